Source: an optimization exercise on an open RTL-to-GDS flow (aim: small area, a short achievable clock period and few clock cycles per item). Production flows keep margins and buffers that such runs may drop.
At most, simulation tests tie the RTL to the original design; equivalence was not proved.
Runs are listed by start time; runs that overlapped did not see each other's results, and the first one shown may already differ from the original design.
Not every run is shown, and edits may drop behaviour that the tests do not exercise.
The RTL of runs 2, 3, 6, 8, 10, 13 and 18 was laid out without a check of its function.

$ cat flow/design.v
module mult_ex #(
    parameter WIDTH = 32
) (
    input  logic            clk,
    input  logic            rst_n,
    input  logic[WIDTH-1:0] a,
    input  logic[WIDTH-1:0] b,
    output logic[WIDTH-1:0] lo,
    output logic[WIDTH-1:0] hi,
    input  logic           valid_in,
    output logic           ready_out,
    output logic           valid_out,
    input  logic           ready_in
);
logic[WIDTH-1:0] data_lo;
logic[WIDTH-1:0] data_hi;
typedef enum logic[1:0] {
    IDLE,
    WORKING1,
    WORKING2,
    FINISH
} state_e;
state_e state;
always_ff @(posedge clk, negedge rst_n) begin
    if (!rst_n) begin
        data_lo <= 'd0;
        data_hi <= 'd0;
        state <= IDLE;
    end 
    else begin
        unique case (state)
            IDLE: begin
                if (valid_in) begin
                    {data_hi, data_lo} <= a * b;
                    state <= WORKING1;
                end
            end
            WORKING1: begin
                state <= WORKING2;
            end
            WORKING2: begin
                state <= FINISH;
            end
            FINISH: begin
                if (ready_in)
                    state <= IDLE;
            end
            default:
                state <= IDLE;
        endcase
    end
end
always_comb begin
    ready_out = 1'b0;
    valid_out = 1'b0;
    lo = 0;
    hi = 0;
    unique case (state)
        IDLE: begin
            ready_out = 1'b1;
        end
        FINISH: begin
            valid_out = 1'b1;
            lo = data_lo;
            hi = data_hi;
        end
        default: begin
        end
    endcase
end
endmodule
$ cat flow/run.sh
#!/bin/bash
# synth_recipe.tcl (not shown) runs the flow's synth.tcl, then flattens the netlist and writes it again
# the make line also repeats each setting of config.mk as NAME=value (left out here)
make -C /OpenROAD-flow-scripts/flow DESIGN_CONFIG=/design/flow/config.mk WORK_HOME=/design/flow/orfs CLKGATE_MAP_FILE= SYNTH_SCRIPT=/design/flow/synth_recipe.tcl finish
$ cat flow/config.mk
export PLATFORM = sky130hd
export DESIGN_NAME = mult_ex
export DESIGN_NICKNAME = mult_ex
export VERILOG_FILES = /design/flow/design.v
export SDC_FILE = /design/flow/constraint.sdc
export NUM_CORES = 4
export LEC_CHECK = 0
export CAP_MARGIN = 20
export CORE_MARGIN = 2
export CORE_UTILIZATION = 40
export SLEW_MARGIN = 20
$ cat flow/constraint.sdc
create_clock -name core_clock -period 11.0 [get_ports {clk}]
set_input_delay 2.2000 -clock core_clock [delete_from_list [all_inputs] [get_ports {clk}]]
set_output_delay 2.2000 -clock core_clock [all_outputs]
set_load 0.01 [all_outputs]
==> results.yml, run 1 <==
run_status:
  run_status: "timing/DRC/antenna clean"
detailed_routing:
  final_antenna_net_count: 0
  first_pass_iters: 6
  routed-via-count: 25700
  routed_wirelength_um: 94900
  remaining_drc_errors: 0
  wire_per_inst_um: 18.3
  vias_per_cell: 4.96
  drt_iter0_markers: 1251
cells_and_area:
  drive_above_1_share: 0.0350
  finalCoreUtilization: 0.436
  nets: 5228
  flip_flop_and_latch_area_mm2: 0.00165
  syn2layout_area_growth_pct: 8.49
  num-fill-cells: 8883
  multiInputGateArea_mm2: 0.0302
timing:
  finalMaxSlewViolations: 0
  post-route-period-util: 0.932
  finalSetupViolations: 0
  timing.final.ws_setup_ns: 0.744
  worst_pin_slew_ns: 1.01
  slew_headroom: 0.322
  clock-skew-final_ns: 0.00639
  whs_ns: 0.469
  grt_setup_unrepaired: "no"
  number_of_hold_slack_violations_in_the_final_timing_report: 0
  finalWorstPathRequiredPeriod_ns: 10.26
  max_clock_freq_mhz: 97.5
  fin_setup_tns_ns: 0
synth:
  yosys_synthesis_warning_count: 1
  synth_nets: 5210
  syn_avg_cell_area_um2: 9.05
  prevailing_post_synth_register_cell: "sky130_fd_sc_hd__dfrtp_1"
  synth_enable_flop_cells: 0
  synth_sequential_area_ratio: 0.0458
  yosys_register_bits: 66
  post_synth_cell_types: 55
  synth_async_sr_flop_share: 1.00
  netlist_area_mm2: 0.0360
  syn_inst: 3980
clock_tree:
  clk_path_buf_depth: 2
  ctsHoldBuffers: 0
  tritoncts.num_buffers: 9
  tritoncts: "yes"
  depth_of_the_cts_h_tree: 3
  cts_repair_resize_count: 0
  clk_latency_ns: 0.34
  clock_sinks: 66
  cts_setup_buffers: 0
  ctsRootBufferMaster: "sky130_fd_sc_hd__clkbuf_16"
  path_clk_slew_ns: 0.06
hold_path:
  worst_hold_path.num_cells: 2
  hold_path_startpoint: "data_lo[3]"
  min-delay-path-class: "reg2reg"
die:
  floorplan.die.height_um: 304
  design.portCount: 134
  row_cnt: 110
  placeable_core_region_mm2: 0.0896
  chipWidth_um: 304
  design.die.area_mm2: 0.0925
  start_util: 0.402
placed_design:
  finalWeightedCongestion: 0.885
  detailed_place_hpwl_um: 82700
  portBuffers: 133
  placement.setup.worst_slack_ns: 0.389
setup_path:
  end_kind: "register"
  cp-startpoint: "a[16]"
  crit_path_start_kind: "input port"
  critPathRequiredTime_ns: 11.27
  timing.setup.critical_path_class: "in2reg"
  worst_r2r_path_depth: 6
  reg2reg_from: "state[0]"
  worstPathArrival_ns: 10.53
  critical_path_peak_fanout: 13
grt:
  globalRouteOverflowTotal: 0
  grt_first_pass_wirelength_um: 157000
  vias_in_the_first_global_route: 28600
  initial_antenna_violation_count: 2
  grt_max_degree: 79
  grtUsageTotal: 0.215
flow_run:
  max_cap_violations: 0
routing by layer:
layer | share of wire | track usage | wire, µm
met3 | 0.035 | 0.0204 | 3330
met2 | 0.52 | 0.389 | 49800
met5 | 0 | 0 | 0
met1 | 0.41 | 0.274 | 39200
met4 | 0.028 | 0.0553 | 2640
kinds of logic after synthesis:
| kind of cell | synth area share |
|---|---|
| and+or+nand+nor | 0.190 |
| adders and majority gates | 0.590 |
| buffers and inverters | 0.116 |
| AOI/OAI and AO/OA | 0.0441 |
| DFF | 0.0458 |
| xor gates and xnor gates | 0.0136 |
| muxes | 0.000278 |
cell type report:
| class | instances | area share |
|---|---|---|
| multi-input cells | 2805 | 0.773 |
| inverters | 870 | 0.0836 |
| repair buffers | 246 | 0.0556 |
| flip-flops and latches | 66 | 0.0423 |
| well taps | 1176 | 0.0377 |
| clock buffers | 9 | 0.00576 |
| clock inverters | 7 | 0.00202 |
| diodes | 3 | 0.000192 |
cells in the mapped netlist, drive strengths merged (2+ instances only):
master	n	area [µm²]
nand2b	4	25.0
o21ai	90	450
nand4	22	138
ha	266	3330
xor2	23	201
o311ai	2	17.5
a221oi	2	17.5
nor2	30	113
a211o	2	17.5
o21bai	12	90.1
xnor2	33	289
fa	896	17900
a21boi	3	22.5
clkbuf	231	867
o31ai	5	37.5
and4	4	35.0
nor3b	3	22.5
o221ai	4	35.0
or3	5	31.3
inv	870	3270
and2	667	4170
nand3	17	85.1
nor4	3	18.8
a41oi	2	17.5
a21oi	69	353
or2	3	18.8
nand2	545	2050
and3	6	37.5
nor3	11	55.1
a31oi	9	56.3
or4	2	15.0
o211ai	5	47.5
a211oi	4	30.0
o31a	4	36.3
o21a	8	60.1
a21o	34	255
buf	8	41.3
dfrtp	66	1650
cells in the final DEF (no fill, tap or decap), types with 34 or more instances in the layout:
master,netlist,final
sky130_fd_sc_hd__a21oi_1,67,67
sky130_fd_sc_hd__buf_4,1,113
sky130_fd_sc_hd__inv_1,870,870
sky130_fd_sc_hd__dfrtp_1,66,66
sky130_fd_sc_hd__nand2_1,545,544
sky130_fd_sc_hd__clkdlybuf4s50_1,0,132
sky130_fd_sc_hd__a21o_1,34,34
sky130_fd_sc_hd__o21ai_0,84,84
sky130_fd_sc_hd__and2_1,667,667
sky130_fd_sc_hd__ha_1,266,266
sky130_fd_sc_hd__fa_1,896,896
path summary, 6_finish.rpt:
check	to	slack [ns]
hold reg to reg	data_lo[3]	0.47
max in group asynchronous	data_lo[15]	8.31
setup reg to reg	data_lo[27]	8.65
setup / recovery	data_hi[30]	0.74
min in group asynchronous	data_hi[29]	2.06
hold / removal	data_lo[3]	0.47
worst max-delay path, stage by stage:
cell                              delay, ns
sky130_fd_sc_hd__clkdlybuf4s50_1       0.84
sky130_fd_sc_hd__buf_4                 0.39
sky130_fd_sc_hd__and2_1                0.16
sky130_fd_sc_hd__fa_1                  0.54
sky130_fd_sc_hd__inv_1                 0.05
sky130_fd_sc_hd__fa_1                  0.50
sky130_fd_sc_hd__fa_1                  0.45
sky130_fd_sc_hd__fa_1                  0.54
sky130_fd_sc_hd__inv_1                 0.05
sky130_fd_sc_hd__fa_1                  0.49
sky130_fd_sc_hd__inv_1                 0.05
sky130_fd_sc_hd__fa_1                  0.54
sky130_fd_sc_hd__inv_1                 0.05
sky130_fd_sc_hd__fa_1                  0.52
sky130_fd_sc_hd__fa_1                  0.43
sky130_fd_sc_hd__ha_1                  0.44
sky130_fd_sc_hd__nand2_1               0.15
sky130_fd_sc_hd__o211ai_1              0.20
sky130_fd_sc_hd__a221oi_1              0.15
sky130_fd_sc_hd__or3_1                 0.39
sky130_fd_sc_hd__a31oi_1               0.33
sky130_fd_sc_hd__nor2_1                0.16
sky130_fd_sc_hd__o21ai_1               0.34
sky130_fd_sc_hd__nand3_1               0.15
sky130_fd_sc_hd__a211o_1               0.32
sky130_fd_sc_hd__nand3_1               0.06
through the flow:
stage / instances / area, µm²
floorplan: 3980 / 36000
global placement: 5163 / 38800
detailed placement: 5163 / 38800
CTS: 5179 / 39100
global route: 5181 / 39100
finish: 5182 / 39100
registers in the layout, summed over array words and instances (netlist names):
register and cells:
data_hi 32, data_lo 32, state 2
Testbench counts, summed over its fixed seeds: cycles 8,192, items 2,048.
Power of run 1 is not shown: default switching activity piles up to over one toggle a cycle in this logic, so the estimate is an artifact.
## Run 2: large edit since run 1, in outline
flow/design.v: 71 -> 3573 lines; modules unchanged: 0
  mult_ex: edited, 71 -> 3573 lines, shown in part
==> module mult_ex, changes in run 2, first 97 of 3614 lines <==
@@ -12,60 +12,3562 @@
     output logic           valid_out,
     input  logic           ready_in
 );
-logic[WIDTH-1:0] data_lo;
-logic[WIDTH-1:0] data_hi;
-typedef enum logic[1:0] {
-    IDLE,
-    WORKING1,
-    WORKING2,
-    FINISH
-} state_e;
-state_e state;
-always_ff @(posedge clk, negedge rst_n) begin
-    if (!rst_n) begin
-        data_lo <= 'd0;
-        data_hi <= 'd0;
-        state <= IDLE;
-    end 
-    else begin
-        unique case (state)
-            IDLE: begin
-                if (valid_in) begin
-                    {data_hi, data_lo} <= a * b;
-                    state <= WORKING1;
-                end
-            end
-            WORKING1: begin
-                state <= WORKING2;
-            end
-            WORKING2: begin
-                state <= FINISH;
-            end
-            FINISH: begin
-                if (ready_in)
-                    state <= IDLE;
-            end
-            default:
-                state <= IDLE;
-        endcase
+logic v0, v1, sv, head_v;
+logic adv;
+logic [WIDTH-1:0] a_r, b_r;
+logic [63:0] res, skid, head;
+logic [16:0] b_one, b_two, b_neg;
+logic pp1;
+logic pp2;
+logic pp3;
+logic pp4;
+logic pp5;
+logic pp6;
+logic pp7;
+logic pp8;
+logic pp9;
+logic pp10;
+logic pp11;
+logic pp12;
+logic pp13;
+logic pp14;
+logic pp15;
+logic pp16;
+logic pp17;
+logic pp18;
+logic pp19;
+logic pp20;
+logic pp21;
+logic pp22;
+logic pp23;
+logic pp24;
+logic pp25;
+logic pp26;
+logic pp27;
+logic pp28;
+logic pp29;
+logic pp30;
+logic pp31;
+logic pp32;
+logic pp33;
+logic ns34;
+logic pp35;
+logic pp36;
+logic pp37;
+logic pp38;
+logic pp39;
+logic pp40;
+logic pp41;
+logic pp42;
+logic pp43;
+logic pp44;
+logic pp45;
+logic pp46;
+logic pp47;
+logic pp48;
+logic pp49;
+logic pp50;
+logic pp51;
+logic pp52;
==> run 2 against run 1 <==
Non-clock buffer count rose by 17. Synthesized area rose by 23%. Clock skew rose by 0.029 ns. Critical path type is now reg2reg.
==> results.yml, run 2 <==
run_status:
  run_status: "timing/DRC/antenna clean"
detailed_routing:
  first_pass_iters: 7
  vias_per_cell: 6.02
  drt_iter0_markers: 5461
  wire_per_inst_um: 22.8
  remaining_drc_errors: 0
  routed-via-count: 41000
  routed_wirelength_um: 155000
  final_antenna_net_count: 0
synth:
  synth_async_sr_flop_share: 0.0124
  synth_sequential_area_ratio: 0.205
  synth.top_cell.area_share: 0.206
  syn_inst: 5671
  synth_nets: 6315
  prevailing_post_synth_register_cell: "sky130_fd_sc_hd__edfxtp_1"
  cell_type_with_the_largest_total_area_after_synthesis: "sky130_fd_sc_hd__fa_1"
  yosys_register_bits: 323
  post_synth_cell_types: 73
  ys_top_cells_by_area: "sky130_fd_sc_hd__fa_1 (21%), sky130_fd_sc_hd__edfxtp_1 (17%), sky130_fd_sc_hd__nand2_1 (6.9%), sky130_fd_sc_hd__a21oi_1 (6.5%), sky130_fd_sc_hd__o21ai_0 (5.2%)"
  syn_avg_cell_area_um2: 7.78
  netlist_area_mm2: 0.0441
  synth_most_common_cell: "sky130_fd_sc_hd__nand2_1"
  synthTopCellsByCount: "sky130_fd_sc_hd__nand2_1 (812), sky130_fd_sc_hd__a21oi_1 (574), sky130_fd_sc_hd__clkbuf_1 (562)"
  yosys_synthesis_warning_count: 1
  synth_enable_flop_cells: 255
grt:
  groute.layer.met2.usage: 0.394
  initial_antenna_violation_count: 4
  grt.met1_usage: 0.396
  globalRouteOverflowTotal: 0
  grtUsageTotal: 0.271
  grt_use_met3: 0.0669
  grt_max_degree: 183
  vias_in_the_first_global_route: 37700
  globalRoute.busiestLayer: "met1"
  grt_first_pass_wirelength_um: 237000
setup_path:
  critical_path_peak_fanout: 60
  timing.setup.critical_path_class: "reg2reg"
  slowest_stage: "sky130_fd_sc_hd__fa_1"
  cpMostUsedCell: "sky130_fd_sc_hd__fa_1"
  worstPathArrival_ns: 6.28
  path_cells: "buf_4 > buf_4 > inv_1 > nor2_1 > buf_4 > nand2_1 > o21ai_0 > a21oi_1 > fa_1 > inv_1 > fa_1 > fa_1 > fa_1 > fa_1 > inv_1 > fa_1"
  critPathBufInv: 6
  end_kind: "register"
  critPathRequiredTime_ns: 11.35
  crit_path_start_kind: "register"
  critPathMaxStageDelay_ns: 0.57
  cell_type_group_with_the_largest_total_delay_on_the_critical_path: "adder cells"
timing:
  finalMaxSlewViolations: 0
  max_clock_freq_mhz: 169
  post-route-period-util: 0.539
  fin_setup_tns_ns: 0
  worst_pin_slew_ns: 1.07
  finalSetupViolations: 0
  number_of_hold_slack_violations_in_the_final_timing_report: 0
  clock-skew-final_ns: 0.0357
  grt_setup_unrepaired: "no"
  finalWorstPathRequiredPeriod_ns: 5.93
  whs_ns: 0.457
  slew_headroom: 0.288
clock_tree:
  cts_setup_buffers: 0
  tritoncts: "yes"
  cts_repair_resize_count: 0
  ctsHoldBuffers: 0
  path_clk_slew_ns: 0.06
  ctsRootBufferMaster: "sky130_fd_sc_hd__clkbuf_16"
  tritoncts.num_buffers: 46
  clock_sinks: 323
  clk_latency_ns: 0.64
  clk_path_buf_depth: 3
  depth_of_the_cts_h_tree: 2
cells_and_area:
  stdcell_count: 6805
  syn2layout_area_growth_pct: 7.24
  most_frequent_standard_cell_in_the_layout_excluding_fill_and_tap_cells: "sky130_fd_sc_hd__nand2_1"
  multiInputGateArea_mm2: 0.0309
  nets: 5937
  most-common-layout-cells: "sky130_fd_sc_hd__nand2_1 (811), sky130_fd_sc_hd__a21oi_1 (574), sky130_fd_sc_hd__o21ai_0 (461)"
  layout_top_registers: "head (64), skid (64)"
  num-fill-cells: 10900
  drive_above_1_share: 0.0467
  flip_flop_and_latch_area_mm2: 0.00904
die:
  start_util: 0.404
  row_cnt: 121
  floorplan.die.height_um: 336
  design.portCount: 134
  placeable_core_region_mm2: 0.109
  design.die.area_mm2: 0.113
  chipWidth_um: 336
flow_run:
  max_cap_violations: 0
placed_design:
  post-place-cells: 6720
  detailed_place_hpwl_um: 104000
  portBuffers: 133
  finalWeightedCongestion: 0.890
hold_path:
  min-delay-path-class: "reg2reg"
-- run 2: stage by stage --
stage          utilization  instance area, µm²  setup slack (ns)
2_1_floorplan            -               44100              2.87
3_3_place_gp         0.420               45800              5.20
3_5_place_dp         0.420               45800              5.16
4_1_cts              0.434               47300              5.12
5_1_grt              0.434               47300              4.77
6_report             0.434               47300              5.07
-- run 2: final timing paths --
path                               from      end  slack, ns  cells after the start
min in group asynchronous         rst_n       sv       1.79                      1
worst min-delay path            skid[9]  skid[9]       0.46                      2
worst max-delay path            b_r[23]  m_c34_1       5.07                     16
worst max register to register  b_r[23]  m_c34_1       5.07                     16
max in group asynchronous         rst_n       sv       9.03                      1
worst min register to register  skid[9]  skid[9]       0.46                      2
-- run 2: cell type report --
cell class / instances / share of cell area
multi-input combinational: 4198 / 0.652
timing repair buffer: 263 / 0.0497
antenna: 1 / 0.0000529
clock inverter: 30 / 0.00608
sequential: 323 / 0.191
tap: 1476 / 0.0390
clock buffer: 53 / 0.0255
inverter: 461 / 0.0367
-- run 2: cell families (layout without fill, tap and decap cells) --
kind of cell	after synthesis	in the layout	synth area share
and+or+nand+nor	1495	1495	0.140
buffers and inverters	1150	807	0.0978
other	0	1	0
adders and majority gates	709	709	0.271
AOI/OAI and AO/OA	1883	1883	0.263
DFF	323	323	0.205
xor gates and xnor gates	81	81	0.0161
muxes	30	30	0.00706
-- run 2: tightest hold or removal path: stages (launching register included) --
cell,delay (ns)
sky130_fd_sc_hd__dfxtp_1,0.30
sky130_fd_sc_hd__nand2_1,0.05
sky130_fd_sc_hd__o41ai_1,0.07
-- run 2: metal layers --
metal | wire, µm | part of all wire | vias up
met4 | 4720 | 0.030 | 6
met3 | 18500 | 0.12 | 264
met2 | 64900 | 0.42 | 2242
met1 | 66900 | 0.43 | 19700
met5 | 33 | 0.00021 | -
li1 | - | - | 18800
Power of run 2 is left out for the same reason.
--- run 3: outline of the changes from run 2 ---
flow/design.v: 3573 -> 3866 lines; modules unchanged: 0
  mult_ex: edited, 3573 -> 3866 lines, shown in part
==> module mult_ex, changes in run 3, first 120 of 3921 lines <==
@@ -14,9 +14,10 @@
 );
 logic v0, v1, sv, head_v;
 logic adv;
-logic [WIDTH-1:0] a_r, b_r;
+logic [WIDTH-1:0] a_r;
 logic [63:0] res, skid, head;
-logic [16:0] b_one, b_two, b_neg;
+logic [16:0] e_one, e_two, e_neg;
+logic [16:0] n_one, n_two, n_neg;
 logic pp1;
 logic pp2;
 logic pp3;
@@ -1645,21 +1646,152 @@
 logic c1626;
 logic s1627;
 logic c1628;
+logic s1629;
+logic c1630;
+logic s1631;
+logic c1632;
+logic s1633;
+logic c1634;
+logic s1635;
+logic c1636;
+logic s1637;
+logic c1638;
+logic s1639;
+logic c1640;
+logic s1641;
+logic c1642;
+logic s1643;
+logic c1644;
+logic s1645;
+logic c1646;
+logic s1647;
+logic c1648;
+logic s1649;
+logic c1650;
+logic s1651;
+logic c1652;
+logic s1653;
+logic c1654;
+logic s1655;
+logic c1656;
+logic s1657;
+logic c1658;
+logic s1659;
+logic c1660;
+logic s1661;
+logic c1662;
+logic s1663;
+logic c1664;
+logic s1665;
+logic c1666;
+logic s1667;
+logic c1668;
+logic s1669;
+logic c1670;
+logic s1671;
+logic c1672;
+logic s1673;
+logic c1674;
+logic s1675;
+logic c1676;
+logic s1677;
+logic c1678;
+logic s1679;
+logic c1680;
+logic s1681;
+logic c1682;
+logic s1683;
+logic c1684;
+logic s1685;
+logic c1686;
+logic s1687;
+logic c1688;
+logic s1689;
+logic c1690;
+logic s1691;
+logic c1692;
+logic s1693;
+logic c1694;
+logic s1695;
+logic c1696;
+logic s1697;
+logic c1698;
+logic s1699;
+logic c1700;
+logic s1701;
+logic c1702;
+logic s1703;
+logic c1704;
+logic s1705;
+logic c1706;
+logic s1707;
+logic c1708;
+logic s1709;
+logic c1710;
+logic s1711;
+logic c1712;
+logic s1713;
+logic c1714;
+logic s1715;
+logic c1716;
+logic s1717;
+logic c1718;
+logic s1719;
+logic c1720;
+logic s1721;
+logic c1722;
+logic s1723;
+logic c1724;
+logic s1725;
+logic c1726;
+logic s1727;
+logic c1728;
+logic s1729;
+logic c1730;
+logic s1731;
removed: flow/run.sh
==> flow/flow/run.sh (new file) <==
#!/bin/bash
set -euo pipefail
sed '1s/-noshare /-noshare -noabc /' synth_recipe.tcl > flow_synth.tcl
grep -q -- '-noabc' flow_synth.tcl
bash standard.sh SYNTH_SCRIPT="$PWD/flow_synth.tcl" SETUP_SLACK_MARGIN=7.5 finish > standard_flow.log 2>&1
==> flow/standard.sh (new file) <==
#!/bin/bash
# synth_recipe.tcl (not shown) runs the flow's synth.tcl, then flattens the netlist and writes it again
# the make line also repeats each setting of config.mk as NAME=value (left out here)
make -C /OpenROAD-flow-scripts/flow DESIGN_CONFIG=/design/flow/config.mk WORK_HOME=/design/flow/orfs CLKGATE_MAP_FILE= SYNTH_SCRIPT=/design/flow/synth_recipe.tcl "${@:-finish}"
--- a/flow/config.mk
+++ b/flow/config.mk
@@ -5,6 +5,7 @@
 export SDC_FILE = /design/flow/constraint.sdc
 export NUM_CORES = 4
 export LEC_CHECK = 0
+export ABC_CLOCK_PERIOD_IN_PS = 3000
 export CAP_MARGIN = 20
 export CORE_MARGIN = 2
 export CORE_UTILIZATION = 40
==> run 3 against run 2 <==
Still clean on timing, DRC and antenna. Critical path depth decreased by 8. Clock-buffer cell count is 1 lower. Clock skew fell by 0.0080 ns. Register-to-register slack improved by 1.9 ns. Hold slack got worse by 0.0039 ns. Synthesized cell count fell by 44%. Wire length fell by 15%. Critical path type unchanged.
==> results.yml, run 3 <==
run_status:
  run_status: "timing/DRC/antenna clean"
detailed_routing:
  final_antenna_net_count: 0
  wire_per_inst_um: 29.8
  first_pass_iters: 6
  vias_per_cell: 6.20
  routed_wirelength_um: 132000
  drt_iter0_markers: 2972
  remaining_drc_errors: 0
  routed-via-count: 27500
clock_tree:
  tritoncts: "yes"
  depth_of_the_cts_h_tree: 2
  clk_latency_ns: 0.61
  tritoncts.num_buffers: 42
  clk_path_buf_depth: 3
  path_clk_slew_ns: 0.06
  ctsRootBufferMaster: "sky130_fd_sc_hd__clkbuf_16"
  clock_sinks: 350
setup_path:
  timing.setup.critical_path_class: "reg2reg"
  end_kind: "register"
  critPathMaxStageDelay_ns: 0.60
  critical_path_peak_fanout: 32
  critPathRequiredTime_ns: 11.33
  r2r_slack_ns: 6.96
  r2r_end: "m_c40_0"
  worst_r2r_path_depth: 8
  path_cells: "buf_8 > a22oi_2 > xnor2_1 > fa_1 > fa_1 > fa_1 > fa_2 > fa_2"
  cp-startpoint: "e_one[6]"
  crit_path_start_kind: "register"
  slowest_stage: "sky130_fd_sc_hd__fa_2"
  cpMostUsedCell: "sky130_fd_sc_hd__fa_1"
  worst_setup_path_endpoint: "m_c40_0"
  reg2reg_from: "e_one[6]"
  worstPathArrival_ns: 4.36
timing:
  grt_setup_unrepaired: "yes"
  finalSetupViolations: 0
  clock-skew-final_ns: 0.0277
  max_clock_freq_mhz: 248
  fin_setup_tns_ns: 0
  slew_headroom: 0.327
  number_of_hold_slack_violations_in_the_final_timing_report: 0
  finalWorstPathRequiredPeriod_ns: 4.04
  finalMaxSlewViolations: 0
  worst_pin_slew_ns: 1.01
  post-route-period-util: 0.367
cells_and_area:
  syn2layout_area_growth_pct: 30.1
  most_frequent_standard_cell_in_the_layout_excluding_fill_and_tap_cells: "sky130_fd_sc_hd__xnor2_1"
  most-common-layout-cells: "sky130_fd_sc_hd__xnor2_1 (324), sky130_fd_sc_hd__fa_1 (323), sky130_fd_sc_hd__a22oi_2 (310)"
  nets: 3960
  drive_above_1_share: 0.334
  layout_top_registers: "head (64), skid (64), a_r (32)"
placed_design:
  finalWeightedCongestion: 0.929
  detailed_place_hpwl_um: 73900
  portBuffers: 133
die:
  chipWidth_um: 302
  start_util: 0.402
  design.die.area_mm2: 0.0912
  placeable_core_region_mm2: 0.0882
  row_cnt: 109
  design.portCount: 134
  floorplan.die.height_um: 302
synth:
  yosys_register_bits: 350
  post_synth_cell_types: 72
  synthTopCellsByCount: "sky130_fd_sc_hd__xnor2_1 (512), sky130_fd_sc_hd__a22oi_1 (496), sky130_fd_sc_hd__fa_1 (470)"
  syn_inst: 3152
  ys_top_cells_by_area: "sky130_fd_sc_hd__fa_1 (26%), sky130_fd_sc_hd__edfxtp_1 (24%), sky130_fd_sc_hd__xnor2_1 (13%), sky130_fd_sc_hd__a22oi_1 (10%), sky130_fd_sc_hd__ha_1 (6.3%)"
  synth_async_sr_flop_share: 0.0114
  prevailing_post_synth_register_cell: "sky130_fd_sc_hd__edfxtp_1"
  synth_sequential_area_ratio: 0.277
  cell_type_with_the_largest_total_area_after_synthesis: "sky130_fd_sc_hd__fa_1"
  synth_nets: 3869
  syn_avg_cell_area_um2: 11.3
  synth.top_cell.area_share: 0.265
  netlist_area_mm2: 0.0355
  synth_enable_flop_cells: 282
  yosys_synthesis_warning_count: 1
  synth_most_common_cell: "sky130_fd_sc_hd__xnor2_1"
grt:
  vias_in_the_first_global_route: 29200
  globalRouteOverflowTotal: 0
  grtUsageTotal: 0.283
  grt_first_pass_wirelength_um: 191000
  initial_antenna_violation_count: 8
  grt_max_degree: 107
hold_path:
  min-delay-path-class: "reg2reg"
  hold_path_startpoint: "skid[54]"
flow_run:
  max_cap_violations: 0
run 3: worst min path at each step:
stage | endpoint | slack, ns | depth (start not counted)
floorplan | skid[49] | 0.42 | 2
CTS | skid[59] | 0.46 | 2
global route | skid[54] | 0.49 | 2
detailed placement | skid[49] | 0.44 | 2
finish | skid[54] | 0.45 | 2
global placement | skid[18] | 0.45 | 2
run 3: what timing repair did:
| action | 4_1_cts | 5_1_grt |
|---|---|---|
| setup endpoints to repair | 224 | 152 |
| gates resized for setup | 476 | 280 |
| hold buffers | 0 | 0 |
| cloned | 18 | 11 |
| pin swaps | 175 | 221 |
| buffers inserted | 90 | 38 |
| endpoints found under the hold margin | 0 | 0 |
run 3: cells by family after synthesis:
logic type / synth area share
AND/OR/NAND/NOR: 0.0486
XOR/XNOR: 0.145
AO/OA/AOI/OAI: 0.154
buffers and inverters: 0.0451
adder cells (fa/ha/maj): 0.328
flip-flops: 0.277
multiplexers: 0.00215
run 3: area by class of cell:
class                           instances  area [µm²]
Antenna cell                            1        2.50
Inverter                               96         379
Clock buffer                           52        1160
Fill cell                            7376       42100
Tap cell                             1165        1460
Sequential cell                       350        9850
Timing Repair inverter                  2        17.5
Timing Repair Buffer                  372        4840
Clock inverter                         25         220
Multi-Input combinational cell       2379       28200
run 3: critical path, delay by kind of cell, from the launching register on:
family	cells	cell delay, ns
buffers and inverters	1	0.35
AO/OA/AOI/OAI	1	0.10
flip-flops	1	0.35
XOR/XNOR	1	0.28
adder cells (fa/ha/maj)	5	2.64
run 3: layer usage:
layer  global-route usage  vias up  share of wire  wire length [µm]
li1                     -    11200              -                 -
met1                0.370    14000           0.39             52100
met2                0.432     1760           0.44             57800
met3               0.0847      498           0.12             15300
met4                0.131        8          0.055              7230
met5                    0        -        0.00042                55
run 3: per-stage QoR:
| stage | instance area, µm² | instances | setup WS, ns | util | hold WS [ns] |
|---|---|---|---|---|---|
| after global placement | 40200 | 4207 | 6.22 | 0.455 | 0.447 |
| after floorplan | 40000 | 3152 | 6.86 | - | 0.417 |
| after global routing | 46200 | 4441 | 6.93 | 0.523 | 0.486 |
| after CTS | 44400 | 4392 | 7.00 | 0.503 | 0.461 |
| after detailed placement | 40200 | 4207 | 6.18 | 0.455 | 0.439 |
| final | 46200 | 4442 | 6.96 | 0.523 | 0.453 |
Power of run 3 is left out for the same reason.
==> run 4: changes to the inputs <==
--- a/flow/design.v
+++ b/flow/design.v
@@ -1810,86 +1810,119 @@
 logic m_c16_0;
 logic m_c16_1;
 logic m_c17_0;
+logic m_c17_1;
+logic m_c17_2;
 logic m_c18_0;
 logic m_c18_1;
 logic m_c19_0;
 logic m_c19_1;
+logic m_c19_2;
 logic m_c20_0;
 logic m_c20_1;
+logic m_c20_2;
 logic m_c21_0;
 logic m_c21_1;
+logic m_c21_2;
 logic m_c22_0;
 logic m_c22_1;
+logic m_c22_2;
 logic m_c23_0;
 logic m_c23_1;
+logic m_c23_2;
 logic m_c24_0;
 logic m_c24_1;
+logic m_c24_2;
 logic m_c25_0;
 logic m_c25_1;
+logic m_c25_2;
 logic m_c26_0;
 logic m_c26_1;
 logic m_c26_2;
+logic m_c26_3;
 logic m_c27_0;
 logic m_c27_1;
+logic m_c27_2;
 logic m_c28_0;
 logic m_c28_1;
 logic m_c28_2;
+logic m_c28_3;
 logic m_c29_0;
 logic m_c29_1;
 logic m_c29_2;
+logic m_c29_3;
 logic m_c30_0;
 logic m_c30_1;
 logic m_c30_2;
+logic m_c30_3;
 logic m_c31_0;
 logic m_c31_1;
 logic m_c31_2;
+logic m_c31_3;
 logic m_c32_0;
 logic m_c32_1;
 logic m_c32_2;
+logic m_c32_3;
 logic m_c33_0;
 logic m_c33_1;
 logic m_c33_2;
+logic m_c33_3;
 logic m_c34_0;
 logic m_c34_1;
 logic m_c34_2;
+logic m_c34_3;
 logic m_c35_0;
 logic m_c35_1;
 logic m_c35_2;
+logic m_c35_3;
 logic m_c36_0;
 logic m_c36_1;
 logic m_c36_2;
+logic m_c36_3;
 logic m_c37_0;
 logic m_c37_1;
 logic m_c37_2;
+logic m_c37_3;
 logic m_c38_0;
 logic m_c38_1;
 logic m_c38_2;
+logic m_c38_3;
 logic m_c39_0;
 logic m_c39_1;
 logic m_c39_2;
+logic m_c39_3;
 logic m_c40_0;
 logic m_c40_1;
 logic m_c40_2;
+logic m_c40_3;
 logic m_c41_0;
 logic m_c41_1;
 logic m_c41_2;
+logic m_c41_3;
 logic m_c42_0;
 logic m_c42_1;
 logic m_c42_2;
+logic m_c42_3;
 logic m_c43_0;
 logic m_c43_1;
+logic m_c43_2;
 logic m_c44_0;
 logic m_c44_1;
+logic m_c44_2;
 logic m_c45_0;
 logic m_c45_1;
+logic m_c45_2;
 logic m_c46_0;
 logic m_c46_1;
+logic m_c46_2;
 logic m_c47_0;
 logic m_c47_1;
+logic m_c47_2;
 logic m_c48_0;
 logic m_c48_1;
+logic m_c48_2;
 logic m_c49_0;
 logic m_c49_1;
+logic m_c49_2;
 logic m_c50_0;
 logic m_c50_1;
 logic m_c51_0;
@@ -3523,177 +3556,177 @@
 assign c1590 = s1451 & c1450;
 assign s1591 = s1453 ^ c1452;
 assign c1592 = s1453 & c1452;
-assign s1593 = s1467 ^ c1282 ^ c1466;
-assign c1594 = (s1467 & c1282) | (s1467 & c1466) | (c1282 & c1466);
-assign s1595 = s1469 ^ c1468;
-assign c1596 = s1469 & c1468;
-assign s1597 = s1471 ^ c1288 ^ c1470;
-assign c1598 = (s1471 & c1288) | (s1471 & c1470) | (c1288 & c1470);
-assign s1599 = s1473 ^ c1292 ^ c1472;
-assign c1600 = (s1473 & c1292) | (s1473 & c1472) | (c1292 & c1472);
-assign s1601 = s1475 ^ c1296 ^ c1474;
-assign c1602 = (s1475 & c1296) | (s1475 & c1474) | (c1296 & c1474);
-assign s1603 = s1477 ^ c1300 ^ c1476;
-assign c1604 = (s1477 & c1300) | (s1477 & c1476) | (c1300 & c1476);
-assign s1605 = s1479 ^ c1304 ^ c1478;
-assign c1606 = (s1479 & c1304) | (s1479 & c1478) | (c1304 & c1478);
-assign s1607 = s1481 ^ c1308 ^ c1480;
-assign c1608 = (s1481 & c1308) | (s1481 & c1480) | (c1308 & c1480);
-assign s1609 = s1483 ^ s1485 ^ c1482;
-assign c1610 = (s1483 & s1485) | (s1483 & c1482) | (s1485 & c1482);
-assign s1611 = s1487 ^ c1316 ^ c1484;
-assign c1612 = (s1487 & c1316) | (s1487 & c1484) | (c1316 & c1484);
-assign s1613 = s1489 ^ s1491 ^ c1488;
-assign c1614 = (s1489 & s1491) | (s1489 & c1488) | (s1491 & c1488);
-assign s1615 = s1493 ^ s1495 ^ c1490;
-assign c1616 = (s1493 & s1495) | (s1493 & c1490) | (s1495 & c1490);
-assign s1617 = s1497 ^ s1499 ^ c1494;
-assign c1618 = (s1497 & s1499) | (s1497 & c1494) | (s1499 & c1494);
-assign s1619 = s1501 ^ s1503 ^ c1498;
-assign c1620 = (s1501 & s1503) | (s1501 & c1498) | (s1503 & c1498);
-assign s1621 = s1505 ^ s1507 ^ c1502;
-assign c1622 = (s1505 & s1507) | (s1505 & c1502) | (s1507 & c1502);
-assign s1623 = s1509 ^ s1511 ^ c1506;
-assign c1624 = (s1509 & s1511) | (s1509 & c1506) | (s1511 & c1506);
-assign s1625 = s1513 ^ s1515 ^ c1510;
-assign c1626 = (s1513 & s1515) | (s1513 & c1510) | (s1515 & c1510);
-assign s1627 = s1517 ^ s1519 ^ c1514;
-assign c1628 = (s1517 & s1519) | (s1517 & c1514) | (s1519 & c1514);
-assign s1629 = s1521 ^ s1523 ^ c1518;
-assign c1630 = (s1521 & s1523) | (s1521 & c1518) | (s1523 & c1518);
-assign s1631 = s1525 ^ s1527 ^ c1522;
-assign c1632 = (s1525 & s1527) | (s1525 & c1522) | (s1527 & c1522);
-assign s1633 = s1529 ^ s1531 ^ c1526;
-assign c1634 = (s1529 & s1531) | (s1529 & c1526) | (s1531 & c1526);
-assign s1635 = s1533 ^ s1535 ^ c1530;
-assign c1636 = (s1533 & s1535) | (s1533 & c1530) | (s1535 & c1530);
-assign s1637 = s1537 ^ s1539 ^ c1534;
-assign c1638 = (s1537 & s1539) | (s1537 & c1534) | (s1539 & c1534);
-assign s1639 = s1541 ^ s1543 ^ c1538;
-assign c1640 = (s1541 & s1543) | (s1541 & c1538) | (s1543 & c1538);
-assign s1641 = s1545 ^ s1547 ^ c1542;
-assign c1642 = (s1545 & s1547) | (s1545 & c1542) | (s1547 & c1542);
-assign s1643 = s1549 ^ c1396 ^ c1546;
-assign c1644 = (s1549 & c1396) | (s1549 & c1546) | (c1396 & c1546);
-assign s1645 = s1551 ^ c1400 ^ c1550;
-assign c1646 = (s1551 & c1400) | (s1551 & c1550) | (c1400 & c1550);
-assign s1647 = s1553 ^ c1404 ^ c1552;
-assign c1648 = (s1553 & c1404) | (s1553 & c1552) | (c1404 & c1552);
-assign s1649 = s1555 ^ c1408 ^ c1554;
-assign c1650 = (s1555 & c1408) | (s1555 & c1554) | (c1408 & c1554);
-assign s1651 = s1557 ^ c1412 ^ c1556;
-assign c1652 = (s1557 & c1412) | (s1557 & c1556) | (c1412 & c1556);
-assign s1653 = s1559 ^ c1416 ^ c1558;
-assign c1654 = (s1559 & c1416) | (s1559 & c1558) | (c1416 & c1558);
-assign s1655 = s1561 ^ c1420 ^ c1560;
-assign c1656 = (s1561 & c1420) | (s1561 & c1560) | (c1420 & c1560);
-assign s1657 = s1563 ^ c1424 ^ c1562;
-assign c1658 = (s1563 & c1424) | (s1563 & c1562) | (c1424 & c1562);
-assign s1659 = s1565 ^ c1564;
-assign c1660 = s1565 & c1564;
-assign s1661 = s1567 ^ c1566;
-assign c1662 = s1567 & c1566;
-assign s1663 = s1569 ^ c1568;
-assign c1664 = s1569 & c1568;
-assign s1665 = s1571 ^ c1570;
-assign c1666 = s1571 & c1570;
-assign s1667 = s1573 ^ c1572;
-assign c1668 = s1573 & c1572;
-assign s1669 = s1575 ^ c1574;
-assign c1670 = s1575 & c1574;
-assign s1671 = s1577 ^ c1576;
-assign c1672 = s1577 & c1576;
-assign s1673 = s1579 ^ c1578;
-assign c1674 = s1579 & c1578;
-assign s1675 = s1581 ^ c1580;
-assign c1676 = s1581 & c1580;
-assign s1677 = s1583 ^ c1582;
-assign c1678 = s1583 & c1582;
-assign s1679 = s1585 ^ c1584;
-assign c1680 = s1585 & c1584;
-assign s1681 = s1587 ^ c1586;
-assign c1682 = s1587 & c1586;
-assign s1683 = s1589 ^ c1588;
-assign c1684 = s1589 & c1588;
-assign s1685 = s1591 ^ c1590;
-assign c1686 = s1591 & c1590;
-assign s1687 = m_c26_0 ^ m_c26_1 ^ m_c26_2;
-assign c1688 = (m_c26_0 & m_c26_1) | (m_c26_0 & m_c26_2) | (m_c26_1 & m_c26_2);
-assign s1689 = m_c27_0 ^ m_c27_1;
-assign c1690 = m_c27_0 & m_c27_1;
-assign s1691 = m_c28_0 ^ m_c28_1 ^ m_c28_2;
-assign c1692 = (m_c28_0 & m_c28_1) | (m_c28_0 & m_c28_2) | (m_c28_1 & m_c28_2);
-assign s1693 = m_c29_0 ^ m_c29_1 ^ m_c29_2;
-assign c1694 = (m_c29_0 & m_c29_1) | (m_c29_0 & m_c29_2) | (m_c29_1 & m_c29_2);
-assign s1695 = m_c30_0 ^ m_c30_1 ^ m_c30_2;
-assign c1696 = (m_c30_0 & m_c30_1) | (m_c30_0 & m_c30_2) | (m_c30_1 & m_c30_2);
-assign s1697 = m_c31_0 ^ m_c31_1 ^ m_c31_2;
-assign c1698 = (m_c31_0 & m_c31_1) | (m_c31_0 & m_c31_2) | (m_c31_1 & m_c31_2);
-assign s1699 = m_c32_0 ^ m_c32_1 ^ m_c32_2;
-assign c1700 = (m_c32_0 & m_c32_1) | (m_c32_0 & m_c32_2) | (m_c32_1 & m_c32_2);
-assign s1701 = m_c33_0 ^ m_c33_1 ^ m_c33_2;
-assign c1702 = (m_c33_0 & m_c33_1) | (m_c33_0 & m_c33_2) | (m_c33_1 & m_c33_2);
-assign s1703 = m_c34_0 ^ m_c34_1 ^ m_c34_2;
-assign c1704 = (m_c34_0 & m_c34_1) | (m_c34_0 & m_c34_2) | (m_c34_1 & m_c34_2);
-assign s1705 = m_c35_0 ^ m_c35_1 ^ m_c35_2;
-assign c1706 = (m_c35_0 & m_c35_1) | (m_c35_0 & m_c35_2) | (m_c35_1 & m_c35_2);
-assign s1707 = m_c36_0 ^ m_c36_1 ^ m_c36_2;
-assign c1708 = (m_c36_0 & m_c36_1) | (m_c36_0 & m_c36_2) | (m_c36_1 & m_c36_2);
-assign s1709 = m_c37_0 ^ m_c37_1 ^ m_c37_2;
-assign c1710 = (m_c37_0 & m_c37_1) | (m_c37_0 & m_c37_2) | (m_c37_1 & m_c37_2);
-assign s1711 = m_c38_0 ^ m_c38_1 ^ m_c38_2;
-assign c1712 = (m_c38_0 & m_c38_1) | (m_c38_0 & m_c38_2) | (m_c38_1 & m_c38_2);
-assign s1713 = m_c39_0 ^ m_c39_1 ^ m_c39_2;
-assign c1714 = (m_c39_0 & m_c39_1) | (m_c39_0 & m_c39_2) | (m_c39_1 & m_c39_2);
-assign s1715 = m_c40_0 ^ m_c40_1 ^ m_c40_2;
-assign c1716 = (m_c40_0 & m_c40_1) | (m_c40_0 & m_c40_2) | (m_c40_1 & m_c40_2);
-assign s1717 = m_c41_0 ^ m_c41_1 ^ m_c41_2;
-assign c1718 = (m_c41_0 & m_c41_1) | (m_c41_0 & m_c41_2) | (m_c41_1 & m_c41_2);
-assign s1719 = m_c42_0 ^ m_c42_1 ^ m_c42_2;
-assign c1720 = (m_c42_0 & m_c42_1) | (m_c42_0 & m_c42_2) | (m_c42_1 & m_c42_2);
-assign s1721 = m_c43_0 ^ m_c43_1;
-assign c1722 = m_c43_0 & m_c43_1;
-assign s1723 = m_c44_0 ^ m_c44_1;
-assign c1724 = m_c44_0 & m_c44_1;
-assign s1725 = m_c45_0 ^ m_c45_1;
-assign c1726 = m_c45_0 & m_c45_1;
-assign s1727 = m_c46_0 ^ m_c46_1;
-assign c1728 = m_c46_0 & m_c46_1;
-assign s1729 = m_c47_0 ^ m_c47_1;
-assign c1730 = m_c47_0 & m_c47_1;
-assign s1731 = m_c48_0 ^ m_c48_1;
-assign c1732 = m_c48_0 & m_c48_1;
-assign s1733 = m_c49_0 ^ m_c49_1;
-assign c1734 = m_c49_0 & m_c49_1;
-assign s1735 = m_c50_0 ^ m_c50_1;
-assign c1736 = m_c50_0 & m_c50_1;
-assign s1737 = m_c51_0 ^ m_c51_1;
-assign c1738 = m_c51_0 & m_c51_1;
-assign s1739 = m_c52_0 ^ m_c52_1;
-assign c1740 = m_c52_0 & m_c52_1;
-assign s1741 = m_c53_0 ^ m_c53_1;
-assign c1742 = m_c53_0 & m_c53_1;
-assign s1743 = m_c54_0 ^ m_c54_1;
-assign c1744 = m_c54_0 & m_c54_1;
-assign s1745 = m_c55_0 ^ m_c55_1;
-assign c1746 = m_c55_0 & m_c55_1;
-assign s1747 = m_c56_0 ^ m_c56_1;
-assign c1748 = m_c56_0 & m_c56_1;
-assign s1749 = m_c57_0 ^ m_c57_1;
-assign c1750 = m_c57_0 & m_c57_1;
-assign s1751 = m_c58_0 ^ m_c58_1;
-assign c1752 = m_c58_0 & m_c58_1;
-assign s1753 = m_c59_0 ^ m_c59_1;
-assign c1754 = m_c59_0 & m_c59_1;
-assign s1755 = m_c60_0 ^ m_c60_1;
-assign c1756 = m_c60_0 & m_c60_1;
-assign s1757 = m_c61_0 ^ m_c61_1;
-assign c1758 = m_c61_0 & m_c61_1;
-assign s1759 = m_c62_0 ^ m_c62_1;
-assign c1760 = m_c62_0 & m_c62_1;
-assign s1761 = m_c63_0 ^ m_c63_1;
-assign c1762 = m_c63_0 & m_c63_1;
-assign res = {s1761, s1759, s1757, s1755, s1753, s1751, s1749, s1747, s1745, s1743, s1741, s1739, s1737, s1735, s1733, s1731, s1729, s1727, s1725, s1723, s1721, s1719, s1717, s1715, s1713, s1711, s1709, s1707, s1705, s1703, s1701, s1699, s1697, s1695, s1693, s1691, s1689, s1687, m_c25_0, m_c24_0, m_c23_0, m_c22_0, m_c21_0, m_c20_0, m_c19_0, m_c18_0, m_c17_0, m_c16_0, m_c15_0, m_c14_0, m_c13_0, m_c12_0, m_c11_0, m_c10_0, m_c9_0, m_c8_0, m_c7_0, m_c6_0, m_c5_0, m_c4_0, m_c3_0, m_c2_0, m_c1_0, m_c0_0} + {c1760, c1758, c1756, c1754, c1752, c1750, c1748, c1746, c1744, c1742, c1740, c1738, c1736, c1734, c1732, c1730, c1728, c1726, c1724, c1722, c1720, c1718, c1716, c1714, c1712, c1710, c1708, c1706, c1704, c1702, c1700, c1698, c1696, c1694, c1692, c1690, c1688, 1'b0, m_c25_1, m_c24_1, m_c23_1, m_c22_1, m_c21_1, m_c20_1, m_c19_1, m_c18_1, 1'b0, m_c16_1, m_c15_1, m_c14_1, m_c13_1, m_c12_1, 1'b0, m_c10_1, m_c9_1, m_c8_1, 1'b0, m_c6_1, m_c5_1, 1'b0, m_c3_1, 1'b0, 1'b0, m_c0_1};
+assign s1593 = m_c17_0 ^ m_c17_1 ^ m_c17_2;
+assign c1594 = (m_c17_0 & m_c17_1) | (m_c17_0 & m_c17_2) | (m_c17_1 & m_c17_2);
+assign s1595 = m_c18_0 ^ m_c18_1;
+assign c1596 = m_c18_0 & m_c18_1;
+assign s1597 = m_c19_0 ^ m_c19_1 ^ m_c19_2;
+assign c1598 = (m_c19_0 & m_c19_1) | (m_c19_0 & m_c19_2) | (m_c19_1 & m_c19_2);
+assign s1599 = m_c20_0 ^ m_c20_1 ^ m_c20_2;
+assign c1600 = (m_c20_0 & m_c20_1) | (m_c20_0 & m_c20_2) | (m_c20_1 & m_c20_2);
+assign s1601 = m_c21_0 ^ m_c21_1 ^ m_c21_2;
+assign c1602 = (m_c21_0 & m_c21_1) | (m_c21_0 & m_c21_2) | (m_c21_1 & m_c21_2);
+assign s1603 = m_c22_0 ^ m_c22_1 ^ m_c22_2;
+assign c1604 = (m_c22_0 & m_c22_1) | (m_c22_0 & m_c22_2) | (m_c22_1 & m_c22_2);
+assign s1605 = m_c23_0 ^ m_c23_1 ^ m_c23_2;
+assign c1606 = (m_c23_0 & m_c23_1) | (m_c23_0 & m_c23_2) | (m_c23_1 & m_c23_2);
+assign s1607 = m_c24_0 ^ m_c24_1 ^ m_c24_2;
+assign c1608 = (m_c24_0 & m_c24_1) | (m_c24_0 & m_c24_2) | (m_c24_1 & m_c24_2);
+assign s1609 = m_c25_0 ^ m_c25_1 ^ m_c25_2;
+assign c1610 = (m_c25_0 & m_c25_1) | (m_c25_0 & m_c25_2) | (m_c25_1 & m_c25_2);
+assign s1611 = m_c26_0 ^ m_c26_1 ^ m_c26_2;
+assign c1612 = (m_c26_0 & m_c26_1) | (m_c26_0 & m_c26_2) | (m_c26_1 & m_c26_2);
+assign s1613 = m_c27_0 ^ m_c27_1 ^ m_c27_2;
+assign c1614 = (m_c27_0 & m_c27_1) | (m_c27_0 & m_c27_2) | (m_c27_1 & m_c27_2);
+assign s1615 = m_c28_0 ^ m_c28_1 ^ m_c28_2;
+assign c1616 = (m_c28_0 & m_c28_1) | (m_c28_0 & m_c28_2) | (m_c28_1 & m_c28_2);
+assign s1617 = m_c29_0 ^ m_c29_1 ^ m_c29_2;
+assign c1618 = (m_c29_0 & m_c29_1) | (m_c29_0 & m_c29_2) | (m_c29_1 & m_c29_2);
+assign s1619 = m_c30_0 ^ m_c30_1 ^ m_c30_2;
+assign c1620 = (m_c30_0 & m_c30_1) | (m_c30_0 & m_c30_2) | (m_c30_1 & m_c30_2);
+assign s1621 = m_c31_0 ^ m_c31_1 ^ m_c31_2;
+assign c1622 = (m_c31_0 & m_c31_1) | (m_c31_0 & m_c31_2) | (m_c31_1 & m_c31_2);
+assign s1623 = m_c32_0 ^ m_c32_1 ^ m_c32_2;
+assign c1624 = (m_c32_0 & m_c32_1) | (m_c32_0 & m_c32_2) | (m_c32_1 & m_c32_2);
+assign s1625 = m_c33_0 ^ m_c33_1 ^ m_c33_2;
+assign c1626 = (m_c33_0 & m_c33_1) | (m_c33_0 & m_c33_2) | (m_c33_1 & m_c33_2);
+assign s1627 = m_c34_0 ^ m_c34_1 ^ m_c34_2;
+assign c1628 = (m_c34_0 & m_c34_1) | (m_c34_0 & m_c34_2) | (m_c34_1 & m_c34_2);
+assign s1629 = m_c35_0 ^ m_c35_1 ^ m_c35_2;
+assign c1630 = (m_c35_0 & m_c35_1) | (m_c35_0 & m_c35_2) | (m_c35_1 & m_c35_2);
+assign s1631 = m_c36_0 ^ m_c36_1 ^ m_c36_2;
+assign c1632 = (m_c36_0 & m_c36_1) | (m_c36_0 & m_c36_2) | (m_c36_1 & m_c36_2);
+assign s1633 = m_c37_0 ^ m_c37_1 ^ m_c37_2;
+assign c1634 = (m_c37_0 & m_c37_1) | (m_c37_0 & m_c37_2) | (m_c37_1 & m_c37_2);
+assign s1635 = m_c38_0 ^ m_c38_1 ^ m_c38_2;
+assign c1636 = (m_c38_0 & m_c38_1) | (m_c38_0 & m_c38_2) | (m_c38_1 & m_c38_2);
+assign s1637 = m_c39_0 ^ m_c39_1 ^ m_c39_2;
+assign c1638 = (m_c39_0 & m_c39_1) | (m_c39_0 & m_c39_2) | (m_c39_1 & m_c39_2);
+assign s1639 = m_c40_0 ^ m_c40_1 ^ m_c40_2;
+assign c1640 = (m_c40_0 & m_c40_1) | (m_c40_0 & m_c40_2) | (m_c40_1 & m_c40_2);
+assign s1641 = m_c41_0 ^ m_c41_1 ^ m_c41_2;
+assign c1642 = (m_c41_0 & m_c41_1) | (m_c41_0 & m_c41_2) | (m_c41_1 & m_c41_2);
+assign s1643 = m_c42_0 ^ m_c42_1 ^ m_c42_2;
+assign c1644 = (m_c42_0 & m_c42_1) | (m_c42_0 & m_c42_2) | (m_c42_1 & m_c42_2);
+assign s1645 = m_c43_0 ^ m_c43_1 ^ m_c43_2;
+assign c1646 = (m_c43_0 & m_c43_1) | (m_c43_0 & m_c43_2) | (m_c43_1 & m_c43_2);
+assign s1647 = m_c44_0 ^ m_c44_1 ^ m_c44_2;
+assign c1648 = (m_c44_0 & m_c44_1) | (m_c44_0 & m_c44_2) | (m_c44_1 & m_c44_2);
+assign s1649 = m_c45_0 ^ m_c45_1 ^ m_c45_2;
+assign c1650 = (m_c45_0 & m_c45_1) | (m_c45_0 & m_c45_2) | (m_c45_1 & m_c45_2);
+assign s1651 = m_c46_0 ^ m_c46_1 ^ m_c46_2;
+assign c1652 = (m_c46_0 & m_c46_1) | (m_c46_0 & m_c46_2) | (m_c46_1 & m_c46_2);
+assign s1653 = m_c47_0 ^ m_c47_1 ^ m_c47_2;
+assign c1654 = (m_c47_0 & m_c47_1) | (m_c47_0 & m_c47_2) | (m_c47_1 & m_c47_2);
+assign s1655 = m_c48_0 ^ m_c48_1 ^ m_c48_2;
+assign c1656 = (m_c48_0 & m_c48_1) | (m_c48_0 & m_c48_2) | (m_c48_1 & m_c48_2);
+assign s1657 = m_c49_0 ^ m_c49_1 ^ m_c49_2;
+assign c1658 = (m_c49_0 & m_c49_1) | (m_c49_0 & m_c49_2) | (m_c49_1 & m_c49_2);
+assign s1659 = m_c50_0 ^ m_c50_1;
+assign c1660 = m_c50_0 & m_c50_1;
+assign s1661 = m_c51_0 ^ m_c51_1;
+assign c1662 = m_c51_0 & m_c51_1;
+assign s1663 = m_c52_0 ^ m_c52_1;
+assign c1664 = m_c52_0 & m_c52_1;
+assign s1665 = m_c53_0 ^ m_c53_1;
+assign c1666 = m_c53_0 & m_c53_1;
+assign s1667 = m_c54_0 ^ m_c54_1;
+assign c1668 = m_c54_0 & m_c54_1;
+assign s1669 = m_c55_0 ^ m_c55_1;
+assign c1670 = m_c55_0 & m_c55_1;
+assign s1671 = m_c56_0 ^ m_c56_1;
+assign c1672 = m_c56_0 & m_c56_1;
+assign s1673 = m_c57_0 ^ m_c57_1;
+assign c1674 = m_c57_0 & m_c57_1;
+assign s1675 = m_c58_0 ^ m_c58_1;
+assign c1676 = m_c58_0 & m_c58_1;
+assign s1677 = m_c59_0 ^ m_c59_1;
+assign c1678 = m_c59_0 & m_c59_1;
+assign s1679 = m_c60_0 ^ m_c60_1;
+assign c1680 = m_c60_0 & m_c60_1;
+assign s1681 = m_c61_0 ^ m_c61_1;
+assign c1682 = m_c61_0 & m_c61_1;
+assign s1683 = m_c62_0 ^ m_c62_1;
+assign c1684 = m_c62_0 & m_c62_1;
+assign s1685 = m_c63_0 ^ m_c63_1;
+assign c1686 = m_c63_0 & m_c63_1;
+assign s1687 = s1611 ^ m_c26_3 ^ c1610;
+assign c1688 = (s1611 & m_c26_3) | (s1611 & c1610) | (m_c26_3 & c1610);
+assign s1689 = s1613 ^ c1612;
+assign c1690 = s1613 & c1612;
+assign s1691 = s1615 ^ m_c28_3 ^ c1614;
+assign c1692 = (s1615 & m_c28_3) | (s1615 & c1614) | (m_c28_3 & c1614);
+assign s1693 = s1617 ^ m_c29_3 ^ c1616;
+assign c1694 = (s1617 & m_c29_3) | (s1617 & c1616) | (m_c29_3 & c1616);
+assign s1695 = s1619 ^ m_c30_3 ^ c1618;
+assign c1696 = (s1619 & m_c30_3) | (s1619 & c1618) | (m_c30_3 & c1618);
+assign s1697 = s1621 ^ m_c31_3 ^ c1620;
+assign c1698 = (s1621 & m_c31_3) | (s1621 & c1620) | (m_c31_3 & c1620);
+assign s1699 = s1623 ^ m_c32_3 ^ c1622;
+assign c1700 = (s1623 & m_c32_3) | (s1623 & c1622) | (m_c32_3 & c1622);
+assign s1701 = s1625 ^ m_c33_3 ^ c1624;
+assign c1702 = (s1625 & m_c33_3) | (s1625 & c1624) | (m_c33_3 & c1624);
+assign s1703 = s1627 ^ m_c34_3 ^ c1626;
+assign c1704 = (s1627 & m_c34_3) | (s1627 & c1626) | (m_c34_3 & c1626);
+assign s1705 = s1629 ^ m_c35_3 ^ c1628;
+assign c1706 = (s1629 & m_c35_3) | (s1629 & c1628) | (m_c35_3 & c1628);
+assign s1707 = s1631 ^ m_c36_3 ^ c1630;
+assign c1708 = (s1631 & m_c36_3) | (s1631 & c1630) | (m_c36_3 & c1630);
+assign s1709 = s1633 ^ m_c37_3 ^ c1632;
+assign c1710 = (s1633 & m_c37_3) | (s1633 & c1632) | (m_c37_3 & c1632);
+assign s1711 = s1635 ^ m_c38_3 ^ c1634;
+assign c1712 = (s1635 & m_c38_3) | (s1635 & c1634) | (m_c38_3 & c1634);
+assign s1713 = s1637 ^ m_c39_3 ^ c1636;
+assign c1714 = (s1637 & m_c39_3) | (s1637 & c1636) | (m_c39_3 & c1636);
+assign s1715 = s1639 ^ m_c40_3 ^ c1638;
+assign c1716 = (s1639 & m_c40_3) | (s1639 & c1638) | (m_c40_3 & c1638);
+assign s1717 = s1641 ^ m_c41_3 ^ c1640;
+assign c1718 = (s1641 & m_c41_3) | (s1641 & c1640) | (m_c41_3 & c1640);
+assign s1719 = s1643 ^ m_c42_3 ^ c1642;
+assign c1720 = (s1643 & m_c42_3) | (s1643 & c1642) | (m_c42_3 & c1642);
+assign s1721 = s1645 ^ c1644;
+assign c1722 = s1645 & c1644;
+assign s1723 = s1647 ^ c1646;
+assign c1724 = s1647 & c1646;
+assign s1725 = s1649 ^ c1648;
+assign c1726 = s1649 & c1648;
+assign s1727 = s1651 ^ c1650;
+assign c1728 = s1651 & c1650;
+assign s1729 = s1653 ^ c1652;
+assign c1730 = s1653 & c1652;
+assign s1731 = s1655 ^ c1654;
+assign c1732 = s1655 & c1654;
+assign s1733 = s1657 ^ c1656;
+assign c1734 = s1657 & c1656;
+assign s1735 = s1659 ^ c1658;
+assign c1736 = s1659 & c1658;
+assign s1737 = s1661 ^ c1660;
+assign c1738 = s1661 & c1660;
+assign s1739 = s1663 ^ c1662;
+assign c1740 = s1663 & c1662;
+assign s1741 = s1665 ^ c1664;
+assign c1742 = s1665 & c1664;
+assign s1743 = s1667 ^ c1666;
+assign c1744 = s1667 & c1666;
+assign s1745 = s1669 ^ c1668;
+assign c1746 = s1669 & c1668;
+assign s1747 = s1671 ^ c1670;
+assign c1748 = s1671 & c1670;
+assign s1749 = s1673 ^ c1672;
+assign c1750 = s1673 & c1672;
+assign s1751 = s1675 ^ c1674;
+assign c1752 = s1675 & c1674;
+assign s1753 = s1677 ^ c1676;
+assign c1754 = s1677 & c1676;
+assign s1755 = s1679 ^ c1678;
+assign c1756 = s1679 & c1678;
+assign s1757 = s1681 ^ c1680;
+assign c1758 = s1681 & c1680;
+assign s1759 = s1683 ^ c1682;
+assign c1760 = s1683 & c1682;
+assign s1761 = s1685 ^ c1684;
+assign c1762 = s1685 & c1684;
+assign res = {s1761, s1759, s1757, s1755, s1753, s1751, s1749, s1747, s1745, s1743, s1741, s1739, s1737, s1735, s1733, s1731, s1729, s1727, s1725, s1723, s1721, s1719, s1717, s1715, s1713, s1711, s1709, s1707, s1705, s1703, s1701, s1699, s1697, s1695, s1693, s1691, s1689, s1687, s1609, s1607, s1605, s1603, s1601, s1599, s1597, s1595, s1593, m_c16_0, m_c15_0, m_c14_0, m_c13_0, m_c12_0, m_c11_0, m_c10_0, m_c9_0, m_c8_0, m_c7_0, m_c6_0, m_c5_0, m_c4_0, m_c3_0, m_c2_0, m_c1_0, m_c0_0} + {c1760, c1758, c1756, c1754, c1752, c1750, c1748, c1746, c1744, c1742, c1740, c1738, c1736, c1734, c1732, c1730, c1728, c1726, c1724, c1722, c1720, c1718, c1716, c1714, c1712, c1710, c1708, c1706, c1704, c1702, c1700, c1698, c1696, c1694, c1692, c1690, c1688, 1'b0, c1608, c1606, c1604, c1602, c1600, c1598, c1596, c1594, 1'b0, m_c16_1, m_c15_1, m_c14_1, m_c13_1, m_c12_1, 1'b0, m_c10_1, m_c9_1, m_c8_1, 1'b0, m_c6_1, m_c5_1, 1'b0, m_c3_1, 1'b0, 1'b0, m_c0_1};
 always_ff @(posedge clk, negedge rst_n) begin
     if (!rst_n) begin
         v0 <= 1'b0;
@@ -3748,115 +3781,148 @@
         m_c15_1 <= c1462;
         m_c16_0 <= s1465;
         m_c16_1 <= c1464;
-        m_c17_0 <= s1593;
-        m_c18_0 <= s1595;
-        m_c18_1 <= c1594;
-        m_c19_0 <= s1597;
-        m_c19_1 <= c1596;
-        m_c20_0 <= s1599;
-        m_c20_1 <= c1598;
-        m_c21_0 <= s1601;
-        m_c21_1 <= c1600;
-        m_c22_0 <= s1603;
-        m_c22_1 <= c1602;
-        m_c23_0 <= s1605;
-        m_c23_1 <= c1604;
-        m_c24_0 <= s1607;
-        m_c24_1 <= c1606;
-        m_c25_0 <= s1609;
-        m_c25_1 <= c1608;
-        m_c26_0 <= s1611;
-        m_c26_1 <= c1486;
-        m_c26_2 <= c1610;
-        m_c27_0 <= s1613;
-        m_c27_1 <= c1612;
-        m_c28_0 <= s1615;
-        m_c28_1 <= c1492;
-        m_c28_2 <= c1614;
-        m_c29_0 <= s1617;
-        m_c29_1 <= c1496;
-        m_c29_2 <= c1616;
-        m_c30_0 <= s1619;
-        m_c30_1 <= c1500;
-        m_c30_2 <= c1618;
-        m_c31_0 <= s1621;
-        m_c31_1 <= c1504;
-        m_c31_2 <= c1620;
-        m_c32_0 <= s1623;
-        m_c32_1 <= c1508;
-        m_c32_2 <= c1622;
-        m_c33_0 <= s1625;
-        m_c33_1 <= c1512;
-        m_c33_2 <= c1624;
-        m_c34_0 <= s1627;
-        m_c34_1 <= c1516;
-        m_c34_2 <= c1626;
-        m_c35_0 <= s1629;
-        m_c35_1 <= c1520;
-        m_c35_2 <= c1628;
-        m_c36_0 <= s1631;
-        m_c36_1 <= c1524;
-        m_c36_2 <= c1630;
-        m_c37_0 <= s1633;
-        m_c37_1 <= c1528;
-        m_c37_2 <= c1632;
-        m_c38_0 <= s1635;
-        m_c38_1 <= c1532;
-        m_c38_2 <= c1634;
-        m_c39_0 <= s1637;
-        m_c39_1 <= c1536;
-        m_c39_2 <= c1636;
-        m_c40_0 <= s1639;
-        m_c40_1 <= c1540;
-        m_c40_2 <= c1638;
-        m_c41_0 <= s1641;
-        m_c41_1 <= c1544;
-        m_c41_2 <= c1640;
-        m_c42_0 <= s1643;
-        m_c42_1 <= c1548;
-        m_c42_2 <= c1642;
-        m_c43_0 <= s1645;
-        m_c43_1 <= c1644;
-        m_c44_0 <= s1647;
-        m_c44_1 <= c1646;
-        m_c45_0 <= s1649;
-        m_c45_1 <= c1648;
-        m_c46_0 <= s1651;
-        m_c46_1 <= c1650;
-        m_c47_0 <= s1653;
-        m_c47_1 <= c1652;
-        m_c48_0 <= s1655;
-        m_c48_1 <= c1654;
-        m_c49_0 <= s1657;
-        m_c49_1 <= c1656;
-        m_c50_0 <= s1659;
-        m_c50_1 <= c1658;
-        m_c51_0 <= s1661;
-        m_c51_1 <= c1660;
-        m_c52_0 <= s1663;
-        m_c52_1 <= c1662;
-        m_c53_0 <= s1665;
-        m_c53_1 <= c1664;
-        m_c54_0 <= s1667;
-        m_c54_1 <= c1666;
-        m_c55_0 <= s1669;
-        m_c55_1 <= c1668;
-        m_c56_0 <= s1671;
-        m_c56_1 <= c1670;
-        m_c57_0 <= s1673;
-        m_c57_1 <= c1672;
-        m_c58_0 <= s1675;
-        m_c58_1 <= c1674;
-        m_c59_0 <= s1677;
-        m_c59_1 <= c1676;
-        m_c60_0 <= s1679;
-        m_c60_1 <= c1678;
-        m_c61_0 <= s1681;
-        m_c61_1 <= c1680;
-        m_c62_0 <= s1683;
-        m_c62_1 <= c1682;
-        m_c63_0 <= s1685;
-        m_c63_1 <= c1684;
+        m_c17_0 <= s1467;
+        m_c17_1 <= c1282;
+        m_c17_2 <= c1466;
+        m_c18_0 <= s1469;
+        m_c18_1 <= c1468;
+        m_c19_0 <= s1471;
+        m_c19_1 <= c1288;
+        m_c19_2 <= c1470;
+        m_c20_0 <= s1473;
+        m_c20_1 <= c1292;
+        m_c20_2 <= c1472;
+        m_c21_0 <= s1475;
+        m_c21_1 <= c1296;
+        m_c21_2 <= c1474;
+        m_c22_0 <= s1477;
+        m_c22_1 <= c1300;
+        m_c22_2 <= c1476;
+        m_c23_0 <= s1479;
+        m_c23_1 <= c1304;
+        m_c23_2 <= c1478;
+        m_c24_0 <= s1481;
+        m_c24_1 <= c1308;
+        m_c24_2 <= c1480;
+        m_c25_0 <= s1483;
+        m_c25_1 <= s1485;
+        m_c25_2 <= c1482;
+        m_c26_0 <= s1487;
+        m_c26_1 <= c1316;
+        m_c26_2 <= c1484;
+        m_c26_3 <= c1486;
+        m_c27_0 <= s1489;
+        m_c27_1 <= s1491;
+        m_c27_2 <= c1488;
+        m_c28_0 <= s1493;
+        m_c28_1 <= s1495;
+        m_c28_2 <= c1490;
+        m_c28_3 <= c1492;
+        m_c29_0 <= s1497;
+        m_c29_1 <= s1499;
+        m_c29_2 <= c1494;
+        m_c29_3 <= c1496;
+        m_c30_0 <= s1501;
+        m_c30_1 <= s1503;
+        m_c30_2 <= c1498;
+        m_c30_3 <= c1500;
+        m_c31_0 <= s1505;
+        m_c31_1 <= s1507;
+        m_c31_2 <= c1502;
+        m_c31_3 <= c1504;
+        m_c32_0 <= s1509;
+        m_c32_1 <= s1511;
+        m_c32_2 <= c1506;
+        m_c32_3 <= c1508;
+        m_c33_0 <= s1513;
+        m_c33_1 <= s1515;
+        m_c33_2 <= c1510;
+        m_c33_3 <= c1512;
+        m_c34_0 <= s1517;
+        m_c34_1 <= s1519;
+        m_c34_2 <= c1514;
+        m_c34_3 <= c1516;
+        m_c35_0 <= s1521;
+        m_c35_1 <= s1523;
+        m_c35_2 <= c1518;
+        m_c35_3 <= c1520;
+        m_c36_0 <= s1525;
+        m_c36_1 <= s1527;
+        m_c36_2 <= c1522;
+        m_c36_3 <= c1524;
+        m_c37_0 <= s1529;
+        m_c37_1 <= s1531;
+        m_c37_2 <= c1526;
+        m_c37_3 <= c1528;
+        m_c38_0 <= s1533;
+        m_c38_1 <= s1535;
+        m_c38_2 <= c1530;
+        m_c38_3 <= c1532;
+        m_c39_0 <= s1537;
+        m_c39_1 <= s1539;
+        m_c39_2 <= c1534;
+        m_c39_3 <= c1536;
+        m_c40_0 <= s1541;
+        m_c40_1 <= s1543;
+        m_c40_2 <= c1538;
+        m_c40_3 <= c1540;
+        m_c41_0 <= s1545;
+        m_c41_1 <= s1547;
+        m_c41_2 <= c1542;
+        m_c41_3 <= c1544;
+        m_c42_0 <= s1549;
+        m_c42_1 <= c1396;
+        m_c42_2 <= c1546;
+        m_c42_3 <= c1548;
+        m_c43_0 <= s1551;
+        m_c43_1 <= c1400;
+        m_c43_2 <= c1550;
+        m_c44_0 <= s1553;
+        m_c44_1 <= c1404;
+        m_c44_2 <= c1552;
+        m_c45_0 <= s1555;
+        m_c45_1 <= c1408;
+        m_c45_2 <= c1554;
+        m_c46_0 <= s1557;
+        m_c46_1 <= c1412;
+        m_c46_2 <= c1556;
+        m_c47_0 <= s1559;
+        m_c47_1 <= c1416;
+        m_c47_2 <= c1558;
+        m_c48_0 <= s1561;
+        m_c48_1 <= c1420;
+        m_c48_2 <= c1560;
+        m_c49_0 <= s1563;
+        m_c49_1 <= c1424;
+        m_c49_2 <= c1562;
+        m_c50_0 <= s1565;
+        m_c50_1 <= c1564;
+        m_c51_0 <= s1567;
+        m_c51_1 <= c1566;
+        m_c52_0 <= s1569;
+        m_c52_1 <= c1568;
+        m_c53_0 <= s1571;
+        m_c53_1 <= c1570;
+        m_c54_0 <= s1573;
+        m_c54_1 <= c1572;
+        m_c55_0 <= s1575;
+        m_c55_1 <= c1574;
+        m_c56_0 <= s1577;
+        m_c56_1 <= c1576;
+        m_c57_0 <= s1579;
+        m_c57_1 <= c1578;
+        m_c58_0 <= s1581;
+        m_c58_1 <= c1580;
+        m_c59_0 <= s1583;
+        m_c59_1 <= c1582;
+        m_c60_0 <= s1585;
+        m_c60_1 <= c1584;
+        m_c61_0 <= s1587;
+        m_c61_1 <= c1586;
+        m_c62_0 <= s1589;
+        m_c62_1 <= c1588;
+        m_c63_0 <= s1591;
+        m_c63_1 <= c1590;
     end
     if (!sv)
         skid <= res;
==> flow/flow/run.sh (replaced) <==
#!/bin/bash
set -euo pipefail
bash standard.sh SETUP_SLACK_MARGIN=7.3 finish > standard_flow.log 2>&1
==> run 4 against run 3 <==
Clock skew shrank 0.0069 ns. Core utilization shrank 6.5 points. Synthesized cell count grew 11%. Largest cell class unchanged. Highest routed layer unchanged. Wire length shrank 8.0%. Worst setup slack gained 0.074 ns. Die area grew 6.2%. Fmax grew 1.9%. Design area shrank 7.1%. Critical endpoint is now head[57]. Cell count grew 7.4%. Still clean.
==> results.yml, run 4 <==
clock_tree:
  clock_sinks: 383
  depth_of_the_cts_h_tree: 2
  path_clk_slew_ns: 0.06
  clk_path_buf_depth: 3
  clk_latency_ns: 0.61
  tritoncts.num_buffers: 47
  ctsHoldBuffers: 0
  tritoncts: "yes"
  ctsRootBufferMaster: "sky130_fd_sc_hd__clkbuf_16"
setup_path:
  worstPathArrival_ns: 4.31
  timing.setup.critical_path_class: "reg2reg"
  crit_path_start_kind: "register"
  critPathRequiredTime_ns: 11.35
  critical_path_peak_fanout: 5
  r2r_slack_ns: 7.04
  end_kind: "register"
  r2r_end: "head[57]"
  worst_r2r_path_depth: 13
  reg2reg_from: "m_c28_1"
grt:
  globalRouteOverflowTotal: 0
  grt_max_degree: 81
  grt_first_pass_wirelength_um: 183000
  grt_use_met3: 0.0848
  groute.layer.met2.usage: 0.367
  initial_antenna_violation_count: 7
  grtUsageTotal: 0.249
  vias_in_the_first_global_route: 28500
  grt.met1_usage: 0.333
  globalRoute.busiestLayer: "met2"
detailed_routing:
  vias_per_cell: 5.77
  first_pass_iters: 9
  final_antenna_net_count: 0
  routed-via-count: 27500
  drt_iter0_markers: 3192
  routed_wirelength_um: 122000
  wire_per_inst_um: 25.6
  remaining_drc_errors: 0
synth:
  synth_enable_flop_cells: 315
  prevailing_post_synth_register_cell: "sky130_fd_sc_hd__edfxtp_1"
  synth_top_family_by_area: "adder cells"
  synth_async_sr_flop_share: 0.0104
  synth_nets: 4195
  netlist_area_mm2: 0.0377
  synth_fa_ha_area_frac: 0.301
  synth_most_common_cell: "sky130_fd_sc_hd__a22oi_1"
  syn_inst: 3498
  post_synth_xor_area_fraction: 0.138
  ys_top_cells_by_area: "sky130_fd_sc_hd__edfxtp_1 (25%), sky130_fd_sc_hd__fa_1 (25%), sky130_fd_sc_hd__a22oi_1 (9.9%), sky130_fd_sc_hd__xnor2_1 (7.6%), sky130_fd_sc_hd__xor2_1 (6.2%)"
  yosys_register_bits: 383
  post_synth_cell_types: 81
  synth.top_cell.area_share: 0.251
  synth-compound-area-share: 0.145
  synth.area.mux_share: 0.00348
  synth_sequential_area_ratio: 0.287
  cell_type_with_the_largest_total_area_after_synthesis: "sky130_fd_sc_hd__edfxtp_1"
  syn_avg_cell_area_um2: 10.8
  yosys_synthesis_warning_count: 1
  synthTopCellsByCount: "sky130_fd_sc_hd__a22oi_1 (496), sky130_fd_sc_hd__fa_1 (465), sky130_fd_sc_hd__inv_1 (407)"
  synthSimpleGateAreaFrac: 0.0476
cells_and_area:
  num-fill-cells: 8678
  most_frequent_standard_cell_in_the_layout_excluding_fill_and_tap_cells: "sky130_fd_sc_hd__a22oi_1"
  drive_above_1_share: 0.103
  layout_top_registers: "head (64), skid (64), a_r (32)"
  syn2layout_area_growth_pct: 13.6
  antennaDiodeCount: 0
  most-common-layout-cells: "sky130_fd_sc_hd__a22oi_1 (495), sky130_fd_sc_hd__fa_1 (453), sky130_fd_sc_hd__inv_1 (405)"
  nets: 4176
hold_path:
  whs_endpoint: "skid[47]"
  min-delay-path-class: "reg2reg"
  worst_hold_path.num_cells: 2
  hold_path_startpoint: "skid[47]"
timing:
  grt_setup_unrepaired: "yes"
  fin_setup_tns_ns: 0
  clock-skew-final_ns: 0.0208
  finalWorstPathRequiredPeriod_ns: 3.96
  post-route-period-util: 0.360
  max_clock_freq_mhz: 252
  slew_headroom: 0.452
  worst_pin_slew_ns: 0.823
  finalMaxSlewViolations: 0
  finalSetupViolations: 0
  number_of_hold_slack_violations_in_the_final_timing_report: 0
die:
  chipWidth_um: 311
  start_util: 0.404
  placeable_core_region_mm2: 0.0935
  design.portCount: 134
  floorplan.die.height_um: 311
  design.die.area_mm2: 0.0968
  row_cnt: 112
placed_design:
  detailed_place_hpwl_um: 75300
  portBuffers: 133
  finalWeightedCongestion: 0.874
run_status:
  run_status: "timing/DRC/antenna clean"
flow_run:
  max_cap_violations: 0
run 4: cell types whose count changed after synthesis, sizes merged, moves of 6 or more:
cell and change:
buf +20, nand2 -15, xor2 +192, nor2 -21
o21ai +6, a311oi -8, nand4 +7, inv +316
nand2b +11, edfxtp +33, ha -15, clkbuf -14
xnor2 -184, nand3b +10
run 4: worst max-delay path by stage:
stage / from / end
floorplan: sv / ready_out
global placement: m_c28_0 / head[61]
detailed placement: e_neg[14] / m_c45_0
CTS: m_c28_1 / head[59]
global route: m_c28_1 / head[57]
finish: m_c28_1 / head[57]
run 4: layout make-up:
class / instances / area, µm² / share of cell area
repair inverters: 3 / 28.8 / 0.000671
multi-input cells: 2367 / 24700 / 0.576
clock buffers: 60 / 1290 / 0.0300
flip-flops and latches: 383 / 10800 / 0.253
repair buffers: 263 / 2550 / 0.0594
inverters: 414 / 1620 / 0.0377
clock inverters: 26 / 290 / 0.00677
well taps: 1254 / 1570 / 0.0366
run 4: timing repair:
action / 4_1_cts / 5_1_grt
setup buffers: 27 / 19
gates cloned: 2 / 1
gates resized for setup: 184 / 125
endpoints found under the setup margin: 312 / 102
pin swaps: 41 / 30
run 4: kinds of logic after synthesis:
| group | Yosys count |
|---|---|
| AO/OA/AOI/OAI | 772 |
| buffers and inverters | 748 |
| adder cells (fa/ha/maj) | 629 |
| XOR/XNOR | 596 |
| flip-flops | 383 |
| AND/OR/NAND/NOR | 358 |
| multiplexers | 12 |
run 4: critical path, stage by stage (launching register included):
cell                       delay, ns
sky130_fd_sc_hd__edfxtp_1       0.39
sky130_fd_sc_hd__fa_1           0.54
sky130_fd_sc_hd__inv_1          0.05
sky130_fd_sc_hd__fa_1           0.48
sky130_fd_sc_hd__inv_2          0.05
sky130_fd_sc_hd__ha_4           0.27
sky130_fd_sc_hd__a21o_4         0.23
sky130_fd_sc_hd__a31oi_2        0.22
sky130_fd_sc_hd__o221ai_4       0.17
sky130_fd_sc_hd__o211ai_1       0.45
sky130_fd_sc_hd__nand3_2        0.23
sky130_fd_sc_hd__a41oi_2        0.30
sky130_fd_sc_hd__xor2_2         0.20
sky130_fd_sc_hd__o21ai_1        0.11
run 4: through the flow:
stage / hold WS, ns / utilization / setup WS [ns] / area, µm² / cells
floorplan: 0.412 / - / 7.08 / 37800 / 3498
global placement: 0.437 / 0.427 / 6.49 / 39900 / 4635
detailed placement: 0.441 / 0.427 / 6.47 / 39900 / 4635
CTS: 0.454 / 0.452 / 7.08 / 42300 / 4750
global route: 0.468 / 0.459 / 6.99 / 42900 / 4770
finish: 0.450 / 0.459 / 7.04 / 42900 / 4770
run 4: layer usage:
layer,vias up,wire length (µm)
li1,11800,-
met2,1683,51700
met4,8,5560
met1,13600,49500
met5,-,55
met3,410,15200
Testbench counts for the RTL of run 4, summed over its fixed seeds: cycles 2,072, items 2,048.
Power of run 4 is left out for the same reason.
--- run 5: outline of the changes from run 4 ---
flow/design.v: 3932 -> 3671 lines; modules unchanged: 0
  mult_ex: edited, 3932 -> 3671 lines, shown in part
==> module mult_ex, changes in run 5, first 114 of 2904 lines <==
@@ -12,10 +12,10 @@
     output logic           valid_out,
     input  logic           ready_in
 );
-logic v0, v1, sv, head_v;
-logic adv;
-logic [WIDTH-1:0] a_r;
-logic [63:0] res, skid, head;
+logic v0, v1, head_v, sk, rdy;
+logic st;
+logic [WIDTH-1:0] a_r, skid_a, skid_b, a_m, b_m;
+logic [63:0] res, head;
 logic [16:0] e_one, e_two, e_neg;
 logic [16:0] n_one, n_two, n_neg;
 logic pp1;
@@ -1646,152 +1646,18 @@
 logic c1626;
 logic s1627;
 logic c1628;
-logic s1629;
-logic c1630;
-logic s1631;
-logic c1632;
-logic s1633;
-logic c1634;
-logic s1635;
-logic c1636;
-logic s1637;
-logic c1638;
-logic s1639;
-logic c1640;
-logic s1641;
-logic c1642;
-logic s1643;
-logic c1644;
-logic s1645;
-logic c1646;
-logic s1647;
-logic c1648;
-logic s1649;
-logic c1650;
-logic s1651;
-logic c1652;
-logic s1653;
-logic c1654;
-logic s1655;
-logic c1656;
-logic s1657;
-logic c1658;
-logic s1659;
-logic c1660;
-logic s1661;
-logic c1662;
-logic s1663;
-logic c1664;
-logic s1665;
-logic c1666;
-logic s1667;
-logic c1668;
-logic s1669;
-logic c1670;
-logic s1671;
-logic c1672;
-logic s1673;
-logic c1674;
-logic s1675;
-logic c1676;
-logic s1677;
-logic c1678;
-logic s1679;
-logic c1680;
-logic s1681;
-logic c1682;
-logic s1683;
-logic c1684;
-logic s1685;
-logic c1686;
-logic s1687;
-logic c1688;
-logic s1689;
-logic c1690;
-logic s1691;
-logic c1692;
-logic s1693;
-logic c1694;
-logic s1695;
-logic c1696;
-logic s1697;
-logic c1698;
-logic s1699;
-logic c1700;
-logic s1701;
-logic c1702;
-logic s1703;
-logic c1704;
-logic s1705;
-logic c1706;
-logic s1707;
-logic c1708;
-logic s1709;
-logic c1710;
-logic s1711;
-logic c1712;
-logic s1713;
-logic c1714;
-logic s1715;
-logic c1716;
-logic s1717;
-logic c1718;
-logic s1719;
-logic c1720;
-logic s1721;
-logic c1722;
-logic s1723;
==> flow/flow/run.sh (replaced) <==
#!/bin/bash
set -euo pipefail
sed '1s/-noshare /-noshare -noabc /' synth_recipe.tcl > flow_synth.tcl
grep -q -- '-noabc' flow_synth.tcl
bash standard.sh SYNTH_SCRIPT="$PWD/flow_synth.tcl" \
    "BUFFER_PORTS_ARGS=-buffer_cell sky130_fd_sc_hd__buf_4" \
    MATCH_CELL_FOOTPRINT=0 SETUP_SLACK_MARGIN=7.6 finish > standard_flow.log 2>&1
==> run 5 against run 4 <==
Still clean. Fmax increased by 0.81%. First-iteration DRC count is 20% higher. Worst setup slack better by 0.032 ns. Clock-buffer cell count fell by 10. Largest cell class unchanged.
==> results.yml, run 5 <==
run_status:
  run_status: "timing/DRC/antenna clean"
grt:
  initial_antenna_violation_count: 1
  grt_first_pass_wirelength_um: 184000
  grtUsageTotal: 0.270
  vias_in_the_first_global_route: 28700
  grt_max_degree: 126
  globalRouteOverflowTotal: 0
detailed_routing:
  routed-via-count: 27200
  final_antenna_net_count: 0
  first_pass_iters: 9
  vias_per_cell: 6.28
  drt_iter0_markers: 3823
  wire_per_inst_um: 29.1
  remaining_drc_errors: 0
  routed_wirelength_um: 126000
clock_tree:
  depth_of_the_cts_h_tree: 2
  clk_path_buf_depth: 3
  clock_sinks: 386
  tritoncts: "yes"
  clk_latency_ns: 0.59
  ctsRootBufferMaster: "sky130_fd_sc_hd__clkbuf_16"
  tritoncts.num_buffers: 43
  path_clk_slew_ns: 0.06
setup_path:
  worstPathArrival_ns: 4.27
  end_kind: "register"
  critPathRequiredTime_ns: 11.34
  crit_path_start_kind: "register"
  timing.setup.critical_path_class: "reg2reg"
  critical_path_peak_fanout: 3
cells_and_area:
  largest_register: "head"
  most_frequent_standard_cell_in_the_layout_excluding_fill_and_tap_cells: "sky130_fd_sc_hd__xnor2_1"
  largest_register_ff_count: 64
  stdcell_count: 4325
  nets: 3778
  drive_above_1_share: 0.313
  most-common-layout-cells: "sky130_fd_sc_hd__xnor2_1 (475), sky130_fd_sc_hd__fa_1 (390), sky130_fd_sc_hd__edfxtp_1 (317)"
  syn2layout_area_growth_pct: 24.6
die:
  floorplan.die.height_um: 303
  placeable_core_region_mm2: 0.0885
  design.die.area_mm2: 0.0918
  row_cnt: 109
  start_util: 0.404
  chipWidth_um: 303
  design.portCount: 134
timing:
  number_of_hold_slack_violations_in_the_final_timing_report: 0
  finalWorstPathRequiredPeriod_ns: 3.93
  post-route-period-util: 0.357
  worst_pin_slew_ns: 0.995
  whs_ns: 0.476
  fin_setup_tns_ns: 0
  clock-skew-final_ns: 0.0205
  slew_headroom: 0.337
  finalSetupViolations: 0
  max_clock_freq_mhz: 254
  finalMaxSlewViolations: 0
  grt_setup_unrepaired: "yes"
  timing.final.ws_setup_ns: 7.07
placed_design:
  finalWeightedCongestion: 0.903
  placement.setup.worst_slack_ns: 5.87
  post-place-cells: 4078
  portBuffers: 133
  detailed_place_hpwl_um: 68100
synth:
  post_synth_cell_types: 80
  yosys_register_bits: 386
  synth_sequential_area_ratio: 0.305
  syn_avg_cell_area_um2: 11.9
  prevailing_post_synth_register_cell: "sky130_fd_sc_hd__edfxtp_1"
  synth_enable_flop_cells: 317
  synth_nets: 3667
  cell_type_with_the_largest_total_area_after_synthesis: "sky130_fd_sc_hd__edfxtp_1"
  ys_top_cells_by_area: "sky130_fd_sc_hd__edfxtp_1 (27%), sky130_fd_sc_hd__fa_1 (27%), sky130_fd_sc_hd__xnor2_1 (13%), sky130_fd_sc_hd__a22oi_1 (10%), sky130_fd_sc_hd__ha_1 (3.8%)"
  yosys_synthesis_warning_count: 1
  synth.top_cell.area_share: 0.266
  synth_most_common_cell: "sky130_fd_sc_hd__xnor2_1"
  synthTopCellsByCount: "sky130_fd_sc_hd__xnor2_1 (538), sky130_fd_sc_hd__a22oi_1 (496), sky130_fd_sc_hd__fa_1 (475)"
  netlist_area_mm2: 0.0358
  synth_async_sr_flop_share: 0.0130
  syn_inst: 3015
flow_run:
  max_cap_violations: 0
hold_path:
  min-delay-path-class: "reg2reg"
-- run 5: cell count changes in the layout (fill, tap and decap cells not counted), moves of 73 or more --
cell,before,now
sky130_fd_sc_hd__inv_1,405,120
sky130_fd_sc_hd__a22oi_1,495,277
sky130_fd_sc_hd__a22oi_2,1,219
sky130_fd_sc_hd__xor2_1,267,55
sky130_fd_sc_hd__xnor2_1,325,475
sky130_fd_sc_hd__buf_4,64,203
sky130_fd_sc_hd__fa_2,12,85
-- run 5: path summary, 6_finish.rpt --
kind                             from    endpoint  slack [ns]  cells past startpoint
max in group asynchronous       rst_n         rdy        9.40                      1
min in group asynchronous       rst_n      head_v        1.40                      1
setup reg to reg              m_c30_2    head[59]        7.07                     13
hold reg to reg            skid_a[20]  skid_a[20]        0.48                      1
hold / removal             skid_a[20]  skid_a[20]        0.48                      1
setup / recovery              m_c30_2    head[59]        7.07                     13
-- run 5: metal layers --
layer  global-route usage  share of wire  routed length (µm)  vias to the layer above
met2                0.389           0.42               53000                     2130
met3                0.117           0.14               17400                      563
met1                0.347           0.38               47800                    13700
met5                    0         0.0021                 268                        -
met4                0.129          0.060                7590                       10
li1                     -              -                   -                    10800
-- run 5: per-stage QoR --
stage	utilization	cell area (µm²)
3_5_place_dp	0.426	37700
4_1_cts	0.482	42600
3_3_place_gp	0.426	37700
6_report	0.503	44600
2_1_floorplan	-	36000
5_1_grt	0.503	44600
-- run 5: cells by family (layout without fill, tap and decap cells) --
group | after synthesis | after routing | synth area share
muxes | 65 | 65 | 0.0196
adders and majority gates | 584 | 584 | 0.304
xor gates and xnor gates | 596 | 596 | 0.146
and+or+nand+nor | 250 | 252 | 0.0343
DFF | 386 | 386 | 0.305
buffers and inverters | 448 | 590 | 0.0488
other | 0 | 1 | 0
AOI/OAI and AO/OA | 686 | 686 | 0.142
-- run 5: what timing repair did --
action | CTS | global route
pin swaps | 262 | 285
setup buffers | 79 | 45
hold buffers | 0 | 0
gates cloned | 36 | 8
resized for setup | 531 | 307
endpoints found under the setup margin | 346 | 205
-- run 5: layout make-up --
type	count	area, µm²
clock buffers	50	1110
well taps	1165	1460
clock inverters	28	269
diodes	1	2.50
inverters	130	488
repair buffers	382	4620
multi-input cells	2183	25700
flip-flops and latches	386	10900
fillers	7401	44000
-- run 5: critical path: stages (launching register included) --
cell                        delay, ns
sky130_fd_sc_hd__edfxtp_1        0.39
sky130_fd_sc_hd__fa_1            0.57
sky130_fd_sc_hd__fa_1            0.45
sky130_fd_sc_hd__ha_4            0.26
sky130_fd_sc_hd__a21o_1          0.18
sky130_fd_sc_hd__o21bai_4        0.20
sky130_fd_sc_hd__a211oi_4        0.23
sky130_fd_sc_hd__o21ai_2         0.12
sky130_fd_sc_hd__o21ai_4         0.28
sky130_fd_sc_hd__a2111oi_4       0.11
sky130_fd_sc_hd__buf_4           0.18
sky130_fd_sc_hd__o211ai_1        0.39
sky130_fd_sc_hd__o21ai_1         0.15
sky130_fd_sc_hd__xor2_1          0.17
Testbench counts for the RTL of run 5, summed over its fixed seeds: cycles 2,072, items 2,048.
Power of run 5 is left out for the same reason.
==> run 6: changes to the inputs <==
--- a/flow/design.v
+++ b/flow/design.v
@@ -1654,10 +1654,9 @@
 logic m_c4_0;
 logic m_c5_0;
 logic m_c6_0;
-logic m_c6_1;
-logic m_c6_2;
 logic m_c7_0;
 logic m_c7_1;
+logic m_c7_2;
 logic m_c8_0;
 logic m_c8_1;
 logic m_c9_0;
@@ -1682,140 +1681,105 @@
 logic m_c18_1;
 logic m_c19_0;
 logic m_c19_1;
-logic m_c19_2;
-logic m_c19_3;
 logic m_c20_0;
 logic m_c20_1;
-logic m_c20_2;
 logic m_c21_0;
 logic m_c21_1;
-logic m_c21_2;
 logic m_c22_0;
 logic m_c22_1;
-logic m_c22_2;
 logic m_c23_0;
 logic m_c23_1;
-logic m_c23_2;
 logic m_c24_0;
 logic m_c24_1;
-logic m_c24_2;
 logic m_c25_0;
 logic m_c25_1;
-logic m_c25_2;
 logic m_c26_0;
 logic m_c26_1;
-logic m_c26_2;
 logic m_c27_0;
 logic m_c27_1;
-logic m_c27_2;
 logic m_c28_0;
 logic m_c28_1;
 logic m_c28_2;
-logic m_c28_3;
 logic m_c29_0;
 logic m_c29_1;
 logic m_c29_2;
-logic m_c29_3;
 logic m_c30_0;
 logic m_c30_1;
 logic m_c30_2;
-logic m_c30_3;
 logic m_c31_0;
 logic m_c31_1;
 logic m_c31_2;
-logic m_c31_3;
 logic m_c32_0;
 logic m_c32_1;
 logic m_c32_2;
-logic m_c32_3;
 logic m_c33_0;
 logic m_c33_1;
 logic m_c33_2;
-logic m_c33_3;
 logic m_c34_0;
 logic m_c34_1;
 logic m_c34_2;
-logic m_c34_3;
 logic m_c35_0;
 logic m_c35_1;
 logic m_c35_2;
-logic m_c35_3;
 logic m_c36_0;
 logic m_c36_1;
 logic m_c36_2;
-logic m_c36_3;
 logic m_c37_0;
 logic m_c37_1;
 logic m_c37_2;
-logic m_c37_3;
 logic m_c38_0;
 logic m_c38_1;
 logic m_c38_2;
-logic m_c38_3;
 logic m_c39_0;
 logic m_c39_1;
 logic m_c39_2;
-logic m_c39_3;
 logic m_c40_0;
 logic m_c40_1;
 logic m_c40_2;
-logic m_c40_3;
 logic m_c41_0;
 logic m_c41_1;
 logic m_c41_2;
-logic m_c41_3;
 logic m_c42_0;
 logic m_c42_1;
-logic m_c42_2;
 logic m_c43_0;
 logic m_c43_1;
 logic m_c43_2;
-logic m_c43_3;
 logic m_c44_0;
 logic m_c44_1;
-logic m_c44_2;
 logic m_c45_0;
 logic m_c45_1;
 logic m_c45_2;
-logic m_c45_3;
 logic m_c46_0;
 logic m_c46_1;
-logic m_c46_2;
 logic m_c47_0;
 logic m_c47_1;
 logic m_c47_2;
-logic m_c47_3;
 logic m_c48_0;
 logic m_c48_1;
-logic m_c48_2;
 logic m_c49_0;
 logic m_c49_1;
+logic m_c49_2;
 logic m_c50_0;
 logic m_c50_1;
 logic m_c51_0;
-logic m_c51_1;
-logic m_c51_2;
 logic m_c52_0;
 logic m_c52_1;
+logic m_c52_2;
 logic m_c53_0;
-logic m_c53_1;
-logic m_c53_2;
 logic m_c54_0;
 logic m_c54_1;
+logic m_c54_2;
 logic m_c55_0;
-logic m_c55_1;
-logic m_c55_2;
 logic m_c56_0;
 logic m_c56_1;
+logic m_c56_2;
 logic m_c57_0;
 logic m_c58_0;
-logic m_c58_1;
-logic m_c58_2;
 logic m_c59_0;
+logic m_c59_1;
 logic m_c60_0;
-logic m_c60_1;
-logic m_c60_2;
 logic m_c61_0;
+logic m_c61_1;
 logic m_c62_0;
 logic m_c63_0;
 logic m_c63_1;
@@ -3296,80 +3260,80 @@
 assign c1460 = (s1173 & c1172) | (s1173 & c1340) | (c1172 & c1340);
 assign s1461 = s937 ^ c936 ^ c1342;
 assign c1462 = (s937 & c936) | (s937 & c1342) | (c936 & c1342);
-assign s1463 = m_c6_0 ^ m_c6_1 ^ m_c6_2;
-assign c1464 = (m_c6_0 & m_c6_1) | (m_c6_0 & m_c6_2) | (m_c6_1 & m_c6_2);
-assign s1465 = m_c19_0 ^ m_c19_1 ^ m_c19_2;
-assign c1466 = (m_c19_0 & m_c19_1) | (m_c19_0 & m_c19_2) | (m_c19_1 & m_c19_2);
-assign s1467 = m_c20_0 ^ m_c20_1 ^ m_c20_2;
-assign c1468 = (m_c20_0 & m_c20_1) | (m_c20_0 & m_c20_2) | (m_c20_1 & m_c20_2);
-assign s1469 = m_c21_0 ^ m_c21_1 ^ m_c21_2;
-assign c1470 = (m_c21_0 & m_c21_1) | (m_c21_0 & m_c21_2) | (m_c21_1 & m_c21_2);
-assign s1471 = m_c22_0 ^ m_c22_1 ^ m_c22_2;
-assign c1472 = (m_c22_0 & m_c22_1) | (m_c22_0 & m_c22_2) | (m_c22_1 & m_c22_2);
-assign s1473 = m_c23_0 ^ m_c23_1 ^ m_c23_2;
-assign c1474 = (m_c23_0 & m_c23_1) | (m_c23_0 & m_c23_2) | (m_c23_1 & m_c23_2);
-assign s1475 = m_c24_0 ^ m_c24_1 ^ m_c24_2;
-assign c1476 = (m_c24_0 & m_c24_1) | (m_c24_0 & m_c24_2) | (m_c24_1 & m_c24_2);
-assign s1477 = m_c25_0 ^ m_c25_1 ^ m_c25_2;
-assign c1478 = (m_c25_0 & m_c25_1) | (m_c25_0 & m_c25_2) | (m_c25_1 & m_c25_2);
-assign s1479 = m_c26_0 ^ m_c26_1 ^ m_c26_2;
-assign c1480 = (m_c26_0 & m_c26_1) | (m_c26_0 & m_c26_2) | (m_c26_1 & m_c26_2);
-assign s1481 = m_c27_0 ^ m_c27_1 ^ m_c27_2;
-assign c1482 = (m_c27_0 & m_c27_1) | (m_c27_0 & m_c27_2) | (m_c27_1 & m_c27_2);
-assign s1483 = m_c28_0 ^ m_c28_1 ^ m_c28_2;
-assign c1484 = (m_c28_0 & m_c28_1) | (m_c28_0 & m_c28_2) | (m_c28_1 & m_c28_2);
-assign s1485 = m_c29_0 ^ m_c29_1 ^ m_c29_2;
-assign c1486 = (m_c29_0 & m_c29_1) | (m_c29_0 & m_c29_2) | (m_c29_1 & m_c29_2);
-assign s1487 = m_c30_0 ^ m_c30_1 ^ m_c30_2;
-assign c1488 = (m_c30_0 & m_c30_1) | (m_c30_0 & m_c30_2) | (m_c30_1 & m_c30_2);
-assign s1489 = m_c31_0 ^ m_c31_1 ^ m_c31_2;
-assign c1490 = (m_c31_0 & m_c31_1) | (m_c31_0 & m_c31_2) | (m_c31_1 & m_c31_2);
-assign s1491 = m_c32_0 ^ m_c32_1 ^ m_c32_2;
-assign c1492 = (m_c32_0 & m_c32_1) | (m_c32_0 & m_c32_2) | (m_c32_1 & m_c32_2);
-assign s1493 = m_c33_0 ^ m_c33_1 ^ m_c33_2;
-assign c1494 = (m_c33_0 & m_c33_1) | (m_c33_0 & m_c33_2) | (m_c33_1 & m_c33_2);
-assign s1495 = m_c34_0 ^ m_c34_1 ^ m_c34_2;
-assign c1496 = (m_c34_0 & m_c34_1) | (m_c34_0 & m_c34_2) | (m_c34_1 & m_c34_2);
-assign s1497 = m_c35_0 ^ m_c35_1 ^ m_c35_2;
-assign c1498 = (m_c35_0 & m_c35_1) | (m_c35_0 & m_c35_2) | (m_c35_1 & m_c35_2);
-assign s1499 = m_c36_0 ^ m_c36_1 ^ m_c36_2;
-assign c1500 = (m_c36_0 & m_c36_1) | (m_c36_0 & m_c36_2) | (m_c36_1 & m_c36_2);
-assign s1501 = m_c37_0 ^ m_c37_1 ^ m_c37_2;
-assign c1502 = (m_c37_0 & m_c37_1) | (m_c37_0 & m_c37_2) | (m_c37_1 & m_c37_2);
-assign s1503 = m_c38_0 ^ m_c38_1 ^ m_c38_2;
-assign c1504 = (m_c38_0 & m_c38_1) | (m_c38_0 & m_c38_2) | (m_c38_1 & m_c38_2);
-assign s1505 = m_c39_0 ^ m_c39_1 ^ m_c39_2;
-assign c1506 = (m_c39_0 & m_c39_1) | (m_c39_0 & m_c39_2) | (m_c39_1 & m_c39_2);
-assign s1507 = m_c40_0 ^ m_c40_1 ^ m_c40_2;
-assign c1508 = (m_c40_0 & m_c40_1) | (m_c40_0 & m_c40_2) | (m_c40_1 & m_c40_2);
-assign s1509 = m_c41_0 ^ m_c41_1 ^ m_c41_2;
-assign c1510 = (m_c41_0 & m_c41_1) | (m_c41_0 & m_c41_2) | (m_c41_1 & m_c41_2);
-assign s1511 = m_c42_0 ^ m_c42_1 ^ m_c42_2;
-assign c1512 = (m_c42_0 & m_c42_1) | (m_c42_0 & m_c42_2) | (m_c42_1 & m_c42_2);
-assign s1513 = m_c43_0 ^ m_c43_1 ^ m_c43_2;
-assign c1514 = (m_c43_0 & m_c43_1) | (m_c43_0 & m_c43_2) | (m_c43_1 & m_c43_2);
-assign s1515 = m_c44_0 ^ m_c44_1 ^ m_c44_2;
-assign c1516 = (m_c44_0 & m_c44_1) | (m_c44_0 & m_c44_2) | (m_c44_1 & m_c44_2);
-assign s1517 = m_c45_0 ^ m_c45_1 ^ m_c45_2;
-assign c1518 = (m_c45_0 & m_c45_1) | (m_c45_0 & m_c45_2) | (m_c45_1 & m_c45_2);
-assign s1519 = m_c46_0 ^ m_c46_1 ^ m_c46_2;
-assign c1520 = (m_c46_0 & m_c46_1) | (m_c46_0 & m_c46_2) | (m_c46_1 & m_c46_2);
-assign s1521 = m_c47_0 ^ m_c47_1 ^ m_c47_2;
-assign c1522 = (m_c47_0 & m_c47_1) | (m_c47_0 & m_c47_2) | (m_c47_1 & m_c47_2);
-assign s1523 = m_c48_0 ^ m_c48_1 ^ m_c48_2;
-assign c1524 = (m_c48_0 & m_c48_1) | (m_c48_0 & m_c48_2) | (m_c48_1 & m_c48_2);
-assign s1525 = m_c51_0 ^ m_c51_1 ^ m_c51_2;
-assign c1526 = (m_c51_0 & m_c51_1) | (m_c51_0 & m_c51_2) | (m_c51_1 & m_c51_2);
-assign s1527 = m_c53_0 ^ m_c53_1 ^ m_c53_2;
-assign c1528 = (m_c53_0 & m_c53_1) | (m_c53_0 & m_c53_2) | (m_c53_1 & m_c53_2);
-assign s1529 = m_c55_0 ^ m_c55_1 ^ m_c55_2;
-assign c1530 = (m_c55_0 & m_c55_1) | (m_c55_0 & m_c55_2) | (m_c55_1 & m_c55_2);
-assign s1531 = m_c58_0 ^ m_c58_1 ^ m_c58_2;
-assign c1532 = (m_c58_0 & m_c58_1) | (m_c58_0 & m_c58_2) | (m_c58_1 & m_c58_2);
-assign s1533 = m_c60_0 ^ m_c60_1 ^ m_c60_2;
-assign c1534 = (m_c60_0 & m_c60_1) | (m_c60_0 & m_c60_2) | (m_c60_1 & m_c60_2);
-assign s1535 = m_c7_0 ^ m_c7_1 ^ c1464;
-assign c1536 = (m_c7_0 & m_c7_1) | (m_c7_0 & c1464) | (m_c7_1 & c1464);
+assign s1463 = s941 ^ c582 ^ c1344;
+assign c1464 = (s941 & c582) | (s941 & c1344) | (c582 & c1344);
+assign s1465 = s1357 ^ c1200 ^ c1202;
+assign c1466 = (s1357 & c1200) | (s1357 & c1202) | (c1200 & c1202);
+assign s1467 = s1359 ^ c1204 ^ c1358;
+assign c1468 = (s1359 & c1204) | (s1359 & c1358) | (c1204 & c1358);
+assign s1469 = s1361 ^ c1206 ^ c1360;
+assign c1470 = (s1361 & c1206) | (s1361 & c1360) | (c1206 & c1360);
+assign s1471 = s1363 ^ c1208 ^ c1362;
+assign c1472 = (s1363 & c1208) | (s1363 & c1362) | (c1208 & c1362);
+assign s1473 = s1365 ^ c1212 ^ c1364;
+assign c1474 = (s1365 & c1212) | (s1365 & c1364) | (c1212 & c1364);
+assign s1475 = s1367 ^ c1216 ^ c1366;
+assign c1476 = (s1367 & c1216) | (s1367 & c1366) | (c1216 & c1366);
+assign s1477 = s1369 ^ c1220 ^ c1368;
+assign c1478 = (s1369 & c1220) | (s1369 & c1368) | (c1220 & c1368);
+assign s1479 = s1371 ^ c1224 ^ c1370;
+assign c1480 = (s1371 & c1224) | (s1371 & c1370) | (c1224 & c1370);
+assign s1481 = s1373 ^ s1375 ^ c1372;
+assign c1482 = (s1373 & s1375) | (s1373 & c1372) | (s1375 & c1372);
+assign s1483 = s1377 ^ s1379 ^ c1374;
+assign c1484 = (s1377 & s1379) | (s1377 & c1374) | (s1379 & c1374);
+assign s1485 = s1381 ^ s1383 ^ c1378;
+assign c1486 = (s1381 & s1383) | (s1381 & c1378) | (s1383 & c1378);
+assign s1487 = s1385 ^ s1387 ^ c1382;
+assign c1488 = (s1385 & s1387) | (s1385 & c1382) | (s1387 & c1382);
+assign s1489 = s1389 ^ s1391 ^ c1386;
+assign c1490 = (s1389 & s1391) | (s1389 & c1386) | (s1391 & c1386);
+assign s1491 = s1393 ^ s1395 ^ c1390;
+assign c1492 = (s1393 & s1395) | (s1393 & c1390) | (s1395 & c1390);
+assign s1493 = s1397 ^ s1399 ^ c1394;
+assign c1494 = (s1397 & s1399) | (s1397 & c1394) | (s1399 & c1394);
+assign s1495 = s1401 ^ s1403 ^ c1398;
+assign c1496 = (s1401 & s1403) | (s1401 & c1398) | (s1403 & c1398);
+assign s1497 = s1405 ^ s1407 ^ c1402;
+assign c1498 = (s1405 & s1407) | (s1405 & c1402) | (s1407 & c1402);
+assign s1499 = s1409 ^ s1411 ^ c1406;
+assign c1500 = (s1409 & s1411) | (s1409 & c1406) | (s1411 & c1406);
+assign s1501 = s1413 ^ s1415 ^ c1410;
+assign c1502 = (s1413 & s1415) | (s1413 & c1410) | (s1415 & c1410);
+assign s1503 = s1417 ^ s1419 ^ c1414;
+assign c1504 = (s1417 & s1419) | (s1417 & c1414) | (s1419 & c1414);
+assign s1505 = s1421 ^ s1423 ^ c1418;
+assign c1506 = (s1421 & s1423) | (s1421 & c1418) | (s1423 & c1418);
+assign s1507 = s1425 ^ s1427 ^ c1422;
+assign c1508 = (s1425 & s1427) | (s1425 & c1422) | (s1427 & c1422);
+assign s1509 = s1429 ^ c1294 ^ c1426;
+assign c1510 = (s1429 & c1294) | (s1429 & c1426) | (c1294 & c1426);
+assign s1511 = s1431 ^ c1298 ^ c1430;
+assign c1512 = (s1431 & c1298) | (s1431 & c1430) | (c1298 & c1430);
+assign s1513 = s1433 ^ c1300 ^ c1302;
+assign c1514 = (s1433 & c1300) | (s1433 & c1302) | (c1300 & c1302);
+assign s1515 = s1435 ^ c1306 ^ c1434;
+assign c1516 = (s1435 & c1306) | (s1435 & c1434) | (c1306 & c1434);
+assign s1517 = s1437 ^ c1308 ^ c1310;
+assign c1518 = (s1437 & c1308) | (s1437 & c1310) | (c1308 & c1310);
+assign s1519 = s1439 ^ c1312 ^ c1438;
+assign c1520 = (s1439 & c1312) | (s1439 & c1438) | (c1312 & c1438);
+assign s1521 = s1441 ^ c1314 ^ c1316;
+assign c1522 = (s1441 & c1314) | (s1441 & c1316) | (c1314 & c1316);
+assign s1523 = s1443 ^ c1318 ^ c1442;
+assign c1524 = (s1443 & c1318) | (s1443 & c1442) | (c1318 & c1442);
+assign s1525 = s1449 ^ c1324 ^ c1448;
+assign c1526 = (s1449 & c1324) | (s1449 & c1448) | (c1324 & c1448);
+assign s1527 = s1453 ^ c1328 ^ c1452;
+assign c1528 = (s1453 & c1328) | (s1453 & c1452) | (c1328 & c1452);
+assign s1529 = s1333 ^ c1332 ^ c1456;
+assign c1530 = (s1333 & c1332) | (s1333 & c1456) | (c1332 & c1456);
+assign s1531 = s1339 ^ c1338 ^ c1458;
+assign c1532 = (s1339 & c1338) | (s1339 & c1458) | (c1338 & c1458);
+assign s1533 = s1175 ^ c1174 ^ c1460;
+assign c1534 = (s1175 & c1174) | (s1175 & c1460) | (c1174 & c1460);
+assign s1535 = m_c7_0 ^ m_c7_1 ^ m_c7_2;
+assign c1536 = (m_c7_0 & m_c7_1) | (m_c7_0 & m_c7_2) | (m_c7_1 & m_c7_2);
 assign s1537 = m_c8_0 ^ m_c8_1;
 assign c1538 = m_c8_0 & m_c8_1;
 assign s1539 = m_c9_0 ^ m_c9_1;
@@ -3392,77 +3356,77 @@
 assign c1556 = m_c17_0 & m_c17_1;
 assign s1557 = m_c18_0 ^ m_c18_1;
 assign c1558 = m_c18_0 & m_c18_1;
-assign s1559 = s1465 ^ m_c19_3;
-assign c1560 = s1465 & m_c19_3;
-assign s1561 = s1467 ^ c1466;
-assign c1562 = s1467 & c1466;
-assign s1563 = s1469 ^ c1468;
-assign c1564 = s1469 & c1468;
-assign s1565 = s1471 ^ c1470;
-assign c1566 = s1471 & c1470;
-assign s1567 = s1473 ^ c1472;
-assign c1568 = s1473 & c1472;
-assign s1569 = s1475 ^ c1474;
-assign c1570 = s1475 & c1474;
-assign s1571 = s1477 ^ c1476;
-assign c1572 = s1477 & c1476;
-assign s1573 = s1479 ^ c1478;
-assign c1574 = s1479 & c1478;
-assign s1575 = s1481 ^ c1480;
-assign c1576 = s1481 & c1480;
-assign s1577 = s1483 ^ m_c28_3 ^ c1482;
-assign c1578 = (s1483 & m_c28_3) | (s1483 & c1482) | (m_c28_3 & c1482);
-assign s1579 = s1485 ^ m_c29_3 ^ c1484;
-assign c1580 = (s1485 & m_c29_3) | (s1485 & c1484) | (m_c29_3 & c1484);
-assign s1581 = s1487 ^ m_c30_3 ^ c1486;
-assign c1582 = (s1487 & m_c30_3) | (s1487 & c1486) | (m_c30_3 & c1486);
-assign s1583 = s1489 ^ m_c31_3 ^ c1488;
-assign c1584 = (s1489 & m_c31_3) | (s1489 & c1488) | (m_c31_3 & c1488);
-assign s1585 = s1491 ^ m_c32_3 ^ c1490;
-assign c1586 = (s1491 & m_c32_3) | (s1491 & c1490) | (m_c32_3 & c1490);
-assign s1587 = s1493 ^ m_c33_3 ^ c1492;
-assign c1588 = (s1493 & m_c33_3) | (s1493 & c1492) | (m_c33_3 & c1492);
-assign s1589 = s1495 ^ m_c34_3 ^ c1494;
-assign c1590 = (s1495 & m_c34_3) | (s1495 & c1494) | (m_c34_3 & c1494);
-assign s1591 = s1497 ^ m_c35_3 ^ c1496;
-assign c1592 = (s1497 & m_c35_3) | (s1497 & c1496) | (m_c35_3 & c1496);
-assign s1593 = s1499 ^ m_c36_3 ^ c1498;
-assign c1594 = (s1499 & m_c36_3) | (s1499 & c1498) | (m_c36_3 & c1498);
-assign s1595 = s1501 ^ m_c37_3 ^ c1500;
-assign c1596 = (s1501 & m_c37_3) | (s1501 & c1500) | (m_c37_3 & c1500);
-assign s1597 = s1503 ^ m_c38_3 ^ c1502;
-assign c1598 = (s1503 & m_c38_3) | (s1503 & c1502) | (m_c38_3 & c1502);
-assign s1599 = s1505 ^ m_c39_3 ^ c1504;
-assign c1600 = (s1505 & m_c39_3) | (s1505 & c1504) | (m_c39_3 & c1504);
-assign s1601 = s1507 ^ m_c40_3 ^ c1506;
-assign c1602 = (s1507 & m_c40_3) | (s1507 & c1506) | (m_c40_3 & c1506);
-assign s1603 = s1509 ^ m_c41_3 ^ c1508;
-assign c1604 = (s1509 & m_c41_3) | (s1509 & c1508) | (m_c41_3 & c1508);
-assign s1605 = s1511 ^ c1510;
-assign c1606 = s1511 & c1510;
-assign s1607 = s1513 ^ m_c43_3 ^ c1512;
-assign c1608 = (s1513 & m_c43_3) | (s1513 & c1512) | (m_c43_3 & c1512);
-assign s1609 = s1515 ^ c1514;
-assign c1610 = s1515 & c1514;
-assign s1611 = s1517 ^ m_c45_3 ^ c1516;
-assign c1612 = (s1517 & m_c45_3) | (s1517 & c1516) | (m_c45_3 & c1516);
-assign s1613 = s1519 ^ c1518;
-assign c1614 = s1519 & c1518;
-assign s1615 = s1521 ^ m_c47_3 ^ c1520;
-assign c1616 = (s1521 & m_c47_3) | (s1521 & c1520) | (m_c47_3 & c1520);
-assign s1617 = s1523 ^ c1522;
-assign c1618 = s1523 & c1522;
-assign s1619 = m_c49_0 ^ m_c49_1 ^ c1524;
-assign c1620 = (m_c49_0 & m_c49_1) | (m_c49_0 & c1524) | (m_c49_1 & c1524);
+assign s1559 = m_c19_0 ^ m_c19_1;
+assign c1560 = m_c19_0 & m_c19_1;
+assign s1561 = m_c20_0 ^ m_c20_1;
+assign c1562 = m_c20_0 & m_c20_1;
+assign s1563 = m_c21_0 ^ m_c21_1;
+assign c1564 = m_c21_0 & m_c21_1;
+assign s1565 = m_c22_0 ^ m_c22_1;
+assign c1566 = m_c22_0 & m_c22_1;
+assign s1567 = m_c23_0 ^ m_c23_1;
+assign c1568 = m_c23_0 & m_c23_1;
+assign s1569 = m_c24_0 ^ m_c24_1;
+assign c1570 = m_c24_0 & m_c24_1;
+assign s1571 = m_c25_0 ^ m_c25_1;
+assign c1572 = m_c25_0 & m_c25_1;
+assign s1573 = m_c26_0 ^ m_c26_1;
+assign c1574 = m_c26_0 & m_c26_1;
+assign s1575 = m_c27_0 ^ m_c27_1;
+assign c1576 = m_c27_0 & m_c27_1;
+assign s1577 = m_c28_0 ^ m_c28_1 ^ m_c28_2;
+assign c1578 = (m_c28_0 & m_c28_1) | (m_c28_0 & m_c28_2) | (m_c28_1 & m_c28_2);
+assign s1579 = m_c29_0 ^ m_c29_1 ^ m_c29_2;
+assign c1580 = (m_c29_0 & m_c29_1) | (m_c29_0 & m_c29_2) | (m_c29_1 & m_c29_2);
+assign s1581 = m_c30_0 ^ m_c30_1 ^ m_c30_2;
+assign c1582 = (m_c30_0 & m_c30_1) | (m_c30_0 & m_c30_2) | (m_c30_1 & m_c30_2);
+assign s1583 = m_c31_0 ^ m_c31_1 ^ m_c31_2;
+assign c1584 = (m_c31_0 & m_c31_1) | (m_c31_0 & m_c31_2) | (m_c31_1 & m_c31_2);
+assign s1585 = m_c32_0 ^ m_c32_1 ^ m_c32_2;
+assign c1586 = (m_c32_0 & m_c32_1) | (m_c32_0 & m_c32_2) | (m_c32_1 & m_c32_2);
+assign s1587 = m_c33_0 ^ m_c33_1 ^ m_c33_2;
+assign c1588 = (m_c33_0 & m_c33_1) | (m_c33_0 & m_c33_2) | (m_c33_1 & m_c33_2);
+assign s1589 = m_c34_0 ^ m_c34_1 ^ m_c34_2;
+assign c1590 = (m_c34_0 & m_c34_1) | (m_c34_0 & m_c34_2) | (m_c34_1 & m_c34_2);
+assign s1591 = m_c35_0 ^ m_c35_1 ^ m_c35_2;
+assign c1592 = (m_c35_0 & m_c35_1) | (m_c35_0 & m_c35_2) | (m_c35_1 & m_c35_2);
+assign s1593 = m_c36_0 ^ m_c36_1 ^ m_c36_2;
+assign c1594 = (m_c36_0 & m_c36_1) | (m_c36_0 & m_c36_2) | (m_c36_1 & m_c36_2);
+assign s1595 = m_c37_0 ^ m_c37_1 ^ m_c37_2;
+assign c1596 = (m_c37_0 & m_c37_1) | (m_c37_0 & m_c37_2) | (m_c37_1 & m_c37_2);
+assign s1597 = m_c38_0 ^ m_c38_1 ^ m_c38_2;
+assign c1598 = (m_c38_0 & m_c38_1) | (m_c38_0 & m_c38_2) | (m_c38_1 & m_c38_2);
+assign s1599 = m_c39_0 ^ m_c39_1 ^ m_c39_2;
+assign c1600 = (m_c39_0 & m_c39_1) | (m_c39_0 & m_c39_2) | (m_c39_1 & m_c39_2);
+assign s1601 = m_c40_0 ^ m_c40_1 ^ m_c40_2;
+assign c1602 = (m_c40_0 & m_c40_1) | (m_c40_0 & m_c40_2) | (m_c40_1 & m_c40_2);
+assign s1603 = m_c41_0 ^ m_c41_1 ^ m_c41_2;
+assign c1604 = (m_c41_0 & m_c41_1) | (m_c41_0 & m_c41_2) | (m_c41_1 & m_c41_2);
+assign s1605 = m_c42_0 ^ m_c42_1;
+assign c1606 = m_c42_0 & m_c42_1;
+assign s1607 = m_c43_0 ^ m_c43_1 ^ m_c43_2;
+assign c1608 = (m_c43_0 & m_c43_1) | (m_c43_0 & m_c43_2) | (m_c43_1 & m_c43_2);
+assign s1609 = m_c44_0 ^ m_c44_1;
+assign c1610 = m_c44_0 & m_c44_1;
+assign s1611 = m_c45_0 ^ m_c45_1 ^ m_c45_2;
+assign c1612 = (m_c45_0 & m_c45_1) | (m_c45_0 & m_c45_2) | (m_c45_1 & m_c45_2);
+assign s1613 = m_c46_0 ^ m_c46_1;
+assign c1614 = m_c46_0 & m_c46_1;
+assign s1615 = m_c47_0 ^ m_c47_1 ^ m_c47_2;
+assign c1616 = (m_c47_0 & m_c47_1) | (m_c47_0 & m_c47_2) | (m_c47_1 & m_c47_2);
+assign s1617 = m_c48_0 ^ m_c48_1;
+assign c1618 = m_c48_0 & m_c48_1;
+assign s1619 = m_c49_0 ^ m_c49_1 ^ m_c49_2;
+assign c1620 = (m_c49_0 & m_c49_1) | (m_c49_0 & m_c49_2) | (m_c49_1 & m_c49_2);
 assign s1621 = m_c50_0 ^ m_c50_1;
 assign c1622 = m_c50_0 & m_c50_1;
-assign s1623 = m_c52_0 ^ m_c52_1 ^ c1526;
-assign c1624 = (m_c52_0 & m_c52_1) | (m_c52_0 & c1526) | (m_c52_1 & c1526);
-assign s1625 = m_c54_0 ^ m_c54_1 ^ c1528;
-assign c1626 = (m_c54_0 & m_c54_1) | (m_c54_0 & c1528) | (m_c54_1 & c1528);
-assign s1627 = m_c56_0 ^ m_c56_1 ^ c1530;
-assign c1628 = (m_c56_0 & m_c56_1) | (m_c56_0 & c1530) | (m_c56_1 & c1530);
-assign res = {m_c63_0, m_c62_0, m_c61_0, s1533, m_c59_0, s1531, m_c57_0, s1627, s1529, s1625, s1527, s1623, s1525, s1621, s1619, s1617, s1615, s1613, s1611, s1609, s1607, s1605, s1603, s1601, s1599, s1597, s1595, s1593, s1591, s1589, s1587, s1585, s1583, s1581, s1579, s1577, s1575, s1573, s1571, s1569, s1567, s1565, s1563, s1561, s1559, s1557, s1555, s1553, s1551, s1549, s1547, s1545, s1543, s1541, s1539, s1537, s1535, s1463, m_c5_0, m_c4_0, m_c3_0, m_c2_0, m_c1_0, m_c0_0} + {m_c63_1, 1'b0, c1534, 1'b0, c1532, 1'b0, c1628, 1'b0, c1626, 1'b0, c1624, 1'b0, c1622, c1620, c1618, c1616, c1614, c1612, c1610, c1608, c1606, c1604, c1602, c1600, c1598, c1596, c1594, c1592, c1590, c1588, c1586, c1584, c1582, c1580, c1578, c1576, c1574, c1572, c1570, c1568, c1566, c1564, c1562, c1560, c1558, c1556, c1554, c1552, c1550, c1548, c1546, c1544, c1542, c1540, c1538, c1536, 1'b0, 1'b0, 1'b0, 1'b0, 1'b0, 1'b0, 1'b0, m_c0_1};
+assign s1623 = m_c52_0 ^ m_c52_1 ^ m_c52_2;
+assign c1624 = (m_c52_0 & m_c52_1) | (m_c52_0 & m_c52_2) | (m_c52_1 & m_c52_2);
+assign s1625 = m_c54_0 ^ m_c54_1 ^ m_c54_2;
+assign c1626 = (m_c54_0 & m_c54_1) | (m_c54_0 & m_c54_2) | (m_c54_1 & m_c54_2);
+assign s1627 = m_c56_0 ^ m_c56_1 ^ m_c56_2;
+assign c1628 = (m_c56_0 & m_c56_1) | (m_c56_0 & m_c56_2) | (m_c56_1 & m_c56_2);
+assign res = {m_c63_0, m_c62_0, m_c61_0, m_c60_0, m_c59_0, m_c58_0, m_c57_0, s1627, m_c55_0, s1625, m_c53_0, s1623, m_c51_0, s1621, s1619, s1617, s1615, s1613, s1611, s1609, s1607, s1605, s1603, s1601, s1599, s1597, s1595, s1593, s1591, s1589, s1587, s1585, s1583, s1581, s1579, s1577, s1575, s1573, s1571, s1569, s1567, s1565, s1563, s1561, s1559, s1557, s1555, s1553, s1551, s1549, s1547, s1545, s1543, s1541, s1539, s1537, s1535, m_c6_0, m_c5_0, m_c4_0, m_c3_0, m_c2_0, m_c1_0, m_c0_0} + {m_c63_1, 1'b0, m_c61_1, 1'b0, m_c59_1, 1'b0, c1628, 1'b0, c1626, 1'b0, c1624, 1'b0, c1622, c1620, c1618, c1616, c1614, c1612, c1610, c1608, c1606, c1604, c1602, c1600, c1598, c1596, c1594, c1592, c1590, c1588, c1586, c1584, c1582, c1580, c1578, c1576, c1574, c1572, c1570, c1568, c1566, c1564, c1562, c1560, c1558, c1556, c1554, c1552, c1550, c1548, c1546, c1544, c1542, c1540, c1538, c1536, 1'b0, 1'b0, 1'b0, 1'b0, 1'b0, 1'b0, 1'b0, m_c0_1};
 logic sk_d;
 assign sk_d = st ? (sk | valid_in) : 1'b0;
 always_ff @(posedge clk, negedge rst_n) begin
@@ -3499,11 +3463,10 @@
         m_c3_0 <= s939;
         m_c4_0 <= s1179;
         m_c5_0 <= s1343;
-        m_c6_0 <= s941;
-        m_c6_1 <= c582;
-        m_c6_2 <= c1344;
+        m_c6_0 <= s1463;
         m_c7_0 <= s943;
         m_c7_1 <= c942;
+        m_c7_2 <= c1464;
         m_c8_0 <= s945;
         m_c8_1 <= c944;
         m_c9_0 <= s1181;
@@ -3526,142 +3489,107 @@
         m_c17_1 <= c1352;
         m_c18_0 <= s1355;
         m_c18_1 <= c1354;
-        m_c19_0 <= s1357;
-        m_c19_1 <= c1200;
-        m_c19_2 <= c1202;
-        m_c19_3 <= c1356;
-        m_c20_0 <= s1359;
-        m_c20_1 <= c1204;
-        m_c20_2 <= c1358;
-        m_c21_0 <= s1361;
-        m_c21_1 <= c1206;
-        m_c21_2 <= c1360;
-        m_c22_0 <= s1363;
-        m_c22_1 <= c1208;
-        m_c22_2 <= c1362;
-        m_c23_0 <= s1365;
-        m_c23_1 <= c1212;
-        m_c23_2 <= c1364;
-        m_c24_0 <= s1367;
-        m_c24_1 <= c1216;
-        m_c24_2 <= c1366;
-        m_c25_0 <= s1369;
-        m_c25_1 <= c1220;
-        m_c25_2 <= c1368;
-        m_c26_0 <= s1371;
-        m_c26_1 <= c1224;
-        m_c26_2 <= c1370;
-        m_c27_0 <= s1373;
-        m_c27_1 <= s1375;
-        m_c27_2 <= c1372;
-        m_c28_0 <= s1377;
-        m_c28_1 <= s1379;
-        m_c28_2 <= c1374;
-        m_c28_3 <= c1376;
-        m_c29_0 <= s1381;
-        m_c29_1 <= s1383;
-        m_c29_2 <= c1378;
-        m_c29_3 <= c1380;
-        m_c30_0 <= s1385;
-        m_c30_1 <= s1387;
-        m_c30_2 <= c1382;
-        m_c30_3 <= c1384;
-        m_c31_0 <= s1389;
-        m_c31_1 <= s1391;
-        m_c31_2 <= c1386;
-        m_c31_3 <= c1388;
-        m_c32_0 <= s1393;
-        m_c32_1 <= s1395;
-        m_c32_2 <= c1390;
-        m_c32_3 <= c1392;
-        m_c33_0 <= s1397;
-        m_c33_1 <= s1399;
-        m_c33_2 <= c1394;
-        m_c33_3 <= c1396;
-        m_c34_0 <= s1401;
-        m_c34_1 <= s1403;
-        m_c34_2 <= c1398;
-        m_c34_3 <= c1400;
-        m_c35_0 <= s1405;
-        m_c35_1 <= s1407;
-        m_c35_2 <= c1402;
-        m_c35_3 <= c1404;
-        m_c36_0 <= s1409;
-        m_c36_1 <= s1411;
-        m_c36_2 <= c1406;
-        m_c36_3 <= c1408;
-        m_c37_0 <= s1413;
-        m_c37_1 <= s1415;
-        m_c37_2 <= c1410;
-        m_c37_3 <= c1412;
-        m_c38_0 <= s1417;
-        m_c38_1 <= s1419;
-        m_c38_2 <= c1414;
-        m_c38_3 <= c1416;
-        m_c39_0 <= s1421;
-        m_c39_1 <= s1423;
-        m_c39_2 <= c1418;
-        m_c39_3 <= c1420;
-        m_c40_0 <= s1425;
-        m_c40_1 <= s1427;
-        m_c40_2 <= c1422;
-        m_c40_3 <= c1424;
-        m_c41_0 <= s1429;
-        m_c41_1 <= c1294;
-        m_c41_2 <= c1426;
-        m_c41_3 <= c1428;
-        m_c42_0 <= s1431;
-        m_c42_1 <= c1298;
-        m_c42_2 <= c1430;
-        m_c43_0 <= s1433;
-        m_c43_1 <= c1300;
-        m_c43_2 <= c1302;
-        m_c43_3 <= c1432;
-        m_c44_0 <= s1435;
-        m_c44_1 <= c1306;
-        m_c44_2 <= c1434;
-        m_c45_0 <= s1437;
-        m_c45_1 <= c1308;
-        m_c45_2 <= c1310;
-        m_c45_3 <= c1436;
-        m_c46_0 <= s1439;
-        m_c46_1 <= c1312;
-        m_c46_2 <= c1438;
-        m_c47_0 <= s1441;
-        m_c47_1 <= c1314;
-        m_c47_2 <= c1316;
-        m_c47_3 <= c1440;
-        m_c48_0 <= s1443;
-        m_c48_1 <= c1318;
-        m_c48_2 <= c1442;
+        m_c19_0 <= s1465;
+        m_c19_1 <= c1356;
+        m_c20_0 <= s1467;
+        m_c20_1 <= c1466;
+        m_c21_0 <= s1469;
+        m_c21_1 <= c1468;
+        m_c22_0 <= s1471;
+        m_c22_1 <= c1470;
+        m_c23_0 <= s1473;
+        m_c23_1 <= c1472;
+        m_c24_0 <= s1475;
+        m_c24_1 <= c1474;
+        m_c25_0 <= s1477;
+        m_c25_1 <= c1476;
+        m_c26_0 <= s1479;
+        m_c26_1 <= c1478;
+        m_c27_0 <= s1481;
+        m_c27_1 <= c1480;
+        m_c28_0 <= s1483;
+        m_c28_1 <= c1376;
+        m_c28_2 <= c1482;
+        m_c29_0 <= s1485;
+        m_c29_1 <= c1380;
+        m_c29_2 <= c1484;
+        m_c30_0 <= s1487;
+        m_c30_1 <= c1384;
+        m_c30_2 <= c1486;
+        m_c31_0 <= s1489;
+        m_c31_1 <= c1388;
+        m_c31_2 <= c1488;
+        m_c32_0 <= s1491;
+        m_c32_1 <= c1392;
+        m_c32_2 <= c1490;
+        m_c33_0 <= s1493;
+        m_c33_1 <= c1396;
+        m_c33_2 <= c1492;
+        m_c34_0 <= s1495;
+        m_c34_1 <= c1400;
+        m_c34_2 <= c1494;
+        m_c35_0 <= s1497;
+        m_c35_1 <= c1404;
+        m_c35_2 <= c1496;
+        m_c36_0 <= s1499;
+        m_c36_1 <= c1408;
+        m_c36_2 <= c1498;
+        m_c37_0 <= s1501;
+        m_c37_1 <= c1412;
+        m_c37_2 <= c1500;
+        m_c38_0 <= s1503;
+        m_c38_1 <= c1416;
+        m_c38_2 <= c1502;
+        m_c39_0 <= s1505;
+        m_c39_1 <= c1420;
+        m_c39_2 <= c1504;
+        m_c40_0 <= s1507;
+        m_c40_1 <= c1424;
+        m_c40_2 <= c1506;
+        m_c41_0 <= s1509;
+        m_c41_1 <= c1428;
+        m_c41_2 <= c1508;
+        m_c42_0 <= s1511;
+        m_c42_1 <= c1510;
+        m_c43_0 <= s1513;
+        m_c43_1 <= c1432;
+        m_c43_2 <= c1512;
+        m_c44_0 <= s1515;
+        m_c44_1 <= c1514;
+        m_c45_0 <= s1517;
+        m_c45_1 <= c1436;
+        m_c45_2 <= c1516;
+        m_c46_0 <= s1519;
+        m_c46_1 <= c1518;
+        m_c47_0 <= s1521;
+        m_c47_1 <= c1440;
+        m_c47_2 <= c1520;
+        m_c48_0 <= s1523;
+        m_c48_1 <= c1522;
         m_c49_0 <= s1445;
         m_c49_1 <= c1444;
+        m_c49_2 <= c1524;
         m_c50_0 <= s1447;
         m_c50_1 <= c1446;
-        m_c51_0 <= s1449;
-        m_c51_1 <= c1324;
-        m_c51_2 <= c1448;
+        m_c51_0 <= s1525;
         m_c52_0 <= s1451;
         m_c52_1 <= c1450;
-        m_c53_0 <= s1453;
-        m_c53_1 <= c1328;
-        m_c53_2 <= c1452;
+        m_c52_2 <= c1526;
+        m_c53_0 <= s1527;
         m_c54_0 <= s1455;
         m_c54_1 <= c1454;
-        m_c55_0 <= s1333;
-        m_c55_1 <= c1332;
-        m_c55_2 <= c1456;
+        m_c54_2 <= c1528;
+        m_c55_0 <= s1529;
         m_c56_0 <= s1335;
         m_c56_1 <= c1334;
+        m_c56_2 <= c1530;
         m_c57_0 <= s1457;
-        m_c58_0 <= s1339;
-        m_c58_1 <= c1338;
-        m_c58_2 <= c1458;
+        m_c58_0 <= s1531;
         m_c59_0 <= s1459;
-        m_c60_0 <= s1175;
-        m_c60_1 <= c1174;
-        m_c60_2 <= c1460;
+        m_c59_1 <= c1532;
+        m_c60_0 <= s1533;
         m_c61_0 <= s1341;
+        m_c61_1 <= c1534;
         m_c62_0 <= s1461;
         m_c63_0 <= s1177;
         m_c63_1 <= c1462;
==> run 6 against run 5 <==
Die area down 3.0%. Clock skew up 0.0070 ns. Critical path depth down 3. Cell count down 1.2%. Critical endpoint is now m_c22_0. Still clean. Synthesized area down 3.0%. Core utilization up 2.3 points. Hold slack worse by 0.0050 ns.
==> results.yml, run 6 <==
run_status:
  run_status: "timing/DRC/antenna clean"
setup_path:
  worstPathArrival_ns: 4.36
  critical_path_peak_fanout: 16
  crit_path_start_kind: "register"
  critPathRequiredTime_ns: 11.32
  timing.setup.critical_path_class: "reg2reg"
  end_kind: "register"
placed_design:
  portBuffers: 133
  post-place-cells: 4022
  finalWeightedCongestion: 0.923
  placement.setup.worst_slack_ns: 6.54
  detailed_place_hpwl_um: 68700
clock_tree:
  clk_path_buf_depth: 3
  path_clk_slew_ns: 0.08
  ctsHoldBuffers: 0
  clk_latency_ns: 0.59
  tritoncts.num_buffers: 42
  tritoncts: "yes"
  depth_of_the_cts_h_tree: 2
  ctsRootBufferMaster: "sky130_fd_sc_hd__clkbuf_16"
  clock_sinks: 350
grt:
  initial_antenna_violation_count: 2
  vias_in_the_first_global_route: 27900
  grtUsageTotal: 0.274
  grt_first_pass_wirelength_um: 183000
  globalRouteOverflowTotal: 0
  grt_max_degree: 74
synth:
  synth_enable_flop_cells: 281
  synth_most_common_cell: "sky130_fd_sc_hd__xnor2_1"
  prevailing_post_synth_register_cell: "sky130_fd_sc_hd__edfxtp_1"
  synth_nets: 3631
  synth_async_sr_flop_share: 0.0143
  yosys_register_bits: 350
  ys_top_cells_by_area: "sky130_fd_sc_hd__fa_1 (27%), sky130_fd_sc_hd__edfxtp_1 (24%), sky130_fd_sc_hd__xnor2_1 (14%), sky130_fd_sc_hd__a22oi_1 (11%), sky130_fd_sc_hd__ha_1 (3.9%)"
  netlist_area_mm2: 0.0347
  synth_sequential_area_ratio: 0.284
  yosys_synthesis_warning_count: 1
  synth.top_cell.area_share: 0.274
  cell_type_with_the_largest_total_area_after_synthesis: "sky130_fd_sc_hd__fa_1"
  synthTopCellsByCount: "sky130_fd_sc_hd__xnor2_1 (538), sky130_fd_sc_hd__a22oi_1 (496), sky130_fd_sc_hd__fa_1 (475)"
  post_synth_cell_types: 80
  syn_avg_cell_area_um2: 11.6
  syn_inst: 2979
die:
  chipWidth_um: 298
  placeable_core_region_mm2: 0.0855
  start_util: 0.405
  row_cnt: 107
  design.die.area_mm2: 0.0891
  floorplan.die.height_um: 298
  design.portCount: 134
timing:
  timing.final.ws_setup_ns: 6.96
  fin_setup_tns_ns: 0
  finalSetupViolations: 0
  slew_headroom: 0.566
  post-route-period-util: 0.367
  worst_pin_slew_ns: 0.651
  finalMaxSlewViolations: 0
  finalWorstPathRequiredPeriod_ns: 4.04
  number_of_hold_slack_violations_in_the_final_timing_report: 0
  grt_setup_unrepaired: "yes"
  max_clock_freq_mhz: 248
  clock-skew-final_ns: 0.0275
detailed_routing:
  drt_iter0_markers: 3009
  routed-via-count: 26700
  routed_wirelength_um: 130000
  first_pass_iters: 7
  vias_per_cell: 6.24
  final_antenna_net_count: 0
  remaining_drc_errors: 0
  wire_per_inst_um: 30.3
hold_path:
  min-delay-path-class: "reg2reg"
cells_and_area:
  most_frequent_standard_cell_in_the_layout_excluding_fill_and_tap_cells: "sky130_fd_sc_hd__xnor2_1"
  nets: 3747
  largest_register: "head"
  stdcell_count: 4274
  finalCoreUtilization: 0.527
  most-common-layout-cells: "sky130_fd_sc_hd__xnor2_1 (376), sky130_fd_sc_hd__fa_1 (347), sky130_fd_sc_hd__a22oi_2 (340)"
  syn2layout_area_growth_pct: 30.0
  drive_above_1_share: 0.396
  largest_register_ff_count: 64
flow_run:
  max_cap_violations: 0
run 6: cell families after synthesis:
kind of cell | share of synthesized area
simple gates | 0.0354
buf+inv | 0.0503
compound gates | 0.146
mux | 0.0202
fa+ha+maj | 0.313
flops | 0.284
xor+xnor | 0.150
run 6: final cells by class:
type	count	area [µm²]
flip-flops and latches	350	9850
inverters	130	488
well taps	1144	1430
diodes	3	7.51
multi-input cells	2181	26900
clock buffers	58	1260
fillers	7074	40500
repair buffers	390	5000
clock inverters	18	190
run 6: what timing repair did:
item | CTS | global route
pin swaps | 126 | 180
gates cloned | 35 | 21
buffers inserted | 71 | 46
setup endpoints to repair | 348 | 176
gates resized for setup | 457 | 193
run 6: worst max-delay path, stage by stage (launching register included):
cell and delay [ns]:
sky130_fd_sc_hd__edfxtp_1 0.40, sky130_fd_sc_hd__buf_6 0.17, sky130_fd_sc_hd__buf_12 0.14, sky130_fd_sc_hd__clkbuf_16 0.20
sky130_fd_sc_hd__a22oi_2 0.17, sky130_fd_sc_hd__xnor2_2 0.14, sky130_fd_sc_hd__fa_1 0.48, sky130_fd_sc_hd__fa_2 0.59
sky130_fd_sc_hd__fa_2 0.45, sky130_fd_sc_hd__fa_2 0.55, sky130_fd_sc_hd__fa_2 0.47
run 6: worst paths after layout:
path	start	to	slack [ns]	cells past startpoint
hold / removal	skid_a[10]	skid_a[10]	0.47	1
setup reg to reg	a_r[8]	m_c22_0	6.96	10
setup / recovery	a_r[8]	m_c22_0	6.96	10
min in group asynchronous	rst_n	v1	1.41	1
max in group asynchronous	rst_n	rdy	9.40	1
hold reg to reg	skid_a[10]	skid_a[10]	0.47	1
run 6: per-stage QoR:
| step | hold WS [ns] | area, µm² |
|---|---|---|
| after CTS | 0.477 | 43400 |
| after global routing | 0.485 | 45100 |
| after floorplan | 0.430 | 38600 |
| after global placement | 0.451 | 39000 |
| after detailed placement | 0.461 | 39000 |
| final | 0.471 | 45100 |
run 6: metal layers:
metal,global-route usage,part of all wire,up-vias
met5,0,0,-
met4,0.118,0.058,0
met3,0.0803,0.13,494
met2,0.407,0.42,2006
met1,0.373,0.39,13500
li1,-,-,10700
Power of run 6 is left out for the same reason.
==> run 7: changes to the inputs <==
==> flow/design.v: back to that of run 5 <==
==> flow/flow/run.sh (replaced) <==
#!/bin/bash
set -euo pipefail
sed '1s/-noshare /-noshare -noabc /' synth_recipe.tcl > flow_synth.tcl
grep -q -- '-noabc' flow_synth.tcl
bash standard.sh SYNTH_SCRIPT="$PWD/flow_synth.tcl" \
    "BUFFER_PORTS_ARGS=-buffer_cell sky130_fd_sc_hd__buf_4" \
    MATCH_CELL_FOOTPRINT=0 SETUP_SLACK_MARGIN=7.0 finish > standard_flow.log 2>&1
==> run 7 against run 6 <==
First-iteration DRC count increased by 19%. Critical path type unchanged. Die area up 3.1%. Synthesized area increased by 3.1%. Highest routed layer is now met5. Non-clock buffer count down 163. Hold slack hardly changed. Still clean.
==> results.yml, run 7 <==
run_status:
  run_status: "timing/DRC/antenna clean"
setup_path:
  worstPathArrival_ns: 4.33
  path_cells: "fa_1 > fa_1 > ha_2 > a21oi_1 > o21a_1 > and2_1 > o21ai_1 > o21ai_2 > buf_12 > a2111oi_4 > buf_4 > o211ai_1 > o21ai_1 > xor2_1"
  critical_path_peak_fanout: 8
  slowest_stage: "sky130_fd_sc_hd__fa_1"
  critPathRequiredTime_ns: 11.34
  crit_path_start_kind: "register"
  cell_type_group_with_the_largest_total_delay_on_the_critical_path: "adder cells"
  critPathMaxStageDelay_ns: 0.54
  timing.setup.critical_path_class: "reg2reg"
  end_kind: "register"
  critPathBufInv: 2
placed_design:
  portBuffers: 133
  finalWeightedCongestion: 0.952
  detailed_place_hpwl_um: 68800
  placement.setup.worst_slack_ns: 6.61
clock_tree:
  clk_latency_ns: 0.61
  path_clk_slew_ns: 0.06
  clk_path_buf_depth: 3
  tritoncts.num_buffers: 45
  tritoncts: "yes"
  depth_of_the_cts_h_tree: 2
  ctsRootBufferMaster: "sky130_fd_sc_hd__clkbuf_16"
  clock_sinks: 386
timing:
  grt_setup_unrepaired: "yes"
  finalSetupViolations: 0
  finalWorstPathRequiredPeriod_ns: 3.99
  worst_pin_slew_ns: 1.02
  number_of_hold_slack_violations_in_the_final_timing_report: 0
  max_clock_freq_mhz: 251
  clock-skew-final_ns: 0.0262
  post-route-period-util: 0.363
  fin_setup_tns_ns: 0
  slew_headroom: 0.320
  timing.final.ws_setup_ns: 7.01
  finalMaxSlewViolations: 0
cells_and_area:
  most-common-layout-cells: "sky130_fd_sc_hd__xnor2_1 (538), sky130_fd_sc_hd__a22oi_1 (496), sky130_fd_sc_hd__fa_1 (471)"
  largest_register: "head"
  num-fill-cells: 7912
  multiInputGateArea_mm2: 0.0235
  most_frequent_standard_cell_in_the_layout_excluding_fill_and_tap_cells: "sky130_fd_sc_hd__xnor2_1"
  drive_above_1_share: 0.141
  nets: 3623
  largest_register_ff_count: 64
  syn2layout_area_growth_pct: 10.9
  flip_flop_and_latch_area_mm2: 0.0109
synth:
  syn_inst: 3015
  cell_type_with_the_largest_total_area_after_synthesis: "sky130_fd_sc_hd__edfxtp_1"
  yosys_synthesis_warning_count: 1
  ys_top_cells_by_area: "sky130_fd_sc_hd__edfxtp_1 (27%), sky130_fd_sc_hd__fa_1 (27%), sky130_fd_sc_hd__xnor2_1 (13%), sky130_fd_sc_hd__a22oi_1 (10%), sky130_fd_sc_hd__ha_1 (3.8%)"
  prevailing_post_synth_register_cell: "sky130_fd_sc_hd__edfxtp_1"
  post_synth_cell_types: 80
  netlist_area_mm2: 0.0358
  synth_enable_flop_cells: 317
  synth_async_sr_flop_share: 0.0130
  syn_avg_cell_area_um2: 11.9
  synth.top_cell.area_share: 0.266
  synth_most_common_cell: "sky130_fd_sc_hd__xnor2_1"
  synthTopCellsByCount: "sky130_fd_sc_hd__xnor2_1 (538), sky130_fd_sc_hd__a22oi_1 (496), sky130_fd_sc_hd__fa_1 (475)"
  yosys_register_bits: 386
  synth_nets: 3667
  synth_sequential_area_ratio: 0.305
detailed_routing:
  topRoutingLayerUsed: "met5"
  first_pass_iters: 9
  routed-via-count: 25900
  wire_per_inst_um: 27.8
  wl_met1_um: 45500
  remaining_drc_errors: 0
  vias_per_cell: 6.19
  sum_of_met3_wire_segment_lengths_after_detailed_routing_um: 15800
  met2RoutedLength_um: 49800
  drt_iter0_markers: 3570
  final_antenna_net_count: 0
  routed_wirelength_um: 116000
grt:
  initial_antenna_violation_count: 8
  globalRouteOverflowTotal: 0
  grt_max_degree: 190
  grtUsageTotal: 0.251
  grt_first_pass_wirelength_um: 173000
  vias_in_the_first_global_route: 28000
die:
  start_util: 0.404
  floorplan.die.height_um: 303
  design.portCount: 134
  placeable_core_region_mm2: 0.0885
  design.die.area_mm2: 0.0918
  row_cnt: 109
  chipWidth_um: 303
hold_path:
  min-delay-path-class: "reg2reg"
flow_run:
  max_cap_violations: 0
[run 7: kinds of logic (layout without fill, tap and decap cells)]
group | count (synthesis) | in the layout | synth area share
and+or+nand+nor | 250 | 250 | 0.0343
adders and majority gates | 584 | 584 | 0.304
xor gates and xnor gates | 596 | 596 | 0.146
other | 0 | 4 | 0
buffers and inverters | 448 | 440 | 0.0488
AOI/OAI and AO/OA | 686 | 686 | 0.142
DFF | 386 | 386 | 0.305
muxes | 65 | 65 | 0.0196
[run 7: worst paths after layout]
kind	start	cells past startpoint	slack (ns)	endpoint
min in group asynchronous	rst_n	1	1.37	v1
min reg2reg	skid_a[4]	1	0.47	skid_a[4]
max	m_c36_0	14	7.01	head[59]
min	skid_a[4]	1	0.47	skid_a[4]
max reg2reg	m_c36_0	14	7.01	head[59]
max in group asynchronous	rst_n	1	9.43	rdy
[run 7: what timing repair did]
action	CTS	global route
setup buffers	4	7
gates resized for setup	21	55
pin swaps	9	29
endpoints found under the setup margin	16	17
hold buffers	0	0
gates cloned	0	0
[run 7: metrics by stage]
stage | area [µm²] | hold WS, ns | util | instances
after floorplan | 35800 | 0.430 | - | 3015
after global placement | 37600 | 0.451 | 0.425 | 4077
after detailed placement | 37600 | 0.451 | 0.425 | 4077
after CTS | 39300 | 0.474 | 0.444 | 4164
after global routing | 39700 | 0.489 | 0.448 | 4173
final | 39700 | 0.471 | 0.448 | 4176
[run 7: layout make-up]
class,count,share of cell area
inverters,130,0.0123
well taps,1165,0.0368
clock buffers,52,0.0303
diodes,4,0.000252
clock inverters,31,0.00845
flip-flops and latches,386,0.276
repair buffers,227,0.0447
multi-input cells,2181,0.592
[run 7: per-layer routing]
layer | global-route usage | vias to the layer above
met5 | 0 | -
met4 | 0.102 | 6
met3 | 0.0942 | 447
met2 | 0.371 | 2009
met1 | 0.332 | 12900
li1 | - | 10400
Testbench counts for the RTL of run 7, summed over its fixed seeds: cycles 2,072, items 2,048.
Power of run 7 is left out for the same reason.
==> run 8: changes to the inputs <==
--- a/flow/design.v
+++ b/flow/design.v
@@ -12,7 +12,7 @@
     output logic           valid_out,
     input  logic           ready_in
 );
-logic v0, v1, head_v, sk, rdy;
+logic v0, v1, v2, head_v, sk, rdy;
 logic st;
 logic [WIDTH-1:0] a_r, skid_a, skid_b, a_m, b_m;
 logic [63:0] res, head;
@@ -1819,6 +1819,121 @@
 logic m_c62_0;
 logic m_c63_0;
 logic m_c63_1;
+logic n_c0_0;
+logic n_c0_1;
+logic n_c1_0;
+logic n_c2_0;
+logic n_c3_0;
+logic n_c4_0;
+logic n_c5_0;
+logic n_c6_0;
+logic n_c7_0;
+logic n_c8_0;
+logic n_c8_1;
+logic n_c9_0;
+logic n_c9_1;
+logic n_c10_0;
+logic n_c10_1;
+logic n_c11_0;
+logic n_c11_1;
+logic n_c12_0;
+logic n_c12_1;
+logic n_c13_0;
+logic n_c13_1;
+logic n_c14_0;
+logic n_c14_1;
+logic n_c15_0;
+logic n_c15_1;
+logic n_c16_0;
+logic n_c16_1;
+logic n_c17_0;
+logic n_c17_1;
+logic n_c18_0;
+logic n_c18_1;
+logic n_c19_0;
+logic n_c19_1;
+logic n_c20_0;
+logic n_c20_1;
+logic n_c21_0;
+logic n_c21_1;
+logic n_c22_0;
+logic n_c22_1;
+logic n_c23_0;
+logic n_c23_1;
+logic n_c24_0;
+logic n_c24_1;
+logic n_c25_0;
+logic n_c25_1;
+logic n_c26_0;
+logic n_c26_1;
+logic n_c27_0;
+logic n_c27_1;
+logic n_c28_0;
+logic n_c28_1;
+logic n_c29_0;
+logic n_c29_1;
+logic n_c30_0;
+logic n_c30_1;
+logic n_c31_0;
+logic n_c31_1;
+logic n_c32_0;
+logic n_c32_1;
+logic n_c33_0;
+logic n_c33_1;
+logic n_c34_0;
+logic n_c34_1;
+logic n_c35_0;
+logic n_c35_1;
+logic n_c36_0;
+logic n_c36_1;
+logic n_c37_0;
+logic n_c37_1;
+logic n_c38_0;
+logic n_c38_1;
+logic n_c39_0;
+logic n_c39_1;
+logic n_c40_0;
+logic n_c40_1;
+logic n_c41_0;
+logic n_c41_1;
+logic n_c42_0;
+logic n_c42_1;
+logic n_c43_0;
+logic n_c43_1;
+logic n_c44_0;
+logic n_c44_1;
+logic n_c45_0;
+logic n_c45_1;
+logic n_c46_0;
+logic n_c46_1;
+logic n_c47_0;
+logic n_c47_1;
+logic n_c48_0;
+logic n_c48_1;
+logic n_c49_0;
+logic n_c49_1;
+logic n_c50_0;
+logic n_c50_1;
+logic n_c51_0;
+logic n_c51_1;
+logic n_c52_0;
+logic n_c53_0;
+logic n_c53_1;
+logic n_c54_0;
+logic n_c55_0;
+logic n_c55_1;
+logic n_c56_0;
+logic n_c57_0;
+logic n_c57_1;
+logic n_c58_0;
+logic n_c59_0;
+logic n_c59_1;
+logic n_c60_0;
+logic n_c61_0;
+logic n_c61_1;
+logic n_c62_0;
+logic n_c63_0;
+logic n_c63_1;
 assign st = head_v & ~ready_in;
 assign ready_out = rdy;
 assign valid_out = head_v;
@@ -3462,13 +3577,14 @@
 assign c1626 = (m_c54_0 & m_c54_1) | (m_c54_0 & c1528) | (m_c54_1 & c1528);
 assign s1627 = m_c56_0 ^ m_c56_1 ^ c1530;
 assign c1628 = (m_c56_0 & m_c56_1) | (m_c56_0 & c1530) | (m_c56_1 & c1530);
-assign res = {m_c63_0, m_c62_0, m_c61_0, s1533, m_c59_0, s1531, m_c57_0, s1627, s1529, s1625, s1527, s1623, s1525, s1621, s1619, s1617, s1615, s1613, s1611, s1609, s1607, s1605, s1603, s1601, s1599, s1597, s1595, s1593, s1591, s1589, s1587, s1585, s1583, s1581, s1579, s1577, s1575, s1573, s1571, s1569, s1567, s1565, s1563, s1561, s1559, s1557, s1555, s1553, s1551, s1549, s1547, s1545, s1543, s1541, s1539, s1537, s1535, s1463, m_c5_0, m_c4_0, m_c3_0, m_c2_0, m_c1_0, m_c0_0} + {m_c63_1, 1'b0, c1534, 1'b0, c1532, 1'b0, c1628, 1'b0, c1626, 1'b0, c1624, 1'b0, c1622, c1620, c1618, c1616, c1614, c1612, c1610, c1608, c1606, c1604, c1602, c1600, c1598, c1596, c1594, c1592, c1590, c1588, c1586, c1584, c1582, c1580, c1578, c1576, c1574, c1572, c1570, c1568, c1566, c1564, c1562, c1560, c1558, c1556, c1554, c1552, c1550, c1548, c1546, c1544, c1542, c1540, c1538, c1536, 1'b0, 1'b0, 1'b0, 1'b0, 1'b0, 1'b0, 1'b0, m_c0_1};
+assign res = {n_c63_0, n_c62_0, n_c61_0, n_c60_0, n_c59_0, n_c58_0, n_c57_0, n_c56_0, n_c55_0, n_c54_0, n_c53_0, n_c52_0, n_c51_0, n_c50_0, n_c49_0, n_c48_0, n_c47_0, n_c46_0, n_c45_0, n_c44_0, n_c43_0, n_c42_0, n_c41_0, n_c40_0, n_c39_0, n_c38_0, n_c37_0, n_c36_0, n_c35_0, n_c34_0, n_c33_0, n_c32_0, n_c31_0, n_c30_0, n_c29_0, n_c28_0, n_c27_0, n_c26_0, n_c25_0, n_c24_0, n_c23_0, n_c22_0, n_c21_0, n_c20_0, n_c19_0, n_c18_0, n_c17_0, n_c16_0, n_c15_0, n_c14_0, n_c13_0, n_c12_0, n_c11_0, n_c10_0, n_c9_0, n_c8_0, n_c7_0, n_c6_0, n_c5_0, n_c4_0, n_c3_0, n_c2_0, n_c1_0, n_c0_0} + {n_c63_1, 1'b0, n_c61_1, 1'b0, n_c59_1, 1'b0, n_c57_1, 1'b0, n_c55_1, 1'b0, n_c53_1, 1'b0, n_c51_1, n_c50_1, n_c49_1, n_c48_1, n_c47_1, n_c46_1, n_c45_1, n_c44_1, n_c43_1, n_c42_1, n_c41_1, n_c40_1, n_c39_1, n_c38_1, n_c37_1, n_c36_1, n_c35_1, n_c34_1, n_c33_1, n_c32_1, n_c31_1, n_c30_1, n_c29_1, n_c28_1, n_c27_1, n_c26_1, n_c25_1, n_c24_1, n_c23_1, n_c22_1, n_c21_1, n_c20_1, n_c19_1, n_c18_1, n_c17_1, n_c16_1, n_c15_1, n_c14_1, n_c13_1, n_c12_1, n_c11_1, n_c10_1, n_c9_1, n_c8_1, 1'b0, 1'b0, 1'b0, 1'b0, 1'b0, 1'b0, 1'b0, n_c0_1};
 logic sk_d;
 assign sk_d = st ? (sk | valid_in) : 1'b0;
 always_ff @(posedge clk, negedge rst_n) begin
     if (!rst_n) begin
         v0 <= 1'b0;
         v1 <= 1'b0;
+        v2 <= 1'b0;
         head_v <= 1'b0;
         sk <= 1'b0;
         rdy <= 1'b1;
@@ -3476,7 +3592,8 @@
         if (!st) begin
             v0 <= sk | valid_in;
             v1 <= v0;
-            head_v <= v1;
+            v2 <= v1;
+            head_v <= v2;
         end
         sk <= sk_d;
         rdy <= ~sk_d;
@@ -3665,6 +3782,121 @@
         m_c62_0 <= s1461;
         m_c63_0 <= s1177;
         m_c63_1 <= c1462;
+        n_c0_0 <= m_c0_0;
+        n_c0_1 <= m_c0_1;
+        n_c1_0 <= m_c1_0;
+        n_c2_0 <= m_c2_0;
+        n_c3_0 <= m_c3_0;
+        n_c4_0 <= m_c4_0;
+        n_c5_0 <= m_c5_0;
+        n_c6_0 <= s1463;
+        n_c7_0 <= s1535;
+        n_c8_0 <= s1537;
+        n_c8_1 <= c1536;
+        n_c9_0 <= s1539;
+        n_c9_1 <= c1538;
+        n_c10_0 <= s1541;
+        n_c10_1 <= c1540;
+        n_c11_0 <= s1543;
+        n_c11_1 <= c1542;
+        n_c12_0 <= s1545;
+        n_c12_1 <= c1544;
+        n_c13_0 <= s1547;
+        n_c13_1 <= c1546;
+        n_c14_0 <= s1549;
+        n_c14_1 <= c1548;
+        n_c15_0 <= s1551;
+        n_c15_1 <= c1550;
+        n_c16_0 <= s1553;
+        n_c16_1 <= c1552;
+        n_c17_0 <= s1555;
+        n_c17_1 <= c1554;
+        n_c18_0 <= s1557;
+        n_c18_1 <= c1556;
+        n_c19_0 <= s1559;
+        n_c19_1 <= c1558;
+        n_c20_0 <= s1561;
+        n_c20_1 <= c1560;
+        n_c21_0 <= s1563;
+        n_c21_1 <= c1562;
+        n_c22_0 <= s1565;
+        n_c22_1 <= c1564;
+        n_c23_0 <= s1567;
+        n_c23_1 <= c1566;
+        n_c24_0 <= s1569;
+        n_c24_1 <= c1568;
+        n_c25_0 <= s1571;
+        n_c25_1 <= c1570;
+        n_c26_0 <= s1573;
+        n_c26_1 <= c1572;
+        n_c27_0 <= s1575;
+        n_c27_1 <= c1574;
+        n_c28_0 <= s1577;
+        n_c28_1 <= c1576;
+        n_c29_0 <= s1579;
+        n_c29_1 <= c1578;
+        n_c30_0 <= s1581;
+        n_c30_1 <= c1580;
+        n_c31_0 <= s1583;
+        n_c31_1 <= c1582;
+        n_c32_0 <= s1585;
+        n_c32_1 <= c1584;
+        n_c33_0 <= s1587;
+        n_c33_1 <= c1586;
+        n_c34_0 <= s1589;
+        n_c34_1 <= c1588;
+        n_c35_0 <= s1591;
+        n_c35_1 <= c1590;
+        n_c36_0 <= s1593;
+        n_c36_1 <= c1592;
+        n_c37_0 <= s1595;
+        n_c37_1 <= c1594;
+        n_c38_0 <= s1597;
+        n_c38_1 <= c1596;
+        n_c39_0 <= s1599;
+        n_c39_1 <= c1598;
+        n_c40_0 <= s1601;
+        n_c40_1 <= c1600;
+        n_c41_0 <= s1603;
+        n_c41_1 <= c1602;
+        n_c42_0 <= s1605;
+        n_c42_1 <= c1604;
+        n_c43_0 <= s1607;
+        n_c43_1 <= c1606;
+        n_c44_0 <= s1609;
+        n_c44_1 <= c1608;
+        n_c45_0 <= s1611;
+        n_c45_1 <= c1610;
+        n_c46_0 <= s1613;
+        n_c46_1 <= c1612;
+        n_c47_0 <= s1615;
+        n_c47_1 <= c1614;
+        n_c48_0 <= s1617;
+        n_c48_1 <= c1616;
+        n_c49_0 <= s1619;
+        n_c49_1 <= c1618;
+        n_c50_0 <= s1621;
+        n_c50_1 <= c1620;
+        n_c51_0 <= s1525;
+        n_c51_1 <= c1622;
+        n_c52_0 <= s1623;
+        n_c53_0 <= s1527;
+        n_c53_1 <= c1624;
+        n_c54_0 <= s1625;
+        n_c55_0 <= s1529;
+        n_c55_1 <= c1626;
+        n_c56_0 <= s1627;
+        n_c57_0 <= m_c57_0;
+        n_c57_1 <= c1628;
+        n_c58_0 <= s1531;
+        n_c59_0 <= m_c59_0;
+        n_c59_1 <= c1532;
+        n_c60_0 <= s1533;
+        n_c61_0 <= m_c61_0;
+        n_c61_1 <= c1534;
+        n_c62_0 <= m_c62_0;
+        n_c63_0 <= m_c63_0;
+        n_c63_1 <= m_c63_1;
         head <= res;
     end
 end
==> flow/flow/run.sh (replaced) <==
#!/bin/bash
set -euo pipefail
sed '1s/-noshare /-noshare -noabc /' synth_recipe.tcl > flow_synth.tcl
grep -q -- '-noabc' flow_synth.tcl
bash standard.sh SYNTH_SCRIPT="$PWD/flow_synth.tcl" \
    "BUFFER_PORTS_ARGS=-buffer_cell sky130_fd_sc_hd__buf_4" \
    MATCH_CELL_FOOTPRINT=0 SETUP_SLACK_MARGIN=7.5 finish > standard_flow.log 2>&1
--- a/flow/config.mk
+++ b/flow/config.mk
@@ -8,5 +8,5 @@
 export ABC_CLOCK_PERIOD_IN_PS = 3000
 export CAP_MARGIN = 20
 export CORE_MARGIN = 2
-export CORE_UTILIZATION = 40
+export CORE_UTILIZATION = 55
 export SLEW_MARGIN = 20
==> run 8 against run 7 <==
Still clean on timing, DRC and antenna. Largest cell class unchanged. Non-clock buffer count up 16. Clock skew shrank 0.0062 ns. Synthesized cell count is 4.8% higher. Flip-flop and latch count increased by 116. Fmax rose by 13%.
==> results.yml, run 8 <==
grt:
  grt_max_degree: 159
  grt_use_met3: 0.113
  grt.met1_usage: 0.457
  globalRouteOverflowTotal: 0
  initial_antenna_violation_count: 3
  grt_first_pass_wirelength_um: 176000
  vias_in_the_first_global_route: 28400
  groute.layer.met2.usage: 0.439
  grtUsageTotal: 0.319
  globalRoute.busiestLayer: "met1"
detailed_routing:
  wire_per_inst_um: 28.7
  drt_iter0_markers: 3586
  final_antenna_net_count: 0
  first_pass_iters: 7
  routed-via-count: 27000
  routed_wirelength_um: 118000
  remaining_drc_errors: 0
  vias_per_cell: 6.57
setup_path:
  r2r_end: "m_c43_0"
  worstPathArrival_ns: 3.87
  end_kind: "register"
  timing.setup.critical_path_class: "reg2reg"
  crit_path_start_kind: "register"
  critPathRequiredTime_ns: 11.34
  worst_r2r_path_depth: 9
  critical_path_peak_fanout: 8
  r2r_slack_ns: 7.47
  reg2reg_from: "a_r[15]"
synth:
  synth.top_cell.area_share: 0.331
  synth_most_common_cell: "sky130_fd_sc_hd__xnor2_1"
  synth_nets: 3813
  post_synth_cell_types: 67
  synth_fa_ha_area_frac: 0.277
  yosys_register_bits: 502
  synthTopCellsByCount: "sky130_fd_sc_hd__xnor2_1 (541), sky130_fd_sc_hd__a22oi_1 (497), sky130_fd_sc_hd__fa_1 (475)"
  netlist_area_mm2: 0.0392
  syn_inst: 3161
  synth.area.mux_share: 0.0180
  syn_avg_cell_area_um2: 12.4
  ys_top_cells_by_area: "sky130_fd_sc_hd__edfxtp_1 (33%), sky130_fd_sc_hd__fa_1 (24%), sky130_fd_sc_hd__xnor2_1 (12%), sky130_fd_sc_hd__a22oi_1 (9.5%), sky130_fd_sc_hd__ha_1 (3.5%)"
  synth_top_family_by_area: "adder cells"
  cell_type_with_the_largest_total_area_after_synthesis: "sky130_fd_sc_hd__edfxtp_1"
  synthSimpleGateAreaFrac: 0.0320
  yosys_synthesis_warning_count: 1
  synth_sequential_area_ratio: 0.367
  synth_async_sr_flop_share: 0.0120
  synth-compound-area-share: 0.130
  synth_enable_flop_cells: 432
  post_synth_xor_area_fraction: 0.133
  prevailing_post_synth_register_cell: "sky130_fd_sc_hd__edfxtp_1"
placed_design:
  post-place-cells: 3995
  detailed_place_hpwl_um: 69000
  cell_area_after_placement_mm2: 0.0409
  placement.setup.worst_slack_ns: 6.19
  portBuffers: 133
  finalWeightedCongestion: 0.911
cells_and_area:
  flip_flop_and_latch_area_mm2: 0.0144
  stdcell_count: 4119
  largest_register: "head"
  final_area_mm2: 0.0443
  drive_above_1_share: 0.159
  nets: 3787
  num-fill-cells: 5390
  multiInputGateArea_mm2: 0.0237
  most-common-layout-cells: "sky130_fd_sc_hd__xnor2_1 (531), sky130_fd_sc_hd__fa_1 (442), sky130_fd_sc_hd__edfxtp_1 (432)"
  largest_register_ff_count: 64
  syn2layout_area_growth_pct: 13.0
  most_frequent_standard_cell_in_the_layout_excluding_fill_and_tap_cells: "sky130_fd_sc_hd__xnor2_1"
clock_tree:
  ctsRootBufferMaster: "sky130_fd_sc_hd__clkbuf_16"
  clk_path_buf_depth: 3
  ctsHoldBuffers: 0
  tritoncts.num_buffers: 52
  depth_of_the_cts_h_tree: 2
  clk_latency_ns: 0.63
  path_clk_slew_ns: 0.06
  tritoncts: "yes"
  clock_sinks: 502
hold_path:
  worst_hold_path.num_cells: 0
  hold_path_startpoint: "m_c62_0"
  whs_endpoint: "n_c62_0"
  min-delay-path-class: "reg2reg"
timing:
  finalMaxSlewViolations: 0
  finalWorstPathRequiredPeriod_ns: 3.53
  timing.final.ws_setup_ns: 7.47
  fin_setup_tns_ns: 0
  clock-skew-final_ns: 0.0200
  max_clock_freq_mhz: 283
  grt_setup_unrepaired: "yes"
  slew_headroom: 0.290
  post-route-period-util: 0.321
  number_of_hold_slack_violations_in_the_final_timing_report: 0
  worst_pin_slew_ns: 1.06
  finalSetupViolations: 0
flow_run:
  max_cap_violations: 0
die:
  chipWidth_um: 271
  row_cnt: 97
  placeable_core_region_mm2: 0.0704
  design.portCount: 134
  start_util: 0.557
  floorplan.die.height_um: 271
  design.die.area_mm2: 0.0735
run_status:
  run_status: "timing/DRC/antenna clean"
## run 8: changes by cell type in the layout (fill, tap and decap cells not counted), moves of 17 or more
| cell | change |
|---|---|
| sky130_fd_sc_hd__a22oi_1 | -85 |
| sky130_fd_sc_hd__buf_8 | +28 |
| sky130_fd_sc_hd__fa_2 | +29 |
| sky130_fd_sc_hd__edfxtp_1 | +115 |
| sky130_fd_sc_hd__clkbuf_16 | +19 |
| sky130_fd_sc_hd__ha_1 | +17 |
| sky130_fd_sc_hd__a22oi_2 | +86 |
| sky130_fd_sc_hd__buf_6 | +18 |
| sky130_fd_sc_hd__buf_12 | +36 |
| sky130_fd_sc_hd__buf_4 | -83 |
| sky130_fd_sc_hd__fa_1 | -29 |
## run 8: repair_timing
item	in CTS	in global routing
setup endpoints to repair	164	142
buffers inserted	0	12
pin swaps	1	98
resized for setup	127	265
cloned	1	13
## run 8: per-layer routing
layer,share of wire,routed length (µm),vias up
met5,0.0011,136,-
met4,0.038,4510,4
met2,0.41,48900,2080
met3,0.14,17000,407
li1,-,-,11100
met1,0.40,47800,13500
## run 8: cell families after synthesis
group,Yosys count
xor+xnor,594
buf+inv,449
flops,502
fa+ha+maj,584
simple gates,255
mux,66
compound gates,711
## run 8: worst max-delay path by stage
stage                         start       to  slack, ns  cells past startpoint
final                       a_r[15]  m_c43_0       7.47                      9
after global routing      e_two[10]  m_c35_0       7.42                      8
after CTS                   a_r[12]  m_c38_0       7.50                      9
after detailed placement   ready_in  m_c20_1       6.19                      4
after global placement     ready_in  m_c20_0       6.25                      4
after floorplan            ready_in       v1       7.09                      3
## run 8: per-stage QoR
step,hold WS (ns),utilization
floorplan,0.400,-
global placement,0.405,0.581
detailed placement,0.405,0.581
CTS,0.419,0.610
global route,0.426,0.630
finish,0.418,0.630
## run 8: final cells by class
class	instances	share of cell area
multi-input combinational	2210	0.536
sequential	502	0.325
timing repair buffer	243	0.0649
clock buffer	71	0.0312
tap	940	0.0265
inverter	126	0.0107
clock inverter	25	0.00590
antenna	2	0.000113
## run 8: critical path: stages (launching register included)
cell and delay (ns):
sky130_fd_sc_hd__edfxtp_1 0.44, sky130_fd_sc_hd__buf_6 0.18, sky130_fd_sc_hd__clkbuf_16 0.18, sky130_fd_sc_hd__buf_12 0.13, sky130_fd_sc_hd__a22oi_1 0.18, sky130_fd_sc_hd__xnor2_1 0.16, sky130_fd_sc_hd__fa_1 0.47, sky130_fd_sc_hd__fa_1 0.48
sky130_fd_sc_hd__fa_2 0.55, sky130_fd_sc_hd__fa_2 0.48
Power of run 8 is left out for the same reason.
==> run 9: changes to the inputs <==
==> flow/design.v: back to that of run 5 <==
==> flow/flow/run.sh (replaced) <==
#!/bin/bash
set -euo pipefail
sed '1s/-noshare /-noshare -noabc /' synth_recipe.tcl > flow_synth.tcl
grep -q -- '-noabc' flow_synth.tcl
bash standard.sh SYNTH_SCRIPT="$PWD/flow_synth.tcl" \
    "BUFFER_PORTS_ARGS=-buffer_cell sky130_fd_sc_hd__buf_4" \
    MATCH_CELL_FOOTPRINT=0 SETUP_SLACK_MARGIN=7.3 finish > standard_flow.log 2>&1
==> run 9 against run 8 <==
Core utilization shrank 1.2 points. Global-route usage is 2.3 points higher. Clock skew is 0.0013 ns higher. Die area fell by 8.7%. Critical path depth is 3 higher. Still clean on timing, DRC and antenna. Via count shrank 4.2%.
==> results.yml, run 9 <==
synth:
  synth_nets: 3667
  yosys_register_bits: 386
  synth_top_family_by_area: "adder cells"
  prevailing_post_synth_register_cell: "sky130_fd_sc_hd__edfxtp_1"
  synth.top_cell.area_share: 0.266
  synth-compound-area-share: 0.142
  cell_type_with_the_largest_total_area_after_synthesis: "sky130_fd_sc_hd__edfxtp_1"
  synth_most_common_cell: "sky130_fd_sc_hd__xnor2_1"
  synth_async_sr_flop_share: 0.0130
  synthTopCellsByCount: "sky130_fd_sc_hd__xnor2_1 (538), sky130_fd_sc_hd__a22oi_1 (496), sky130_fd_sc_hd__fa_1 (475)"
  synthSimpleGateAreaFrac: 0.0343
  synth.area.mux_share: 0.0196
  synth_enable_flop_cells: 317
  netlist_area_mm2: 0.0358
  yosys_synthesis_warning_count: 1
  ys_top_cells_by_area: "sky130_fd_sc_hd__edfxtp_1 (27%), sky130_fd_sc_hd__fa_1 (27%), sky130_fd_sc_hd__xnor2_1 (13%), sky130_fd_sc_hd__a22oi_1 (10%), sky130_fd_sc_hd__ha_1 (3.8%)"
  syn_inst: 3015
  post_synth_cell_types: 80
  post_synth_xor_area_fraction: 0.146
  syn_avg_cell_area_um2: 11.9
  synth_fa_ha_area_frac: 0.304
  synth_sequential_area_ratio: 0.305
clock_tree:
  tritoncts.num_buffers: 45
  depth_of_the_cts_h_tree: 2
  clock_sinks: 386
  clk_latency_ns: 0.59
  ctsRootBufferMaster: "sky130_fd_sc_hd__clkbuf_16"
  path_clk_slew_ns: 0.06
  tritoncts: "yes"
  clk_path_buf_depth: 3
  ctsHoldBuffers: 0
detailed_routing:
  wire_per_inst_um: 29.5
  vias_per_cell: 6.68
  routed-via-count: 25900
  first_pass_iters: 6
  topRoutingLayerUsed: "met5"
  met2RoutedLength_um: 47600
  sum_of_met3_wire_segment_lengths_after_detailed_routing_um: 16800
  remaining_drc_errors: 0
  routed_wirelength_um: 115000
  drt_iter0_markers: 3353
  final_antenna_net_count: 0
  wl_met1_um: 45500
timing:
  worst_pin_slew_ns: 1.04
  finalSetupViolations: 0
  max_clock_freq_mhz: 265
  slew_headroom: 0.307
  finalWorstPathRequiredPeriod_ns: 3.77
  grt_setup_unrepaired: "yes"
  clock-skew-final_ns: 0.0213
  number_of_hold_slack_violations_in_the_final_timing_report: 0
  fin_setup_tns_ns: 0
  post-route-period-util: 0.343
  finalMaxSlewViolations: 0
grt:
  grtUsageTotal: 0.342
  globalRouteOverflowTotal: 0
  initial_antenna_violation_count: 5
  vias_in_the_first_global_route: 27600
  grt_max_degree: 149
  grt_first_pass_wirelength_um: 170000
cells_and_area:
  largest_register_ff_count: 64
  nets: 3643
  drive_above_1_share: 0.154
  syn2layout_area_growth_pct: 11.1
  most_frequent_standard_cell_in_the_layout_excluding_fill_and_tap_cells: "sky130_fd_sc_hd__xnor2_1"
  antennaDiodeCount: 0
  most-common-layout-cells: "sky130_fd_sc_hd__xnor2_1 (538), sky130_fd_sc_hd__a22oi_1 (495), sky130_fd_sc_hd__fa_1 (465)"
  largest_register: "head"
setup_path:
  crit_path_start_kind: "register"
  timing.setup.critical_path_class: "reg2reg"
  worstPathArrival_ns: 4.09
  critPathRequiredTime_ns: 11.32
  critical_path_peak_fanout: 3
  end_kind: "register"
die:
  floorplan.die.height_um: 259
  design.portCount: 134
  row_cnt: 93
  design.die.area_mm2: 0.0671
  chipWidth_um: 259
  start_util: 0.556
  placeable_core_region_mm2: 0.0643
placed_design:
  detailed_place_hpwl_um: 67700
  portBuffers: 133
  finalWeightedCongestion: 0.887
flow_run:
  max_cap_violations: 0
hold_path:
  min-delay-path-class: "reg2reg"
run_status:
  run_status: "timing/DRC/antenna clean"
-- run 9: changes by cell type after synthesis, sizes merged, moves of 7 or more --
cell	delta
nor2	-8
clkbuf	-8
and2	+9
o21ai	-12
edfxtp	-115
a21o	-12
a21oi	-7
-- run 9: layer usage --
metal  vias up  global-route usage
li1      10500                   -
met1     13100               0.476
met2      1920               0.478
met3       396               0.140
met4        12               0.128
met5         -              0.0121
-- run 9: worst max-delay path: stages (launching register included) --
cell	delay [ns]
sky130_fd_sc_hd__edfxtp_1	0.41
sky130_fd_sc_hd__fa_2	0.50
sky130_fd_sc_hd__fa_2	0.60
sky130_fd_sc_hd__ha_4	0.22
sky130_fd_sc_hd__a21oi_4	0.17
sky130_fd_sc_hd__o21bai_1	0.08
sky130_fd_sc_hd__a21o_1	0.17
sky130_fd_sc_hd__or4_1	0.40
sky130_fd_sc_hd__a311o_1	0.32
sky130_fd_sc_hd__o211ai_2	0.13
sky130_fd_sc_hd__o21ai_4	0.11
sky130_fd_sc_hd__a2111oi_4	0.34
sky130_fd_sc_hd__nor3_2	0.08
-- run 9: cell families (layout without fill, tap and decap cells) --
logic type,count (synthesis),after routing
fa+ha+maj,584,584
mux,65,65
flops,386,386
buf+inv,448,457
xor+xnor,596,596
simple gates,250,250
compound gates,686,686
-- run 9: area by class of cell --
| class | instances | area, µm² |
|---|---|---|
| tap | 855 | 1070 |
| inverter | 130 | 488 |
| fill | 5140 | 24600 |
| timing repair buffer | 247 | 2170 |
| clock buffer | 56 | 1210 |
| clock inverter | 24 | 170 |
| sequential | 386 | 10900 |
| multi-input combinational | 2181 | 23700 |
-- run 9: metrics by stage --
step	area, µm²	cells	setup slack, ns	utilization	hold slack (ns)
6_report	39700	3879	7.23	0.617	0.469
5_1_grt	39700	3879	7.10	0.617	0.490
4_1_cts	39100	3867	7.13	0.607	0.475
3_5_place_dp	37200	3769	6.76	0.579	0.459
3_3_place_gp	37200	3769	6.81	0.579	0.446
2_1_floorplan	35800	3015	5.96	-	0.430
-- run 9: path summary, 6_finish.rpt --
kind                            end  slack, ns  cells past startpoint     from
max                        head[60]       7.23                     12  m_c33_2
min                          head_v       0.47                      1       v1
max reg2reg                head[60]       7.23                     12  m_c33_2
min reg2reg                  head_v       0.47                      1       v1
max in group asynchronous       rdy       9.39                      1    rst_n
min in group asynchronous        sk       1.42                      1    rst_n
-- run 9: what timing repair did --
action | CTS | global route
buffers inserted | 18 | 12
resized for setup | 69 | 138
pin swaps | 35 | 40
endpoints found under the setup margin | 44 | 67
hold endpoints to repair | 0 | 0
Testbench counts for the RTL of run 9, summed over its fixed seeds: cycles 2,072, items 2,048.
Power of run 9 is left out for the same reason.
==> run 10: changes to the inputs <==
--- a/flow/design.v
+++ b/flow/design.v
@@ -12,7 +12,7 @@
     output logic           valid_out,
     input  logic           ready_in
 );
-logic v0, v1, head_v, sk, rdy;
+logic v0, v1, v2, head_v, sk, rdy;
 logic st;
 logic [WIDTH-1:0] a_r, skid_a, skid_b, a_m, b_m;
 logic [63:0] res, head;
@@ -1653,9 +1653,10 @@
 logic m_c3_0;
 logic m_c4_0;
 logic m_c5_0;
+logic m_c5_1;
+logic m_c5_2;
 logic m_c6_0;
 logic m_c6_1;
-logic m_c6_2;
 logic m_c7_0;
 logic m_c7_1;
 logic m_c8_0;
@@ -1670,96 +1671,133 @@
 logic m_c12_1;
 logic m_c13_0;
 logic m_c13_1;
+logic m_c13_2;
+logic m_c13_3;
 logic m_c14_0;
 logic m_c14_1;
+logic m_c14_2;
 logic m_c15_0;
 logic m_c15_1;
+logic m_c15_2;
 logic m_c16_0;
 logic m_c16_1;
+logic m_c16_2;
 logic m_c17_0;
 logic m_c17_1;
+logic m_c17_2;
 logic m_c18_0;
 logic m_c18_1;
+logic m_c18_2;
 logic m_c19_0;
 logic m_c19_1;
 logic m_c19_2;
 logic m_c19_3;
+logic m_c19_4;
 logic m_c20_0;
 logic m_c20_1;
 logic m_c20_2;
+logic m_c20_3;
 logic m_c21_0;
 logic m_c21_1;
 logic m_c21_2;
+logic m_c21_3;
 logic m_c22_0;
 logic m_c22_1;
 logic m_c22_2;
+logic m_c22_3;
 logic m_c23_0;
 logic m_c23_1;
 logic m_c23_2;
+logic m_c23_3;
 logic m_c24_0;
 logic m_c24_1;
 logic m_c24_2;
+logic m_c24_3;
 logic m_c25_0;
 logic m_c25_1;
 logic m_c25_2;
+logic m_c25_3;
 logic m_c26_0;
 logic m_c26_1;
 logic m_c26_2;
+logic m_c26_3;
 logic m_c27_0;
 logic m_c27_1;
 logic m_c27_2;
+logic m_c27_3;
+logic m_c27_4;
+logic m_c27_5;
 logic m_c28_0;
 logic m_c28_1;
 logic m_c28_2;
 logic m_c28_3;
+logic m_c28_4;
 logic m_c29_0;
 logic m_c29_1;
 logic m_c29_2;
 logic m_c29_3;
+logic m_c29_4;
 logic m_c30_0;
 logic m_c30_1;
 logic m_c30_2;
 logic m_c30_3;
+logic m_c30_4;
 logic m_c31_0;
 logic m_c31_1;
 logic m_c31_2;
 logic m_c31_3;
+logic m_c31_4;
 logic m_c32_0;
 logic m_c32_1;
 logic m_c32_2;
 logic m_c32_3;
+logic m_c32_4;
+logic m_c32_5;
 logic m_c33_0;
 logic m_c33_1;
 logic m_c33_2;
 logic m_c33_3;
+logic m_c33_4;
 logic m_c34_0;
 logic m_c34_1;
 logic m_c34_2;
 logic m_c34_3;
+logic m_c34_4;
+logic m_c34_5;
 logic m_c35_0;
 logic m_c35_1;
 logic m_c35_2;
 logic m_c35_3;
+logic m_c35_4;
+logic m_c35_5;
 logic m_c36_0;
 logic m_c36_1;
 logic m_c36_2;
 logic m_c36_3;
+logic m_c36_4;
+logic m_c36_5;
 logic m_c37_0;
 logic m_c37_1;
 logic m_c37_2;
 logic m_c37_3;
+logic m_c37_4;
+logic m_c37_5;
 logic m_c38_0;
 logic m_c38_1;
 logic m_c38_2;
 logic m_c38_3;
+logic m_c38_4;
 logic m_c39_0;
 logic m_c39_1;
 logic m_c39_2;
 logic m_c39_3;
+logic m_c39_4;
+logic m_c39_5;
 logic m_c40_0;
 logic m_c40_1;
 logic m_c40_2;
 logic m_c40_3;
+logic m_c40_4;
 logic m_c41_0;
 logic m_c41_1;
 logic m_c41_2;
@@ -1767,58 +1805,188 @@
 logic m_c42_0;
 logic m_c42_1;
 logic m_c42_2;
+logic m_c42_3;
 logic m_c43_0;
 logic m_c43_1;
 logic m_c43_2;
 logic m_c43_3;
+logic m_c43_4;
 logic m_c44_0;
 logic m_c44_1;
 logic m_c44_2;
+logic m_c44_3;
 logic m_c45_0;
 logic m_c45_1;
 logic m_c45_2;
 logic m_c45_3;
+logic m_c45_4;
 logic m_c46_0;
 logic m_c46_1;
 logic m_c46_2;
+logic m_c46_3;
 logic m_c47_0;
 logic m_c47_1;
 logic m_c47_2;
 logic m_c47_3;
+logic m_c47_4;
 logic m_c48_0;
 logic m_c48_1;
 logic m_c48_2;
+logic m_c48_3;
 logic m_c49_0;
 logic m_c49_1;
+logic m_c49_2;
 logic m_c50_0;
 logic m_c50_1;
+logic m_c50_2;
 logic m_c51_0;
 logic m_c51_1;
 logic m_c51_2;
+logic m_c51_3;
 logic m_c52_0;
 logic m_c52_1;
+logic m_c52_2;
 logic m_c53_0;
 logic m_c53_1;
 logic m_c53_2;
+logic m_c53_3;
 logic m_c54_0;
 logic m_c54_1;
+logic m_c54_2;
 logic m_c55_0;
 logic m_c55_1;
-logic m_c55_2;
 logic m_c56_0;
 logic m_c56_1;
 logic m_c57_0;
+logic m_c57_1;
+logic m_c57_2;
 logic m_c58_0;
 logic m_c58_1;
-logic m_c58_2;
 logic m_c59_0;
+logic m_c59_1;
+logic m_c59_2;
 logic m_c60_0;
 logic m_c60_1;
-logic m_c60_2;
 logic m_c61_0;
 logic m_c62_0;
+logic m_c62_1;
+logic m_c62_2;
 logic m_c63_0;
-logic m_c63_1;
+logic n_c0_0;
+logic n_c0_1;
+logic n_c1_0;
+logic n_c2_0;
+logic n_c3_0;
+logic n_c4_0;
+logic n_c5_0;
+logic n_c6_0;
+logic n_c7_0;
+logic n_c8_0;
+logic n_c8_1;
+logic n_c9_0;
+logic n_c9_1;
+logic n_c10_0;
+logic n_c10_1;
+logic n_c11_0;
+logic n_c11_1;
+logic n_c12_0;
+logic n_c12_1;
+logic n_c13_0;
+logic n_c13_1;
+logic n_c14_0;
+logic n_c14_1;
+logic n_c15_0;
+logic n_c15_1;
+logic n_c16_0;
+logic n_c16_1;
+logic n_c17_0;
+logic n_c17_1;
+logic n_c18_0;
+logic n_c18_1;
+logic n_c19_0;
+logic n_c19_1;
+logic n_c20_0;
+logic n_c20_1;
+logic n_c21_0;
+logic n_c21_1;
+logic n_c22_0;
+logic n_c22_1;
+logic n_c23_0;
+logic n_c23_1;
+logic n_c24_0;
+logic n_c24_1;
+logic n_c25_0;
+logic n_c25_1;
+logic n_c26_0;
+logic n_c26_1;
+logic n_c27_0;
+logic n_c27_1;
+logic n_c28_0;
+logic n_c28_1;
+logic n_c29_0;
+logic n_c29_1;
+logic n_c30_0;
+logic n_c30_1;
+logic n_c31_0;
+logic n_c31_1;
+logic n_c32_0;
+logic n_c32_1;
+logic n_c33_0;
+logic n_c33_1;
+logic n_c34_0;
+logic n_c34_1;
+logic n_c35_0;
+logic n_c35_1;
+logic n_c36_0;
+logic n_c36_1;
+logic n_c37_0;
+logic n_c37_1;
+logic n_c38_0;
+logic n_c38_1;
+logic n_c39_0;
+logic n_c39_1;
+logic n_c40_0;
+logic n_c40_1;
+logic n_c41_0;
+logic n_c41_1;
+logic n_c42_0;
+logic n_c42_1;
+logic n_c43_0;
+logic n_c43_1;
+logic n_c44_0;
+logic n_c44_1;
+logic n_c45_0;
+logic n_c45_1;
+logic n_c46_0;
+logic n_c46_1;
+logic n_c47_0;
+logic n_c47_1;
+logic n_c48_0;
+logic n_c48_1;
+logic n_c49_0;
+logic n_c49_1;
+logic n_c50_0;
+logic n_c50_1;
+logic n_c51_0;
+logic n_c51_1;
+logic n_c52_0;
+logic n_c53_0;
+logic n_c53_1;
+logic n_c54_0;
+logic n_c55_0;
+logic n_c55_1;
+logic n_c56_0;
+logic n_c57_0;
+logic n_c57_1;
+logic n_c58_0;
+logic n_c59_0;
+logic n_c59_1;
+logic n_c60_0;
+logic n_c61_0;
+logic n_c61_1;
+logic n_c62_0;
+logic n_c63_0;
+logic n_c63_1;
 assign st = head_v & ~ready_in;
 assign ready_out = rdy;
 assign valid_out = head_v;
@@ -3176,198 +3344,198 @@
 assign c1340 = (s1171 & c928) | (s1171 & c1170) | (c928 & c1170);
 assign s1341 = s935 ^ c934 ^ c1176;
 assign c1342 = (s935 & c934) | (s935 & c1176) | (c934 & c1176);
-assign s1343 = s581 ^ c580 ^ c1180;
-assign c1344 = (s581 & c580) | (s581 & c1180) | (c580 & c1180);
-assign s1345 = s1189 ^ c954 ^ c956;
-assign c1346 = (s1189 & c954) | (s1189 & c956) | (c954 & c956);
-assign s1347 = s1191 ^ c958 ^ c1190;
-assign c1348 = (s1191 & c958) | (s1191 & c1190) | (c958 & c1190);
-assign s1349 = s1193 ^ c960 ^ c1192;
-assign c1350 = (s1193 & c960) | (s1193 & c1192) | (c960 & c1192);
-assign s1351 = s1195 ^ c964 ^ c1194;
-assign c1352 = (s1195 & c964) | (s1195 & c1194) | (c964 & c1194);
-assign s1353 = s1197 ^ c968 ^ c1196;
-assign c1354 = (s1197 & c968) | (s1197 & c1196) | (c968 & c1196);
-assign s1355 = s1199 ^ s1201 ^ c1198;
-assign c1356 = (s1199 & s1201) | (s1199 & c1198) | (s1201 & c1198);
-assign s1357 = s1203 ^ c974 ^ c976;
-assign c1358 = (s1203 & c974) | (s1203 & c976) | (c974 & c976);
-assign s1359 = s1205 ^ c978 ^ c980;
-assign c1360 = (s1205 & c978) | (s1205 & c980) | (c978 & c980);
-assign s1361 = s1207 ^ c982 ^ c984;
-assign c1362 = (s1207 & c982) | (s1207 & c984) | (c982 & c984);
-assign s1363 = s1209 ^ s1211 ^ c990;
-assign c1364 = (s1209 & s1211) | (s1209 & c990) | (s1211 & c990);
-assign s1365 = s1213 ^ s1215 ^ c1210;
-assign c1366 = (s1213 & s1215) | (s1213 & c1210) | (s1215 & c1210);
-assign s1367 = s1217 ^ s1219 ^ c1214;
-assign c1368 = (s1217 & s1219) | (s1217 & c1214) | (s1219 & c1214);
-assign s1369 = s1221 ^ s1223 ^ c1218;
-assign c1370 = (s1221 & s1223) | (s1221 & c1218) | (s1223 & c1218);
-assign s1371 = s1225 ^ s1227 ^ c1222;
-assign c1372 = (s1225 & s1227) | (s1225 & c1222) | (s1227 & c1222);
-assign s1373 = s1229 ^ s1231 ^ c1014;
-assign c1374 = (s1229 & s1231) | (s1229 & c1014) | (s1231 & c1014);
-assign s1375 = c1016 ^ c1226 ^ c1228;
-assign c1376 = (c1016 & c1226) | (c1016 & c1228) | (c1226 & c1228);
-assign s1377 = s1233 ^ s1235 ^ c1022;
-assign c1378 = (s1233 & s1235) | (s1233 & c1022) | (s1235 & c1022);
-assign s1379 = c1230 ^ c1232;
-assign c1380 = c1230 & c1232;
-assign s1381 = s1237 ^ s1239 ^ c1028;
-assign c1382 = (s1237 & s1239) | (s1237 & c1028) | (s1239 & c1028);
-assign s1383 = c1234 ^ c1236;
-assign c1384 = c1234 & c1236;
-assign s1385 = s1241 ^ s1243 ^ c1034;
-assign c1386 = (s1241 & s1243) | (s1241 & c1034) | (s1243 & c1034);
-assign s1387 = c1238 ^ c1240;
-assign c1388 = c1238 & c1240;
-assign s1389 = s1245 ^ s1247 ^ s1249;
-assign c1390 = (s1245 & s1247) | (s1245 & s1249) | (s1247 & s1249);
-assign s1391 = c1242 ^ c1244;
-assign c1392 = c1242 & c1244;
-assign s1393 = s1251 ^ s1253 ^ c1048;
-assign c1394 = (s1251 & s1253) | (s1251 & c1048) | (s1253 & c1048);
-assign s1395 = c1246 ^ c1248 ^ c1250;
-assign c1396 = (c1246 & c1248) | (c1246 & c1250) | (c1248 & c1250);
-assign s1397 = s1255 ^ s1257 ^ s1259;
-assign c1398 = (s1255 & s1257) | (s1255 & s1259) | (s1257 & s1259);
-assign s1399 = c1252 ^ c1254;
-assign c1400 = c1252 & c1254;
-assign s1401 = s1261 ^ s1263 ^ s1265;
-assign c1402 = (s1261 & s1263) | (s1261 & s1265) | (s1263 & s1265);
-assign s1403 = c1256 ^ c1258 ^ c1260;
-assign c1404 = (c1256 & c1258) | (c1256 & c1260) | (c1258 & c1260);
-assign s1405 = s1267 ^ s1269 ^ s1271;
-assign c1406 = (s1267 & s1269) | (s1267 & s1271) | (s1269 & s1271);
-assign s1407 = c1262 ^ c1264 ^ c1266;
-assign c1408 = (c1262 & c1264) | (c1262 & c1266) | (c1264 & c1266);
-assign s1409 = s1273 ^ s1275 ^ s1277;
-assign c1410 = (s1273 & s1275) | (s1273 & s1277) | (s1275 & s1277);
-assign s1411 = c1268 ^ c1270 ^ c1272;
-assign c1412 = (c1268 & c1270) | (c1268 & c1272) | (c1270 & c1272);
-assign s1413 = s1279 ^ s1281 ^ c1082;
-assign c1414 = (s1279 & s1281) | (s1279 & c1082) | (s1281 & c1082);
-assign s1415 = c1274 ^ c1276 ^ c1278;
-assign c1416 = (c1274 & c1276) | (c1274 & c1278) | (c1276 & c1278);
-assign s1417 = s1283 ^ s1285 ^ c1088;
-assign c1418 = (s1283 & s1285) | (s1283 & c1088) | (s1285 & c1088);
-assign s1419 = c1280 ^ c1282;
-assign c1420 = c1280 & c1282;
-assign s1421 = s1287 ^ s1289 ^ c1092;
-assign c1422 = (s1287 & s1289) | (s1287 & c1092) | (s1289 & c1092);
-assign s1423 = c1094 ^ c1284 ^ c1286;
-assign c1424 = (c1094 & c1284) | (c1094 & c1286) | (c1284 & c1286);
-assign s1425 = s1291 ^ s1293 ^ c1100;
-assign c1426 = (s1291 & s1293) | (s1291 & c1100) | (s1293 & c1100);
-assign s1427 = c1288 ^ c1290;
-assign c1428 = c1288 & c1290;
-assign s1429 = s1295 ^ s1297 ^ c1292;
-assign c1430 = (s1295 & s1297) | (s1295 & c1292) | (s1297 & c1292);
-assign s1431 = s1299 ^ s1301 ^ c1296;
-assign c1432 = (s1299 & s1301) | (s1299 & c1296) | (s1301 & c1296);
-assign s1433 = s1303 ^ s1305 ^ c1118;
-assign c1434 = (s1303 & s1305) | (s1303 & c1118) | (s1305 & c1118);
-assign s1435 = s1307 ^ s1309 ^ c1304;
-assign c1436 = (s1307 & s1309) | (s1307 & c1304) | (s1309 & c1304);
-assign s1437 = s1311 ^ c1124 ^ c1126;
-assign c1438 = (s1311 & c1124) | (s1311 & c1126) | (c1124 & c1126);
-assign s1439 = s1313 ^ s1315 ^ c1132;
-assign c1440 = (s1313 & s1315) | (s1313 & c1132) | (s1315 & c1132);
-assign s1441 = s1317 ^ c1134 ^ c1136;
-assign c1442 = (s1317 & c1134) | (s1317 & c1136) | (c1134 & c1136);
-assign s1443 = s1319 ^ c1138 ^ c1140;
-assign c1444 = (s1319 & c1138) | (s1319 & c1140) | (c1138 & c1140);
-assign s1445 = s1321 ^ c1144 ^ c1320;
-assign c1446 = (s1321 & c1144) | (s1321 & c1320) | (c1144 & c1320);
-assign s1447 = s1323 ^ c1148 ^ c1322;
-assign c1448 = (s1323 & c1148) | (s1323 & c1322) | (c1148 & c1322);
-assign s1449 = s1325 ^ c1150 ^ c1152;
-assign c1450 = (s1325 & c1150) | (s1325 & c1152) | (c1150 & c1152);
-assign s1451 = s1327 ^ c1156 ^ c1326;
-assign c1452 = (s1327 & c1156) | (s1327 & c1326) | (c1156 & c1326);
-assign s1453 = s1329 ^ c1158 ^ c1160;
-assign c1454 = (s1329 & c1158) | (s1329 & c1160) | (c1158 & c1160);
-assign s1455 = s1331 ^ c1162 ^ c1330;
-assign c1456 = (s1331 & c1162) | (s1331 & c1330) | (c1162 & c1330);
-assign s1457 = s1337 ^ c1168 ^ c1336;
-assign c1458 = (s1337 & c1168) | (s1337 & c1336) | (c1168 & c1336);
-assign s1459 = s1173 ^ c1172 ^ c1340;
-assign c1460 = (s1173 & c1172) | (s1173 & c1340) | (c1172 & c1340);
-assign s1461 = s937 ^ c936 ^ c1342;
-assign c1462 = (s937 & c936) | (s937 & c1342) | (c936 & c1342);
-assign s1463 = m_c6_0 ^ m_c6_1 ^ m_c6_2;
-assign c1464 = (m_c6_0 & m_c6_1) | (m_c6_0 & m_c6_2) | (m_c6_1 & m_c6_2);
-assign s1465 = m_c19_0 ^ m_c19_1 ^ m_c19_2;
-assign c1466 = (m_c19_0 & m_c19_1) | (m_c19_0 & m_c19_2) | (m_c19_1 & m_c19_2);
-assign s1467 = m_c20_0 ^ m_c20_1 ^ m_c20_2;
-assign c1468 = (m_c20_0 & m_c20_1) | (m_c20_0 & m_c20_2) | (m_c20_1 & m_c20_2);
-assign s1469 = m_c21_0 ^ m_c21_1 ^ m_c21_2;
-assign c1470 = (m_c21_0 & m_c21_1) | (m_c21_0 & m_c21_2) | (m_c21_1 & m_c21_2);
-assign s1471 = m_c22_0 ^ m_c22_1 ^ m_c22_2;
-assign c1472 = (m_c22_0 & m_c22_1) | (m_c22_0 & m_c22_2) | (m_c22_1 & m_c22_2);
-assign s1473 = m_c23_0 ^ m_c23_1 ^ m_c23_2;
-assign c1474 = (m_c23_0 & m_c23_1) | (m_c23_0 & m_c23_2) | (m_c23_1 & m_c23_2);
-assign s1475 = m_c24_0 ^ m_c24_1 ^ m_c24_2;
-assign c1476 = (m_c24_0 & m_c24_1) | (m_c24_0 & m_c24_2) | (m_c24_1 & m_c24_2);
-assign s1477 = m_c25_0 ^ m_c25_1 ^ m_c25_2;
-assign c1478 = (m_c25_0 & m_c25_1) | (m_c25_0 & m_c25_2) | (m_c25_1 & m_c25_2);
-assign s1479 = m_c26_0 ^ m_c26_1 ^ m_c26_2;
-assign c1480 = (m_c26_0 & m_c26_1) | (m_c26_0 & m_c26_2) | (m_c26_1 & m_c26_2);
-assign s1481 = m_c27_0 ^ m_c27_1 ^ m_c27_2;
-assign c1482 = (m_c27_0 & m_c27_1) | (m_c27_0 & m_c27_2) | (m_c27_1 & m_c27_2);
-assign s1483 = m_c28_0 ^ m_c28_1 ^ m_c28_2;
-assign c1484 = (m_c28_0 & m_c28_1) | (m_c28_0 & m_c28_2) | (m_c28_1 & m_c28_2);
-assign s1485 = m_c29_0 ^ m_c29_1 ^ m_c29_2;
-assign c1486 = (m_c29_0 & m_c29_1) | (m_c29_0 & m_c29_2) | (m_c29_1 & m_c29_2);
-assign s1487 = m_c30_0 ^ m_c30_1 ^ m_c30_2;
-assign c1488 = (m_c30_0 & m_c30_1) | (m_c30_0 & m_c30_2) | (m_c30_1 & m_c30_2);
-assign s1489 = m_c31_0 ^ m_c31_1 ^ m_c31_2;
-assign c1490 = (m_c31_0 & m_c31_1) | (m_c31_0 & m_c31_2) | (m_c31_1 & m_c31_2);
-assign s1491 = m_c32_0 ^ m_c32_1 ^ m_c32_2;
-assign c1492 = (m_c32_0 & m_c32_1) | (m_c32_0 & m_c32_2) | (m_c32_1 & m_c32_2);
-assign s1493 = m_c33_0 ^ m_c33_1 ^ m_c33_2;
-assign c1494 = (m_c33_0 & m_c33_1) | (m_c33_0 & m_c33_2) | (m_c33_1 & m_c33_2);
-assign s1495 = m_c34_0 ^ m_c34_1 ^ m_c34_2;
-assign c1496 = (m_c34_0 & m_c34_1) | (m_c34_0 & m_c34_2) | (m_c34_1 & m_c34_2);
-assign s1497 = m_c35_0 ^ m_c35_1 ^ m_c35_2;
-assign c1498 = (m_c35_0 & m_c35_1) | (m_c35_0 & m_c35_2) | (m_c35_1 & m_c35_2);
-assign s1499 = m_c36_0 ^ m_c36_1 ^ m_c36_2;
-assign c1500 = (m_c36_0 & m_c36_1) | (m_c36_0 & m_c36_2) | (m_c36_1 & m_c36_2);
-assign s1501 = m_c37_0 ^ m_c37_1 ^ m_c37_2;
-assign c1502 = (m_c37_0 & m_c37_1) | (m_c37_0 & m_c37_2) | (m_c37_1 & m_c37_2);
-assign s1503 = m_c38_0 ^ m_c38_1 ^ m_c38_2;
-assign c1504 = (m_c38_0 & m_c38_1) | (m_c38_0 & m_c38_2) | (m_c38_1 & m_c38_2);
-assign s1505 = m_c39_0 ^ m_c39_1 ^ m_c39_2;
-assign c1506 = (m_c39_0 & m_c39_1) | (m_c39_0 & m_c39_2) | (m_c39_1 & m_c39_2);
-assign s1507 = m_c40_0 ^ m_c40_1 ^ m_c40_2;
-assign c1508 = (m_c40_0 & m_c40_1) | (m_c40_0 & m_c40_2) | (m_c40_1 & m_c40_2);
-assign s1509 = m_c41_0 ^ m_c41_1 ^ m_c41_2;
-assign c1510 = (m_c41_0 & m_c41_1) | (m_c41_0 & m_c41_2) | (m_c41_1 & m_c41_2);
-assign s1511 = m_c42_0 ^ m_c42_1 ^ m_c42_2;
-assign c1512 = (m_c42_0 & m_c42_1) | (m_c42_0 & m_c42_2) | (m_c42_1 & m_c42_2);
-assign s1513 = m_c43_0 ^ m_c43_1 ^ m_c43_2;
-assign c1514 = (m_c43_0 & m_c43_1) | (m_c43_0 & m_c43_2) | (m_c43_1 & m_c43_2);
-assign s1515 = m_c44_0 ^ m_c44_1 ^ m_c44_2;
-assign c1516 = (m_c44_0 & m_c44_1) | (m_c44_0 & m_c44_2) | (m_c44_1 & m_c44_2);
-assign s1517 = m_c45_0 ^ m_c45_1 ^ m_c45_2;
-assign c1518 = (m_c45_0 & m_c45_1) | (m_c45_0 & m_c45_2) | (m_c45_1 & m_c45_2);
-assign s1519 = m_c46_0 ^ m_c46_1 ^ m_c46_2;
-assign c1520 = (m_c46_0 & m_c46_1) | (m_c46_0 & m_c46_2) | (m_c46_1 & m_c46_2);
-assign s1521 = m_c47_0 ^ m_c47_1 ^ m_c47_2;
-assign c1522 = (m_c47_0 & m_c47_1) | (m_c47_0 & m_c47_2) | (m_c47_1 & m_c47_2);
-assign s1523 = m_c48_0 ^ m_c48_1 ^ m_c48_2;
-assign c1524 = (m_c48_0 & m_c48_1) | (m_c48_0 & m_c48_2) | (m_c48_1 & m_c48_2);
-assign s1525 = m_c51_0 ^ m_c51_1 ^ m_c51_2;
-assign c1526 = (m_c51_0 & m_c51_1) | (m_c51_0 & m_c51_2) | (m_c51_1 & m_c51_2);
-assign s1527 = m_c53_0 ^ m_c53_1 ^ m_c53_2;
-assign c1528 = (m_c53_0 & m_c53_1) | (m_c53_0 & m_c53_2) | (m_c53_1 & m_c53_2);
-assign s1529 = m_c55_0 ^ m_c55_1 ^ m_c55_2;
-assign c1530 = (m_c55_0 & m_c55_1) | (m_c55_0 & m_c55_2) | (m_c55_1 & m_c55_2);
-assign s1531 = m_c58_0 ^ m_c58_1 ^ m_c58_2;
-assign c1532 = (m_c58_0 & m_c58_1) | (m_c58_0 & m_c58_2) | (m_c58_1 & m_c58_2);
-assign s1533 = m_c60_0 ^ m_c60_1 ^ m_c60_2;
-assign c1534 = (m_c60_0 & m_c60_1) | (m_c60_0 & m_c60_2) | (m_c60_1 & m_c60_2);
+assign s1343 = m_c5_0 ^ m_c5_1 ^ m_c5_2;
+assign c1344 = (m_c5_0 & m_c5_1) | (m_c5_0 & m_c5_2) | (m_c5_1 & m_c5_2);
+assign s1345 = m_c13_0 ^ m_c13_1 ^ m_c13_2;
+assign c1346 = (m_c13_0 & m_c13_1) | (m_c13_0 & m_c13_2) | (m_c13_1 & m_c13_2);
+assign s1347 = m_c14_0 ^ m_c14_1 ^ m_c14_2;
+assign c1348 = (m_c14_0 & m_c14_1) | (m_c14_0 & m_c14_2) | (m_c14_1 & m_c14_2);
+assign s1349 = m_c15_0 ^ m_c15_1 ^ m_c15_2;
+assign c1350 = (m_c15_0 & m_c15_1) | (m_c15_0 & m_c15_2) | (m_c15_1 & m_c15_2);
+assign s1351 = m_c16_0 ^ m_c16_1 ^ m_c16_2;
+assign c1352 = (m_c16_0 & m_c16_1) | (m_c16_0 & m_c16_2) | (m_c16_1 & m_c16_2);
+assign s1353 = m_c17_0 ^ m_c17_1 ^ m_c17_2;
+assign c1354 = (m_c17_0 & m_c17_1) | (m_c17_0 & m_c17_2) | (m_c17_1 & m_c17_2);
+assign s1355 = m_c18_0 ^ m_c18_1 ^ m_c18_2;
+assign c1356 = (m_c18_0 & m_c18_1) | (m_c18_0 & m_c18_2) | (m_c18_1 & m_c18_2);
+assign s1357 = m_c19_0 ^ m_c19_1 ^ m_c19_2;
+assign c1358 = (m_c19_0 & m_c19_1) | (m_c19_0 & m_c19_2) | (m_c19_1 & m_c19_2);
+assign s1359 = m_c20_0 ^ m_c20_1 ^ m_c20_2;
+assign c1360 = (m_c20_0 & m_c20_1) | (m_c20_0 & m_c20_2) | (m_c20_1 & m_c20_2);
+assign s1361 = m_c21_0 ^ m_c21_1 ^ m_c21_2;
+assign c1362 = (m_c21_0 & m_c21_1) | (m_c21_0 & m_c21_2) | (m_c21_1 & m_c21_2);
+assign s1363 = m_c22_0 ^ m_c22_1 ^ m_c22_2;
+assign c1364 = (m_c22_0 & m_c22_1) | (m_c22_0 & m_c22_2) | (m_c22_1 & m_c22_2);
+assign s1365 = m_c23_0 ^ m_c23_1 ^ m_c23_2;
+assign c1366 = (m_c23_0 & m_c23_1) | (m_c23_0 & m_c23_2) | (m_c23_1 & m_c23_2);
+assign s1367 = m_c24_0 ^ m_c24_1 ^ m_c24_2;
+assign c1368 = (m_c24_0 & m_c24_1) | (m_c24_0 & m_c24_2) | (m_c24_1 & m_c24_2);
+assign s1369 = m_c25_0 ^ m_c25_1 ^ m_c25_2;
+assign c1370 = (m_c25_0 & m_c25_1) | (m_c25_0 & m_c25_2) | (m_c25_1 & m_c25_2);
+assign s1371 = m_c26_0 ^ m_c26_1 ^ m_c26_2;
+assign c1372 = (m_c26_0 & m_c26_1) | (m_c26_0 & m_c26_2) | (m_c26_1 & m_c26_2);
+assign s1373 = m_c27_0 ^ m_c27_1 ^ m_c27_2;
+assign c1374 = (m_c27_0 & m_c27_1) | (m_c27_0 & m_c27_2) | (m_c27_1 & m_c27_2);
+assign s1375 = m_c27_3 ^ m_c27_4 ^ m_c27_5;
+assign c1376 = (m_c27_3 & m_c27_4) | (m_c27_3 & m_c27_5) | (m_c27_4 & m_c27_5);
+assign s1377 = m_c28_0 ^ m_c28_1 ^ m_c28_2;
+assign c1378 = (m_c28_0 & m_c28_1) | (m_c28_0 & m_c28_2) | (m_c28_1 & m_c28_2);
+assign s1379 = m_c28_3 ^ m_c28_4;
+assign c1380 = m_c28_3 & m_c28_4;
+assign s1381 = m_c29_0 ^ m_c29_1 ^ m_c29_2;
+assign c1382 = (m_c29_0 & m_c29_1) | (m_c29_0 & m_c29_2) | (m_c29_1 & m_c29_2);
+assign s1383 = m_c29_3 ^ m_c29_4;
+assign c1384 = m_c29_3 & m_c29_4;
+assign s1385 = m_c30_0 ^ m_c30_1 ^ m_c30_2;
+assign c1386 = (m_c30_0 & m_c30_1) | (m_c30_0 & m_c30_2) | (m_c30_1 & m_c30_2);
+assign s1387 = m_c30_3 ^ m_c30_4;
+assign c1388 = m_c30_3 & m_c30_4;
+assign s1389 = m_c31_0 ^ m_c31_1 ^ m_c31_2;
+assign c1390 = (m_c31_0 & m_c31_1) | (m_c31_0 & m_c31_2) | (m_c31_1 & m_c31_2);
+assign s1391 = m_c31_3 ^ m_c31_4;
+assign c1392 = m_c31_3 & m_c31_4;
+assign s1393 = m_c32_0 ^ m_c32_1 ^ m_c32_2;
+assign c1394 = (m_c32_0 & m_c32_1) | (m_c32_0 & m_c32_2) | (m_c32_1 & m_c32_2);
+assign s1395 = m_c32_3 ^ m_c32_4 ^ m_c32_5;
+assign c1396 = (m_c32_3 & m_c32_4) | (m_c32_3 & m_c32_5) | (m_c32_4 & m_c32_5);
+assign s1397 = m_c33_0 ^ m_c33_1 ^ m_c33_2;
+assign c1398 = (m_c33_0 & m_c33_1) | (m_c33_0 & m_c33_2) | (m_c33_1 & m_c33_2);
+assign s1399 = m_c33_3 ^ m_c33_4;
+assign c1400 = m_c33_3 & m_c33_4;
+assign s1401 = m_c34_0 ^ m_c34_1 ^ m_c34_2;
+assign c1402 = (m_c34_0 & m_c34_1) | (m_c34_0 & m_c34_2) | (m_c34_1 & m_c34_2);
+assign s1403 = m_c34_3 ^ m_c34_4 ^ m_c34_5;
+assign c1404 = (m_c34_3 & m_c34_4) | (m_c34_3 & m_c34_5) | (m_c34_4 & m_c34_5);
+assign s1405 = m_c35_0 ^ m_c35_1 ^ m_c35_2;
+assign c1406 = (m_c35_0 & m_c35_1) | (m_c35_0 & m_c35_2) | (m_c35_1 & m_c35_2);
+assign s1407 = m_c35_3 ^ m_c35_4 ^ m_c35_5;
+assign c1408 = (m_c35_3 & m_c35_4) | (m_c35_3 & m_c35_5) | (m_c35_4 & m_c35_5);
+assign s1409 = m_c36_0 ^ m_c36_1 ^ m_c36_2;
+assign c1410 = (m_c36_0 & m_c36_1) | (m_c36_0 & m_c36_2) | (m_c36_1 & m_c36_2);
+assign s1411 = m_c36_3 ^ m_c36_4 ^ m_c36_5;
+assign c1412 = (m_c36_3 & m_c36_4) | (m_c36_3 & m_c36_5) | (m_c36_4 & m_c36_5);
+assign s1413 = m_c37_0 ^ m_c37_1 ^ m_c37_2;
+assign c1414 = (m_c37_0 & m_c37_1) | (m_c37_0 & m_c37_2) | (m_c37_1 & m_c37_2);
+assign s1415 = m_c37_3 ^ m_c37_4 ^ m_c37_5;
+assign c1416 = (m_c37_3 & m_c37_4) | (m_c37_3 & m_c37_5) | (m_c37_4 & m_c37_5);
+assign s1417 = m_c38_0 ^ m_c38_1 ^ m_c38_2;
+assign c1418 = (m_c38_0 & m_c38_1) | (m_c38_0 & m_c38_2) | (m_c38_1 & m_c38_2);
+assign s1419 = m_c38_3 ^ m_c38_4;
+assign c1420 = m_c38_3 & m_c38_4;
+assign s1421 = m_c39_0 ^ m_c39_1 ^ m_c39_2;
+assign c1422 = (m_c39_0 & m_c39_1) | (m_c39_0 & m_c39_2) | (m_c39_1 & m_c39_2);
+assign s1423 = m_c39_3 ^ m_c39_4 ^ m_c39_5;
+assign c1424 = (m_c39_3 & m_c39_4) | (m_c39_3 & m_c39_5) | (m_c39_4 & m_c39_5);
+assign s1425 = m_c40_0 ^ m_c40_1 ^ m_c40_2;
+assign c1426 = (m_c40_0 & m_c40_1) | (m_c40_0 & m_c40_2) | (m_c40_1 & m_c40_2);
+assign s1427 = m_c40_3 ^ m_c40_4;
+assign c1428 = m_c40_3 & m_c40_4;
+assign s1429 = m_c41_0 ^ m_c41_1 ^ m_c41_2;
+assign c1430 = (m_c41_0 & m_c41_1) | (m_c41_0 & m_c41_2) | (m_c41_1 & m_c41_2);
+assign s1431 = m_c42_0 ^ m_c42_1 ^ m_c42_2;
+assign c1432 = (m_c42_0 & m_c42_1) | (m_c42_0 & m_c42_2) | (m_c42_1 & m_c42_2);
+assign s1433 = m_c43_0 ^ m_c43_1 ^ m_c43_2;
+assign c1434 = (m_c43_0 & m_c43_1) | (m_c43_0 & m_c43_2) | (m_c43_1 & m_c43_2);
+assign s1435 = m_c44_0 ^ m_c44_1 ^ m_c44_2;
+assign c1436 = (m_c44_0 & m_c44_1) | (m_c44_0 & m_c44_2) | (m_c44_1 & m_c44_2);
+assign s1437 = m_c45_0 ^ m_c45_1 ^ m_c45_2;
+assign c1438 = (m_c45_0 & m_c45_1) | (m_c45_0 & m_c45_2) | (m_c45_1 & m_c45_2);
+assign s1439 = m_c46_0 ^ m_c46_1 ^ m_c46_2;
+assign c1440 = (m_c46_0 & m_c46_1) | (m_c46_0 & m_c46_2) | (m_c46_1 & m_c46_2);
+assign s1441 = m_c47_0 ^ m_c47_1 ^ m_c47_2;
+assign c1442 = (m_c47_0 & m_c47_1) | (m_c47_0 & m_c47_2) | (m_c47_1 & m_c47_2);
+assign s1443 = m_c48_0 ^ m_c48_1 ^ m_c48_2;
+assign c1444 = (m_c48_0 & m_c48_1) | (m_c48_0 & m_c48_2) | (m_c48_1 & m_c48_2);
+assign s1445 = m_c49_0 ^ m_c49_1 ^ m_c49_2;
+assign c1446 = (m_c49_0 & m_c49_1) | (m_c49_0 & m_c49_2) | (m_c49_1 & m_c49_2);
+assign s1447 = m_c50_0 ^ m_c50_1 ^ m_c50_2;
+assign c1448 = (m_c50_0 & m_c50_1) | (m_c50_0 & m_c50_2) | (m_c50_1 & m_c50_2);
+assign s1449 = m_c51_0 ^ m_c51_1 ^ m_c51_2;
+assign c1450 = (m_c51_0 & m_c51_1) | (m_c51_0 & m_c51_2) | (m_c51_1 & m_c51_2);
+assign s1451 = m_c52_0 ^ m_c52_1 ^ m_c52_2;
+assign c1452 = (m_c52_0 & m_c52_1) | (m_c52_0 & m_c52_2) | (m_c52_1 & m_c52_2);
+assign s1453 = m_c53_0 ^ m_c53_1 ^ m_c53_2;
+assign c1454 = (m_c53_0 & m_c53_1) | (m_c53_0 & m_c53_2) | (m_c53_1 & m_c53_2);
+assign s1455 = m_c54_0 ^ m_c54_1 ^ m_c54_2;
+assign c1456 = (m_c54_0 & m_c54_1) | (m_c54_0 & m_c54_2) | (m_c54_1 & m_c54_2);
+assign s1457 = m_c57_0 ^ m_c57_1 ^ m_c57_2;
+assign c1458 = (m_c57_0 & m_c57_1) | (m_c57_0 & m_c57_2) | (m_c57_1 & m_c57_2);
+assign s1459 = m_c59_0 ^ m_c59_1 ^ m_c59_2;
+assign c1460 = (m_c59_0 & m_c59_1) | (m_c59_0 & m_c59_2) | (m_c59_1 & m_c59_2);
+assign s1461 = m_c62_0 ^ m_c62_1 ^ m_c62_2;
+assign c1462 = (m_c62_0 & m_c62_1) | (m_c62_0 & m_c62_2) | (m_c62_1 & m_c62_2);
+assign s1463 = m_c6_0 ^ m_c6_1 ^ c1344;
+assign c1464 = (m_c6_0 & m_c6_1) | (m_c6_0 & c1344) | (m_c6_1 & c1344);
+assign s1465 = s1357 ^ m_c19_3 ^ m_c19_4;
+assign c1466 = (s1357 & m_c19_3) | (s1357 & m_c19_4) | (m_c19_3 & m_c19_4);
+assign s1467 = s1359 ^ m_c20_3 ^ c1358;
+assign c1468 = (s1359 & m_c20_3) | (s1359 & c1358) | (m_c20_3 & c1358);
+assign s1469 = s1361 ^ m_c21_3 ^ c1360;
+assign c1470 = (s1361 & m_c21_3) | (s1361 & c1360) | (m_c21_3 & c1360);
+assign s1471 = s1363 ^ m_c22_3 ^ c1362;
+assign c1472 = (s1363 & m_c22_3) | (s1363 & c1362) | (m_c22_3 & c1362);
+assign s1473 = s1365 ^ m_c23_3 ^ c1364;
+assign c1474 = (s1365 & m_c23_3) | (s1365 & c1364) | (m_c23_3 & c1364);
+assign s1475 = s1367 ^ m_c24_3 ^ c1366;
+assign c1476 = (s1367 & m_c24_3) | (s1367 & c1366) | (m_c24_3 & c1366);
+assign s1477 = s1369 ^ m_c25_3 ^ c1368;
+assign c1478 = (s1369 & m_c25_3) | (s1369 & c1368) | (m_c25_3 & c1368);
+assign s1479 = s1371 ^ m_c26_3 ^ c1370;
+assign c1480 = (s1371 & m_c26_3) | (s1371 & c1370) | (m_c26_3 & c1370);
+assign s1481 = s1373 ^ s1375 ^ c1372;
+assign c1482 = (s1373 & s1375) | (s1373 & c1372) | (s1375 & c1372);
+assign s1483 = s1377 ^ s1379 ^ c1374;
+assign c1484 = (s1377 & s1379) | (s1377 & c1374) | (s1379 & c1374);
+assign s1485 = s1381 ^ s1383 ^ c1378;
+assign c1486 = (s1381 & s1383) | (s1381 & c1378) | (s1383 & c1378);
+assign s1487 = s1385 ^ s1387 ^ c1382;
+assign c1488 = (s1385 & s1387) | (s1385 & c1382) | (s1387 & c1382);
+assign s1489 = s1389 ^ s1391 ^ c1386;
+assign c1490 = (s1389 & s1391) | (s1389 & c1386) | (s1391 & c1386);
+assign s1491 = s1393 ^ s1395 ^ c1390;
+assign c1492 = (s1393 & s1395) | (s1393 & c1390) | (s1395 & c1390);
+assign s1493 = s1397 ^ s1399 ^ c1394;
+assign c1494 = (s1397 & s1399) | (s1397 & c1394) | (s1399 & c1394);
+assign s1495 = s1401 ^ s1403 ^ c1398;
+assign c1496 = (s1401 & s1403) | (s1401 & c1398) | (s1403 & c1398);
+assign s1497 = s1405 ^ s1407 ^ c1402;
+assign c1498 = (s1405 & s1407) | (s1405 & c1402) | (s1407 & c1402);
+assign s1499 = s1409 ^ s1411 ^ c1406;
+assign c1500 = (s1409 & s1411) | (s1409 & c1406) | (s1411 & c1406);
+assign s1501 = s1413 ^ s1415 ^ c1410;
+assign c1502 = (s1413 & s1415) | (s1413 & c1410) | (s1415 & c1410);
+assign s1503 = s1417 ^ s1419 ^ c1414;
+assign c1504 = (s1417 & s1419) | (s1417 & c1414) | (s1419 & c1414);
+assign s1505 = s1421 ^ s1423 ^ c1418;
+assign c1506 = (s1421 & s1423) | (s1421 & c1418) | (s1423 & c1418);
+assign s1507 = s1425 ^ s1427 ^ c1422;
+assign c1508 = (s1425 & s1427) | (s1425 & c1422) | (s1427 & c1422);
+assign s1509 = s1429 ^ m_c41_3 ^ c1426;
+assign c1510 = (s1429 & m_c41_3) | (s1429 & c1426) | (m_c41_3 & c1426);
+assign s1511 = s1431 ^ m_c42_3 ^ c1430;
+assign c1512 = (s1431 & m_c42_3) | (s1431 & c1430) | (m_c42_3 & c1430);
+assign s1513 = s1433 ^ m_c43_3 ^ m_c43_4;
+assign c1514 = (s1433 & m_c43_3) | (s1433 & m_c43_4) | (m_c43_3 & m_c43_4);
+assign s1515 = s1435 ^ m_c44_3 ^ c1434;
+assign c1516 = (s1435 & m_c44_3) | (s1435 & c1434) | (m_c44_3 & c1434);
+assign s1517 = s1437 ^ m_c45_3 ^ m_c45_4;
+assign c1518 = (s1437 & m_c45_3) | (s1437 & m_c45_4) | (m_c45_3 & m_c45_4);
+assign s1519 = s1439 ^ m_c46_3 ^ c1438;
+assign c1520 = (s1439 & m_c46_3) | (s1439 & c1438) | (m_c46_3 & c1438);
+assign s1521 = s1441 ^ m_c47_3 ^ m_c47_4;
+assign c1522 = (s1441 & m_c47_3) | (s1441 & m_c47_4) | (m_c47_3 & m_c47_4);
+assign s1523 = s1443 ^ m_c48_3 ^ c1442;
+assign c1524 = (s1443 & m_c48_3) | (s1443 & c1442) | (m_c48_3 & c1442);
+assign s1525 = s1449 ^ m_c51_3 ^ c1448;
+assign c1526 = (s1449 & m_c51_3) | (s1449 & c1448) | (m_c51_3 & c1448);
+assign s1527 = s1453 ^ m_c53_3 ^ c1452;
+assign c1528 = (s1453 & m_c53_3) | (s1453 & c1452) | (m_c53_3 & c1452);
+assign s1529 = m_c55_0 ^ m_c55_1 ^ c1456;
+assign c1530 = (m_c55_0 & m_c55_1) | (m_c55_0 & c1456) | (m_c55_1 & c1456);
+assign s1531 = m_c58_0 ^ m_c58_1 ^ c1458;
+assign c1532 = (m_c58_0 & m_c58_1) | (m_c58_0 & c1458) | (m_c58_1 & c1458);
+assign s1533 = m_c60_0 ^ m_c60_1 ^ c1460;
+assign c1534 = (m_c60_0 & m_c60_1) | (m_c60_0 & c1460) | (m_c60_1 & c1460);
 assign s1535 = m_c7_0 ^ m_c7_1 ^ c1464;
 assign c1536 = (m_c7_0 & m_c7_1) | (m_c7_0 & c1464) | (m_c7_1 & c1464);
 assign s1537 = m_c8_0 ^ m_c8_1;
@@ -3380,20 +3548,20 @@
 assign c1544 = m_c11_0 & m_c11_1;
 assign s1545 = m_c12_0 ^ m_c12_1;
 assign c1546 = m_c12_0 & m_c12_1;
-assign s1547 = m_c13_0 ^ m_c13_1;
-assign c1548 = m_c13_0 & m_c13_1;
-assign s1549 = m_c14_0 ^ m_c14_1;
-assign c1550 = m_c14_0 & m_c14_1;
-assign s1551 = m_c15_0 ^ m_c15_1;
-assign c1552 = m_c15_0 & m_c15_1;
-assign s1553 = m_c16_0 ^ m_c16_1;
-assign c1554 = m_c16_0 & m_c16_1;
-assign s1555 = m_c17_0 ^ m_c17_1;
-assign c1556 = m_c17_0 & m_c17_1;
-assign s1557 = m_c18_0 ^ m_c18_1;
-assign c1558 = m_c18_0 & m_c18_1;
-assign s1559 = s1465 ^ m_c19_3;
-assign c1560 = s1465 & m_c19_3;
+assign s1547 = s1345 ^ m_c13_3;
+assign c1548 = s1345 & m_c13_3;
+assign s1549 = s1347 ^ c1346;
+assign c1550 = s1347 & c1346;
+assign s1551 = s1349 ^ c1348;
+assign c1552 = s1349 & c1348;
+assign s1553 = s1351 ^ c1350;
+assign c1554 = s1351 & c1350;
+assign s1555 = s1353 ^ c1352;
+assign c1556 = s1353 & c1352;
+assign s1557 = s1355 ^ c1354;
+assign c1558 = s1355 & c1354;
+assign s1559 = s1465 ^ c1356;
+assign c1560 = s1465 & c1356;
 assign s1561 = s1467 ^ c1466;
 assign c1562 = s1467 & c1466;
 assign s1563 = s1469 ^ c1468;
@@ -3410,65 +3578,66 @@
 assign c1574 = s1479 & c1478;
 assign s1575 = s1481 ^ c1480;
 assign c1576 = s1481 & c1480;
-assign s1577 = s1483 ^ m_c28_3 ^ c1482;
-assign c1578 = (s1483 & m_c28_3) | (s1483 & c1482) | (m_c28_3 & c1482);
-assign s1579 = s1485 ^ m_c29_3 ^ c1484;
-assign c1580 = (s1485 & m_c29_3) | (s1485 & c1484) | (m_c29_3 & c1484);
-assign s1581 = s1487 ^ m_c30_3 ^ c1486;
-assign c1582 = (s1487 & m_c30_3) | (s1487 & c1486) | (m_c30_3 & c1486);
-assign s1583 = s1489 ^ m_c31_3 ^ c1488;
-assign c1584 = (s1489 & m_c31_3) | (s1489 & c1488) | (m_c31_3 & c1488);
-assign s1585 = s1491 ^ m_c32_3 ^ c1490;
-assign c1586 = (s1491 & m_c32_3) | (s1491 & c1490) | (m_c32_3 & c1490);
-assign s1587 = s1493 ^ m_c33_3 ^ c1492;
-assign c1588 = (s1493 & m_c33_3) | (s1493 & c1492) | (m_c33_3 & c1492);
-assign s1589 = s1495 ^ m_c34_3 ^ c1494;
-assign c1590 = (s1495 & m_c34_3) | (s1495 & c1494) | (m_c34_3 & c1494);
-assign s1591 = s1497 ^ m_c35_3 ^ c1496;
-assign c1592 = (s1497 & m_c35_3) | (s1497 & c1496) | (m_c35_3 & c1496);
-assign s1593 = s1499 ^ m_c36_3 ^ c1498;
-assign c1594 = (s1499 & m_c36_3) | (s1499 & c1498) | (m_c36_3 & c1498);
-assign s1595 = s1501 ^ m_c37_3 ^ c1500;
-assign c1596 = (s1501 & m_c37_3) | (s1501 & c1500) | (m_c37_3 & c1500);
-assign s1597 = s1503 ^ m_c38_3 ^ c1502;
-assign c1598 = (s1503 & m_c38_3) | (s1503 & c1502) | (m_c38_3 & c1502);
-assign s1599 = s1505 ^ m_c39_3 ^ c1504;
-assign c1600 = (s1505 & m_c39_3) | (s1505 & c1504) | (m_c39_3 & c1504);
-assign s1601 = s1507 ^ m_c40_3 ^ c1506;
-assign c1602 = (s1507 & m_c40_3) | (s1507 & c1506) | (m_c40_3 & c1506);
-assign s1603 = s1509 ^ m_c41_3 ^ c1508;
-assign c1604 = (s1509 & m_c41_3) | (s1509 & c1508) | (m_c41_3 & c1508);
+assign s1577 = s1483 ^ c1376 ^ c1482;
+assign c1578 = (s1483 & c1376) | (s1483 & c1482) | (c1376 & c1482);
+assign s1579 = s1485 ^ c1380 ^ c1484;
+assign c1580 = (s1485 & c1380) | (s1485 & c1484) | (c1380 & c1484);
+assign s1581 = s1487 ^ c1384 ^ c1486;
+assign c1582 = (s1487 & c1384) | (s1487 & c1486) | (c1384 & c1486);
+assign s1583 = s1489 ^ c1388 ^ c1488;
+assign c1584 = (s1489 & c1388) | (s1489 & c1488) | (c1388 & c1488);
+assign s1585 = s1491 ^ c1392 ^ c1490;
+assign c1586 = (s1491 & c1392) | (s1491 & c1490) | (c1392 & c1490);
+assign s1587 = s1493 ^ c1396 ^ c1492;
+assign c1588 = (s1493 & c1396) | (s1493 & c1492) | (c1396 & c1492);
+assign s1589 = s1495 ^ c1400 ^ c1494;
+assign c1590 = (s1495 & c1400) | (s1495 & c1494) | (c1400 & c1494);
+assign s1591 = s1497 ^ c1404 ^ c1496;
+assign c1592 = (s1497 & c1404) | (s1497 & c1496) | (c1404 & c1496);
+assign s1593 = s1499 ^ c1408 ^ c1498;
+assign c1594 = (s1499 & c1408) | (s1499 & c1498) | (c1408 & c1498);
+assign s1595 = s1501 ^ c1412 ^ c1500;
+assign c1596 = (s1501 & c1412) | (s1501 & c1500) | (c1412 & c1500);
+assign s1597 = s1503 ^ c1416 ^ c1502;
+assign c1598 = (s1503 & c1416) | (s1503 & c1502) | (c1416 & c1502);
+assign s1599 = s1505 ^ c1420 ^ c1504;
+assign c1600 = (s1505 & c1420) | (s1505 & c1504) | (c1420 & c1504);
+assign s1601 = s1507 ^ c1424 ^ c1506;
+assign c1602 = (s1507 & c1424) | (s1507 & c1506) | (c1424 & c1506);
+assign s1603 = s1509 ^ c1428 ^ c1508;
+assign c1604 = (s1509 & c1428) | (s1509 & c1508) | (c1428 & c1508);
 assign s1605 = s1511 ^ c1510;
 assign c1606 = s1511 & c1510;
-assign s1607 = s1513 ^ m_c43_3 ^ c1512;
-assign c1608 = (s1513 & m_c43_3) | (s1513 & c1512) | (m_c43_3 & c1512);
+assign s1607 = s1513 ^ c1432 ^ c1512;
+assign c1608 = (s1513 & c1432) | (s1513 & c1512) | (c1432 & c1512);
 assign s1609 = s1515 ^ c1514;
 assign c1610 = s1515 & c1514;
-assign s1611 = s1517 ^ m_c45_3 ^ c1516;
-assign c1612 = (s1517 & m_c45_3) | (s1517 & c1516) | (m_c45_3 & c1516);
+assign s1611 = s1517 ^ c1436 ^ c1516;
+assign c1612 = (s1517 & c1436) | (s1517 & c1516) | (c1436 & c1516);
 assign s1613 = s1519 ^ c1518;
 assign c1614 = s1519 & c1518;
-assign s1615 = s1521 ^ m_c47_3 ^ c1520;
-assign c1616 = (s1521 & m_c47_3) | (s1521 & c1520) | (m_c47_3 & c1520);
+assign s1615 = s1521 ^ c1440 ^ c1520;
+assign c1616 = (s1521 & c1440) | (s1521 & c1520) | (c1440 & c1520);
 assign s1617 = s1523 ^ c1522;
 assign c1618 = s1523 & c1522;
-assign s1619 = m_c49_0 ^ m_c49_1 ^ c1524;
-assign c1620 = (m_c49_0 & m_c49_1) | (m_c49_0 & c1524) | (m_c49_1 & c1524);
-assign s1621 = m_c50_0 ^ m_c50_1;
-assign c1622 = m_c50_0 & m_c50_1;
-assign s1623 = m_c52_0 ^ m_c52_1 ^ c1526;
-assign c1624 = (m_c52_0 & m_c52_1) | (m_c52_0 & c1526) | (m_c52_1 & c1526);
-assign s1625 = m_c54_0 ^ m_c54_1 ^ c1528;
-assign c1626 = (m_c54_0 & m_c54_1) | (m_c54_0 & c1528) | (m_c54_1 & c1528);
+assign s1619 = s1445 ^ c1444 ^ c1524;
+assign c1620 = (s1445 & c1444) | (s1445 & c1524) | (c1444 & c1524);
+assign s1621 = s1447 ^ c1446;
+assign c1622 = s1447 & c1446;
+assign s1623 = s1451 ^ c1450 ^ c1526;
+assign c1624 = (s1451 & c1450) | (s1451 & c1526) | (c1450 & c1526);
+assign s1625 = s1455 ^ c1454 ^ c1528;
+assign c1626 = (s1455 & c1454) | (s1455 & c1528) | (c1454 & c1528);
 assign s1627 = m_c56_0 ^ m_c56_1 ^ c1530;
 assign c1628 = (m_c56_0 & m_c56_1) | (m_c56_0 & c1530) | (m_c56_1 & c1530);
-assign res = {m_c63_0, m_c62_0, m_c61_0, s1533, m_c59_0, s1531, m_c57_0, s1627, s1529, s1625, s1527, s1623, s1525, s1621, s1619, s1617, s1615, s1613, s1611, s1609, s1607, s1605, s1603, s1601, s1599, s1597, s1595, s1593, s1591, s1589, s1587, s1585, s1583, s1581, s1579, s1577, s1575, s1573, s1571, s1569, s1567, s1565, s1563, s1561, s1559, s1557, s1555, s1553, s1551, s1549, s1547, s1545, s1543, s1541, s1539, s1537, s1535, s1463, m_c5_0, m_c4_0, m_c3_0, m_c2_0, m_c1_0, m_c0_0} + {m_c63_1, 1'b0, c1534, 1'b0, c1532, 1'b0, c1628, 1'b0, c1626, 1'b0, c1624, 1'b0, c1622, c1620, c1618, c1616, c1614, c1612, c1610, c1608, c1606, c1604, c1602, c1600, c1598, c1596, c1594, c1592, c1590, c1588, c1586, c1584, c1582, c1580, c1578, c1576, c1574, c1572, c1570, c1568, c1566, c1564, c1562, c1560, c1558, c1556, c1554, c1552, c1550, c1548, c1546, c1544, c1542, c1540, c1538, c1536, 1'b0, 1'b0, 1'b0, 1'b0, 1'b0, 1'b0, 1'b0, m_c0_1};
+assign res = {n_c63_0, n_c62_0, n_c61_0, n_c60_0, n_c59_0, n_c58_0, n_c57_0, n_c56_0, n_c55_0, n_c54_0, n_c53_0, n_c52_0, n_c51_0, n_c50_0, n_c49_0, n_c48_0, n_c47_0, n_c46_0, n_c45_0, n_c44_0, n_c43_0, n_c42_0, n_c41_0, n_c40_0, n_c39_0, n_c38_0, n_c37_0, n_c36_0, n_c35_0, n_c34_0, n_c33_0, n_c32_0, n_c31_0, n_c30_0, n_c29_0, n_c28_0, n_c27_0, n_c26_0, n_c25_0, n_c24_0, n_c23_0, n_c22_0, n_c21_0, n_c20_0, n_c19_0, n_c18_0, n_c17_0, n_c16_0, n_c15_0, n_c14_0, n_c13_0, n_c12_0, n_c11_0, n_c10_0, n_c9_0, n_c8_0, n_c7_0, n_c6_0, n_c5_0, n_c4_0, n_c3_0, n_c2_0, n_c1_0, n_c0_0} + {n_c63_1, 1'b0, n_c61_1, 1'b0, n_c59_1, 1'b0, n_c57_1, 1'b0, n_c55_1, 1'b0, n_c53_1, 1'b0, n_c51_1, n_c50_1, n_c49_1, n_c48_1, n_c47_1, n_c46_1, n_c45_1, n_c44_1, n_c43_1, n_c42_1, n_c41_1, n_c40_1, n_c39_1, n_c38_1, n_c37_1, n_c36_1, n_c35_1, n_c34_1, n_c33_1, n_c32_1, n_c31_1, n_c30_1, n_c29_1, n_c28_1, n_c27_1, n_c26_1, n_c25_1, n_c24_1, n_c23_1, n_c22_1, n_c21_1, n_c20_1, n_c19_1, n_c18_1, n_c17_1, n_c16_1, n_c15_1, n_c14_1, n_c13_1, n_c12_1, n_c11_1, n_c10_1, n_c9_1, n_c8_1, 1'b0, 1'b0, 1'b0, 1'b0, 1'b0, 1'b0, 1'b0, n_c0_1};
 logic sk_d;
 assign sk_d = st ? (sk | valid_in) : 1'b0;
 always_ff @(posedge clk, negedge rst_n) begin
     if (!rst_n) begin
         v0 <= 1'b0;
         v1 <= 1'b0;
+        v2 <= 1'b0;
         head_v <= 1'b0;
         sk <= 1'b0;
         rdy <= 1'b1;
@@ -3476,7 +3645,8 @@
         if (!st) begin
             v0 <= sk | valid_in;
             v1 <= v0;
-            head_v <= v1;
+            v2 <= v1;
+            head_v <= v2;
         end
         sk <= sk_d;
         rdy <= ~sk_d;
@@ -3498,10 +3668,11 @@
         m_c2_0 <= s577;
         m_c3_0 <= s939;
         m_c4_0 <= s1179;
-        m_c5_0 <= s1343;
+        m_c5_0 <= s581;
+        m_c5_1 <= c580;
+        m_c5_2 <= c1180;
         m_c6_0 <= s941;
         m_c6_1 <= c582;
-        m_c6_2 <= c1344;
         m_c7_0 <= s943;
         m_c7_1 <= c942;
         m_c8_0 <= s945;
@@ -3514,157 +3685,324 @@
         m_c11_1 <= c1184;
         m_c12_0 <= s1187;
         m_c12_1 <= c1186;
-        m_c13_0 <= s1345;
-        m_c13_1 <= c1188;
-        m_c14_0 <= s1347;
-        m_c14_1 <= c1346;
-        m_c15_0 <= s1349;
-        m_c15_1 <= c1348;
-        m_c16_0 <= s1351;
-        m_c16_1 <= c1350;
-        m_c17_0 <= s1353;
-        m_c17_1 <= c1352;
-        m_c18_0 <= s1355;
-        m_c18_1 <= c1354;
-        m_c19_0 <= s1357;
-        m_c19_1 <= c1200;
-        m_c19_2 <= c1202;
-        m_c19_3 <= c1356;
-        m_c20_0 <= s1359;
-        m_c20_1 <= c1204;
-        m_c20_2 <= c1358;
-        m_c21_0 <= s1361;
-        m_c21_1 <= c1206;
-        m_c21_2 <= c1360;
-        m_c22_0 <= s1363;
-        m_c22_1 <= c1208;
-        m_c22_2 <= c1362;
-        m_c23_0 <= s1365;
-        m_c23_1 <= c1212;
-        m_c23_2 <= c1364;
-        m_c24_0 <= s1367;
-        m_c24_1 <= c1216;
-        m_c24_2 <= c1366;
-        m_c25_0 <= s1369;
-        m_c25_1 <= c1220;
-        m_c25_2 <= c1368;
-        m_c26_0 <= s1371;
-        m_c26_1 <= c1224;
-        m_c26_2 <= c1370;
-        m_c27_0 <= s1373;
-        m_c27_1 <= s1375;
-        m_c27_2 <= c1372;
-        m_c28_0 <= s1377;
-        m_c28_1 <= s1379;
-        m_c28_2 <= c1374;
-        m_c28_3 <= c1376;
-        m_c29_0 <= s1381;
-        m_c29_1 <= s1383;
-        m_c29_2 <= c1378;
-        m_c29_3 <= c1380;
-        m_c30_0 <= s1385;
-        m_c30_1 <= s1387;
-        m_c30_2 <= c1382;
-        m_c30_3 <= c1384;
-        m_c31_0 <= s1389;
-        m_c31_1 <= s1391;
-        m_c31_2 <= c1386;
-        m_c31_3 <= c1388;
-        m_c32_0 <= s1393;
-        m_c32_1 <= s1395;
-        m_c32_2 <= c1390;
-        m_c32_3 <= c1392;
-        m_c33_0 <= s1397;
-        m_c33_1 <= s1399;
-        m_c33_2 <= c1394;
-        m_c33_3 <= c1396;
-        m_c34_0 <= s1401;
-        m_c34_1 <= s1403;
-        m_c34_2 <= c1398;
-        m_c34_3 <= c1400;
-        m_c35_0 <= s1405;
-        m_c35_1 <= s1407;
-        m_c35_2 <= c1402;
-        m_c35_3 <= c1404;
-        m_c36_0 <= s1409;
-        m_c36_1 <= s1411;
-        m_c36_2 <= c1406;
-        m_c36_3 <= c1408;
-        m_c37_0 <= s1413;
-        m_c37_1 <= s1415;
-        m_c37_2 <= c1410;
-        m_c37_3 <= c1412;
-        m_c38_0 <= s1417;
-        m_c38_1 <= s1419;
-        m_c38_2 <= c1414;
-        m_c38_3 <= c1416;
-        m_c39_0 <= s1421;
-        m_c39_1 <= s1423;
-        m_c39_2 <= c1418;
-        m_c39_3 <= c1420;
-        m_c40_0 <= s1425;
-        m_c40_1 <= s1427;
-        m_c40_2 <= c1422;
-        m_c40_3 <= c1424;
-        m_c41_0 <= s1429;
-        m_c41_1 <= c1294;
-        m_c41_2 <= c1426;
-        m_c41_3 <= c1428;
-        m_c42_0 <= s1431;
-        m_c42_1 <= c1298;
-        m_c42_2 <= c1430;
-        m_c43_0 <= s1433;
-        m_c43_1 <= c1300;
-        m_c43_2 <= c1302;
-        m_c43_3 <= c1432;
-        m_c44_0 <= s1435;
-        m_c44_1 <= c1306;
-        m_c44_2 <= c1434;
-        m_c45_0 <= s1437;
-        m_c45_1 <= c1308;
-        m_c45_2 <= c1310;
-        m_c45_3 <= c1436;
-        m_c46_0 <= s1439;
-        m_c46_1 <= c1312;
-        m_c46_2 <= c1438;
-        m_c47_0 <= s1441;
-        m_c47_1 <= c1314;
-        m_c47_2 <= c1316;
-        m_c47_3 <= c1440;
-        m_c48_0 <= s1443;
-        m_c48_1 <= c1318;
-        m_c48_2 <= c1442;
-        m_c49_0 <= s1445;
-        m_c49_1 <= c1444;
-        m_c50_0 <= s1447;
-        m_c50_1 <= c1446;
-        m_c51_0 <= s1449;
-        m_c51_1 <= c1324;
-        m_c51_2 <= c1448;
-        m_c52_0 <= s1451;
-        m_c52_1 <= c1450;
-        m_c53_0 <= s1453;
-        m_c53_1 <= c1328;
-        m_c53_2 <= c1452;
-        m_c54_0 <= s1455;
-        m_c54_1 <= c1454;
+        m_c13_0 <= s1189;
+        m_c13_1 <= c954;
+        m_c13_2 <= c956;
+        m_c13_3 <= c1188;
+        m_c14_0 <= s1191;
+        m_c14_1 <= c958;
+        m_c14_2 <= c1190;
+        m_c15_0 <= s1193;
+        m_c15_1 <= c960;
+        m_c15_2 <= c1192;
+        m_c16_0 <= s1195;
+        m_c16_1 <= c964;
+        m_c16_2 <= c1194;
+        m_c17_0 <= s1197;
+        m_c17_1 <= c968;
+        m_c17_2 <= c1196;
+        m_c18_0 <= s1199;
+        m_c18_1 <= s1201;
+        m_c18_2 <= c1198;
+        m_c19_0 <= s1203;
+        m_c19_1 <= c974;
+        m_c19_2 <= c976;
+        m_c19_3 <= c1200;
+        m_c19_4 <= c1202;
+        m_c20_0 <= s1205;
+        m_c20_1 <= c978;
+        m_c20_2 <= c980;
+        m_c20_3 <= c1204;
+        m_c21_0 <= s1207;
+        m_c21_1 <= c982;
+        m_c21_2 <= c984;
+        m_c21_3 <= c1206;
+        m_c22_0 <= s1209;
+        m_c22_1 <= s1211;
+        m_c22_2 <= c990;
+        m_c22_3 <= c1208;
+        m_c23_0 <= s1213;
+        m_c23_1 <= s1215;
+        m_c23_2 <= c1210;
+        m_c23_3 <= c1212;
+        m_c24_0 <= s1217;
+        m_c24_1 <= s1219;
+        m_c24_2 <= c1214;
+        m_c24_3 <= c1216;
+        m_c25_0 <= s1221;
+        m_c25_1 <= s1223;
+        m_c25_2 <= c1218;
+        m_c25_3 <= c1220;
+        m_c26_0 <= s1225;
+        m_c26_1 <= s1227;
+        m_c26_2 <= c1222;
+        m_c26_3 <= c1224;
+        m_c27_0 <= s1229;
+        m_c27_1 <= s1231;
+        m_c27_2 <= c1014;
+        m_c27_3 <= c1016;
+        m_c27_4 <= c1226;
+        m_c27_5 <= c1228;
+        m_c28_0 <= s1233;
+        m_c28_1 <= s1235;
+        m_c28_2 <= c1022;
+        m_c28_3 <= c1230;
+        m_c28_4 <= c1232;
+        m_c29_0 <= s1237;
+        m_c29_1 <= s1239;
+        m_c29_2 <= c1028;
+        m_c29_3 <= c1234;
+        m_c29_4 <= c1236;
+        m_c30_0 <= s1241;
+        m_c30_1 <= s1243;
+        m_c30_2 <= c1034;
+        m_c30_3 <= c1238;
+        m_c30_4 <= c1240;
+        m_c31_0 <= s1245;
+        m_c31_1 <= s1247;
+        m_c31_2 <= s1249;
+        m_c31_3 <= c1242;
+        m_c31_4 <= c1244;
+        m_c32_0 <= s1251;
+        m_c32_1 <= s1253;
+        m_c32_2 <= c1048;
+        m_c32_3 <= c1246;
+        m_c32_4 <= c1248;
+        m_c32_5 <= c1250;
+        m_c33_0 <= s1255;
+        m_c33_1 <= s1257;
+        m_c33_2 <= s1259;
+        m_c33_3 <= c1252;
+        m_c33_4 <= c1254;
+        m_c34_0 <= s1261;
+        m_c34_1 <= s1263;
+        m_c34_2 <= s1265;
+        m_c34_3 <= c1256;
+        m_c34_4 <= c1258;
+        m_c34_5 <= c1260;
+        m_c35_0 <= s1267;
+        m_c35_1 <= s1269;
+        m_c35_2 <= s1271;
+        m_c35_3 <= c1262;
+        m_c35_4 <= c1264;
+        m_c35_5 <= c1266;
+        m_c36_0 <= s1273;
+        m_c36_1 <= s1275;
+        m_c36_2 <= s1277;
+        m_c36_3 <= c1268;
+        m_c36_4 <= c1270;
+        m_c36_5 <= c1272;
+        m_c37_0 <= s1279;
+        m_c37_1 <= s1281;
+        m_c37_2 <= c1082;
+        m_c37_3 <= c1274;
+        m_c37_4 <= c1276;
+        m_c37_5 <= c1278;
+        m_c38_0 <= s1283;
+        m_c38_1 <= s1285;
+        m_c38_2 <= c1088;
+        m_c38_3 <= c1280;
+        m_c38_4 <= c1282;
+        m_c39_0 <= s1287;
+        m_c39_1 <= s1289;
+        m_c39_2 <= c1092;
+        m_c39_3 <= c1094;
+        m_c39_4 <= c1284;
+        m_c39_5 <= c1286;
+        m_c40_0 <= s1291;
+        m_c40_1 <= s1293;
+        m_c40_2 <= c1100;
+        m_c40_3 <= c1288;
+        m_c40_4 <= c1290;
+        m_c41_0 <= s1295;
+        m_c41_1 <= s1297;
+        m_c41_2 <= c1292;
+        m_c41_3 <= c1294;
+        m_c42_0 <= s1299;
+        m_c42_1 <= s1301;
+        m_c42_2 <= c1296;
+        m_c42_3 <= c1298;
+        m_c43_0 <= s1303;
+        m_c43_1 <= s1305;
+        m_c43_2 <= c1118;
+        m_c43_3 <= c1300;
+        m_c43_4 <= c1302;
+        m_c44_0 <= s1307;
+        m_c44_1 <= s1309;
+        m_c44_2 <= c1304;
+        m_c44_3 <= c1306;
+        m_c45_0 <= s1311;
+        m_c45_1 <= c1124;
+        m_c45_2 <= c1126;
+        m_c45_3 <= c1308;
+        m_c45_4 <= c1310;
+        m_c46_0 <= s1313;
+        m_c46_1 <= s1315;
+        m_c46_2 <= c1132;
+        m_c46_3 <= c1312;
+        m_c47_0 <= s1317;
+        m_c47_1 <= c1134;
+        m_c47_2 <= c1136;
+        m_c47_3 <= c1314;
+        m_c47_4 <= c1316;
+        m_c48_0 <= s1319;
+        m_c48_1 <= c1138;
+        m_c48_2 <= c1140;
+        m_c48_3 <= c1318;
+        m_c49_0 <= s1321;
+        m_c49_1 <= c1144;
+        m_c49_2 <= c1320;
+        m_c50_0 <= s1323;
+        m_c50_1 <= c1148;
+        m_c50_2 <= c1322;
+        m_c51_0 <= s1325;
+        m_c51_1 <= c1150;
+        m_c51_2 <= c1152;
+        m_c51_3 <= c1324;
+        m_c52_0 <= s1327;
+        m_c52_1 <= c1156;
+        m_c52_2 <= c1326;
+        m_c53_0 <= s1329;
+        m_c53_1 <= c1158;
+        m_c53_2 <= c1160;
+        m_c53_3 <= c1328;
+        m_c54_0 <= s1331;
+        m_c54_1 <= c1162;
+        m_c54_2 <= c1330;
         m_c55_0 <= s1333;
         m_c55_1 <= c1332;
-        m_c55_2 <= c1456;
         m_c56_0 <= s1335;
         m_c56_1 <= c1334;
-        m_c57_0 <= s1457;
+        m_c57_0 <= s1337;
+        m_c57_1 <= c1168;
+        m_c57_2 <= c1336;
         m_c58_0 <= s1339;
         m_c58_1 <= c1338;
-        m_c58_2 <= c1458;
-        m_c59_0 <= s1459;
+        m_c59_0 <= s1173;
+        m_c59_1 <= c1172;
+        m_c59_2 <= c1340;
         m_c60_0 <= s1175;
         m_c60_1 <= c1174;
-        m_c60_2 <= c1460;
         m_c61_0 <= s1341;
-        m_c62_0 <= s1461;
+        m_c62_0 <= s937;
+        m_c62_1 <= c936;
+        m_c62_2 <= c1342;
         m_c63_0 <= s1177;
-        m_c63_1 <= c1462;
+        n_c0_0 <= m_c0_0;
+        n_c0_1 <= m_c0_1;
+        n_c1_0 <= m_c1_0;
+        n_c2_0 <= m_c2_0;
+        n_c3_0 <= m_c3_0;
+        n_c4_0 <= m_c4_0;
+        n_c5_0 <= s1343;
+        n_c6_0 <= s1463;
+        n_c7_0 <= s1535;
+        n_c8_0 <= s1537;
+        n_c8_1 <= c1536;
+        n_c9_0 <= s1539;
+        n_c9_1 <= c1538;
+        n_c10_0 <= s1541;
+        n_c10_1 <= c1540;
+        n_c11_0 <= s1543;
+        n_c11_1 <= c1542;
+        n_c12_0 <= s1545;
+        n_c12_1 <= c1544;
+        n_c13_0 <= s1547;
+        n_c13_1 <= c1546;
+        n_c14_0 <= s1549;
+        n_c14_1 <= c1548;
+        n_c15_0 <= s1551;
+        n_c15_1 <= c1550;
+        n_c16_0 <= s1553;
+        n_c16_1 <= c1552;
+        n_c17_0 <= s1555;
+        n_c17_1 <= c1554;
+        n_c18_0 <= s1557;
+        n_c18_1 <= c1556;
+        n_c19_0 <= s1559;
+        n_c19_1 <= c1558;
+        n_c20_0 <= s1561;
+        n_c20_1 <= c1560;
+        n_c21_0 <= s1563;
+        n_c21_1 <= c1562;
+        n_c22_0 <= s1565;
+        n_c22_1 <= c1564;
+        n_c23_0 <= s1567;
+        n_c23_1 <= c1566;
+        n_c24_0 <= s1569;
+        n_c24_1 <= c1568;
+        n_c25_0 <= s1571;
+        n_c25_1 <= c1570;
+        n_c26_0 <= s1573;
+        n_c26_1 <= c1572;
+        n_c27_0 <= s1575;
+        n_c27_1 <= c1574;
+        n_c28_0 <= s1577;
+        n_c28_1 <= c1576;
+        n_c29_0 <= s1579;
+        n_c29_1 <= c1578;
+        n_c30_0 <= s1581;
+        n_c30_1 <= c1580;
+        n_c31_0 <= s1583;
+        n_c31_1 <= c1582;
+        n_c32_0 <= s1585;
+        n_c32_1 <= c1584;
+        n_c33_0 <= s1587;
+        n_c33_1 <= c1586;
+        n_c34_0 <= s1589;
+        n_c34_1 <= c1588;
+        n_c35_0 <= s1591;
+        n_c35_1 <= c1590;
+        n_c36_0 <= s1593;
+        n_c36_1 <= c1592;
+        n_c37_0 <= s1595;
+        n_c37_1 <= c1594;
+        n_c38_0 <= s1597;
+        n_c38_1 <= c1596;
+        n_c39_0 <= s1599;
+        n_c39_1 <= c1598;
+        n_c40_0 <= s1601;
+        n_c40_1 <= c1600;
+        n_c41_0 <= s1603;
+        n_c41_1 <= c1602;
+        n_c42_0 <= s1605;
+        n_c42_1 <= c1604;
+        n_c43_0 <= s1607;
+        n_c43_1 <= c1606;
+        n_c44_0 <= s1609;
+        n_c44_1 <= c1608;
+        n_c45_0 <= s1611;
+        n_c45_1 <= c1610;
+        n_c46_0 <= s1613;
+        n_c46_1 <= c1612;
+        n_c47_0 <= s1615;
+        n_c47_1 <= c1614;
+        n_c48_0 <= s1617;
+        n_c48_1 <= c1616;
+        n_c49_0 <= s1619;
+        n_c49_1 <= c1618;
+        n_c50_0 <= s1621;
+        n_c50_1 <= c1620;
+        n_c51_0 <= s1525;
+        n_c51_1 <= c1622;
+        n_c52_0 <= s1623;
+        n_c53_0 <= s1527;
+        n_c53_1 <= c1624;
+        n_c54_0 <= s1625;
+        n_c55_0 <= s1529;
+        n_c55_1 <= c1626;
+        n_c56_0 <= s1627;
+        n_c57_0 <= s1457;
+        n_c57_1 <= c1628;
+        n_c58_0 <= s1531;
+        n_c59_0 <= s1459;
+        n_c59_1 <= c1532;
+        n_c60_0 <= s1533;
+        n_c61_0 <= m_c61_0;
+        n_c61_1 <= c1534;
+        n_c62_0 <= s1461;
+        n_c63_0 <= m_c63_0;
+        n_c63_1 <= c1462;
         head <= res;
     end
 end
==> flow/flow/run.sh (replaced) <==
#!/bin/bash
set -euo pipefail
sed '1s/-noshare /-noshare -noabc /' synth_recipe.tcl > flow_synth.tcl
grep -q -- '-noabc' flow_synth.tcl
bash standard.sh SYNTH_SCRIPT="$PWD/flow_synth.tcl" \
    "BUFFER_PORTS_ARGS=-buffer_cell sky130_fd_sc_hd__buf_4" \
    MATCH_CELL_FOOTPRINT=0 SETUP_SLACK_MARGIN=7.5 finish > standard_flow.log 2>&1
==> run 10 against run 9 <==
Still clean on timing, DRC and antenna. Hold slack got worse by 0.047 ns. Fmax rose by 9.1%. Core utilization fell by 0.89 points. Via count rose by 4.7%. Clock-buffer cell count rose by 20. Synthesized cell count rose by 5.6%. Worst setup slack improved by 0.31 ns. Sequential share of layout area rose by 8.5 points. Largest cell class unchanged.
==> results.yml, run 10 <==
setup_path:
  critPathRequiredTime_ns: 8.80
  cell_type_group_with_the_largest_total_delay_on_the_critical_path: "flip-flops"
  worstPathArrival_ns: 1.26
  slowest_stage: "sky130_fd_sc_hd__dfstp_2"
  crit_path_start_kind: "register"
  path_cells: "buf_4"
  timing.setup.critical_path_class: "reg2out"
  critical_path_peak_fanout: 1
  r2r_slack_ns: 7.57
  critPathBufInv: 1
  critPathMaxStageDelay_ns: 0.52
  end_kind: "primary output"
die:
  design.die.area_mm2: 0.0761
  floorplan.die.height_um: 276
  placeable_core_region_mm2: 0.0731
  chipWidth_um: 276
  row_cnt: 99
  start_util: 0.556
  design.portCount: 134
synth:
  prevailing_post_synth_register_cell: "sky130_fd_sc_hd__edfxtp_1"
  synth.area.mux_share: 0.0175
  post_synth_xor_area_fraction: 0.128
  synth_nets: 3836
  syn_inst: 3184
  synth_sequential_area_ratio: 0.394
  yosys_register_bits: 555
  synth_enable_flop_cells: 485
  synthTopCellsByCount: "sky130_fd_sc_hd__xnor2_1 (535), sky130_fd_sc_hd__a22oi_1 (497), sky130_fd_sc_hd__edfxtp_1 (485)"
  synth_top_family_by_area: "adder cells"
  synthSimpleGateAreaFrac: 0.0286
  ys_top_cells_by_area: "sky130_fd_sc_hd__edfxtp_1 (36%), sky130_fd_sc_hd__fa_1 (23%), sky130_fd_sc_hd__xnor2_1 (12%), sky130_fd_sc_hd__a22oi_1 (9.2%), sky130_fd_sc_hd__ha_1 (3.4%)"
  netlist_area_mm2: 0.0406
  cell_type_with_the_largest_total_area_after_synthesis: "sky130_fd_sc_hd__edfxtp_1"
  yosys_synthesis_warning_count: 1
  syn_avg_cell_area_um2: 12.8
  synth-compound-area-share: 0.123
  post_synth_cell_types: 71
  synth_async_sr_flop_share: 0.0108
  synth.top_cell.area_share: 0.358
  synth_most_common_cell: "sky130_fd_sc_hd__xnor2_1"
  synth_fa_ha_area_frac: 0.268
cells_and_area:
  syn2layout_area_growth_pct: 9.41
  flip_flop_and_latch_area_mm2: 0.0160
  largest_register_ff_count: 64
  most-common-layout-cells: "sky130_fd_sc_hd__xnor2_1 (535), sky130_fd_sc_hd__a22oi_1 (497), sky130_fd_sc_hd__edfxtp_1 (485)"
  largest_register: "head"
  num-fill-cells: 5837
  drive_above_1_share: 0.121
  multiInputGateArea_mm2: 0.0231
  nets: 3802
  stdcell_count: 4159
  most_frequent_standard_cell_in_the_layout_excluding_fill_and_tap_cells: "sky130_fd_sc_hd__xnor2_1"
detailed_routing:
  drt_iter0_markers: 3250
  remaining_drc_errors: 0
  routed_wirelength_um: 117000
  routed-via-count: 27100
  first_pass_iters: 17
  wire_per_inst_um: 28.0
  vias_per_cell: 6.53
  final_antenna_net_count: 0
grt:
  grtUsageTotal: 0.309
  groute.layer.met2.usage: 0.446
  globalRoute.busiestLayer: "met2"
  vias_in_the_first_global_route: 28800
  grt_use_met3: 0.0956
  initial_antenna_violation_count: 3
  grt.met1_usage: 0.441
  grt_max_degree: 189
  grt_first_pass_wirelength_um: 176000
  globalRouteOverflowTotal: 0
timing:
  finalWorstPathRequiredPeriod_ns: 3.46
  fin_setup_tns_ns: 0
  grt_setup_unrepaired: "no"
  number_of_hold_slack_violations_in_the_final_timing_report: 0
  max_clock_freq_mhz: 289
  slew_headroom: 0.334
  clock-skew-final_ns: 0.0192
  post-route-period-util: 0.314
  finalMaxSlewViolations: 0
  worst_pin_slew_ns: 1.00
  finalSetupViolations: 0
clock_tree:
  tritoncts.num_buffers: 59
  clock_sinks: 555
  ctsHoldBuffers: 0
  depth_of_the_cts_h_tree: 2
  clk_path_buf_depth: 3
  path_clk_slew_ns: 0.06
  clk_latency_ns: 0.64
  ctsRootBufferMaster: "sky130_fd_sc_hd__clkbuf_16"
  tritoncts: "yes"
flow_run:
  max_cap_violations: 0
run_status:
  run_status: "timing/DRC/antenna clean"
placed_design:
  detailed_place_hpwl_um: 72200
  portBuffers: 133
  finalWeightedCongestion: 0.874
  post-place-cells: 4044
hold_path:
  min-delay-path-class: "reg2reg"
## run 10: cell types whose count changed after synthesis, sizes merged, moves of 5 or more
cell | before | now
edfxtp | 317 | 485
a21oi | 52 | 64
nor2 | 31 | 43
nand2 | 104 | 115
o21ai | 37 | 48
nand3 | 26 | 17
a21o | 19 | 11
clkbuf | 278 | 286
buf | 38 | 31
inv | 130 | 123
nand4 | 17 | 12
## run 10: metrics by stage
| step | worst slack [ns] | utilization | hold slack, ns | instance area (µm²) |
|---|---|---|---|---|
| floorplan | 6.89 | - | 0.400 | 40700 |
| global placement | 6.66 | 0.579 | 0.406 | 42300 |
| detailed placement | 6.57 | 0.579 | 0.407 | 42300 |
| CTS | 7.47 | 0.607 | 0.425 | 44400 |
| global route | 7.49 | 0.608 | 0.433 | 44500 |
| finish | 7.54 | 0.608 | 0.422 | 44500 |
## run 10: cells by family (layout without fill, tap and decap cells)
| group | count (synthesis) | in the layout |
|---|---|---|
| muxes | 66 | 66 |
| and+or+nand+nor | 252 | 253 |
| buffers and inverters | 440 | 452 |
| adders and majority gates | 584 | 584 |
| xor gates and xnor gates | 596 | 596 |
| DFF | 555 | 555 |
| other | 0 | 3 |
| AOI/OAI and AO/OA | 691 | 691 |
## run 10: final cells by class
| type | count | share of cell area |
|---|---|---|
| clock inverter | 32 | 0.00765 |
| inverter | 123 | 0.0104 |
| tap | 959 | 0.0270 |
| timing repair buffer | 221 | 0.0385 |
| clock buffer | 76 | 0.0363 |
| multi-input combinational | 2190 | 0.520 |
| sequential | 555 | 0.360 |
| antenna | 3 | 0.000169 |
## run 10: final timing paths
kind | from | end | cells past startpoint
max in group asynchronous | rst_n | rdy | 1
min reg2reg | m_c0_0 | n_c0_0 | 0
max reg2reg | a_r[17] | m_c36_0 | 8
min | m_c0_0 | n_c0_0 | 0
max | rdy | ready_out | 1
min in group asynchronous | rst_n | head_v | 1
## run 10: per-layer routing
metal / up-vias / wire (µm)
met2: 1836 / 49600
li1: 11100 / -
met3: 372 / 14500
met1: 13800 / 48200
met4: 2 / 4200
met5: - / 19
## run 10: timing repair
action | 4_1_cts | 5_1_grt
endpoints found under the setup margin | 416 | 19
pin swaps | 1 | 4
gates resized for setup | 13 | 12
buffers inserted | 0 | 3
cloned | 1 | 0
Power of run 10 is left out for the same reason.
==> run 11: changes to the inputs <==
==> flow/design.v: back to that of run 5 <==
==> flow/flow/run.sh (replaced) <==
#!/bin/bash
set -euo pipefail
sed '1s/-noshare /-noshare -noabc /' synth_recipe.tcl > flow_synth.tcl
grep -q -- '-noabc' flow_synth.tcl
bash standard.sh SYNTH_SCRIPT="$PWD/flow_synth.tcl" \
    "BUFFER_PORTS_ARGS=-buffer_cell sky130_fd_sc_hd__buf_4" \
    MATCH_CELL_FOOTPRINT=0 SETUP_SLACK_MARGIN=7.3 finish > standard_flow.log 2>&1
--- a/flow/config.mk
+++ b/flow/config.mk
@@ -8,5 +8,5 @@
 export ABC_CLOCK_PERIOD_IN_PS = 3000
 export CAP_MARGIN = 20
 export CORE_MARGIN = 2
-export CORE_UTILIZATION = 55
+export CORE_UTILIZATION = 65
 export SLEW_MARGIN = 20
==> run 11 against run 10 <==
Die area is 25% lower. Largest cell class unchanged. Critical endpoint is now head[60]. Clock-buffer cell count is 22 lower. Non-clock buffer count is 24 higher. Global-route usage is 8.0 points higher. Hold slack better by 0.051 ns. First-iteration DRC count is 28% higher.
==> results.yml, run 11 <==
run_status:
  run_status: "timing/DRC/antenna clean"
hold_path:
  worst_hold_path.num_cells: 1
  hold_path_startpoint: "skid_a[22]"
  whs_endpoint: "skid_a[22]"
  min-delay-path-class: "reg2reg"
synth:
  synth.top_cell.area_share: 0.266
  yosys_synthesis_warning_count: 1
  synth_sequential_area_ratio: 0.305
  synth_most_common_cell: "sky130_fd_sc_hd__xnor2_1"
  yosys_register_bits: 386
  prevailing_post_synth_register_cell: "sky130_fd_sc_hd__edfxtp_1"
  synth_enable_flop_cells: 317
  ys_top_cells_by_area: "sky130_fd_sc_hd__edfxtp_1 (27%), sky130_fd_sc_hd__fa_1 (27%), sky130_fd_sc_hd__xnor2_1 (13%), sky130_fd_sc_hd__a22oi_1 (10%), sky130_fd_sc_hd__ha_1 (3.8%)"
  netlist_area_mm2: 0.0358
  synth_async_sr_flop_share: 0.0130
  syn_avg_cell_area_um2: 11.9
  post_synth_cell_types: 80
  syn_inst: 3015
  synthTopCellsByCount: "sky130_fd_sc_hd__xnor2_1 (538), sky130_fd_sc_hd__a22oi_1 (496), sky130_fd_sc_hd__fa_1 (475)"
  cell_type_with_the_largest_total_area_after_synthesis: "sky130_fd_sc_hd__edfxtp_1"
  synth_nets: 3667
detailed_routing:
  wire_per_inst_um: 29.8
  routed_wirelength_um: 111000
  remaining_drc_errors: 0
  vias_per_cell: 7.09
  drt_iter0_markers: 4162
  first_pass_iters: 9
  routed-via-count: 26400
  final_antenna_net_count: 0
grt:
  grt_first_pass_wirelength_um: 165000
  initial_antenna_violation_count: 6
  grtUsageTotal: 0.389
  grt_max_degree: 194
  vias_in_the_first_global_route: 27800
  globalRouteOverflowTotal: 0
timing:
  finalMaxSlewViolations: 0
  timing.final.ws_setup_ns: 7.17
  slew_headroom: 0.394
  finalWorstPathRequiredPeriod_ns: 3.83
  whs_ns: 0.473
  finalSetupViolations: 0
  grt_setup_unrepaired: "yes"
  post-route-period-util: 0.348
  max_clock_freq_mhz: 261
  clock-skew-final_ns: 0.0238
  fin_setup_tns_ns: 0
  number_of_hold_slack_violations_in_the_final_timing_report: 0
  worst_pin_slew_ns: 0.908
die:
  placeable_core_region_mm2: 0.0541
  row_cnt: 85
  start_util: 0.661
  floorplan.die.height_um: 239
  design.portCount: 134
  chipWidth_um: 239
  design.die.area_mm2: 0.0569
cells_and_area:
  syn2layout_area_growth_pct: 10.3
  largest_register: "head"
  nets: 3638
  drive_above_1_share: 0.149
  most-common-layout-cells: "sky130_fd_sc_hd__xnor2_1 (538), sky130_fd_sc_hd__a22oi_1 (494), sky130_fd_sc_hd__fa_1 (471)"
  most_frequent_standard_cell_in_the_layout_excluding_fill_and_tap_cells: "sky130_fd_sc_hd__xnor2_1"
  largest_register_ff_count: 64
setup_path:
  cpMostUsedCell: "sky130_fd_sc_hd__fa_1"
  worstPathArrival_ns: 4.15
  path_cells: "fa_1 > fa_1 > ha_4 > a21oi_4 > o21bai_1 > a21o_1 > or4_1 > a311o_1 > o211ai_2 > o21ai_4 > a2111oi_4 > nor3_2"
  cell_type_group_with_the_largest_total_delay_on_the_critical_path: "compound AO/OA/AOI/OAI gates"
  worst_r2r_path_depth: 12
  critPathRequiredTime_ns: 11.32
  crit_path_start_kind: "register"
  critPathMaxStageDelay_ns: 0.57
  r2r_end: "head[60]"
  timing.setup.critical_path_class: "reg2reg"
  critPathBufInv: 0
  r2r_slack_ns: 7.17
  slowest_stage: "sky130_fd_sc_hd__fa_1"
  reg2reg_from: "m_c33_2"
  critical_path_peak_fanout: 5
  path_depth: 12
  end_kind: "register"
placed_design:
  placement.setup.worst_slack_ns: 6.73
  portBuffers: 133
  finalWeightedCongestion: 0.933
  detailed_place_hpwl_um: 66400
clock_tree:
  clk_latency_ns: 0.59
  ctsRootBufferMaster: "sky130_fd_sc_hd__clkbuf_16"
  clock_sinks: 386
  clk_path_buf_depth: 3
  path_clk_slew_ns: 0.06
  depth_of_the_cts_h_tree: 2
  tritoncts.num_buffers: 42
  tritoncts: "yes"
flow_run:
  max_cap_violations: 0
## run 11: metrics by stage
| step | utilization | area (µm²) | std cells |
|---|---|---|---|
| after floorplan | - | 35800 | 3015 |
| after global placement | 0.684 | 37000 | 3610 |
| after detailed placement | 0.684 | 37000 | 3610 |
| after CTS | 0.718 | 38900 | 3701 |
| after global routing | 0.729 | 39400 | 3715 |
| final | 0.729 | 39400 | 3716 |
## run 11: worst reg2reg max path: cells and delay by family, from the launching register on
family / cells / cell delay (ns)
AOI/OAI and AO/OA: 7 / 1.33
adders and majority gates: 3 / 1.29
and+or+nand+nor: 2 / 0.56
DFF: 1 / 0.40
## run 11: repair_timing
item,4_1_cts,5_1_grt
resized for setup,72,110
hold buffers,0,0
cloned,0,1
setup buffers,14,13
pin swaps,31,19
hold endpoints to repair,0,0
endpoints found under the setup margin,36,314
## run 11: cell families (layout without fill, tap and decap cells)
logic type | Yosys count | in the layout | share of synthesized area
AND/OR/NAND/NOR | 250 | 250 | 0.0343
XOR/XNOR | 596 | 596 | 0.146
flip-flops | 386 | 386 | 0.305
multiplexers | 65 | 65 | 0.0196
AO/OA/AOI/OAI | 686 | 686 | 0.142
adder cells (fa/ha/maj) | 584 | 584 | 0.304
other | 0 | 1 | 0
buffers and inverters | 448 | 452 | 0.0488
## run 11: how the worst max path moves through the flow
stage / slack, ns / start / end
2_1_floorplan: 5.96 / ready_in / v1
3_3_place_gp: 6.80 / ready_in / m_c58_1
3_5_place_dp: 6.73 / ready_in / m_c54_0
4_1_cts: 7.21 / m_c33_2 / head[60]
5_1_grt: 7.08 / m_c33_2 / head[60]
6_report: 7.17 / m_c33_2 / head[60]
## run 11: area by class of cell
type                    instances  area (µm²)
fillers                      3682       14700
well taps                     696         871
clock buffers                  54        1170
clock inverters                23         218
inverters                     130         488
flip-flops and latches        386       10900
diodes                          1        2.50
multi-input cells            2181       23600
repair buffers                245        2150
## run 11: per-layer routing
| layer | global-route usage | vias to the layer above | part of all wire |
|---|---|---|---|
| li1 | - | 10500 | - |
| met1 | 0.515 | 12900 | 0.37 |
| met2 | 0.554 | 2420 | 0.41 |
| met3 | 0.186 | 580 | 0.17 |
| met4 | 0.155 | 10 | 0.048 |
| met5 | 0 | - | 0.00074 |
Testbench counts for the RTL of run 11, summed over its fixed seeds: cycles 2,072, items 2,048.
Power of run 11 is left out for the same reason.
==> run 12: changes to the inputs <==
==> flow/config.mk (replaced) <==
export PLATFORM = sky130hd
export DESIGN_NAME = mult_ex
export DESIGN_NICKNAME = mult_ex
export VERILOG_FILES = /design/flow/design.v
export SDC_FILE = /design/flow/constraint.sdc
export NUM_CORES = 4
export LEC_CHECK = 0
export ABC_AREA = 1
export CAP_MARGIN = 20
export CORE_MARGIN = 2
export CORE_UTILIZATION = 55
export SLEW_MARGIN = 20
==> run 12 against run 11 <==
Register-to-register slack better by 0.09 ns. Synthesized area is 4.7% higher. Wire length is 21% higher. Critical path depth is 5 lower. Flip-flop and latch count stayed put. Via count is 15% higher. Critical endpoint is now m_c16_0. First-iteration DRC count is 7.2% lower. Still clean. Fmax is 2.4% higher.
==> results.yml, run 12 <==
clock_tree:
  path_clk_slew_ns: 0.06
  tritoncts.num_buffers: 45
  ctsRootBufferMaster: "sky130_fd_sc_hd__clkbuf_16"
  ctsHoldBuffers: 0
  clk_path_buf_depth: 3
  clk_latency_ns: 0.60
  tritoncts: "yes"
  depth_of_the_cts_h_tree: 2
  clock_sinks: 386
setup_path:
  worst_r2r_path_depth: 7
  critical_path_peak_fanout: 32
  critPathRequiredTime_ns: 11.28
  end_kind: "register"
  r2r_slack_ns: 7.26
  r2r_end: "m_c16_0"
  worstPathArrival_ns: 4.01
  reg2reg_from: "a_r[10]"
  timing.setup.critical_path_class: "reg2reg"
  crit_path_start_kind: "register"
synth:
  yosys_synthesis_warning_count: 1
  synthSimpleGateAreaFrac: 0.107
  synth_most_common_cell: "sky130_fd_sc_hd__nand2_1"
  synth-compound-area-share: 0.0992
  netlist_area_mm2: 0.0374
  syn_avg_cell_area_um2: 9.73
  synth_nets: 4501
  yosys_register_bits: 386
  synth_enable_flop_cells: 317
  post_synth_cell_types: 43
  cell_type_with_the_largest_total_area_after_synthesis: "sky130_fd_sc_hd__edfxtp_1"
  synth.top_cell.area_share: 0.254
  ys_top_cells_by_area: "sky130_fd_sc_hd__edfxtp_1 (25%), sky130_fd_sc_hd__fa_1 (25%), sky130_fd_sc_hd__xor2_1 (13%), sky130_fd_sc_hd__o22ai_1 (8.3%), sky130_fd_sc_hd__nand2_1 (6.7%)"
  post_synth_xor_area_fraction: 0.133
  synth_sequential_area_ratio: 0.292
  synth_fa_ha_area_frac: 0.290
  prevailing_post_synth_register_cell: "sky130_fd_sc_hd__edfxtp_1"
  synth_async_sr_flop_share: 0.0130
  synth.area.mux_share: 0
  synth_top_family_by_area: "adder cells"
  syn_inst: 3849
  synthTopCellsByCount: "sky130_fd_sc_hd__nand2_1 (664), sky130_fd_sc_hd__xor2_1 (565), sky130_fd_sc_hd__o22ai_1 (496)"
flow_run:
  max_cap_violations: 0
cells_and_area:
  largest_register_ff_count: 64
  largest_register: "head"
  nets: 4511
  most-common-layout-cells: "sky130_fd_sc_hd__nand2_1 (664), sky130_fd_sc_hd__xor2_1 (564), sky130_fd_sc_hd__o22ai_1 (492)"
  syn2layout_area_growth_pct: 10.5
  most_frequent_standard_cell_in_the_layout_excluding_fill_and_tap_cells: "sky130_fd_sc_hd__nand2_1"
  finalCoreUtilization: 0.615
  drive_above_1_share: 0.112
detailed_routing:
  sum_of_met3_wire_segment_lengths_after_detailed_routing_um: 19500
  topRoutingLayerUsed: "met5"
  routed-via-count: 30300
  drt_iter0_markers: 3864
  wl_met1_um: 48900
  met2RoutedLength_um: 57400
  remaining_drc_errors: 0
  routed_wirelength_um: 134000
  vias_per_cell: 6.34
  wire_per_inst_um: 28.1
  final_antenna_net_count: 0
  first_pass_iters: 8
die:
  design.die.area_mm2: 0.0702
  row_cnt: 95
  floorplan.die.height_um: 265
  design.portCount: 134
  placeable_core_region_mm2: 0.0673
  chipWidth_um: 265
  start_util: 0.556
grt:
  vias_in_the_first_global_route: 31500
  grt_first_pass_wirelength_um: 197000
  initial_antenna_violation_count: 8
  grt_max_degree: 89
  globalRouteOverflowTotal: 0
  grtUsageTotal: 0.382
hold_path:
  worst_hold_path.num_cells: 2
  hold_path_startpoint: "skid_a[7]"
  whs_endpoint: "skid_a[7]"
  min-delay-path-class: "reg2reg"
run_status:
  run_status: "timing/DRC/antenna clean"
timing:
  slew_headroom: 0.381
  post-route-period-util: 0.340
  finalWorstPathRequiredPeriod_ns: 3.74
  grt_setup_unrepaired: "yes"
  clock-skew-final_ns: 0.0326
  number_of_hold_slack_violations_in_the_final_timing_report: 0
  finalMaxSlewViolations: 0
  finalSetupViolations: 0
  fin_setup_tns_ns: 0
  worst_pin_slew_ns: 0.928
  max_clock_freq_mhz: 268
placed_design:
  detailed_place_hpwl_um: 87500
  finalWeightedCongestion: 0.971
  portBuffers: 133
## run 12: cell types whose count changed after synthesis, moves of 39 or more
cell / previous run / this run
sky130_fd_sc_hd__nand2_1: 104 / 664
sky130_fd_sc_hd__xnor2_1: 538 / 3
sky130_fd_sc_hd__xor2_1: 58 / 565
sky130_fd_sc_hd__a22oi_1: 496 / 0
sky130_fd_sc_hd__o22ai_1: 6 / 496
sky130_fd_sc_hd__inv_1: 130 / 482
sky130_fd_sc_hd__nor2_1: 31 / 105
sky130_fd_sc_hd__clkbuf_1: 274 / 211
sky130_fd_sc_hd__nand3_1: 26 / 88
sky130_fd_sc_hd__buf_2: 3 / 53
sky130_fd_sc_hd__mux2_2: 39 / 0
## run 12: repair_timing
item                                    in CTS  in global routing
endpoints found under the setup margin     246                 68
pin swaps                                    0                  6
hold endpoints to repair                     0                  0
gates cloned                                 1                  1
setup buffers                               14                  7
gates resized for setup                     59                108
## run 12: layout make-up
type	instances	area (µm²)
Antenna cell	4	10.0
Clock buffer	60	1290
Clock inverter	24	248
Fill cell	5709	25900
Inverter	491	1920
Multi-Input combinational cell	2700	23600
Sequential cell	386	10900
Tap cell	873	1090
Timing Repair Buffer	235	2280
## run 12: worst max-delay path, cell delays in order (launching register included)
cell and delay [ns]:
sky130_fd_sc_hd__edfxtp_1 0.47, sky130_fd_sc_hd__inv_6 0.39, sky130_fd_sc_hd__o22ai_1 0.20, sky130_fd_sc_hd__xor2_1 0.20, sky130_fd_sc_hd__fa_1 0.60, sky130_fd_sc_hd__fa_1 0.46
sky130_fd_sc_hd__fa_1 0.54, sky130_fd_sc_hd__fa_1 0.53
## run 12: per-layer routing
metal,vias up,track usage
met3,617,0.170
met2,2418,0.575
met4,8,0.189
met5,-,0.00277
met1,14600,0.467
li1,12600,-
## run 12: cells by family (layout without fill, tap and decap cells)
family | Yosys count | after routing
other | 0 | 4
and+or+nand+nor | 955 | 955
DFF | 386 | 386
xor gates and xnor gates | 568 | 568
adders and majority gates | 584 | 584
AOI/OAI and AO/OA | 593 | 593
buffers and inverters | 763 | 810
## run 12: stage by stage
stage	hold slack [ns]	instances	area (µm²)	worst slack, ns
6_report	0.450	4773	41400	7.26
3_3_place_gp	0.432	4661	39000	6.36
4_1_cts	0.453	4761	40900	7.30
5_1_grt	0.465	4769	41400	7.24
3_5_place_dp	0.439	4662	39100	6.48
2_1_floorplan	0.418	3849	37400	3.52
## run 12: worst max path at each step
stage / startpoint / endpoint / slack [ns]
3_3_place_gp: ready_in / head[60] / 6.36
3_5_place_dp: a_r[31] / m_c31_0 / 6.48
5_1_grt: a_r[12] / m_c17_0 / 7.24
4_1_cts: a_r[18] / m_c36_0 / 7.30
2_1_floorplan: ready_in / a_r[0] / 3.52
6_report: a_r[10] / m_c16_0 / 7.26
Power of run 12 is left out for the same reason.
==> run 13: changes to the inputs <==
--- a/flow/design.v
+++ b/flow/design.v
@@ -1653,9 +1653,10 @@
 logic m_c3_0;
 logic m_c4_0;
 logic m_c5_0;
+logic m_c5_1;
+logic m_c5_2;
 logic m_c6_0;
 logic m_c6_1;
-logic m_c6_2;
 logic m_c7_0;
 logic m_c7_1;
 logic m_c8_0;
@@ -1670,96 +1671,133 @@
 logic m_c12_1;
 logic m_c13_0;
 logic m_c13_1;
+logic m_c13_2;
+logic m_c13_3;
 logic m_c14_0;
 logic m_c14_1;
+logic m_c14_2;
 logic m_c15_0;
 logic m_c15_1;
+logic m_c15_2;
 logic m_c16_0;
 logic m_c16_1;
+logic m_c16_2;
 logic m_c17_0;
 logic m_c17_1;
+logic m_c17_2;
 logic m_c18_0;
 logic m_c18_1;
+logic m_c18_2;
 logic m_c19_0;
 logic m_c19_1;
 logic m_c19_2;
 logic m_c19_3;
+logic m_c19_4;
 logic m_c20_0;
 logic m_c20_1;
 logic m_c20_2;
+logic m_c20_3;
 logic m_c21_0;
 logic m_c21_1;
 logic m_c21_2;
+logic m_c21_3;
 logic m_c22_0;
 logic m_c22_1;
 logic m_c22_2;
+logic m_c22_3;
 logic m_c23_0;
 logic m_c23_1;
 logic m_c23_2;
+logic m_c23_3;
 logic m_c24_0;
 logic m_c24_1;
 logic m_c24_2;
+logic m_c24_3;
 logic m_c25_0;
 logic m_c25_1;
 logic m_c25_2;
+logic m_c25_3;
 logic m_c26_0;
 logic m_c26_1;
 logic m_c26_2;
+logic m_c26_3;
 logic m_c27_0;
 logic m_c27_1;
 logic m_c27_2;
+logic m_c27_3;
+logic m_c27_4;
+logic m_c27_5;
 logic m_c28_0;
 logic m_c28_1;
 logic m_c28_2;
 logic m_c28_3;
+logic m_c28_4;
 logic m_c29_0;
 logic m_c29_1;
 logic m_c29_2;
 logic m_c29_3;
+logic m_c29_4;
 logic m_c30_0;
 logic m_c30_1;
 logic m_c30_2;
 logic m_c30_3;
+logic m_c30_4;
 logic m_c31_0;
 logic m_c31_1;
 logic m_c31_2;
 logic m_c31_3;
+logic m_c31_4;
 logic m_c32_0;
 logic m_c32_1;
 logic m_c32_2;
 logic m_c32_3;
+logic m_c32_4;
+logic m_c32_5;
 logic m_c33_0;
 logic m_c33_1;
 logic m_c33_2;
 logic m_c33_3;
+logic m_c33_4;
 logic m_c34_0;
 logic m_c34_1;
 logic m_c34_2;
 logic m_c34_3;
+logic m_c34_4;
+logic m_c34_5;
 logic m_c35_0;
 logic m_c35_1;
 logic m_c35_2;
 logic m_c35_3;
+logic m_c35_4;
+logic m_c35_5;
 logic m_c36_0;
 logic m_c36_1;
 logic m_c36_2;
 logic m_c36_3;
+logic m_c36_4;
+logic m_c36_5;
 logic m_c37_0;
 logic m_c37_1;
 logic m_c37_2;
 logic m_c37_3;
+logic m_c37_4;
+logic m_c37_5;
 logic m_c38_0;
 logic m_c38_1;
 logic m_c38_2;
 logic m_c38_3;
+logic m_c38_4;
 logic m_c39_0;
 logic m_c39_1;
 logic m_c39_2;
 logic m_c39_3;
+logic m_c39_4;
+logic m_c39_5;
 logic m_c40_0;
 logic m_c40_1;
 logic m_c40_2;
 logic m_c40_3;
+logic m_c40_4;
 logic m_c41_0;
 logic m_c41_1;
 logic m_c41_2;
@@ -1767,58 +1805,73 @@
 logic m_c42_0;
 logic m_c42_1;
 logic m_c42_2;
+logic m_c42_3;
 logic m_c43_0;
 logic m_c43_1;
 logic m_c43_2;
 logic m_c43_3;
+logic m_c43_4;
 logic m_c44_0;
 logic m_c44_1;
 logic m_c44_2;
+logic m_c44_3;
 logic m_c45_0;
 logic m_c45_1;
 logic m_c45_2;
 logic m_c45_3;
+logic m_c45_4;
 logic m_c46_0;
 logic m_c46_1;
 logic m_c46_2;
+logic m_c46_3;
 logic m_c47_0;
 logic m_c47_1;
 logic m_c47_2;
 logic m_c47_3;
+logic m_c47_4;
 logic m_c48_0;
 logic m_c48_1;
 logic m_c48_2;
+logic m_c48_3;
 logic m_c49_0;
 logic m_c49_1;
+logic m_c49_2;
 logic m_c50_0;
 logic m_c50_1;
+logic m_c50_2;
 logic m_c51_0;
 logic m_c51_1;
 logic m_c51_2;
+logic m_c51_3;
 logic m_c52_0;
 logic m_c52_1;
+logic m_c52_2;
 logic m_c53_0;
 logic m_c53_1;
 logic m_c53_2;
+logic m_c53_3;
 logic m_c54_0;
 logic m_c54_1;
+logic m_c54_2;
 logic m_c55_0;
 logic m_c55_1;
-logic m_c55_2;
 logic m_c56_0;
 logic m_c56_1;
 logic m_c57_0;
+logic m_c57_1;
+logic m_c57_2;
 logic m_c58_0;
 logic m_c58_1;
-logic m_c58_2;
 logic m_c59_0;
+logic m_c59_1;
+logic m_c59_2;
 logic m_c60_0;
 logic m_c60_1;
-logic m_c60_2;
 logic m_c61_0;
 logic m_c62_0;
+logic m_c62_1;
+logic m_c62_2;
 logic m_c63_0;
-logic m_c63_1;
 assign st = head_v & ~ready_in;
 assign ready_out = rdy;
 assign valid_out = head_v;
@@ -3176,198 +3229,198 @@
 assign c1340 = (s1171 & c928) | (s1171 & c1170) | (c928 & c1170);
 assign s1341 = s935 ^ c934 ^ c1176;
 assign c1342 = (s935 & c934) | (s935 & c1176) | (c934 & c1176);
-assign s1343 = s581 ^ c580 ^ c1180;
-assign c1344 = (s581 & c580) | (s581 & c1180) | (c580 & c1180);
-assign s1345 = s1189 ^ c954 ^ c956;
-assign c1346 = (s1189 & c954) | (s1189 & c956) | (c954 & c956);
-assign s1347 = s1191 ^ c958 ^ c1190;
-assign c1348 = (s1191 & c958) | (s1191 & c1190) | (c958 & c1190);
-assign s1349 = s1193 ^ c960 ^ c1192;
-assign c1350 = (s1193 & c960) | (s1193 & c1192) | (c960 & c1192);
-assign s1351 = s1195 ^ c964 ^ c1194;
-assign c1352 = (s1195 & c964) | (s1195 & c1194) | (c964 & c1194);
-assign s1353 = s1197 ^ c968 ^ c1196;
-assign c1354 = (s1197 & c968) | (s1197 & c1196) | (c968 & c1196);
-assign s1355 = s1199 ^ s1201 ^ c1198;
-assign c1356 = (s1199 & s1201) | (s1199 & c1198) | (s1201 & c1198);
-assign s1357 = s1203 ^ c974 ^ c976;
-assign c1358 = (s1203 & c974) | (s1203 & c976) | (c974 & c976);
-assign s1359 = s1205 ^ c978 ^ c980;
-assign c1360 = (s1205 & c978) | (s1205 & c980) | (c978 & c980);
-assign s1361 = s1207 ^ c982 ^ c984;
-assign c1362 = (s1207 & c982) | (s1207 & c984) | (c982 & c984);
-assign s1363 = s1209 ^ s1211 ^ c990;
-assign c1364 = (s1209 & s1211) | (s1209 & c990) | (s1211 & c990);
-assign s1365 = s1213 ^ s1215 ^ c1210;
-assign c1366 = (s1213 & s1215) | (s1213 & c1210) | (s1215 & c1210);
-assign s1367 = s1217 ^ s1219 ^ c1214;
-assign c1368 = (s1217 & s1219) | (s1217 & c1214) | (s1219 & c1214);
-assign s1369 = s1221 ^ s1223 ^ c1218;
-assign c1370 = (s1221 & s1223) | (s1221 & c1218) | (s1223 & c1218);
-assign s1371 = s1225 ^ s1227 ^ c1222;
-assign c1372 = (s1225 & s1227) | (s1225 & c1222) | (s1227 & c1222);
-assign s1373 = s1229 ^ s1231 ^ c1014;
-assign c1374 = (s1229 & s1231) | (s1229 & c1014) | (s1231 & c1014);
-assign s1375 = c1016 ^ c1226 ^ c1228;
-assign c1376 = (c1016 & c1226) | (c1016 & c1228) | (c1226 & c1228);
-assign s1377 = s1233 ^ s1235 ^ c1022;
-assign c1378 = (s1233 & s1235) | (s1233 & c1022) | (s1235 & c1022);
-assign s1379 = c1230 ^ c1232;
-assign c1380 = c1230 & c1232;
-assign s1381 = s1237 ^ s1239 ^ c1028;
-assign c1382 = (s1237 & s1239) | (s1237 & c1028) | (s1239 & c1028);
-assign s1383 = c1234 ^ c1236;
-assign c1384 = c1234 & c1236;
-assign s1385 = s1241 ^ s1243 ^ c1034;
-assign c1386 = (s1241 & s1243) | (s1241 & c1034) | (s1243 & c1034);
-assign s1387 = c1238 ^ c1240;
-assign c1388 = c1238 & c1240;
-assign s1389 = s1245 ^ s1247 ^ s1249;
-assign c1390 = (s1245 & s1247) | (s1245 & s1249) | (s1247 & s1249);
-assign s1391 = c1242 ^ c1244;
-assign c1392 = c1242 & c1244;
-assign s1393 = s1251 ^ s1253 ^ c1048;
-assign c1394 = (s1251 & s1253) | (s1251 & c1048) | (s1253 & c1048);
-assign s1395 = c1246 ^ c1248 ^ c1250;
-assign c1396 = (c1246 & c1248) | (c1246 & c1250) | (c1248 & c1250);
-assign s1397 = s1255 ^ s1257 ^ s1259;
-assign c1398 = (s1255 & s1257) | (s1255 & s1259) | (s1257 & s1259);
-assign s1399 = c1252 ^ c1254;
-assign c1400 = c1252 & c1254;
-assign s1401 = s1261 ^ s1263 ^ s1265;
-assign c1402 = (s1261 & s1263) | (s1261 & s1265) | (s1263 & s1265);
-assign s1403 = c1256 ^ c1258 ^ c1260;
-assign c1404 = (c1256 & c1258) | (c1256 & c1260) | (c1258 & c1260);
-assign s1405 = s1267 ^ s1269 ^ s1271;
-assign c1406 = (s1267 & s1269) | (s1267 & s1271) | (s1269 & s1271);
-assign s1407 = c1262 ^ c1264 ^ c1266;
-assign c1408 = (c1262 & c1264) | (c1262 & c1266) | (c1264 & c1266);
-assign s1409 = s1273 ^ s1275 ^ s1277;
-assign c1410 = (s1273 & s1275) | (s1273 & s1277) | (s1275 & s1277);
-assign s1411 = c1268 ^ c1270 ^ c1272;
-assign c1412 = (c1268 & c1270) | (c1268 & c1272) | (c1270 & c1272);
-assign s1413 = s1279 ^ s1281 ^ c1082;
-assign c1414 = (s1279 & s1281) | (s1279 & c1082) | (s1281 & c1082);
-assign s1415 = c1274 ^ c1276 ^ c1278;
-assign c1416 = (c1274 & c1276) | (c1274 & c1278) | (c1276 & c1278);
-assign s1417 = s1283 ^ s1285 ^ c1088;
-assign c1418 = (s1283 & s1285) | (s1283 & c1088) | (s1285 & c1088);
-assign s1419 = c1280 ^ c1282;
-assign c1420 = c1280 & c1282;
-assign s1421 = s1287 ^ s1289 ^ c1092;
-assign c1422 = (s1287 & s1289) | (s1287 & c1092) | (s1289 & c1092);
-assign s1423 = c1094 ^ c1284 ^ c1286;
-assign c1424 = (c1094 & c1284) | (c1094 & c1286) | (c1284 & c1286);
-assign s1425 = s1291 ^ s1293 ^ c1100;
-assign c1426 = (s1291 & s1293) | (s1291 & c1100) | (s1293 & c1100);
-assign s1427 = c1288 ^ c1290;
-assign c1428 = c1288 & c1290;
-assign s1429 = s1295 ^ s1297 ^ c1292;
-assign c1430 = (s1295 & s1297) | (s1295 & c1292) | (s1297 & c1292);
-assign s1431 = s1299 ^ s1301 ^ c1296;
-assign c1432 = (s1299 & s1301) | (s1299 & c1296) | (s1301 & c1296);
-assign s1433 = s1303 ^ s1305 ^ c1118;
-assign c1434 = (s1303 & s1305) | (s1303 & c1118) | (s1305 & c1118);
-assign s1435 = s1307 ^ s1309 ^ c1304;
-assign c1436 = (s1307 & s1309) | (s1307 & c1304) | (s1309 & c1304);
-assign s1437 = s1311 ^ c1124 ^ c1126;
-assign c1438 = (s1311 & c1124) | (s1311 & c1126) | (c1124 & c1126);
-assign s1439 = s1313 ^ s1315 ^ c1132;
-assign c1440 = (s1313 & s1315) | (s1313 & c1132) | (s1315 & c1132);
-assign s1441 = s1317 ^ c1134 ^ c1136;
-assign c1442 = (s1317 & c1134) | (s1317 & c1136) | (c1134 & c1136);
-assign s1443 = s1319 ^ c1138 ^ c1140;
-assign c1444 = (s1319 & c1138) | (s1319 & c1140) | (c1138 & c1140);
-assign s1445 = s1321 ^ c1144 ^ c1320;
-assign c1446 = (s1321 & c1144) | (s1321 & c1320) | (c1144 & c1320);
-assign s1447 = s1323 ^ c1148 ^ c1322;
-assign c1448 = (s1323 & c1148) | (s1323 & c1322) | (c1148 & c1322);
-assign s1449 = s1325 ^ c1150 ^ c1152;
-assign c1450 = (s1325 & c1150) | (s1325 & c1152) | (c1150 & c1152);
-assign s1451 = s1327 ^ c1156 ^ c1326;
-assign c1452 = (s1327 & c1156) | (s1327 & c1326) | (c1156 & c1326);
-assign s1453 = s1329 ^ c1158 ^ c1160;
-assign c1454 = (s1329 & c1158) | (s1329 & c1160) | (c1158 & c1160);
-assign s1455 = s1331 ^ c1162 ^ c1330;
-assign c1456 = (s1331 & c1162) | (s1331 & c1330) | (c1162 & c1330);
-assign s1457 = s1337 ^ c1168 ^ c1336;
-assign c1458 = (s1337 & c1168) | (s1337 & c1336) | (c1168 & c1336);
-assign s1459 = s1173 ^ c1172 ^ c1340;
-assign c1460 = (s1173 & c1172) | (s1173 & c1340) | (c1172 & c1340);
-assign s1461 = s937 ^ c936 ^ c1342;
-assign c1462 = (s937 & c936) | (s937 & c1342) | (c936 & c1342);
-assign s1463 = m_c6_0 ^ m_c6_1 ^ m_c6_2;
-assign c1464 = (m_c6_0 & m_c6_1) | (m_c6_0 & m_c6_2) | (m_c6_1 & m_c6_2);
-assign s1465 = m_c19_0 ^ m_c19_1 ^ m_c19_2;
-assign c1466 = (m_c19_0 & m_c19_1) | (m_c19_0 & m_c19_2) | (m_c19_1 & m_c19_2);
-assign s1467 = m_c20_0 ^ m_c20_1 ^ m_c20_2;
-assign c1468 = (m_c20_0 & m_c20_1) | (m_c20_0 & m_c20_2) | (m_c20_1 & m_c20_2);
-assign s1469 = m_c21_0 ^ m_c21_1 ^ m_c21_2;
-assign c1470 = (m_c21_0 & m_c21_1) | (m_c21_0 & m_c21_2) | (m_c21_1 & m_c21_2);
-assign s1471 = m_c22_0 ^ m_c22_1 ^ m_c22_2;
-assign c1472 = (m_c22_0 & m_c22_1) | (m_c22_0 & m_c22_2) | (m_c22_1 & m_c22_2);
-assign s1473 = m_c23_0 ^ m_c23_1 ^ m_c23_2;
-assign c1474 = (m_c23_0 & m_c23_1) | (m_c23_0 & m_c23_2) | (m_c23_1 & m_c23_2);
-assign s1475 = m_c24_0 ^ m_c24_1 ^ m_c24_2;
-assign c1476 = (m_c24_0 & m_c24_1) | (m_c24_0 & m_c24_2) | (m_c24_1 & m_c24_2);
-assign s1477 = m_c25_0 ^ m_c25_1 ^ m_c25_2;
-assign c1478 = (m_c25_0 & m_c25_1) | (m_c25_0 & m_c25_2) | (m_c25_1 & m_c25_2);
-assign s1479 = m_c26_0 ^ m_c26_1 ^ m_c26_2;
-assign c1480 = (m_c26_0 & m_c26_1) | (m_c26_0 & m_c26_2) | (m_c26_1 & m_c26_2);
-assign s1481 = m_c27_0 ^ m_c27_1 ^ m_c27_2;
-assign c1482 = (m_c27_0 & m_c27_1) | (m_c27_0 & m_c27_2) | (m_c27_1 & m_c27_2);
-assign s1483 = m_c28_0 ^ m_c28_1 ^ m_c28_2;
-assign c1484 = (m_c28_0 & m_c28_1) | (m_c28_0 & m_c28_2) | (m_c28_1 & m_c28_2);
-assign s1485 = m_c29_0 ^ m_c29_1 ^ m_c29_2;
-assign c1486 = (m_c29_0 & m_c29_1) | (m_c29_0 & m_c29_2) | (m_c29_1 & m_c29_2);
-assign s1487 = m_c30_0 ^ m_c30_1 ^ m_c30_2;
-assign c1488 = (m_c30_0 & m_c30_1) | (m_c30_0 & m_c30_2) | (m_c30_1 & m_c30_2);
-assign s1489 = m_c31_0 ^ m_c31_1 ^ m_c31_2;
-assign c1490 = (m_c31_0 & m_c31_1) | (m_c31_0 & m_c31_2) | (m_c31_1 & m_c31_2);
-assign s1491 = m_c32_0 ^ m_c32_1 ^ m_c32_2;
-assign c1492 = (m_c32_0 & m_c32_1) | (m_c32_0 & m_c32_2) | (m_c32_1 & m_c32_2);
-assign s1493 = m_c33_0 ^ m_c33_1 ^ m_c33_2;
-assign c1494 = (m_c33_0 & m_c33_1) | (m_c33_0 & m_c33_2) | (m_c33_1 & m_c33_2);
-assign s1495 = m_c34_0 ^ m_c34_1 ^ m_c34_2;
-assign c1496 = (m_c34_0 & m_c34_1) | (m_c34_0 & m_c34_2) | (m_c34_1 & m_c34_2);
-assign s1497 = m_c35_0 ^ m_c35_1 ^ m_c35_2;
-assign c1498 = (m_c35_0 & m_c35_1) | (m_c35_0 & m_c35_2) | (m_c35_1 & m_c35_2);
-assign s1499 = m_c36_0 ^ m_c36_1 ^ m_c36_2;
-assign c1500 = (m_c36_0 & m_c36_1) | (m_c36_0 & m_c36_2) | (m_c36_1 & m_c36_2);
-assign s1501 = m_c37_0 ^ m_c37_1 ^ m_c37_2;
-assign c1502 = (m_c37_0 & m_c37_1) | (m_c37_0 & m_c37_2) | (m_c37_1 & m_c37_2);
-assign s1503 = m_c38_0 ^ m_c38_1 ^ m_c38_2;
-assign c1504 = (m_c38_0 & m_c38_1) | (m_c38_0 & m_c38_2) | (m_c38_1 & m_c38_2);
-assign s1505 = m_c39_0 ^ m_c39_1 ^ m_c39_2;
-assign c1506 = (m_c39_0 & m_c39_1) | (m_c39_0 & m_c39_2) | (m_c39_1 & m_c39_2);
-assign s1507 = m_c40_0 ^ m_c40_1 ^ m_c40_2;
-assign c1508 = (m_c40_0 & m_c40_1) | (m_c40_0 & m_c40_2) | (m_c40_1 & m_c40_2);
-assign s1509 = m_c41_0 ^ m_c41_1 ^ m_c41_2;
-assign c1510 = (m_c41_0 & m_c41_1) | (m_c41_0 & m_c41_2) | (m_c41_1 & m_c41_2);
-assign s1511 = m_c42_0 ^ m_c42_1 ^ m_c42_2;
-assign c1512 = (m_c42_0 & m_c42_1) | (m_c42_0 & m_c42_2) | (m_c42_1 & m_c42_2);
-assign s1513 = m_c43_0 ^ m_c43_1 ^ m_c43_2;
-assign c1514 = (m_c43_0 & m_c43_1) | (m_c43_0 & m_c43_2) | (m_c43_1 & m_c43_2);
-assign s1515 = m_c44_0 ^ m_c44_1 ^ m_c44_2;
-assign c1516 = (m_c44_0 & m_c44_1) | (m_c44_0 & m_c44_2) | (m_c44_1 & m_c44_2);
-assign s1517 = m_c45_0 ^ m_c45_1 ^ m_c45_2;
-assign c1518 = (m_c45_0 & m_c45_1) | (m_c45_0 & m_c45_2) | (m_c45_1 & m_c45_2);
-assign s1519 = m_c46_0 ^ m_c46_1 ^ m_c46_2;
-assign c1520 = (m_c46_0 & m_c46_1) | (m_c46_0 & m_c46_2) | (m_c46_1 & m_c46_2);
-assign s1521 = m_c47_0 ^ m_c47_1 ^ m_c47_2;
-assign c1522 = (m_c47_0 & m_c47_1) | (m_c47_0 & m_c47_2) | (m_c47_1 & m_c47_2);
-assign s1523 = m_c48_0 ^ m_c48_1 ^ m_c48_2;
-assign c1524 = (m_c48_0 & m_c48_1) | (m_c48_0 & m_c48_2) | (m_c48_1 & m_c48_2);
-assign s1525 = m_c51_0 ^ m_c51_1 ^ m_c51_2;
-assign c1526 = (m_c51_0 & m_c51_1) | (m_c51_0 & m_c51_2) | (m_c51_1 & m_c51_2);
-assign s1527 = m_c53_0 ^ m_c53_1 ^ m_c53_2;
-assign c1528 = (m_c53_0 & m_c53_1) | (m_c53_0 & m_c53_2) | (m_c53_1 & m_c53_2);
-assign s1529 = m_c55_0 ^ m_c55_1 ^ m_c55_2;
-assign c1530 = (m_c55_0 & m_c55_1) | (m_c55_0 & m_c55_2) | (m_c55_1 & m_c55_2);
-assign s1531 = m_c58_0 ^ m_c58_1 ^ m_c58_2;
-assign c1532 = (m_c58_0 & m_c58_1) | (m_c58_0 & m_c58_2) | (m_c58_1 & m_c58_2);
-assign s1533 = m_c60_0 ^ m_c60_1 ^ m_c60_2;
-assign c1534 = (m_c60_0 & m_c60_1) | (m_c60_0 & m_c60_2) | (m_c60_1 & m_c60_2);
+assign s1343 = m_c5_0 ^ m_c5_1 ^ m_c5_2;
+assign c1344 = (m_c5_0 & m_c5_1) | (m_c5_0 & m_c5_2) | (m_c5_1 & m_c5_2);
+assign s1345 = m_c13_0 ^ m_c13_1 ^ m_c13_2;
+assign c1346 = (m_c13_0 & m_c13_1) | (m_c13_0 & m_c13_2) | (m_c13_1 & m_c13_2);
+assign s1347 = m_c14_0 ^ m_c14_1 ^ m_c14_2;
+assign c1348 = (m_c14_0 & m_c14_1) | (m_c14_0 & m_c14_2) | (m_c14_1 & m_c14_2);
+assign s1349 = m_c15_0 ^ m_c15_1 ^ m_c15_2;
+assign c1350 = (m_c15_0 & m_c15_1) | (m_c15_0 & m_c15_2) | (m_c15_1 & m_c15_2);
+assign s1351 = m_c16_0 ^ m_c16_1 ^ m_c16_2;
+assign c1352 = (m_c16_0 & m_c16_1) | (m_c16_0 & m_c16_2) | (m_c16_1 & m_c16_2);
+assign s1353 = m_c17_0 ^ m_c17_1 ^ m_c17_2;
+assign c1354 = (m_c17_0 & m_c17_1) | (m_c17_0 & m_c17_2) | (m_c17_1 & m_c17_2);
+assign s1355 = m_c18_0 ^ m_c18_1 ^ m_c18_2;
+assign c1356 = (m_c18_0 & m_c18_1) | (m_c18_0 & m_c18_2) | (m_c18_1 & m_c18_2);
+assign s1357 = m_c19_0 ^ m_c19_1 ^ m_c19_2;
+assign c1358 = (m_c19_0 & m_c19_1) | (m_c19_0 & m_c19_2) | (m_c19_1 & m_c19_2);
+assign s1359 = m_c20_0 ^ m_c20_1 ^ m_c20_2;
+assign c1360 = (m_c20_0 & m_c20_1) | (m_c20_0 & m_c20_2) | (m_c20_1 & m_c20_2);
+assign s1361 = m_c21_0 ^ m_c21_1 ^ m_c21_2;
+assign c1362 = (m_c21_0 & m_c21_1) | (m_c21_0 & m_c21_2) | (m_c21_1 & m_c21_2);
+assign s1363 = m_c22_0 ^ m_c22_1 ^ m_c22_2;
+assign c1364 = (m_c22_0 & m_c22_1) | (m_c22_0 & m_c22_2) | (m_c22_1 & m_c22_2);
+assign s1365 = m_c23_0 ^ m_c23_1 ^ m_c23_2;
+assign c1366 = (m_c23_0 & m_c23_1) | (m_c23_0 & m_c23_2) | (m_c23_1 & m_c23_2);
+assign s1367 = m_c24_0 ^ m_c24_1 ^ m_c24_2;
+assign c1368 = (m_c24_0 & m_c24_1) | (m_c24_0 & m_c24_2) | (m_c24_1 & m_c24_2);
+assign s1369 = m_c25_0 ^ m_c25_1 ^ m_c25_2;
+assign c1370 = (m_c25_0 & m_c25_1) | (m_c25_0 & m_c25_2) | (m_c25_1 & m_c25_2);
+assign s1371 = m_c26_0 ^ m_c26_1 ^ m_c26_2;
+assign c1372 = (m_c26_0 & m_c26_1) | (m_c26_0 & m_c26_2) | (m_c26_1 & m_c26_2);
+assign s1373 = m_c27_0 ^ m_c27_1 ^ m_c27_2;
+assign c1374 = (m_c27_0 & m_c27_1) | (m_c27_0 & m_c27_2) | (m_c27_1 & m_c27_2);
+assign s1375 = m_c27_3 ^ m_c27_4 ^ m_c27_5;
+assign c1376 = (m_c27_3 & m_c27_4) | (m_c27_3 & m_c27_5) | (m_c27_4 & m_c27_5);
+assign s1377 = m_c28_0 ^ m_c28_1 ^ m_c28_2;
+assign c1378 = (m_c28_0 & m_c28_1) | (m_c28_0 & m_c28_2) | (m_c28_1 & m_c28_2);
+assign s1379 = m_c28_3 ^ m_c28_4;
+assign c1380 = m_c28_3 & m_c28_4;
+assign s1381 = m_c29_0 ^ m_c29_1 ^ m_c29_2;
+assign c1382 = (m_c29_0 & m_c29_1) | (m_c29_0 & m_c29_2) | (m_c29_1 & m_c29_2);
+assign s1383 = m_c29_3 ^ m_c29_4;
+assign c1384 = m_c29_3 & m_c29_4;
+assign s1385 = m_c30_0 ^ m_c30_1 ^ m_c30_2;
+assign c1386 = (m_c30_0 & m_c30_1) | (m_c30_0 & m_c30_2) | (m_c30_1 & m_c30_2);
+assign s1387 = m_c30_3 ^ m_c30_4;
+assign c1388 = m_c30_3 & m_c30_4;
+assign s1389 = m_c31_0 ^ m_c31_1 ^ m_c31_2;
+assign c1390 = (m_c31_0 & m_c31_1) | (m_c31_0 & m_c31_2) | (m_c31_1 & m_c31_2);
+assign s1391 = m_c31_3 ^ m_c31_4;
+assign c1392 = m_c31_3 & m_c31_4;
+assign s1393 = m_c32_0 ^ m_c32_1 ^ m_c32_2;
+assign c1394 = (m_c32_0 & m_c32_1) | (m_c32_0 & m_c32_2) | (m_c32_1 & m_c32_2);
+assign s1395 = m_c32_3 ^ m_c32_4 ^ m_c32_5;
+assign c1396 = (m_c32_3 & m_c32_4) | (m_c32_3 & m_c32_5) | (m_c32_4 & m_c32_5);
+assign s1397 = m_c33_0 ^ m_c33_1 ^ m_c33_2;
+assign c1398 = (m_c33_0 & m_c33_1) | (m_c33_0 & m_c33_2) | (m_c33_1 & m_c33_2);
+assign s1399 = m_c33_3 ^ m_c33_4;
+assign c1400 = m_c33_3 & m_c33_4;
+assign s1401 = m_c34_0 ^ m_c34_1 ^ m_c34_2;
+assign c1402 = (m_c34_0 & m_c34_1) | (m_c34_0 & m_c34_2) | (m_c34_1 & m_c34_2);
+assign s1403 = m_c34_3 ^ m_c34_4 ^ m_c34_5;
+assign c1404 = (m_c34_3 & m_c34_4) | (m_c34_3 & m_c34_5) | (m_c34_4 & m_c34_5);
+assign s1405 = m_c35_0 ^ m_c35_1 ^ m_c35_2;
+assign c1406 = (m_c35_0 & m_c35_1) | (m_c35_0 & m_c35_2) | (m_c35_1 & m_c35_2);
+assign s1407 = m_c35_3 ^ m_c35_4 ^ m_c35_5;
+assign c1408 = (m_c35_3 & m_c35_4) | (m_c35_3 & m_c35_5) | (m_c35_4 & m_c35_5);
+assign s1409 = m_c36_0 ^ m_c36_1 ^ m_c36_2;
+assign c1410 = (m_c36_0 & m_c36_1) | (m_c36_0 & m_c36_2) | (m_c36_1 & m_c36_2);
+assign s1411 = m_c36_3 ^ m_c36_4 ^ m_c36_5;
+assign c1412 = (m_c36_3 & m_c36_4) | (m_c36_3 & m_c36_5) | (m_c36_4 & m_c36_5);
+assign s1413 = m_c37_0 ^ m_c37_1 ^ m_c37_2;
+assign c1414 = (m_c37_0 & m_c37_1) | (m_c37_0 & m_c37_2) | (m_c37_1 & m_c37_2);
+assign s1415 = m_c37_3 ^ m_c37_4 ^ m_c37_5;
+assign c1416 = (m_c37_3 & m_c37_4) | (m_c37_3 & m_c37_5) | (m_c37_4 & m_c37_5);
+assign s1417 = m_c38_0 ^ m_c38_1 ^ m_c38_2;
+assign c1418 = (m_c38_0 & m_c38_1) | (m_c38_0 & m_c38_2) | (m_c38_1 & m_c38_2);
+assign s1419 = m_c38_3 ^ m_c38_4;
+assign c1420 = m_c38_3 & m_c38_4;
+assign s1421 = m_c39_0 ^ m_c39_1 ^ m_c39_2;
+assign c1422 = (m_c39_0 & m_c39_1) | (m_c39_0 & m_c39_2) | (m_c39_1 & m_c39_2);
+assign s1423 = m_c39_3 ^ m_c39_4 ^ m_c39_5;
+assign c1424 = (m_c39_3 & m_c39_4) | (m_c39_3 & m_c39_5) | (m_c39_4 & m_c39_5);
+assign s1425 = m_c40_0 ^ m_c40_1 ^ m_c40_2;
+assign c1426 = (m_c40_0 & m_c40_1) | (m_c40_0 & m_c40_2) | (m_c40_1 & m_c40_2);
+assign s1427 = m_c40_3 ^ m_c40_4;
+assign c1428 = m_c40_3 & m_c40_4;
+assign s1429 = m_c41_0 ^ m_c41_1 ^ m_c41_2;
+assign c1430 = (m_c41_0 & m_c41_1) | (m_c41_0 & m_c41_2) | (m_c41_1 & m_c41_2);
+assign s1431 = m_c42_0 ^ m_c42_1 ^ m_c42_2;
+assign c1432 = (m_c42_0 & m_c42_1) | (m_c42_0 & m_c42_2) | (m_c42_1 & m_c42_2);
+assign s1433 = m_c43_0 ^ m_c43_1 ^ m_c43_2;
+assign c1434 = (m_c43_0 & m_c43_1) | (m_c43_0 & m_c43_2) | (m_c43_1 & m_c43_2);
+assign s1435 = m_c44_0 ^ m_c44_1 ^ m_c44_2;
+assign c1436 = (m_c44_0 & m_c44_1) | (m_c44_0 & m_c44_2) | (m_c44_1 & m_c44_2);
+assign s1437 = m_c45_0 ^ m_c45_1 ^ m_c45_2;
+assign c1438 = (m_c45_0 & m_c45_1) | (m_c45_0 & m_c45_2) | (m_c45_1 & m_c45_2);
+assign s1439 = m_c46_0 ^ m_c46_1 ^ m_c46_2;
+assign c1440 = (m_c46_0 & m_c46_1) | (m_c46_0 & m_c46_2) | (m_c46_1 & m_c46_2);
+assign s1441 = m_c47_0 ^ m_c47_1 ^ m_c47_2;
+assign c1442 = (m_c47_0 & m_c47_1) | (m_c47_0 & m_c47_2) | (m_c47_1 & m_c47_2);
+assign s1443 = m_c48_0 ^ m_c48_1 ^ m_c48_2;
+assign c1444 = (m_c48_0 & m_c48_1) | (m_c48_0 & m_c48_2) | (m_c48_1 & m_c48_2);
+assign s1445 = m_c49_0 ^ m_c49_1 ^ m_c49_2;
+assign c1446 = (m_c49_0 & m_c49_1) | (m_c49_0 & m_c49_2) | (m_c49_1 & m_c49_2);
+assign s1447 = m_c50_0 ^ m_c50_1 ^ m_c50_2;
+assign c1448 = (m_c50_0 & m_c50_1) | (m_c50_0 & m_c50_2) | (m_c50_1 & m_c50_2);
+assign s1449 = m_c51_0 ^ m_c51_1 ^ m_c51_2;
+assign c1450 = (m_c51_0 & m_c51_1) | (m_c51_0 & m_c51_2) | (m_c51_1 & m_c51_2);
+assign s1451 = m_c52_0 ^ m_c52_1 ^ m_c52_2;
+assign c1452 = (m_c52_0 & m_c52_1) | (m_c52_0 & m_c52_2) | (m_c52_1 & m_c52_2);
+assign s1453 = m_c53_0 ^ m_c53_1 ^ m_c53_2;
+assign c1454 = (m_c53_0 & m_c53_1) | (m_c53_0 & m_c53_2) | (m_c53_1 & m_c53_2);
+assign s1455 = m_c54_0 ^ m_c54_1 ^ m_c54_2;
+assign c1456 = (m_c54_0 & m_c54_1) | (m_c54_0 & m_c54_2) | (m_c54_1 & m_c54_2);
+assign s1457 = m_c57_0 ^ m_c57_1 ^ m_c57_2;
+assign c1458 = (m_c57_0 & m_c57_1) | (m_c57_0 & m_c57_2) | (m_c57_1 & m_c57_2);
+assign s1459 = m_c59_0 ^ m_c59_1 ^ m_c59_2;
+assign c1460 = (m_c59_0 & m_c59_1) | (m_c59_0 & m_c59_2) | (m_c59_1 & m_c59_2);
+assign s1461 = m_c62_0 ^ m_c62_1 ^ m_c62_2;
+assign c1462 = (m_c62_0 & m_c62_1) | (m_c62_0 & m_c62_2) | (m_c62_1 & m_c62_2);
+assign s1463 = m_c6_0 ^ m_c6_1 ^ c1344;
+assign c1464 = (m_c6_0 & m_c6_1) | (m_c6_0 & c1344) | (m_c6_1 & c1344);
+assign s1465 = s1357 ^ m_c19_3 ^ m_c19_4;
+assign c1466 = (s1357 & m_c19_3) | (s1357 & m_c19_4) | (m_c19_3 & m_c19_4);
+assign s1467 = s1359 ^ m_c20_3 ^ c1358;
+assign c1468 = (s1359 & m_c20_3) | (s1359 & c1358) | (m_c20_3 & c1358);
+assign s1469 = s1361 ^ m_c21_3 ^ c1360;
+assign c1470 = (s1361 & m_c21_3) | (s1361 & c1360) | (m_c21_3 & c1360);
+assign s1471 = s1363 ^ m_c22_3 ^ c1362;
+assign c1472 = (s1363 & m_c22_3) | (s1363 & c1362) | (m_c22_3 & c1362);
+assign s1473 = s1365 ^ m_c23_3 ^ c1364;
+assign c1474 = (s1365 & m_c23_3) | (s1365 & c1364) | (m_c23_3 & c1364);
+assign s1475 = s1367 ^ m_c24_3 ^ c1366;
+assign c1476 = (s1367 & m_c24_3) | (s1367 & c1366) | (m_c24_3 & c1366);
+assign s1477 = s1369 ^ m_c25_3 ^ c1368;
+assign c1478 = (s1369 & m_c25_3) | (s1369 & c1368) | (m_c25_3 & c1368);
+assign s1479 = s1371 ^ m_c26_3 ^ c1370;
+assign c1480 = (s1371 & m_c26_3) | (s1371 & c1370) | (m_c26_3 & c1370);
+assign s1481 = s1373 ^ s1375 ^ c1372;
+assign c1482 = (s1373 & s1375) | (s1373 & c1372) | (s1375 & c1372);
+assign s1483 = s1377 ^ s1379 ^ c1374;
+assign c1484 = (s1377 & s1379) | (s1377 & c1374) | (s1379 & c1374);
+assign s1485 = s1381 ^ s1383 ^ c1378;
+assign c1486 = (s1381 & s1383) | (s1381 & c1378) | (s1383 & c1378);
+assign s1487 = s1385 ^ s1387 ^ c1382;
+assign c1488 = (s1385 & s1387) | (s1385 & c1382) | (s1387 & c1382);
+assign s1489 = s1389 ^ s1391 ^ c1386;
+assign c1490 = (s1389 & s1391) | (s1389 & c1386) | (s1391 & c1386);
+assign s1491 = s1393 ^ s1395 ^ c1390;
+assign c1492 = (s1393 & s1395) | (s1393 & c1390) | (s1395 & c1390);
+assign s1493 = s1397 ^ s1399 ^ c1394;
+assign c1494 = (s1397 & s1399) | (s1397 & c1394) | (s1399 & c1394);
+assign s1495 = s1401 ^ s1403 ^ c1398;
+assign c1496 = (s1401 & s1403) | (s1401 & c1398) | (s1403 & c1398);
+assign s1497 = s1405 ^ s1407 ^ c1402;
+assign c1498 = (s1405 & s1407) | (s1405 & c1402) | (s1407 & c1402);
+assign s1499 = s1409 ^ s1411 ^ c1406;
+assign c1500 = (s1409 & s1411) | (s1409 & c1406) | (s1411 & c1406);
+assign s1501 = s1413 ^ s1415 ^ c1410;
+assign c1502 = (s1413 & s1415) | (s1413 & c1410) | (s1415 & c1410);
+assign s1503 = s1417 ^ s1419 ^ c1414;
+assign c1504 = (s1417 & s1419) | (s1417 & c1414) | (s1419 & c1414);
+assign s1505 = s1421 ^ s1423 ^ c1418;
+assign c1506 = (s1421 & s1423) | (s1421 & c1418) | (s1423 & c1418);
+assign s1507 = s1425 ^ s1427 ^ c1422;
+assign c1508 = (s1425 & s1427) | (s1425 & c1422) | (s1427 & c1422);
+assign s1509 = s1429 ^ m_c41_3 ^ c1426;
+assign c1510 = (s1429 & m_c41_3) | (s1429 & c1426) | (m_c41_3 & c1426);
+assign s1511 = s1431 ^ m_c42_3 ^ c1430;
+assign c1512 = (s1431 & m_c42_3) | (s1431 & c1430) | (m_c42_3 & c1430);
+assign s1513 = s1433 ^ m_c43_3 ^ m_c43_4;
+assign c1514 = (s1433 & m_c43_3) | (s1433 & m_c43_4) | (m_c43_3 & m_c43_4);
+assign s1515 = s1435 ^ m_c44_3 ^ c1434;
+assign c1516 = (s1435 & m_c44_3) | (s1435 & c1434) | (m_c44_3 & c1434);
+assign s1517 = s1437 ^ m_c45_3 ^ m_c45_4;
+assign c1518 = (s1437 & m_c45_3) | (s1437 & m_c45_4) | (m_c45_3 & m_c45_4);
+assign s1519 = s1439 ^ m_c46_3 ^ c1438;
+assign c1520 = (s1439 & m_c46_3) | (s1439 & c1438) | (m_c46_3 & c1438);
+assign s1521 = s1441 ^ m_c47_3 ^ m_c47_4;
+assign c1522 = (s1441 & m_c47_3) | (s1441 & m_c47_4) | (m_c47_3 & m_c47_4);
+assign s1523 = s1443 ^ m_c48_3 ^ c1442;
+assign c1524 = (s1443 & m_c48_3) | (s1443 & c1442) | (m_c48_3 & c1442);
+assign s1525 = s1449 ^ m_c51_3 ^ c1448;
+assign c1526 = (s1449 & m_c51_3) | (s1449 & c1448) | (m_c51_3 & c1448);
+assign s1527 = s1453 ^ m_c53_3 ^ c1452;
+assign c1528 = (s1453 & m_c53_3) | (s1453 & c1452) | (m_c53_3 & c1452);
+assign s1529 = m_c55_0 ^ m_c55_1 ^ c1456;
+assign c1530 = (m_c55_0 & m_c55_1) | (m_c55_0 & c1456) | (m_c55_1 & c1456);
+assign s1531 = m_c58_0 ^ m_c58_1 ^ c1458;
+assign c1532 = (m_c58_0 & m_c58_1) | (m_c58_0 & c1458) | (m_c58_1 & c1458);
+assign s1533 = m_c60_0 ^ m_c60_1 ^ c1460;
+assign c1534 = (m_c60_0 & m_c60_1) | (m_c60_0 & c1460) | (m_c60_1 & c1460);
 assign s1535 = m_c7_0 ^ m_c7_1 ^ c1464;
 assign c1536 = (m_c7_0 & m_c7_1) | (m_c7_0 & c1464) | (m_c7_1 & c1464);
 assign s1537 = m_c8_0 ^ m_c8_1;
@@ -3380,20 +3433,20 @@
 assign c1544 = m_c11_0 & m_c11_1;
 assign s1545 = m_c12_0 ^ m_c12_1;
 assign c1546 = m_c12_0 & m_c12_1;
-assign s1547 = m_c13_0 ^ m_c13_1;
-assign c1548 = m_c13_0 & m_c13_1;
-assign s1549 = m_c14_0 ^ m_c14_1;
-assign c1550 = m_c14_0 & m_c14_1;
-assign s1551 = m_c15_0 ^ m_c15_1;
-assign c1552 = m_c15_0 & m_c15_1;
-assign s1553 = m_c16_0 ^ m_c16_1;
-assign c1554 = m_c16_0 & m_c16_1;
-assign s1555 = m_c17_0 ^ m_c17_1;
-assign c1556 = m_c17_0 & m_c17_1;
-assign s1557 = m_c18_0 ^ m_c18_1;
-assign c1558 = m_c18_0 & m_c18_1;
-assign s1559 = s1465 ^ m_c19_3;
-assign c1560 = s1465 & m_c19_3;
+assign s1547 = s1345 ^ m_c13_3;
+assign c1548 = s1345 & m_c13_3;
+assign s1549 = s1347 ^ c1346;
+assign c1550 = s1347 & c1346;
+assign s1551 = s1349 ^ c1348;
+assign c1552 = s1349 & c1348;
+assign s1553 = s1351 ^ c1350;
+assign c1554 = s1351 & c1350;
+assign s1555 = s1353 ^ c1352;
+assign c1556 = s1353 & c1352;
+assign s1557 = s1355 ^ c1354;
+assign c1558 = s1355 & c1354;
+assign s1559 = s1465 ^ c1356;
+assign c1560 = s1465 & c1356;
 assign s1561 = s1467 ^ c1466;
 assign c1562 = s1467 & c1466;
 assign s1563 = s1469 ^ c1468;
@@ -3410,59 +3463,59 @@
 assign c1574 = s1479 & c1478;
 assign s1575 = s1481 ^ c1480;
 assign c1576 = s1481 & c1480;
-assign s1577 = s1483 ^ m_c28_3 ^ c1482;
-assign c1578 = (s1483 & m_c28_3) | (s1483 & c1482) | (m_c28_3 & c1482);
-assign s1579 = s1485 ^ m_c29_3 ^ c1484;
-assign c1580 = (s1485 & m_c29_3) | (s1485 & c1484) | (m_c29_3 & c1484);
-assign s1581 = s1487 ^ m_c30_3 ^ c1486;
-assign c1582 = (s1487 & m_c30_3) | (s1487 & c1486) | (m_c30_3 & c1486);
-assign s1583 = s1489 ^ m_c31_3 ^ c1488;
-assign c1584 = (s1489 & m_c31_3) | (s1489 & c1488) | (m_c31_3 & c1488);
-assign s1585 = s1491 ^ m_c32_3 ^ c1490;
-assign c1586 = (s1491 & m_c32_3) | (s1491 & c1490) | (m_c32_3 & c1490);
-assign s1587 = s1493 ^ m_c33_3 ^ c1492;
-assign c1588 = (s1493 & m_c33_3) | (s1493 & c1492) | (m_c33_3 & c1492);
-assign s1589 = s1495 ^ m_c34_3 ^ c1494;
-assign c1590 = (s1495 & m_c34_3) | (s1495 & c1494) | (m_c34_3 & c1494);
-assign s1591 = s1497 ^ m_c35_3 ^ c1496;
-assign c1592 = (s1497 & m_c35_3) | (s1497 & c1496) | (m_c35_3 & c1496);
-assign s1593 = s1499 ^ m_c36_3 ^ c1498;
-assign c1594 = (s1499 & m_c36_3) | (s1499 & c1498) | (m_c36_3 & c1498);
-assign s1595 = s1501 ^ m_c37_3 ^ c1500;
-assign c1596 = (s1501 & m_c37_3) | (s1501 & c1500) | (m_c37_3 & c1500);
-assign s1597 = s1503 ^ m_c38_3 ^ c1502;
-assign c1598 = (s1503 & m_c38_3) | (s1503 & c1502) | (m_c38_3 & c1502);
-assign s1599 = s1505 ^ m_c39_3 ^ c1504;
-assign c1600 = (s1505 & m_c39_3) | (s1505 & c1504) | (m_c39_3 & c1504);
-assign s1601 = s1507 ^ m_c40_3 ^ c1506;
-assign c1602 = (s1507 & m_c40_3) | (s1507 & c1506) | (m_c40_3 & c1506);
-assign s1603 = s1509 ^ m_c41_3 ^ c1508;
-assign c1604 = (s1509 & m_c41_3) | (s1509 & c1508) | (m_c41_3 & c1508);
+assign s1577 = s1483 ^ c1376 ^ c1482;
+assign c1578 = (s1483 & c1376) | (s1483 & c1482) | (c1376 & c1482);
+assign s1579 = s1485 ^ c1380 ^ c1484;
+assign c1580 = (s1485 & c1380) | (s1485 & c1484) | (c1380 & c1484);
+assign s1581 = s1487 ^ c1384 ^ c1486;
+assign c1582 = (s1487 & c1384) | (s1487 & c1486) | (c1384 & c1486);
+assign s1583 = s1489 ^ c1388 ^ c1488;
+assign c1584 = (s1489 & c1388) | (s1489 & c1488) | (c1388 & c1488);
+assign s1585 = s1491 ^ c1392 ^ c1490;
+assign c1586 = (s1491 & c1392) | (s1491 & c1490) | (c1392 & c1490);
+assign s1587 = s1493 ^ c1396 ^ c1492;
+assign c1588 = (s1493 & c1396) | (s1493 & c1492) | (c1396 & c1492);
+assign s1589 = s1495 ^ c1400 ^ c1494;
+assign c1590 = (s1495 & c1400) | (s1495 & c1494) | (c1400 & c1494);
+assign s1591 = s1497 ^ c1404 ^ c1496;
+assign c1592 = (s1497 & c1404) | (s1497 & c1496) | (c1404 & c1496);
+assign s1593 = s1499 ^ c1408 ^ c1498;
+assign c1594 = (s1499 & c1408) | (s1499 & c1498) | (c1408 & c1498);
+assign s1595 = s1501 ^ c1412 ^ c1500;
+assign c1596 = (s1501 & c1412) | (s1501 & c1500) | (c1412 & c1500);
+assign s1597 = s1503 ^ c1416 ^ c1502;
+assign c1598 = (s1503 & c1416) | (s1503 & c1502) | (c1416 & c1502);
+assign s1599 = s1505 ^ c1420 ^ c1504;
+assign c1600 = (s1505 & c1420) | (s1505 & c1504) | (c1420 & c1504);
+assign s1601 = s1507 ^ c1424 ^ c1506;
+assign c1602 = (s1507 & c1424) | (s1507 & c1506) | (c1424 & c1506);
+assign s1603 = s1509 ^ c1428 ^ c1508;
+assign c1604 = (s1509 & c1428) | (s1509 & c1508) | (c1428 & c1508);
 assign s1605 = s1511 ^ c1510;
 assign c1606 = s1511 & c1510;
-assign s1607 = s1513 ^ m_c43_3 ^ c1512;
-assign c1608 = (s1513 & m_c43_3) | (s1513 & c1512) | (m_c43_3 & c1512);
+assign s1607 = s1513 ^ c1432 ^ c1512;
+assign c1608 = (s1513 & c1432) | (s1513 & c1512) | (c1432 & c1512);
 assign s1609 = s1515 ^ c1514;
 assign c1610 = s1515 & c1514;
-assign s1611 = s1517 ^ m_c45_3 ^ c1516;
-assign c1612 = (s1517 & m_c45_3) | (s1517 & c1516) | (m_c45_3 & c1516);
+assign s1611 = s1517 ^ c1436 ^ c1516;
+assign c1612 = (s1517 & c1436) | (s1517 & c1516) | (c1436 & c1516);
 assign s1613 = s1519 ^ c1518;
 assign c1614 = s1519 & c1518;
-assign s1615 = s1521 ^ m_c47_3 ^ c1520;
-assign c1616 = (s1521 & m_c47_3) | (s1521 & c1520) | (m_c47_3 & c1520);
+assign s1615 = s1521 ^ c1440 ^ c1520;
+assign c1616 = (s1521 & c1440) | (s1521 & c1520) | (c1440 & c1520);
 assign s1617 = s1523 ^ c1522;
 assign c1618 = s1523 & c1522;
-assign s1619 = m_c49_0 ^ m_c49_1 ^ c1524;
-assign c1620 = (m_c49_0 & m_c49_1) | (m_c49_0 & c1524) | (m_c49_1 & c1524);
-assign s1621 = m_c50_0 ^ m_c50_1;
-assign c1622 = m_c50_0 & m_c50_1;
-assign s1623 = m_c52_0 ^ m_c52_1 ^ c1526;
-assign c1624 = (m_c52_0 & m_c52_1) | (m_c52_0 & c1526) | (m_c52_1 & c1526);
-assign s1625 = m_c54_0 ^ m_c54_1 ^ c1528;
-assign c1626 = (m_c54_0 & m_c54_1) | (m_c54_0 & c1528) | (m_c54_1 & c1528);
+assign s1619 = s1445 ^ c1444 ^ c1524;
+assign c1620 = (s1445 & c1444) | (s1445 & c1524) | (c1444 & c1524);
+assign s1621 = s1447 ^ c1446;
+assign c1622 = s1447 & c1446;
+assign s1623 = s1451 ^ c1450 ^ c1526;
+assign c1624 = (s1451 & c1450) | (s1451 & c1526) | (c1450 & c1526);
+assign s1625 = s1455 ^ c1454 ^ c1528;
+assign c1626 = (s1455 & c1454) | (s1455 & c1528) | (c1454 & c1528);
 assign s1627 = m_c56_0 ^ m_c56_1 ^ c1530;
 assign c1628 = (m_c56_0 & m_c56_1) | (m_c56_0 & c1530) | (m_c56_1 & c1530);
-assign res = {m_c63_0, m_c62_0, m_c61_0, s1533, m_c59_0, s1531, m_c57_0, s1627, s1529, s1625, s1527, s1623, s1525, s1621, s1619, s1617, s1615, s1613, s1611, s1609, s1607, s1605, s1603, s1601, s1599, s1597, s1595, s1593, s1591, s1589, s1587, s1585, s1583, s1581, s1579, s1577, s1575, s1573, s1571, s1569, s1567, s1565, s1563, s1561, s1559, s1557, s1555, s1553, s1551, s1549, s1547, s1545, s1543, s1541, s1539, s1537, s1535, s1463, m_c5_0, m_c4_0, m_c3_0, m_c2_0, m_c1_0, m_c0_0} + {m_c63_1, 1'b0, c1534, 1'b0, c1532, 1'b0, c1628, 1'b0, c1626, 1'b0, c1624, 1'b0, c1622, c1620, c1618, c1616, c1614, c1612, c1610, c1608, c1606, c1604, c1602, c1600, c1598, c1596, c1594, c1592, c1590, c1588, c1586, c1584, c1582, c1580, c1578, c1576, c1574, c1572, c1570, c1568, c1566, c1564, c1562, c1560, c1558, c1556, c1554, c1552, c1550, c1548, c1546, c1544, c1542, c1540, c1538, c1536, 1'b0, 1'b0, 1'b0, 1'b0, 1'b0, 1'b0, 1'b0, m_c0_1};
+assign res = {m_c63_0, s1461, m_c61_0, s1533, s1459, s1531, s1457, s1627, s1529, s1625, s1527, s1623, s1525, s1621, s1619, s1617, s1615, s1613, s1611, s1609, s1607, s1605, s1603, s1601, s1599, s1597, s1595, s1593, s1591, s1589, s1587, s1585, s1583, s1581, s1579, s1577, s1575, s1573, s1571, s1569, s1567, s1565, s1563, s1561, s1559, s1557, s1555, s1553, s1551, s1549, s1547, s1545, s1543, s1541, s1539, s1537, s1535, s1463, s1343, m_c4_0, m_c3_0, m_c2_0, m_c1_0, m_c0_0} + {c1462, 1'b0, c1534, 1'b0, c1532, 1'b0, c1628, 1'b0, c1626, 1'b0, c1624, 1'b0, c1622, c1620, c1618, c1616, c1614, c1612, c1610, c1608, c1606, c1604, c1602, c1600, c1598, c1596, c1594, c1592, c1590, c1588, c1586, c1584, c1582, c1580, c1578, c1576, c1574, c1572, c1570, c1568, c1566, c1564, c1562, c1560, c1558, c1556, c1554, c1552, c1550, c1548, c1546, c1544, c1542, c1540, c1538, c1536, 1'b0, 1'b0, 1'b0, 1'b0, 1'b0, 1'b0, 1'b0, m_c0_1};
 logic sk_d;
 assign sk_d = st ? (sk | valid_in) : 1'b0;
 always_ff @(posedge clk, negedge rst_n) begin
@@ -3498,10 +3551,11 @@
         m_c2_0 <= s577;
         m_c3_0 <= s939;
         m_c4_0 <= s1179;
-        m_c5_0 <= s1343;
+        m_c5_0 <= s581;
+        m_c5_1 <= c580;
+        m_c5_2 <= c1180;
         m_c6_0 <= s941;
         m_c6_1 <= c582;
-        m_c6_2 <= c1344;
         m_c7_0 <= s943;
         m_c7_1 <= c942;
         m_c8_0 <= s945;
@@ -3514,157 +3568,209 @@
         m_c11_1 <= c1184;
         m_c12_0 <= s1187;
         m_c12_1 <= c1186;
-        m_c13_0 <= s1345;
-        m_c13_1 <= c1188;
-        m_c14_0 <= s1347;
-        m_c14_1 <= c1346;
-        m_c15_0 <= s1349;
-        m_c15_1 <= c1348;
-        m_c16_0 <= s1351;
-        m_c16_1 <= c1350;
-        m_c17_0 <= s1353;
-        m_c17_1 <= c1352;
-        m_c18_0 <= s1355;
-        m_c18_1 <= c1354;
-        m_c19_0 <= s1357;
-        m_c19_1 <= c1200;
-        m_c19_2 <= c1202;
-        m_c19_3 <= c1356;
-        m_c20_0 <= s1359;
-        m_c20_1 <= c1204;
-        m_c20_2 <= c1358;
-        m_c21_0 <= s1361;
-        m_c21_1 <= c1206;
-        m_c21_2 <= c1360;
-        m_c22_0 <= s1363;
-        m_c22_1 <= c1208;
-        m_c22_2 <= c1362;
-        m_c23_0 <= s1365;
-        m_c23_1 <= c1212;
-        m_c23_2 <= c1364;
-        m_c24_0 <= s1367;
-        m_c24_1 <= c1216;
-        m_c24_2 <= c1366;
-        m_c25_0 <= s1369;
-        m_c25_1 <= c1220;
-        m_c25_2 <= c1368;
-        m_c26_0 <= s1371;
-        m_c26_1 <= c1224;
-        m_c26_2 <= c1370;
-        m_c27_0 <= s1373;
-        m_c27_1 <= s1375;
-        m_c27_2 <= c1372;
-        m_c28_0 <= s1377;
-        m_c28_1 <= s1379;
-        m_c28_2 <= c1374;
-        m_c28_3 <= c1376;
-        m_c29_0 <= s1381;
-        m_c29_1 <= s1383;
-        m_c29_2 <= c1378;
-        m_c29_3 <= c1380;
-        m_c30_0 <= s1385;
-        m_c30_1 <= s1387;
-        m_c30_2 <= c1382;
-        m_c30_3 <= c1384;
-        m_c31_0 <= s1389;
-        m_c31_1 <= s1391;
-        m_c31_2 <= c1386;
-        m_c31_3 <= c1388;
-        m_c32_0 <= s1393;
-        m_c32_1 <= s1395;
-        m_c32_2 <= c1390;
-        m_c32_3 <= c1392;
-        m_c33_0 <= s1397;
-        m_c33_1 <= s1399;
-        m_c33_2 <= c1394;
-        m_c33_3 <= c1396;
-        m_c34_0 <= s1401;
-        m_c34_1 <= s1403;
-        m_c34_2 <= c1398;
-        m_c34_3 <= c1400;
-        m_c35_0 <= s1405;
-        m_c35_1 <= s1407;
-        m_c35_2 <= c1402;
-        m_c35_3 <= c1404;
-        m_c36_0 <= s1409;
-        m_c36_1 <= s1411;
-        m_c36_2 <= c1406;
-        m_c36_3 <= c1408;
-        m_c37_0 <= s1413;
-        m_c37_1 <= s1415;
-        m_c37_2 <= c1410;
-        m_c37_3 <= c1412;
-        m_c38_0 <= s1417;
-        m_c38_1 <= s1419;
-        m_c38_2 <= c1414;
-        m_c38_3 <= c1416;
-        m_c39_0 <= s1421;
-        m_c39_1 <= s1423;
-        m_c39_2 <= c1418;
-        m_c39_3 <= c1420;
-        m_c40_0 <= s1425;
-        m_c40_1 <= s1427;
-        m_c40_2 <= c1422;
-        m_c40_3 <= c1424;
-        m_c41_0 <= s1429;
-        m_c41_1 <= c1294;
-        m_c41_2 <= c1426;
-        m_c41_3 <= c1428;
-        m_c42_0 <= s1431;
-        m_c42_1 <= c1298;
-        m_c42_2 <= c1430;
-        m_c43_0 <= s1433;
-        m_c43_1 <= c1300;
-        m_c43_2 <= c1302;
-        m_c43_3 <= c1432;
-        m_c44_0 <= s1435;
-        m_c44_1 <= c1306;
-        m_c44_2 <= c1434;
-        m_c45_0 <= s1437;
-        m_c45_1 <= c1308;
-        m_c45_2 <= c1310;
-        m_c45_3 <= c1436;
-        m_c46_0 <= s1439;
-        m_c46_1 <= c1312;
-        m_c46_2 <= c1438;
-        m_c47_0 <= s1441;
-        m_c47_1 <= c1314;
-        m_c47_2 <= c1316;
-        m_c47_3 <= c1440;
-        m_c48_0 <= s1443;
-        m_c48_1 <= c1318;
-        m_c48_2 <= c1442;
-        m_c49_0 <= s1445;
-        m_c49_1 <= c1444;
-        m_c50_0 <= s1447;
-        m_c50_1 <= c1446;
-        m_c51_0 <= s1449;
-        m_c51_1 <= c1324;
-        m_c51_2 <= c1448;
-        m_c52_0 <= s1451;
-        m_c52_1 <= c1450;
-        m_c53_0 <= s1453;
-        m_c53_1 <= c1328;
-        m_c53_2 <= c1452;
-        m_c54_0 <= s1455;
-        m_c54_1 <= c1454;
+        m_c13_0 <= s1189;
+        m_c13_1 <= c954;
+        m_c13_2 <= c956;
+        m_c13_3 <= c1188;
+        m_c14_0 <= s1191;
+        m_c14_1 <= c958;
+        m_c14_2 <= c1190;
+        m_c15_0 <= s1193;
+        m_c15_1 <= c960;
+        m_c15_2 <= c1192;
+        m_c16_0 <= s1195;
+        m_c16_1 <= c964;
+        m_c16_2 <= c1194;
+        m_c17_0 <= s1197;
+        m_c17_1 <= c968;
+        m_c17_2 <= c1196;
+        m_c18_0 <= s1199;
+        m_c18_1 <= s1201;
+        m_c18_2 <= c1198;
+        m_c19_0 <= s1203;
+        m_c19_1 <= c974;
+        m_c19_2 <= c976;
+        m_c19_3 <= c1200;
+        m_c19_4 <= c1202;
+        m_c20_0 <= s1205;
+        m_c20_1 <= c978;
+        m_c20_2 <= c980;
+        m_c20_3 <= c1204;
+        m_c21_0 <= s1207;
+        m_c21_1 <= c982;
+        m_c21_2 <= c984;
+        m_c21_3 <= c1206;
+        m_c22_0 <= s1209;
+        m_c22_1 <= s1211;
+        m_c22_2 <= c990;
+        m_c22_3 <= c1208;
+        m_c23_0 <= s1213;
+        m_c23_1 <= s1215;
+        m_c23_2 <= c1210;
+        m_c23_3 <= c1212;
+        m_c24_0 <= s1217;
+        m_c24_1 <= s1219;
+        m_c24_2 <= c1214;
+        m_c24_3 <= c1216;
+        m_c25_0 <= s1221;
+        m_c25_1 <= s1223;
+        m_c25_2 <= c1218;
+        m_c25_3 <= c1220;
+        m_c26_0 <= s1225;
+        m_c26_1 <= s1227;
+        m_c26_2 <= c1222;
+        m_c26_3 <= c1224;
+        m_c27_0 <= s1229;
+        m_c27_1 <= s1231;
+        m_c27_2 <= c1014;
+        m_c27_3 <= c1016;
+        m_c27_4 <= c1226;
+        m_c27_5 <= c1228;
+        m_c28_0 <= s1233;
+        m_c28_1 <= s1235;
+        m_c28_2 <= c1022;
+        m_c28_3 <= c1230;
+        m_c28_4 <= c1232;
+        m_c29_0 <= s1237;
+        m_c29_1 <= s1239;
+        m_c29_2 <= c1028;
+        m_c29_3 <= c1234;
+        m_c29_4 <= c1236;
+        m_c30_0 <= s1241;
+        m_c30_1 <= s1243;
+        m_c30_2 <= c1034;
+        m_c30_3 <= c1238;
+        m_c30_4 <= c1240;
+        m_c31_0 <= s1245;
+        m_c31_1 <= s1247;
+        m_c31_2 <= s1249;
+        m_c31_3 <= c1242;
+        m_c31_4 <= c1244;
+        m_c32_0 <= s1251;
+        m_c32_1 <= s1253;
+        m_c32_2 <= c1048;
+        m_c32_3 <= c1246;
+        m_c32_4 <= c1248;
+        m_c32_5 <= c1250;
+        m_c33_0 <= s1255;
+        m_c33_1 <= s1257;
+        m_c33_2 <= s1259;
+        m_c33_3 <= c1252;
+        m_c33_4 <= c1254;
+        m_c34_0 <= s1261;
+        m_c34_1 <= s1263;
+        m_c34_2 <= s1265;
+        m_c34_3 <= c1256;
+        m_c34_4 <= c1258;
+        m_c34_5 <= c1260;
+        m_c35_0 <= s1267;
+        m_c35_1 <= s1269;
+        m_c35_2 <= s1271;
+        m_c35_3 <= c1262;
+        m_c35_4 <= c1264;
+        m_c35_5 <= c1266;
+        m_c36_0 <= s1273;
+        m_c36_1 <= s1275;
+        m_c36_2 <= s1277;
+        m_c36_3 <= c1268;
+        m_c36_4 <= c1270;
+        m_c36_5 <= c1272;
+        m_c37_0 <= s1279;
+        m_c37_1 <= s1281;
+        m_c37_2 <= c1082;
+        m_c37_3 <= c1274;
+        m_c37_4 <= c1276;
+        m_c37_5 <= c1278;
+        m_c38_0 <= s1283;
+        m_c38_1 <= s1285;
+        m_c38_2 <= c1088;
+        m_c38_3 <= c1280;
+        m_c38_4 <= c1282;
+        m_c39_0 <= s1287;
+        m_c39_1 <= s1289;
+        m_c39_2 <= c1092;
+        m_c39_3 <= c1094;
+        m_c39_4 <= c1284;
+        m_c39_5 <= c1286;
+        m_c40_0 <= s1291;
+        m_c40_1 <= s1293;
+        m_c40_2 <= c1100;
+        m_c40_3 <= c1288;
+        m_c40_4 <= c1290;
+        m_c41_0 <= s1295;
+        m_c41_1 <= s1297;
+        m_c41_2 <= c1292;
+        m_c41_3 <= c1294;
+        m_c42_0 <= s1299;
+        m_c42_1 <= s1301;
+        m_c42_2 <= c1296;
+        m_c42_3 <= c1298;
+        m_c43_0 <= s1303;
+        m_c43_1 <= s1305;
+        m_c43_2 <= c1118;
+        m_c43_3 <= c1300;
+        m_c43_4 <= c1302;
+        m_c44_0 <= s1307;
+        m_c44_1 <= s1309;
+        m_c44_2 <= c1304;
+        m_c44_3 <= c1306;
+        m_c45_0 <= s1311;
+        m_c45_1 <= c1124;
+        m_c45_2 <= c1126;
+        m_c45_3 <= c1308;
+        m_c45_4 <= c1310;
+        m_c46_0 <= s1313;
+        m_c46_1 <= s1315;
+        m_c46_2 <= c1132;
+        m_c46_3 <= c1312;
+        m_c47_0 <= s1317;
+        m_c47_1 <= c1134;
+        m_c47_2 <= c1136;
+        m_c47_3 <= c1314;
+        m_c47_4 <= c1316;
+        m_c48_0 <= s1319;
+        m_c48_1 <= c1138;
+        m_c48_2 <= c1140;
+        m_c48_3 <= c1318;
+        m_c49_0 <= s1321;
+        m_c49_1 <= c1144;
+        m_c49_2 <= c1320;
+        m_c50_0 <= s1323;
+        m_c50_1 <= c1148;
+        m_c50_2 <= c1322;
+        m_c51_0 <= s1325;
+        m_c51_1 <= c1150;
+        m_c51_2 <= c1152;
+        m_c51_3 <= c1324;
+        m_c52_0 <= s1327;
+        m_c52_1 <= c1156;
+        m_c52_2 <= c1326;
+        m_c53_0 <= s1329;
+        m_c53_1 <= c1158;
+        m_c53_2 <= c1160;
+        m_c53_3 <= c1328;
+        m_c54_0 <= s1331;
+        m_c54_1 <= c1162;
+        m_c54_2 <= c1330;
         m_c55_0 <= s1333;
         m_c55_1 <= c1332;
-        m_c55_2 <= c1456;
         m_c56_0 <= s1335;
         m_c56_1 <= c1334;
-        m_c57_0 <= s1457;
+        m_c57_0 <= s1337;
+        m_c57_1 <= c1168;
+        m_c57_2 <= c1336;
         m_c58_0 <= s1339;
         m_c58_1 <= c1338;
-        m_c58_2 <= c1458;
-        m_c59_0 <= s1459;
+        m_c59_0 <= s1173;
+        m_c59_1 <= c1172;
+        m_c59_2 <= c1340;
         m_c60_0 <= s1175;
         m_c60_1 <= c1174;
-        m_c60_2 <= c1460;
         m_c61_0 <= s1341;
-        m_c62_0 <= s1461;
+        m_c62_0 <= s937;
+        m_c62_1 <= c936;
+        m_c62_2 <= c1342;
         m_c63_0 <= s1177;
-        m_c63_1 <= c1462;
         head <= res;
     end
 end
==> flow/flow/run.sh (replaced) <==
#!/bin/bash
set -euo pipefail
sed '1s/-noshare /-noshare -noabc /' synth_recipe.tcl > flow_synth.tcl
grep -q -- '-noabc' flow_synth.tcl
bash standard.sh SYNTH_SCRIPT="$PWD/flow_synth.tcl" \
    "BUFFER_PORTS_ARGS=-buffer_cell sky130_fd_sc_hd__buf_4" \
    MATCH_CELL_FOOTPRINT=0 SETUP_SLACK_MARGIN=7.5 finish > standard_flow.log 2>&1
==> run 13 against run 12 <==
Register-to-register slack gained 0.19 ns. Critical endpoint is now head[53]. Cell count grew 2.6%. Largest cell class unchanged. Hold slack gained 0.00089 ns.
==> results.yml, run 13 <==
cells_and_area:
  num-fill-cells: 5766
  most_frequent_standard_cell_in_the_layout_excluding_fill_and_tap_cells: "sky130_fd_sc_hd__xor2_1"
  largest_register_ff_count: 64
  most-common-layout-cells: "sky130_fd_sc_hd__xor2_1 (570), sky130_fd_sc_hd__nand2_1 (562), sky130_fd_sc_hd__o22ai_1 (496)"
  syn2layout_area_growth_pct: 13.3
  largest_register: "head"
  nets: 4564
  drive_above_1_share: 0.173
flow_run:
  max_cap_violations: 0
synth:
  yosys_synthesis_warning_count: 1
  ys_top_cells_by_area: "sky130_fd_sc_hd__edfxtp_1 (29%), sky130_fd_sc_hd__fa_1 (24%), sky130_fd_sc_hd__xor2_1 (13%), sky130_fd_sc_hd__o22ai_1 (8.0%), sky130_fd_sc_hd__nand2_1 (6.3%)"
  prevailing_post_synth_register_cell: "sky130_fd_sc_hd__edfxtp_1"
  synth_sequential_area_ratio: 0.321
  cell_type_with_the_largest_total_area_after_synthesis: "sky130_fd_sc_hd__edfxtp_1"
  synth_nets: 4535
  synth_async_sr_flop_share: 0.0114
  synthTopCellsByCount: "sky130_fd_sc_hd__nand2_1 (654), sky130_fd_sc_hd__xor2_1 (571), sky130_fd_sc_hd__o22ai_1 (496)"
  syn_avg_cell_area_um2: 10.0
  synth_most_common_cell: "sky130_fd_sc_hd__nand2_1"
  netlist_area_mm2: 0.0390
  post_synth_cell_types: 43
  synth_enable_flop_cells: 370
  yosys_register_bits: 439
  syn_inst: 3883
  synth.top_cell.area_share: 0.285
grt:
  grt_max_degree: 90
  initial_antenna_violation_count: 8
  globalRouteOverflowTotal: 0
  grtUsageTotal: 0.377
  vias_in_the_first_global_route: 32600
  grt_first_pass_wirelength_um: 203000
die:
  floorplan.die.height_um: 270
  row_cnt: 97
  placeable_core_region_mm2: 0.0700
  start_util: 0.556
  design.die.area_mm2: 0.0730
  design.portCount: 134
  chipWidth_um: 270
detailed_routing:
  drt_iter0_markers: 4050
  first_pass_iters: 8
  remaining_drc_errors: 0
  wire_per_inst_um: 28.3
  vias_per_cell: 6.34
  routed-via-count: 31100
  routed_wirelength_um: 139000
  final_antenna_net_count: 0
timing:
  finalWorstPathRequiredPeriod_ns: 3.55
  grt_setup_unrepaired: "yes"
  worst_pin_slew_ns: 0.955
  slew_headroom: 0.363
  fin_setup_tns_ns: 0
  post-route-period-util: 0.322
  clock-skew-final_ns: 0.0369
  finalMaxSlewViolations: 0
  max_clock_freq_mhz: 282
  finalSetupViolations: 0
  number_of_hold_slack_violations_in_the_final_timing_report: 0
setup_path:
  end_kind: "register"
  path_cells: "fa_2 > fa_1 > fa_1 > ha_4 > nand2_4 > nor2_4 > inv_2 > nor2_4 > nand2_2 > nor2_1 > nand2_1 > nand4_1 > nand2_1"
  worstPathArrival_ns: 3.91
  timing.setup.critical_path_class: "reg2reg"
  crit_path_start_kind: "register"
  critPathRequiredTime_ns: 11.36
  critPathMaxStageDelay_ns: 0.69
  critical_path_peak_fanout: 4
  slowest_stage: "sky130_fd_sc_hd__fa_2"
clock_tree:
  depth_of_the_cts_h_tree: 2
  clk_path_buf_depth: 3
  clock_sinks: 439
  tritoncts.num_buffers: 49
  tritoncts: "yes"
  path_clk_slew_ns: 0.07
  ctsRootBufferMaster: "sky130_fd_sc_hd__clkbuf_16"
  clk_latency_ns: 0.62
placed_design:
  finalWeightedCongestion: 0.937
  detailed_place_hpwl_um: 88500
  portBuffers: 133
hold_path:
  min-delay-path-class: "reg2reg"
run_status:
  run_status: "timing/DRC/antenna clean"
## run 13: logic make-up (layout without fill, tap and decap cells)
kind of cell               after synthesis  after routing  synth area share
AOI/OAI and AO/OA                      590            590            0.0943
xor gates and xnor gates               574            574             0.129
adders and majority gates              584            584             0.279
other                                    0              5                 0
DFF                                    439            439             0.321
buffers and inverters                  761            829            0.0753
and+or+nand+nor                        935            935             0.101
## run 13: per-stage QoR
stage	setup WS [ns]	cell area, µm²	utilization	std cells	hold slack (ns)
2_1_floorplan	2.72	39000	-	3883	0.418
3_3_place_gp	6.32	40700	0.581	4761	0.435
3_5_place_dp	6.25	40700	0.581	4761	0.436
4_1_cts	7.46	43200	0.617	4867	0.454
5_1_grt	7.31	44100	0.630	4891	0.468
6_report	7.45	44100	0.630	4896	0.451
## run 13: path summary, 6_finish.rpt
path,startpoint,end,slack [ns],cells past startpoint
setup / recovery,m_c35_3,head[53],7.45,13
hold / removal,skid_a[22],skid_a[22],0.45,2
setup reg to reg,m_c35_3,head[53],7.45,13
hold reg to reg,skid_a[22],skid_a[22],0.45,2
max in group asynchronous,rst_n,rdy,9.41,1
min in group asynchronous,rst_n,head_v,1.40,1
## run 13: area by class of cell
class | instances | area [µm²] | share of cell area
inverter | 489 | 1880 | 0.0426
timing repair buffer | 249 | 2020 | 0.0457
clock buffer | 63 | 1400 | 0.0318
clock inverter | 27 | 259 | 0.00587
antenna | 5 | 12.5 | 0.000283
multi-input combinational | 2683 | 24900 | 0.563
tap | 940 | 1180 | 0.0266
sequential | 439 | 12500 | 0.284
timing repair inverter | 1 | 5.00 | 0.000113
## run 13: worst max-delay path: cells and delay by family (launching register included)
kind,cells,cell delay (ns)
simple gates,8,0.82
flops,1,0.41
buf+inv,1,0.06
fa+ha+maj,4,2.00
## run 13: metal layers
| layer | wire length, µm | part of all wire | up-vias | track usage |
|---|---|---|---|---|
| met5 | 243 | 0.0018 | - | 0 |
| met1 | 49200 | 0.36 | 14900 | 0.458 |
| met2 | 57500 | 0.41 | 2520 | 0.548 |
| met4 | 10200 | 0.074 | 10 | 0.223 |
| li1 | - | - | 12800 | - |
| met3 | 21400 | 0.15 | 826 | 0.176 |
## run 13: what timing repair did
item	in CTS	in global routing
hold buffers	0	0
gates resized for setup	174	206
cloned	3	0
pin swaps	44	97
setup endpoints to repair	343	267
setup buffers	13	24
endpoints found under the hold margin	0	0
Power of run 13 is left out for the same reason.
==> run 14: changes to the inputs <==
==> flow/design.v: back to that of run 5 <==
==> flow/flow/run.sh (replaced) <==
#!/bin/bash
set -euo pipefail
sed '1s/-noshare /-noshare -noabc /' synth_recipe.tcl > flow_synth.tcl
grep -q -- '-noabc' flow_synth.tcl
bash standard.sh SYNTH_SCRIPT="$PWD/flow_synth.tcl" \
    "BUFFER_PORTS_ARGS=-buffer_cell sky130_fd_sc_hd__buf_4" \
    MATCH_CELL_FOOTPRINT=0 SETUP_SLACK_MARGIN=7.3 finish > standard_flow.log 2>&1
--- a/flow/config.mk
+++ b/flow/config.mk
@@ -5,8 +5,10 @@
 export SDC_FILE = /design/flow/constraint.sdc
 export NUM_CORES = 4
 export LEC_CHECK = 0
-export ABC_AREA = 1
+export ABC_CLOCK_PERIOD_IN_PS = 3000
 export CAP_MARGIN = 20
 export CORE_MARGIN = 2
 export CORE_UTILIZATION = 55
+export CTS_CLUSTER_DIAMETER = 100
+export CTS_CLUSTER_SIZE = 30
 export SLEW_MARGIN = 20
==> run 14 against run 13 <==
Core utilization decreased by 2.0 points. Critical endpoint is now head[52]. Highest routed layer unchanged. Fmax decreased by 7.4%. Via count decreased by 17%. Critical path type unchanged. Synthesized cell count decreased by 22%. Cell count decreased by 21%. Still clean on timing, DRC and antenna. Hold slack improved by 0.032 ns.
==> results.yml, run 14 <==
detailed_routing:
  vias_per_cell: 6.72
  routed_wirelength_um: 114000
  wire_per_inst_um: 29.7
  final_antenna_net_count: 0
  remaining_drc_errors: 0
  first_pass_iters: 6
  routed-via-count: 25900
  drt_iter0_markers: 3239
grt:
  grtUsageTotal: 0.339
  initial_antenna_violation_count: 5
  vias_in_the_first_global_route: 27400
  globalRouteOverflowTotal: 0
  grt_max_degree: 149
  grt_first_pass_wirelength_um: 170000
setup_path:
  path_cells: "fa_2 > fa_2 > ha_4 > and3_4 > a41oi_4 > and2_4 > o311ai_4 > a311o_1 > o211ai_2 > o21ai_4 > buf_6 > a31oi_4 > xnor2_1"
  critPathRequiredTime_ns: 11.33
  r2r_slack_ns: 7.17
  crit_path_start_kind: "register"
  critPathMaxStageDelay_ns: 0.42
  timing.setup.critical_path_class: "reg2reg"
  slowest_stage: "sky130_fd_sc_hd__edfxtp_1"
  critical_path_peak_fanout: 3
  worstPathArrival_ns: 4.16
  end_kind: "register"
  cpMostUsedCell: "sky130_fd_sc_hd__fa_2"
timing:
  timing.final.ws_setup_ns: 7.17
  fin_setup_tns_ns: 0
  slew_headroom: 0.324
  clock-skew-final_ns: 0.0380
  grt_setup_unrepaired: "yes"
  worst_pin_slew_ns: 1.01
  post-route-period-util: 0.348
  finalWorstPathRequiredPeriod_ns: 3.83
  finalMaxSlewViolations: 0
  max_clock_freq_mhz: 261
  finalSetupViolations: 0
  number_of_hold_slack_violations_in_the_final_timing_report: 0
run_status:
  run_status: "timing/DRC/antenna clean"
die:
  row_cnt: 93
  design.portCount: 134
  chipWidth_um: 259
  floorplan.die.height_um: 259
  placeable_core_region_mm2: 0.0643
  design.die.area_mm2: 0.0671
  start_util: 0.556
cells_and_area:
  final_area_mm2: 0.0393
  finalCoreUtilization: 0.610
  drive_above_1_share: 0.147
  most-common-layout-cells: "sky130_fd_sc_hd__xnor2_1 (536), sky130_fd_sc_hd__a22oi_1 (495), sky130_fd_sc_hd__fa_1 (469)"
  antennaDiodeCount: 0
  nets: 3624
  largest_register_ff_count: 64
  num-fill-cells: 5177
  largest_register: "head"
  syn2layout_area_growth_pct: 9.83
  most_frequent_standard_cell_in_the_layout_excluding_fill_and_tap_cells: "sky130_fd_sc_hd__xnor2_1"
synth:
  synth_most_common_cell: "sky130_fd_sc_hd__xnor2_1"
  synth_sequential_area_ratio: 0.305
  synth_async_sr_flop_share: 0.0130
  cell_type_with_the_largest_total_area_after_synthesis: "sky130_fd_sc_hd__edfxtp_1"
  synth_nets: 3667
  synthTopCellsByCount: "sky130_fd_sc_hd__xnor2_1 (538), sky130_fd_sc_hd__a22oi_1 (496), sky130_fd_sc_hd__fa_1 (475)"
  syn_inst: 3015
  syn_avg_cell_area_um2: 11.9
  prevailing_post_synth_register_cell: "sky130_fd_sc_hd__edfxtp_1"
  yosys_synthesis_warning_count: 1
  synth_enable_flop_cells: 317
  yosys_register_bits: 386
  netlist_area_mm2: 0.0358
  post_synth_cell_types: 80
  synth.top_cell.area_share: 0.266
  ys_top_cells_by_area: "sky130_fd_sc_hd__edfxtp_1 (27%), sky130_fd_sc_hd__fa_1 (27%), sky130_fd_sc_hd__xnor2_1 (13%), sky130_fd_sc_hd__a22oi_1 (10%), sky130_fd_sc_hd__ha_1 (3.8%)"
clock_tree:
  depth_of_the_cts_h_tree: 1
  ctsHoldBuffers: 0
  tritoncts.num_buffers: 23
  ctsRootBufferMaster: "sky130_fd_sc_hd__clkbuf_16"
  tritoncts: "yes"
  clk_path_buf_depth: 3
  clock_sinks: 386
  clk_latency_ns: 0.59
  path_clk_slew_ns: 0.11
placed_design:
  detailed_place_hpwl_um: 67700
  finalWeightedCongestion: 0.887
  placement.setup.worst_slack_ns: 6.76
  portBuffers: 133
  cell_area_after_placement_mm2: 0.0372
hold_path:
  min-delay-path-class: "reg2reg"
flow_run:
  max_cap_violations: 0
## run 14: cell types whose count changed after synthesis, moves of 50 or more
cell and change:
sky130_fd_sc_hd__edfxtp_1 -53, sky130_fd_sc_hd__nor2_1 -71, sky130_fd_sc_hd__o22ai_1 -490, sky130_fd_sc_hd__xnor2_1 +535, sky130_fd_sc_hd__a22oi_1 +496, sky130_fd_sc_hd__inv_1 -352, sky130_fd_sc_hd__clkbuf_1 +61, sky130_fd_sc_hd__buf_2 -50
sky130_fd_sc_hd__nand2_1 -550, sky130_fd_sc_hd__xor2_1 -513
## run 14: stage by stage
stage,hold slack (ns),instances
after floorplan,0.430,3015
after global placement,0.446,3769
after detailed placement,0.459,3769
after CTS,0.487,3830
after global routing,0.503,3844
final,0.482,3844
## run 14: cell type report
type | instances | area [µm²] | area share
clock buffer | 26 | 587 | 0.0149
clock inverter | 16 | 248 | 0.00631
inverter | 130 | 488 | 0.0124
multi-input combinational | 2181 | 23700 | 0.604
sequential | 386 | 10900 | 0.278
tap | 855 | 1070 | 0.0272
timing repair buffer | 250 | 2250 | 0.0573
## run 14: final timing paths
| kind | to | depth (start not counted) | startpoint |
|---|---|---|---|
| setup / recovery | head[52] | 13 | m_c6_0 |
| hold / removal | skid_a[1] | 1 | skid_a[1] |
| setup reg to reg | head[52] | 13 | m_c6_0 |
| hold reg to reg | skid_a[1] | 1 | skid_a[1] |
| max in group asynchronous | rdy | 1 | rst_n |
| min in group asynchronous | v1 | 1 | rst_n |
## run 14: per-layer routing
layer,vias up,GRT usage,part of all wire
li1,10400,-,-
met4,8,0.116,0.037
met2,1970,0.479,0.42
met5,-,0,0.00050
met1,13100,0.476,0.40
met3,381,0.135,0.14
## run 14: logic make-up after synthesis
family / synth area share
AOI/OAI and AO/OA: 0.142
muxes: 0.0196
adders and majority gates: 0.304
and+or+nand+nor: 0.0343
buffers and inverters: 0.0488
xor gates and xnor gates: 0.146
DFF: 0.305
## run 14: critical path: cells and delay by family (launching register included)
family	cells	cell delay [ns]
AND/OR/NAND/NOR	2	0.42
flip-flops	1	0.42
buffers and inverters	1	0.13
AO/OA/AOI/OAI	6	1.39
XOR/XNOR	1	0.14
adder cells (fa/ha/maj)	3	1.06
## run 14: repair_timing
item                                   in CTS  in global routing
setup endpoints to repair                  40                 76
setup buffers                              19                 14
gates resized for setup                    65                163
endpoints found under the hold margin       0                  0
pin swaps                                  32                 50
Testbench counts for the RTL of run 14, summed over its fixed seeds: cycles 2,072, items 2,048.
Power of run 14 is left out for the same reason.
==> run 15: changes to the inputs <==
==> flow/flow/run.sh (replaced) <==
#!/bin/bash
set -euo pipefail
sed '1s/-noshare /-noshare -noabc /' synth_recipe.tcl > flow_synth.tcl
grep -q -- '-noabc' flow_synth.tcl
bash standard.sh SYNTH_SCRIPT="$PWD/flow_synth.tcl" \
    "BUFFER_PORTS_ARGS=-buffer_cell sky130_fd_sc_hd__buf_2" \
    MATCH_CELL_FOOTPRINT=0 SETUP_SLACK_MARGIN=7.4 finish > standard_flow.log 2>&1
--- a/flow/config.mk
+++ b/flow/config.mk
@@ -9,6 +9,4 @@
 export CAP_MARGIN = 20
 export CORE_MARGIN = 2
 export CORE_UTILIZATION = 55
-export CTS_CLUSTER_DIAMETER = 100
-export CTS_CLUSTER_SIZE = 30
 export SLEW_MARGIN = 20
==> run 15 against run 14 <==
Flip-flop and latch count is the same. Clock-buffer cell count grew 31. Register-to-register slack is essentially flat. Highest routed layer unchanged.
==> results.yml, run 15 <==
run_status:
  run_status: "timing/DRC/antenna clean"
detailed_routing:
  routed_wirelength_um: 113000
  first_pass_iters: 7
  routed-via-count: 25700
  final_antenna_net_count: 0
  drt_iter0_markers: 3226
  remaining_drc_errors: 0
  wire_per_inst_um: 28.9
  vias_per_cell: 6.60
setup_path:
  critical_path_peak_fanout: 5
  r2r_slack_ns: 7.16
  r2r_end: "head[48]"
  path_cells: "fa_2 > fa_2 > ha_4 > buf_6 > and3_4 > a41oi_4 > and2_4 > o311ai_4 > a311o_1 > o211ai_4 > o21ai_4 > buf_4 > a21oi_2 > xnor2_1"
  crit_path_start_kind: "register"
  cpMostUsedCell: "sky130_fd_sc_hd__fa_2"
  worst_r2r_path_depth: 14
  critPathBufInv: 2
  slowest_stage: "sky130_fd_sc_hd__fa_2"
  cell_type_group_with_the_largest_total_delay_on_the_critical_path: "compound AO/OA/AOI/OAI gates"
  reg2reg_from: "m_c6_0"
  critPathRequiredTime_ns: 11.33
  end_kind: "register"
  worstPathArrival_ns: 4.16
  timing.setup.critical_path_class: "reg2reg"
  critPathMaxStageDelay_ns: 0.42
timing:
  finalMaxSlewViolations: 0
  max_clock_freq_mhz: 261
  slew_headroom: 0.401
  finalSetupViolations: 0
  finalWorstPathRequiredPeriod_ns: 3.84
  number_of_hold_slack_violations_in_the_final_timing_report: 0
  post-route-period-util: 0.349
  fin_setup_tns_ns: 0
  grt_setup_unrepaired: "yes"
  worst_pin_slew_ns: 0.899
  clock-skew-final_ns: 0.0226
die:
  row_cnt: 93
  design.portCount: 134
  floorplan.die.height_um: 259
  placeable_core_region_mm2: 0.0643
  start_util: 0.556
  design.die.area_mm2: 0.0671
  chipWidth_um: 259
cells_and_area:
  drive_above_1_share: 0.159
  largest_register: "head"
  num-fill-cells: 5107
  stdcell_count: 3895
  largest_register_ff_count: 64
  syn2layout_area_growth_pct: 11.3
  most-common-layout-cells: "sky130_fd_sc_hd__xnor2_1 (535), sky130_fd_sc_hd__a22oi_1 (491), sky130_fd_sc_hd__fa_1 (465)"
  most_frequent_standard_cell_in_the_layout_excluding_fill_and_tap_cells: "sky130_fd_sc_hd__xnor2_1"
  nets: 3657
synth:
  netlist_area_mm2: 0.0358
  post_synth_cell_types: 80
  yosys_synthesis_warning_count: 1
  yosys_register_bits: 386
  ys_top_cells_by_area: "sky130_fd_sc_hd__edfxtp_1 (27%), sky130_fd_sc_hd__fa_1 (27%), sky130_fd_sc_hd__xnor2_1 (13%), sky130_fd_sc_hd__a22oi_1 (10%), sky130_fd_sc_hd__ha_1 (3.8%)"
  synth_async_sr_flop_share: 0.0130
  synth_most_common_cell: "sky130_fd_sc_hd__xnor2_1"
  syn_avg_cell_area_um2: 11.9
  synth_nets: 3667
  synthTopCellsByCount: "sky130_fd_sc_hd__xnor2_1 (538), sky130_fd_sc_hd__a22oi_1 (496), sky130_fd_sc_hd__fa_1 (475)"
  synth_enable_flop_cells: 317
  synth_sequential_area_ratio: 0.305
  cell_type_with_the_largest_total_area_after_synthesis: "sky130_fd_sc_hd__edfxtp_1"
  syn_inst: 3015
  prevailing_post_synth_register_cell: "sky130_fd_sc_hd__edfxtp_1"
  synth.top_cell.area_share: 0.266
grt:
  grt_max_degree: 92
  grtUsageTotal: 0.336
  initial_antenna_violation_count: 4
  globalRouteOverflowTotal: 0
  grt_first_pass_wirelength_um: 169000
  vias_in_the_first_global_route: 27400
clock_tree:
  clk_path_buf_depth: 3
  clk_latency_ns: 0.58
  path_clk_slew_ns: 0.06
  tritoncts: "yes"
  ctsRootBufferMaster: "sky130_fd_sc_hd__clkbuf_16"
  clock_sinks: 386
  tritoncts.num_buffers: 45
  depth_of_the_cts_h_tree: 2
placed_design:
  detailed_place_hpwl_um: 67300
  portBuffers: 133
  finalWeightedCongestion: 0.909
  post-place-cells: 3770
hold_path:
  whs_endpoint: "skid_a[10]"
  min-delay-path-class: "reg2reg"
  hold_path_startpoint: "skid_a[10]"
  worst_hold_path.num_cells: 1
flow_run:
  max_cap_violations: 0
-- run 15: final cells by class --
class	instances	area [µm²]	area share
clock buffers	57	1210	0.0305
repair buffers	260	2190	0.0550
inverters	130	488	0.0123
clock inverters	24	219	0.00550
flip-flops and latches	386	10900	0.275
well taps	855	1070	0.0269
multi-input cells	2182	23700	0.595
diodes	1	2.50	0.0000629
-- run 15: kinds of logic (layout without fill, tap and decap cells) --
family                   count (synthesis)  in the layout  share of synthesized area
AO/OA/AOI/OAI                          686            686                      0.142
other                                    0              1                          0
XOR/XNOR                               596            596                      0.146
adder cells (fa/ha/maj)                584            584                      0.304
multiplexers                            65             65                     0.0196
buffers and inverters                  448            471                     0.0488
flip-flops                             386            386                      0.305
AND/OR/NAND/NOR                        250            251                     0.0343
-- run 15: repair_timing --
action / in CTS / in global routing
hold buffers: 0 / 0
setup buffers: 28 / 14
resized for setup: 148 / 153
gates cloned: 1 / 0
pin swaps: 44 / 29
endpoints found under the setup margin: 240 / 126
-- run 15: worst max path at each step --
stage | end | startpoint | cells past startpoint
after floorplan | v1 | ready_in | 2
after global placement | m_c43_0 | ready_in | 4
after detailed placement | m_c43_0 | ready_in | 4
after CTS | head[60] | m_c33_2 | 12
after global routing | head[63] | m_c6_0 | 14
final | head[48] | m_c6_0 | 14
-- run 15: stage by stage --
step                instance area (µm²)  hold WS [ns]  setup slack (ns)   util
floorplan                         35800         0.430              5.96      -
global placement                  36900         0.450              5.96  0.573
detailed placement                36900         0.459              5.87  0.573
CTS                               39200         0.473              7.18  0.609
global route                      39800         0.488              7.08  0.618
finish                            39800         0.471              7.16  0.619
-- run 15: worst reg2reg max path, delay by kind of cell, from the launching register on --
kind	cells	cell delay (ns)
buffers and inverters	2	0.25
adder cells (fa/ha/maj)	3	1.12
AO/OA/AOI/OAI	6	1.28
XOR/XNOR	1	0.12
flip-flops	1	0.40
AND/OR/NAND/NOR	2	0.43
-- run 15: metal layers --
layer	wire length, µm	up-vias	track usage
met4	3860	4	0.123
li1	-	10500	-
met5	33	-	0
met2	47900	1888	0.484
met3	15800	347	0.125
met1	45100	13000	0.467
Power of run 15 is left out for the same reason.
==> run 16: changes to the inputs <==
==> flow/flow/run.sh (replaced) <==
#!/bin/bash
set -euo pipefail
sed '1s/-noshare /-noshare -noabc /' synth_recipe.tcl > flow_synth.tcl
grep -q -- '-noabc' flow_synth.tcl
bash standard.sh SYNTH_SCRIPT="$PWD/flow_synth.tcl" \
    "BUFFER_PORTS_ARGS=-buffer_cell sky130_fd_sc_hd__buf_2" \
    MATCH_CELL_FOOTPRINT=0 SETUP_SLACK_MARGIN=7.3 finish > standard_flow.log 2>&1
--- a/flow/config.mk
+++ b/flow/config.mk
@@ -9,4 +9,5 @@
 export CAP_MARGIN = 20
 export CORE_MARGIN = 2
 export CORE_UTILIZATION = 55
+export PLACE_DENSITY = 0.75
 export SLEW_MARGIN = 20
==> run 16 against run 15 <==
Still clean on timing, DRC and antenna. Fmax is 2.0% lower. Via count up 4.9%. Core utilization down 0.29 points. Synthesized area unchanged. Die area did not move.
==> results.yml, run 16 <==
setup_path:
  r2r_end: "head[60]"
  crit_path_start_kind: "register"
  worstPathArrival_ns: 4.23
  r2r_slack_ns: 7.09
  worst_r2r_path_depth: 13
  reg2reg_from: "m_c33_0"
  end_kind: "register"
  critical_path_peak_fanout: 3
  timing.setup.critical_path_class: "reg2reg"
  critPathRequiredTime_ns: 11.32
synth:
  netlist_area_mm2: 0.0358
  prevailing_post_synth_register_cell: "sky130_fd_sc_hd__edfxtp_1"
  cell_type_with_the_largest_total_area_after_synthesis: "sky130_fd_sc_hd__edfxtp_1"
  synth_most_common_cell: "sky130_fd_sc_hd__xnor2_1"
  synth_nets: 3667
  ys_top_cells_by_area: "sky130_fd_sc_hd__edfxtp_1 (27%), sky130_fd_sc_hd__fa_1 (27%), sky130_fd_sc_hd__xnor2_1 (13%), sky130_fd_sc_hd__a22oi_1 (10%), sky130_fd_sc_hd__ha_1 (3.8%)"
  yosys_synthesis_warning_count: 1
  syn_avg_cell_area_um2: 11.9
  synth.top_cell.area_share: 0.266
  yosys_register_bits: 386
  synthTopCellsByCount: "sky130_fd_sc_hd__xnor2_1 (538), sky130_fd_sc_hd__a22oi_1 (496), sky130_fd_sc_hd__fa_1 (475)"
  synth_async_sr_flop_share: 0.0130
  synth_enable_flop_cells: 317
  synth_sequential_area_ratio: 0.305
  post_synth_cell_types: 80
  syn_inst: 3015
detailed_routing:
  routed-via-count: 27000
  routed_wirelength_um: 111000
  final_antenna_net_count: 0
  first_pass_iters: 10
  drt_iter0_markers: 4180
  remaining_drc_errors: 0
  wl_met1_um: 39400
  vias_per_cell: 6.94
  wire_per_inst_um: 28.6
  topRoutingLayerUsed: "met5"
  sum_of_met3_wire_segment_lengths_after_detailed_routing_um: 18100
  met2RoutedLength_um: 46600
hold_path:
  whs_endpoint: "skid_a[20]"
  worst_hold_path.num_cells: 1
  min-delay-path-class: "reg2reg"
  hold_path_startpoint: "skid_a[20]"
cells_and_area:
  num-fill-cells: 4822
  most_frequent_standard_cell_in_the_layout_excluding_fill_and_tap_cells: "sky130_fd_sc_hd__xnor2_1"
  drive_above_1_share: 0.155
  largest_register_ff_count: 64
  nets: 3647
  syn2layout_area_growth_pct: 10.8
  largest_register: "head"
  most-common-layout-cells: "sky130_fd_sc_hd__xnor2_1 (537), sky130_fd_sc_hd__a22oi_1 (496), sky130_fd_sc_hd__fa_1 (469)"
die:
  placeable_core_region_mm2: 0.0643
  design.die.area_mm2: 0.0671
  chipWidth_um: 259
  design.portCount: 134
  floorplan.die.height_um: 259
  row_cnt: 93
  start_util: 0.556
grt:
  initial_antenna_violation_count: 6
  vias_in_the_first_global_route: 28700
  globalRouteOverflowTotal: 0
  grt_max_degree: 168
  grtUsageTotal: 0.326
  grt_first_pass_wirelength_um: 167000
timing:
  post-route-period-util: 0.356
  slew_headroom: 0.241
  finalSetupViolations: 0
  finalWorstPathRequiredPeriod_ns: 3.91
  fin_setup_tns_ns: 0
  number_of_hold_slack_violations_in_the_final_timing_report: 0
  grt_setup_unrepaired: "yes"
  worst_pin_slew_ns: 1.14
  clock-skew-final_ns: 0.0303
  finalMaxSlewViolations: 0
  max_clock_freq_mhz: 255
clock_tree:
  path_clk_slew_ns: 0.06
  ctsRootBufferMaster: "sky130_fd_sc_hd__clkbuf_16"
  clk_latency_ns: 0.59
  clock_sinks: 386
  clk_path_buf_depth: 3
  tritoncts.num_buffers: 44
  tritoncts: "yes"
  depth_of_the_cts_h_tree: 2
placed_design:
  detailed_place_hpwl_um: 65100
  portBuffers: 133
  finalWeightedCongestion: 0.930
run_status:
  run_status: "timing/DRC/antenna clean"
flow_run:
  max_cap_violations: 0
[run 16: per-stage QoR]
| step | setup WS, ns | instances | hold WS [ns] | util | cell area (µm²) |
|---|---|---|---|---|---|
| after detailed placement | 6.52 | 3768 | 0.449 | 0.573 | 36900 |
| after global placement | 6.63 | 3768 | 0.450 | 0.573 | 36900 |
| after global routing | 6.97 | 3886 | 0.490 | 0.616 | 39600 |
| after floorplan | 5.96 | 3015 | 0.430 | - | 35800 |
| after CTS | 7.08 | 3870 | 0.474 | 0.605 | 38900 |
| final | 7.09 | 3887 | 0.470 | 0.616 | 39600 |
[run 16: logic make-up after synthesis]
kind of cell,share of synthesized area
AND/OR/NAND/NOR,0.0343
multiplexers,0.0196
flip-flops,0.305
XOR/XNOR,0.146
adder cells (fa/ha/maj),0.304
AO/OA/AOI/OAI,0.142
buffers and inverters,0.0488
[run 16: area by class of cell]
class | count | area (µm²) | area share
multi-input combinational | 2182 | 23700 | 0.599
clock buffer | 61 | 1240 | 0.0313
tap | 855 | 1070 | 0.0270
timing repair buffer | 251 | 1910 | 0.0481
inverter | 130 | 488 | 0.0123
antenna | 1 | 2.50 | 0.0000632
clock inverter | 21 | 262 | 0.00660
sequential | 386 | 10900 | 0.276
[run 16: how the worst max path moves through the flow]
stage | from | endpoint | cells after the start
after floorplan | ready_in | v1 | 2
after global placement | ready_in | head[33] | 3
after detailed placement | ready_in | head[32] | 3
after CTS | m_c33_2 | head[60] | 13
after global routing | m_c30_1 | head[59] | 14
final | m_c33_0 | head[60] | 13
[run 16: what timing repair did]
| item | 4_1_cts | 5_1_grt |
|---|---|---|
| gates resized for setup | 83 | 130 |
| setup endpoints to repair | 233 | 66 |
| hold buffers | 0 | 0 |
| buffers inserted | 19 | 16 |
| cloned | 1 | 0 |
| pin swaps | 40 | 40 |
[run 16: layer usage]
| layer | up-vias | track usage |
|---|---|---|
| li1 | 10500 | - |
| met1 | 13100 | 0.414 |
| met2 | 2598 | 0.479 |
| met3 | 739 | 0.146 |
| met4 | 8 | 0.148 |
| met5 | - | 0.00214 |
[run 16: worst max-delay path: stages, from the launching register on]
cell and delay [ns]:
sky130_fd_sc_hd__edfxtp_1 0.42, sky130_fd_sc_hd__fa_2 0.50, sky130_fd_sc_hd__fa_1 0.58, sky130_fd_sc_hd__ha_4 0.22, sky130_fd_sc_hd__a21oi_4 0.13, sky130_fd_sc_hd__o21bai_1 0.07, sky130_fd_sc_hd__a21o_1 0.17, sky130_fd_sc_hd__or4_1 0.47
sky130_fd_sc_hd__a311o_1 0.32, sky130_fd_sc_hd__o211ai_2 0.12, sky130_fd_sc_hd__o21ai_4 0.12, sky130_fd_sc_hd__buf_6 0.14, sky130_fd_sc_hd__a2111oi_4 0.29, sky130_fd_sc_hd__nor3_2 0.08
Power of run 16 is left out for the same reason.
==> run 17: changes to the inputs <==
--- a/flow/config.mk
+++ b/flow/config.mk
@@ -9,5 +9,5 @@
 export CAP_MARGIN = 20
 export CORE_MARGIN = 2
 export CORE_UTILIZATION = 55
-export PLACE_DENSITY = 0.75
+export CTS_BUF_LIST = sky130_fd_sc_hd__clkbuf_8
 export SLEW_MARGIN = 20
==> run 17 against run 16 <==
Critical path depth is the same. Design area shrank 0.79%. Non-clock buffer count shrank 5. Via count shrank 3.6%. Worst setup slack gained 0.12 ns. Register-to-register slack gained 0.12 ns. First-iteration DRC count shrank 22%. Hold slack gained 0.0030 ns. Largest cell class unchanged. Flip-flop and latch count is the same. Still clean. Wire length grew 2.5%.
==> results.yml, run 17 <==
clock_tree:
  clock_sinks: 386
  tritoncts: "yes"
  clk_latency_ns: 0.69
  path_clk_slew_ns: 0.06
  clk_path_buf_depth: 3
  depth_of_the_cts_h_tree: 3
  tritoncts.num_buffers: 69
  ctsRootBufferMaster: "sky130_fd_sc_hd__clkbuf_8"
hold_path:
  min-delay-path-class: "reg2reg"
  worst_hold_path.num_cells: 1
  whs_endpoint: "skid_a[14]"
  hold_path_startpoint: "skid_a[14]"
detailed_routing:
  routed_wirelength_um: 114000
  drt_iter0_markers: 3241
  remaining_drc_errors: 0
  first_pass_iters: 6
  vias_per_cell: 6.63
  routed-via-count: 26000
  wire_per_inst_um: 29.0
  final_antenna_net_count: 0
run_status:
  run_status: "timing/DRC/antenna clean"
setup_path:
  r2r_end: "head[61]"
  crit_path_start_kind: "register"
  critical_path_peak_fanout: 3
  reg2reg_from: "m_c33_2"
  timing.setup.critical_path_class: "reg2reg"
  r2r_slack_ns: 7.20
  cp-startpoint: "m_c33_2"
  end_kind: "register"
  critPathRequiredTime_ns: 11.39
  worstPathArrival_ns: 4.19
  worst_r2r_path_depth: 13
timing:
  number_of_hold_slack_violations_in_the_final_timing_report: 0
  clock-skew-final_ns: 0.0542
  slew_headroom: 0.396
  finalMaxSlewViolations: 0
  post-route-period-util: 0.345
  timing.final.ws_setup_ns: 7.20
  finalSetupViolations: 0
  worst_pin_slew_ns: 0.906
  fin_setup_tns_ns: 0
  max_clock_freq_mhz: 263
  finalWorstPathRequiredPeriod_ns: 3.80
  grt_setup_unrepaired: "yes"
synth:
  synth_sequential_area_ratio: 0.305
  synth.top_cell.area_share: 0.266
  synth_async_sr_flop_share: 0.0130
  ys_top_cells_by_area: "sky130_fd_sc_hd__edfxtp_1 (27%), sky130_fd_sc_hd__fa_1 (27%), sky130_fd_sc_hd__xnor2_1 (13%), sky130_fd_sc_hd__a22oi_1 (10%), sky130_fd_sc_hd__ha_1 (3.8%)"
  synthTopCellsByCount: "sky130_fd_sc_hd__xnor2_1 (538), sky130_fd_sc_hd__a22oi_1 (496), sky130_fd_sc_hd__fa_1 (475)"
  yosys_synthesis_warning_count: 1
  syn_avg_cell_area_um2: 11.9
  post_synth_cell_types: 80
  syn_inst: 3015
  synth_nets: 3667
  synth_enable_flop_cells: 317
  netlist_area_mm2: 0.0358
  yosys_register_bits: 386
  prevailing_post_synth_register_cell: "sky130_fd_sc_hd__edfxtp_1"
  cell_type_with_the_largest_total_area_after_synthesis: "sky130_fd_sc_hd__edfxtp_1"
  synth_most_common_cell: "sky130_fd_sc_hd__xnor2_1"
die:
  chipWidth_um: 259
  design.portCount: 134
  placeable_core_region_mm2: 0.0643
  row_cnt: 93
  floorplan.die.height_um: 259
  design.die.area_mm2: 0.0671
  start_util: 0.556
cells_and_area:
  largest_register_ff_count: 64
  multiInputGateArea_mm2: 0.0236
  drive_above_1_share: 0.157
  flip_flop_and_latch_area_mm2: 0.0109
  num-fill-cells: 5126
  most_frequent_standard_cell_in_the_layout_excluding_fill_and_tap_cells: "sky130_fd_sc_hd__xnor2_1"
  nets: 3666
  syn2layout_area_growth_pct: 9.88
  most-common-layout-cells: "sky130_fd_sc_hd__xnor2_1 (538), sky130_fd_sc_hd__a22oi_1 (495), sky130_fd_sc_hd__fa_1 (466)"
  largest_register: "head"
placed_design:
  portBuffers: 133
  finalWeightedCongestion: 0.915
  detailed_place_hpwl_um: 67800
  placement.setup.worst_slack_ns: 6.28
grt:
  grtUsageTotal: 0.340
  globalRouteOverflowTotal: 0
  initial_antenna_violation_count: 6
  grt_max_degree: 92
  grt_first_pass_wirelength_um: 169000
  vias_in_the_first_global_route: 27300
flow_run:
  max_cap_violations: 0
-- run 17: changes by cell type in the layout (fill, tap and decap cells not counted), sizes merged --
cell      before  now
buf          250  241
bufinv         4    3
clkbuf        62   81
clkinv         8   20
clkinvlp       3    4
inv          136  149
nand2b         5    4
-- run 17: worst max-delay path: stages, from the launching register on --
cell	delay, ns
sky130_fd_sc_hd__edfxtp_1	0.40
sky130_fd_sc_hd__fa_2	0.58
sky130_fd_sc_hd__fa_1	0.45
sky130_fd_sc_hd__ha_4	0.32
sky130_fd_sc_hd__buf_6	0.10
sky130_fd_sc_hd__nand2_4	0.04
sky130_fd_sc_hd__nor2_4	0.14
sky130_fd_sc_hd__nand3_2	0.10
sky130_fd_sc_hd__or4_4	0.54
sky130_fd_sc_hd__nor3_4	0.33
sky130_fd_sc_hd__o21ai_4	0.13
sky130_fd_sc_hd__a21boi_2	0.20
sky130_fd_sc_hd__or4_1	0.13
sky130_fd_sc_hd__o2111ai_1	0.09
-- run 17: cell type report --
| class | instances | area share |
|---|---|---|
| timing repair buffer | 246 | 0.0483 |
| clock buffer | 76 | 0.0266 |
| clock inverter | 46 | 0.00720 |
| multi-input combinational | 2181 | 0.600 |
| tap | 855 | 0.0272 |
| antenna | 1 | 0.0000637 |
| sequential | 386 | 0.278 |
| inverter | 130 | 0.0124 |
-- run 17: worst max path at each step --
stage / endpoint / slack, ns / depth (start not counted)
finish: head[61] / 7.20 / 13
global route: head[52] / 7.09 / 14
CTS: head[60] / 7.10 / 12
detailed placement: m_c16_1 / 6.28 / 4
global placement: m_c15_0 / 6.38 / 4
floorplan: v1 / 5.96 / 2
-- run 17: what timing repair did --
| item | CTS | global route |
|---|---|---|
| endpoints found under the setup margin | 234 | 145 |
| gates resized for setup | 81 | 146 |
| cloned | 0 | 0 |
| pin swaps | 37 | 23 |
| setup buffers | 12 | 15 |
| hold buffers | 0 | 0 |
-- run 17: logic make-up after synthesis --
group / Yosys count / synth area share
and+or+nand+nor: 250 / 0.0343
AOI/OAI and AO/OA: 686 / 0.142
xor gates and xnor gates: 596 / 0.146
adders and majority gates: 584 / 0.304
muxes: 65 / 0.0196
buffers and inverters: 448 / 0.0488
DFF: 386 / 0.305
-- run 17: stage by stage --
stage	instances	hold WS (ns)	area (µm²)	utilization
CTS	3905	0.475	38700	0.601
global placement	3771	0.451	36900	0.573
global route	3921	0.486	39300	0.611
detailed placement	3771	0.453	36900	0.573
finish	3921	0.473	39300	0.611
floorplan	3015	0.430	35800	-
-- run 17: per-layer routing --
metal | wire, µm | track usage | vias up | part of all wire
met5 | 44 | 0 | - | 0.00039
met1 | 45900 | 0.472 | 13000 | 0.40
met4 | 4150 | 0.129 | 8 | 0.036
met3 | 16500 | 0.137 | 392 | 0.15
met2 | 47100 | 0.477 | 2003 | 0.41
li1 | - | - | 10500 | -
Power of run 17 is left out for the same reason.
==> run 18: changes to the inputs <==
--- a/flow/design.v
+++ b/flow/design.v
@@ -1480,172 +1480,354 @@
 logic c1460;
 logic s1461;
 logic c1462;
-logic s1463;
-logic c1464;
-logic s1465;
-logic c1466;
-logic s1467;
-logic c1468;
-logic s1469;
-logic c1470;
-logic s1471;
-logic c1472;
-logic s1473;
-logic c1474;
-logic s1475;
-logic c1476;
-logic s1477;
-logic c1478;
-logic s1479;
-logic c1480;
-logic s1481;
-logic c1482;
-logic s1483;
-logic c1484;
-logic s1485;
-logic c1486;
-logic s1487;
-logic c1488;
-logic s1489;
-logic c1490;
-logic s1491;
-logic c1492;
-logic s1493;
-logic c1494;
-logic s1495;
-logic c1496;
-logic s1497;
-logic c1498;
-logic s1499;
-logic c1500;
-logic s1501;
-logic c1502;
-logic s1503;
-logic c1504;
-logic s1505;
-logic c1506;
-logic s1507;
-logic c1508;
-logic s1509;
-logic c1510;
-logic s1511;
-logic c1512;
-logic s1513;
-logic c1514;
-logic s1515;
-logic c1516;
-logic s1517;
-logic c1518;
-logic s1519;
-logic c1520;
-logic s1521;
-logic c1522;
-logic s1523;
-logic c1524;
-logic s1525;
-logic c1526;
-logic s1527;
-logic c1528;
-logic s1529;
-logic c1530;
-logic s1531;
-logic c1532;
-logic s1533;
-logic c1534;
-logic s1535;
-logic c1536;
-logic s1537;
-logic c1538;
-logic s1539;
-logic c1540;
-logic s1541;
-logic c1542;
-logic s1543;
-logic c1544;
-logic s1545;
-logic c1546;
-logic s1547;
-logic c1548;
-logic s1549;
-logic c1550;
-logic s1551;
-logic c1552;
-logic s1553;
-logic c1554;
-logic s1555;
-logic c1556;
-logic s1557;
-logic c1558;
-logic s1559;
-logic c1560;
-logic s1561;
-logic c1562;
-logic s1563;
-logic c1564;
-logic s1565;
-logic c1566;
-logic s1567;
-logic c1568;
-logic s1569;
-logic c1570;
-logic s1571;
-logic c1572;
-logic s1573;
-logic c1574;
-logic s1575;
-logic c1576;
-logic s1577;
-logic c1578;
-logic s1579;
-logic c1580;
-logic s1581;
-logic c1582;
-logic s1583;
-logic c1584;
-logic s1585;
-logic c1586;
-logic s1587;
-logic c1588;
-logic s1589;
-logic c1590;
-logic s1591;
-logic c1592;
-logic s1593;
-logic c1594;
-logic s1595;
-logic c1596;
-logic s1597;
-logic c1598;
-logic s1599;
-logic c1600;
-logic s1601;
-logic c1602;
-logic s1603;
-logic c1604;
-logic s1605;
-logic c1606;
-logic s1607;
-logic c1608;
-logic s1609;
-logic c1610;
-logic s1611;
-logic c1612;
-logic s1613;
-logic c1614;
-logic s1615;
-logic c1616;
-logic s1617;
-logic c1618;
-logic s1619;
-logic c1620;
-logic s1621;
-logic c1622;
-logic s1623;
-logic c1624;
-logic s1625;
-logic c1626;
-logic s1627;
-logic c1628;
+logic q1463;
+logic q1464;
+logic q1465;
+logic q1466;
+logic q1467;
+logic q1468;
+logic q1469;
+logic q1470;
+logic q1471;
+logic q1472;
+logic q1473;
+logic q1474;
+logic q1475;
+logic q1476;
+logic q1477;
+logic q1478;
+logic q1479;
+logic q1480;
+logic q1481;
+logic q1482;
+logic q1483;
+logic q1484;
+logic q1485;
+logic q1486;
+logic q1487;
+logic q1488;
+logic q1489;
+logic q1490;
+logic q1491;
+logic q1492;
+logic q1493;
+logic q1494;
+logic q1495;
+logic q1496;
+logic q1497;
+logic q1498;
+logic q1499;
+logic q1500;
+logic q1501;
+logic q1502;
+logic q1503;
+logic q1504;
+logic q1505;
+logic q1506;
+logic q1507;
+logic q1508;
+logic q1509;
+logic q1510;
+logic q1511;
+logic q1512;
+logic q1513;
+logic q1514;
+logic q1515;
+logic q1516;
+logic q1517;
+logic q1518;
+logic q1519;
+logic q1520;
+logic q1521;
+logic q1522;
+logic q1523;
+logic q1524;
+logic q1525;
+logic q1526;
+logic q1527;
+logic q1528;
+logic q1529;
+logic q1530;
+logic q1531;
+logic q1532;
+logic q1533;
+logic q1534;
+logic q1535;
+logic q1536;
+logic q1537;
+logic q1538;
+logic q1539;
+logic q1540;
+logic q1541;
+logic q1542;
+logic q1543;
+logic q1544;
+logic q1545;
+logic q1546;
+logic q1547;
+logic q1548;
+logic q1549;
+logic q1550;
+logic q1551;
+logic q1552;
+logic q1553;
+logic q1554;
+logic q1555;
+logic q1556;
+logic q1557;
+logic q1558;
+logic q1559;
+logic q1560;
+logic q1561;
+logic q1562;
+logic q1563;
+logic q1564;
+logic q1565;
+logic q1566;
+logic q1567;
+logic q1568;
+logic q1569;
+logic q1570;
+logic q1571;
+logic q1572;
+logic q1573;
+logic q1574;
+logic q1575;
+logic q1576;
+logic q1577;
+logic q1578;
+logic q1579;
+logic q1580;
+logic q1581;
+logic q1582;
+logic q1583;
+logic q1584;
+logic q1585;
+logic q1586;
+logic q1587;
+logic q1588;
+logic q1589;
+logic q1590;
+logic q1591;
+logic q1592;
+logic q1593;
+logic q1594;
+logic q1595;
+logic q1596;
+logic q1597;
+logic q1598;
+logic q1599;
+logic q1600;
+logic q1601;
+logic q1602;
+logic q1603;
+logic q1604;
+logic q1605;
+logic q1606;
+logic q1607;
+logic q1608;
+logic q1609;
+logic q1610;
+logic q1611;
+logic q1612;
+logic q1613;
+logic q1614;
+logic q1615;
+logic q1616;
+logic q1617;
+logic q1618;
+logic q1619;
+logic q1620;
+logic q1621;
+logic q1622;
+logic q1623;
+logic q1624;
+logic q1625;
+logic q1626;
+logic q1627;
+logic q1628;
+logic q1629;
+logic q1630;
+logic q1631;
+logic q1632;
+logic q1633;
+logic q1634;
+logic q1635;
+logic q1636;
+logic q1637;
+logic q1638;
+logic q1639;
+logic q1640;
+logic q1641;
+logic q1642;
+logic q1643;
+logic q1644;
+logic q1645;
+logic q1646;
+logic q1647;
+logic q1648;
+logic q1649;
+logic q1650;
+logic q1651;
+logic q1652;
+logic q1653;
+logic q1654;
+logic q1655;
+logic q1656;
+logic q1657;
+logic q1658;
+logic q1659;
+logic q1660;
+logic q1661;
+logic q1662;
+logic q1663;
+logic q1664;
+logic q1665;
+logic q1666;
+logic q1667;
+logic q1668;
+logic q1669;
+logic q1670;
+logic q1671;
+logic q1672;
+logic q1673;
+logic q1674;
+logic q1675;
+logic q1676;
+logic q1677;
+logic q1678;
+logic q1679;
+logic q1680;
+logic q1681;
+logic q1682;
+logic q1683;
+logic q1684;
+logic q1685;
+logic q1686;
+logic q1687;
+logic q1688;
+logic q1689;
+logic q1690;
+logic q1691;
+logic q1692;
+logic q1693;
+logic q1694;
+logic q1695;
+logic q1696;
+logic q1697;
+logic q1698;
+logic q1699;
+logic q1700;
+logic q1701;
+logic q1702;
+logic q1703;
+logic q1704;
+logic q1705;
+logic q1706;
+logic q1707;
+logic q1708;
+logic q1709;
+logic q1710;
+logic q1711;
+logic q1712;
+logic q1713;
+logic q1714;
+logic q1715;
+logic q1716;
+logic q1717;
+logic q1718;
+logic q1719;
+logic q1720;
+logic q1721;
+logic q1722;
+logic q1723;
+logic q1724;
+logic q1725;
+logic q1726;
+logic q1727;
+logic q1728;
+logic q1729;
+logic q1730;
+logic q1731;
+logic q1732;
+logic q1733;
+logic q1734;
+logic q1735;
+logic q1736;
+logic q1737;
+logic q1738;
+logic q1739;
+logic q1740;
+logic q1741;
+logic q1742;
+logic q1743;
+logic q1744;
+logic q1745;
+logic q1746;
+logic q1747;
+logic q1748;
+logic q1749;
+logic q1750;
+logic q1751;
+logic q1752;
+logic q1753;
+logic q1754;
+logic q1755;
+logic q1756;
+logic q1757;
+logic q1758;
+logic q1759;
+logic q1760;
+logic q1761;
+logic q1762;
+logic q1763;
+logic q1764;
+logic q1765;
+logic q1766;
+logic q1767;
+logic q1768;
+logic q1769;
+logic q1770;
+logic q1771;
+logic q1772;
+logic q1773;
+logic q1774;
+logic q1775;
+logic q1776;
+logic q1777;
+logic q1778;
+logic q1779;
+logic q1780;
+logic q1781;
+logic q1782;
+logic q1783;
+logic q1784;
+logic q1785;
+logic q1786;
+logic q1787;
+logic q1788;
+logic q1789;
+logic q1790;
+logic q1791;
+logic q1792;
+logic q1793;
+logic q1794;
+logic q1795;
+logic q1796;
+logic q1797;
+logic q1798;
+logic q1799;
+logic q1800;
+logic q1801;
+logic q1802;
+logic q1803;
+logic q1804;
+logic q1805;
+logic q1806;
+logic q1807;
+logic q1808;
+logic q1809;
+logic q1810;
 logic m_c0_0;
 logic m_c0_1;
 logic m_c1_0;
@@ -3296,173 +3478,355 @@
 assign c1460 = (s1173 & c1172) | (s1173 & c1340) | (c1172 & c1340);
 assign s1461 = s937 ^ c936 ^ c1342;
 assign c1462 = (s937 & c936) | (s937 & c1342) | (c936 & c1342);
-assign s1463 = m_c6_0 ^ m_c6_1 ^ m_c6_2;
-assign c1464 = (m_c6_0 & m_c6_1) | (m_c6_0 & m_c6_2) | (m_c6_1 & m_c6_2);
-assign s1465 = m_c19_0 ^ m_c19_1 ^ m_c19_2;
-assign c1466 = (m_c19_0 & m_c19_1) | (m_c19_0 & m_c19_2) | (m_c19_1 & m_c19_2);
-assign s1467 = m_c20_0 ^ m_c20_1 ^ m_c20_2;
-assign c1468 = (m_c20_0 & m_c20_1) | (m_c20_0 & m_c20_2) | (m_c20_1 & m_c20_2);
-assign s1469 = m_c21_0 ^ m_c21_1 ^ m_c21_2;
-assign c1470 = (m_c21_0 & m_c21_1) | (m_c21_0 & m_c21_2) | (m_c21_1 & m_c21_2);
-assign s1471 = m_c22_0 ^ m_c22_1 ^ m_c22_2;
-assign c1472 = (m_c22_0 & m_c22_1) | (m_c22_0 & m_c22_2) | (m_c22_1 & m_c22_2);
-assign s1473 = m_c23_0 ^ m_c23_1 ^ m_c23_2;
-assign c1474 = (m_c23_0 & m_c23_1) | (m_c23_0 & m_c23_2) | (m_c23_1 & m_c23_2);
-assign s1475 = m_c24_0 ^ m_c24_1 ^ m_c24_2;
-assign c1476 = (m_c24_0 & m_c24_1) | (m_c24_0 & m_c24_2) | (m_c24_1 & m_c24_2);
-assign s1477 = m_c25_0 ^ m_c25_1 ^ m_c25_2;
-assign c1478 = (m_c25_0 & m_c25_1) | (m_c25_0 & m_c25_2) | (m_c25_1 & m_c25_2);
-assign s1479 = m_c26_0 ^ m_c26_1 ^ m_c26_2;
-assign c1480 = (m_c26_0 & m_c26_1) | (m_c26_0 & m_c26_2) | (m_c26_1 & m_c26_2);
-assign s1481 = m_c27_0 ^ m_c27_1 ^ m_c27_2;
-assign c1482 = (m_c27_0 & m_c27_1) | (m_c27_0 & m_c27_2) | (m_c27_1 & m_c27_2);
-assign s1483 = m_c28_0 ^ m_c28_1 ^ m_c28_2;
-assign c1484 = (m_c28_0 & m_c28_1) | (m_c28_0 & m_c28_2) | (m_c28_1 & m_c28_2);
-assign s1485 = m_c29_0 ^ m_c29_1 ^ m_c29_2;
-assign c1486 = (m_c29_0 & m_c29_1) | (m_c29_0 & m_c29_2) | (m_c29_1 & m_c29_2);
-assign s1487 = m_c30_0 ^ m_c30_1 ^ m_c30_2;
-assign c1488 = (m_c30_0 & m_c30_1) | (m_c30_0 & m_c30_2) | (m_c30_1 & m_c30_2);
-assign s1489 = m_c31_0 ^ m_c31_1 ^ m_c31_2;
-assign c1490 = (m_c31_0 & m_c31_1) | (m_c31_0 & m_c31_2) | (m_c31_1 & m_c31_2);
-assign s1491 = m_c32_0 ^ m_c32_1 ^ m_c32_2;
-assign c1492 = (m_c32_0 & m_c32_1) | (m_c32_0 & m_c32_2) | (m_c32_1 & m_c32_2);
-assign s1493 = m_c33_0 ^ m_c33_1 ^ m_c33_2;
-assign c1494 = (m_c33_0 & m_c33_1) | (m_c33_0 & m_c33_2) | (m_c33_1 & m_c33_2);
-assign s1495 = m_c34_0 ^ m_c34_1 ^ m_c34_2;
-assign c1496 = (m_c34_0 & m_c34_1) | (m_c34_0 & m_c34_2) | (m_c34_1 & m_c34_2);
-assign s1497 = m_c35_0 ^ m_c35_1 ^ m_c35_2;
-assign c1498 = (m_c35_0 & m_c35_1) | (m_c35_0 & m_c35_2) | (m_c35_1 & m_c35_2);
-assign s1499 = m_c36_0 ^ m_c36_1 ^ m_c36_2;
-assign c1500 = (m_c36_0 & m_c36_1) | (m_c36_0 & m_c36_2) | (m_c36_1 & m_c36_2);
-assign s1501 = m_c37_0 ^ m_c37_1 ^ m_c37_2;
-assign c1502 = (m_c37_0 & m_c37_1) | (m_c37_0 & m_c37_2) | (m_c37_1 & m_c37_2);
-assign s1503 = m_c38_0 ^ m_c38_1 ^ m_c38_2;
-assign c1504 = (m_c38_0 & m_c38_1) | (m_c38_0 & m_c38_2) | (m_c38_1 & m_c38_2);
-assign s1505 = m_c39_0 ^ m_c39_1 ^ m_c39_2;
-assign c1506 = (m_c39_0 & m_c39_1) | (m_c39_0 & m_c39_2) | (m_c39_1 & m_c39_2);
-assign s1507 = m_c40_0 ^ m_c40_1 ^ m_c40_2;
-assign c1508 = (m_c40_0 & m_c40_1) | (m_c40_0 & m_c40_2) | (m_c40_1 & m_c40_2);
-assign s1509 = m_c41_0 ^ m_c41_1 ^ m_c41_2;
-assign c1510 = (m_c41_0 & m_c41_1) | (m_c41_0 & m_c41_2) | (m_c41_1 & m_c41_2);
-assign s1511 = m_c42_0 ^ m_c42_1 ^ m_c42_2;
-assign c1512 = (m_c42_0 & m_c42_1) | (m_c42_0 & m_c42_2) | (m_c42_1 & m_c42_2);
-assign s1513 = m_c43_0 ^ m_c43_1 ^ m_c43_2;
-assign c1514 = (m_c43_0 & m_c43_1) | (m_c43_0 & m_c43_2) | (m_c43_1 & m_c43_2);
-assign s1515 = m_c44_0 ^ m_c44_1 ^ m_c44_2;
-assign c1516 = (m_c44_0 & m_c44_1) | (m_c44_0 & m_c44_2) | (m_c44_1 & m_c44_2);
-assign s1517 = m_c45_0 ^ m_c45_1 ^ m_c45_2;
-assign c1518 = (m_c45_0 & m_c45_1) | (m_c45_0 & m_c45_2) | (m_c45_1 & m_c45_2);
-assign s1519 = m_c46_0 ^ m_c46_1 ^ m_c46_2;
-assign c1520 = (m_c46_0 & m_c46_1) | (m_c46_0 & m_c46_2) | (m_c46_1 & m_c46_2);
-assign s1521 = m_c47_0 ^ m_c47_1 ^ m_c47_2;
-assign c1522 = (m_c47_0 & m_c47_1) | (m_c47_0 & m_c47_2) | (m_c47_1 & m_c47_2);
-assign s1523 = m_c48_0 ^ m_c48_1 ^ m_c48_2;
-assign c1524 = (m_c48_0 & m_c48_1) | (m_c48_0 & m_c48_2) | (m_c48_1 & m_c48_2);
-assign s1525 = m_c51_0 ^ m_c51_1 ^ m_c51_2;
-assign c1526 = (m_c51_0 & m_c51_1) | (m_c51_0 & m_c51_2) | (m_c51_1 & m_c51_2);
-assign s1527 = m_c53_0 ^ m_c53_1 ^ m_c53_2;
-assign c1528 = (m_c53_0 & m_c53_1) | (m_c53_0 & m_c53_2) | (m_c53_1 & m_c53_2);
-assign s1529 = m_c55_0 ^ m_c55_1 ^ m_c55_2;
-assign c1530 = (m_c55_0 & m_c55_1) | (m_c55_0 & m_c55_2) | (m_c55_1 & m_c55_2);
-assign s1531 = m_c58_0 ^ m_c58_1 ^ m_c58_2;
-assign c1532 = (m_c58_0 & m_c58_1) | (m_c58_0 & m_c58_2) | (m_c58_1 & m_c58_2);
-assign s1533 = m_c60_0 ^ m_c60_1 ^ m_c60_2;
-assign c1534 = (m_c60_0 & m_c60_1) | (m_c60_0 & m_c60_2) | (m_c60_1 & m_c60_2);
-assign s1535 = m_c7_0 ^ m_c7_1 ^ c1464;
-assign c1536 = (m_c7_0 & m_c7_1) | (m_c7_0 & c1464) | (m_c7_1 & c1464);
-assign s1537 = m_c8_0 ^ m_c8_1;
-assign c1538 = m_c8_0 & m_c8_1;
-assign s1539 = m_c9_0 ^ m_c9_1;
-assign c1540 = m_c9_0 & m_c9_1;
-assign s1541 = m_c10_0 ^ m_c10_1;
-assign c1542 = m_c10_0 & m_c10_1;
-assign s1543 = m_c11_0 ^ m_c11_1;
-assign c1544 = m_c11_0 & m_c11_1;
-assign s1545 = m_c12_0 ^ m_c12_1;
-assign c1546 = m_c12_0 & m_c12_1;
-assign s1547 = m_c13_0 ^ m_c13_1;
-assign c1548 = m_c13_0 & m_c13_1;
-assign s1549 = m_c14_0 ^ m_c14_1;
-assign c1550 = m_c14_0 & m_c14_1;
-assign s1551 = m_c15_0 ^ m_c15_1;
-assign c1552 = m_c15_0 & m_c15_1;
-assign s1553 = m_c16_0 ^ m_c16_1;
-assign c1554 = m_c16_0 & m_c16_1;
-assign s1555 = m_c17_0 ^ m_c17_1;
-assign c1556 = m_c17_0 & m_c17_1;
-assign s1557 = m_c18_0 ^ m_c18_1;
-assign c1558 = m_c18_0 & m_c18_1;
-assign s1559 = s1465 ^ m_c19_3;
-assign c1560 = s1465 & m_c19_3;
-assign s1561 = s1467 ^ c1466;
-assign c1562 = s1467 & c1466;
-assign s1563 = s1469 ^ c1468;
-assign c1564 = s1469 & c1468;
-assign s1565 = s1471 ^ c1470;
-assign c1566 = s1471 & c1470;
-assign s1567 = s1473 ^ c1472;
-assign c1568 = s1473 & c1472;
-assign s1569 = s1475 ^ c1474;
-assign c1570 = s1475 & c1474;
-assign s1571 = s1477 ^ c1476;
-assign c1572 = s1477 & c1476;
-assign s1573 = s1479 ^ c1478;
-assign c1574 = s1479 & c1478;
-assign s1575 = s1481 ^ c1480;
-assign c1576 = s1481 & c1480;
-assign s1577 = s1483 ^ m_c28_3 ^ c1482;
-assign c1578 = (s1483 & m_c28_3) | (s1483 & c1482) | (m_c28_3 & c1482);
-assign s1579 = s1485 ^ m_c29_3 ^ c1484;
-assign c1580 = (s1485 & m_c29_3) | (s1485 & c1484) | (m_c29_3 & c1484);
-assign s1581 = s1487 ^ m_c30_3 ^ c1486;
-assign c1582 = (s1487 & m_c30_3) | (s1487 & c1486) | (m_c30_3 & c1486);
-assign s1583 = s1489 ^ m_c31_3 ^ c1488;
-assign c1584 = (s1489 & m_c31_3) | (s1489 & c1488) | (m_c31_3 & c1488);
-assign s1585 = s1491 ^ m_c32_3 ^ c1490;
-assign c1586 = (s1491 & m_c32_3) | (s1491 & c1490) | (m_c32_3 & c1490);
-assign s1587 = s1493 ^ m_c33_3 ^ c1492;
-assign c1588 = (s1493 & m_c33_3) | (s1493 & c1492) | (m_c33_3 & c1492);
-assign s1589 = s1495 ^ m_c34_3 ^ c1494;
-assign c1590 = (s1495 & m_c34_3) | (s1495 & c1494) | (m_c34_3 & c1494);
-assign s1591 = s1497 ^ m_c35_3 ^ c1496;
-assign c1592 = (s1497 & m_c35_3) | (s1497 & c1496) | (m_c35_3 & c1496);
-assign s1593 = s1499 ^ m_c36_3 ^ c1498;
-assign c1594 = (s1499 & m_c36_3) | (s1499 & c1498) | (m_c36_3 & c1498);
-assign s1595 = s1501 ^ m_c37_3 ^ c1500;
-assign c1596 = (s1501 & m_c37_3) | (s1501 & c1500) | (m_c37_3 & c1500);
-assign s1597 = s1503 ^ m_c38_3 ^ c1502;
-assign c1598 = (s1503 & m_c38_3) | (s1503 & c1502) | (m_c38_3 & c1502);
-assign s1599 = s1505 ^ m_c39_3 ^ c1504;
-assign c1600 = (s1505 & m_c39_3) | (s1505 & c1504) | (m_c39_3 & c1504);
-assign s1601 = s1507 ^ m_c40_3 ^ c1506;
-assign c1602 = (s1507 & m_c40_3) | (s1507 & c1506) | (m_c40_3 & c1506);
-assign s1603 = s1509 ^ m_c41_3 ^ c1508;
-assign c1604 = (s1509 & m_c41_3) | (s1509 & c1508) | (m_c41_3 & c1508);
-assign s1605 = s1511 ^ c1510;
-assign c1606 = s1511 & c1510;
-assign s1607 = s1513 ^ m_c43_3 ^ c1512;
-assign c1608 = (s1513 & m_c43_3) | (s1513 & c1512) | (m_c43_3 & c1512);
-assign s1609 = s1515 ^ c1514;
-assign c1610 = s1515 & c1514;
-assign s1611 = s1517 ^ m_c45_3 ^ c1516;
-assign c1612 = (s1517 & m_c45_3) | (s1517 & c1516) | (m_c45_3 & c1516);
-assign s1613 = s1519 ^ c1518;
-assign c1614 = s1519 & c1518;
-assign s1615 = s1521 ^ m_c47_3 ^ c1520;
-assign c1616 = (s1521 & m_c47_3) | (s1521 & c1520) | (m_c47_3 & c1520);
-assign s1617 = s1523 ^ c1522;
-assign c1618 = s1523 & c1522;
-assign s1619 = m_c49_0 ^ m_c49_1 ^ c1524;
-assign c1620 = (m_c49_0 & m_c49_1) | (m_c49_0 & c1524) | (m_c49_1 & c1524);
-assign s1621 = m_c50_0 ^ m_c50_1;
-assign c1622 = m_c50_0 & m_c50_1;
-assign s1623 = m_c52_0 ^ m_c52_1 ^ c1526;
-assign c1624 = (m_c52_0 & m_c52_1) | (m_c52_0 & c1526) | (m_c52_1 & c1526);
-assign s1625 = m_c54_0 ^ m_c54_1 ^ c1528;
-assign c1626 = (m_c54_0 & m_c54_1) | (m_c54_0 & c1528) | (m_c54_1 & c1528);
-assign s1627 = m_c56_0 ^ m_c56_1 ^ c1530;
-assign c1628 = (m_c56_0 & m_c56_1) | (m_c56_0 & c1530) | (m_c56_1 & c1530);
-assign res = {m_c63_0, m_c62_0, m_c61_0, s1533, m_c59_0, s1531, m_c57_0, s1627, s1529, s1625, s1527, s1623, s1525, s1621, s1619, s1617, s1615, s1613, s1611, s1609, s1607, s1605, s1603, s1601, s1599, s1597, s1595, s1593, s1591, s1589, s1587, s1585, s1583, s1581, s1579, s1577, s1575, s1573, s1571, s1569, s1567, s1565, s1563, s1561, s1559, s1557, s1555, s1553, s1551, s1549, s1547, s1545, s1543, s1541, s1539, s1537, s1535, s1463, m_c5_0, m_c4_0, m_c3_0, m_c2_0, m_c1_0, m_c0_0} + {m_c63_1, 1'b0, c1534, 1'b0, c1532, 1'b0, c1628, 1'b0, c1626, 1'b0, c1624, 1'b0, c1622, c1620, c1618, c1616, c1614, c1612, c1610, c1608, c1606, c1604, c1602, c1600, c1598, c1596, c1594, c1592, c1590, c1588, c1586, c1584, c1582, c1580, c1578, c1576, c1574, c1572, c1570, c1568, c1566, c1564, c1562, c1560, c1558, c1556, c1554, c1552, c1550, c1548, c1546, c1544, c1542, c1540, c1538, c1536, 1'b0, 1'b0, 1'b0, 1'b0, 1'b0, 1'b0, 1'b0, m_c0_1};
+assign q1463 = m_c6_0 ^ m_c6_1;
+assign q1464 = m_c6_2 ^ 1'b0;
+assign q1465 = q1463 ^ q1464;
+assign q1466 = q1465 ^ 1'b0;
+assign q1467 = q1465 ? 1'b0 : 1'b0;
+assign q1468 = (m_c6_0 & m_c6_1) | (m_c6_2 & q1463);
+assign q1469 = m_c7_0 ^ m_c7_1;
+assign q1470 = 1'b0 ^ 1'b0;
+assign q1471 = q1469 ^ q1470;
+assign q1472 = q1471 ^ q1468;
+assign q1473 = q1471 ? q1468 : 1'b0;
+assign q1474 = (m_c7_0 & m_c7_1) | (1'b0 & q1469);
+assign q1475 = m_c8_0 ^ m_c8_1;
+assign q1476 = 1'b0 ^ 1'b0;
+assign q1477 = q1475 ^ q1476;
+assign q1478 = q1477 ^ q1474;
+assign q1479 = q1477 ? q1474 : 1'b0;
+assign q1480 = (m_c8_0 & m_c8_1) | (1'b0 & q1475);
+assign q1481 = m_c9_0 ^ m_c9_1;
+assign q1482 = 1'b0 ^ 1'b0;
+assign q1483 = q1481 ^ q1482;
+assign q1484 = q1483 ^ q1480;
+assign q1485 = q1483 ? q1480 : 1'b0;
+assign q1486 = (m_c9_0 & m_c9_1) | (1'b0 & q1481);
+assign q1487 = m_c10_0 ^ m_c10_1;
+assign q1488 = 1'b0 ^ 1'b0;
+assign q1489 = q1487 ^ q1488;
+assign q1490 = q1489 ^ q1486;
+assign q1491 = q1489 ? q1486 : 1'b0;
+assign q1492 = (m_c10_0 & m_c10_1) | (1'b0 & q1487);
+assign q1493 = m_c11_0 ^ m_c11_1;
+assign q1494 = 1'b0 ^ 1'b0;
+assign q1495 = q1493 ^ q1494;
+assign q1496 = q1495 ^ q1492;
+assign q1497 = q1495 ? q1492 : 1'b0;
+assign q1498 = (m_c11_0 & m_c11_1) | (1'b0 & q1493);
+assign q1499 = m_c12_0 ^ m_c12_1;
+assign q1500 = 1'b0 ^ 1'b0;
+assign q1501 = q1499 ^ q1500;
+assign q1502 = q1501 ^ q1498;
+assign q1503 = q1501 ? q1498 : 1'b0;
+assign q1504 = (m_c12_0 & m_c12_1) | (1'b0 & q1499);
+assign q1505 = m_c13_0 ^ m_c13_1;
+assign q1506 = 1'b0 ^ 1'b0;
+assign q1507 = q1505 ^ q1506;
+assign q1508 = q1507 ^ q1504;
+assign q1509 = q1507 ? q1504 : 1'b0;
+assign q1510 = (m_c13_0 & m_c13_1) | (1'b0 & q1505);
+assign q1511 = m_c14_0 ^ m_c14_1;
+assign q1512 = 1'b0 ^ 1'b0;
+assign q1513 = q1511 ^ q1512;
+assign q1514 = q1513 ^ q1510;
+assign q1515 = q1513 ? q1510 : 1'b0;
+assign q1516 = (m_c14_0 & m_c14_1) | (1'b0 & q1511);
+assign q1517 = m_c15_0 ^ m_c15_1;
+assign q1518 = 1'b0 ^ 1'b0;
+assign q1519 = q1517 ^ q1518;
+assign q1520 = q1519 ^ q1516;
+assign q1521 = q1519 ? q1516 : 1'b0;
+assign q1522 = (m_c15_0 & m_c15_1) | (1'b0 & q1517);
+assign q1523 = m_c16_0 ^ m_c16_1;
+assign q1524 = 1'b0 ^ 1'b0;
+assign q1525 = q1523 ^ q1524;
+assign q1526 = q1525 ^ q1522;
+assign q1527 = q1525 ? q1522 : 1'b0;
+assign q1528 = (m_c16_0 & m_c16_1) | (1'b0 & q1523);
+assign q1529 = m_c17_0 ^ m_c17_1;
+assign q1530 = 1'b0 ^ 1'b0;
+assign q1531 = q1529 ^ q1530;
+assign q1532 = q1531 ^ q1528;
+assign q1533 = q1531 ? q1528 : 1'b0;
+assign q1534 = (m_c17_0 & m_c17_1) | (1'b0 & q1529);
+assign q1535 = m_c18_0 ^ m_c18_1;
+assign q1536 = 1'b0 ^ 1'b0;
+assign q1537 = q1535 ^ q1536;
+assign q1538 = q1537 ^ q1534;
+assign q1539 = q1537 ? q1534 : 1'b0;
+assign q1540 = (m_c18_0 & m_c18_1) | (1'b0 & q1535);
+assign q1541 = m_c19_0 ^ m_c19_1;
+assign q1542 = m_c19_2 ^ m_c19_3;
+assign q1543 = q1541 ^ q1542;
+assign q1544 = q1543 ^ q1540;
+assign q1545 = q1543 ? q1540 : m_c19_3;
+assign q1546 = (m_c19_0 & m_c19_1) | (m_c19_2 & q1541);
+assign q1547 = m_c20_0 ^ m_c20_1;
+assign q1548 = m_c20_2 ^ 1'b0;
+assign q1549 = q1547 ^ q1548;
+assign q1550 = q1549 ^ q1546;
+assign q1551 = q1549 ? q1546 : 1'b0;
+assign q1552 = (m_c20_0 & m_c20_1) | (m_c20_2 & q1547);
+assign q1553 = m_c21_0 ^ m_c21_1;
+assign q1554 = m_c21_2 ^ 1'b0;
+assign q1555 = q1553 ^ q1554;
+assign q1556 = q1555 ^ q1552;
+assign q1557 = q1555 ? q1552 : 1'b0;
+assign q1558 = (m_c21_0 & m_c21_1) | (m_c21_2 & q1553);
+assign q1559 = m_c22_0 ^ m_c22_1;
+assign q1560 = m_c22_2 ^ 1'b0;
+assign q1561 = q1559 ^ q1560;
+assign q1562 = q1561 ^ q1558;
+assign q1563 = q1561 ? q1558 : 1'b0;
+assign q1564 = (m_c22_0 & m_c22_1) | (m_c22_2 & q1559);
+assign q1565 = m_c23_0 ^ m_c23_1;
+assign q1566 = m_c23_2 ^ 1'b0;
+assign q1567 = q1565 ^ q1566;
+assign q1568 = q1567 ^ q1564;
+assign q1569 = q1567 ? q1564 : 1'b0;
+assign q1570 = (m_c23_0 & m_c23_1) | (m_c23_2 & q1565);
+assign q1571 = m_c24_0 ^ m_c24_1;
+assign q1572 = m_c24_2 ^ 1'b0;
+assign q1573 = q1571 ^ q1572;
+assign q1574 = q1573 ^ q1570;
+assign q1575 = q1573 ? q1570 : 1'b0;
+assign q1576 = (m_c24_0 & m_c24_1) | (m_c24_2 & q1571);
+assign q1577 = m_c25_0 ^ m_c25_1;
+assign q1578 = m_c25_2 ^ 1'b0;
+assign q1579 = q1577 ^ q1578;
+assign q1580 = q1579 ^ q1576;
+assign q1581 = q1579 ? q1576 : 1'b0;
+assign q1582 = (m_c25_0 & m_c25_1) | (m_c25_2 & q1577);
+assign q1583 = m_c26_0 ^ m_c26_1;
+assign q1584 = m_c26_2 ^ 1'b0;
+assign q1585 = q1583 ^ q1584;
+assign q1586 = q1585 ^ q1582;
+assign q1587 = q1585 ? q1582 : 1'b0;
+assign q1588 = (m_c26_0 & m_c26_1) | (m_c26_2 & q1583);
+assign q1589 = m_c27_0 ^ m_c27_1;
+assign q1590 = m_c27_2 ^ 1'b0;
+assign q1591 = q1589 ^ q1590;
+assign q1592 = q1591 ^ q1588;
+assign q1593 = q1591 ? q1588 : 1'b0;
+assign q1594 = (m_c27_0 & m_c27_1) | (m_c27_2 & q1589);
+assign q1595 = m_c28_0 ^ m_c28_1;
+assign q1596 = m_c28_2 ^ m_c28_3;
+assign q1597 = q1595 ^ q1596;
+assign q1598 = q1597 ^ q1594;
+assign q1599 = q1597 ? q1594 : m_c28_3;
+assign q1600 = (m_c28_0 & m_c28_1) | (m_c28_2 & q1595);
+assign q1601 = m_c29_0 ^ m_c29_1;
+assign q1602 = m_c29_2 ^ m_c29_3;
+assign q1603 = q1601 ^ q1602;
+assign q1604 = q1603 ^ q1600;
+assign q1605 = q1603 ? q1600 : m_c29_3;
+assign q1606 = (m_c29_0 & m_c29_1) | (m_c29_2 & q1601);
+assign q1607 = m_c30_0 ^ m_c30_1;
+assign q1608 = m_c30_2 ^ m_c30_3;
+assign q1609 = q1607 ^ q1608;
+assign q1610 = q1609 ^ q1606;
+assign q1611 = q1609 ? q1606 : m_c30_3;
+assign q1612 = (m_c30_0 & m_c30_1) | (m_c30_2 & q1607);
+assign q1613 = m_c31_0 ^ m_c31_1;
+assign q1614 = m_c31_2 ^ m_c31_3;
+assign q1615 = q1613 ^ q1614;
+assign q1616 = q1615 ^ q1612;
+assign q1617 = q1615 ? q1612 : m_c31_3;
+assign q1618 = (m_c31_0 & m_c31_1) | (m_c31_2 & q1613);
+assign q1619 = m_c32_0 ^ m_c32_1;
+assign q1620 = m_c32_2 ^ m_c32_3;
+assign q1621 = q1619 ^ q1620;
+assign q1622 = q1621 ^ q1618;
+assign q1623 = q1621 ? q1618 : m_c32_3;
+assign q1624 = (m_c32_0 & m_c32_1) | (m_c32_2 & q1619);
+assign q1625 = m_c33_0 ^ m_c33_1;
+assign q1626 = m_c33_2 ^ m_c33_3;
+assign q1627 = q1625 ^ q1626;
+assign q1628 = q1627 ^ q1624;
+assign q1629 = q1627 ? q1624 : m_c33_3;
+assign q1630 = (m_c33_0 & m_c33_1) | (m_c33_2 & q1625);
+assign q1631 = m_c34_0 ^ m_c34_1;
+assign q1632 = m_c34_2 ^ m_c34_3;
+assign q1633 = q1631 ^ q1632;
+assign q1634 = q1633 ^ q1630;
+assign q1635 = q1633 ? q1630 : m_c34_3;
+assign q1636 = (m_c34_0 & m_c34_1) | (m_c34_2 & q1631);
+assign q1637 = m_c35_0 ^ m_c35_1;
+assign q1638 = m_c35_2 ^ m_c35_3;
+assign q1639 = q1637 ^ q1638;
+assign q1640 = q1639 ^ q1636;
+assign q1641 = q1639 ? q1636 : m_c35_3;
+assign q1642 = (m_c35_0 & m_c35_1) | (m_c35_2 & q1637);
+assign q1643 = m_c36_0 ^ m_c36_1;
+assign q1644 = m_c36_2 ^ m_c36_3;
+assign q1645 = q1643 ^ q1644;
+assign q1646 = q1645 ^ q1642;
+assign q1647 = q1645 ? q1642 : m_c36_3;
+assign q1648 = (m_c36_0 & m_c36_1) | (m_c36_2 & q1643);
+assign q1649 = m_c37_0 ^ m_c37_1;
+assign q1650 = m_c37_2 ^ m_c37_3;
+assign q1651 = q1649 ^ q1650;
+assign q1652 = q1651 ^ q1648;
+assign q1653 = q1651 ? q1648 : m_c37_3;
+assign q1654 = (m_c37_0 & m_c37_1) | (m_c37_2 & q1649);
+assign q1655 = m_c38_0 ^ m_c38_1;
+assign q1656 = m_c38_2 ^ m_c38_3;
+assign q1657 = q1655 ^ q1656;
+assign q1658 = q1657 ^ q1654;
+assign q1659 = q1657 ? q1654 : m_c38_3;
+assign q1660 = (m_c38_0 & m_c38_1) | (m_c38_2 & q1655);
+assign q1661 = m_c39_0 ^ m_c39_1;
+assign q1662 = m_c39_2 ^ m_c39_3;
+assign q1663 = q1661 ^ q1662;
+assign q1664 = q1663 ^ q1660;
+assign q1665 = q1663 ? q1660 : m_c39_3;
+assign q1666 = (m_c39_0 & m_c39_1) | (m_c39_2 & q1661);
+assign q1667 = m_c40_0 ^ m_c40_1;
+assign q1668 = m_c40_2 ^ m_c40_3;
+assign q1669 = q1667 ^ q1668;
+assign q1670 = q1669 ^ q1666;
+assign q1671 = q1669 ? q1666 : m_c40_3;
+assign q1672 = (m_c40_0 & m_c40_1) | (m_c40_2 & q1667);
+assign q1673 = m_c41_0 ^ m_c41_1;
+assign q1674 = m_c41_2 ^ m_c41_3;
+assign q1675 = q1673 ^ q1674;
+assign q1676 = q1675 ^ q1672;
+assign q1677 = q1675 ? q1672 : m_c41_3;
+assign q1678 = (m_c41_0 & m_c41_1) | (m_c41_2 & q1673);
+assign q1679 = m_c42_0 ^ m_c42_1;
+assign q1680 = m_c42_2 ^ 1'b0;
+assign q1681 = q1679 ^ q1680;
+assign q1682 = q1681 ^ q1678;
+assign q1683 = q1681 ? q1678 : 1'b0;
+assign q1684 = (m_c42_0 & m_c42_1) | (m_c42_2 & q1679);
+assign q1685 = m_c43_0 ^ m_c43_1;
+assign q1686 = m_c43_2 ^ m_c43_3;
+assign q1687 = q1685 ^ q1686;
+assign q1688 = q1687 ^ q1684;
+assign q1689 = q1687 ? q1684 : m_c43_3;
+assign q1690 = (m_c43_0 & m_c43_1) | (m_c43_2 & q1685);
+assign q1691 = m_c44_0 ^ m_c44_1;
+assign q1692 = m_c44_2 ^ 1'b0;
+assign q1693 = q1691 ^ q1692;
+assign q1694 = q1693 ^ q1690;
+assign q1695 = q1693 ? q1690 : 1'b0;
+assign q1696 = (m_c44_0 & m_c44_1) | (m_c44_2 & q1691);
+assign q1697 = m_c45_0 ^ m_c45_1;
+assign q1698 = m_c45_2 ^ m_c45_3;
+assign q1699 = q1697 ^ q1698;
+assign q1700 = q1699 ^ q1696;
+assign q1701 = q1699 ? q1696 : m_c45_3;
+assign q1702 = (m_c45_0 & m_c45_1) | (m_c45_2 & q1697);
+assign q1703 = m_c46_0 ^ m_c46_1;
+assign q1704 = m_c46_2 ^ 1'b0;
+assign q1705 = q1703 ^ q1704;
+assign q1706 = q1705 ^ q1702;
+assign q1707 = q1705 ? q1702 : 1'b0;
+assign q1708 = (m_c46_0 & m_c46_1) | (m_c46_2 & q1703);
+assign q1709 = m_c47_0 ^ m_c47_1;
+assign q1710 = m_c47_2 ^ m_c47_3;
+assign q1711 = q1709 ^ q1710;
+assign q1712 = q1711 ^ q1708;
+assign q1713 = q1711 ? q1708 : m_c47_3;
+assign q1714 = (m_c47_0 & m_c47_1) | (m_c47_2 & q1709);
+assign q1715 = m_c48_0 ^ m_c48_1;
+assign q1716 = m_c48_2 ^ 1'b0;
+assign q1717 = q1715 ^ q1716;
+assign q1718 = q1717 ^ q1714;
+assign q1719 = q1717 ? q1714 : 1'b0;
+assign q1720 = (m_c48_0 & m_c48_1) | (m_c48_2 & q1715);
+assign q1721 = m_c49_0 ^ m_c49_1;
+assign q1722 = 1'b0 ^ 1'b0;
+assign q1723 = q1721 ^ q1722;
+assign q1724 = q1723 ^ q1720;
+assign q1725 = q1723 ? q1720 : 1'b0;
+assign q1726 = (m_c49_0 & m_c49_1) | (1'b0 & q1721);
+assign q1727 = m_c50_0 ^ m_c50_1;
+assign q1728 = 1'b0 ^ 1'b0;
+assign q1729 = q1727 ^ q1728;
+assign q1730 = q1729 ^ q1726;
+assign q1731 = q1729 ? q1726 : 1'b0;
+assign q1732 = (m_c50_0 & m_c50_1) | (1'b0 & q1727);
+assign q1733 = m_c51_0 ^ m_c51_1;
+assign q1734 = m_c51_2 ^ 1'b0;
+assign q1735 = q1733 ^ q1734;
+assign q1736 = q1735 ^ q1732;
+assign q1737 = q1735 ? q1732 : 1'b0;
+assign q1738 = (m_c51_0 & m_c51_1) | (m_c51_2 & q1733);
+assign q1739 = m_c52_0 ^ m_c52_1;
+assign q1740 = 1'b0 ^ 1'b0;
+assign q1741 = q1739 ^ q1740;
+assign q1742 = q1741 ^ q1738;
+assign q1743 = q1741 ? q1738 : 1'b0;
+assign q1744 = (m_c52_0 & m_c52_1) | (1'b0 & q1739);
+assign q1745 = m_c53_0 ^ m_c53_1;
+assign q1746 = m_c53_2 ^ 1'b0;
+assign q1747 = q1745 ^ q1746;
+assign q1748 = q1747 ^ q1744;
+assign q1749 = q1747 ? q1744 : 1'b0;
+assign q1750 = (m_c53_0 & m_c53_1) | (m_c53_2 & q1745);
+assign q1751 = m_c54_0 ^ m_c54_1;
+assign q1752 = 1'b0 ^ 1'b0;
+assign q1753 = q1751 ^ q1752;
+assign q1754 = q1753 ^ q1750;
+assign q1755 = q1753 ? q1750 : 1'b0;
+assign q1756 = (m_c54_0 & m_c54_1) | (1'b0 & q1751);
+assign q1757 = m_c55_0 ^ m_c55_1;
+assign q1758 = m_c55_2 ^ 1'b0;
+assign q1759 = q1757 ^ q1758;
+assign q1760 = q1759 ^ q1756;
+assign q1761 = q1759 ? q1756 : 1'b0;
+assign q1762 = (m_c55_0 & m_c55_1) | (m_c55_2 & q1757);
+assign q1763 = m_c56_0 ^ m_c56_1;
+assign q1764 = 1'b0 ^ 1'b0;
+assign q1765 = q1763 ^ q1764;
+assign q1766 = q1765 ^ q1762;
+assign q1767 = q1765 ? q1762 : 1'b0;
+assign q1768 = (m_c56_0 & m_c56_1) | (1'b0 & q1763);
+assign q1769 = m_c57_0 ^ 1'b0;
+assign q1770 = 1'b0 ^ 1'b0;
+assign q1771 = q1769 ^ q1770;
+assign q1772 = q1771 ^ q1768;
+assign q1773 = q1771 ? q1768 : 1'b0;
+assign q1774 = (m_c57_0 & 1'b0) | (1'b0 & q1769);
+assign q1775 = m_c58_0 ^ m_c58_1;
+assign q1776 = m_c58_2 ^ 1'b0;
+assign q1777 = q1775 ^ q1776;
+assign q1778 = q1777 ^ q1774;
+assign q1779 = q1777 ? q1774 : 1'b0;
+assign q1780 = (m_c58_0 & m_c58_1) | (m_c58_2 & q1775);
+assign q1781 = m_c59_0 ^ 1'b0;
+assign q1782 = 1'b0 ^ 1'b0;
+assign q1783 = q1781 ^ q1782;
+assign q1784 = q1783 ^ q1780;
+assign q1785 = q1783 ? q1780 : 1'b0;
+assign q1786 = (m_c59_0 & 1'b0) | (1'b0 & q1781);
+assign q1787 = m_c60_0 ^ m_c60_1;
+assign q1788 = m_c60_2 ^ 1'b0;
+assign q1789 = q1787 ^ q1788;
+assign q1790 = q1789 ^ q1786;
+assign q1791 = q1789 ? q1786 : 1'b0;
+assign q1792 = (m_c60_0 & m_c60_1) | (m_c60_2 & q1787);
+assign q1793 = m_c61_0 ^ 1'b0;
+assign q1794 = 1'b0 ^ 1'b0;
+assign q1795 = q1793 ^ q1794;
+assign q1796 = q1795 ^ q1792;
+assign q1797 = q1795 ? q1792 : 1'b0;
+assign q1798 = (m_c61_0 & 1'b0) | (1'b0 & q1793);
+assign q1799 = m_c62_0 ^ 1'b0;
+assign q1800 = 1'b0 ^ 1'b0;
+assign q1801 = q1799 ^ q1800;
+assign q1802 = q1801 ^ q1798;
+assign q1803 = q1801 ? q1798 : 1'b0;
+assign q1804 = (m_c62_0 & 1'b0) | (1'b0 & q1799);
+assign q1805 = m_c63_0 ^ m_c63_1;
+assign q1806 = 1'b0 ^ 1'b0;
+assign q1807 = q1805 ^ q1806;
+assign q1808 = q1807 ^ q1804;
+assign q1809 = q1807 ? q1804 : 1'b0;
+assign q1810 = (m_c63_0 & m_c63_1) | (1'b0 & q1805);
+assign res = {q1808, q1802, q1796, q1790, q1784, q1778, q1772, q1766, q1760, q1754, q1748, q1742, q1736, q1730, q1724, q1718, q1712, q1706, q1700, q1694, q1688, q1682, q1676, q1670, q1664, q1658, q1652, q1646, q1640, q1634, q1628, q1622, q1616, q1610, q1604, q1598, q1592, q1586, q1580, q1574, q1568, q1562, q1556, q1550, q1544, q1538, q1532, q1526, q1520, q1514, q1508, q1502, q1496, q1490, q1484, q1478, q1472, q1466, m_c5_0, m_c4_0, m_c3_0, m_c2_0, m_c1_0, m_c0_0} + {q1803, q1797, q1791, q1785, q1779, q1773, q1767, q1761, q1755, q1749, q1743, q1737, q1731, q1725, q1719, q1713, q1707, q1701, q1695, q1689, q1683, q1677, q1671, q1665, q1659, q1653, q1647, q1641, q1635, q1629, q1623, q1617, q1611, q1605, q1599, q1593, q1587, q1581, q1575, q1569, q1563, q1557, q1551, q1545, q1539, q1533, q1527, q1521, q1515, q1509, q1503, q1497, q1491, q1485, q1479, q1473, q1467, 1'b0, 1'b0, 1'b0, 1'b0, 1'b0, 1'b0, m_c0_1};
 logic sk_d;
 assign sk_d = st ? (sk | valid_in) : 1'b0;
 always_ff @(posedge clk, negedge rst_n) begin
==> run 18 against run 17 <==
Design area is 2.6% higher. Sequential share of layout area down 0.71 points. Non-clock buffer count up 30. Clock skew down 0.0038 ns. Fmax fell by 2.6%. Global-route usage rose by 0.11 points. Worst setup slack lost 0.10 ns. Flip-flop and latch count did not move. Core utilization grew 0.50 points. Wire length grew 3.0%. Synthesized area is 1.3% higher. Critical path type unchanged. Highest routed layer unchanged.
==> results.yml, run 18 <==
timing:
  post-route-period-util: 0.354
  grt_setup_unrepaired: "yes"
  fin_setup_tns_ns: 0
  finalSetupViolations: 0
  finalMaxSlewViolations: 0
  number_of_hold_slack_violations_in_the_final_timing_report: 0
  worst_pin_slew_ns: 0.960
  clock-skew-final_ns: 0.0504
  slew_headroom: 0.360
  finalWorstPathRequiredPeriod_ns: 3.90
  max_clock_freq_mhz: 256
cells_and_area:
  num-fill-cells: 5187
  nets: 3836
  largest_register_ff_count: 64
  multiInputGateArea_mm2: 0.0245
  stdcell_count: 4094
  most-common-layout-cells: "sky130_fd_sc_hd__xnor2_1 (555), sky130_fd_sc_hd__a22oi_1 (493), sky130_fd_sc_hd__fa_1 (432)"
  largest_register: "head"
  syn2layout_area_growth_pct: 11.3
  drive_above_1_share: 0.162
  most_frequent_standard_cell_in_the_layout_excluding_fill_and_tap_cells: "sky130_fd_sc_hd__xnor2_1"
  flip_flop_and_latch_area_mm2: 0.0109
detailed_routing:
  routed_wirelength_um: 117000
  vias_per_cell: 6.58
  final_antenna_net_count: 0
  remaining_drc_errors: 0
  wire_per_inst_um: 28.6
  drt_iter0_markers: 3081
  routed-via-count: 26900
  first_pass_iters: 9
die:
  start_util: 0.553
  row_cnt: 94
  floorplan.die.height_um: 261
  design.die.area_mm2: 0.0680
  placeable_core_region_mm2: 0.0655
  design.portCount: 134
  chipWidth_um: 261
flow_run:
  max_cap_violations: 0
setup_path:
  r2r_slack_ns: 7.10
  r2r_end: "head[59]"
  timing.setup.critical_path_class: "reg2reg"
  crit_path_start_kind: "register"
  slowest_stage: "sky130_fd_sc_hd__a2111o_1"
  end_kind: "register"
  worst_r2r_path_depth: 13
  critPathRequiredTime_ns: 11.40
  critPathMaxStageDelay_ns: 0.44
  critical_path_peak_fanout: 4
  reg2reg_from: "m_c19_1"
  path_cells: "ha_4 > xor2_2 > maj3_2 > ha_4 > nand2_2 > or3_1 > a21o_4 > a2111o_1 > a2111oi_4 > nor3_2 > o21ba_2 > o21a_1 > xnor2_1"
  worstPathArrival_ns: 4.30
  cpMostUsedCell: "sky130_fd_sc_hd__ha_4"
synth:
  synth_async_sr_flop_share: 0.0130
  yosys_synthesis_warning_count: 1
  synth_nets: 3814
  syn_avg_cell_area_um2: 11.5
  synth_sequential_area_ratio: 0.302
  netlist_area_mm2: 0.0362
  prevailing_post_synth_register_cell: "sky130_fd_sc_hd__edfxtp_1"
  synth_most_common_cell: "sky130_fd_sc_hd__xnor2_1"
  yosys_register_bits: 386
  synth.top_cell.area_share: 0.263
  syn_inst: 3153
  post_synth_cell_types: 63
  cell_type_with_the_largest_total_area_after_synthesis: "sky130_fd_sc_hd__edfxtp_1"
  synth_enable_flop_cells: 317
  ys_top_cells_by_area: "sky130_fd_sc_hd__edfxtp_1 (26%), sky130_fd_sc_hd__fa_1 (24%), sky130_fd_sc_hd__xnor2_1 (14%), sky130_fd_sc_hd__a22oi_1 (10%), sky130_fd_sc_hd__ha_1 (5.5%)"
  synthTopCellsByCount: "sky130_fd_sc_hd__xnor2_1 (562), sky130_fd_sc_hd__a22oi_1 (496), sky130_fd_sc_hd__fa_1 (435)"
clock_tree:
  ctsHoldBuffers: 0
  depth_of_the_cts_h_tree: 3
  clk_path_buf_depth: 3
  tritoncts: "yes"
  clock_sinks: 386
  path_clk_slew_ns: 0.07
  ctsRootBufferMaster: "sky130_fd_sc_hd__clkbuf_8"
  tritoncts.num_buffers: 67
  clk_latency_ns: 0.67
hold_path:
  worst_hold_path.num_cells: 1
  whs_endpoint: "head_v"
  hold_path_startpoint: "v1"
  min-delay-path-class: "reg2reg"
grt:
  grt.met1_usage: 0.460
  globalRoute.busiestLayer: "met2"
  globalRouteOverflowTotal: 0
  grt_max_degree: 161
  initial_antenna_violation_count: 16
  grt_use_met3: 0.145
  grtUsageTotal: 0.341
  groute.layer.met2.usage: 0.486
  grt_first_pass_wirelength_um: 172000
  vias_in_the_first_global_route: 28000
placed_design:
  detailed_place_hpwl_um: 70300
  portBuffers: 133
  finalWeightedCongestion: 0.899
  post-place-cells: 3911
run_status:
  run_status: "timing/DRC/antenna clean"
## run 18: worst max path at each step
stage | endpoint | slack [ns] | startpoint | cells after the start
after floorplan | v1 | 5.96 | ready_in | 2
after global placement | head[55] | 6.51 | ready_in | 4
after detailed placement | head[51] | 6.44 | ready_in | 4
after CTS | head[59] | 6.92 | m_c6_2 | 14
after global routing | head[59] | 7.00 | m_c19_1 | 13
final | head[59] | 7.10 | m_c19_1 | 13
## run 18: final cells by class
type,instances,area share
clock buffer,72,0.0246
tap,864,0.0268
antenna,4,0.000248
multi-input combinational,2321,0.608
inverter,123,0.0114
timing repair buffer,276,0.0528
clock inverter,48,0.00527
sequential,386,0.271
## run 18: critical path: cells and delay by family, from the launching register on
| kind | cells | cell delay (ns) |
|---|---|---|
| AOI/OAI and AO/OA | 5 | 1.51 |
| adders and majority gates | 3 | 0.89 |
| and+or+nand+nor | 3 | 0.56 |
| DFF | 1 | 0.41 |
| xor gates and xnor gates | 2 | 0.27 |
## run 18: per-stage QoR
step | hold WS, ns | cell area (µm²) | setup slack, ns | utilization
final | 0.462 | 40300 | 7.10 | 0.616
after global routing | 0.484 | 40300 | 7.00 | 0.616
after global placement | 0.447 | 37400 | 6.51 | 0.572
after CTS | 0.469 | 39300 | 6.92 | 0.600
after detailed placement | 0.452 | 37400 | 6.44 | 0.572
after floorplan | 0.430 | 36300 | 5.96 | -
## run 18: cell families after synthesis
logic type | count (synthesis) | synth area share
xor gates and xnor gates | 639 | 0.154
buffers and inverters | 446 | 0.0463
and+or+nand+nor | 283 | 0.0388
adders and majority gates | 598 | 0.296
AOI/OAI and AO/OA | 736 | 0.143
DFF | 386 | 0.302
muxes | 65 | 0.0192
## run 18: timing repair
action | CTS | global route
setup buffers | 31 | 27
gates cloned | 0 | 1
setup endpoints to repair | 110 | 124
pin swaps | 35 | 62
gates resized for setup | 74 | 174
endpoints found under the hold margin | 0 | 0
## run 18: per-layer routing
layer | up-vias | share of wire | wire length, µm
met3 | 456 | 0.14 | 16900
met4 | 26 | 0.038 | 4510
li1 | 11100 | - | -
met1 | 13400 | 0.39 | 45800
met2 | 2005 | 0.42 | 49700
met5 | - | 0.0033 | 384
Power of run 18 is left out for the same reason.

==> what the ideal ports hide <==
The flow's constraints put no driver on any port. The routed layouts listed below were extracted and timed again, unchanged, in two steps. Step 1 assumes that a clkbuf_16 drives the clock port and a buf_2 every other input. Step 2 times the ports against the registers' clock, not the clock port: input delays grow and output delays shrink by t, the midpoint of the rising clock arrivals with the driver on. Three values: no drivers, after step 1, after step 2; two values: the first two.
run	t, ns	setup slack, ns	hold WS [ns]
run 1	0.380	0.744 / 0.770 / 0.390	0.469 / 0.469 / 0.469
run 2	0.690	5.067 / 5.067 / 5.067	0.457 / 0.457 / 0.457
run 3	0.668	6.963 / 6.963 / 6.963	0.453 / 0.453 / 0.453
run 4	0.667	7.036 / 7.036 / 7.031	0.450 / 0.450 / 0.450
run 5	0.651	7.068 / 7.068 / 7.068	0.476 / 0.476 / 0.476
run 6	0.639	6.963 / 6.963 / 6.963	0.471 / 0.471 / 0.471
run 7	0.663	7.011 / 7.011 / 6.673	0.471 / 0.471 / 0.471
run 8	0.690	7.472 / 7.472 / 6.963	0.418 / 0.418 / 0.418
run 9	0.643	7.228 / 7.228 / 7.093	0.469 / 0.469 / 0.469
run 10	0.696	7.541 / 7.472 / 6.946	0.422 / 0.422 / 0.422
run 11	0.637	7.174 / 7.174 / 6.933	0.473 / 0.473 / 0.473
run 12	0.657	7.264 / 7.264 / 6.866	0.450 / 0.450 / 0.450
run 13	0.671	7.455 / 7.455 / 7.268	0.451 / 0.451 / 0.451
run 14	0.639	7.171 / 7.171 / 7.128	0.482 / 0.482 / 0.482
run 15	0.636	7.162 / 7.162 / 6.992	0.471 / 0.471 / 0.471
run 16	0.642	7.085 / 7.085 / 6.844	0.470 / 0.470 / 0.470
run 17	0.718	7.201 / 7.201 / 6.747	0.473 / 0.473 / 0.473
run 18	0.710	7.101 / 7.101 / 6.894	0.462 / 0.462 / 0.462
After both steps setup and hold are still met in every run listed. For run 10, which loses most, drivers alone change the setup slack by -0.069 ns; drivers and shift together by -0.595 ns.
